What follows belongs to an exercise in optimizing a design on an open flow for small area and a short achievable clock period; a production flow would make more cautious choices. At most, simulation tests tie the RTL to the original design; equivalence was not proved. Runs are listed by start time; runs that overlapped did not see each other's results, and the first one shown may already differ from the original design. Some runs may be left out. An edit can pass the tests and still lose a function that they never use. Function not checked in runs 2 to 4, 7 to 10, 19 to 21, 23, 26, 29 to 33, 35 to 38 and 42: the RTL went through the layout flow alone. Power is estimated from default activity; no workload was simulated.

==> design.v <==
module MULTI_32bit(clk, rst,A, B, F);
   input clk, rst;
   input [31:0]A;
   input [31:0]B;
   output [31:0]F;
   reg [31:0]F;
reg [62:0] P1;
reg [64:0] P2;
reg [31:0] P3;
wire [1:0]sign;
wire [49:0]mantissa;
assign sign = A[31]+B[31];
always @ ( posedge clk )
begin
	P1[0] <= (sign == 1'b1) ? 1'b1 : 1'b0;
	P1[31:1] <= A[30:0];
	P1[62:32] <= B[30:0];
	P2[0] <= P1[0];
	P2[48:1] <={1'b1, P1[23:1]} * {1'b1, P1[54:32]};
	P2[56:49] <= P1[31:24];
	P2[64:57] <= P1[62:55];
    P3[0] = P2[0];
    if(P2[48] == 1) begin
	   P3[23:1] = P2[47:25];
       P3[31:24] = P2[56:49] + P2[64:57] - 8'b01111111 + 8'h1;
	end
	else if(P2[47] == 1) begin
	   P3[23:1] = P2[46:24];
       P3[31:24] = P2[56:49] + P2[64:57] - 8'b01111111 ;
	end
	F[31] <= P3[0];
	F[30:0] <= P3[31:1];
end
endmodule
==> run.sh <==
#!/bin/bash
# synth_recipe.tcl (not shown) runs the flow's synth.tcl, then flattens the netlist and writes it again
# the make line also repeats each setting of config.mk as NAME=value (left out here)
make -C /OpenROAD-flow-scripts/flow DESIGN_CONFIG=/design/flow/config.mk WORK_HOME=/design/flow/orfs CLKGATE_MAP_FILE= SYNTH_SCRIPT=/design/flow/synth_recipe.tcl finish
==> config.mk <==
export PLATFORM = sky130hd
export DESIGN_NAME = MULTI_32bit
export DESIGN_NICKNAME = MULTI_32bit
export VERILOG_FILES = /design/flow/design.v
export SDC_FILE = /design/flow/constraint.sdc
export NUM_CORES = 4
export LEC_CHECK = 0
export ABC_CLOCK_PERIOD_IN_PS = 4500
export CAP_MARGIN = 20
export CORE_MARGIN = 2
export CORE_UTILIZATION = 40
export SETUP_SLACK_MARGIN = 2
export SLEW_MARGIN = 20
==> constraint.sdc <==
create_clock -name core_clock -period 7.0 [get_ports {clk}]
set_input_delay 1.4000 -clock core_clock [delete_from_list [all_inputs] [get_ports {clk}]]
set_output_delay 1.4000 -clock core_clock [all_outputs]
set_load 0.01 [all_outputs]
==> results_dict.tcl, run 1 <==
set metrics [dict create \
    status "no timing/DRC/antenna violations" \
    r2r-start "P1[14]" \
    rr_endpoint "P2[34]" \
    clk_path_buf_depth 2 \
    yosysTopAreaCellShare 0.438 \
    synth_cell_types 56 \
    fmax_mhz 152 \
    post-route-period-util 0.942 \
    grt_overflow 0 \
    die_w_um 239 \
    ys.warnings.count 1 \
    setup_tns_ps 0 \
    place_congestion 0.906 \
    multi_input_comb_area_sq_um 17300 \
    startpoint "P1[14]" \
    fin_skew_ps 29.0 \
    dieHeight_um 239 \
    cp-end-kind "flop" \
    rrSetupSlack_ps 410 \
    antenna_found_initial 0 \
    slew_violations 0 \
    clkTransAtPathRegs_ps 60 \
    rsz0062_at_grt "yes" \
    root_buffer "clkbuf_16" \
    layout-area-overhead-vs-synth_pct 25.2 \
    worstRegToRegCells 26 \
    dieArea_sq_um 57000 \
    worst_path_most_repeated_cell "fa_1" \
    n_fill_cell 4921 \
    tightest_slew_ps 1060 \
    mappedNetlistArea_sq_um 22000 \
    groute.usage.overall 0.233 \
    hold_viol 0 \
    routed_wl_mm 64.2 \
    port_buffers 96 \
    grt_pass1_wl_mm 99.7 \
    max_stage_delay_ps 530 \
    finalNetCount 3300 \
    crit_end "P2[34]" \
    yosysSeqAreaShare 0.139 \
    max_cap_violations 0 \
    synth-edff-count 31 \
    final_common_cell "inv_1" \
    numClockSinks 137 \
    relSlewSlack 0.290 \
    ant_nets 0 \
    start_util 0.402 \
    synth_ff_type "dfxtp_1" \
    cts-htree-levels 4 \
    drcViolationCount 0 \
    clk_latency_ps 490 \
    drt_iter0_markers 1074 \
    critPathKind "flop to flop" \
    synth.avg_cell_area_sq_um 9.55 \
    setup_violations 0 \
    avgViaCountPerCell 4.99 \
    cts_made_buffers 17 \
    layout_common_cells "inv_1 (553), fa_1 (464), nand2_1 (269)" \
    async_flop_share 0 \
    routedWlPerCell_um 19.5 \
    dp_hpwl_mm 48.9 \
    startpoint_type "flop" \
    cts_tree "yes" \
    min_path_type "flop to flop" \
    vias 16400 \
    ys_ff_latch 137 \
    grt_pass1_vias 18400 \
    crit_family "adder cells" \
    cp.depth 26 \
    worstPathArrival_ps 6950 \
    register_area_sq_um 3170 \
    crit_fanout 5 \
    cp_num_buf_inv 8 \
    num_rows 86 \
    core_sq_um 54800 \
    synthCells 2307 \
    grt_max_degree 34 \
    dr.pass1.iters 5 \
    worst_path_max_delay_cell "fa_2" \
    synth_area_leaders "fa_1 (44%), ha_1 (10%), inv_1 (9.9%), dfxtp_1 (9.6%), and2_1 (6.8%)" \
    required_ps 7360 \
    synth.largest_area_cell "fa_1" \
    io_pins 98 \
    cts_hold_buf 0 \
    drive_gt1_frac 0.183 \
    period_needed_ps 6590 \
]
[through the flow]
stage          setup WS [ps]  hold WS [ps]   util  area (sq um)  cells
2_1_floorplan            908           310      -         22600   2307
3_3_place_gp             104           310  0.456         25000   3150
3_5_place_dp            77.8           312  0.456         25000   3150
5_1_grt                  203           329  0.504         27600   3286
4_1_cts                  436           327  0.477         26100   3213
6_report                 408           326  0.504         27600   3288
[worst min path at each step]
stage	start	endpoint	slack, ps	depth (start not counted)
finish	P1[62]	P2[64]	330	0
global route	P1[55]	P2[57]	330	0
CTS	P1[30]	P2[55]	330	0
detailed placement	P1[55]	P2[57]	310	0
global placement	P1[0]	P2[0]	310	0
floorplan	P1[0]	P2[0]	310	0
[routing by layer]
metal / global-route usage / up-vias / wire [um]
met1: 0.295 / 8511 / 26700
met2: 0.397 / 489 / 31700
li1: - / 7309 / -
met3: 0.0411 / 105 / 3900
met5: 0 / - / 0
met4: 0.0917 / 0 / 1940
[kinds of logic (layout without fill, tap and decap cells)]
group,count (synthesis),count (layout),share of synthesized area
other,0,2,0
DFF,137,137,0.139
muxes,1,1,0.000454
xor gates and xnor gates,37,37,0.0147
buffers and inverters,679,954,0.116
adders and majority gates,665,665,0.542
AOI/OAI and AO/OA,151,151,0.0483
and+or+nand+nor,637,637,0.141
[state kept, by name (all words and copies together), names as in the netlist]
signal / count
P1: 63
P2: 42
P3: 31
F: 1
[layout make-up]
| type | instances | area share |
|---|---|---|
| timing repair buffer | 338 | 0.126 |
| inverter | 584 | 0.0810 |
| clock buffer | 21 | 0.0171 |
| antenna | 2 | 0.000181 |
| clock inverter | 11 | 0.00304 |
| sequential | 137 | 0.115 |
| multi-input combinational | 1491 | 0.626 |
| tap | 704 | 0.0319 |
[cell usage after synthesis, drive strengths merged (4+ instances only)]
| cell | number |
|---|---|
| nor3 | 8 |
| a22o | 26 |
| nand2b | 6 |
| a31oi | 5 |
| inv | 581 |
| dfxtp | 106 |
| a211oi | 7 |
| a21oi | 39 |
| o21ai | 30 |
| and3 | 4 |
| clkbuf | 94 |
| o21a | 4 |
| a21o | 16 |
| ha | 183 |
| and2 | 240 |
| xnor2 | 23 |
| nand3 | 13 |
| o211ai | 4 |
| xor2 | 14 |
| nor2 | 66 |
| nand2 | 282 |
| fa | 482 |
| edfxtp | 31 |
| nand4 | 8 |
[repair_timing]
item | CTS | global route
setup endpoints to repair | 25 | 25
pin swaps | 17 | 72
buffers inserted | 29 | 68
gates resized for setup | 75 | 184
gates cloned | 2 | 5
Power of run 1 is not shown: default switching activity piles up to over one toggle a cycle in this logic, so the estimate is an artifact.
## Run 2: large edit since run 1, in outline
design.v: 34 -> 2342 lines; modules unchanged: 0
  MULTI_32bit: edited, 34 -> 2342 lines, not shown
--- a/config.mk
+++ b/config.mk
@@ -5,9 +5,9 @@
 export SDC_FILE = /design/flow/constraint.sdc
 export NUM_CORES = 4
 export LEC_CHECK = 0
-export ABC_CLOCK_PERIOD_IN_PS = 4500
+export ABC_CLOCK_PERIOD_IN_PS = 2500
 export CAP_MARGIN = 20
 export CORE_MARGIN = 2
 export CORE_UTILIZATION = 40
-export SETUP_SLACK_MARGIN = 2
+export SETUP_SLACK_MARGIN = 4.5
 export SLEW_MARGIN = 20
==> results_dict.tcl, run 2 <==
set metrics [dict create \
    synthCells 2286 \
    min_path_type "flop to flop" \
    rr_endpoint "F[17]" \
    dieHeight_um 243 \
    synth_most_common_cell "inv_1" \
    root_buffer "clkbuf_16" \
    top_register "F" \
    clkTransAtPathRegs_ps 60 \
    grt_overflow 0 \
    core_sq_um 56300 \
    drcViolationCount 0 \
    rsz0062_at_grt "yes" \
    crit_fanout 5 \
    synth_common_cells "inv_1 (450), dfxtp_1 (348), xnor2_1 (270), fa_1 (258), a22oi_1 (242)" \
    yosysTopAreaCellShare 0.306 \
    synth.avg_cell_area_sq_um 9.95 \
    antenna_cells 0 \
    critPathKind "flop to flop" \
    ys_ff_latch 348 \
    async_flop_share 0 \
    layout_setup_ws_ps 2560 \
    grt_pass1_vias 17700 \
    relSlewSlack 0.475 \
    tightest_slew_ps 780 \
    register_area_sq_um 7010 \
    design_area_sq_um 28200 \
    layout-area-overhead-vs-synth_pct 24.1 \
    io_pins 98 \
    grt_max_degree 49 \
    final_common_cell "inv_1" \
    setup_tns_ps 0 \
    synth.largest_area_cell "dfxtp_1" \
    die_w_um 243 \
    clk_path_buf_depth 3 \
    fin_skew_ps 17.8 \
    synth_ff_type "dfxtp_1" \
    drive_gt1_frac 0.191 \
    cp-end-kind "flop" \
    r2r-start "r2_c15_2" \
    layout_common_cells "inv_1 (436), dfxtp_1 (330), xnor2_1 (253)" \
    yosysSeqAreaShare 0.306 \
    period_needed_ps 4440 \
    port_buffers 96 \
    grt_pass1_wl_mm 103 \
    post-route-period-util 0.634 \
    multi_input_comb_area_sq_um 14700 \
    slew_violations 0 \
    synth_cell_types 66 \
    worstPathArrival_ps 4900 \
    ant_nets 0 \
    min_from "r1_s" \
    numClockSinks 348 \
    start_util 0.404 \
    num_rows 87 \
    max_cap_violations 0 \
    cts_tree "yes" \
    whs_path_depth 0 \
    routedWlPerCell_um 21.5 \
    hold_viol 0 \
    dieArea_sq_um 58800 \
    startpoint_type "flop" \
    min_to "r2_s" \
    cts-htree-levels 2 \
    fmax_mhz 225 \
    dp_hpwl_mm 43.4 \
    worstRegToRegCells 15 \
    groute.usage.overall 0.229 \
    routed_wl_mm 69.0 \
    fin_util 0.502 \
    mappedNetlistArea_sq_um 22800 \
    finalNetCount 2856 \
    required_ps 7460 \
    dp_slack_ps 1870 \
    synth_area_leaders "dfxtp_1 (31%), fa_1 (23%), xnor2_1 (10%), a22oi_1 (8.0%), inv_1 (7.4%)" \
    synth-edff-count 0 \
    ys.warnings.count 1 \
    avgViaCountPerCell 5.26 \
    status "no timing/DRC/antenna violations" \
    rrSetupSlack_ps 2560 \
    vias 16900 \
    startpoint "r2_c15_2" \
    cts_made_buffers 41 \
    clk_latency_ps 580 \
    dr.pass1.iters 6 \
    antenna_found_initial 0 \
    n_fill_cell 5079 \
    largest_reg_flops 32 \
    cts_hold_buf 0 \
    drt_iter0_markers 1425 \
    setup_violations 0 \
    place_congestion 0.868 \
    place_area_sq_um 24700 \
]
-- run 2: changes by cell type after synthesis, sizes merged, moves of 198 or more --
| cell | change |
|---|---|
| and2 | -238 |
| fa | -224 |
| dfxtp | +242 |
| nand2 | -198 |
| xnor2 | +247 |
| a22oi | +242 |
-- run 2: per-stage QoR --
| stage | hold slack (ps) | cells |
|---|---|---|
| finish | 325 | 3213 |
| global route | 331 | 3213 |
| CTS | 329 | 3171 |
| detailed placement | 315 | 3049 |
| global placement | 311 | 3049 |
| floorplan | 310 | 2286 |
-- run 2: cell families (layout without fill, tap and decap cells) --
family	after synthesis	count (layout)	synth area share
simple gates	208	208	0.0458
compound gates	433	433	0.133
mux	20	20	0.00951
fa+ha+maj	363	363	0.285
flops	348	348	0.306
buf+inv	600	771	0.100
xor+xnor	314	314	0.121
-- run 2: how the worst max path moves through the flow --
stage	to	slack, ps	cells past startpoint
after CTS	F[17]	2630	15
final	F[17]	2560	15
after global placement	F[22]	1860	15
after detailed placement	F[22]	1870	15
after floorplan	F[16]	2960	15
after global routing	F[20]	2460	16
-- run 2: area by class of cell --
type / instances / share of cell area
flip-flops and latches: 348 / 0.248
repair buffers: 245 / 0.0873
multi-input cells: 1338 / 0.520
clock buffers: 59 / 0.0423
well taps: 756 / 0.0335
inverters: 453 / 0.0614
clock inverters: 14 / 0.00704
-- run 2: timing repair --
| action | in CTS | in global routing |
|---|---|---|
| cloned | 7 | 8 |
| resized for setup | 300 | 144 |
| buffers inserted | 42 | 34 |
| pin swaps | 30 | 49 |
| endpoints found under the setup margin | 211 | 50 |
-- run 2: worst max-delay path, stage by stage, from the launching register on --
cell and delay [ps]:
dfxtp_2 320, inv_2 40, fa_1 520, inv_1 50, fa_1 480, fa_1 550, ha_4 320, and3_4 210
nand3_4 70, or4b_4 530, nand4_4 180, a21oi_4 90, o31a_4 320, o31ai_4 240, xor2_2 130, mux2_2 270
-- run 2: layer usage --
metal	share of wire	track usage	vias up	routed length (um)
met1	0.41	0.291	8457	28200
met3	0.078	0.0425	173	5360
met4	0.040	0.0968	0	2770
met5	0	0	-	0
met2	0.47	0.382	723	32700
li1	-	-	7547	-
Power of run 2 is left out for the same reason.
==> run 3: too many edits to list; what changed since run 2 <==
design.v: 2342 -> 2271 lines; modules unchanged: 0
  MULTI_32bit: edited, 2342 -> 2271 lines, not shown
==> results_dict.tcl, run 3 <==
set metrics [dict create \
    relSlewSlack 0.559 \
    async_flop_share 0 \
    routed_wl_mm 72.9 \
    layoutNonFillerInstCount 3128 \
    finalNetCount 2846 \
    min_path_type "flop to flop" \
    clk_latency_ps 550 \
    setup_violations 0 \
    place_congestion 0.866 \
    drcViolationCount 0 \
    mappedNetlistArea_sq_um 21100 \
    startpoint "r2_c19_2" \
    synth_common_cells "inv_1 (384), xnor2_1 (283), dfxtp_1 (274), fa_1 (258), a22oi_1 (242)" \
    grt_pass1_vias 18200 \
    groute.usage.overall 0.267 \
    max_stage_delay_ps 580 \
    fmax_mhz 238 \
    clkTransAtPathRegs_ps 60 \
    ys.warnings.count 1 \
    avgViaCountPerCell 5.53 \
    dr.pass1.iters 5 \
    cts_made_buffers 35 \
    routedWlPerCell_um 23.3 \
    yosysTopAreaCellShare 0.260 \
    rsz0062_at_grt "yes" \
    r2r-start "r2_c19_2" \
    period_needed_ps 4200 \
    ys_ff_latch 274 \
    cts-htree-levels 2 \
    cp_num_buf_inv 4 \
    yosysSeqAreaShare 0.260 \
    post-route-period-util 0.599 \
    hold_viol 0 \
    layout_common_cells "inv_1 (322), xnor2_1 (249), dfxtp_1 (246)" \
    critPathKind "flop to flop" \
    grt_overflow 0 \
    cp-end-kind "flop" \
    min_from "r2_s" \
    crit_fanout 5 \
    worstPathArrival_ps 4630 \
    cts_tree "yes" \
    io_pins 98 \
    dieArea_sq_um 54600 \
    root_buffer "clkbuf_16" \
    dp_hpwl_mm 41.2 \
    drive_gt1_frac 0.356 \
    port_buffers 96 \
    n_fill_cell 4310 \
    fin_util 0.558 \
    num_rows 84 \
    cts_hold_buf 0 \
    die_w_um 234 \
    start_util 0.403 \
    synth_most_common_cell "inv_1" \
    largest_reg_flops 32 \
    fin_skew_ps 25.6 \
    synth.largest_area_cell "dfxtp_1" \
    max_cap_violations 0 \
    slew_violations 0 \
    top_register "F" \
    worst_path_max_delay_cell "fa_1" \
    setup_tns_ps 0 \
    vias 17300 \
    startpoint_type "flop" \
    tightest_slew_ps 659 \
    clk_path_buf_depth 3 \
    antenna_found_initial 0 \
    synthCells 2144 \
    crit_family "adder cells" \
    dieHeight_um 234 \
    layout-area-overhead-vs-synth_pct 38.3 \
    synth_cell_types 63 \
    final_common_cell "inv_1" \
    grt_pass1_wl_mm 109 \
    ant_nets 0 \
    status "no timing/DRC/antenna violations" \
    path_cells "inv_2 -> fa_1 -> fa_1 -> inv_2 -> ha_4 -> nand4_4 -> a2111oi_4 -> o21ai_4 -> a2111oi_4 -> buf_4 -> o41ai_4 -> a21oi_2 -> o31a_4 -> buf_12 -> xnor2_4 -> mux2_4" \
    synth-edff-count 0 \
    drt_iter0_markers 1479 \
    grt_max_degree 49 \
    synth_ff_type "dfxtp_1" \
    synth.avg_cell_area_sq_um 9.84 \
    required_ps 7430 \
    core_sq_um 52300 \
    numClockSinks 274 \
    synth_area_leaders "dfxtp_1 (26%), fa_1 (24%), xnor2_1 (12%), a22oi_1 (8.6%), inv_1 (6.8%)" \
    antenna_cells 0 \
    dp.cells 2816 \
]
-- run 3: cell types whose count changed after synthesis, sizes merged, moves of 9 or more --
cell,previous run,this run
nand2b,27,18
xnor2,270,284
nand3,17,7
mux2,13,3
o21ai,60,45
o211ai,19,5
inv,452,392
dfxtp,348,274
a21oi,61,84
nand2,84,72
-- run 3: logic make-up after synthesis --
kind of cell	count (synthesis)	share of synthesized area
adder cells (fa/ha/maj)	363	0.307
AO/OA/AOI/OAI	452	0.150
buffers and inverters	539	0.0973
multiplexers	13	0.00634
XOR/XNOR	336	0.140
flip-flops	274	0.260
AND/OR/NAND/NOR	167	0.0387
-- run 3: worst paths after layout --
path	to	slack, ps	cells after the start
setup / recovery	F[12]	2800	16
hold reg to reg	F[31]	320	0
setup reg to reg	F[12]	2800	16
hold / removal	F[31]	320	0
-- run 3: per-layer routing --
metal / wire length, um / vias up / share of wire / track usage
met2: 32700 / 1028 / 0.45 / 0.420
met5: 0 / - / 0 / 0
met1: 28200 / 8517 / 0.39 / 0.336
li1: - / 7484 / - / -
met3: 7420 / 265 / 0.10 / 0.0630
met4: 4560 / 0 / 0.063 / 0.152
-- run 3: repair_timing --
| action | in CTS | in global routing |
|---|---|---|
| setup endpoints to repair | 186 | 146 |
| pin swaps | 230 | 115 |
| gates resized for setup | 547 | 142 |
| gates cloned | 23 | 1 |
| setup buffers | 168 | 59 |
-- run 3: final cells by class --
type	instances	area, sq um	share of cell area
clock inverters	13	189	0.00647
repair buffers	366	3960	0.136
well taps	688	861	0.0295
inverters	393	1560	0.0535
multi-input cells	1346	16100	0.550
clock buffers	47	1000	0.0343
flip-flops and latches	274	5550	0.190
repair inverters	1	8.76	0.000300
-- run 3: per-stage QoR --
stage          cell area, sq um  hold WS [ps]  setup slack [ps]
2_1_floorplan             22300           310              3100
3_3_place_gp              23300           311              2050
3_5_place_dp              23300           313              2030
4_1_cts                   28100           327              2820
5_1_grt                   29200           333              2620
6_report                  29200           324              2800
Power of run 3 is not shown: the default activity estimate is doubtful for this run.
==> run 4: too many edits to list; what changed since run 3 <==
design.v: 2271 -> 2816 lines; modules unchanged: 0
  MULTI_32bit: edited, 2271 -> 2816 lines, not shown
==> results_dict.tcl, run 4 <==
set metrics [dict create \
    p_leak_nw 13.7 \
    hold_viol 0 \
    grt_pass1_vias 18200 \
    post-route-period-util 0.544 \
    worstPathArrival_ps 4300 \
    dp_hpwl_mm 45.9 \
    r2r-start "r2_c5_0" \
    dr.pass1.iters 5 \
    clk_path_buf_depth 3 \
    die_w_um 255 \
    grt_overflow 0 \
    grt_max_degree 45 \
    top_register "F" \
    cts-htree-levels 2 \
    fin_util 0.511 \
    fmax_mhz 263 \
    layoutNonFillerInstCount 3333 \
    clkTransAtPathRegs_ps 60 \
    finalNetCount 2870 \
    dieArea_sq_um 65100 \
    clk_latency_ps 640 \
    ant_nets 0 \
    routed_wl_mm 78.6 \
    dp_slack_ps 2670 \
    start_util 0.402 \
    tightest_slew_ps 951 \
    path_cells "inv_1 -> fa_1 -> inv_2 -> ha_4 -> nand4_1 -> a221oi_2 -> o211ai_1 -> a2111o_1 -> a31o_4 -> a22oi_4 -> o21ai_4 -> xnor2_4 -> buf_12 -> clkbuf_16 -> mux2_2" \
    avgViaCountPerCell 5.22 \
    startpoint "r2_c5_0" \
    holdWs_ps 324 \
    cp.depth 15 \
    required_ps 7490 \
    antenna_found_initial 0 \
    synth-edff-count 0 \
    dp.cells 3117 \
    ys.warnings.count 1 \
    ir_drop_mv 0.288 \
    place_area_sq_um 28100 \
    layout_common_cells "dfxtp_1 (496), inv_1 (305), fa_1 (227)" \
    largest_reg_flops 32 \
    layout_setup_ws_ps 3190 \
    final_common_cell "dfxtp_1" \
    max_cap_violations 0 \
    rsz0062_at_grt "yes" \
    root_buffer "clkbuf_16" \
    cp_num_buf_inv 4 \
    yosysSeqAreaShare 0.398 \
    critPathKind "flop to flop" \
    startpoint_type "flop" \
    core_sq_um 62700 \
    crit_fanout 11 \
    cp-end-kind "flop" \
    powerDensity_nw_per_um2 515 \
    setup_tns_ps 0 \
    synth.avg_cell_area_sq_um 11.0 \
    mappedNetlistArea_sq_um 25200 \
    ys_ff_latch 502 \
    status "no timing/DRC/antenna violations" \
    crit_family "compound AO/OA/AOI/OAI gates" \
    synth_ff_type "dfxtp_1" \
    crit_end "F[1]" \
    rrSetupSlack_ps 3190 \
    num_rows 92 \
    groute.usage.overall 0.235 \
    port_buffers 96 \
    synth_cell_types 53 \
    cts_made_buffers 54 \
    antenna_cells 0 \
    vias 17400 \
    async_flop_share 0 \
    slew_violations 0 \
    cts_tree "yes" \
    drt_iter0_markers 1454 \
    numClockSinks 502 \
    relSlewSlack 0.366 \
    synth_common_cells "dfxtp_1 (502), inv_1 (311), xnor2_1 (269), fa_1 (258), a22oi_1 (242)" \
    layout-area-overhead-vs-synth_pct 27.0 \
    worstRegToRegCells 15 \
    fin_skew_ps 36.5 \
    routedWlPerCell_um 23.6 \
    synth.largest_area_cell "dfxtp_1" \
    place_congestion 0.810 \
    design_area_sq_um 32000 \
    io_pins 98 \
    max_stage_delay_ps 550 \
    min_path_type "flop to flop" \
    dieHeight_um 255 \
    rr_endpoint "F[1]" \
    drive_gt1_frac 0.230 \
    yosysTopAreaCellShare 0.398 \
    worst_path_max_delay_cell "fa_1" \
    total_power_mw 16.5 \
    grt_pass1_wl_mm 112 \
    setup_violations 0 \
    drcViolationCount 0 \
    synthCells 2296 \
    period_needed_ps 3810 \
    synth_most_common_cell "dfxtp_1" \
    synth_area_leaders "dfxtp_1 (40%), fa_1 (20%), xnor2_1 (9.3%), a22oi_1 (7.2%), ha_1 (5.2%)" \
]
[run 4: cell types whose count changed in the layout (fill, tap and decap cells not counted), sizes merged, moves of 12 or more]
cell,change
dfxtp,+228
buf,-128
inv,-69
clkbuf,+40
clkdlybuf4s50,-40
xnor2,-16
clkinv,+12
xor2,+12
[run 4: cell families (layout without fill, tap and decap cells)]
kind of cell / after synthesis / count (layout) / share of synthesized area
flops: 502 / 502 / 0.398
fa+ha+maj: 363 / 363 / 0.257
mux: 15 / 15 / 0.00660
simple gates: 181 / 181 / 0.0343
compound gates: 427 / 430 / 0.116
buf+inv: 474 / 662 / 0.0712
xor+xnor: 334 / 334 / 0.117
[run 4: worst min path at each step]
stage / start / end / depth (start not counted)
final: r1_e[0] / r2_e[0] / 0
after global routing: r1_c1_0 / r2_c1_0 / 0
after CTS: r1_c4_2 / r2_c4_1 / 0
after detailed placement: r1_c46_2 / r2_c46_2 / 0
after global placement: r2_s / F[31] / 0
after floorplan: r2_s / F[31] / 0
[run 4: report_power, final]
part	internal (mW)	leakage [nW]	total (mW)	switching, mW
clock network	1.89	0.964	3.15	1.26
registers	3.83	4.23	4.25	0.419
logic	4.08	8.54	9.10	5.02
total	9.80	13.7	16.5	6.70
[run 4: metal layers]
metal | vias up | routed length [um] | track usage
li1 | 7711 | - | -
met1 | 8770 | 32600 | 0.304
met2 | 732 | 36700 | 0.383
met3 | 176 | 6010 | 0.0491
met4 | 0 | 3300 | 0.100
met5 | - | 0 | 0
[run 4: area by class of cell]
| cell class | instances | area [sq um] |
|---|---|---|
| Fill cell | 5462 | 30700 |
| Multi-Input combinational cell | 1323 | 14900 |
| Sequential cell | 502 | 10100 |
| Timing Repair Buffer | 236 | 2610 |
| Clock buffer | 66 | 1480 |
| Inverter | 321 | 1370 |
| Tap cell | 846 | 1060 |
| Clock inverter | 36 | 508 |
| Timing Repair inverter | 3 | 26.3 |
[run 4: worst reg2reg max path, cell delays in order, from the launching register on]
cell,delay (ps)
dfxtp_2,310
inv_1,50
fa_1,550
inv_2,50
ha_4,260
nand4_1,120
a221oi_2,270
o211ai_1,120
a2111o_1,500
a31o_4,310
a22oi_4,230
o21ai_4,100
xnor2_4,180
buf_12,150
clkbuf_16,170
mux2_2,340
[run 4: what timing repair did]
action | 4_1_cts | 5_1_grt
resized for setup | 351 | 78
setup buffers | 70 | 19
pin swaps | 44 | 28
hold endpoints to repair | 0 | 0
gates cloned | 13 | 12
setup endpoints to repair | 333 | 81
hold buffers | 0 | 0
## Run 5: large edit since run 4, in outline
design.v: 2816 -> 2728 lines; modules unchanged: 0
  MULTI_32bit: edited, 2816 -> 2728 lines, not shown
==> results_dict.tcl, run 5 <==
set metrics [dict create \
    status "no timing/DRC/antenna violations" \
    cp-end-kind "flop" \
    holdWs_ps 328 \
    clk_path_buf_depth 3 \
    die_w_um 252 \
    synth_cell_types 65 \
    period_needed_ps 2860 \
    critPathKind "flop to flop" \
    max_cap_violations 0 \
    synth_common_cells "dfxtp_1 (458), inv_1 (346), xnor2_1 (274), fa_1 (258), a22oi_1 (242)" \
    ir_drop_mv 0.239 \
    max_stage_delay_ps 480 \
    relSlewSlack 0.391 \
    setup_violations 0 \
    layout-area-overhead-vs-synth_pct 30.5 \
    num_rows 91 \
    synth.largest_area_cell "dfxtp_1" \
    startpoint_type "flop" \
    drive_gt1_frac 0.313 \
    numClockSinks 458 \
    met1_length_mm 33.3 \
    fin_skew_ps 16.5 \
    rsz0062_at_grt "yes" \
    slew_violations 0 \
    grt_pass1_vias 19000 \
    dieArea_sq_um 63700 \
    grt_overflow 0 \
    n_fill_cell 5225 \
    grt_pass1_wl_mm 118 \
    io_pins 98 \
    clkTransAtPathRegs_ps 60 \
    grt_max_degree 42 \
    drcViolationCount 0 \
    avgViaCountPerCell 5.34 \
    min_to "r2_e[4]" \
    port_buffers 96 \
    routedWlPerCell_um 24.2 \
    worst_path_max_delay_cell "a2111o_1" \
    post-route-period-util 0.408 \
    tightest_slew_ps 914 \
    place_congestion 0.844 \
    dr.pass1.iters 5 \
    top_register "F" \
    dp_hpwl_mm 46.6 \
    powerDensity_nw_per_um2 488 \
    start_util 0.402 \
    core_sq_um 61400 \
    vias 17600 \
    cp_num_buf_inv 2 \
    ant_nets 0 \
    synth_most_common_cell "dfxtp_1" \
    yosysTopAreaCellShare 0.372 \
    required_ps 7480 \
    whs_path_depth 0 \
    crit_family "compound AO/OA/AOI/OAI gates" \
    min_from "r1_e[4]" \
    ys.warnings.count 1 \
    cp.depth 12 \
    synth.avg_cell_area_sq_um 10.8 \
    cts-htree-levels 2 \
    layout_common_cells "dfxtp_1 (423), inv_1 (320), xnor2_1 (219)" \
    rr_endpoint "F[9]" \
    rrSetupSlack_ps 4140 \
    final_common_cell "dfxtp_1" \
    top_layer "met5" \
    path_cells "ha_4 -> nand4_1 -> a2111o_1 -> a211o_4 -> nand3_4 -> nor2b_4 -> nor3_4 -> buf_6 -> o211a_4 -> nor2_4 -> buf_12 -> mux2_4" \
    synth_area_leaders "dfxtp_1 (37%), fa_1 (21%), xnor2_1 (9.7%), a22oi_1 (7.4%), ha_1 (5.3%)" \
    setup_tns_ps 0 \
    largest_reg_flops 32 \
    synth_ff_type "dfxtp_1" \
    p_leak_nw 13.8 \
    synth-edff-count 0 \
    dieHeight_um 252 \
    worstRegToRegCells 12 \
    mappedNetlistArea_sq_um 24700 \
    fmax_mhz 350 \
    finalNetCount 2903 \
    wl_met2_mm 37.2 \
    worstPathArrival_ps 3340 \
    yosysSeqAreaShare 0.372 \
    cts_made_buffers 50 \
    startpoint "r2_c2_1" \
    async_flop_share 0 \
    total_power_mw 15.7 \
    routed_wl_mm 79.9 \
    dr_wl_met3_mm 6.04 \
    root_buffer "clkbuf_16" \
    clk_latency_ps 600 \
    drt_iter0_markers 1522 \
    r2r-start "r2_c2_1" \
    crit_fanout 7 \
    antenna_found_initial 5 \
    ys_ff_latch 458 \
    hold_viol 0 \
    cts_tree "yes" \
    min_path_type "flop to flop" \
    fin_util 0.525 \
    groute.usage.overall 0.249 \
    synthCells 2291 \
    antenna_cells 0 \
]
## run 5: cell count changes after synthesis, moves of 5 or more
| cell | change |
|---|---|
| a21o_1 | +7 |
| and3_1 | -6 |
| clkbuf_1 | -11 |
| dfxtp_1 | -44 |
| inv_1 | +35 |
| mux2_4 | +7 |
| nand2_1 | -11 |
| nor2_1 | -6 |
| nor3_1 | +8 |
| o21ai_0 | -8 |
| xnor2_1 | +5 |
## run 5: area by class of cell
| cell class | instances | area (sq um) | share of cell area |
|---|---|---|---|
| Inverter | 356 | 1470 | 0.0456 |
| Tap cell | 790 | 988 | 0.0307 |
| Clock buffer | 68 | 1470 | 0.0456 |
| Multi-Input combinational cell | 1340 | 15900 | 0.492 |
| Timing Repair inverter | 3 | 26.3 | 0.000816 |
| Timing Repair Buffer | 265 | 2960 | 0.0918 |
| Clock inverter | 24 | 238 | 0.00738 |
| Sequential cell | 458 | 9210 | 0.286 |
## run 5: metrics by stage
stage | cell area, sq um | setup slack (ps) | cells
finish | 32200 | 4140 | 3304
global route | 32200 | 4050 | 3304
CTS | 31600 | 4130 | 3279
detailed placement | 27700 | 2690 | 3064
global placement | 27700 | 2490 | 3062
floorplan | 26800 | 4140 | 2291
## run 5: routing by layer
metal | up-vias | track usage
li1 | 7821 | -
met4 | 4 | 0.0986
met2 | 717 | 0.406
met3 | 181 | 0.0458
met5 | - | 0
met1 | 8919 | 0.329
## run 5: cells by family after synthesis
| group | count (synthesis) | share of synthesized area |
|---|---|---|
| compound gates | 443 | 0.124 |
| simple gates | 174 | 0.0359 |
| mux | 20 | 0.0100 |
| fa+ha+maj | 363 | 0.263 |
| flops | 458 | 0.372 |
| xor+xnor | 336 | 0.119 |
| buf+inv | 497 | 0.0764 |
## run 5: worst max-delay path by stage
stage,endpoint,slack (ps)
2_1_floorplan,r1_c26_7,4140
3_3_place_gp,r1_c24_5,2490
3_5_place_dp,r1_c24_5,2690
4_1_cts,F[13],4130
5_1_grt,F[2],4050
6_report,F[9],4140
## run 5: worst register-to-register path, cell delays in order (launching register included)
cell and delay (ps):
dfxtp_2 330, ha_4 250, nand4_1 100, a2111o_1 480, a211o_4 390, nand3_4 110, nor2b_4 60, nor3_4 150
buf_6 150, o211a_4 220, nor2_4 70, buf_12 150, mux2_4 300
## run 5: power by group
| part | internal [mW] | leakage [nW] | switching, mW |
|---|---|---|---|
| Clock | 1.62 | 0.860 | 1.14 |
| Combinational | 4.12 | 9.06 | 4.93 |
| Sequential | 3.52 | 3.86 | 0.394 |
| Total | 9.26 | 13.8 | 6.46 |
## run 5: timing repair
item | CTS | global route
resized for setup | 497 | 122
hold buffers | 0 | 0
buffers inserted | 106 | 16
endpoints found under the setup margin | 357 | 105
pin swaps | 113 | 91
cloned | 17 | 9
==> run 6: changes to the inputs <==
==> flow/run.sh (new file) <==
#!/bin/bash
# The standard layout, but with port buffers of a plain buffer cell
# (buffer_ports otherwise picks a delay cell, clkdlybuf4s50_1).
set -euo pipefail
export BUFFER_PORTS_ARGS="-buffer_cell sky130_fd_sc_hd__buf_4"
bash standard.sh > make_finish.log 2>&1
==> standard.sh (new file) <==
#!/bin/bash
# synth_recipe.tcl (not shown) runs the flow's synth.tcl, then flattens the netlist and writes it again
# the make line also repeats each setting of config.mk as NAME=value (left out here)
make -C /OpenROAD-flow-scripts/flow DESIGN_CONFIG=/design/flow/config.mk WORK_HOME=/design/flow/orfs CLKGATE_MAP_FILE= SYNTH_SCRIPT=/design/flow/synth_recipe.tcl "${@:-finish}"
removed: run.sh
==> results_dict.tcl, run 6 <==
set metrics [dict create \
    synth_area_leaders "dfxtp_1 (37%), fa_1 (21%), xnor2_1 (9.7%), a22oi_1 (7.4%), ha_1 (5.3%)" \
    max_stage_delay_ps 380 \
    dr.pass1.iters 5 \
    clk_latency_ps 600 \
    yosysSeqAreaShare 0.372 \
    numClockSinks 458 \
    finalNetCount 2810 \
    register_area_sq_um 9220 \
    routedWlPerCell_um 23.3 \
    dieArea_sq_um 63700 \
    avgViaCountPerCell 5.34 \
    grt_overflow 0 \
    whs_path_depth 0 \
    antenna_found_initial 4 \
    min_from "r1_e[6]" \
    fmax_mhz 347 \
    async_flop_share 0 \
    io_pins 98 \
    dp.cells 3045 \
    layout_common_cells "dfxtp_1 (418), inv_1 (322), xnor2_1 (229)" \
    worstPathArrival_ps 3350 \
    synth_cell_types 65 \
    powerDensity_nw_per_um2 505 \
    n_fill_cell 5317 \
    die_w_um 252 \
    synth-edff-count 0 \
    synth_most_common_cell "dfxtp_1" \
    top_register "F" \
    drt_iter0_markers 1249 \
    core_sq_um 61400 \
    clk_path_buf_depth 3 \
    worstRegToRegCells 12 \
    cts_hold_buf 0 \
    crit_fanout 13 \
    synth_common_cells "dfxtp_1 (458), inv_1 (346), xnor2_1 (274), fa_1 (258), a22oi_1 (242)" \
    antenna_cells 0 \
    relSlewSlack 0.534 \
    synth.avg_cell_area_sq_um 10.8 \
    slew_violations 0 \
    min_to "r2_e[6]" \
    setup_tns_ps 0 \
    grt_max_degree 46 \
    hold_viol 0 \
    required_ps 7470 \
    multi_input_comb_area_sq_um 15700 \
    cts-htree-levels 2 \
    synth.largest_area_cell "dfxtp_1" \
    layout_setup_ws_ps 4120 \
    cts_tree "yes" \
    status "no timing/DRC/antenna violations" \
    dp_slack_ps 3220 \
    dieHeight_um 252 \
    final_common_cell "dfxtp_1" \
    rr_endpoint "F[3]" \
    setup_violations 0 \
    rsz0062_at_grt "yes" \
    grt_pass1_wl_mm 111 \
    rrSetupSlack_ps 4120 \
    max_cap_violations 0 \
    num_rows 91 \
    crit_family "simple AND/OR/NAND/NOR gates" \
    routed_wl_mm 74.7 \
    startpoint "r2_c14_1" \
    layout-area-overhead-vs-synth_pct 24.8 \
    ant_nets 0 \
    start_util 0.402 \
    place_congestion 0.814 \
    dp_hpwl_mm 45.5 \
    clkTransAtPathRegs_ps 60 \
    drive_gt1_frac 0.293 \
    worst_path_max_delay_cell "ha_1" \
    grt_pass1_vias 18200 \
    ir_drop_mv 0.264 \
    synthCells 2291 \
    post-route-period-util 0.411 \
    r2r-start "r2_c14_1" \
    cp-end-kind "flop" \
    tightest_slew_ps 699 \
    startpoint_type "flop" \
    layoutNonFillerInstCount 3209 \
    cp_num_buf_inv 2 \
    min_path_type "flop to flop" \
    mappedNetlistArea_sq_um 24700 \
    p_leak_nw 13.0 \
    root_buffer "clkbuf_16" \
    critPathKind "flop to flop" \
    period_needed_ps 2880 \
    ys_ff_latch 458 \
    groute.usage.overall 0.233 \
    largest_reg_flops 32 \
    port_buffers 96 \
    fin_skew_ps 17.1 \
    cts_made_buffers 50 \
    ys.warnings.count 1 \
    vias 17100 \
    synth_ff_type "dfxtp_1" \
    drcViolationCount 0 \
    path_cells "ha_1 -> and4_4 -> nand4_1 -> a211o_1 -> nand3_4 -> nor2b_4 -> nor3_4 -> buf_4 -> o211a_4 -> nor2_4 -> buf_12 -> mux2_4" \
    yosysTopAreaCellShare 0.372 \
]
## run 6: cell counts after synthesis
No cell type changed its count.
## run 6: what timing repair did
item	in CTS	in global routing
gates resized for setup	143	146
gates cloned	3	4
setup endpoints to repair	137	111
pin swaps	64	97
setup buffers	37	30
## run 6: worst max-delay path by stage
stage	end	slack, ps	depth (start not counted)
2_1_floorplan	r1_c26_7	4140	6
3_3_place_gp	r1_c19_2	3320	7
3_5_place_dp	r1_c19_2	3220	7
4_1_cts	F[26]	4120	12
5_1_grt	F[10]	4030	12
6_report	F[3]	4120	12
## run 6: final cells by class
class                      instances  share of cell area
clock inverter                    21              0.0103
multi-input combinational       1338               0.510
sequential                       458               0.299
tap                              790              0.0321
timing repair inverter             1            0.000284
inverter                         356              0.0473
timing repair buffer             176              0.0546
clock buffer                      69              0.0462
## run 6: power by group
group | internal, mW | total [mW] | switching, mW
clock | 1.71 | 2.81 | 1.09
combinational | 3.97 | 8.82 | 4.84
sequential | 3.52 | 3.91 | 0.387
total | 9.21 | 15.5 | 6.32
## run 6: cell families (layout without fill, tap and decap cells)
logic type,count (synthesis),after routing,synth area share
flip-flops,458,458,0.372
AO/OA/AOI/OAI,443,445,0.124
AND/OR/NAND/NOR,174,174,0.0359
buffers and inverters,497,623,0.0764
multiplexers,20,20,0.0100
adder cells (fa/ha/maj),363,363,0.263
XOR/XNOR,336,336,0.119
## run 6: per-stage QoR
| stage | util | cell area (sq um) | hold slack (ps) | power, mW |
|---|---|---|---|---|
| after floorplan | - | 26800 | 310 | 9.03 |
| after global placement | 0.445 | 27300 | 313 | 11.6 |
| after detailed placement | 0.445 | 27300 | 313 | 11.8 |
| after CTS | 0.488 | 30000 | 323 | 15.1 |
| after global routing | 0.502 | 30800 | 324 | 16.7 |
| final | 0.502 | 30800 | 322 | 15.5 |
## run 6: worst register-to-register path: cells and delay by family, from the launching register on
family / cells / cell delay, ps
buf+inv: 2 / 310
flops: 1 / 310
compound gates: 2 / 550
fa+ha+maj: 1 / 380
mux: 1 / 300
simple gates: 6 / 910
## run 6: per-layer routing
metal | global-route usage | wire, um
met1 | 0.309 | 32100
met2 | 0.388 | 35100
met3 | 0.0404 | 5240
met4 | 0.0691 | 2270
met5 | 0 | 0
==> run 7: too many edits to list; what changed since run 6 <==
design.v: 2728 -> 3816 lines; modules unchanged: 0
  MULTI_32bit: edited, 2728 -> 3816 lines, not shown
==> results_dict.tcl, run 7 <==
set metrics [dict create \
    cts_hold_buf 0 \
    fin_skew_ps 16.9 \
    die_w_um 253 \
    holdWs_ps 327 \
    critPathKind "flop to flop" \
    startpoint_type "flop" \
    synth.avg_cell_area_sq_um 10.5 \
    clkTransAtPathRegs_ps 60 \
    vias 17500 \
    drive_gt1_frac 0.342 \
    dieHeight_um 253 \
    synth-edff-count 0 \
    cts_tree "yes" \
    antenna_found_initial 0 \
    cp-end-kind "flop" \
    required_ps 7500 \
    synth_cell_types 63 \
    synth_area_leaders "dfxtp_1 (37%), fa_1 (21%), xnor2_1 (9.4%), a22oi_1 (7.3%), inv_1 (5.6%)" \
    dp_slack_ps 3370 \
    grt_max_degree 46 \
    worstRegToRegCells 7 \
    numClockSinks 456 \
    cts-htree-levels 2 \
    port_buffers 96 \
    synthCells 2361 \
    synth.largest_area_cell "dfxtp_1" \
    hold_viol 0 \
    top_register "F" \
    slew_violations 0 \
    post-route-period-util 0.396 \
    io_pins 98 \
    root_buffer "clkbuf_16" \
    drcViolationCount 0 \
    whs_path_depth 0 \
    dp_hpwl_mm 45.1 \
    layout-area-overhead-vs-synth_pct 26.0 \
    groute.usage.overall 0.230 \
    multi_input_comb_area_sq_um 15800 \
    final_common_cell "dfxtp_1" \
    largest_reg_flops 32 \
    relSlewSlack 0.363 \
    yosysSeqAreaShare 0.368 \
    num_rows 91 \
    cts_made_buffers 51 \
    grt_overflow 0 \
    yosysTopAreaCellShare 0.368 \
    dieArea_sq_um 64000 \
    dr.pass1.iters 5 \
    core_sq_um 61500 \
    fmax_mhz 361 \
    grt_pass1_wl_mm 110 \
    place_congestion 0.854 \
    routed_wl_mm 75.1 \
    clk_latency_ps 600 \
    synth_most_common_cell "dfxtp_1" \
    min_path_type "flop to flop" \
    ys.warnings.count 1 \
    status "no timing/DRC/antenna violations" \
    start_util 0.403 \
    tightest_slew_ps 955 \
    ant_nets 0 \
    crit_fanout 1 \
    mappedNetlistArea_sq_um 24800 \
    n_fill_cell 5366 \
    antenna_cells 0 \
    routedWlPerCell_um 22.8 \
    layout_common_cells "dfxtp_1 (371), inv_1 (284), xnor2_1 (220)" \
    ys_ff_latch 456 \
    synth_ff_type "dfxtp_1" \
    worstPathArrival_ps 3270 \
    max_cap_violations 0 \
    grt_pass1_vias 18200 \
    synth_common_cells "dfxtp_1 (456), inv_1 (373), xnor2_1 (267), fa_1 (257), a22oi_1 (242)" \
    setup_tns_ps 0 \
    drt_iter0_markers 1301 \
    rsz0062_at_grt "yes" \
    register_area_sq_um 9240 \
    avgViaCountPerCell 5.31 \
    clk_path_buf_depth 3 \
    fin_util 0.508 \
    setup_violations 0 \
    layout_setup_ws_ps 4230 \
    finalNetCount 2886 \
    async_flop_share 0 \
    period_needed_ps 2770 \
]
==> run 7: cell types whose count changed after synthesis, moves of 8 or more <==
cell,delta
xor2_1,-17
mux2i_1,+13
clkbuf_1,+9
a21o_1,-12
o21ai_0,+13
nand2_1,+16
nand2b_1,+8
inv_1,+27
nand3_1,+19
a21oi_1,-8
mux2_2,-10
==> run 7: per-stage QoR <==
step	instance area [sq um]	std cells
2_1_floorplan	26700	2361
3_3_place_gp	27400	3107
3_5_place_dp	27400	3107
4_1_cts	30100	3244
5_1_grt	31200	3287
6_report	31200	3287
==> run 7: path summary, 6_finish.rpt <==
kind,slack (ps),start,to
worst max-delay path,4230,r1_c14_5,r2_p15
worst min-delay path,330,r1_e[6],r2_e[6]
worst max register to register,4230,r1_c14_5,r2_p15
worst min register to register,330,r1_e[6],r2_e[6]
==> run 7: area by class of cell <==
| type | count | area share |
|---|---|---|
| timing repair buffer | 193 | 0.0625 |
| multi-input combinational | 1370 | 0.505 |
| sequential | 456 | 0.296 |
| clock inverter | 15 | 0.00657 |
| timing repair inverter | 2 | 0.000561 |
| inverter | 383 | 0.0498 |
| tap | 790 | 0.0316 |
| clock buffer | 78 | 0.0479 |
==> run 7: timing repair <==
action / in CTS / in global routing
gates resized for setup: 206 / 177
setup endpoints to repair: 181 / 120
buffers inserted: 38 / 35
pin swaps: 89 / 107
gates cloned: 6 / 8
==> run 7: kinds of logic after synthesis <==
group           count (synthesis)  share of synthesized area
buf+inv                       536                     0.0817
xor+xnor                      313                      0.111
simple gates                  234                     0.0465
mux                            17                    0.00707
compound gates                442                      0.124
fa+ha+maj                     363                      0.261
flops                         456                      0.368
==> run 7: routing by layer <==
| layer | up-vias | wire [um] | GRT usage | part of all wire |
|---|---|---|---|---|
| li1 | 7819 | - | - | - |
| met1 | 8801 | 31500 | 0.298 | 0.42 |
| met4 | 0 | 2320 | 0.0827 | 0.031 |
| met5 | - | 0 | 0 | 0 |
| met2 | 706 | 35400 | 0.375 | 0.47 |
| met3 | 140 | 5870 | 0.0515 | 0.078 |
==> run 7: worst max-delay path, stage by stage, from the launching register on <==
cell and delay [ps]:
dfxtp_2 320, fa_1 550, inv_2 40, fa_2 370, fa_2 480, fa_1 620
inv_2 70, ha_4 210
Power of run 7 is not shown: the default activity estimate is doubtful for this run.
--- run 8: outline of the changes from run 7 ---
design.v: 3816 -> 3814 lines; modules unchanged: 0
  MULTI_32bit: edited, 3816 -> 3814 lines, not shown
==> results_dict.tcl, run 8 <==
set metrics [dict create \
    status "no timing/DRC/antenna violations" \
    r2r-start "r1_c18_8" \
    synth.avg_cell_area_sq_um 10.9 \
    synth_cell_types 49 \
    routedWlPerCell_um 23.1 \
    fin_skew_ps 22.6 \
    hold_viol 0 \
    fin_util 0.515 \
    cts_tree "yes" \
    mappedNetlistArea_sq_um 25100 \
    required_ps 7470 \
    routed_wl_mm 76.4 \
    synth_ff_type "dfxtp_1" \
    layout-area-overhead-vs-synth_pct 27.0 \
    num_rows 91 \
    slew_violations 0 \
    rsz0062_at_grt "yes" \
    layout_common_cells "dfxtp_1 (416), inv_1 (268), xnor2_1 (224)" \
    setup_tns_ps 0 \
    ys.warnings.count 1 \
    vias 17100 \
    period_needed_ps 2940 \
    min_from "r1_s" \
    ys_ff_latch 480 \
    rrSetupSlack_ps 4060 \
    port_buffers 96 \
    cts_made_buffers 53 \
    min_to "r2_s" \
    startpoint_type "flop" \
    dr.pass1.iters 5 \
    top_register "F" \
    relSlewSlack 0.339 \
    max_cap_violations 0 \
    ant_nets 0 \
    drive_gt1_frac 0.348 \
    dieArea_sq_um 64800 \
    yosysSeqAreaShare 0.383 \
    grt_pass1_vias 18200 \
    die_w_um 254 \
    post-route-period-util 0.419 \
    cts-htree-levels 2 \
    yosysTopAreaCellShare 0.383 \
    groute.usage.overall 0.230 \
    fmax_mhz 341 \
    tightest_slew_ps 991 \
    grt_overflow 0 \
    synth_common_cells "dfxtp_1 (480), inv_1 (372), xnor2_1 (268), fa_1 (257), a22oi_1 (242)" \
    cp-end-kind "flop" \
    largest_reg_flops 32 \
    synth-edff-count 0 \
    crit_fanout 3 \
    clk_path_buf_depth 3 \
    drcViolationCount 0 \
    worstRegToRegCells 8 \
    worstPathArrival_ps 3400 \
    grt_pass1_wl_mm 110 \
    holdWs_ps 326 \
    core_sq_um 61800 \
    whs_path_depth 0 \
    clk_latency_ps 610 \
    avgViaCountPerCell 5.19 \
    io_pins 98 \
    synth_area_leaders "dfxtp_1 (38%), fa_1 (21%), xnor2_1 (9.4%), a22oi_1 (7.2%), inv_1 (5.6%)" \
    async_flop_share 0 \
    clkTransAtPathRegs_ps 60 \
    place_congestion 0.831 \
    finalNetCount 2856 \
    synth.largest_area_cell "dfxtp_1" \
    setup_violations 0 \
    synth_most_common_cell "dfxtp_1" \
    grt_max_degree 42 \
    start_util 0.406 \
    synthCells 2307 \
    cts_hold_buf 0 \
    antenna_found_initial 1 \
    critPathKind "flop to flop" \
    dp_hpwl_mm 44.9 \
    numClockSinks 480 \
    root_buffer "clkbuf_16" \
    final_common_cell "dfxtp_1" \
    drt_iter0_markers 1350 \
    dieHeight_um 254 \
    min_path_type "flop to flop" \
    rr_endpoint "r2_g20" \
]
## run 8: worst max-delay path, stage by stage, from the launching register on
cell and delay, ps:
dfxtp_2 320, fa_2 560, inv_2 40, fa_2 400, fa_2 460, fa_1 480, inv_1 140, ha_4 230
a21o_1 180
## run 8: timing repair
| action | CTS | global route |
|---|---|---|
| buffers inserted | 31 | 55 |
| gates cloned | 9 | 8 |
| setup endpoints to repair | 201 | 145 |
| endpoints found under the hold margin | 0 | 0 |
| gates resized for setup | 222 | 130 |
| pin swaps | 90 | 89 |
## run 8: worst max-delay path by stage
stage                          end  depth (start not counted)  slack, ps      from
after floorplan           r1_c25_7                          7       4110     B[21]
after global placement    r1_c19_2                          7       3250      B[1]
after detailed placement  r1_c19_2                          7       3240      B[1]
after CTS                   r2_g35                          8       4080  r1_c34_0
after global routing        r2_g30                          8       4020  r1_c29_6
final                       r2_g20                          8       4060  r1_c18_8
## run 8: logic make-up (layout without fill, tap and decap cells)
kind of cell | after synthesis | after routing | synth area share
and+or+nand+nor | 184 | 184 | 0.0378
buffers and inverters | 528 | 683 | 0.0799
other | 0 | 1 | 0
AOI/OAI and AO/OA | 402 | 403 | 0.116
DFF | 480 | 480 | 0.383
adders and majority gates | 363 | 363 | 0.258
xor gates and xnor gates | 318 | 319 | 0.112
muxes | 32 | 32 | 0.0138
## run 8: layout make-up
type | instances | area (sq um)
diodes | 1 | 2.50
clock buffers | 83 | 1630
clock inverters | 9 | 80.1
fillers | 5353 | 30000
inverters | 382 | 1550
multi-input cells | 1301 | 15700
flip-flops and latches | 480 | 9690
well taps | 837 | 1050
repair buffers | 206 | 2160
repair inverters | 3 | 26.3
## run 8: stage by stage
step	std cells	setup slack (ps)	instance area, sq um
after global placement	3105	3250	28000
after floorplan	2307	4110	27300
after global routing	3301	4020	31900
after detailed placement	3106	3240	28000
after CTS	3238	4080	30800
final	3302	4060	31900
## run 8: routing by layer
| metal | wire, um | GRT usage |
|---|---|---|
| met1 | 32600 | 0.302 |
| met2 | 36000 | 0.376 |
| met3 | 5630 | 0.0455 |
| met4 | 2160 | 0.0797 |
| met5 | 0 | 0.00451 |
Power of run 8 is not shown: the default activity estimate is doubtful for this run.
--- run 9: outline of the changes from run 8 ---
design.v: 3814 -> 3766 lines; modules unchanged: 0
  MULTI_32bit: edited, 3814 -> 3766 lines, not shown
--- a/config.mk
+++ b/config.mk
@@ -9,5 +9,5 @@
 export CAP_MARGIN = 20
 export CORE_MARGIN = 2
 export CORE_UTILIZATION = 40
-export SETUP_SLACK_MARGIN = 4.5
+export SETUP_SLACK_MARGIN = 4.8
 export SLEW_MARGIN = 20
==> results_dict.tcl, run 9 <==
set metrics [dict create \
    dp_slack_ps 3440 \
    slew_violations 0 \
    finalNetCount 3006 \
    dieHeight_um 254 \
    groute.usage.overall 0.261 \
    vias 18200 \
    synth.avg_cell_area_sq_um 10.5 \
    grt_pass1_wl_mm 123 \
    synth_area_leaders "dfxtp_1 (37%), fa_1 (21%), xnor2_1 (9.3%), a22oi_1 (7.3%), inv_1 (5.6%)" \
    max_cap_violations 0 \
    tightest_slew_ps 619 \
    final_common_cell "dfxtp_1" \
    critPathKind "flop to flop" \
    clk_latency_ps 600 \
    yosysSeqAreaShare 0.366 \
    synth_ff_type "dfxtp_1" \
    drcViolationCount 0 \
    grt_max_degree 43 \
    largest_reg_flops 32 \
    die_w_um 254 \
    register_area_sq_um 9310 \
    dp_hpwl_mm 46.0 \
    worstPathArrival_ps 3320 \
    dieArea_sq_um 64400 \
    path_cells "fa_2 -> inv_2 -> fa_2 -> fa_2 -> fa_1 -> inv_1 -> ha_2" \
    multi_input_comb_area_sq_um 17100 \
    grt_overflow 0 \
    n_fill_cell 5045 \
    drt_iter0_markers 1323 \
    total_power_mw 18.0 \
    post-route-period-util 0.404 \
    antenna_cells 0 \
    avgViaCountPerCell 5.26 \
    synthCells 2366 \
    top_register "F" \
    hold_viol 0 \
    ir_drop_mv 0.334 \
    layout-area-overhead-vs-synth_pct 39.5 \
    port_buffers 96 \
    clk_path_buf_depth 3 \
    crit_fanout 1 \
    layout_common_cells "dfxtp_1 (322), inv_1 (274), xnor2_1 (181)" \
    cts-htree-levels 2 \
    relSlewSlack 0.588 \
    routedWlPerCell_um 24.1 \
    place_congestion 0.812 \
    status "no timing/DRC/antenna violations" \
    grt_pass1_vias 19100 \
    ys_ff_latch 456 \
    antenna_found_initial 0 \
    num_rows 91 \
    fmax_mhz 354 \
    ys.warnings.count 1 \
    rsz0062_at_grt "yes" \
    worst_path_most_repeated_cell "fa_2" \
    start_util 0.404 \
    max_stage_delay_ps 590 \
    required_ps 7490 \
    layout_setup_ws_ps 4170 \
    cp-end-kind "flop" \
    powerDensity_nw_per_um2 519 \
    async_flop_share 0 \
    setup_violations 0 \
    cts_tree "yes" \
    p_leak_nw 14.4 \
    synth_common_cells "dfxtp_1 (456), inv_1 (375), xnor2_1 (264), fa_1 (257), a22oi_1 (243)" \
    yosysTopAreaCellShare 0.366 \
    fin_util 0.564 \
    period_needed_ps 2830 \
    core_sq_um 61700 \
    numClockSinks 456 \
    place_area_sq_um 28300 \
    worst_path_max_delay_cell "fa_2" \
    mappedNetlistArea_sq_um 24900 \
    dr.pass1.iters 5 \
    startpoint_type "flop" \
    design_area_sq_um 34800 \
    io_pins 98 \
    ant_nets 0 \
    routed_wl_mm 83.3 \
    synth_most_common_cell "dfxtp_1" \
    drive_gt1_frac 0.474 \
    rrSetupSlack_ps 4170 \
    clkTransAtPathRegs_ps 60 \
    root_buffer "clkbuf_16" \
    synth-edff-count 0 \
    fin_skew_ps 27.1 \
    min_path_type "flop to flop" \
    synth_cell_types 70 \
    synth.largest_area_cell "dfxtp_1" \
    cts_made_buffers 50 \
    setup_tns_ps 0 \
]
-- run 9: stage by stage --
step                instances  hold slack, ps
floorplan                2366             310
global placement         3158             311
detailed placement       3158             312
CTS                      3417             324
global route             3453             328
finish                   3453             322
-- run 9: worst paths after layout --
path            start  endpoint  cells after the start
min reg2reg   r1_e[4]   r2_e[4]                      0
max          r1_c16_2    r2_p17                      7
min           r1_e[4]   r2_e[4]                      0
max reg2reg  r1_c16_2    r2_p17                      7
-- run 9: report_power, final --
group	switching, mW	internal, mW	total [mW]
Clock	1.13	1.69	2.82
Sequential	0.570	3.61	4.18
Combinational	5.81	5.23	11.0
-- run 9: worst max-delay path: cells and delay by family, from the launching register on --
family / cells / cell delay, ps
buffers and inverters: 2 / 140
flip-flops: 1 / 330
adder cells (fa/ha/maj): 5 / 2250
-- run 9: area by class of cell --
type	instances	share of cell area
Clock buffer	66	0.0397
Clock inverter	25	0.0100
Inverter	385	0.0467
Multi-Input combinational cell	1371	0.490
Sequential cell	456	0.268
Tap cell	837	0.0301
Timing Repair Buffer	304	0.113
Timing Repair inverter	9	0.00241
-- run 9: what timing repair did --
item,in CTS,in global routing
resized for setup,452,213
setup endpoints to repair,259,217
setup buffers,135,36
hold buffers,0,0
pin swaps,244,193
cloned,33,0
-- run 9: cell families (layout without fill, tap and decap cells) --
logic type      after synthesis  after routing  synth area share
mux                          25             25            0.0107
xor+xnor                    313            313             0.111
compound gates              433            433             0.123
flops                       456            456             0.366
fa+ha+maj                   363            363             0.259
buf+inv                     539            789            0.0826
simple gates                237            237            0.0470
-- run 9: metal layers --
layer / track usage / vias up / part of all wire
met4: 0.0995 / 0 / 0.039
met3: 0.0506 / 192 / 0.076
met5: 0 / - / 0
met1: 0.336 / 9165 / 0.41
li1: - / 8080 / -
met2: 0.434 / 741 / 0.47
==> run 10: changes to the inputs <==
--- a/config.mk
+++ b/config.mk
@@ -9,5 +9,5 @@
 export CAP_MARGIN = 20
 export CORE_MARGIN = 2
 export CORE_UTILIZATION = 40
-export SETUP_SLACK_MARGIN = 4.8
+export SETUP_SLACK_MARGIN = 4.0
 export SLEW_MARGIN = 20
==> results_dict.tcl, run 10 <==
set metrics [dict create \
    largest_reg_flops 32 \
    drcViolationCount 0 \
    cts_tree "yes" \
    p_leak_nw 12.3 \
    grt_max_degree 46 \
    groute.usage.overall 0.215 \
    synth_cell_types 70 \
    relSlewSlack 0.372 \
    min_path_type "flop to flop" \
    worstRegToRegCells 7 \
    status "no timing/DRC/antenna violations" \
    place_congestion 0.849 \
    ir_drop_mv 0.268 \
    layout-area-overhead-vs-synth_pct 12.6 \
    dp_hpwl_mm 44.8 \
    min_from "r1_e[7]" \
    yosysSeqAreaShare 0.366 \
    synth_most_common_cell "dfxtp_1" \
    design_area_sq_um 28100 \
    place_area_sq_um 26300 \
    top_register "F" \
    startpoint_type "primary input" \
    worst_path_max_delay_cell "inv_2" \
    fin_skew_ps 30.3 \
    hold_viol 0 \
    cp-end-kind "flop" \
    max_cap_violations 0 \
    min_to "r2_e[7]" \
    start_util 0.404 \
    num_rows 91 \
    ys.warnings.count 1 \
    async_flop_share 0 \
    vias 16900 \
    drive_gt1_frac 0.106 \
    synth_ff_type "dfxtp_1" \
    cts-htree-levels 2 \
    rrSetupSlack_ps 4050 \
    grt_pass1_vias 17900 \
    final_common_cell "dfxtp_1" \
    setup_tns_ps 0 \
    ant_nets 0 \
    drt_iter0_markers 1269 \
    cts_made_buffers 49 \
    cts_setup_buffers 0 \
    numClockSinks 456 \
    total_power_mw 14.5 \
    die_w_um 254 \
    finalNetCount 2810 \
    synth_area_leaders "dfxtp_1 (37%), fa_1 (21%), xnor2_1 (9.3%), a22oi_1 (7.3%), inv_1 (5.6%)" \
    period_needed_ps 2980 \
    crit_family "buffers and inverters" \
    cp_num_buf_inv 2 \
    required_ps 7480 \
    synthCells 2366 \
    grt_pass1_wl_mm 105 \
    clkTransAtPathRegs_ps 60 \
    max_stage_delay_ps 730 \
    worstPathArrival_ps 3460 \
    post-route-period-util 0.426 \
    clk_latency_ps 610 \
    cts_hold_buf 0 \
    grt_overflow 0 \
    yosysTopAreaCellShare 0.366 \
    slew_violations 0 \
    dieHeight_um 254 \
    dieArea_sq_um 64400 \
    io_pins 98 \
    routedWlPerCell_um 21.0 \
    powerDensity_nw_per_um2 516 \
    tightest_slew_ps 942 \
    whs_path_depth 0 \
    path_cells "buf_4 -> ha_1 -> nand2b_1 -> inv_2 -> xnor2_1 -> fa_1" \
    holdWs_ps 316 \
    setup_violations 0 \
    avgViaCountPerCell 5.18 \
    r2r-start "r1_c21_6" \
    synth.largest_area_cell "dfxtp_1" \
    critPathKind "primary input to flop" \
    synth-edff-count 0 \
    rsz0062_at_grt "no" \
    fmax_mhz 335 \
    routed_wl_mm 68.4 \
    port_buffers 96 \
    layoutNonFillerInstCount 3259 \
    dr.pass1.iters 6 \
    synth_common_cells "dfxtp_1 (456), inv_1 (375), xnor2_1 (264), fa_1 (257), a22oi_1 (243)" \
    clk_path_buf_depth 3 \
    mappedNetlistArea_sq_um 24900 \
    rr_endpoint "r2_p22" \
    core_sq_um 61700 \
    crit_fanout 24 \
    layout_common_cells "dfxtp_1 (456), inv_1 (375), xnor2_1 (264)" \
    ys_ff_latch 456 \
    antenna_found_initial 1 \
    root_buffer "clkbuf_16" \
    synth.avg_cell_area_sq_um 10.5 \
    dp.cells 3167 \
]
## run 10: logic make-up after synthesis
| group | count (synthesis) | share of synthesized area |
|---|---|---|
| buffers and inverters | 539 | 0.0826 |
| flip-flops | 456 | 0.366 |
| AO/OA/AOI/OAI | 433 | 0.123 |
| adder cells (fa/ha/maj) | 363 | 0.259 |
| XOR/XNOR | 313 | 0.111 |
| AND/OR/NAND/NOR | 237 | 0.0470 |
| multiplexers | 25 | 0.0107 |
## run 10: worst max path at each step
stage | cells past startpoint | slack [ps] | endpoint | start
4_1_cts | 6 | 4020 | r1_c24_4 | B[1]
5_1_grt | 7 | 4000 | r2_p22 | r1_c21_6
3_3_place_gp | 6 | 3200 | r1_c18_1 | B[1]
6_report | 6 | 4020 | r1_c24_7 | B[19]
2_1_floorplan | 6 | 4010 | r1_c26_7 | B[19]
3_5_place_dp | 6 | 3130 | r1_c19_2 | B[1]
## run 10: worst register-to-register path: stages, from the launching register on
cell,delay (ps)
dfxtp_1,330
fa_1,480
fa_1,560
inv_1,60
fa_1,500
fa_1,570
inv_1,50
ha_1,270
## run 10: what timing repair did
item,4_1_cts,5_1_grt
pin swaps,0,6
setup endpoints to repair,44,37
gates resized for setup,8,15
## run 10: layout make-up
type / count / area (sq um)
fill: 5704 / 33600
clock buffer: 65 / 1390
multi-input combinational: 1371 / 13800
clock inverter: 26 / 350
inverter: 385 / 1470
antenna: 1 / 2.50
timing repair buffer: 118 / 893
tap: 837 / 1050
sequential: 456 / 9130
## run 10: report_power, final
part	switching (mW)	internal, mW
registers	0.515	3.54
logic	4.35	3.32
clock network	1.11	1.66
total	5.98	8.51
## run 10: per-layer routing
layer  up-vias  GRT usage  routed length, um
met1      8412      0.283              29300
met5         -          0                  0
li1       7649          -                  -
met4         0     0.0850               2510
met3       170     0.0310               4630
met2       641      0.358              31900
## run 10: stage by stage
| stage | worst slack, ps | utilization |
|---|---|---|
| detailed placement | 3130 | 0.426 |
| finish | 4020 | 0.455 |
| global route | 4000 | 0.455 |
| CTS | 4020 | 0.455 |
| floorplan | 4010 | - |
| global placement | 3200 | 0.426 |
--- run 11: outline of the changes from run 10 ---
design.v: 3766 -> 3482 lines; modules unchanged: 0
  MULTI_32bit: edited, 3766 -> 3470 lines, shown in part
  MULTI_32bit_fa: new, 6 lines
  MULTI_32bit_ha: new, 6 lines
==> module MULTI_32bit, changes in run 11, first 16 of 902 lines <==
@@ -2643,598 +2643,6 @@
   assign pp346 = (one320 | (two321 & A[22])) ^ neg322;
   assign pp347 = (two321) ^ neg322;
   assign nn348 = ~neg322;
-  assign s349 = neg235 ^ pp20;
-  assign c350 = neg235 & pp20;
-  assign s351 = pp21 ^ pp48;
-  assign c352 = pp21 & pp48;
-  assign s353 = neg264 ^ pp22 ^ pp49;
-  assign c354 = (neg264 & pp22) | (neg264 & pp49) | (pp22 & pp49);
-  assign s355 = pp76 ^ pp103;
-  assign c356 = pp76 & pp103;
-  assign s357 = pp23 ^ pp50 ^ pp77;
-  assign c358 = (pp23 & pp50) | (pp23 & pp77) | (pp50 & pp77);
-  assign s359 = pp104 ^ pp131;
-  assign c360 = pp104 & pp131;
==> module MULTI_32bit_fa as of run 11 <==
module MULTI_32bit_fa(a, b, c, s, co);
  input a, b, c;
  output s, co;
  assign s = a ^ b ^ c;
  assign co = (a & b) | (a & c) | (b & c);
endmodule
==> module MULTI_32bit_ha as of run 11 <==
module MULTI_32bit_ha(a, b, s, co);
  input a, b;
  output s, co;
  assign s = a ^ b;
  assign co = a & b;
endmodule
--- a/config.mk
+++ b/config.mk
@@ -9,5 +9,7 @@
 export CAP_MARGIN = 20
 export CORE_MARGIN = 2
 export CORE_UTILIZATION = 40
-export SETUP_SLACK_MARGIN = 4.0
+export SETUP_SLACK_MARGIN = 4.3
 export SLEW_MARGIN = 20
+export SYNTH_HIERARCHICAL = 1
+export SYNTH_MINIMUM_KEEP_SIZE = 0
==> results_dict.tcl, run 11 <==
set metrics [dict create \
    antenna_found_initial 1 \
    grt_max_degree 55 \
    clkTransAtPathRegs_ps 60 \
    worst_path_max_delay_cell "a211oi_4" \
    tightest_slew_ps 992 \
    synth.largest_area_cell "dfxtp_1" \
    routedWlPerCell_um 24.9 \
    worstPathArrival_ps 3270 \
    dp_slack_ps 3320 \
    worst_path_most_repeated_cell "a21oi_2" \
    crit_fanout 5 \
    startpoint_type "flop" \
    clk_latency_ps 610 \
    critPathKind "flop to flop" \
    avgViaCountPerCell 5.59 \
    dp_hpwl_mm 42.0 \
    ant_nets 0 \
    hold_viol 0 \
    synth_most_common_cell "dfxtp_1" \
    ys_ff_latch 456 \
    vias 15800 \
    grt_pass1_vias 16700 \
    powerDensity_nw_per_um2 526 \
    startpoint "r2_p8" \
    path_cells "nand4_1 -> a211oi_4 -> o311ai_2 -> a21oi_2 -> or3_4 -> a21oi_2 -> nor4_4 -> buf_4 -> buf_12 -> buf_16 -> mux2_1" \
    min_from "r1_e[0]" \
    yosysSeqAreaShare 0.390 \
    clock_power_share 0.189 \
    switching_share 0.383 \
    top_register "F" \
    core_sq_um 57800 \
    power_frac_comb 0.538 \
    die_w_um 246 \
    setup_violations 0 \
    yosysTopAreaCellShare 0.390 \
    async_flop_share 0 \
    synth.avg_cell_area_sq_um 12.0 \
    largest_reg_flops 32 \
    synth_area_leaders "dfxtp_1 (39%), fa_1 (23%), xnor2_1 (11%), a22oi_1 (7.8%), ha_1 (5.5%)" \
    drt_iter0_markers 1357 \
    holdWs_ps 325 \
    p_seq_frac 0.273 \
    synth_common_cells "dfxtp_1 (456), xnor2_1 (291), fa_1 (265), a22oi_1 (242), clkbuf_1 (111)" \
    rsz0062_at_grt "yes" \
    fmax_mhz 359 \
    p_leak_nw 10.9 \
    cp-end-kind "flop" \
    fin_skew_ps 22.1 \
    ir_drop_mv 0.295 \
    synthCells 1953 \
    ys.warnings.count 7 \
    drive_gt1_frac 0.230 \
    min_path_type "flop to flop" \
    slew_violations 0 \
    post-route-period-util 0.398 \
    status "no timing/DRC/antenna violations" \
    required_ps 7490 \
    dp.cells 2686 \
    io_pins 98 \
    fin_util 0.488 \
    period_needed_ps 2790 \
    dieHeight_um 246 \
    grt_pass1_wl_mm 105 \
    drcViolationCount 0 \
    synth_ff_type "dfxtp_1" \
    cts_hold_buf 0 \
    relSlewSlack 0.339 \
    finalNetCount 2451 \
    grt_overflow 0 \
    dieArea_sq_um 60400 \
    groute.usage.overall 0.234 \
    mappedNetlistArea_sq_um 23400 \
    cts-htree-levels 2 \
    port_buffers 96 \
    root_buffer "clkbuf_16" \
    max_stage_delay_ps 380 \
    cts_tree "yes" \
    max_cap_violations 0 \
    clk_path_buf_depth 3 \
    layout_setup_ws_ps 4210 \
    cts_made_buffers 51 \
    power_switching_mw 5.70 \
    synth_cell_types 62 \
    layout_common_cells "dfxtp_1 (444), xnor2_1 (273), a22oi_1 (206)" \
    antenna_cells 0 \
    routed_wl_mm 70.2 \
    setup_tns_ps 0 \
    numClockSinks 456 \
    start_util 0.405 \
    num_rows 88 \
    r2r-start "r2_p8" \
    place_congestion 0.812 \
    layout-area-overhead-vs-synth_pct 20.6 \
    synth-edff-count 0 \
    dr.pass1.iters 6 \
    n_fill_cell 5055 \
    layoutNonFillerInstCount 2822 \
    final_common_cell "dfxtp_1" \
    internal-power_mw 9.17 \
]
run 11: Yosys stat by module, one instance, submodules excluded:
module,area [sq um],copies in the design
MULTI_32bit,17700,1
MULTI_32bit_fa,20.0,264
MULTI_32bit_ha,12.5,32
run 11: stage by stage:
stage          power [mW]  cell area (sq um)
2_1_floorplan        8.53              24700
6_report             14.9              28200
5_1_grt              16.1              28200
3_3_place_gp         10.7              25300
3_5_place_dp         10.9              25300
4_1_cts              14.5              27700
run 11: area by class of cell:
class                   instances  area, sq um  area share
repair inverters                4         35.0     0.00124
inverters                      30          279     0.00988
repair buffers                131         1220      0.0433
multi-input cells            1343        14800       0.524
flip-flops and latches        456         9140       0.324
clock buffers                  70         1490      0.0527
well taps                     765          957      0.0339
clock inverters                23          298      0.0105
run 11: power groups by stage:
stage	registers (mW)	logic (mW)	clock network, mW
floorplan	3.98	4.55	0
global placement	4.07	6.66	0
detailed placement	4.09	6.82	0
CTS	4.05	7.58	2.85
global route	4.14	8.99	2.97
finish	4.05	8.00	2.81
run 11: logic make-up after synthesis:
group | Yosys count | synth area share
mux | 18 | 0.00861
flops | 456 | 0.390
fa+ha+maj | 368 | 0.282
simple gates | 214 | 0.0497
xor+xnor | 314 | 0.118
other cells | 1 | 0.000160
compound gates | 410 | 0.123
buf+inv | 172 | 0.0290
run 11: path summary, 6_finish.rpt:
path	end	slack, ps	cells past startpoint
setup / recovery	F[13]	4210	11
hold / removal	r2_e[0]	330	0
setup reg to reg	F[13]	4210	11
hold reg to reg	r2_e[0]	330	0
run 11: worst max-delay path: cells and delay by family (launching register included):
kind	cells	cell delay, ps
AOI/OAI and AO/OA	4	890
and+or+nand+nor	3	720
buffers and inverters	3	410
DFF	1	330
muxes	1	310
run 11: what timing repair did:
item | 4_1_cts | 5_1_grt
cloned | 16 | 3
pin swaps | 43 | 38
endpoints found under the setup margin | 119 | 77
resized for setup | 86 | 86
buffers inserted | 7 | 17
run 11: layer usage:
metal / global-route usage / share of wire / vias up
li1: - / - / 6835
met1: 0.306 / 0.41 / 7963
met2: 0.379 / 0.46 / 788
met3: 0.0452 / 0.082 / 186
met4: 0.0950 / 0.040 / 0
met5: 0 / 0 / -
==> run 12: changes to the inputs <==
--- a/config.mk
+++ b/config.mk
@@ -9,7 +9,7 @@
 export CAP_MARGIN = 20
 export CORE_MARGIN = 2
 export CORE_UTILIZATION = 40
-export SETUP_SLACK_MARGIN = 4.3
+export SETUP_SLACK_MARGIN = 4.5
 export SLEW_MARGIN = 20
 export SYNTH_HIERARCHICAL = 1
 export SYNTH_MINIMUM_KEEP_SIZE = 0
==> results_dict.tcl, run 12 <==
set metrics [dict create \
    drt_iter0_markers 1178 \
    cts_made_buffers 50 \
    layout-area-overhead-vs-synth_pct 25.3 \
    rsz0062_at_grt "yes" \
    layout_setup_ws_ps 4250 \
    setup_tns_ps 0 \
    yosysSeqAreaShare 0.390 \
    synth_cell_types 62 \
    n_fill_cell 4841 \
    hold_viol 0 \
    synth-edff-count 0 \
    finalNetCount 2478 \
    synth.avg_cell_area_sq_um 12.0 \
    required_ps 7480 \
    dp_slack_ps 3250 \
    relSlewSlack 0.437 \
    port_buffers 96 \
    grt_max_degree 55 \
    ant_nets 0 \
    grt_pass1_vias 16400 \
    dp_hpwl_mm 42.5 \
    yosysTopAreaCellShare 0.390 \
    p_leak_nw 11.0 \
    status "no timing/DRC/antenna violations" \
    clk_latency_ps 610 \
    avgViaCountPerCell 5.52 \
    core_sq_um 57800 \
    io_pins 98 \
    start_util 0.405 \
    final_common_cell "dfxtp_1" \
    async_flop_share 0 \
    drive_gt1_frac 0.329 \
    startpoint_type "flop" \
    cts-htree-levels 2 \
    powerDensity_nw_per_um2 529 \
    slew_violations 0 \
    drcViolationCount 0 \
    dr.pass1.iters 5 \
    clkTransAtPathRegs_ps 60 \
    synth_ff_type "dfxtp_1" \
    crit_fanout 1 \
    critPathKind "flop to flop" \
    multi_input_comb_area_sq_um 15400 \
    total_power_mw 15.5 \
    min_path_type "flop to flop" \
    synthCells 1953 \
    place_congestion 0.824 \
    synth_common_cells "dfxtp_1 (456), xnor2_1 (291), fa_1 (265), a22oi_1 (242), clkbuf_1 (111)" \
    register_area_sq_um 9200 \
    mappedNetlistArea_sq_um 23400 \
    synth_most_common_cell "dfxtp_1" \
    num_rows 88 \
    layout_common_cells "dfxtp_1 (403), xnor2_1 (257), a22oi_1 (176)" \
    dieHeight_um 246 \
    grt_overflow 0 \
    tightest_slew_ps 843 \
    worstPathArrival_ps 3240 \
    period_needed_ps 2750 \
    cts_hold_buf 0 \
    groute.usage.overall 0.230 \
    setup_violations 0 \
    post-route-period-util 0.393 \
    synth_area_leaders "dfxtp_1 (39%), fa_1 (23%), xnor2_1 (11%), a22oi_1 (7.8%), ha_1 (5.5%)" \
    die_w_um 246 \
    vias 15700 \
    routedWlPerCell_um 25.1 \
    fmax_mhz 363 \
    ys_ff_latch 456 \
    largest_reg_flops 32 \
    cts_tree "yes" \
    clk_path_buf_depth 3 \
    ys.warnings.count 7 \
    routed_wl_mm 71.6 \
    numClockSinks 456 \
    synth.largest_area_cell "dfxtp_1" \
    cp-end-kind "flop" \
    root_buffer "clkbuf_16" \
    antenna_found_initial 1 \
    antenna_cells 0 \
    grt_pass1_wl_mm 102 \
    ir_drop_mv 0.427 \
    dieArea_sq_um 60400 \
    fin_skew_ps 22.2 \
    top_register "F" \
    max_cap_violations 0 \
]
-- run 12: path summary, 6_finish.rpt --
kind	cells past startpoint	end	slack (ps)	startpoint
worst max-delay path	5	r2_h30	4250	r1_c29_2
worst min-delay path	0	r2_e[0]	320	r1_e[0]
worst max register to register	5	r2_h30	4250	r1_c29_2
worst min register to register	0	r2_e[0]	320	r1_e[0]
-- run 12: per-stage QoR --
step | std cells | hold slack, ps | util | instance area, sq um
global route | 2848 | 332 | 0.507 | 29300
floorplan | 1963 | 310 | - | 25300
detailed placement | 2692 | 312 | 0.446 | 25800
CTS | 2812 | 326 | 0.493 | 28500
finish | 2848 | 324 | 0.507 | 29300
global placement | 2692 | 310 | 0.446 | 25800
-- run 12: timing repair --
action | in CTS | in global routing
gates cloned | 13 | 12
resized for setup | 161 | 102
pin swaps | 58 | 59
setup endpoints to repair | 198 | 116
setup buffers | 16 | 24
-- run 12: final cells by class --
type,count,area share
Clock buffer,73,0.0508
Clock inverter,18,0.00930
Inverter,30,0.0102
Multi-Input combinational cell,1336,0.524
Sequential cell,456,0.314
Tap cell,765,0.0326
Timing Repair Buffer,161,0.0572
Timing Repair inverter,9,0.00269
-- run 12: layer usage --
layer,up-vias,share of wire,GRT usage,routed length (um)
li1,6878,-,-,-
met1,8013,0.42,0.303,29900
met2,679,0.46,0.375,33300
met3,158,0.077,0.0389,5490
met4,0,0.041,0.0943,2920
met5,-,0,0,0
-- run 12: power breakdown --
group	switching, mW	internal [mW]	total (mW)
Combinational	4.46	4.17	8.63
Clock	1.09	1.70	2.79
Sequential	0.537	3.56	4.10
-- run 12: per-module statistics from Yosys, one instance, submodules excluded --
module / copies in the design / area [sq um]
MULTI_32bit_fa: 264 / 20.0
MULTI_32bit: 1 / 17700
MULTI_32bit_ha: 32 / 12.5
-- run 12: critical path: stages (launching register included) --
cell	delay, ps
dfxtp_1	320
fa_1	440
fa_2	550
fa_1	440
fa_2	610
ha_2	280
-- run 12: logic make-up after synthesis --
family                   Yosys count  synth area share
buffers and inverters            172            0.0290
multiplexers                      18           0.00861
XOR/XNOR                         314             0.118
flip-flops                       456             0.390
adder cells (fa/ha/maj)          368             0.282
other                              1          0.000160
AND/OR/NAND/NOR                  214            0.0497
AO/OA/AOI/OAI                    410             0.123
--- run 13: outline of the changes from run 12 ---
design.v: 3482 -> 3366 lines; modules unchanged: 2
  MULTI_32bit: edited, 3470 -> 3354 lines, not shown
==> results_dict.tcl, run 13 <==
set metrics [dict create \
    grt_pass1_vias 17100 \
    ant_nets 0 \
    ys.warnings.count 7 \
    top_register "F" \
    drcViolationCount 0 \
    routedWlPerCell_um 27.1 \
    antenna_cells 0 \
    design_area_sq_um 30600 \
    synth-edff-count 0 \
    min_from "r1_e[1]" \
    met1_length_mm 31.1 \
    cts_tree "yes" \
    setup_violations 0 \
    worstRegToRegCells 5 \
    drt_iter0_markers 1304 \
    total_power_mw 15.4 \
    avgViaCountPerCell 5.67 \
    p_leak_nw 11.8 \
    io_pins 98 \
    crit_end "r2_h34" \
    hold_viol 0 \
    grt_max_degree 55 \
    startpoint "r1_c33_0" \
    dieHeight_um 239 \
    dp_hpwl_mm 42.8 \
    dr.pass1.iters 5 \
    layoutNonFillerInstCount 2864 \
    grt_overflow 0 \
    relSlewSlack 0.594 \
    synth_common_cells "dfxtp_1 (397), xnor2_1 (284), fa_1 (266), a22oi_1 (242), clkbuf_1 (110)" \
    rr_endpoint "r2_h34" \
    status "no timing/DRC/antenna violations" \
    groute.usage.overall 0.264 \
    synthCells 1899 \
    powerDensity_nw_per_um2 502 \
    synth_cell_types 60 \
    crit_fanout 1 \
    fin_skew_ps 28.2 \
    yosysSeqAreaShare 0.359 \
    required_ps 7480 \
    start_util 0.403 \
    dp.cells 2620 \
    period_needed_ps 2680 \
    synth_area_leaders "dfxtp_1 (36%), fa_1 (24%), xnor2_1 (11%), a22oi_1 (8.2%), ha_1 (5.7%)" \
    synth.avg_cell_area_sq_um 11.7 \
    synth_most_common_cell "dfxtp_1" \
    fin_util 0.556 \
    num_rows 86 \
    rsz0062_at_grt "yes" \
    r2r-start "r1_c33_0" \
    clk_latency_ps 600 \
    dr_wl_met3_mm 7.49 \
    dp_slack_ps 3160 \
    largest_reg_flops 32 \
    final_common_cell "dfxtp_1" \
    mappedNetlistArea_sq_um 22200 \
    die_w_um 239 \
    path_cells "fa_2 -> fa_2 -> fa_1 -> fa_2 -> ha_4" \
    worst_path_most_repeated_cell "fa_2" \
    yosysTopAreaCellShare 0.359 \
    top_layer "met4" \
    antenna_found_initial 2 \
    vias 16200 \
    core_sq_um 55000 \
    place_congestion 0.805 \
    worst_path_max_delay_cell "fa_2" \
    holdWs_ps 326 \
    layout_common_cells "dfxtp_1 (356), a22oi_2 (170), xnor2_1 (160)" \
    clk_path_buf_depth 3 \
    cts_made_buffers 45 \
    wl_met2_mm 35.7 \
    place_area_sq_um 25400 \
    fmax_mhz 373 \
    layout_setup_ws_ps 4320 \
    cp-end-kind "flop" \
    worstPathArrival_ps 3160 \
    dieArea_sq_um 57300 \
    rrSetupSlack_ps 4320 \
    clkTransAtPathRegs_ps 50 \
    port_buffers 96 \
    root_buffer "clkbuf_16" \
    max_stage_delay_ps 630 \
    async_flop_share 0 \
    cts-htree-levels 2 \
    numClockSinks 397 \
    max_cap_violations 0 \
    synth_ff_type "dfxtp_1" \
    setup_tns_ps 0 \
    post-route-period-util 0.383 \
    routed_wl_mm 77.7 \
    layout-area-overhead-vs-synth_pct 38.0 \
    slew_violations 0 \
    grt_pass1_wl_mm 109 \
    ys_ff_latch 397 \
    synth.largest_area_cell "dfxtp_1" \
    tightest_slew_ps 609 \
    ir_drop_mv 0.487 \
    finalNetCount 2515 \
    startpoint_type "flop" \
    critPathKind "flop to flop" \
    drive_gt1_frac 0.458 \
    min_path_type "flop to flop" \
]
[run 13: cell count changes in the layout (fill, tap and decap cells not counted), sizes merged, moves of 6 or more]
cell    delta
nor2      +12
clkbuf    -10
o21a       -7
nand2      +6
a21oi      +8
nor3       +7
bufinv     -6
xnor2      -7
buf       +94
dfxtp     -59
[run 13: worst min path at each step]
| stage | endpoint | cells past startpoint | slack [ps] |
|---|---|---|---|
| floorplan | F[31] | 0 | 310 |
| global placement | r2_e[3] | 0 | 310 |
| detailed placement | r2_e[1] | 0 | 310 |
| CTS | r2_e[1] | 0 | 330 |
| global route | r2_e[1] | 0 | 330 |
| finish | r2_e[1] | 0 | 330 |
[run 13: worst max-delay path, delay by kind of cell, from the launching register on]
kind,cells,cell delay [ps]
fa+ha+maj,5,2240
flops,1,320
[run 13: kinds of logic after synthesis]
group	Yosys count	synth area share
AOI/OAI and AO/OA	404	0.126
xor gates and xnor gates	311	0.123
adders and majority gates	367	0.297
buffers and inverters	173	0.0308
DFF	397	0.359
muxes	21	0.0104
other	1	0.000169
and+or+nand+nor	225	0.0533
[run 13: modules after synthesis, one instance, submodules excluded]
module / cell area [sq um] / copies in the design
MULTI_32bit_fa: 20.0 / 265
MULTI_32bit: 16500 / 1
MULTI_32bit_ha: 12.5 / 31
[run 13: repair_timing]
item	in CTS	in global routing
setup buffers	72	64
pin swaps	71	159
hold buffers	0	0
endpoints found under the setup margin	266	138
cloned	18	9
gates resized for setup	177	201
[run 13: cell type report]
| cell class | instances | area [sq um] |
|---|---|---|
| Clock inverter | 15 | 214 |
| Clock buffer | 66 | 1290 |
| Timing Repair inverter | 10 | 105 |
| Sequential cell | 397 | 8000 |
| Fill cell | 4425 | 24400 |
| Inverter | 32 | 275 |
| Timing Repair Buffer | 253 | 3080 |
| Tap cell | 748 | 936 |
| Multi-Input combinational cell | 1343 | 16700 |
[run 13: report_power, final]
group / internal, mW / total, mW / leakage (nW) / switching (mW)
Clock: 1.43 / 2.43 / 0.733 / 0.991
Sequential: 3.31 / 3.88 / 3.34 / 0.569
Combinational: 4.37 / 9.06 / 7.68 / 4.69
Total: 9.11 / 15.4 / 11.8 / 6.25
[run 13: metal layers]
metal / vias to the layer above / global-route usage
met2: 874 / 0.427
met4: 0 / 0.121
li1: 6911 / -
met5: - / 0
met1: 8251 / 0.329
met3: 199 / 0.0721
==> run 14: changes to the inputs <==
--- a/config.mk
+++ b/config.mk
@@ -9,6 +9,7 @@
 export CAP_MARGIN = 20
 export CORE_MARGIN = 2
 export CORE_UTILIZATION = 40
+export CTS_BUF_LIST = sky130_fd_sc_hd__clkbuf_8
 export SETUP_SLACK_MARGIN = 4.5
 export SLEW_MARGIN = 20
 export SYNTH_HIERARCHICAL = 1
==> results_dict.tcl, run 14 <==
set metrics [dict create \
    status "no timing/DRC/antenna violations" \
    period_needed_ps 2710 \
    drcViolationCount 0 \
    path_cells "fa_2 -> fa_1 -> fa_1 -> fa_2 -> ha_4" \
    worstPathArrival_ps 3240 \
    p_leak_nw 11.4 \
    dr.pass1.iters 5 \
    cts_made_buffers 70 \
    layout-area-overhead-vs-synth_pct 33.7 \
    crit_family "adder cells" \
    max_cap_violations 0 \
    ir_drop_mv 0.488 \
    routedWlPerCell_um 26.9 \
    final_common_cell "dfxtp_1" \
    fmax_mhz 369 \
    die_w_um 239 \
    routed_wl_mm 76.8 \
    core_sq_um 55000 \
    ys.warnings.count 7 \
    synthCells 1899 \
    ant_nets 0 \
    synth.avg_cell_area_sq_um 11.7 \
    hold_viol 0 \
    worstRegToRegCells 5 \
    avgViaCountPerCell 5.59 \
    cts_tree "yes" \
    synth_most_common_cell "dfxtp_1" \
    antenna_found_initial 0 \
    slew_violations 0 \
    grt_pass1_vias 17200 \
    port_buffers 96 \
    root_buffer "clkbuf_8" \
    grt_pass1_wl_mm 109 \
    vias 16000 \
    powerDensity_nw_per_um2 520 \
    synth_ff_type "dfxtp_1" \
    largest_reg_flops 32 \
    dp_slack_ps 3160 \
    synth_common_cells "dfxtp_1 (397), xnor2_1 (284), fa_1 (266), a22oi_1 (242), clkbuf_1 (110)" \
    numClockSinks 397 \
    yosysTopAreaCellShare 0.359 \
    critPathKind "flop to flop" \
    ys_ff_latch 397 \
    synth_cell_types 60 \
    io_pins 98 \
    num_rows 86 \
    async_flop_share 0 \
    setup_violations 0 \
    place_congestion 0.805 \
    clk_path_buf_depth 3 \
    synth.largest_area_cell "dfxtp_1" \
    total_power_mw 15.4 \
    required_ps 7530 \
    cts-htree-levels 3 \
    clk_latency_ps 650 \
    setup_tns_ps 0 \
    cp_num_buf_inv 0 \
    crit_fanout 1 \
    mappedNetlistArea_sq_um 22200 \
    dieArea_sq_um 57300 \
    min_path_type "flop to flop" \
    rr_endpoint "r2_h31" \
    r2r-start "r1_c30_0" \
    rrSetupSlack_ps 4290 \
    cp.depth 5 \
    rsz0062_at_grt "yes" \
    top_register "F" \
    startpoint "r1_c30_0" \
    yosysSeqAreaShare 0.359 \
    dieHeight_um 239 \
    finalNetCount 2488 \
    max_stage_delay_ps 670 \
    startpoint_type "flop" \
    layout_common_cells "dfxtp_1 (318), xnor2_1 (210), fa_2 (153)" \
    crit_end "r2_h31" \
    cts_hold_buf 0 \
    layout_setup_ws_ps 4290 \
    drt_iter0_markers 1408 \
    cp-end-kind "flop" \
    dp_hpwl_mm 42.8 \
    worst_path_max_delay_cell "fa_2" \
    relSlewSlack 0.587 \
    groute.usage.overall 0.263 \
    post-route-period-util 0.387 \
    synth-edff-count 0 \
    synth_area_leaders "dfxtp_1 (36%), fa_1 (24%), xnor2_1 (11%), a22oi_1 (8.2%), ha_1 (5.7%)" \
    grt_overflow 0 \
    tightest_slew_ps 619 \
    start_util 0.403 \
    grt_max_degree 55 \
    fin_skew_ps 28.8 \
    drive_gt1_frac 0.430 \
    clkTransAtPathRegs_ps 60 \
]
[run 14: cell types whose count changed in the layout (fill, tap and decap cells not counted), moves of 27 or more]
cell and delta:
buf_4 -60, buf_6 +28, dfxtp_1 -38, a22oi_1 +32, dfxtp_2 +33, xnor2_1 +50, inv_1 +27, clkbuf_8 +76
clkbuf_16 -47, xnor2_2 -50, a22oi_2 -32
[run 14: logic make-up after synthesis]
kind of cell    count (synthesis)  share of synthesized area
other cells                     1                   0.000169
fa+ha+maj                     367                      0.297
flops                         397                      0.359
simple gates                  225                     0.0533
buf+inv                       173                     0.0308
compound gates                404                      0.126
mux                            21                     0.0104
xor+xnor                      311                      0.123
[run 14: cell type report]
cell class	instances	area, sq um
Multi-Input combinational cell	1343	16200
Fill cell	4547	25300
Antenna cell	1	2.50
Inverter	32	280
Sequential cell	397	8060
Tap cell	748	936
Clock inverter	42	310
Timing Repair Buffer	201	2560
Timing Repair inverter	10	92.6
Clock buffer	85	1170
[run 14: where the power goes]
part | internal, mW | switching [mW]
registers | 3.34 | 0.584
clock network | 1.26 | 1.02
logic | 4.48 | 4.73
[run 14: worst min path at each step]
| stage | cells past startpoint | start | endpoint |
|---|---|---|---|
| after CTS | 0 | r1_e[1] | r2_e[1] |
| after global placement | 0 | r1_e[3] | r2_e[3] |
| after global routing | 0 | r1_e[1] | r2_e[1] |
| after floorplan | 0 | r2_s | F[31] |
| final | 0 | r1_e[1] | r2_e[1] |
| after detailed placement | 0 | r1_e[1] | r2_e[1] |
[run 14: routing by layer]
layer | part of all wire | wire length, um | global-route usage
met1 | 0.40 | 30500 | 0.324
met2 | 0.45 | 34900 | 0.417
met3 | 0.10 | 7700 | 0.0838
met4 | 0.049 | 3760 | 0.131
met5 | 0 | 0 | 0
[run 14: per-stage QoR]
step           instances  instance area, sq um  hold WS [ps]   util
6_report            2859                 29600           324  0.539
5_1_grt             2858                 29600           328  0.539
4_1_cts             2824                 28700           322  0.522
3_5_place_dp        2620                 25400           313  0.461
3_3_place_gp        2617                 25300           311  0.460
2_1_floorplan       1909                 25000           310      -
[run 14: what timing repair did]
item / CTS / global route
buffers inserted: 60 / 26
cloned: 17 / 8
gates resized for setup: 208 / 129
pin swaps: 64 / 76
endpoints found under the setup margin: 290 / 148
[run 14: per-module statistics from Yosys, one instance, submodules excluded]
module / cell area [sq um] / flops+latches / cells / copies in the design
MULTI_32bit: 16500 / 397 / 1603 / 1
MULTI_32bit_ha: 12.5 / 0 / 1 / 31
MULTI_32bit_fa: 20.0 / 0 / 1 / 265
==> run 15: changes to the inputs <==
--- a/config.mk
+++ b/config.mk
@@ -8,7 +8,7 @@
 export ABC_CLOCK_PERIOD_IN_PS = 2500
 export CAP_MARGIN = 20
 export CORE_MARGIN = 2
-export CORE_UTILIZATION = 40
+export CORE_UTILIZATION = 60
 export CTS_BUF_LIST = sky130_fd_sc_hd__clkbuf_8
 export SETUP_SLACK_MARGIN = 4.5
 export SLEW_MARGIN = 20
==> results_dict.tcl, run 15 <==
set metrics [dict create \
    synth_area_leaders "dfxtp_1 (36%), fa_1 (24%), xnor2_1 (11%), a22oi_1 (8.2%), ha_1 (5.7%)" \
    dr.pass1.iters 8 \
    rr_endpoint "r2_h31" \
    setup_violations 0 \
    layout-area-overhead-vs-synth_pct 31.6 \
    fin_util 0.799 \
    total_power_mw 15.3 \
    core_sq_um 36500 \
    cts_made_buffers 67 \
    worstPathArrival_ps 3310 \
    synth_most_common_cell "dfxtp_1" \
    dp_hpwl_mm 40.9 \
    startpoint "r1_c30_2" \
    ys.warnings.count 7 \
    slew_violations 0 \
    layout_common_cells "dfxtp_1 (353), xnor2_1 (199), fa_2 (157)" \
    numClockSinks 397 \
    ant_nets 0 \
    grt_overflow 0 \
    min_path_type "flop to flop" \
    dieArea_sq_um 38500 \
    cts_hold_buf 0 \
    p_seq_frac 0.254 \
    dr_wl_met3_mm 9.33 \
    fin_skew_ps 41.5 \
    ys_ff_latch 397 \
    top_layer "met4" \
    finalNetCount 2507 \
    synth_ff_type "dfxtp_1" \
    startpoint_type "flop" \
    io_pins 98 \
    min_from "r1_e[1]" \
    p_leak_nw 11.3 \
    synth.largest_area_cell "dfxtp_1" \
    groute.usage.overall 0.390 \
    grt_pass1_vias 17400 \
    rrSetupSlack_ps 4200 \
    layoutNonFillerInstCount 2588 \
    drive_gt1_frac 0.428 \
    largest_reg_flops 32 \
    yosys.area_share.simple 0.0533 \
    clk_path_buf_depth 3 \
    grt_pass1_wl_mm 108 \
    powerDensity_nw_per_um2 523 \
    top_register "F" \
    synthCells 1899 \
    routed_wl_mm 76.3 \
    critPathKind "flop to flop" \
    synth_mux_area_frac 0.0104 \
    avgViaCountPerCell 6.52 \
    final_common_cell "dfxtp_1" \
    clk_latency_ps 650 \
    grt_max_degree 55 \
    synth_top_family_by_area "adder cells" \
    met1_length_mm 28.4 \
    tightest_slew_ps 606 \
    relSlewSlack 0.596 \
    place_congestion 0.890 \
    yosysSeqAreaShare 0.359 \
    cts_tree "yes" \
    switching_share 0.414 \
    antenna_found_initial 1 \
    wl_met2_mm 34.2 \
    r2r-start "r1_c30_2" \
    port_buffers 96 \
    synth-edff-count 0 \
    fmax_mhz 358 \
    period_needed_ps 2800 \
    synth_adder_area_share 0.297 \
    drcViolationCount 0 \
    synth.avg_cell_area_sq_um 11.7 \
    setup_tns_ps 0 \
    clkTransAtPathRegs_ps 60 \
    vias 16900 \
    drt_iter0_markers 1594 \
    holdWs_ps 323 \
    synth_xor_area_frac 0.123 \
    post-route-period-util 0.399 \
    synth_common_cells "dfxtp_1 (397), xnor2_1 (284), fa_1 (266), a22oi_1 (242), clkbuf_1 (110)" \
    routedWlPerCell_um 29.5 \
    yosysTopAreaCellShare 0.359 \
    synth_cell_types 60 \
    worstRegToRegCells 5 \
    max_cap_violations 0 \
    power_frac_comb 0.606 \
    power_switching_mw 6.32 \
    cts-htree-levels 3 \
    cp-end-kind "flop" \
    crit_fanout 1 \
    required_ps 7510 \
    die_w_um 196 \
    mappedNetlistArea_sq_um 22200 \
    n_fill_cell 2138 \
    dp.cells 2338 \
    clock_power_share 0.140 \
    internal-power_mw 8.94 \
    status "no timing/DRC/antenna violations" \
    crit_end "r2_h31" \
    root_buffer "clkbuf_8" \
    ir_drop_mv 0.502 \
    antenna_cells 0 \
    synth_compound_area_frac 0.126 \
    rsz0062_at_grt "yes" \
    hold_viol 0 \
    async_flop_share 0 \
    dieHeight_um 196 \
    num_rows 70 \
    start_util 0.607 \
]
==> run 15: cell types whose count changed in the layout (fill, tap and decap cells not counted), sizes merged <==
cell	previous run	this run
clkinvlp	2	1
inv	70	63
clkbuf	93	94
clkinv	7	3
o21ai	57	58
diode	1	0
buf	193	214
bufinv	5	4
==> run 15: worst max-delay path, stage by stage, from the launching register on <==
cell and delay [ps]:
dfxtp_2 330, fa_2 400, fa_1 580, fa_1 480, fa_2 650, ha_4 220
==> run 15: final cells by class <==
type                    count  area [sq um]  share of cell area
inverters                  32           290             0.00995
flip-flops and latches    397          8010               0.275
clock inverters            29           184             0.00630
repair buffers            222          2520              0.0863
clock buffers              86          1180              0.0406
well taps                 468           586              0.0201
multi-input cells        1344         16300               0.559
repair inverters           10          97.6             0.00335
==> run 15: power groups by stage <==
| stage | Combinational (mW) | Clock (mW) | Sequential, mW |
|---|---|---|---|
| final | 9.24 | 2.14 | 3.87 |
| after global routing | 10.1 | 2.26 | 3.95 |
| after CTS | 8.20 | 2.15 | 3.82 |
| after detailed placement | 7.47 | 0 | 3.85 |
| after global placement | 7.18 | 0 | 3.83 |
| after floorplan | 4.76 | 0 | 3.73 |
==> run 15: per-module statistics from Yosys (local to each module, per instance) <==
module / copies in the design / cell area [sq um] / cells / flops+latches
MULTI_32bit_ha: 31 / 12.5 / 1 / 0
MULTI_32bit_fa: 265 / 20.0 / 1 / 0
MULTI_32bit: 1 / 16500 / 1603 / 397
==> run 15: what timing repair did <==
item,in CTS,in global routing
setup endpoints to repair,265,140
pin swaps,50,82
buffers inserted,81,30
cloned,15,9
gates resized for setup,147,148
==> run 15: per-stage QoR <==
| stage | cell area [sq um] | setup slack [ps] |
|---|---|---|
| after floorplan | 25000 | 4150 |
| after global placement | 24900 | 3130 |
| after detailed placement | 25000 | 3130 |
| after CTS | 28100 | 4330 |
| after global routing | 29200 | 4210 |
| final | 29200 | 4200 |
==> run 15: how the worst min path moves through the flow <==
stage | to | slack (ps) | depth (start not counted)
final | r2_e[1] | 320 | 0
after detailed placement | r2_e[7] | 310 | 0
after floorplan | F[31] | 310 | 0
after global placement | r2_e[2] | 310 | 0
after global routing | r2_p2 | 330 | 0
after CTS | r2_e[1] | 320 | 0
==> run 15: metal layers <==
layer | GRT usage | vias up
met5 | 0 | -
met4 | 0.213 | 0
met3 | 0.132 | 342
met2 | 0.597 | 1244
met1 | 0.489 | 8405
li1 | - | 6886
==> run 15: cells by family after synthesis <==
logic type | count (synthesis)
AO/OA/AOI/OAI | 404
flip-flops | 397
adder cells (fa/ha/maj) | 367
XOR/XNOR | 311
AND/OR/NAND/NOR | 225
buffers and inverters | 173
multiplexers | 21
other | 1
==> run 16: changes to the inputs <==
--- a/config.mk
+++ b/config.mk
@@ -8,9 +8,9 @@
 export ABC_CLOCK_PERIOD_IN_PS = 2500
 export CAP_MARGIN = 20
 export CORE_MARGIN = 2
-export CORE_UTILIZATION = 60
+export CORE_UTILIZATION = 40
 export CTS_BUF_LIST = sky130_fd_sc_hd__clkbuf_8
-export SETUP_SLACK_MARGIN = 4.5
+export SETUP_SLACK_MARGIN = 4.1
 export SLEW_MARGIN = 20
 export SYNTH_HIERARCHICAL = 1
 export SYNTH_MINIMUM_KEEP_SIZE = 0
==> results_dict.tcl, run 16 <==
set metrics [dict create \
    status "no timing/DRC/antenna violations" \
    powerDensity_nw_per_um2 505 \
    min_from "r1_s" \
    numClockSinks 397 \
    num_rows 86 \
    synth_common_cells "dfxtp_1 (397), xnor2_1 (284), fa_1 (266), a22oi_1 (242), clkbuf_1 (110)" \
    io_pins 98 \
    yosysTopAreaCellShare 0.359 \
    max_cap_violations 0 \
    place_congestion 0.857 \
    grt_pass1_wl_mm 98.7 \
    cts_tree "yes" \
    synth_most_common_cell "dfxtp_1" \
    whs_path_depth 0 \
    layoutNonFillerInstCount 2761 \
    hold_viol 0 \
    cts_made_buffers 69 \
    core_sq_um 55000 \
    multi_input_comb_area_sq_um 13800 \
    rr_endpoint "F[17]" \
    crit_fanout 24 \
    groute.usage.overall 0.232 \
    cp-end-kind "flop" \
    drt_iter0_markers 1450 \
    setup_violations 0 \
    port_buffers 96 \
    ys_ff_latch 397 \
    yosysSeqAreaShare 0.359 \
    grt_max_degree 55 \
    dieArea_sq_um 57300 \
    clk_path_buf_depth 3 \
    synth_area_leaders "dfxtp_1 (36%), fa_1 (24%), xnor2_1 (11%), a22oi_1 (8.2%), ha_1 (5.7%)" \
    register_area_sq_um 7950 \
    routedWlPerCell_um 24.5 \
    clkTransAtPathRegs_ps 60 \
    fin_skew_ps 25.9 \
    worstPathArrival_ps 3420 \
    final_common_cell "dfxtp_1" \
    fmax_mhz 344 \
    post-route-period-util 0.416 \
    dp_hpwl_mm 41.6 \
    critPathKind "primary input to flop" \
    ant_nets 0 \
    relSlewSlack 0.434 \
    root_buffer "clkbuf_8" \
    required_ps 7510 \
    largest_reg_flops 32 \
    async_flop_share 0 \
    p_leak_nw 9.86 \
    slew_violations 0 \
    rsz0062_at_grt "yes" \
    worstRegToRegCells 9 \
    routed_wl_mm 67.5 \
    synth_cell_types 60 \
    antenna_found_initial 1 \
    start_util 0.403 \
    synth_ff_type "dfxtp_1" \
    dieHeight_um 239 \
    drive_gt1_frac 0.149 \
    startpoint_type "primary input" \
    min_to "r2_s" \
    layout-area-overhead-vs-synth_pct 13.8 \
    synth-edff-count 0 \
    top_register "F" \
    finalNetCount 2396 \
    avgViaCountPerCell 5.55 \
    tightest_slew_ps 848 \
    min_path_type "flop to flop" \
    grt_pass1_vias 16400 \
    drcViolationCount 0 \
    period_needed_ps 2910 \
    vias 15300 \
    fin_util 0.459 \
    layout_common_cells "dfxtp_1 (394), xnor2_1 (284), fa_1 (265)" \
    synth.avg_cell_area_sq_um 11.7 \
    clk_latency_ps 650 \
    ir_drop_mv 0.265 \
    cts-htree-levels 3 \
    n_fill_cell 4997 \
    ys.warnings.count 7 \
    dp.cells 2625 \
    die_w_um 239 \
    synth.largest_area_cell "dfxtp_1" \
    synthCells 1899 \
    mappedNetlistArea_sq_um 22200 \
    setup_tns_ps 0 \
    rrSetupSlack_ps 4210 \
    r2r-start "r2_p5" \
    dr.pass1.iters 5 \
    grt_overflow 0 \
]
==> run 16: layout make-up <==
type	instances	share of cell area
inverters	32	0.00585
multi-input cells	1342	0.546
clock buffers	92	0.0502
clock inverters	28	0.00605
diodes	1	0.0000992
repair buffers	121	0.0394
flip-flops and latches	397	0.315
well taps	748	0.0371
==> run 16: cells by family after synthesis <==
kind of cell | Yosys count | synth area share
fa+ha+maj | 367 | 0.297
buf+inv | 173 | 0.0308
xor+xnor | 311 | 0.123
simple gates | 225 | 0.0533
flops | 397 | 0.359
compound gates | 404 | 0.126
other cells | 1 | 0.000169
mux | 21 | 0.0104
==> run 16: worst max path at each step <==
stage | from | end | cells after the start
floorplan | B[9] | r1_c29_5 | 7
global placement | B[1] | r1_c21_4 | 5
detailed placement | B[1] | r1_c11_2 | 5
CTS | B[6] | r1_c10_2 | 6
global route | B[5] | r1_c28_5 | 6
finish | B[13] | r1_c14_4 | 5
==> run 16: worst max-delay path: stages <==
cell and delay [ps]:
buf_4 130, ha_2 760, nand2_1 140, xor2_1 470, fa_1 510
==> run 16: per-stage QoR <==
stage                     setup WS [ps]  area (sq um)  total power [mW]  hold slack [ps]
final                              4090         25200              12.7              321
after global routing               4040         25200              14.0              331
after CTS                          4050         25000              12.8              325
after detailed placement           2920         23500              10.5              312
after global placement             2990         23500              10.3              310
after floorplan                    4100         22400              8.23              310
==> run 16: routing by layer <==
metal / track usage / part of all wire / routed length [um] / vias up
met5: 0 / 0 / 0 / -
met4: 0.107 / 0.039 / 2620 / 0
met3: 0.0501 / 0.087 / 5860 / 187
met2: 0.380 / 0.47 / 31700 / 766
met1: 0.293 / 0.41 / 27400 / 7734
li1: - / - / - / 6639
==> run 16: repair_timing <==
action / CTS / global route
pin swaps: 1 / 4
gates resized for setup: 27 / 9
setup buffers: 1 / 11
hold buffers: 0 / 0
setup endpoints to repair: 192 / 93
cloned: 0 / 3
==> run 16: power breakdown <==
part	leakage [nW]	switching [mW]	internal, mW
registers	3.34	0.541	3.29
logic	5.73	3.59	3.14
clock network	0.793	0.969	1.21
total	9.86	5.10	7.64
==> run 16: modules after synthesis (local to each module, per instance) <==
module          times used  flip-flops and latches  area [sq um]  cells inside
MULTI_32bit_fa         265                       0          20.0             1
MULTI_32bit              1                     397         16500          1603
MULTI_32bit_ha          31                       0          12.5             1
==> run 17: changes to the inputs <==
--- a/config.mk
+++ b/config.mk
@@ -10,7 +10,7 @@
 export CORE_MARGIN = 2
 export CORE_UTILIZATION = 40
 export CTS_BUF_LIST = sky130_fd_sc_hd__clkbuf_8
-export SETUP_SLACK_MARGIN = 4.1
+export SETUP_SLACK_MARGIN = 4.2
 export SLEW_MARGIN = 20
 export SYNTH_HIERARCHICAL = 1
 export SYNTH_MINIMUM_KEEP_SIZE = 0
==> results_dict.tcl, run 17 <==
set metrics [dict create \
    p_leak_nw 9.91 \
    worstRegToRegCells 5 \
    ys_ff_latch 397 \
    place_congestion 0.840 \
    port_buffers 96 \
    top_register "F" \
    crit_end "r1_c24_5" \
    status "no timing/DRC/antenna violations" \
    synth_area_leaders "dfxtp_1 (36%), fa_1 (24%), xnor2_1 (11%), a22oi_1 (8.2%), ha_1 (5.7%)" \
    hold_viol 0 \
    synth_ff_type "dfxtp_1" \
    layoutNonFillerInstCount 2762 \
    avgViaCountPerCell 5.57 \
    clk_latency_ps 660 \
    routed_wl_mm 66.8 \
    ys.warnings.count 7 \
    fmax_mhz 354 \
    path_cells "buf_4 -> nand3b_1 -> o21ai_4 -> buf_12 -> a22oi_1 -> xnor2_1 -> fa_1" \
    groute.usage.overall 0.238 \
    cts_hold_buf 0 \
    cp-end-kind "flop" \
    antenna_found_initial 1 \
    period_needed_ps 2820 \
    clk_path_buf_depth 3 \
    synth-edff-count 0 \
    dp_slack_ps 3310 \
    crit_fanout 12 \
    powerDensity_nw_per_um2 505 \
    setup_tns_ps 0 \
    synthCells 1899 \
    use_met1 0.309 \
    drcViolationCount 0 \
    vias 15400 \
    routedWlPerCell_um 24.2 \
    fin_util 0.464 \
    layout_setup_ws_ps 4180 \
    grt_overflow 0 \
    min_path_type "flop to flop" \
    rr_endpoint "r2_h25" \
    startpoint_type "primary input" \
    r2r-start "r1_c24_0" \
    critPathKind "primary input to flop" \
    drive_gt1_frac 0.160 \
    numClockSinks 397 \
    rsz0062_at_grt "no" \
    largest_reg_flops 32 \
    worstPathArrival_ps 3350 \
    yosysTopAreaCellShare 0.359 \
    grt_use_met3 0.0549 \
    yosysSeqAreaShare 0.359 \
    required_ps 7530 \
    top_usage_layer "met2" \
    dp.cells 2620 \
    max_stage_delay_ps 500 \
    die_w_um 239 \
    startpoint "B[5]" \
    synth_common_cells "dfxtp_1 (397), xnor2_1 (284), fa_1 (266), a22oi_1 (242), clkbuf_1 (110)" \
    grt_pass1_wl_mm 101 \
    synth.avg_cell_area_sq_um 11.7 \
    multi_input_comb_area_sq_um 14000 \
    layout-area-overhead-vs-synth_pct 15.2 \
    async_flop_share 0 \
    ant_nets 0 \
    dieArea_sq_um 57300 \
    synth.largest_area_cell "dfxtp_1" \
    dr.pass1.iters 5 \
    ir_drop_mv 0.243 \
    mappedNetlistArea_sq_um 22200 \
    core_sq_um 55000 \
    cts_made_buffers 70 \
    setup_violations 0 \
    dp_hpwl_mm 41.3 \
    synth_most_common_cell "dfxtp_1" \
    dieHeight_um 239 \
    tightest_slew_ps 902 \
    worst_path_max_delay_cell "fa_1" \
    drt_iter0_markers 1243 \
    cts_tree "yes" \
    cts-htree-levels 3 \
    start_util 0.403 \
    max_cap_violations 0 \
    post-route-period-util 0.403 \
    finalNetCount 2397 \
    register_area_sq_um 7950 \
    num_rows 86 \
    use_met2 0.375 \
    final_common_cell "dfxtp_1" \
    io_pins 98 \
    layout_common_cells "dfxtp_1 (395), xnor2_1 (284), fa_1 (265)" \
    fin_skew_ps 34.7 \
    relSlewSlack 0.398 \
    n_fill_cell 4980 \
    synth_cell_types 60 \
    grt_max_degree 55 \
    root_buffer "clkbuf_8" \
    grt_pass1_vias 16500 \
    clkTransAtPathRegs_ps 60 \
    rrSetupSlack_ps 4290 \
    slew_violations 0 \
]
## run 17: metrics by stage
stage | power (mW) | hold slack (ps) | area [sq um]
after floorplan | 8.26 | 310 | 22800
after global placement | 10.3 | 310 | 23600
after detailed placement | 10.5 | 312 | 23600
after CTS | 12.9 | 323 | 25400
after global routing | 14.1 | 327 | 25500
final | 12.9 | 322 | 25500
## run 17: modules after synthesis, one instance, submodules excluded
module	area (sq um)	flip-flops and latches	times used	cells
MULTI_32bit_ha	12.5	0	31	1
MULTI_32bit	16500	397	1	1603
MULTI_32bit_fa	20.0	0	265	1
## run 17: what timing repair did
action	in CTS	in global routing
hold endpoints to repair	0	0
setup endpoints to repair	107	79
resized for setup	16	23
pin swaps	3	4
gates cloned	3	0
setup buffers	11	6
## run 17: how the worst min path moves through the flow
stage,slack [ps],end,start,cells past startpoint
after CTS,320,r2_e[5],r1_e[5],0
final,320,r2_e[5],r1_e[5],0
after global routing,330,r2_e[4],r1_e[4],0
after global placement,310,r2_s,r1_s,0
after floorplan,310,F[31],r2_s,0
after detailed placement,310,r2_e[5],r1_e[5],0
## run 17: final cells by class
cell class | count | share of cell area
repair buffers | 121 | 0.0396
clock inverters | 32 | 0.0107
clock buffers | 89 | 0.0480
well taps | 748 | 0.0366
multi-input cells | 1342 | 0.548
flip-flops and latches | 397 | 0.311
diodes | 1 | 0.0000980
inverters | 32 | 0.00617
## run 17: cell families after synthesis
kind of cell / after synthesis / synth area share
other: 1 / 0.000169
buffers and inverters: 173 / 0.0308
and+or+nand+nor: 225 / 0.0533
DFF: 397 / 0.359
muxes: 21 / 0.0104
adders and majority gates: 367 / 0.297
xor gates and xnor gates: 311 / 0.123
AOI/OAI and AO/OA: 404 / 0.126
## run 17: worst max-delay path: cells and delay by family
kind                       cells  cell delay (ps)
adders and majority gates      1              500
buffers and inverters          2              380
AOI/OAI and AO/OA              2              280
xor gates and xnor gates       1              340
and+or+nand+nor                1              430
## run 17: power breakdown
group          total [mW]  internal (mW)  switching, mW
Sequential           3.82           3.29          0.533
Combinational        6.78           3.17           3.61
Clock                2.30           1.30           1.01
## run 17: layer usage
layer  up-vias  part of all wire
li1       6644                 -
met1      7743              0.41
met2       811              0.46
met3       175             0.089
met4         0             0.041
met5         -                 0
==> run 18: changes to the inputs <==
--- a/config.mk
+++ b/config.mk
@@ -10,7 +10,7 @@
 export CORE_MARGIN = 2
 export CORE_UTILIZATION = 40
 export CTS_BUF_LIST = sky130_fd_sc_hd__clkbuf_8
-export SETUP_SLACK_MARGIN = 4.2
+export SETUP_SLACK_MARGIN = 4.3
 export SLEW_MARGIN = 20
 export SYNTH_HIERARCHICAL = 1
 export SYNTH_MINIMUM_KEEP_SIZE = 0
==> results_dict.tcl, run 18 <==
set metrics [dict create \
    status "no timing/DRC/antenna violations" \
    min_to "F[31]" \
    num_rows 86 \
    ys_ff_latch 397 \
    period_needed_ps 2710 \
    dp.cells 2614 \
    clk_latency_ps 660 \
    cp-end-kind "flop" \
    fin_util 0.490 \
    io_pins 98 \
    post-route-period-util 0.387 \
    startpoint_type "primary input" \
    fmax_mhz 369 \
    min_path_type "flop to flop" \
    hold_viol 0 \
    layout_common_cells "dfxtp_1 (393), fa_1 (256), xnor2_1 (230)" \
    setup_violations 0 \
    cts-htree-levels 3 \
    synth_common_cells "dfxtp_1 (397), xnor2_1 (284), fa_1 (266), a22oi_1 (242), clkbuf_1 (110)" \
    drive_gt1_frac 0.258 \
    synth_cell_types 60 \
    max_stage_delay_ps 590 \
    avgViaCountPerCell 5.60 \
    path_cells "buf_4 -> ha_4 -> nand2_1 -> xor2_1 -> fa_1" \
    dieHeight_um 239 \
    dr.pass1.iters 5 \
    synth_ff_type "dfxtp_1" \
    routed_wl_mm 72.2 \
    max_cap_violations 0 \
    final_common_cell "dfxtp_1" \
    synthCells 1899 \
    powerDensity_nw_per_um2 488 \
    grt_max_degree 56 \
    synth_area_leaders "dfxtp_1 (36%), fa_1 (24%), xnor2_1 (11%), a22oi_1 (8.2%), ha_1 (5.7%)" \
    rrSetupSlack_ps 4300 \
    multi_input_comb_area_sq_um 15200 \
    top_register "F" \
    relSlewSlack 0.429 \
    grt_pass1_vias 17000 \
    min_from "r2_s" \
    total_power_mw 13.1 \
    ys.warnings.count 7 \
    mappedNetlistArea_sq_um 22200 \
    worstRegToRegCells 5 \
    dp_slack_ps 3280 \
    tightest_slew_ps 855 \
    n_fill_cell 4842 \
    worst_path_max_delay_cell "ha_4" \
    vias 15600 \
    layoutNonFillerInstCount 2785 \
    worstPathArrival_ps 3230 \
    whs_path_depth 0 \
    layout_setup_ws_ps 4290 \
    place_area_sq_um 24700 \
    cts_made_buffers 68 \
    cts_tree "yes" \
    yosysSeqAreaShare 0.359 \
    fin_skew_ps 37.3 \
    finalNetCount 2428 \
    core_sq_um 55000 \
    cts_hold_buf 0 \
    place_congestion 0.837 \
    crit_fanout 24 \
    start_util 0.403 \
    setup_tns_ps 0 \
    root_buffer "clkbuf_8" \
    drt_iter0_markers 1202 \
    critPathKind "primary input to flop" \
    die_w_um 239 \
    numClockSinks 397 \
    dieArea_sq_um 57300 \
    p_leak_nw 10.5 \
    antenna_found_initial 1 \
    ant_nets 0 \
    routedWlPerCell_um 25.9 \
    design_area_sq_um 26900 \
    grt_pass1_wl_mm 108 \
    dp_hpwl_mm 42.3 \
    largest_reg_flops 32 \
    clk_path_buf_depth 3 \
    register_area_sq_um 7950 \
    port_buffers 96 \
    synth-edff-count 0 \
    synth.avg_cell_area_sq_um 11.7 \
    groute.usage.overall 0.257 \
    grt_overflow 0 \
    clkTransAtPathRegs_ps 60 \
    yosysTopAreaCellShare 0.359 \
    rr_endpoint "r2_p22" \
    synth.largest_area_cell "dfxtp_1" \
    slew_violations 0 \
    r2r-start "r1_c20_0" \
    ir_drop_mv 0.317 \
    rsz0062_at_grt "no" \
    async_flop_share 0 \
    required_ps 7520 \
    drcViolationCount 0 \
    synth_most_common_cell "dfxtp_1" \
    layout-area-overhead-vs-synth_pct 21.5 \
    holdWs_ps 317 \
]
run 18: cell counts after synthesis:
Identical to the previous run, type by type.
run 18: worst max-delay path by stage:
stage,start,endpoint,cells past startpoint
2_1_floorplan,A[24],r1_e[7],9
3_3_place_gp,B[1],r1_c17_3,5
3_5_place_dp,B[5],r1_c14_3,6
4_1_cts,r2_p5,F[5],9
5_1_grt,B[20],r1_c40_3,6
6_report,B[13],r1_c14_4,5
run 18: power breakdown:
part | internal, mW | switching (mW)
sequential | 3.29 | 0.548
combinational | 3.40 | 3.86
clock | 1.07 | 0.960
total | 7.76 | 5.37
run 18: final cells by class:
type | count | share of cell area
diodes | 1 | 0.0000929
clock buffers | 80 | 0.0409
clock inverters | 31 | 0.00646
inverters | 32 | 0.00897
multi-input cells | 1348 | 0.563
flip-flops and latches | 397 | 0.295
well taps | 748 | 0.0348
repair buffers | 147 | 0.0507
repair inverters | 1 | 0.000325
run 18: cells by family after synthesis:
| family | after synthesis | synth area share |
|---|---|---|
| AOI/OAI and AO/OA | 404 | 0.126 |
| DFF | 397 | 0.359 |
| adders and majority gates | 367 | 0.297 |
| xor gates and xnor gates | 311 | 0.123 |
| and+or+nand+nor | 225 | 0.0533 |
| buffers and inverters | 173 | 0.0308 |
| muxes | 21 | 0.0104 |
| other | 1 | 0.000169 |
run 18: worst max-delay path, delay by kind of cell:
family	cells	cell delay (ps)
simple gates	1	120
fa+ha+maj	2	1090
xor+xnor	1	420
buf+inv	1	170
run 18: layer usage:
layer / global-route usage / vias to the layer above / part of all wire
li1: - / 6723 / -
met3: 0.0552 / 178 / 0.081
met5: 0 / - / 0
met2: 0.414 / 699 / 0.47
met1: 0.335 / 8002 / 0.42
met4: 0.111 / 0 / 0.036
run 18: timing repair:
item,in CTS,in global routing
pin swaps,11,10
resized for setup,29,31
buffers inserted,24,24
setup endpoints to repair,211,111
endpoints found under the hold margin,0,0
gates cloned,9,2
run 18: per-module statistics from Yosys (local to each module, per instance):
module          copies in the design  flops+latches
MULTI_32bit_fa                   265              0
MULTI_32bit                        1            397
MULTI_32bit_ha                    31              0
--- run 19: outline of the changes from run 18 ---
design.v: 3366 -> 4044 lines; modules unchanged: 2
  MULTI_32bit: edited, 3354 -> 4003 lines, not shown
  MULTI_32bit_enc: new, 7 lines
  MULTI_32bit_c42: new, 9 lines, not shown
  MULTI_32bit_c42n: new, 8 lines, not shown
  MULTI_32bit_pp: new, 5 lines
==> module MULTI_32bit_enc as of run 19 <==
module MULTI_32bit_enc(y2, y1, y0, one, two, neg);
  input y2, y1, y0;
  output one, two, neg;
  assign one = y1 ^ y0;
  assign two = (y2 & ~y1 & ~y0) | (~y2 & y1 & y0);
  assign neg = y2 & ~(y1 & y0);
endmodule
==> module MULTI_32bit_pp as of run 19 <==
module MULTI_32bit_pp(one, two, t0, t1, pp);
  input one, two, t0, t1;
  output pp;
  assign pp = (one & t0) | (two & t1);
endmodule
==> results_dict.tcl, run 19 <==
set metrics [dict create \
    status "no timing/DRC/antenna violations" \
    place_congestion 0.852 \
    period_needed_ps 2740 \
    fin_skew_ps 31.5 \
    clk_path_buf_depth 3 \
    ys_ff_latch 397 \
    ant_nets 0 \
    mappedNetlistArea_sq_um 22400 \
    holdWs_ps 325 \
    fmax_mhz 365 \
    yosysTopAreaCellShare 0.355 \
    start_util 0.405 \
    relSlewSlack 0.567 \
    synth_cell_types 60 \
    core_sq_um 55200 \
    antenna_cells 0 \
    cts-htree-levels 3 \
    design_area_sq_um 26300 \
    avgViaCountPerCell 5.52 \
    setup_tns_ps 0 \
    grt_pass1_vias 16300 \
    fin_util 0.476 \
    yosysSeqAreaShare 0.355 \
    clk_latency_ps 650 \
    synthCells 1863 \
    layout_common_cells "dfxtp_1 (388), a22o_1 (297), xor2_1 (269)" \
    cp-end-kind "flop" \
    register_area_sq_um 7960 \
    worstPathArrival_ps 3220 \
    routedWlPerCell_um 23.4 \
    multi_input_comb_area_sq_um 14400 \
    total_power_mw 12.0 \
    num_rows 86 \
    drive_gt1_frac 0.168 \
    grt_overflow 0 \
    root_buffer "clkbuf_8" \
    place_area_sq_um 24000 \
    powerDensity_nw_per_um2 458 \
    post-route-period-util 0.391 \
    routed_wl_mm 65.6 \
    n_fill_cell 4912 \
    dp.cells 2639 \
    clkTransAtPathRegs_ps 60 \
    tightest_slew_ps 648 \
    dp_hpwl_mm 45.6 \
    grt_max_degree 34 \
    layout_setup_ws_ps 4260 \
    synth.largest_area_cell "dfxtp_1" \
    largest_reg_flops 32 \
    layout-area-overhead-vs-synth_pct 17.4 \
    vias 15500 \
    synth-edff-count 0 \
    synth_most_common_cell "dfxtp_1" \
    p_leak_nw 11.5 \
    synth_ff_type "dfxtp_1" \
    antenna_found_initial 0 \
    dr.pass1.iters 5 \
    crit_fanout 32 \
    dp_slack_ps 3070 \
    dieArea_sq_um 57800 \
    grt_pass1_wl_mm 98.5 \
    setup_violations 0 \
    ys.warnings.count 7 \
    startpoint_type "primary input" \
    top_register "F" \
    rsz0062_at_grt "yes" \
    ir_drop_mv 0.220 \
    synth_area_leaders "dfxtp_1 (36%), fa_1 (23%), a22o_1 (12%), xor2_1 (11%), ha_1 (6.2%)" \
    slew_violations 0 \
    max_cap_violations 0 \
    die_w_um 240 \
    synth.avg_cell_area_sq_um 12.0 \
    critPathKind "primary input to flop" \
    async_flop_share 0 \
    layoutNonFillerInstCount 2805 \
    drcViolationCount 0 \
    cts_hold_buf 0 \
    cts_made_buffers 68 \
    port_buffers 96 \
    dieHeight_um 240 \
    synth_common_cells "dfxtp_1 (397), a22o_1 (297), xor2_1 (269), fa_1 (255), ha_1 (111)" \
    io_pins 98 \
    groute.usage.overall 0.229 \
    cts_tree "yes" \
    drt_iter0_markers 1224 \
    hold_viol 0 \
    min_path_type "flop to flop" \
    final_common_cell "dfxtp_1" \
    required_ps 7480 \
    numClockSinks 397 \
    finalNetCount 2439 \
]
-- run 19: path summary, 6_finish.rpt --
| check | slack, ps | end | from | cells after the start |
|---|---|---|---|---|
| setup / recovery | 4260 | r1_c25_3 | B[17] | 6 |
| hold / removal | 320 | r2_e[4] | r1_e[4] | 0 |
| setup reg to reg | 4270 | r2_p22 | r1_c21_0 | 5 |
| hold reg to reg | 320 | r2_e[4] | r1_e[4] | 0 |
-- run 19: routing by layer --
metal,up-vias,track usage,part of all wire
met3,158,0.0442,0.071
met1,7785,0.304,0.43
met5,-,0,0
met2,662,0.359,0.45
li1,6873,-,-
met4,0,0.113,0.044
-- run 19: cells by family after synthesis --
family                     Yosys count  synth area share
AOI/OAI and AO/OA                  452             0.160
DFF                                397             0.355
adders and majority gates          366             0.290
xor gates and xnor gates           293             0.115
and+or+nand+nor                    173            0.0400
buffers and inverters              162            0.0283
muxes                               20            0.0114
-- run 19: critical path, stage by stage --
cell and delay (ps):
buf_6 320, inv_1 150, nand3_1 310, o21ai_4 260
a22o_1 270, fa_1 500
-- run 19: layout make-up --
type / count / share of cell area
clock inverters: 35 / 0.0104
inverters: 93 / 0.0134
well taps: 748 / 0.0356
multi-input cells: 1319 / 0.549
flip-flops and latches: 397 / 0.303
clock buffers: 85 / 0.0446
repair buffers: 128 / 0.0441
-- run 19: report_power, final --
group	internal [mW]	total (mW)	switching, mW
registers	3.12	3.65	0.526
clock network	1.25	2.22	0.972
logic	2.86	6.15	3.30
total	7.23	12.0	4.80
-- run 19: modules after synthesis (local to each module, per instance) --
module / flops+latches / cells inside
MULTI_32bit_pp: 0 / 1
MULTI_32bit: 397 / 1281
MULTI_32bit_fa: 0 / 1
MULTI_32bit_ha: 0 / 1
-- run 19: timing repair --
| action | 4_1_cts | 5_1_grt |
|---|---|---|
| setup endpoints to repair | 161 | 157 |
| setup buffers | 16 | 15 |
| pin swaps | 16 | 17 |
| gates resized for setup | 38 | 42 |
| cloned | 13 | 2 |
## Run 20: large edit since run 19, in outline
design.v: 4044 -> 3406 lines; modules unchanged: 6
  MULTI_32bit: edited, 4003 -> 3365 lines, not shown
==> results_dict.tcl, run 20 <==
set metrics [dict create \
    synth.avg_cell_area_sq_um 11.6 \
    synth_xor_area_frac 0.126 \
    top_register "F" \
    status "no timing/DRC/antenna violations" \
    whs_path_depth 0 \
    yosysSeqAreaShare 0.357 \
    groute.usage.overall 0.251 \
    synth_top_family_by_area "adder cells" \
    drcViolationCount 0 \
    relSlewSlack 0.441 \
    crit_fanout 5 \
    vias 15700 \
    yosys.area_share.simple 0.0459 \
    dr_wl_met3_mm 5.96 \
    core_sq_um 55100 \
    synth_mux_area_frac 0.00979 \
    synth_adder_area_share 0.292 \
    grt_overflow 0 \
    critPathKind "flop to flop" \
    worstPathArrival_ps 3440 \
    met1_length_mm 29.4 \
    rrSetupSlack_ps 4090 \
    grt_max_degree 56 \
    fmax_mhz 344 \
    antenna_found_initial 3 \
    min_path_type "flop to flop" \
    drt_iter0_markers 1250 \
    layoutNonFillerInstCount 2821 \
    post-route-period-util 0.416 \
    hold_viol 0 \
    wl_met2_mm 33.3 \
    synth-edff-count 0 \
    max_cap_violations 0 \
    clkTransAtPathRegs_ps 60 \
    dieArea_sq_um 57500 \
    async_flop_share 0 \
    slew_violations 0 \
    top_layer "met4" \
    cts_tree "yes" \
    dp_hpwl_mm 43.1 \
    startpoint_type "flop" \
    ant_nets 0 \
    start_util 0.404 \
    finalNetCount 2450 \
    period_needed_ps 2910 \
    synthCells 1923 \
    cts-htree-levels 3 \
    io_pins 98 \
    place_congestion 0.806 \
    dieHeight_um 240 \
    synth_ff_type "dfxtp_1" \
    dp.cells 2637 \
    synth_area_leaders "dfxtp_1 (36%), fa_1 (23%), xnor2_1 (11%), a22oi_1 (8.2%), ha_1 (6.3%)" \
    p_leak_nw 10.5 \
    tightest_slew_ps 837 \
    mappedNetlistArea_sq_um 22200 \
    synth_compound_area_frac 0.135 \
    die_w_um 240 \
    root_buffer "clkbuf_8" \
    cp-end-kind "flop" \
    numClockSinks 397 \
    clk_path_buf_depth 3 \
    worstRegToRegCells 11 \
    synth_common_cells "dfxtp_1 (397), xnor2_1 (292), fa_1 (255), a22oi_1 (244), ha_1 (112)" \
    clk_latency_ps 670 \
    avgViaCountPerCell 5.56 \
    powerDensity_nw_per_um2 538 \
    synth_most_common_cell "dfxtp_1" \
    grt_pass1_wl_mm 106 \
    setup_tns_ps 0 \
    cts_made_buffers 70 \
    dr.pass1.iters 6 \
    routed_wl_mm 71.2 \
    routedWlPerCell_um 25.2 \
    synth_cell_types 61 \
    rsz0062_at_grt "yes" \
    port_buffers 96 \
    yosysTopAreaCellShare 0.357 \
    synth.largest_area_cell "dfxtp_1" \
    ir_drop_mv 0.298 \
    fin_skew_ps 43.9 \
    drive_gt1_frac 0.249 \
    grt_pass1_vias 16600 \
    largest_reg_flops 32 \
    layout_common_cells "dfxtp_1 (384), xnor2_1 (289), fa_1 (236)" \
    required_ps 7530 \
    cts_hold_buf 0 \
    layout-area-overhead-vs-synth_pct 21.8 \
    ys.warnings.count 7 \
    num_rows 86 \
    setup_violations 0 \
    final_common_cell "dfxtp_1" \
    ys_ff_latch 397 \
]
-- run 20: changes by cell type in the layout (fill, tap and decap cells not counted), moves of 38 or more --
cell	before	now
a22oi_2	0	106
xnor2_1	24	289
a22oi_1	2	138
xor2_1	269	25
a22o_1	297	0
inv_1	105	67
-- run 20: logic make-up after synthesis --
logic type / after synthesis
buffers and inverters: 196
muxes: 20
xor gates and xnor gates: 318
DFF: 397
adders and majority gates: 367
AOI/OAI and AO/OA: 427
and+or+nand+nor: 198
-- run 20: repair_timing --
item,in CTS,in global routing
buffers inserted,13,26
setup endpoints to repair,203,114
pin swaps,17,28
gates resized for setup,58,57
gates cloned,14,3
-- run 20: layout make-up --
| class | count | area [sq um] |
|---|---|---|
| sequential | 397 | 7970 |
| inverter | 65 | 274 |
| antenna | 2 | 5.00 |
| fill | 4934 | 28000 |
| clock buffer | 87 | 1200 |
| tap | 748 | 936 |
| timing repair buffer | 143 | 1430 |
| clock inverter | 39 | 357 |
| multi-input combinational | 1340 | 14900 |
-- run 20: worst paths after layout --
check | startpoint | endpoint
min reg2reg | r1_e[3] | r2_e[3]
min | r1_e[3] | r2_e[3]
max | r2_p8 | F[21]
max reg2reg | r2_p8 | F[21]
-- run 20: routing by layer --
| layer | GRT usage | vias to the layer above |
|---|---|---|
| li1 | - | 6821 |
| met5 | 0 | - |
| met3 | 0.0622 | 159 |
| met1 | 0.321 | 7981 |
| met2 | 0.405 | 720 |
| met4 | 0.108 | 0 |
-- run 20: stage by stage --
step                total power, mW  utilization  hold slack [ps]  worst slack, ps  instance area, sq um
CTS                            14.1        0.481              324             4150                 26500
finish                         14.6        0.492              323             4090                 27100
global route                   15.8        0.492              330             3950                 27100
floorplan                      8.38            -              310             4130                 23900
detailed placement             11.2        0.443              312             3190                 24400
global placement               11.1        0.443              313             3170                 24400
-- run 20: per-module statistics from Yosys, one instance, submodules excluded --
module          area [sq um]  cells inside  copies in the design
MULTI_32bit_fa          20.0             1                   254
MULTI_32bit            16800          1638                     1
MULTI_32bit_ha          12.5             1                    31
-- run 20: power breakdown --
| group | switching (mW) | internal (mW) | total (mW) |
|---|---|---|---|
| Clock | 1.03 | 1.36 | 2.39 |
| Sequential | 0.560 | 3.29 | 3.85 |
| Combinational | 4.41 | 3.93 | 8.34 |
| Total | 6.00 | 8.58 | 14.6 |
-- run 20: critical path: stages (launching register included) --
cell and delay [ps]:
dfxtp_4 370, a21oi_4 160, o22ai_2 90, o41ai_2 330, nand4b_1 310, a221oi_4 470, o311ai_4 180, xor2_4 190
buf_12 150, buf_6 110, buf_12 130, mux2_1 320
==> run 21: changes to the inputs <==
==> design.v: back to that of run 19 <==
--- a/config.mk
+++ b/config.mk
@@ -10,7 +10,8 @@
 export CORE_MARGIN = 2
 export CORE_UTILIZATION = 40
 export CTS_BUF_LIST = sky130_fd_sc_hd__clkbuf_8
-export SETUP_SLACK_MARGIN = 4.3
+export SETUP_SLACK_MARGIN = 4.5
 export SLEW_MARGIN = 20
 export SYNTH_HIERARCHICAL = 1
 export SYNTH_MINIMUM_KEEP_SIZE = 0
+export TNS_END_PERCENT = 10
==> results_dict.tcl, run 21 <==
set metrics [dict create \
    place_congestion 0.883 \
    vias 15600 \
    power_switching_mw 4.83 \
    clk_latency_ps 670 \
    startpoint_type "primary input" \
    ys_ff_latch 397 \
    drcViolationCount 0 \
    die_w_um 240 \
    p_leak_nw 11.6 \
    fin_skew_ps 40.7 \
    post-route-period-util 0.391 \
    num_rows 86 \
    required_ps 7500 \
    worstPathArrival_ps 3240 \
    port_buffers 96 \
    final_common_cell "dfxtp_1" \
    crit_fanout 33 \
    synth_cell_types 60 \
    critPathKind "primary input to flop" \
    grt_pass1_vias 16200 \
    grt_overflow 0 \
    powerDensity_nw_per_um2 458 \
    yosysSeqAreaShare 0.355 \
    r2r-start "r1_c19_2" \
    synth_xor_area_frac 0.115 \
    status "no timing/DRC/antenna violations" \
    grt_pass1_wl_mm 99.0 \
    ys.warnings.count 7 \
    mappedNetlistArea_sq_um 22400 \
    max_cap_violations 0 \
    dp_slack_ps 3320 \
    setup_tns_ps 0 \
    yosys.area_share.simple 0.0400 \
    startpoint "B[17]" \
    clkTransAtPathRegs_ps 60 \
    ant_nets 0 \
    setup_violations 0 \
    grt_max_degree 34 \
    synth_mux_area_frac 0.0114 \
    routed_wl_mm 66.2 \
    period_needed_ps 2740 \
    synth-edff-count 0 \
    synth_compound_area_frac 0.160 \
    async_flop_share 0 \
    clk_path_buf_depth 3 \
    cts_made_buffers 70 \
    relSlewSlack 0.581 \
    synth.largest_area_cell "dfxtp_1" \
    numClockSinks 397 \
    synth.avg_cell_area_sq_um 12.0 \
    dieArea_sq_um 57800 \
    slew_violations 0 \
    antenna_found_initial 1 \
    fin_util 0.482 \
    synth_most_common_cell "dfxtp_1" \
    rsz0062_at_grt "yes" \
    drt_iter0_markers 1561 \
    synth_area_leaders "dfxtp_1 (36%), fa_1 (23%), a22o_1 (12%), xor2_1 (11%), ha_1 (6.2%)" \
    routedWlPerCell_um 23.5 \
    cts_hold_buf 0 \
    cp-end-kind "flop" \
    p_seq_frac 0.302 \
    layout_setup_ws_ps 4260 \
    layout_common_cells "dfxtp_1 (373), a22o_1 (297), xor2_1 (269)" \
    synthCells 1863 \
    dp_hpwl_mm 45.6 \
    min_path_type "flop to flop" \
    synth_adder_area_share 0.290 \
    dr.pass1.iters 6 \
    yosysTopAreaCellShare 0.355 \
    avgViaCountPerCell 5.52 \
    tightest_slew_ps 628 \
    layout-area-overhead-vs-synth_pct 19.0 \
    root_buffer "clkbuf_8" \
    groute.usage.overall 0.231 \
    dieHeight_um 240 \
    power_frac_comb 0.508 \
    synth_common_cells "dfxtp_1 (397), a22o_1 (297), xor2_1 (269), fa_1 (255), ha_1 (111)" \
    switching_share 0.396 \
    min_from "r1_e[1]" \
    synth_top_family_by_area "adder cells" \
    hold_viol 0 \
    internal-power_mw 7.37 \
    finalNetCount 2448 \
    drive_gt1_frac 0.181 \
    start_util 0.405 \
    io_pins 98 \
    cts-htree-levels 3 \
    core_sq_um 55200 \
    largest_reg_flops 32 \
    clock_power_share 0.190 \
    cts_tree "yes" \
    synth_ff_type "dfxtp_1" \
    fmax_mhz 365 \
    top_register "F" \
    ir_drop_mv 0.197 \
]
==> run 21: changes by cell type after synthesis, moves of 16 or more <==
cell      delta
a21oi_1     -16
a22o_1     +297
a22oi_1    -242
clkbuf_1    -72
inv_1       +39
nand2_1     -35
nor2_1      +20
xnor2_1    -268
xor2_1     +244
==> run 21: final timing paths <==
kind,to,slack [ps],depth (start not counted)
worst max-delay path,r1_c27_7,4260,6
worst min-delay path,r2_e[1],310,0
worst max register to register,r2_p20,4310,5
worst min register to register,r2_e[1],310,0
==> run 21: power by group through the flow <==
stage	Sequential (mW)	Combinational, mW	Clock [mW]
2_1_floorplan	3.53	3.81	0
3_3_place_gp	3.68	5.63	0
3_5_place_dp	3.68	5.75	0
4_1_cts	3.65	6.09	2.37
5_1_grt	3.75	6.98	2.48
6_report	3.68	6.20	2.32
==> run 21: what timing repair did <==
item	4_1_cts	5_1_grt
resized for setup	98	60
endpoints found under the setup margin	298	271
pin swaps	24	19
buffers inserted	26	8
cloned	17	1
==> run 21: kinds of logic after synthesis <==
family                     after synthesis
muxes                                   20
DFF                                    397
AOI/OAI and AO/OA                      452
buffers and inverters                  162
adders and majority gates              366
xor gates and xnor gates               293
and+or+nand+nor                        173
==> run 21: per-layer routing <==
metal	share of wire	global-route usage
met3	0.075	0.0485
met1	0.43	0.306
met4	0.038	0.0949
met2	0.46	0.366
met5	0	0
==> run 21: final cells by class <==
type,instances,area (sq um)
clock buffer,83,1140
multi-input combinational,1319,14500
timing repair buffer,135,1270
sequential,397,7990
fill,4903,28600
inverter,93,349
clock inverter,44,374
tap,748,936
antenna,1,2.50
==> run 21: Yosys stat by module (local to each module, per instance) <==
module          cell area, sq um  cells
MULTI_32bit_fa              20.0      1
MULTI_32bit_ha              12.5      1
MULTI_32bit_pp              8.76      1
MULTI_32bit                14300   1281
==> run 21: stage by stage <==
step                      instances  hold slack [ps]  power, mW  cell area, sq um
after CTS                      2810              319       12.1             26300
after global routing           2820              322       13.2             26600
after global placement         2640              310       9.30             23900
after floorplan                1863              310       7.34             22900
after detailed placement       2640              312       9.44             23900
final                          2820              311       12.2             26600
==> run 21: critical path, cell delays in order <==
cell and delay, ps:
clkbuf_8 310, inv_1 150, nand3_1 280, o21ai_4 220, a22o_1 280, fa_1 540
--- run 22: outline of the changes from run 21 ---
design.v: 4044 -> 4068 lines; modules unchanged: 6
  MULTI_32bit: edited, 4003 -> 4027 lines, not shown
--- a/config.mk
+++ b/config.mk
@@ -10,8 +10,7 @@
 export CORE_MARGIN = 2
 export CORE_UTILIZATION = 40
 export CTS_BUF_LIST = sky130_fd_sc_hd__clkbuf_8
-export SETUP_SLACK_MARGIN = 4.5
+export SETUP_SLACK_MARGIN = 4.3
 export SLEW_MARGIN = 20
 export SYNTH_HIERARCHICAL = 1
 export SYNTH_MINIMUM_KEEP_SIZE = 0
-export TNS_END_PERCENT = 10
==> results_dict.tcl, run 22 <==
set metrics [dict create \
    cts_tree "yes" \
    ir_drop_mv 0.246 \
    rrSetupSlack_ps 4300 \
    required_ps 7490 \
    period_needed_ps 2700 \
    slew_violations 0 \
    n_fill_cell 5051 \
    r2r-start "r1_c26_6" \
    dr_wl_met3_mm 3.66 \
    ys.warnings.count 7 \
    vias 14700 \
    drcViolationCount 0 \
    final_common_cell "dfxtp_1" \
    ant_nets 0 \
    clk_latency_ps 620 \
    start_util 0.406 \
    worstPathArrival_ps 3190 \
    cts_made_buffers 69 \
    antenna_found_initial 0 \
    routed_wl_mm 59.1 \
    num_rows 86 \
    p_leak_nw 11.4 \
    setup_tns_ps 0 \
    dieHeight_um 241 \
    layout-area-overhead-vs-synth_pct 15.0 \
    dieArea_sq_um 58200 \
    relSlewSlack 0.513 \
    groute.usage.overall 0.208 \
    core_sq_um 55400 \
    rr_endpoint "r2_h27" \
    min_path_type "flop to flop" \
    crit_fanout 1 \
    startpoint_type "flop" \
    hold_viol 0 \
    grt_overflow 0 \
    synth.avg_cell_area_sq_um 12.1 \
    place_area_sq_um 24000 \
    grt_pass1_vias 15200 \
    root_buffer "clkbuf_8" \
    dp_hpwl_mm 45.0 \
    fin_util 0.467 \
    cp-end-kind "flop" \
    tightest_slew_ps 731 \
    multi_input_comb_area_sq_um 14300 \
    powerDensity_nw_per_um2 459 \
    top_layer "met4" \
    die_w_um 241 \
    rsz0062_at_grt "yes" \
    synthCells 1860 \
    startpoint "r1_c26_6" \
    numClockSinks 397 \
    port_buffers 96 \
    fmax_mhz 370 \
    io_pins 98 \
    drt_iter0_markers 1128 \
    met1_length_mm 28.2 \
    fin_skew_ps 37.0 \
    place_congestion 0.851 \
    setup_violations 0 \
    wl_met2_mm 26.0 \
    clkTransAtPathRegs_ps 60 \
    post-route-period-util 0.386 \
    layout_common_cells "dfxtp_1 (385), a22o_1 (297), xor2_1 (268)" \
    grt_max_degree 38 \
    avgViaCountPerCell 5.30 \
    register_area_sq_um 7970 \
    dr.pass1.iters 5 \
    status "no timing/DRC/antenna violations" \
    finalNetCount 2423 \
    grt_pass1_wl_mm 90.5 \
    routedWlPerCell_um 21.3 \
    crit_end "r2_h27" \
    clk_path_buf_depth 3 \
    cts-htree-levels 3 \
    design_area_sq_um 25900 \
    top_register "F" \
    max_cap_violations 0 \
    critPathKind "flop to flop" \
    mappedNetlistArea_sq_um 22500 \
    worstRegToRegCells 5 \
    largest_reg_flops 32 \
    drive_gt1_frac 0.153 \
]
## run 22: critical path, stage by stage (launching register included)
cell and delay [ps]:
dfxtp_1 330, fa_1 450, fa_2 560, fa_1 440
fa_1 490, ha_1 300
## run 22: per-layer routing
metal	vias up	global-route usage
met4	0	0.0666
met5	-	0.00168
met3	84	0.0356
met1	7399	0.299
met2	502	0.319
li1	6732	-
## run 22: timing repair
item,in CTS,in global routing
buffers inserted,4,2
hold buffers,0,0
endpoints found under the hold margin,0,0
resized for setup,42,53
setup endpoints to repair,65,125
cloned,2,0
pin swaps,17,15
## run 22: worst min-delay path by stage
| stage | start | to | slack, ps | cells after the start |
|---|---|---|---|---|
| 3_5_place_dp | r1_e[4] | r2_e[4] | 310 | 0 |
| 3_3_place_gp | r1_c2_0 | r2_p2 | 310 | 0 |
| 6_report | r1_e[4] | r2_e[4] | 330 | 0 |
| 4_1_cts | r1_e[4] | r2_e[4] | 330 | 0 |
| 2_1_floorplan | r2_s | F[31] | 310 | 0 |
| 5_1_grt | r1_e[3] | r2_e[3] | 330 | 0 |
## run 22: layout make-up
cell class | instances | area share
Antenna cell | 1 | 0.0000966
Clock buffer | 88 | 0.0468
Clock inverter | 33 | 0.00725
Inverter | 92 | 0.0133
Multi-Input combinational cell | 1314 | 0.554
Sequential cell | 397 | 0.308
Tap cell | 748 | 0.0361
Timing Repair Buffer | 105 | 0.0350
## run 22: metrics by stage
stage | hold WS, ps | worst slack [ps] | std cells | power, mW
after global routing | 332 | 4210 | 2777 | 12.9
final | 326 | 4300 | 2778 | 11.9
after detailed placement | 312 | 3530 | 2648 | 9.44
after floorplan | 310 | 4130 | 1869 | 7.22
after global placement | 312 | 3580 | 2648 | 9.27
after CTS | 329 | 4210 | 2775 | 11.9
## run 22: power breakdown
part	switching, mW	total [mW]	internal (mW)
sequential	0.488	3.62	3.13
combinational	3.25	6.15	2.90
clock	0.946	2.12	1.17
total	4.68	11.9	7.21
## Run 23: large edit since run 22, in outline
design.v: 4068 -> 4116 lines; modules unchanged: 6
  MULTI_32bit: edited, 4027 -> 4075 lines, not shown
==> results_dict.tcl, run 23 <==
set metrics [dict create \
    dp_hpwl_mm 45.8 \
    power_switching_mw 4.51 \
    synth.avg_cell_area_sq_um 12.0 \
    n_fill_cell 5126 \
    holdWs_ps 319 \
    hold_viol 0 \
    p_leak_nw 11.6 \
    finalNetCount 2485 \
    grt_max_degree 43 \
    max_cap_violations 0 \
    numClockSinks 397 \
    min_path_type "flop to flop" \
    ir_drop_mv 0.235 \
    clk_latency_ps 650 \
    routed_wl_mm 60.1 \
    total_power_mw 11.6 \
    vias 14900 \
    start_util 0.406 \
    mappedNetlistArea_sq_um 22900 \
    startpoint_type "flop" \
    p_seq_frac 0.313 \
    num_rows 87 \
    root_buffer "clkbuf_8" \
    layout-area-overhead-vs-synth_pct 14.0 \
    slew_violations 0 \
    cts_tree "yes" \
    internal-power_mw 7.12 \
    setup_tns_ps 0 \
    power_frac_comb 0.497 \
    worstPathArrival_ps 3220 \
    crit_fanout 1 \
    core_sq_um 56500 \
    groute.usage.overall 0.205 \
    dieArea_sq_um 59300 \
    io_pins 98 \
    top_register "F" \
    met1_length_mm 28.9 \
    place_congestion 0.879 \
    synthCells 1908 \
    ant_nets 0 \
    dr_wl_met3_mm 3.70 \
    cts_made_buffers 69 \
    rsz0062_at_grt "yes" \
    dp_slack_ps 3570 \
    wl_met2_mm 26.0 \
    switching_share 0.388 \
    fmax_mhz 370 \
    cts-htree-levels 3 \
    cts_hold_buf 0 \
    top_layer "met4" \
    avgViaCountPerCell 5.27 \
    clk_path_buf_depth 3 \
    die_w_um 243 \
    setup_violations 0 \
    port_buffers 96 \
    layout_setup_ws_ps 4300 \
    relSlewSlack 0.471 \
    largest_reg_flops 32 \
    ys.warnings.count 7 \
    clkTransAtPathRegs_ps 60 \
    drcViolationCount 0 \
    grt_overflow 0 \
    antenna_found_initial 2 \
    critPathKind "flop to flop" \
    drt_iter0_markers 991 \
    cp-end-kind "flop" \
    powerDensity_nw_per_um2 444 \
    dp.cells 2709 \
    fin_skew_ps 32.9 \
    dr.pass1.iters 5 \
    layout_common_cells "dfxtp_1 (386), a22o_1 (297), xor2_1 (268)" \
    dieHeight_um 243 \
    required_ps 7520 \
    final_common_cell "dfxtp_1" \
    post-route-period-util 0.386 \
    drive_gt1_frac 0.147 \
    routedWlPerCell_um 21.2 \
    grt_pass1_wl_mm 92.2 \
    clock_power_share 0.189 \
    layoutNonFillerInstCount 2837 \
    status "no timing/DRC/antenna violations" \
    period_needed_ps 2700 \
    tightest_slew_ps 792 \
    grt_pass1_vias 15600 \
]
==> run 23: cell count changes in the layout (fill, tap and decap cells not counted), moves of 12 or more <==
| cell | before | now |
|---|---|---|
| nand2b_1 | 26 | 38 |
| o22ai_4 | 18 | 0 |
| o22ai_2 | 6 | 36 |
| nand2_1 | 61 | 74 |
| ha_1 | 119 | 133 |
==> run 23: worst paths after layout <==
path | startpoint | endpoint | slack [ps] | cells past startpoint
worst min register to register | r1_e[7] | r2_e[7] | 320 | 0
worst min-delay path | r1_e[7] | r2_e[7] | 320 | 0
worst max-delay path | r1_c29_5 | r2_h30 | 4300 | 5
worst max register to register | r1_c29_5 | r2_h30 | 4300 | 5
==> run 23: layout make-up <==
cell class	count	area, sq um	area share
clock inverters	37	274	0.0105
clock buffers	85	1170	0.0447
flip-flops and latches	397	7960	0.304
repair buffers	102	870	0.0333
inverters	92	345	0.0132
multi-input cells	1367	14600	0.558
diodes	1	2.50	0.0000957
well taps	756	946	0.0362
==> run 23: power groups by stage <==
stage / Sequential [mW] / Combinational [mW] / Clock, mW
floorplan: 3.53 / 3.70 / 0
global placement: 3.67 / 5.39 / 0
detailed placement: 3.68 / 5.55 / 0
CTS: 3.63 / 5.76 / 2.27
global route: 3.72 / 6.63 / 2.37
finish: 3.64 / 5.78 / 2.20
==> run 23: stage by stage <==
step,utilization,instance area (sq um)
6_report,0.463,26200
5_1_grt,0.463,26200
4_1_cts,0.461,26000
3_5_place_dp,0.433,24400
3_3_place_gp,0.433,24400
2_1_floorplan,-,23300
==> run 23: critical path, stage by stage (launching register included) <==
cell	delay [ps]
dfxtp_1	410
fa_2	480
fa_1	430
fa_1	520
fa_2	450
ha_1	300
==> run 23: what timing repair did <==
action | in CTS | in global routing
setup buffers | 3 | 0
endpoints found under the setup margin | 32 | 70
pin swaps | 6 | 12
cloned | 2 | 0
gates resized for setup | 10 | 43
==> run 23: routing by layer <==
metal | GRT usage | vias up
li1 | - | 6895
met1 | 0.295 | 7472
met2 | 0.311 | 478
met3 | 0.0341 | 94
met4 | 0.0724 | 0
met5 | 0 | -
==> run 24: changes to the inputs <==
==> design.v: back to that of run 22 <==
--- a/config.mk
+++ b/config.mk
@@ -10,7 +10,7 @@
 export CORE_MARGIN = 2
 export CORE_UTILIZATION = 40
 export CTS_BUF_LIST = sky130_fd_sc_hd__clkbuf_8
-export SETUP_SLACK_MARGIN = 4.3
+export SETUP_SLACK_MARGIN = 4.2
 export SLEW_MARGIN = 20
 export SYNTH_HIERARCHICAL = 1
 export SYNTH_MINIMUM_KEEP_SIZE = 0
==> results_dict.tcl, run 24 <==
set metrics [dict create \
    drive_gt1_frac 0.139 \
    start_util 0.406 \
    slew_violations 0 \
    clkTransAtPathRegs_ps 60 \
    worstPathArrival_ps 3300 \
    largest_reg_flops 32 \
    setup_tns_ps 0 \
    required_ps 7490 \
    min_path_type "flop to flop" \
    rsz0062_at_grt "yes" \
    dieArea_sq_um 58200 \
    internal-power_mw 7.23 \
    io_pins 98 \
    finalNetCount 2427 \
    fin_skew_ps 30.9 \
    worstRegToRegCells 11 \
    max_cap_violations 0 \
    routedWlPerCell_um 21.6 \
    antenna_found_initial 1 \
    ir_drop_mv 0.242 \
    avgViaCountPerCell 5.33 \
    powerDensity_nw_per_um2 460 \
    groute.usage.overall 0.207 \
    p_leak_nw 11.4 \
    vias 14800 \
    status "no timing/DRC/antenna violations" \
    relSlewSlack 0.465 \
    grt_pass1_vias 15100 \
    final_common_cell "dfxtp_1" \
    routed_wl_mm 60.0 \
    tightest_slew_ps 803 \
    mappedNetlistArea_sq_um 22500 \
    grt_max_degree 38 \
    cts_made_buffers 70 \
    layout_setup_ws_ps 4190 \
    grt_pass1_wl_mm 90.2 \
    port_buffers 96 \
    place_congestion 0.857 \
    synth.avg_cell_area_sq_um 12.1 \
    min_to "r2_s" \
    whs_path_depth 0 \
    cp-end-kind "flop" \
    ant_nets 0 \
    power_switching_mw 4.67 \
    cts-htree-levels 3 \
    p_seq_frac 0.304 \
    dr.pass1.iters 5 \
    r2r-start "r2_p3" \
    layout-area-overhead-vs-synth_pct 14.9 \
    root_buffer "clkbuf_8" \
    drcViolationCount 0 \
    top_register "F" \
    clk_latency_ps 650 \
    min_from "r1_s" \
    period_needed_ps 2810 \
    synthCells 1860 \
    startpoint_type "primary input" \
    fmax_mhz 356 \
    core_sq_um 55400 \
    switching_share 0.393 \
    clock_power_share 0.190 \
    numClockSinks 397 \
    num_rows 86 \
    critPathKind "primary input to flop" \
    clk_path_buf_depth 3 \
    layout_common_cells "dfxtp_1 (397), a22o_1 (297), xor2_1 (268)" \
    drt_iter0_markers 1275 \
    power_frac_comb 0.506 \
    crit_fanout 37 \
    rr_endpoint "F[21]" \
    rrSetupSlack_ps 4220 \
    die_w_um 241 \
    dp_slack_ps 3420 \
    dieHeight_um 241 \
    cts_tree "yes" \
    setup_violations 0 \
    hold_viol 0 \
    post-route-period-util 0.402 \
    ys.warnings.count 7 \
    dp_hpwl_mm 44.8 \
    grt_overflow 0 \
]
[run 24: worst max-delay path, cell delays in order]
cell    delay (ps)
buf_4          490
ha_1           550
a22o_1         360
fa_1           490
[run 24: layout make-up]
class / count / area [sq um]
clock buffer: 91 / 1250
tap: 748 / 936
fill: 5121 / 29600
multi-input combinational: 1314 / 14200
inverter: 92 / 345
antenna: 1 / 2.50
sequential: 397 / 7950
timing repair buffer: 108 / 905
clock inverter: 32 / 234
[run 24: worst max path at each step]
stage	from	to	slack (ps)	cells after the start
floorplan	A[24]	r1_e[7]	4130	9
global placement	r2_p20	F[21]	3480	10
detailed placement	r2_p10	F[21]	3420	10
CTS	r2_p3	F[21]	4170	11
global route	r2_p3	F[21]	4150	11
finish	B[19]	r1_c31_5	4190	4
[run 24: what timing repair did]
action	4_1_cts	5_1_grt
gates resized for setup	12	27
pin swaps	10	3
setup endpoints to repair	31	60
buffers inserted	9	0
hold buffers	0	0
gates cloned	2	0
[run 24: per-stage QoR]
stage,hold WS [ps],power [mW],utilization,std cells,area (sq um)
CTS,328,12.0,0.464,2782,25700
global route,339,12.9,0.467,2783,25900
detailed placement,312,9.44,0.433,2648,24000
floorplan,310,7.20,-,1869,22700
global placement,312,9.25,0.433,2648,24000
finish,325,11.9,0.467,2783,25900
[run 24: layer usage]
metal,routed length (um),share of wire,track usage,vias to the layer above
li1,-,-,-,6734
met4,1210,0.020,0.0552,0
met5,0,0,0,-
met3,3820,0.064,0.0395,97
met2,27500,0.46,0.330,540
met1,27400,0.46,0.290,7459
[run 24: power by group through the flow]
| stage | logic (mW) | clock network [mW] | registers [mW] |
|---|---|---|---|
| floorplan | 3.68 | 0 | 3.53 |
| global placement | 5.60 | 0 | 3.65 |
| detailed placement | 5.77 | 0 | 3.67 |
| CTS | 6.03 | 2.33 | 3.62 |
| global route | 6.80 | 2.42 | 3.70 |
| finish | 6.02 | 2.26 | 3.62 |
==> run 25: changes to the inputs <==
--- a/config.mk
+++ b/config.mk
@@ -10,7 +10,7 @@
 export CORE_MARGIN = 2
 export CORE_UTILIZATION = 40
 export CTS_BUF_LIST = sky130_fd_sc_hd__clkbuf_8
-export SETUP_SLACK_MARGIN = 4.2
+export SETUP_SLACK_MARGIN = 4.4
 export SLEW_MARGIN = 20
 export SYNTH_HIERARCHICAL = 1
 export SYNTH_MINIMUM_KEEP_SIZE = 0
==> results_dict.tcl, run 25 <==
set metrics [dict create \
    status "no timing/DRC/antenna violations" \
    register_area_sq_um 7970 \
    max_stage_delay_ps 600 \
    max_cap_violations 0 \
    core_sq_um 55400 \
    setup_tns_ps 0 \
    slew_violations 0 \
    required_ps 7520 \
    p_seq_frac 0.291 \
    antenna_found_initial 4 \
    n_fill_cell 4926 \
    switching_share 0.389 \
    crit_fanout 1 \
    clk_path_buf_depth 3 \
    hold_viol 0 \
    ir_drop_mv 0.319 \
    rrSetupSlack_ps 4280 \
    tightest_slew_ps 681 \
    worst_path_max_delay_cell "fa_2" \
    cts_hold_buf 0 \
    top_register "F" \
    die_w_um 241 \
    r2r-start "r1_c26_2" \
    grt_pass1_wl_mm 90.9 \
    worstRegToRegCells 5 \
    dieArea_sq_um 58200 \
    fin_skew_ps 32.3 \
    routedWlPerCell_um 21.5 \
    total_power_mw 12.5 \
    cts-htree-levels 3 \
    grt_max_degree 38 \
    cp-end-kind "flop" \
    port_buffers 96 \
    drt_iter0_markers 1216 \
    dr.pass1.iters 5 \
    internal-power_mw 7.64 \
    layout_common_cells "dfxtp_1 (378), a22o_1 (297), xor2_1 (256)" \
    clock_power_share 0.180 \
    routed_wl_mm 60.1 \
    powerDensity_nw_per_um2 469 \
    synthCells 1860 \
    worstPathArrival_ps 3250 \
    io_pins 98 \
    dp_hpwl_mm 45.4 \
    startpoint_type "flop" \
    layout-area-overhead-vs-synth_pct 18.4 \
    drcViolationCount 0 \
    period_needed_ps 2720 \
    power_switching_mw 4.86 \
    critPathKind "flop to flop" \
    num_rows 86 \
    finalNetCount 2437 \
    p_leak_nw 11.4 \
    cts_made_buffers 69 \
    path_cells "fa_2 -> fa_2 -> fa_1 -> fa_1 -> ha_2" \
    grt_pass1_vias 15300 \
    final_common_cell "dfxtp_1" \
    post-route-period-util 0.389 \
    ys.warnings.count 7 \
    grt_overflow 0 \
    setup_violations 0 \
    cts_tree "yes" \
    dieHeight_um 241 \
    clkTransAtPathRegs_ps 60 \
    place_congestion 0.865 \
    groute.usage.overall 0.210 \
    vias 14800 \
    avgViaCountPerCell 5.32 \
    largest_reg_flops 32 \
    synth.avg_cell_area_sq_um 12.1 \
    startpoint "r1_c26_2" \
    start_util 0.406 \
    root_buffer "clkbuf_8" \
    fmax_mhz 367 \
    ant_nets 0 \
    mappedNetlistArea_sq_um 22500 \
    rsz0062_at_grt "yes" \
    whs_path_depth 0 \
    min_from "r1_e[6]" \
    relSlewSlack 0.545 \
    clk_latency_ps 640 \
    min_path_type "flop to flop" \
    power_frac_comb 0.529 \
    numClockSinks 397 \
    multi_input_comb_area_sq_um 14800 \
    drive_gt1_frac 0.206 \
]
-- run 25: path summary, 6_finish.rpt --
kind / end
min reg2reg: r2_e[6]
max: r2_h27
min: r2_e[6]
max reg2reg: r2_h27
-- run 25: per-stage QoR --
stage,worst slack (ps),area [sq um],utilization,std cells,hold WS (ps)
floorplan,4130,23500,-,1869,310
global placement,3530,24300,0.438,2648,310
detailed placement,3470,24300,0.438,2648,312
CTS,4200,26300,0.475,2782,322
global route,4160,26700,0.481,2790,332
finish,4280,26700,0.481,2790,320
-- run 25: worst max-delay path: cells and delay by family (launching register included) --
family | cells | cell delay, ps
adder cells (fa/ha/maj) | 5 | 2280
flip-flops | 1 | 330
-- run 25: cell type report --
cell class,instances,area share
diodes,2,0.000188
repair buffers,118,0.0420
flip-flops and latches,397,0.299
multi-input cells,1315,0.555
inverters,92,0.0130
clock buffers,90,0.0465
well taps,748,0.0351
clock inverters,28,0.00878
-- run 25: per-layer routing --
metal  wire length, um  part of all wire  track usage  vias to the layer above
met3              4150             0.069       0.0427                      137
met5                 0                 0            0                        -
met2             25800              0.43        0.315                      525
met1             27900              0.46        0.294                     7438
li1                  -                 -            -                     6742
met4              2260             0.038       0.0926                        0
-- run 25: power by group through the flow --
stage	logic [mW]	clock network (mW)	registers (mW)
3_3_place_gp	5.64	0	3.65
4_1_cts	6.34	2.31	3.63
2_1_floorplan	3.73	0	3.53
6_report	6.61	2.25	3.64
5_1_grt	7.48	2.41	3.71
3_5_place_dp	5.82	0	3.66
-- run 25: timing repair --
item,CTS,global route
resized for setup,102,60
cloned,5,1
buffers inserted,11,5
endpoints found under the setup margin,131,116
hold endpoints to repair,0,0
pin swaps,45,41
--- run 26: outline of the changes from run 25 ---
design.v: 4068 -> 4078 lines; modules unchanged: 6
  MULTI_32bit: edited, 4027 -> 4027 lines, not shown
  MULTI_32bit_xor: new, 5 lines
  MULTI_32bit_and: new, 5 lines
==> module MULTI_32bit_xor as of run 26 <==
module MULTI_32bit_xor(a, b, y);
  input a, b;
  output y;
  assign y = a ^ b;
endmodule
==> module MULTI_32bit_and as of run 26 <==
module MULTI_32bit_and(a, b, y);
  input a, b;
  output y;
  assign y = a & b;
endmodule
--- a/config.mk
+++ b/config.mk
@@ -10,7 +10,7 @@
 export CORE_MARGIN = 2
 export CORE_UTILIZATION = 40
 export CTS_BUF_LIST = sky130_fd_sc_hd__clkbuf_8
-export SETUP_SLACK_MARGIN = 4.4
+export SETUP_SLACK_MARGIN = 4.3
 export SLEW_MARGIN = 20
 export SYNTH_HIERARCHICAL = 1
 export SYNTH_MINIMUM_KEEP_SIZE = 0
==> results_dict.tcl, run 26 <==
set metrics [dict create \
    cts_made_buffers 71 \
    hold_viol 0 \
    num_rows 87 \
    startpoint_type "flop" \
    tightest_slew_ps 846 \
    grt_max_degree 38 \
    layout_common_cells "dfxtp_1 (391), xor2_1 (308), a22o_1 (297)" \
    groute.usage.overall 0.208 \
    dieArea_sq_um 59300 \
    dieHeight_um 243 \
    max_stage_delay_ps 530 \
    io_pins 98 \
    synth.avg_cell_area_sq_um 11.8 \
    status "no timing/DRC/antenna violations" \
    worst_path_most_repeated_cell "fa_1" \
    drt_iter0_markers 1178 \
    p_leak_nw 11.4 \
    startpoint "r1_c31_0" \
    rsz0062_at_grt "yes" \
    min_path_type "flop to flop" \
    worstPathArrival_ps 3160 \
    synthCells 1948 \
    min_from "r1_c2_0" \
    routedWlPerCell_um 21.4 \
    ys.warnings.count 7 \
    largest_reg_flops 32 \
    final_common_cell "dfxtp_1" \
    relSlewSlack 0.435 \
    ir_drop_mv 0.249 \
    cts_tree "yes" \
    start_util 0.406 \
    die_w_um 243 \
    clkTransAtPathRegs_ps 60 \
    setup_violations 0 \
    fin_skew_ps 31.2 \
    drcViolationCount 0 \
    critPathKind "flop to flop" \
    layout-area-overhead-vs-synth_pct 14.9 \
    setup_tns_ps 0 \
    drive_gt1_frac 0.140 \
    mappedNetlistArea_sq_um 22900 \
    powerDensity_nw_per_um2 485 \
    grt_pass1_vias 16000 \
    fmax_mhz 377 \
    top_register "F" \
    place_congestion 0.856 \
    routed_wl_mm 61.5 \
    period_needed_ps 2650 \
    core_sq_um 56500 \
    clk_path_buf_depth 3 \
    grt_overflow 0 \
    dr.pass1.iters 5 \
    max_cap_violations 0 \
    clk_latency_ps 640 \
    worst_path_max_delay_cell "fa_1" \
    path_cells "fa_1 -> fa_1 -> fa_1 -> fa_1 -> xor2_1" \
    ant_nets 0 \
    dp_hpwl_mm 46.9 \
    antenna_found_initial 1 \
    grt_pass1_wl_mm 93.8 \
    cts-htree-levels 3 \
    cp_num_buf_inv 0 \
    required_ps 7510 \
    root_buffer "clkbuf_8" \
    total_power_mw 12.8 \
    post-route-period-util 0.379 \
    numClockSinks 397 \
    slew_violations 0 \
    rrSetupSlack_ps 4350 \
    cts_hold_buf 0 \
    avgViaCountPerCell 5.35 \
    cp-end-kind "flop" \
    port_buffers 96 \
    crit_fanout 2 \
    finalNetCount 2470 \
    vias 15400 \
    crit_family "adder cells" \
    r2r-start "r1_c31_0" \
]
==> run 26: worst paths after layout <==
check,endpoint,cells past startpoint
hold / removal,r2_p2,0
setup / recovery,r2_h32,5
setup reg to reg,r2_h32,5
hold reg to reg,r2_p2,0
==> run 26: area by class of cell <==
type | count | area, sq um
fillers | 5164 | 30100
inverters | 97 | 364
well taps | 756 | 946
flip-flops and latches | 397 | 7960
repair buffers | 105 | 846
clock inverters | 32 | 285
diodes | 2 | 5.00
multi-input cells | 1398 | 14700
clock buffers | 92 | 1270
==> run 26: layer usage <==
metal  track usage  wire length (um)
met1         0.294             28700
met2         0.313             26600
met3        0.0366              4110
met4        0.0888              2130
met5             0                 0
==> run 26: metrics by stage <==
step                utilization  hold WS, ps  area [sq um]  worst slack (ps)  cells
finish                    0.466          325         26400              4350   2879
global route              0.466          329         26400              4220   2878
CTS                       0.462          325         26100              4240   2874
detailed placement        0.432          313         24400              3590   2743
global placement          0.432          311         24400              3610   2743
floorplan                     -          310         23200              4120   1957
==> run 26: worst reg2reg max path, stage by stage, from the launching register on <==
cell,delay (ps)
dfxtp_1,310
fa_1,500
fa_1,450
fa_1,530
fa_1,520
xor2_1,210
==> run 26: repair_timing <==
action | CTS | global route
buffers inserted | 6 | 3
gates cloned | 1 | 0
pin swaps | 6 | 7
gates resized for setup | 11 | 43
setup endpoints to repair | 33 | 110
==> run 26: power breakdown <==
| part | switching, mW | leakage [nW] | internal (mW) |
|---|---|---|---|
| Clock | 0.986 | 0.838 | 1.36 |
| Sequential | 0.544 | 3.33 | 3.14 |
| Combinational | 3.52 | 7.23 | 3.22 |
==> run 27: changes to the inputs <==
--- a/design.v
+++ b/design.v
@@ -619,101 +619,101 @@
   always @(posedge clk) begin
     r2_s <= r1_s;
     r2_e <= r1_e;
-    r2_h23 <= h1342;
-    r2_h24 <= h1344;
-    r2_h25 <= h1346;
-    r2_h26 <= h1348;
-    r2_h27 <= h1350;
-    r2_h28 <= h1352;
-    r2_h29 <= h1354;
-    r2_h30 <= h1356;
-    r2_h31 <= h1358;
-    r2_h32 <= h1360;
-    r2_h33 <= h1362;
-    r2_h34 <= h1364;
-    r2_h35 <= h1366;
-    r2_h36 <= h1368;
-    r2_h37 <= h1370;
-    r2_h38 <= h1372;
-    r2_h39 <= h1374;
-    r2_h40 <= h1376;
-    r2_h41 <= h1378;
-    r2_h42 <= h1380;
-    r2_h43 <= h1382;
-    r2_h44 <= h1384;
-    r2_h45 <= h1386;
-    r2_h46 <= h1388;
-    r2_h47 <= h1390;
-    r2_g0 <= g1297;
-    r2_g1 <= g1299;
-    r2_g2 <= g1301;
-    r2_g3 <= g1303;
-    r2_g4 <= g1305;
-    r2_g5 <= g1307;
-    r2_g6 <= g1309;
-    r2_g7 <= g1311;
-    r2_g8 <= g1313;
-    r2_g9 <= g1315;
-    r2_g10 <= g1317;
-    r2_g11 <= g1319;
-    r2_g12 <= g1321;
-    r2_g13 <= g1323;
-    r2_g14 <= g1325;
-    r2_g15 <= g1327;
-    r2_g16 <= g1329;
-    r2_g17 <= g1331;
-    r2_g18 <= g1333;
-    r2_g19 <= g1335;
-    r2_g20 <= g1337;
-    r2_g21 <= g1339;
-    r2_g22 <= g1341;
-    r2_g23 <= g1343;
-    r2_g24 <= g1345;
-    r2_g25 <= g1347;
-    r2_g26 <= g1349;
-    r2_g27 <= g1351;
-    r2_g28 <= g1353;
-    r2_g29 <= g1355;
-    r2_g30 <= g1357;
-    r2_g31 <= g1359;
-    r2_g32 <= g1361;
-    r2_g33 <= g1363;
-    r2_g34 <= g1365;
-    r2_g35 <= g1367;
-    r2_g36 <= g1369;
-    r2_g37 <= g1371;
-    r2_g38 <= g1373;
-    r2_g39 <= g1375;
-    r2_g40 <= g1377;
-    r2_g41 <= g1379;
-    r2_g42 <= g1381;
-    r2_g43 <= g1383;
-    r2_g44 <= g1385;
-    r2_g45 <= g1387;
-    r2_g46 <= g1389;
+    r2_h23 <= h1319;
+    r2_h24 <= h1320;
+    r2_h25 <= h1321;
+    r2_h26 <= h1322;
+    r2_h27 <= h1323;
+    r2_h28 <= h1324;
+    r2_h29 <= h1325;
+    r2_h30 <= h1326;
+    r2_h31 <= h1327;
+    r2_h32 <= h1328;
+    r2_h33 <= h1329;
+    r2_h34 <= h1330;
+    r2_h35 <= h1331;
+    r2_h36 <= h1332;
+    r2_h37 <= h1333;
+    r2_h38 <= h1334;
+    r2_h39 <= h1335;
+    r2_h40 <= h1336;
+    r2_h41 <= h1337;
+    r2_h42 <= h1338;
+    r2_h43 <= h1339;
+    r2_h44 <= h1340;
+    r2_h45 <= h1341;
+    r2_h46 <= h1342;
+    r2_h47 <= h1343;
+    r2_g0 <= g1344;
+    r2_g1 <= g1345;
+    r2_g2 <= g1346;
+    r2_g3 <= g1347;
+    r2_g4 <= g1348;
+    r2_g5 <= g1349;
+    r2_g6 <= g1350;
+    r2_g7 <= g1351;
+    r2_g8 <= g1352;
+    r2_g9 <= g1353;
+    r2_g10 <= g1354;
+    r2_g11 <= g1355;
+    r2_g12 <= g1356;
+    r2_g13 <= g1357;
+    r2_g14 <= g1358;
+    r2_g15 <= g1359;
+    r2_g16 <= g1360;
+    r2_g17 <= g1361;
+    r2_g18 <= g1362;
+    r2_g19 <= g1363;
+    r2_g20 <= g1364;
+    r2_g21 <= g1365;
+    r2_g22 <= g1366;
+    r2_g23 <= g1367;
+    r2_g24 <= g1368;
+    r2_g25 <= g1369;
+    r2_g26 <= g1370;
+    r2_g27 <= g1371;
+    r2_g28 <= g1372;
+    r2_g29 <= g1373;
+    r2_g30 <= g1374;
+    r2_g31 <= g1375;
+    r2_g32 <= g1376;
+    r2_g33 <= g1377;
+    r2_g34 <= g1378;
+    r2_g35 <= g1379;
+    r2_g36 <= g1380;
+    r2_g37 <= g1381;
+    r2_g38 <= g1382;
+    r2_g39 <= g1383;
+    r2_g40 <= g1384;
+    r2_g41 <= g1385;
+    r2_g42 <= g1386;
+    r2_g43 <= g1387;
+    r2_g44 <= g1388;
+    r2_g45 <= g1389;
+    r2_g46 <= g1390;
     r2_g47 <= g1391;
-    r2_p1 <= h1298;
-    r2_p2 <= h1300;
-    r2_p3 <= h1302;
-    r2_p4 <= h1304;
-    r2_p5 <= h1306;
-    r2_p6 <= h1308;
-    r2_p7 <= h1310;
-    r2_p8 <= h1312;
-    r2_p9 <= h1314;
-    r2_p10 <= h1316;
-    r2_p11 <= h1318;
-    r2_p12 <= h1320;
-    r2_p13 <= h1322;
-    r2_p14 <= h1324;
-    r2_p15 <= h1326;
-    r2_p16 <= h1328;
-    r2_p17 <= h1330;
-    r2_p18 <= h1332;
-    r2_p19 <= h1334;
-    r2_p20 <= h1336;
-    r2_p21 <= h1338;
-    r2_p22 <= h1340;
+    r2_p1 <= h1297;
+    r2_p2 <= h1298;
+    r2_p3 <= h1299;
+    r2_p4 <= h1300;
+    r2_p5 <= h1301;
+    r2_p6 <= h1302;
+    r2_p7 <= h1303;
+    r2_p8 <= h1304;
+    r2_p9 <= h1305;
+    r2_p10 <= h1306;
+    r2_p11 <= h1307;
+    r2_p12 <= h1308;
+    r2_p13 <= h1309;
+    r2_p14 <= h1310;
+    r2_p15 <= h1311;
+    r2_p16 <= h1312;
+    r2_p17 <= h1313;
+    r2_p18 <= h1314;
+    r2_p19 <= h1315;
+    r2_p20 <= h1316;
+    r2_p21 <= h1317;
+    r2_p22 <= h1318;
   end
   wire one1;
   wire two2;
@@ -2011,100 +2011,100 @@
   wire s1294;
   wire c1295;
   wire h1296;
-  wire g1297;
+  wire h1297;
   wire h1298;
-  wire g1299;
+  wire h1299;
   wire h1300;
-  wire g1301;
+  wire h1301;
   wire h1302;
-  wire g1303;
+  wire h1303;
   wire h1304;
-  wire g1305;
+  wire h1305;
   wire h1306;
-  wire g1307;
+  wire h1307;
   wire h1308;
-  wire g1309;
+  wire h1309;
   wire h1310;
-  wire g1311;
+  wire h1311;
   wire h1312;
-  wire g1313;
+  wire h1313;
   wire h1314;
-  wire g1315;
+  wire h1315;
   wire h1316;
-  wire g1317;
+  wire h1317;
   wire h1318;
-  wire g1319;
+  wire h1319;
   wire h1320;
-  wire g1321;
+  wire h1321;
   wire h1322;
-  wire g1323;
+  wire h1323;
   wire h1324;
-  wire g1325;
+  wire h1325;
   wire h1326;
-  wire g1327;
+  wire h1327;
   wire h1328;
-  wire g1329;
+  wire h1329;
   wire h1330;
-  wire g1331;
+  wire h1331;
   wire h1332;
-  wire g1333;
+  wire h1333;
   wire h1334;
-  wire g1335;
+  wire h1335;
   wire h1336;
-  wire g1337;
+  wire h1337;
   wire h1338;
-  wire g1339;
+  wire h1339;
   wire h1340;
-  wire g1341;
+  wire h1341;
   wire h1342;
-  wire g1343;
-  wire h1344;
+  wire h1343;
+  wire g1344;
   wire g1345;
-  wire h1346;
+  wire g1346;
   wire g1347;
-  wire h1348;
+  wire g1348;
   wire g1349;
-  wire h1350;
+  wire g1350;
   wire g1351;
-  wire h1352;
+  wire g1352;
   wire g1353;
-  wire h1354;
+  wire g1354;
   wire g1355;
-  wire h1356;
+  wire g1356;
   wire g1357;
-  wire h1358;
+  wire g1358;
   wire g1359;
-  wire h1360;
+  wire g1360;
   wire g1361;
-  wire h1362;
+  wire g1362;
   wire g1363;
-  wire h1364;
+  wire g1364;
   wire g1365;
-  wire h1366;
+  wire g1366;
   wire g1367;
-  wire h1368;
+  wire g1368;
   wire g1369;
-  wire h1370;
+  wire g1370;
   wire g1371;
-  wire h1372;
+  wire g1372;
   wire g1373;
-  wire h1374;
+  wire g1374;
   wire g1375;
-  wire h1376;
+  wire g1376;
   wire g1377;
-  wire h1378;
+  wire g1378;
   wire g1379;
-  wire h1380;
+  wire g1380;
   wire g1381;
-  wire h1382;
+  wire g1382;
   wire g1383;
-  wire h1384;
+  wire g1384;
   wire g1385;
-  wire h1386;
+  wire g1386;
   wire g1387;
-  wire h1388;
+  wire g1388;
   wire g1389;
-  wire h1390;
+  wire g1390;
   wire g1391;
   wire G1392;
   wire G1393;
@@ -2890,10 +2890,102 @@
   assign c911 = A[22] | pp702;
   assign s1294 = ~(r1_c47_0 ^ r1_c47_2);
   assign c1295 = r1_c47_0 | r1_c47_2;
-  assign h1298 = r1_c1_0 ^ 1'b0;
-  assign g1299 = r1_c1_0 & 1'b0;
-  assign h1300 = r1_c2_0 ^ 1'b0;
-  assign g1301 = r1_c2_0 & 1'b0;
+  assign h1296 = r1_c0_0 ^ r1_c0_1;
+  assign h1297 = r1_c1_0 ^ 1'b0;
+  assign h1298 = r1_c2_0 ^ 1'b0;
+  assign h1299 = s1206 ^ r1_c3_2;
+  assign h1300 = c1207 ^ s1208;
+  assign h1301 = c1209 ^ s1210;
+  assign h1302 = c1211 ^ s1212;
+  assign h1303 = c1213 ^ s1214;
+  assign h1304 = c1215 ^ s1216;
+  assign h1305 = c1217 ^ s1218;
+  assign h1306 = c1219 ^ s1220;
+  assign h1307 = c1221 ^ s1222;
+  assign h1308 = c1223 ^ s1224;
+  assign h1309 = c1225 ^ s1226;
+  assign h1310 = c1227 ^ s1228;
+  assign h1311 = c1229 ^ s1230;
+  assign h1312 = c1231 ^ s1232;
+  assign h1313 = c1233 ^ s1234;
+  assign h1314 = c1235 ^ s1236;
+  assign h1315 = c1237 ^ s1238;
+  assign h1316 = c1239 ^ s1240;
+  assign h1317 = c1241 ^ s1242;
+  assign h1318 = c1243 ^ s1244;
+  assign h1319 = c1245 ^ s1246;
+  assign h1320 = c1247 ^ s1248;
+  assign h1321 = c1249 ^ s1250;
+  assign h1322 = c1251 ^ s1252;
+  assign h1323 = c1253 ^ s1254;
+  assign h1324 = c1255 ^ s1256;
+  assign h1325 = c1257 ^ s1258;
+  assign h1326 = c1259 ^ s1260;
+  assign h1327 = c1261 ^ s1262;
+  assign h1328 = c1263 ^ s1264;
+  assign h1329 = c1265 ^ s1266;
+  assign h1330 = c1267 ^ s1268;
+  assign h1331 = c1269 ^ s1270;
+  assign h1332 = c1271 ^ s1272;
+  assign h1333 = c1273 ^ s1274;
+  assign h1334 = c1275 ^ s1276;
+  assign h1335 = c1277 ^ s1278;
+  assign h1336 = c1279 ^ s1280;
+  assign h1337 = c1281 ^ s1282;
+  assign h1338 = c1283 ^ s1284;
+  assign h1339 = c1285 ^ s1286;
+  assign h1340 = c1287 ^ s1288;
+  assign h1341 = c1289 ^ s1290;
+  assign h1342 = c1291 ^ s1292;
+  assign h1343 = c1293 ^ s1294;
+  assign g1344 = r1_c0_0 & r1_c0_1;
+  assign g1345 = r1_c1_0 & 1'b0;
+  assign g1346 = r1_c2_0 & 1'b0;
+  assign g1347 = s1206 & r1_c3_2;
+  assign g1348 = c1207 & s1208;
+  assign g1349 = c1209 & s1210;
+  assign g1350 = c1211 & s1212;
+  assign g1351 = c1213 & s1214;
+  assign g1352 = c1215 & s1216;
+  assign g1353 = c1217 & s1218;
+  assign g1354 = c1219 & s1220;
+  assign g1355 = c1221 & s1222;
+  assign g1356 = c1223 & s1224;
+  assign g1357 = c1225 & s1226;
+  assign g1358 = c1227 & s1228;
+  assign g1359 = c1229 & s1230;
+  assign g1360 = c1231 & s1232;
+  assign g1361 = c1233 & s1234;
+  assign g1362 = c1235 & s1236;
+  assign g1363 = c1237 & s1238;
+  assign g1364 = c1239 & s1240;
+  assign g1365 = c1241 & s1242;
+  assign g1366 = c1243 & s1244;
+  assign g1367 = c1245 & s1246;
+  assign g1368 = c1247 & s1248;
+  assign g1369 = c1249 & s1250;
+  assign g1370 = c1251 & s1252;
+  assign g1371 = c1253 & s1254;
+  assign g1372 = c1255 & s1256;
+  assign g1373 = c1257 & s1258;
+  assign g1374 = c1259 & s1260;
+  assign g1375 = c1261 & s1262;
+  assign g1376 = c1263 & s1264;
+  assign g1377 = c1265 & s1266;
+  assign g1378 = c1267 & s1268;
+  assign g1379 = c1269 & s1270;
+  assign g1380 = c1271 & s1272;
+  assign g1381 = c1273 & s1274;
+  assign g1382 = c1275 & s1276;
+  assign g1383 = c1277 & s1278;
+  assign g1384 = c1279 & s1280;
+  assign g1385 = c1281 & s1282;
+  assign g1386 = c1283 & s1284;
+  assign g1387 = c1285 & s1286;
+  assign g1388 = c1287 & s1288;
+  assign g1389 = c1289 & s1290;
+  assign g1390 = c1291 & s1292;
+  assign g1391 = c1293 & s1294;
   assign G1392 = r2_g1 | (r2_p1 & r2_g0);
   assign G1393 = r2_g2 | (r2_p2 & r2_g1);
   assign P1394 = r2_p2 & r2_p1;
@@ -3928,98 +4020,6 @@
   MULTI_32bit_fa u_s1288 (.a(r1_c44_2), .b(s1204), .c(c1203), .s(s1288), .co(c1289));
   MULTI_32bit_fa u_s1290 (.a(r1_c45_0), .b(r1_c45_1), .c(c1205), .s(s1290), .co(c1291));
   MULTI_32bit_ha u_s1292 (.a(r1_c46_0), .b(r1_c46_1), .s(s1292), .co(c1293));
-  MULTI_32bit_xor u_h1296 (.a(r1_c0_0), .b(r1_c0_1), .y(h1296));
-  MULTI_32bit_and u_g1297 (.a(r1_c0_0), .b(r1_c0_1), .y(g1297));
-  MULTI_32bit_xor u_h1302 (.a(s1206), .b(r1_c3_2), .y(h1302));
-  MULTI_32bit_and u_g1303 (.a(s1206), .b(r1_c3_2), .y(g1303));
-  MULTI_32bit_xor u_h1304 (.a(c1207), .b(s1208), .y(h1304));
-  MULTI_32bit_and u_g1305 (.a(c1207), .b(s1208), .y(g1305));
-  MULTI_32bit_xor u_h1306 (.a(c1209), .b(s1210), .y(h1306));
-  MULTI_32bit_and u_g1307 (.a(c1209), .b(s1210), .y(g1307));
-  MULTI_32bit_xor u_h1308 (.a(c1211), .b(s1212), .y(h1308));
-  MULTI_32bit_and u_g1309 (.a(c1211), .b(s1212), .y(g1309));
-  MULTI_32bit_xor u_h1310 (.a(c1213), .b(s1214), .y(h1310));
-  MULTI_32bit_and u_g1311 (.a(c1213), .b(s1214), .y(g1311));
-  MULTI_32bit_xor u_h1312 (.a(c1215), .b(s1216), .y(h1312));
-  MULTI_32bit_and u_g1313 (.a(c1215), .b(s1216), .y(g1313));
-  MULTI_32bit_xor u_h1314 (.a(c1217), .b(s1218), .y(h1314));
-  MULTI_32bit_and u_g1315 (.a(c1217), .b(s1218), .y(g1315));
-  MULTI_32bit_xor u_h1316 (.a(c1219), .b(s1220), .y(h1316));
-  MULTI_32bit_and u_g1317 (.a(c1219), .b(s1220), .y(g1317));
-  MULTI_32bit_xor u_h1318 (.a(c1221), .b(s1222), .y(h1318));
-  MULTI_32bit_and u_g1319 (.a(c1221), .b(s1222), .y(g1319));
-  MULTI_32bit_xor u_h1320 (.a(c1223), .b(s1224), .y(h1320));
-  MULTI_32bit_and u_g1321 (.a(c1223), .b(s1224), .y(g1321));
-  MULTI_32bit_xor u_h1322 (.a(c1225), .b(s1226), .y(h1322));
-  MULTI_32bit_and u_g1323 (.a(c1225), .b(s1226), .y(g1323));
-  MULTI_32bit_xor u_h1324 (.a(c1227), .b(s1228), .y(h1324));
-  MULTI_32bit_and u_g1325 (.a(c1227), .b(s1228), .y(g1325));
-  MULTI_32bit_xor u_h1326 (.a(c1229), .b(s1230), .y(h1326));
-  MULTI_32bit_and u_g1327 (.a(c1229), .b(s1230), .y(g1327));
-  MULTI_32bit_xor u_h1328 (.a(c1231), .b(s1232), .y(h1328));
-  MULTI_32bit_and u_g1329 (.a(c1231), .b(s1232), .y(g1329));
-  MULTI_32bit_xor u_h1330 (.a(c1233), .b(s1234), .y(h1330));
-  MULTI_32bit_and u_g1331 (.a(c1233), .b(s1234), .y(g1331));
-  MULTI_32bit_xor u_h1332 (.a(c1235), .b(s1236), .y(h1332));
-  MULTI_32bit_and u_g1333 (.a(c1235), .b(s1236), .y(g1333));
-  MULTI_32bit_xor u_h1334 (.a(c1237), .b(s1238), .y(h1334));
-  MULTI_32bit_and u_g1335 (.a(c1237), .b(s1238), .y(g1335));
-  MULTI_32bit_xor u_h1336 (.a(c1239), .b(s1240), .y(h1336));
-  MULTI_32bit_and u_g1337 (.a(c1239), .b(s1240), .y(g1337));
-  MULTI_32bit_xor u_h1338 (.a(c1241), .b(s1242), .y(h1338));
-  MULTI_32bit_and u_g1339 (.a(c1241), .b(s1242), .y(g1339));
-  MULTI_32bit_xor u_h1340 (.a(c1243), .b(s1244), .y(h1340));
-  MULTI_32bit_and u_g1341 (.a(c1243), .b(s1244), .y(g1341));
-  MULTI_32bit_xor u_h1342 (.a(c1245), .b(s1246), .y(h1342));
-  MULTI_32bit_and u_g1343 (.a(c1245), .b(s1246), .y(g1343));
-  MULTI_32bit_xor u_h1344 (.a(c1247), .b(s1248), .y(h1344));
-  MULTI_32bit_and u_g1345 (.a(c1247), .b(s1248), .y(g1345));
-  MULTI_32bit_xor u_h1346 (.a(c1249), .b(s1250), .y(h1346));
-  MULTI_32bit_and u_g1347 (.a(c1249), .b(s1250), .y(g1347));
-  MULTI_32bit_xor u_h1348 (.a(c1251), .b(s1252), .y(h1348));
-  MULTI_32bit_and u_g1349 (.a(c1251), .b(s1252), .y(g1349));
-  MULTI_32bit_xor u_h1350 (.a(c1253), .b(s1254), .y(h1350));
-  MULTI_32bit_and u_g1351 (.a(c1253), .b(s1254), .y(g1351));
-  MULTI_32bit_xor u_h1352 (.a(c1255), .b(s1256), .y(h1352));
-  MULTI_32bit_and u_g1353 (.a(c1255), .b(s1256), .y(g1353));
-  MULTI_32bit_xor u_h1354 (.a(c1257), .b(s1258), .y(h1354));
-  MULTI_32bit_and u_g1355 (.a(c1257), .b(s1258), .y(g1355));
-  MULTI_32bit_xor u_h1356 (.a(c1259), .b(s1260), .y(h1356));
-  MULTI_32bit_and u_g1357 (.a(c1259), .b(s1260), .y(g1357));
-  MULTI_32bit_xor u_h1358 (.a(c1261), .b(s1262), .y(h1358));
-  MULTI_32bit_and u_g1359 (.a(c1261), .b(s1262), .y(g1359));
-  MULTI_32bit_xor u_h1360 (.a(c1263), .b(s1264), .y(h1360));
-  MULTI_32bit_and u_g1361 (.a(c1263), .b(s1264), .y(g1361));
-  MULTI_32bit_xor u_h1362 (.a(c1265), .b(s1266), .y(h1362));
-  MULTI_32bit_and u_g1363 (.a(c1265), .b(s1266), .y(g1363));
-  MULTI_32bit_xor u_h1364 (.a(c1267), .b(s1268), .y(h1364));
-  MULTI_32bit_and u_g1365 (.a(c1267), .b(s1268), .y(g1365));
-  MULTI_32bit_xor u_h1366 (.a(c1269), .b(s1270), .y(h1366));
-  MULTI_32bit_and u_g1367 (.a(c1269), .b(s1270), .y(g1367));
-  MULTI_32bit_xor u_h1368 (.a(c1271), .b(s1272), .y(h1368));
-  MULTI_32bit_and u_g1369 (.a(c1271), .b(s1272), .y(g1369));
-  MULTI_32bit_xor u_h1370 (.a(c1273), .b(s1274), .y(h1370));
-  MULTI_32bit_and u_g1371 (.a(c1273), .b(s1274), .y(g1371));
-  MULTI_32bit_xor u_h1372 (.a(c1275), .b(s1276), .y(h1372));
-  MULTI_32bit_and u_g1373 (.a(c1275), .b(s1276), .y(g1373));
-  MULTI_32bit_xor u_h1374 (.a(c1277), .b(s1278), .y(h1374));
-  MULTI_32bit_and u_g1375 (.a(c1277), .b(s1278), .y(g1375));
-  MULTI_32bit_xor u_h1376 (.a(c1279), .b(s1280), .y(h1376));
-  MULTI_32bit_and u_g1377 (.a(c1279), .b(s1280), .y(g1377));
-  MULTI_32bit_xor u_h1378 (.a(c1281), .b(s1282), .y(h1378));
-  MULTI_32bit_and u_g1379 (.a(c1281), .b(s1282), .y(g1379));
-  MULTI_32bit_xor u_h1380 (.a(c1283), .b(s1284), .y(h1380));
-  MULTI_32bit_and u_g1381 (.a(c1283), .b(s1284), .y(g1381));
-  MULTI_32bit_xor u_h1382 (.a(c1285), .b(s1286), .y(h1382));
-  MULTI_32bit_and u_g1383 (.a(c1285), .b(s1286), .y(g1383));
-  MULTI_32bit_xor u_h1384 (.a(c1287), .b(s1288), .y(h1384));
-  MULTI_32bit_and u_g1385 (.a(c1287), .b(s1288), .y(g1385));
-  MULTI_32bit_xor u_h1386 (.a(c1289), .b(s1290), .y(h1386));
-  MULTI_32bit_and u_g1387 (.a(c1289), .b(s1290), .y(g1387));
-  MULTI_32bit_xor u_h1388 (.a(c1291), .b(s1292), .y(h1388));
-  MULTI_32bit_and u_g1389 (.a(c1291), .b(s1292), .y(g1389));
-  MULTI_32bit_xor u_h1390 (.a(c1293), .b(s1294), .y(h1390));
-  MULTI_32bit_and u_g1391 (.a(c1293), .b(s1294), .y(g1391));
   wire [47:0] p = {q1819, q1818, q1817, q1816, q1815, q1814, q1813, q1812, q1811, q1810, q1809, q1808, q1807, q1806, q1805, q1804, q1803, q1802, q1801, q1800, q1799, q1798, q1797, q1796, q1795, 1'b0, 1'b0, 1'b0, 1'b0, 1'b0, 1'b0, 1'b0, 1'b0, 1'b0, 1'b0, 1'b0, 1'b0, 1'b0, 1'b0, 1'b0, 1'b0, 1'b0, 1'b0, 1'b0, 1'b0, 1'b0, 1'b0, 1'b0};
   wire [7:0] e1 = r2_e + 8'd1;
   always @(posedge clk)
--- a/config.mk
+++ b/config.mk
@@ -10,6 +10,8 @@
 export CORE_MARGIN = 2
 export CORE_UTILIZATION = 40
 export CTS_BUF_LIST = sky130_fd_sc_hd__clkbuf_8
+export CTS_CLUSTER_DIAMETER = 60
+export CTS_CLUSTER_SIZE = 20
 export SETUP_SLACK_MARGIN = 4.3
 export SLEW_MARGIN = 20
 export SYNTH_HIERARCHICAL = 1
==> results_dict.tcl, run 27 <==
set metrics [dict create \
    status "no timing/DRC/antenna violations" \
    critPathKind "flop to flop" \
    required_ps 7590 \
    ys.warnings.count 7 \
    tightest_slew_ps 751 \
    fin_util 0.455 \
    routed_wl_mm 58.1 \
    start_util 0.406 \
    relSlewSlack 0.499 \
    max_stage_delay_ps 520 \
    cts_made_buffers 30 \
    rsz0062_at_grt "yes" \
    grt_overflow 0 \
    drcViolationCount 0 \
    clk_latency_ps 700 \
    worstRegToRegCells 5 \
    finalNetCount 2386 \
    drive_gt1_frac 0.135 \
    core_sq_um 55400 \
    crit_fanout 1 \
    period_needed_ps 2710 \
    grt_max_degree 38 \
    mappedNetlistArea_sq_um 22500 \
    place_congestion 0.851 \
    cts_hold_buf 0 \
    max_cap_violations 0 \
    setup_tns_ps 0 \
    ir_drop_mv 0.278 \
    port_buffers 96 \
    fmax_mhz 370 \
    num_rows 86 \
    dieHeight_um 241 \
    groute.usage.overall 0.203 \
    ant_nets 0 \
    grt_pass1_wl_mm 89.0 \
    slew_violations 0 \
    powerDensity_nw_per_um2 444 \
    routedWlPerCell_um 21.4 \
    root_buffer "clkbuf_8" \
    fin_skew_ps 77.1 \
    post-route-period-util 0.386 \
    clk_path_buf_depth 3 \
    final_common_cell "dfxtp_1" \
    largest_reg_flops 32 \
    startpoint_type "flop" \
    grt_pass1_vias 14700 \
    hold_viol 0 \
    top_register "F" \
    synthCells 1860 \
    layout_common_cells "dfxtp_1 (381), a22o_1 (297), xor2_1 (268)" \
    layout-area-overhead-vs-synth_pct 11.9 \
    cp-end-kind "flop" \
    worst_path_most_repeated_cell "fa_1" \
    clkTransAtPathRegs_ps 110 \
    numClockSinks 397 \
    setup_violations 0 \
    drt_iter0_markers 1148 \
    worst_path_max_delay_cell "fa_1" \
    avgViaCountPerCell 5.31 \
    cts_tree "yes" \
    whs_path_depth 0 \
    p_leak_nw 10.9 \
    dp_hpwl_mm 45.0 \
    dr.pass1.iters 5 \
    antenna_found_initial 2 \
    min_path_type "flop to flop" \
    worstPathArrival_ps 3290 \
    cts-htree-levels 1 \
    vias 14400 \
    synth.avg_cell_area_sq_um 12.1 \
    path_cells "fa_2 -> fa_1 -> fa_1 -> fa_1 -> ha_1" \
    io_pins 98 \
    die_w_um 241 \
    dieArea_sq_um 58200 \
]
==> run 27: cell count changes in the layout (fill, tap and decap cells not counted), moves of 9 or more <==
cell	change
xor2_1	-40
clkbuf_8	-60
ha_1	+44
fa_2	+26
fa_1	-26
and2_1	-48
clkinv_2	-9
inv_1	-16
dfxtp_2	+9
dfxtp_1	-10
==> run 27: per-layer routing <==
metal | wire length, um | up-vias | global-route usage | part of all wire
met5 | 0 | - | 0 | 0
met4 | 1140 | 0 | 0.0455 | 0.020
met3 | 3300 | 51 | 0.0248 | 0.057
met2 | 25500 | 447 | 0.316 | 0.44
met1 | 28200 | 7269 | 0.302 | 0.48
li1 | - | 6630 | - | -
==> run 27: where the power goes <==
group          total, mW  internal (mW)  switching, mW
Clock               1.45          0.614          0.838
Sequential          3.61           3.13          0.486
Combinational       6.12           2.88           3.24
==> run 27: what timing repair did <==
action / CTS / global route
pin swaps: 17 / 18
endpoints found under the setup margin: 42 / 103
hold endpoints to repair: 0 / 0
setup buffers: 7 / 1
cloned: 2 / 0
gates resized for setup: 41 / 45
==> run 27: path summary, 6_finish.rpt <==
check | startpoint | end | slack, ps
worst min register to register | r1_e[4] | r2_e[4] | 340
worst max-delay path | r1_c26_1 | r2_h27 | 4300
worst max register to register | r1_c26_1 | r2_h27 | 4300
worst min-delay path | r1_e[4] | r2_e[4] | 340
==> run 27: area by class of cell <==
class	instances	area, sq um
Fill cell	5103	30200
Sequential cell	397	7970
Inverter	92	345
Antenna cell	1	2.50
Multi-Input combinational cell	1314	14300
Clock inverter	22	298
Clock buffer	32	440
Timing Repair Buffer	107	907
Tap cell	748	936
==> run 27: through the flow <==
step | area, sq um | hold WS, ps | worst slack (ps) | cells | total power, mW
floorplan | 22900 | 310 | 4130 | 1869 | 7.22
global placement | 24000 | 312 | 3580 | 2648 | 9.27
detailed placement | 24000 | 312 | 3530 | 2648 | 9.44
CTS | 25000 | 338 | 4290 | 2711 | 11.2
global route | 25200 | 344 | 4250 | 2713 | 12.2
finish | 25200 | 337 | 4300 | 2713 | 11.2
==> run 27: worst max-delay path, delay by kind of cell (launching register included) <==
kind | cells | cell delay, ps
DFF | 1 | 410
adders and majority gates | 5 | 2200
==> run 28: changes to the inputs <==
==> flow/run.sh (replaced) <==
#!/bin/bash
# The standard layout, but with port buffers of a plain buffer cell
# (buffer_ports otherwise picks a delay cell, clkdlybuf4s50_1).
set -euo pipefail
export BUFFER_PORTS_ARGS="-buffer_cell sky130_fd_sc_hd__buf_2"
bash standard.sh > make_finish.log 2>&1
--- a/config.mk
+++ b/config.mk
@@ -10,8 +10,6 @@
 export CORE_MARGIN = 2
 export CORE_UTILIZATION = 40
 export CTS_BUF_LIST = sky130_fd_sc_hd__clkbuf_8
-export CTS_CLUSTER_DIAMETER = 60
-export CTS_CLUSTER_SIZE = 20
 export SETUP_SLACK_MARGIN = 4.3
 export SLEW_MARGIN = 20
 export SYNTH_HIERARCHICAL = 1
==> results_dict.tcl, run 28 <==
set metrics [dict create \
    dp.cells 2650 \
    grt_max_degree 38 \
    start_util 0.406 \
    ant_nets 0 \
    slew_violations 0 \
    register_area_sq_um 7960 \
    max_stage_delay_ps 310 \
    core_sq_um 55400 \
    crit_family "compound AO/OA/AOI/OAI gates" \
    clkTransAtPathRegs_ps 60 \
    startpoint "r2_p3" \
    setup_violations 0 \
    grt_overflow 0 \
    worst_path_max_delay_cell "o2111ai_4" \
    avgViaCountPerCell 5.25 \
    layoutNonFillerInstCount 2792 \
    p_leak_nw 11.5 \
    routedWlPerCell_um 21.5 \
    period_needed_ps 2770 \
    finalNetCount 2440 \
    io_pins 98 \
    root_buffer "clkbuf_8" \
    antenna_found_initial 2 \
    routed_wl_mm 59.9 \
    relSlewSlack 0.529 \
    holdWs_ps 325 \
    ir_drop_mv 0.258 \
    mappedNetlistArea_sq_um 22500 \
    critPathKind "flop to flop" \
    n_fill_cell 4969 \
    required_ps 7530 \
    setup_tns_ps 0 \
    grt_pass1_vias 15500 \
    cts_tree "yes" \
    numClockSinks 397 \
    largest_reg_flops 32 \
    synth.avg_cell_area_sq_um 12.1 \
    clk_path_buf_depth 3 \
    port_buffers 96 \
    dieHeight_um 241 \
    rr_endpoint "F[3]" \
    drt_iter0_markers 971 \
    dp_hpwl_mm 45.0 \
    cts_made_buffers 69 \
    layout_common_cells "dfxtp_1 (384), a22o_1 (297), xor2_1 (268)" \
    crit_end "F[3]" \
    synthCells 1860 \
    vias 14700 \
    grt_pass1_wl_mm 91.4 \
    clk_latency_ps 630 \
    post-route-period-util 0.396 \
    max_cap_violations 0 \
    status "no timing/DRC/antenna violations" \
    groute.usage.overall 0.210 \
    startpoint_type "flop" \
    tightest_slew_ps 705 \
    cts_hold_buf 0 \
    fin_skew_ps 35.0 \
    fmax_mhz 361 \
    cp_num_buf_inv 2 \
    ys.warnings.count 7 \
    drcViolationCount 0 \
    dr.pass1.iters 5 \
    powerDensity_nw_per_um2 476 \
    drive_gt1_frac 0.167 \
    path_cells "a41o_1 -> a31o_1 -> o2111ai_4 -> nand4_4 -> and3_4 -> a211oi_4 -> xnor2_4 -> buf_6 -> bufbuf_16 -> a21o_1 -> a221oi_2" \
    rrSetupSlack_ps 4230 \
    place_area_sq_um 23800 \
    cp.depth 11 \
    rsz0062_at_grt "yes" \
    design_area_sq_um 26200 \
    place_congestion 0.860 \
    top_register "F" \
    worstRegToRegCells 11 \
    multi_input_comb_area_sq_um 14400 \
    die_w_um 241 \
    hold_viol 0 \
    final_common_cell "dfxtp_1" \
    worstPathArrival_ps 3300 \
    layout-area-overhead-vs-synth_pct 16.2 \
    cts-htree-levels 3 \
    num_rows 86 \
    min_path_type "flop to flop" \
    r2r-start "r2_p3" \
    crit_fanout 4 \
    dieArea_sq_um 58200 \
    cp-end-kind "flop" \
]
-- run 28: cell types whose count changed in the layout (fill, tap and decap cells not counted), sizes merged --
cell,before,now
clkbuf,32,90
buf,105,119
inv,100,106
bufinv,4,7
bufbuf,2,1
clkinvlp,2,1
-- run 28: how the worst min path moves through the flow --
stage                     startpoint       to  slack [ps]  depth (start not counted)
after global placement       r1_e[1]  r2_e[1]         310                          0
final                        r1_c2_0    r2_p2         320                          0
after CTS                    r1_c2_0    r2_p2         330                          0
after floorplan                 r2_s    F[31]         310                          0
after global routing         r1_e[3]  r2_e[3]         330                          0
after detailed placement     r1_c2_0    r2_p2         310                          0
-- run 28: per-stage QoR --
stage	util	total power, mW	worst slack (ps)
finish	0.472	12.4	4230
global route	0.472	13.5	4120
CTS	0.466	12.2	4140
detailed placement	0.429	9.35	3240
global placement	0.429	9.20	3240
floorplan	-	7.22	4130
-- run 28: what timing repair did --
action / CTS / global route
gates resized for setup: 60 / 77
pin swaps: 19 / 34
buffers inserted: 13 / 3
setup endpoints to repair: 235 / 118
cloned: 6 / 1
-- run 28: cell type report --
cell class                 count  share of cell area
antenna                        1           0.0000957
clock buffer                  88              0.0463
clock inverter                30              0.0125
inverter                      92              0.0132
multi-input combinational   1314               0.552
sequential                   397               0.304
tap                          748              0.0358
timing repair buffer         122              0.0359
-- run 28: report_power, final --
part	switching, mW	leakage (nW)	internal (mW)	total (mW)
clock	0.961	0.837	1.39	2.35
sequential	0.493	3.33	3.14	3.63
combinational	3.35	7.32	3.11	6.47
total	4.81	11.5	7.64	12.4
-- run 28: per-layer routing --
layer  track usage  share of wire  up-vias
met3        0.0480          0.071      100
met4        0.0731          0.027        0
met5             0              0        -
li1              -              -     6758
met2         0.324           0.44      494
met1         0.291           0.46     7308
--- run 29: outline of the changes from run 28 ---
design.v: 4078 -> 4112 lines; modules unchanged: 8
  MULTI_32bit: edited, 4027 -> 4055 lines, not shown
  MULTI_32bit_enc2: new, 6 lines
==> module MULTI_32bit_enc2 as of run 29 <==
module MULTI_32bit_enc2(y2, y1, y0, two, neg);
  input y2, y1, y0;
  output two, neg;
  assign two = (y2 & ~y1 & ~y0) | (~y2 & y1 & y0);
  assign neg = y2 & ~(y1 & y0);
endmodule
==> flow/run.sh (replaced) <==
#!/bin/bash
# The standard layout, but with port buffers of a plain buffer cell
# (buffer_ports otherwise picks a delay cell, clkdlybuf4s50_1).
set -euo pipefail
export BUFFER_PORTS_ARGS="-buffer_cell sky130_fd_sc_hd__buf_4"
bash standard.sh > make_finish.log 2>&1
--- a/config.mk
+++ b/config.mk
@@ -9,7 +9,9 @@
 export CAP_MARGIN = 20
 export CORE_MARGIN = 2
 export CORE_UTILIZATION = 40
-export CTS_BUF_LIST = sky130_fd_sc_hd__clkbuf_8
+export CTS_BUF_LIST = sky130_fd_sc_hd__clkbuf_16
+export CTS_CLUSTER_DIAMETER = 80
+export CTS_CLUSTER_SIZE = 30
 export SETUP_SLACK_MARGIN = 4.3
 export SLEW_MARGIN = 20
 export SYNTH_HIERARCHICAL = 1
==> results_dict.tcl, run 29 <==
set metrics [dict create \
    dp.cells 2682 \
    num_rows 86 \
    core_sq_um 55400 \
    grt_overflow 0 \
    avgViaCountPerCell 5.34 \
    ir_drop_mv 0.282 \
    fin_skew_ps 30.6 \
    dieHeight_um 241 \
    synthCells 1904 \
    n_fill_cell 5050 \
    routedWlPerCell_um 21.3 \
    critPathKind "flop to flop" \
    numClockSinks 397 \
    cts_made_buffers 25 \
    ant_nets 0 \
    rsz0062_at_grt "yes" \
    fmax_mhz 372 \
    worst_path_most_repeated_cell "fa_1" \
    grt_pass1_wl_mm 89.1 \
    p_leak_nw 11.0 \
    setup_tns_ps 0 \
    hold_viol 0 \
    total_power_mw 12.0 \
    status "no timing/DRC/antenna violations" \
    worst_path_max_delay_cell "fa_1" \
    cp-end-kind "flop" \
    clkTransAtPathRegs_ps 100 \
    worstPathArrival_ps 3140 \
    setup_violations 0 \
    layout_common_cells "dfxtp_1 (391), xor2_1 (311), a22o_1 (297)" \
    io_pins 98 \
    mappedNetlistArea_sq_um 22500 \
    powerDensity_nw_per_um2 466 \
    clk_path_buf_depth 3 \
    tightest_slew_ps 715 \
    finalNetCount 2350 \
    grt_pass1_vias 15100 \
    relSlewSlack 0.523 \
    start_util 0.406 \
    antenna_found_initial 0 \
    min_path_type "flop to flop" \
    startpoint_type "flop" \
    slew_violations 0 \
    root_buffer "clkbuf_16" \
    largest_reg_flops 32 \
    grt_max_degree 38 \
    groute.usage.overall 0.202 \
    post-route-period-util 0.384 \
    port_buffers 96 \
    drive_gt1_frac 0.127 \
    ys.warnings.count 7 \
    max_stage_delay_ps 560 \
    period_needed_ps 2690 \
    crit_fanout 2 \
    clk_latency_ps 590 \
    layoutNonFillerInstCount 2739 \
    dr.pass1.iters 6 \
    vias 14600 \
    dp_slack_ps 3230 \
    place_congestion 0.862 \
    required_ps 7450 \
    layout-area-overhead-vs-synth_pct 14.5 \
    cts-htree-levels 1 \
    max_cap_violations 0 \
    path_cells "fa_1 -> fa_1 -> fa_1 -> fa_1 -> xor2_1" \
    cts_tree "yes" \
    die_w_um 241 \
    cts_hold_buf 0 \
    layout_setup_ws_ps 4310 \
    dp_hpwl_mm 44.7 \
    routed_wl_mm 58.2 \
    synth.avg_cell_area_sq_um 11.8 \
    cp_num_buf_inv 0 \
    final_common_cell "dfxtp_1" \
    drcViolationCount 0 \
    drt_iter0_markers 1138 \
    crit_family "adder cells" \
    dieArea_sq_um 58200 \
    top_register "F" \
]
## run 29: layer usage
layer  up-vias  track usage  part of all wire
met5         -            0                 0
met4         0       0.0481             0.021
met3        66       0.0398             0.065
met2       439        0.320              0.46
met1      7414        0.285              0.46
li1       6715            -                 -
## run 29: area by class of cell
type	instances	area, sq um	share of cell area
well taps	748	936	0.0363
multi-input cells	1347	14700	0.568
flip-flops and latches	397	7960	0.309
clock buffers	25	626	0.0243
clock inverters	20	308	0.0119
repair buffers	109	942	0.0366
inverters	92	355	0.0138
diodes	1	2.50	0.0000971
## run 29: worst paths after layout
check,from,end,slack [ps],cells after the start
worst max register to register,r1_c35_0,r2_h36,4310,5
worst max-delay path,r1_c35_0,r2_h36,4310,5
worst min register to register,r1_c2_0,r2_p2,340,0
worst min-delay path,r1_c2_0,r2_p2,340,0
## run 29: stage by stage
stage	hold slack, ps	cell area [sq um]	util
final	335	25800	0.465
after detailed placement	313	24100	0.435
after CTS	337	25400	0.459
after global routing	343	25800	0.465
after floorplan	310	23000	-
after global placement	310	24100	0.434
## run 29: what timing repair did
action | in CTS | in global routing
resized for setup | 66 | 42
pin swaps | 11 | 13
setup buffers | 2 | 8
cloned | 1 | 0
setup endpoints to repair | 151 | 83
## run 29: where the power goes
group | internal (mW) | switching [mW]
combinational | 3.22 | 3.45
sequential | 3.12 | 0.509
clock | 0.753 | 0.970
total | 7.09 | 4.93
==> run 30: changes to the inputs <==
--- a/config.mk
+++ b/config.mk
@@ -12,6 +12,7 @@
 export CTS_BUF_LIST = sky130_fd_sc_hd__clkbuf_16
 export CTS_CLUSTER_DIAMETER = 80
 export CTS_CLUSTER_SIZE = 30
+export PLACE_DENSITY = 0.65
 export SETUP_SLACK_MARGIN = 4.3
 export SLEW_MARGIN = 20
 export SYNTH_HIERARCHICAL = 1
==> results_dict.tcl, run 30 <==
set metrics [dict create \
    power_switching_mw 4.81 \
    internal-power_mw 6.99 \
    drt_iter0_markers 1305 \
    num_rows 86 \
    ys.warnings.count 7 \
    tightest_slew_ps 674 \
    drcViolationCount 0 \
    clk_path_buf_depth 3 \
    die_w_um 241 \
    path_cells "clkbuf_8 -> nand2_1 -> o22ai_4 -> a22o_1 -> fa_1" \
    min_path_type "flop to flop" \
    top_register "F" \
    grt_overflow 0 \
    slew_violations 0 \
    r2r-start "r2_g43" \
    hold_viol 0 \
    period_needed_ps 2700 \
    layout_common_cells "dfxtp_1 (394), xor2_1 (312), a22o_1 (297)" \
    switching_share 0.408 \
    largest_reg_flops 32 \
    powerDensity_nw_per_um2 460 \
    relSlewSlack 0.551 \
    holdWs_ps 333 \
    port_buffers 96 \
    finalNetCount 2347 \
    worstPathArrival_ps 3120 \
    core_sq_um 55400 \
    max_cap_violations 0 \
    setup_violations 0 \
    cp_num_buf_inv 1 \
    final_common_cell "dfxtp_1" \
    grt_max_degree 38 \
    synthCells 1904 \
    drive_gt1_frac 0.117 \
    io_pins 98 \
    groute.usage.overall 0.197 \
    routed_wl_mm 57.4 \
    post-route-period-util 0.386 \
    place_area_sq_um 24100 \
    layout-area-overhead-vs-synth_pct 13.9 \
    ir_drop_mv 0.295 \
    dp_hpwl_mm 43.5 \
    clk_latency_ps 560 \
    mappedNetlistArea_sq_um 22500 \
    ant_nets 0 \
    total_power_mw 11.8 \
    rsz0062_at_grt "yes" \
    avgViaCountPerCell 5.43 \
    crit_fanout 37 \
    clkTransAtPathRegs_ps 100 \
    dieArea_sq_um 58200 \
    p_seq_frac 0.307 \
    dieHeight_um 241 \
    startpoint_type "primary input" \
    routedWlPerCell_um 21.0 \
    p_leak_nw 10.9 \
    root_buffer "clkbuf_16" \
    fin_skew_ps 20.3 \
    numClockSinks 397 \
    worst_path_max_delay_cell "fa_1" \
    vias 14800 \
    startpoint "B[15]" \
    place_congestion 0.847 \
    critPathKind "primary input to flop" \
    grt_pass1_wl_mm 87.9 \
    synth.avg_cell_area_sq_um 11.8 \
    cts-htree-levels 1 \
    setup_tns_ps 0 \
    cts_hold_buf 0 \
    required_ps 7420 \
    grt_pass1_vias 15400 \
    crit_family "compound AO/OA/AOI/OAI gates" \
    antenna_found_initial 3 \
    cts_tree "yes" \
    cp-end-kind "flop" \
    clock_power_share 0.136 \
    power_frac_comb 0.558 \
    status "no timing/DRC/antenna violations" \
    design_area_sq_um 25600 \
    min_from "r1_e[1]" \
    max_stage_delay_ps 460 \
    start_util 0.406 \
    dr.pass1.iters 5 \
    cts_made_buffers 23 \
    fmax_mhz 371 \
]
-- run 30: worst paths after layout --
check                  end  slack [ps]  cells past startpoint
hold reg to reg    r2_e[1]         330                      0
hold / removal     r2_e[1]         330                      0
setup reg to reg     F[22]        4310                      9
setup / recovery  r1_c23_6        4300                      5
-- run 30: layout make-up --
cell class                      instances  area (sq um)
Clock buffer                           23           576
Sequential cell                       397          7950
Inverter                               92           355
Fill cell                            5048         29800
Antenna cell                            1          2.50
Clock inverter                         17           269
Multi-Input combinational cell       1348         14600
Tap cell                              748           936
Timing Repair Buffer                  107           937
-- run 30: power by group through the flow --
| stage | clock network (mW) | registers (mW) | logic, mW |
|---|---|---|---|
| 5_1_grt | 1.73 | 3.70 | 7.34 |
| 3_3_place_gp | 0 | 3.63 | 6.18 |
| 6_report | 1.60 | 3.62 | 6.58 |
| 3_5_place_dp | 0 | 3.65 | 6.36 |
| 2_1_floorplan | 0 | 3.52 | 4.55 |
| 4_1_cts | 1.65 | 3.61 | 6.54 |
-- run 30: per-stage QoR --
stage          std cells  worst slack, ps   util
6_report            2733             4300  0.463
5_1_grt             2733             4180  0.463
4_1_cts             2723             4300  0.458
3_5_place_dp        2681             3280  0.435
3_3_place_gp        2681             3210  0.434
2_1_floorplan       1904             4120      -
-- run 30: per-layer routing --
layer | share of wire | track usage | up-vias | routed length, um
li1 | - | - | 6704 | -
met1 | 0.45 | 0.275 | 7466 | 25900
met2 | 0.45 | 0.315 | 568 | 25800
met3 | 0.069 | 0.0332 | 96 | 3990
met4 | 0.030 | 0.0556 | 0 | 1730
met5 | 0 | 0 | - | 0
-- run 30: timing repair --
item	CTS	global route
endpoints found under the hold margin	0	0
resized for setup	69	20
endpoints found under the setup margin	163	60
pin swaps	7	10
cloned	1	1
setup buffers	1	8
==> run 31: changes to the inputs <==
--- a/config.mk
+++ b/config.mk
@@ -12,7 +12,7 @@
 export CTS_BUF_LIST = sky130_fd_sc_hd__clkbuf_16
 export CTS_CLUSTER_DIAMETER = 80
 export CTS_CLUSTER_SIZE = 30
-export PLACE_DENSITY = 0.65
+export GPL_ROUTABILITY_DRIVEN = 0
 export SETUP_SLACK_MARGIN = 4.3
 export SLEW_MARGIN = 20
 export SYNTH_HIERARCHICAL = 1
==> results_dict.tcl, run 31 <==
set metrics [dict create \
    drcViolationCount 0 \
    path_cells "fa_1 -> fa_1 -> fa_1 -> fa_1 -> xor2_1" \
    startpoint "r1_c35_0" \
    grt_pass1_vias 15100 \
    routed_wl_mm 58.2 \
    relSlewSlack 0.523 \
    status "no timing/DRC/antenna violations" \
    top_register "F" \
    design_area_sq_um 25800 \
    dieArea_sq_um 58200 \
    finalNetCount 2350 \
    clk_latency_ps 590 \
    grt_max_degree 38 \
    dp_slack_ps 3230 \
    place_area_sq_um 24100 \
    cts-htree-levels 1 \
    port_buffers 96 \
    dp.cells 2682 \
    worst_path_max_delay_cell "fa_1" \
    setup_violations 0 \
    final_common_cell "dfxtp_1" \
    required_ps 7450 \
    root_buffer "clkbuf_16" \
    period_needed_ps 2690 \
    ant_nets 0 \
    p_leak_nw 11.0 \
    post-route-period-util 0.384 \
    fmax_mhz 372 \
    max_cap_violations 0 \
    tightest_slew_ps 715 \
    core_sq_um 55400 \
    drt_iter0_markers 1138 \
    max_stage_delay_ps 560 \
    clk_path_buf_depth 3 \
    cts_hold_buf 0 \
    worst_path_most_repeated_cell "fa_1" \
    start_util 0.406 \
    whs_path_depth 0 \
    min_path_type "flop to flop" \
    avgViaCountPerCell 5.34 \
    layoutNonFillerInstCount 2739 \
    min_from "r1_c2_0" \
    vias 14600 \
    layout-area-overhead-vs-synth_pct 14.5 \
    cp.depth 5 \
    io_pins 98 \
    crit_family "adder cells" \
    layout_setup_ws_ps 4310 \
    setup_tns_ps 0 \
    fin_util 0.465 \
    cp-end-kind "flop" \
    drive_gt1_frac 0.127 \
    mappedNetlistArea_sq_um 22500 \
    numClockSinks 397 \
    fin_skew_ps 30.6 \
    slew_violations 0 \
    worstRegToRegCells 5 \
    cp_num_buf_inv 0 \
    critPathKind "flop to flop" \
    ir_drop_mv 0.282 \
    hold_viol 0 \
    layout_common_cells "dfxtp_1 (391), xor2_1 (311), a22o_1 (297)" \
    dp_hpwl_mm 44.7 \
    holdWs_ps 335 \
    powerDensity_nw_per_um2 466 \
    routedWlPerCell_um 21.3 \
    synth.avg_cell_area_sq_um 11.8 \
    clkTransAtPathRegs_ps 100 \
    groute.usage.overall 0.202 \
    rsz0062_at_grt "yes" \
    ys.warnings.count 7 \
    antenna_found_initial 0 \
    dieHeight_um 241 \
    cts_tree "yes" \
    worstPathArrival_ps 3140 \
    cts_made_buffers 25 \
    crit_fanout 2 \
    dr.pass1.iters 6 \
    startpoint_type "flop" \
    r2r-start "r1_c35_0" \
    grt_overflow 0 \
    synthCells 1904 \
    die_w_um 241 \
    num_rows 86 \
    grt_pass1_wl_mm 89.1 \
    largest_reg_flops 32 \
    total_power_mw 12.0 \
]
run 31: cell count changes in the layout (fill, tap and decap cells not counted), sizes merged:
cell | previous run | this run
buf | 104 | 105
bufinv | 1 | 0
clkbuf | 25 | 28
clkinv | 5 | 3
inv | 103 | 109
nor2 | 30 | 29
run 31: what timing repair did:
| item | 4_1_cts | 5_1_grt |
|---|---|---|
| pin swaps | 11 | 13 |
| gates cloned | 1 | 0 |
| setup endpoints to repair | 151 | 83 |
| resized for setup | 66 | 42 |
| endpoints found under the hold margin | 0 | 0 |
| setup buffers | 2 | 8 |
run 31: final timing paths:
path	end	slack, ps
worst min-delay path	r2_p2	340
worst max register to register	r2_h36	4310
worst max-delay path	r2_h36	4310
worst min register to register	r2_p2	340
run 31: power by group:
group          total [mW]  switching (mW)  internal (mW)
clock network        1.72           0.970          0.753
registers            3.62           0.509           3.12
logic                6.67            3.45           3.22
run 31: layout make-up:
cell class | instances | area, sq um
Fill cell | 5050 | 29600
Tap cell | 748 | 936
Clock inverter | 20 | 308
Antenna cell | 1 | 2.50
Sequential cell | 397 | 7960
Inverter | 92 | 355
Multi-Input combinational cell | 1347 | 14700
Timing Repair Buffer | 109 | 942
Clock buffer | 25 | 626
run 31: layer usage:
layer	global-route usage	wire length (um)	vias to the layer above
met5	0	0	-
met3	0.0398	3780	66
met1	0.285	26600	7414
met4	0.0481	1210	0
met2	0.320	26700	439
li1	-	-	6715
--- run 32: outline of the changes from run 31 ---
design.v: 4112 -> 4174 lines; modules unchanged: 9
  MULTI_32bit: edited, 4055 -> 4117 lines, not shown
--- a/config.mk
+++ b/config.mk
@@ -12,7 +12,6 @@
 export CTS_BUF_LIST = sky130_fd_sc_hd__clkbuf_16
 export CTS_CLUSTER_DIAMETER = 80
 export CTS_CLUSTER_SIZE = 30
-export GPL_ROUTABILITY_DRIVEN = 0
 export SETUP_SLACK_MARGIN = 4.3
 export SLEW_MARGIN = 20
 export SYNTH_HIERARCHICAL = 1
==> results_dict.tcl, run 32 <==
set metrics [dict create \
    layout-area-overhead-vs-synth_pct 13.3 \
    ant_nets 0 \
    place_congestion 0.864 \
    top_register "F" \
    period_needed_ps 2710 \
    dr.pass1.iters 5 \
    clk_latency_ps 580 \
    worstPathArrival_ps 3190 \
    tightest_slew_ps 628 \
    slew_violations 0 \
    num_rows 87 \
    antenna_found_initial 2 \
    whs_path_depth 0 \
    routedWlPerCell_um 21.3 \
    root_buffer "clkbuf_16" \
    r2r-start "r2_p10" \
    p_leak_nw 11.1 \
    cts_made_buffers 26 \
    io_pins 98 \
    min_path_type "flop to flop" \
    layoutNonFillerInstCount 2789 \
    grt_max_degree 43 \
    routed_wl_mm 59.4 \
    ir_drop_mv 0.349 \
    start_util 0.405 \
    setup_violations 0 \
    synthCells 1944 \
    met1_length_mm 28.0 \
    drt_iter0_markers 1082 \
    top_layer "met4" \
    power_frac_comb 0.560 \
    critPathKind "flop to flop" \
    groute.usage.overall 0.200 \
    clk_path_buf_depth 3 \
    max_cap_violations 0 \
    wl_met2_mm 27.6 \
    final_common_cell "dfxtp_1" \
    dp_hpwl_mm 45.0 \
    rsz0062_at_grt "yes" \
    dp.cells 2729 \
    relSlewSlack 0.580 \
    min_from "r2_s" \
    finalNetCount 2390 \
    startpoint_type "flop" \
    power_switching_mw 4.99 \
    grt_overflow 0 \
    ys.warnings.count 7 \
    largest_reg_flops 32 \
    clock_power_share 0.144 \
    hold_viol 0 \
    grt_pass1_wl_mm 91.2 \
    setup_tns_ps 0 \
    status "no timing/DRC/antenna violations" \
    p_seq_frac 0.297 \
    dieArea_sq_um 59000 \
    required_ps 7480 \
    powerDensity_nw_per_um2 470 \
    startpoint "r2_p10" \
    rrSetupSlack_ps 4290 \
    port_buffers 96 \
    layout_common_cells "dfxtp_1 (395), xor2_1 (318), a22o_1 (297)" \
    min_to "F[31]" \
    cts_tree "yes" \
    worstRegToRegCells 10 \
    synth.avg_cell_area_sq_um 11.7 \
    cts-htree-levels 1 \
    numClockSinks 397 \
    dr_wl_met3_mm 2.64 \
    avgViaCountPerCell 5.30 \
    vias 14800 \
    drcViolationCount 0 \
    mappedNetlistArea_sq_um 22800 \
    post-route-period-util 0.387 \
    fmax_mhz 369 \
    drive_gt1_frac 0.128 \
    cp-end-kind "flop" \
    switching_share 0.410 \
    die_w_um 243 \
    clkTransAtPathRegs_ps 100 \
    rr_endpoint "F[9]" \
    core_sq_um 56400 \
    fin_skew_ps 16.2 \
    crit_fanout 25 \
    internal-power_mw 7.17 \
    dieHeight_um 243 \
    grt_pass1_vias 15500 \
]
run 32: how the worst max path moves through the flow:
stage / to / slack, ps / cells after the start
5_1_grt: F[20] / 4160 / 9
3_3_place_gp: r1_c10_1 / 3470 / 4
2_1_floorplan: r1_e[7] / 4120 / 9
4_1_cts: F[24] / 4210 / 10
3_5_place_dp: r1_c10_1 / 3460 / 4
6_report: F[9] / 4290 / 10
run 32: cell type report:
cell class	count	area, sq um
flip-flops and latches	397	7950
diodes	1	2.50
fillers	5306	30500
clock inverters	21	290
well taps	756	946
inverters	92	355
multi-input cells	1388	14700
repair buffers	107	920
clock buffers	27	676
run 32: routing by layer:
| layer | global-route usage | up-vias |
|---|---|---|
| li1 | - | 6838 |
| met1 | 0.286 | 7535 |
| met2 | 0.324 | 350 |
| met3 | 0.0198 | 55 |
| met4 | 0.0514 | 0 |
| met5 | 0 | - |
run 32: timing repair:
action / in CTS / in global routing
setup buffers: 3 / 3
endpoints found under the setup margin: 108 / 98
pin swaps: 5 / 4
hold endpoints to repair: 0 / 0
hold buffers: 0 / 0
gates resized for setup: 49 / 32
cloned: 2 / 3
run 32: per-stage QoR:
| stage | worst slack [ps] | cell area [sq um] | power [mW] | hold WS (ps) | util |
|---|---|---|---|---|---|
| 6_report | 4290 | 25900 | 12.2 | 328 | 0.459 |
| 5_1_grt | 4160 | 25900 | 13.2 | 334 | 0.459 |
| 4_1_cts | 4210 | 25600 | 12.0 | 329 | 0.455 |
| 3_5_place_dp | 3460 | 24300 | 10.1 | 312 | 0.431 |
| 3_3_place_gp | 3470 | 24300 | 9.97 | 310 | 0.431 |
| 2_1_floorplan | 4120 | 23200 | 8.08 | 310 | - |
run 32: power groups by stage:
stage / Sequential (mW) / Clock [mW] / Combinational [mW]
global placement: 3.63 / 0 / 6.34
finish: 3.61 / 1.75 / 6.81
CTS: 3.60 / 1.79 / 6.65
global route: 3.69 / 1.88 / 7.59
detailed placement: 3.65 / 0 / 6.50
floorplan: 3.52 / 0 / 4.56
run 32: worst max-delay path, stage by stage, from the launching register on:
cell and delay, ps:
dfxtp_4 370, nand4_1 210, nor3_2 240, o31ai_4 90
buf_6 140, o211a_4 250, o211a_4 260, o21a_4 240
o211ai_4 220, buf_12 210, mux2_2 360
==> run 33: changes to the inputs <==
==> design.v: back to that of run 29 <==
--- a/config.mk
+++ b/config.mk
@@ -12,7 +12,7 @@
 export CTS_BUF_LIST = sky130_fd_sc_hd__clkbuf_16
 export CTS_CLUSTER_DIAMETER = 80
 export CTS_CLUSTER_SIZE = 30
-export SETUP_SLACK_MARGIN = 4.3
+export SETUP_SLACK_MARGIN = 4.5
 export SLEW_MARGIN = 20
 export SYNTH_HIERARCHICAL = 1
 export SYNTH_MINIMUM_KEEP_SIZE = 0
==> results_dict.tcl, run 33 <==
set metrics [dict create \
    synth.avg_cell_area_sq_um 11.8 \
    layout_setup_ws_ps 4220 \
    cts_tree "yes" \
    required_ps 7470 \
    rsz0062_at_grt "yes" \
    dieHeight_um 241 \
    dieArea_sq_um 58200 \
    drive_gt1_frac 0.246 \
    worst_path_most_repeated_cell "o211a_4" \
    numClockSinks 397 \
    grt_overflow 0 \
    largest_reg_flops 32 \
    root_buffer "clkbuf_16" \
    worstPathArrival_ps 3250 \
    startpoint_type "flop" \
    clk_path_buf_depth 3 \
    status "no timing/DRC/antenna violations" \
    routed_wl_mm 59.5 \
    place_congestion 0.848 \
    dp_slack_ps 3260 \
    layout-area-overhead-vs-synth_pct 20.0 \
    layout_common_cells "dfxtp_1 (345), xor2_1 (306), a22o_1 (297)" \
    grt_pass1_wl_mm 90.7 \
    critPathKind "flop to flop" \
    routedWlPerCell_um 21.5 \
    ir_drop_mv 0.275 \
    synthCells 1904 \
    fin_skew_ps 23.1 \
    worst_path_max_delay_cell "dfxtp_2" \
    cp-end-kind "flop" \
    min_path_type "flop to flop" \
    hold_viol 0 \
    finalNetCount 2379 \
    antenna_found_initial 0 \
    drcViolationCount 0 \
    cts-htree-levels 1 \
    drt_iter0_markers 1107 \
    ant_nets 0 \
    dp.cells 2681 \
    post-route-period-util 0.397 \
    final_common_cell "dfxtp_1" \
    top_register "F" \
    port_buffers 96 \
    crit_fanout 6 \
    tightest_slew_ps 574 \
    core_sq_um 55400 \
    fmax_mhz 360 \
    ys.warnings.count 7 \
    max_stage_delay_ps 370 \
    relSlewSlack 0.617 \
    slew_violations 0 \
    grt_max_degree 38 \
    vias 14800 \
    setup_violations 0 \
    setup_tns_ps 0 \
    dp_hpwl_mm 44.6 \
    p_leak_nw 11.1 \
    cts_made_buffers 26 \
    holdWs_ps 333 \
    num_rows 86 \
    powerDensity_nw_per_um2 471 \
    die_w_um 241 \
    avgViaCountPerCell 5.34 \
    clkTransAtPathRegs_ps 100 \
    io_pins 98 \
    start_util 0.406 \
    path_cells "nand4_1 -> nor3_2 -> o31ai_4 -> buf_6 -> o211a_4 -> o211a_4 -> o21a_4 -> o211ai_4 -> buf_12 -> buf_16 -> mux2_4" \
    dr.pass1.iters 5 \
    period_needed_ps 2780 \
    grt_pass1_vias 15400 \
    mappedNetlistArea_sq_um 22500 \
    groute.usage.overall 0.206 \
    total_power_mw 12.7 \
    max_cap_violations 0 \
    clk_latency_ps 600 \
    layoutNonFillerInstCount 2768 \
    antenna_cells 0 \
]
==> run 33: cell types whose count changed in the layout (fill, tap and decap cells not counted), sizes merged, moves of 2 or more <==
cell    previous run  this run
buf              105       135
nand2b            35        25
clkbuf            29        27
nand2             57        47
o22ai             30        20
clkinv             9         7
inv              103       106
xor2             342       332
==> run 33: power breakdown <==
part	switching, mW	internal (mW)
clock	0.968	0.776
sequential	0.514	3.13
combinational	3.68	3.65
total	5.16	7.56
==> run 33: path summary, 6_finish.rpt <==
check	startpoint	to	slack, ps	cells after the start
worst min register to register	r1_s	r2_s	330	0
worst max register to register	r2_p10	F[15]	4220	11
worst max-delay path	r2_p10	F[15]	4220	11
worst min-delay path	r1_s	r2_s	330	0
==> run 33: cell type report <==
type | count | area (sq um)
multi-input cells | 1348 | 15300
inverters | 92 | 358
well taps | 748 | 936
repair buffers | 136 | 1480
clock inverters | 21 | 323
flip-flops and latches | 397 | 8020
clock buffers | 26 | 651
fillers | 4887 | 28400
==> run 33: metrics by stage <==
stage,cell area (sq um),utilization
2_1_floorplan,23700,-
3_3_place_gp,24400,0.441
3_5_place_dp,24400,0.441
4_1_cts,26700,0.482
5_1_grt,27000,0.488
6_report,27000,0.488
==> run 33: timing repair <==
action                                  4_1_cts  5_1_grt
endpoints found under the setup margin      206      148
endpoints found under the hold margin         0        0
setup buffers                                21       12
pin swaps                                    85       52
hold buffers                                  0        0
gates cloned                                  7        0
resized for setup                           214       45
==> run 33: layer usage <==
layer | GRT usage | up-vias | routed length (um)
met4 | 0.0614 | 0 | 1870
met1 | 0.286 | 7427 | 27100
li1 | - | 6793 | -
met5 | 0 | - | 0
met2 | 0.334 | 472 | 27300
met3 | 0.0297 | 93 | 3290
==> run 33: worst max-delay path: cells and delay by family, from the launching register on <==
family / cells / cell delay [ps]
DFF: 1 / 370
muxes: 1 / 290
and+or+nand+nor: 2 / 440
AOI/OAI and AO/OA: 5 / 1050
buffers and inverters: 3 / 480
==> run 34: changes to the inputs <==
==> design.v: back to that of run 27 <==
--- a/config.mk
+++ b/config.mk
@@ -12,7 +12,7 @@
 export CTS_BUF_LIST = sky130_fd_sc_hd__clkbuf_16
 export CTS_CLUSTER_DIAMETER = 80
 export CTS_CLUSTER_SIZE = 30
-export SETUP_SLACK_MARGIN = 4.5
+export SETUP_SLACK_MARGIN = 4.3
 export SLEW_MARGIN = 20
 export SYNTH_HIERARCHICAL = 1
 export SYNTH_MINIMUM_KEEP_SIZE = 0
==> results_dict.tcl, run 34 <==
set metrics [dict create \
    status "no timing/DRC/antenna violations" \
    dr.pass1.iters 5 \
    crit_fanout 37 \
    max_cap_violations 0 \
    slew_violations 0 \
    setup_tns_ps 0 \
    rsz0062_at_grt "yes" \
    synth.avg_cell_area_sq_um 12.1 \
    grt_pass1_vias 14700 \
    vias 14300 \
    relSlewSlack 0.497 \
    die_w_um 241 \
    mappedNetlistArea_sq_um 22500 \
    max_stage_delay_ps 650 \
    cts-htree-levels 1 \
    largest_reg_flops 32 \
    setup_violations 0 \
    drt_iter0_markers 1039 \
    antenna_found_initial 0 \
    min_path_type "flop to flop" \
    num_rows 86 \
    drive_gt1_frac 0.137 \
    dp_hpwl_mm 45.0 \
    hold_viol 0 \
    dr_wl_met3_mm 3.26 \
    holdWs_ps 332 \
    grt_overflow 0 \
    place_congestion 0.851 \
    io_pins 98 \
    routed_wl_mm 58.3 \
    fmax_mhz 371 \
    dieHeight_um 241 \
    powerDensity_nw_per_um2 447 \
    clk_path_buf_depth 3 \
    drcViolationCount 0 \
    finalNetCount 2378 \
    required_ps 7460 \
    top_register "F" \
    critPathKind "primary input to flop" \
    cts_tree "yes" \
    cts_hold_buf 0 \
    grt_max_degree 38 \
    cts_made_buffers 22 \
    p_leak_nw 10.9 \
    n_fill_cell 5076 \
    ys.warnings.count 7 \
    numClockSinks 397 \
    antenna_cells 0 \
    dieArea_sq_um 58200 \
    tightest_slew_ps 754 \
    post-route-period-util 0.385 \
    core_sq_um 55400 \
    path_cells "buf_6 -> ha_2 -> a22o_1 -> fa_1" \
    fin_skew_ps 59.5 \
    synthCells 1860 \
    clk_latency_ps 590 \
    routedWlPerCell_um 21.6 \
    clkTransAtPathRegs_ps 90 \
    ant_nets 0 \
    top_layer "met4" \
    root_buffer "clkbuf_16" \
    final_common_cell "dfxtp_1" \
    avgViaCountPerCell 5.31 \
    groute.usage.overall 0.203 \
    grt_pass1_wl_mm 89.0 \
    wl_met2_mm 25.7 \
    ir_drop_mv 0.282 \
    cp-end-kind "flop" \
    start_util 0.406 \
    startpoint_type "primary input" \
    layout-area-overhead-vs-synth_pct 12.7 \
    worst_path_max_delay_cell "fa_1" \
    period_needed_ps 2700 \
    layout_common_cells "dfxtp_1 (376), a22o_1 (297), xor2_1 (268)" \
    met1_length_mm 28.3 \
    worstPathArrival_ps 3160 \
    port_buffers 96 \
]
## run 34: metrics by stage
step / power (mW) / cell area (sq um) / util / instances / setup slack (ps)
2_1_floorplan: 7.22 / 22900 / - / 1869 / 4130
3_3_place_gp: 9.27 / 24000 / 0.433 / 2648 / 3580
3_5_place_dp: 9.44 / 24000 / 0.433 / 2648 / 3530
4_1_cts: 11.3 / 25100 / 0.454 / 2694 / 4250
5_1_grt: 12.4 / 25400 / 0.458 / 2697 / 4220
6_report: 11.3 / 25400 / 0.458 / 2697 / 4300
## run 34: final timing paths
kind / to / slack [ps] / startpoint / cells after the start
worst max-delay path: r1_c18_4 / 4300 / B[3] / 4
worst min-delay path: r2_e[4] / 330 / r1_e[4] / 0
worst max register to register: r2_h32 / 4300 / r1_c31_3 / 5
worst min register to register: r2_e[4] / 330 / r1_e[4] / 0
## run 34: layout make-up
cell class	instances	area, sq um	share of cell area
inverters	92	345	0.0136
well taps	748	936	0.0369
multi-input cells	1314	14400	0.567
clock inverters	16	251	0.00991
flip-flops and latches	397	7980	0.314
repair buffers	107	915	0.0360
clock buffers	23	576	0.0227
## run 34: per-layer routing
metal,up-vias,track usage
met5,-,0
met1,7250,0.299
li1,6605,-
met2,420,0.318
met4,0,0.0443
met3,55,0.0293
## run 34: critical path, delay by kind of cell
kind | cells | cell delay, ps
AO/OA/AOI/OAI | 1 | 280
buffers and inverters | 1 | 350
adder cells (fa/ha/maj) | 2 | 1110
## run 34: what timing repair did
item / 4_1_cts / 5_1_grt
setup endpoints to repair: 111 / 70
setup buffers: 5 / 3
cloned: 2 / 0
pin swaps: 19 / 21
endpoints found under the hold margin: 0 / 0
resized for setup: 55 / 58
## run 34: power by group
part           switching (mW)  internal, mW  total (mW)
Combinational            3.24          2.87        6.11
Clock                   0.854         0.759        1.61
Sequential              0.488          3.13        3.62
==> run 35: too many edits to list; what changed since run 34 <==
design.v: 4078 -> 4070 lines; modules unchanged: 8
  MULTI_32bit: edited, 4027 -> 4013 lines, not shown
  MULTI_32bit_enc2: new, 6 lines
==> module MULTI_32bit_enc2 as of run 35 <==
module MULTI_32bit_enc2(y2, y1, y0, two, neg);
  input y2, y1, y0;
  output two, neg;
  assign two = (y2 & ~y1 & ~y0) | (~y2 & y1 & y0);
  assign neg = y2 & ~(y1 & y0);
endmodule
==> results_dict.tcl, run 35 <==
set metrics [dict create \
    final_common_cell "dfxtp_1" \
    p_seq_frac 0.284 \
    setup_violations 0 \
    r2r-start "r2_h32" \
    use_met1 0.288 \
    cts_hold_buf 0 \
    routedWlPerCell_um 22.1 \
    hold_viol 0 \
    mappedNetlistArea_sq_um 21900 \
    dp_slack_ps 3230 \
    slew_violations 0 \
    ir_drop_mv 0.269 \
    vias 14500 \
    grt_max_degree 38 \
    top_register "F" \
    grt_overflow 0 \
    power_frac_comb 0.571 \
    io_pins 98 \
    layout_setup_ws_ps 4210 \
    drt_iter0_markers 1214 \
    largest_reg_flops 32 \
    ys.warnings.count 7 \
    num_rows 85 \
    grt_pass1_vias 14900 \
    switching_share 0.411 \
    max_cap_violations 0 \
    crit_fanout 10 \
    core_sq_um 54000 \
    whs_path_depth 0 \
    rrSetupSlack_ps 4210 \
    drcViolationCount 0 \
    drive_gt1_frac 0.145 \
    relSlewSlack 0.361 \
    synth.avg_cell_area_sq_um 12.1 \
    grt_use_met3 0.0362 \
    post-route-period-util 0.398 \
    ant_nets 0 \
    fmax_mhz 359 \
    grt_pass1_wl_mm 88.4 \
    use_met2 0.321 \
    cts-htree-levels 1 \
    internal-power_mw 7.02 \
    setup_tns_ps 0 \
    synthCells 1816 \
    layout_common_cells "dfxtp_1 (368), xor2_1 (298), a22o_1 (297)" \
    dp_hpwl_mm 42.8 \
    dr.pass1.iters 5 \
    path_cells "a211oi_1 -> nor2_1 -> o31a_1 -> o31ai_4 -> a2111o_1 -> nand2_2 -> a211o_4 -> a21bo_1 -> a221oi_2" \
    power_switching_mw 4.89 \
    clkTransAtPathRegs_ps 90 \
    max_stage_delay_ps 450 \
    dieArea_sq_um 56700 \
    routed_wl_mm 58.0 \
    start_util 0.406 \
    min_path_type "flop to flop" \
    clock_power_share 0.146 \
    layout-area-overhead-vs-synth_pct 15.7 \
    groute.usage.overall 0.203 \
    dieHeight_um 238 \
    die_w_um 238 \
    finalNetCount 2295 \
    period_needed_ps 2790 \
    required_ps 7480 \
    port_buffers 96 \
    cp-end-kind "flop" \
    antenna_found_initial 1 \
    p_leak_nw 10.8 \
    tightest_slew_ps 959 \
    powerDensity_nw_per_um2 470 \
    worst_path_max_delay_cell "a211o_4" \
    avgViaCountPerCell 5.51 \
    cts_tree "yes" \
    clk_path_buf_depth 3 \
    rsz0062_at_grt "yes" \
    min_from "r1_e[7]" \
    clk_latency_ps 600 \
    fin_skew_ps 47.9 \
    root_buffer "clkbuf_16" \
    cts_made_buffers 26 \
    antenna_cells 0 \
    place_congestion 0.861 \
    status "no timing/DRC/antenna violations" \
    startpoint_type "flop" \
    critPathKind "flop to flop" \
    worstPathArrival_ps 3260 \
    rr_endpoint "F[4]" \
    min_to "r2_e[7]" \
    top_usage_layer "met2" \
    worstRegToRegCells 9 \
    numClockSinks 377 \
]
[run 35: cell count changes in the layout (fill, tap and decap cells not counted), sizes merged, moves of 6 or more]
cell,delta
and2,+46
dfxtp,-20
ha,-57
nor2b,-8
xor2,+50
nand4,-6
a21oi,-8
buf,+10
clkbuf,+9
conb,-11
nand2,-25
[run 35: power groups by stage]
stage               registers [mW]  logic (mW)  clock network (mW)
finish                        3.38        6.80                1.74
global route                  3.45        7.55                1.86
CTS                           3.38        6.60                1.79
detailed placement            3.44        6.41                   0
global placement              3.42        6.26                   0
floorplan                     3.34        4.55                   0
[run 35: cell type report]
type	count	area [sq um]
clock buffer	27	676
inverter	89	344
sequential	377	7580
fill	4878	28700
multi-input combinational	1293	14500
clock inverter	21	305
tap	696	871
timing repair buffer	121	1050
[run 35: metal layers]
| metal | wire, um | vias to the layer above |
|---|---|---|
| li1 | - | 6500 |
| met1 | 26200 | 7322 |
| met2 | 26200 | 552 |
| met3 | 4080 | 83 |
| met4 | 1590 | 0 |
| met5 | 0 | - |
[run 35: worst max path at each step]
stage / from / end / depth (start not counted)
2_1_floorplan: A[24] / r1_e[7] / 9
3_3_place_gp: B[13] / r1_c35_4 / 4
3_5_place_dp: B[13] / r1_c33_4 / 4
4_1_cts: r2_h23 / F[4] / 10
5_1_grt: r2_h32 / F[4] / 9
6_report: r2_h32 / F[4] / 9
[run 35: metrics by stage]
stage               area (sq um)  hold slack, ps   util  cells  total power, mW
floorplan                  22400             310      -   1816             7.89
global placement           23400             310  0.433   2544             9.68
detailed placement         23400             312  0.433   2544             9.85
CTS                        24900             334  0.460   2606             11.8
global route               25400             336  0.469   2624             12.9
finish                     25400             330  0.469   2624             11.9
[run 35: timing repair]
action | in CTS | in global routing
gates cloned | 3 | 4
setup endpoints to repair | 174 | 94
pin swaps | 7 | 18
gates resized for setup | 71 | 45
buffers inserted | 11 | 14
[run 35: critical path: cells and delay by family, from the launching register on]
family          cells  cell delay (ps)
simple gates        2              310
flops               1              380
compound gates      7             2000
## Run 36: large edit since run 35, in outline
design.v: 4070 -> 4064 lines; modules unchanged: 9
  MULTI_32bit: edited, 4013 -> 4007 lines, not shown
==> results_dict.tcl, run 36 <==
set metrics [dict create \
    ir_drop_mv 0.281 \
    use_met2 0.307 \
    drive_gt1_frac 0.173 \
    powerDensity_nw_per_um2 478 \
    num_rows 87 \
    layout_common_cells "dfxtp_1 (367), xor2_1 (320), a22o_1 (300)" \
    worst_path_max_delay_cell "or4_4" \
    path_cells "nand4_1 -> or4_4 -> or3b_4 -> and4b_4 -> nor2_8 -> o31ai_4 -> or2_4 -> mux2_4" \
    top_usage_layer "met2" \
    root_buffer "clkbuf_16" \
    cp_num_buf_inv 0 \
    worstPathArrival_ps 3140 \
    groute.usage.overall 0.195 \
    numClockSinks 381 \
    synthCells 1911 \
    n_fill_cell 5193 \
    dp.cells 2683 \
    max_stage_delay_ps 510 \
    finalNetCount 2362 \
    dieHeight_um 242 \
    startpoint_type "flop" \
    clkTransAtPathRegs_ps 110 \
    antenna_found_initial 0 \
    required_ps 7420 \
    async_flop_share 0 \
    internal-power_mw 7.22 \
    relSlewSlack 0.385 \
    dp_hpwl_mm 44.0 \
    power_switching_mw 5.09 \
    cts_tree "yes" \
    post-route-period-util 0.389 \
    grt_pass1_vias 15500 \
    synth-edff-count 0 \
    io_pins 98 \
    vias 14700 \
    power_frac_comb 0.588 \
    min_from "r1_s" \
    startpoint "r2_p22" \
    crit_fanout 6 \
    antenna_cells 0 \
    grt_pass1_wl_mm 89.2 \
    synth_most_common_cell "dfxtp_1" \
    mappedNetlistArea_sq_um 22600 \
    clk_latency_ps 580 \
    synth_common_cells "dfxtp_1 (381), xor2_1 (336), a22o_1 (300), fa_1 (255), inv_1 (75)" \
    rsz0062_at_grt "yes" \
    core_sq_um 56200 \
    grt_overflow 0 \
    routedWlPerCell_um 20.9 \
    register_area_sq_um 7650 \
    setup_violations 0 \
    place_congestion 0.841 \
    largest_reg_flops 32 \
    avgViaCountPerCell 5.36 \
    final_common_cell "dfxtp_1" \
    port_buffers 96 \
    grt_max_degree 36 \
    ys_ff_latch 381 \
    cts-htree-levels 1 \
    tightest_slew_ps 920 \
    period_needed_ps 2720 \
    total_power_mw 12.3 \
    drcViolationCount 0 \
    ys.warnings.count 7 \
    routed_wl_mm 57.5 \
    p_leak_nw 11.0 \
    ant_nets 0 \
    layout-area-overhead-vs-synth_pct 13.9 \
    start_util 0.403 \
    hold_viol 0 \
    synth.avg_cell_area_sq_um 11.8 \
    yosysSeqAreaShare 0.337 \
    clk_path_buf_depth 3 \
    clock_power_share 0.126 \
    p_seq_frac 0.286 \
    drt_iter0_markers 1169 \
    dieArea_sq_um 58500 \
    synth.largest_area_cell "dfxtp_1" \
    dr.pass1.iters 6 \
    slew_violations 0 \
    cts_hold_buf 0 \
    synth_cell_types 65 \
    status "no timing/DRC/antenna violations" \
    r2r-start "r2_p22" \
    cp-end-kind "flop" \
    grt_use_met3 0.0260 \
    synth_area_leaders "dfxtp_1 (34%), fa_1 (23%), xor2_1 (13%), a22o_1 (12%), ha_1 (3.5%)" \
    fin_skew_ps 56.0 \
    yosysTopAreaCellShare 0.337 \
    critPathKind "flop to flop" \
    top_register "F" \
    min_path_type "flop to flop" \
    synth_ff_type "dfxtp_1" \
    switching_share 0.414 \
    die_w_um 242 \
    cts_made_buffers 23 \
    setup_tns_ps 0 \
    use_met1 0.282 \
    max_cap_violations 0 \
    fmax_mhz 367 \
    crit_family "simple AND/OR/NAND/NOR gates" \
    layoutNonFillerInstCount 2747 \
    multi_input_comb_area_sq_um 15100 \
]
-- run 36: worst paths after layout --
kind,depth (start not counted),slack (ps),endpoint
worst min-delay path,0,320,r2_s
worst min register to register,0,320,r2_s
worst max-delay path,8,4280,F[1]
worst max register to register,8,4280,F[1]
-- run 36: metal layers --
metal / wire length [um] / vias to the layer above
met5: 0 / -
met3: 3130 / 95
met4: 1450 / 0
li1: - / 6754
met1: 27500 / 7389
met2: 25500 / 475
-- run 36: repair_timing --
action | CTS | global route
setup buffers | 15 | 6
pin swaps | 8 | 19
resized for setup | 36 | 45
setup endpoints to repair | 53 | 63
gates cloned | 4 | 0
hold endpoints to repair | 0 | 0
-- run 36: power by group through the flow --
stage | logic (mW) | registers (mW) | clock network (mW)
after detailed placement | 6.85 | 3.55 | 0
after global routing | 8.06 | 3.60 | 1.68
after CTS | 7.04 | 3.50 | 1.60
after global placement | 6.66 | 3.55 | 0
after floorplan | 4.97 | 3.42 | 0
final | 7.25 | 3.52 | 1.55
-- run 36: stage by stage --
step / utilization / setup WS [ps] / instance area [sq um] / hold slack (ps)
after floorplan: - / 4130 / 23500 / 310
after global placement: 0.434 / 3490 / 24400 / 315
after detailed placement: 0.434 / 3470 / 24400 / 313
after CTS: 0.454 / 4230 / 25500 / 320
after global routing: 0.459 / 4180 / 25800 / 324
final: 0.459 / 4280 / 25800 / 319
-- run 36: area by class of cell --
class,instances,share of cell area
Clock inverter,16,0.0101
Sequential cell,381,0.297
Multi-Input combinational cell,1377,0.588
Tap cell,756,0.0367
Timing Repair Buffer,119,0.0350
Clock buffer,23,0.0223
Inverter,75,0.0112
-- run 36: modules after synthesis, one instance, submodules excluded --
module / area [sq um] / copies in the design / flip-flops and latches
MULTI_32bit_fa: 20.0 / 254 / 0
MULTI_32bit_ha: 12.5 / 31 / 0
MULTI_32bit_xor: 8.76 / 58 / 0
MULTI_32bit_enc2: 28.8 / 20 / 0
MULTI_32bit: 13200 / 1 / 381
MULTI_32bit_and: 6.26 / 37 / 0
MULTI_32bit_pp: 8.76 / 300 / 0
-- run 36: cell families after synthesis --
group	count (synthesis)	synth area share
AOI/OAI and AO/OA	458	0.170
DFF	381	0.337
xor gates and xnor gates	378	0.146
adders and majority gates	319	0.261
and+or+nand+nor	201	0.0488
buffers and inverters	157	0.0273
muxes	17	0.00963
==> run 37: changes to the inputs <==
--- a/design.v
+++ b/design.v
@@ -3308,10 +3308,8 @@
   MULTI_32bit_pp u_pp53 (.one(one4), .two(two5), .t0(xt52), .t1(xt50), .pp(pp53));
   MULTI_32bit_pp u_pp55 (.one(one4), .two(two5), .t0(xi54), .t1(xt52), .pp(pp55));
   MULTI_32bit_pp u_pp57 (.one(one4), .two(two5), .t0(neg6), .t1(xi56), .pp(pp57));
-  MULTI_32bit_xor u_one1_0 (.a(B[2]), .b(B[1]), .y(one59));
-  MULTI_32bit_enc2 u_enc1_0 (.y2(B[3]), .y1(B[2]), .y0(B[1]), .two(two60), .neg(neg61));
-  MULTI_32bit_xor u_one1_1 (.a(B[2]), .b(B[1]), .y(one62));
-  MULTI_32bit_enc2 u_enc1_1 (.y2(B[3]), .y1(B[2]), .y0(B[1]), .two(two63), .neg(neg64));
+  MULTI_32bit_enc u_enc1_0 (.y2(B[3]), .y1(B[2]), .y0(B[1]), .one(one59), .two(two60), .neg(neg61));
+  MULTI_32bit_enc u_enc1_1 (.y2(B[3]), .y1(B[2]), .y0(B[1]), .one(one62), .two(two63), .neg(neg64));
   MULTI_32bit_pp u_pp66 (.one(one59), .two(two60), .t0(xt65), .t1(neg61), .pp(pp66));
   MULTI_32bit_pp u_pp68 (.one(one59), .two(two60), .t0(xt67), .t1(xt65), .pp(pp68));
   MULTI_32bit_pp u_pp70 (.one(one59), .two(two60), .t0(xt69), .t1(xt67), .pp(pp70));
@@ -3337,10 +3335,8 @@
   MULTI_32bit_pp u_pp111 (.one(one62), .two(two63), .t0(xt110), .t1(xt108), .pp(pp111));
   MULTI_32bit_pp u_pp113 (.one(one62), .two(two63), .t0(xi112), .t1(xt110), .pp(pp113));
   MULTI_32bit_pp u_pp115 (.one(one62), .two(two63), .t0(neg64), .t1(xi114), .pp(pp115));
-  MULTI_32bit_xor u_one2_0 (.a(B[4]), .b(B[3]), .y(one117));
-  MULTI_32bit_enc2 u_enc2_0 (.y2(B[5]), .y1(B[4]), .y0(B[3]), .two(two118), .neg(neg119));
-  MULTI_32bit_xor u_one2_1 (.a(B[4]), .b(B[3]), .y(one120));
-  MULTI_32bit_enc2 u_enc2_1 (.y2(B[5]), .y1(B[4]), .y0(B[3]), .two(two121), .neg(neg122));
+  MULTI_32bit_enc u_enc2_0 (.y2(B[5]), .y1(B[4]), .y0(B[3]), .one(one117), .two(two118), .neg(neg119));
+  MULTI_32bit_enc u_enc2_1 (.y2(B[5]), .y1(B[4]), .y0(B[3]), .one(one120), .two(two121), .neg(neg122));
   MULTI_32bit_pp u_pp124 (.one(one117), .two(two118), .t0(xt123), .t1(neg119), .pp(pp124));
   MULTI_32bit_pp u_pp126 (.one(one117), .two(two118), .t0(xt125), .t1(xt123), .pp(pp126));
   MULTI_32bit_pp u_pp128 (.one(one117), .two(two118), .t0(xt127), .t1(xt125), .pp(pp128));
@@ -3366,10 +3362,8 @@
   MULTI_32bit_pp u_pp169 (.one(one120), .two(two121), .t0(xt168), .t1(xt166), .pp(pp169));
   MULTI_32bit_pp u_pp171 (.one(one120), .two(two121), .t0(xi170), .t1(xt168), .pp(pp171));
   MULTI_32bit_pp u_pp173 (.one(one120), .two(two121), .t0(neg122), .t1(xi172), .pp(pp173));
-  MULTI_32bit_xor u_one3_0 (.a(B[6]), .b(B[5]), .y(one175));
-  MULTI_32bit_enc2 u_enc3_0 (.y2(B[7]), .y1(B[6]), .y0(B[5]), .two(two176), .neg(neg177));
-  MULTI_32bit_xor u_one3_1 (.a(B[6]), .b(B[5]), .y(one178));
-  MULTI_32bit_enc2 u_enc3_1 (.y2(B[7]), .y1(B[6]), .y0(B[5]), .two(two179), .neg(neg180));
+  MULTI_32bit_enc u_enc3_0 (.y2(B[7]), .y1(B[6]), .y0(B[5]), .one(one175), .two(two176), .neg(neg177));
+  MULTI_32bit_enc u_enc3_1 (.y2(B[7]), .y1(B[6]), .y0(B[5]), .one(one178), .two(two179), .neg(neg180));
   MULTI_32bit_pp u_pp182 (.one(one175), .two(two176), .t0(xt181), .t1(neg177), .pp(pp182));
   MULTI_32bit_pp u_pp184 (.one(one175), .two(two176), .t0(xt183), .t1(xt181), .pp(pp184));
   MULTI_32bit_pp u_pp186 (.one(one175), .two(two176), .t0(xt185), .t1(xt183), .pp(pp186));
@@ -3395,10 +3389,8 @@
   MULTI_32bit_pp u_pp227 (.one(one178), .two(two179), .t0(xt226), .t1(xt224), .pp(pp227));
   MULTI_32bit_pp u_pp229 (.one(one178), .two(two179), .t0(xi228), .t1(xt226), .pp(pp229));
   MULTI_32bit_pp u_pp231 (.one(one178), .two(two179), .t0(neg180), .t1(xi230), .pp(pp231));
-  MULTI_32bit_xor u_one4_0 (.a(B[8]), .b(B[7]), .y(one233));
-  MULTI_32bit_enc2 u_enc4_0 (.y2(B[9]), .y1(B[8]), .y0(B[7]), .two(two234), .neg(neg235));
-  MULTI_32bit_xor u_one4_1 (.a(B[8]), .b(B[7]), .y(one236));
-  MULTI_32bit_enc2 u_enc4_1 (.y2(B[9]), .y1(B[8]), .y0(B[7]), .two(two237), .neg(neg238));
+  MULTI_32bit_enc u_enc4_0 (.y2(B[9]), .y1(B[8]), .y0(B[7]), .one(one233), .two(two234), .neg(neg235));
+  MULTI_32bit_enc u_enc4_1 (.y2(B[9]), .y1(B[8]), .y0(B[7]), .one(one236), .two(two237), .neg(neg238));
   MULTI_32bit_pp u_pp240 (.one(one233), .two(two234), .t0(xt239), .t1(neg235), .pp(pp240));
   MULTI_32bit_pp u_pp242 (.one(one233), .two(two234), .t0(xt241), .t1(xt239), .pp(pp242));
   MULTI_32bit_pp u_pp244 (.one(one233), .two(two234), .t0(xt243), .t1(xt241), .pp(pp244));
@@ -3424,10 +3416,8 @@
   MULTI_32bit_pp u_pp285 (.one(one236), .two(two237), .t0(xt284), .t1(xt282), .pp(pp285));
   MULTI_32bit_pp u_pp287 (.one(one236), .two(two237), .t0(xi286), .t1(xt284), .pp(pp287));
   MULTI_32bit_pp u_pp289 (.one(one236), .two(two237), .t0(neg238), .t1(xi288), .pp(pp289));
-  MULTI_32bit_xor u_one5_0 (.a(B[10]), .b(B[9]), .y(one291));
-  MULTI_32bit_enc2 u_enc5_0 (.y2(B[11]), .y1(B[10]), .y0(B[9]), .two(two292), .neg(neg293));
-  MULTI_32bit_xor u_one5_1 (.a(B[10]), .b(B[9]), .y(one294));
-  MULTI_32bit_enc2 u_enc5_1 (.y2(B[11]), .y1(B[10]), .y0(B[9]), .two(two295), .neg(neg296));
+  MULTI_32bit_enc u_enc5_0 (.y2(B[11]), .y1(B[10]), .y0(B[9]), .one(one291), .two(two292), .neg(neg293));
+  MULTI_32bit_enc u_enc5_1 (.y2(B[11]), .y1(B[10]), .y0(B[9]), .one(one294), .two(two295), .neg(neg296));
   MULTI_32bit_pp u_pp298 (.one(one291), .two(two292), .t0(xt297), .t1(neg293), .pp(pp298));
   MULTI_32bit_pp u_pp300 (.one(one291), .two(two292), .t0(xt299), .t1(xt297), .pp(pp300));
   MULTI_32bit_pp u_pp302 (.one(one291), .two(two292), .t0(xt301), .t1(xt299), .pp(pp302));
@@ -3453,10 +3443,8 @@
   MULTI_32bit_pp u_pp343 (.one(one294), .two(two295), .t0(xt342), .t1(xt340), .pp(pp343));
   MULTI_32bit_pp u_pp345 (.one(one294), .two(two295), .t0(xi344), .t1(xt342), .pp(pp345));
   MULTI_32bit_pp u_pp347 (.one(one294), .two(two295), .t0(neg296), .t1(xi346), .pp(pp347));
-  MULTI_32bit_xor u_one6_0 (.a(B[12]), .b(B[11]), .y(one349));
-  MULTI_32bit_enc2 u_enc6_0 (.y2(B[13]), .y1(B[12]), .y0(B[11]), .two(two350), .neg(neg351));
-  MULTI_32bit_xor u_one6_1 (.a(B[12]), .b(B[11]), .y(one352));
-  MULTI_32bit_enc2 u_enc6_1 (.y2(B[13]), .y1(B[12]), .y0(B[11]), .two(two353), .neg(neg354));
+  MULTI_32bit_enc u_enc6_0 (.y2(B[13]), .y1(B[12]), .y0(B[11]), .one(one349), .two(two350), .neg(neg351));
+  MULTI_32bit_enc u_enc6_1 (.y2(B[13]), .y1(B[12]), .y0(B[11]), .one(one352), .two(two353), .neg(neg354));
   MULTI_32bit_pp u_pp356 (.one(one349), .two(two350), .t0(xt355), .t1(neg351), .pp(pp356));
   MULTI_32bit_pp u_pp358 (.one(one349), .two(two350), .t0(xt357), .t1(xt355), .pp(pp358));
   MULTI_32bit_pp u_pp360 (.one(one349), .two(two350), .t0(xt359), .t1(xt357), .pp(pp360));
@@ -3482,10 +3470,8 @@
   MULTI_32bit_pp u_pp401 (.one(one352), .two(two353), .t0(xt400), .t1(xt398), .pp(pp401));
   MULTI_32bit_pp u_pp403 (.one(one352), .two(two353), .t0(xi402), .t1(xt400), .pp(pp403));
   MULTI_32bit_pp u_pp405 (.one(one352), .two(two353), .t0(neg354), .t1(xi404), .pp(pp405));
-  MULTI_32bit_xor u_one7_0 (.a(B[14]), .b(B[13]), .y(one407));
-  MULTI_32bit_enc2 u_enc7_0 (.y2(B[15]), .y1(B[14]), .y0(B[13]), .two(two408), .neg(neg409));
-  MULTI_32bit_xor u_one7_1 (.a(B[14]), .b(B[13]), .y(one410));
-  MULTI_32bit_enc2 u_enc7_1 (.y2(B[15]), .y1(B[14]), .y0(B[13]), .two(two411), .neg(neg412));
+  MULTI_32bit_enc u_enc7_0 (.y2(B[15]), .y1(B[14]), .y0(B[13]), .one(one407), .two(two408), .neg(neg409));
+  MULTI_32bit_enc u_enc7_1 (.y2(B[15]), .y1(B[14]), .y0(B[13]), .one(one410), .two(two411), .neg(neg412));
   MULTI_32bit_pp u_pp414 (.one(one407), .two(two408), .t0(xt413), .t1(neg409), .pp(pp414));
   MULTI_32bit_pp u_pp416 (.one(one407), .two(two408), .t0(xt415), .t1(xt413), .pp(pp416));
   MULTI_32bit_pp u_pp418 (.one(one407), .two(two408), .t0(xt417), .t1(xt415), .pp(pp418));
@@ -3511,10 +3497,8 @@
   MULTI_32bit_pp u_pp459 (.one(one410), .two(two411), .t0(xt458), .t1(xt456), .pp(pp459));
   MULTI_32bit_pp u_pp461 (.one(one410), .two(two411), .t0(xi460), .t1(xt458), .pp(pp461));
   MULTI_32bit_pp u_pp463 (.one(one410), .two(two411), .t0(neg412), .t1(xi462), .pp(pp463));
-  MULTI_32bit_xor u_one8_0 (.a(B[16]), .b(B[15]), .y(one465));
-  MULTI_32bit_enc2 u_enc8_0 (.y2(B[17]), .y1(B[16]), .y0(B[15]), .two(two466), .neg(neg467));
-  MULTI_32bit_xor u_one8_1 (.a(B[16]), .b(B[15]), .y(one468));
-  MULTI_32bit_enc2 u_enc8_1 (.y2(B[17]), .y1(B[16]), .y0(B[15]), .two(two469), .neg(neg470));
+  MULTI_32bit_enc u_enc8_0 (.y2(B[17]), .y1(B[16]), .y0(B[15]), .one(one465), .two(two466), .neg(neg467));
+  MULTI_32bit_enc u_enc8_1 (.y2(B[17]), .y1(B[16]), .y0(B[15]), .one(one468), .two(two469), .neg(neg470));
   MULTI_32bit_pp u_pp472 (.one(one465), .two(two466), .t0(xt471), .t1(neg467), .pp(pp472));
   MULTI_32bit_pp u_pp474 (.one(one465), .two(two466), .t0(xt473), .t1(xt471), .pp(pp474));
   MULTI_32bit_pp u_pp476 (.one(one465), .two(two466), .t0(xt475), .t1(xt473), .pp(pp476));
@@ -3540,10 +3524,8 @@
   MULTI_32bit_pp u_pp517 (.one(one468), .two(two469), .t0(xt516), .t1(xt514), .pp(pp517));
   MULTI_32bit_pp u_pp519 (.one(one468), .two(two469), .t0(xi518), .t1(xt516), .pp(pp519));
   MULTI_32bit_pp u_pp521 (.one(one468), .two(two469), .t0(neg470), .t1(xi520), .pp(pp521));
-  MULTI_32bit_xor u_one9_0 (.a(B[18]), .b(B[17]), .y(one523));
-  MULTI_32bit_enc2 u_enc9_0 (.y2(B[19]), .y1(B[18]), .y0(B[17]), .two(two524), .neg(neg525));
-  MULTI_32bit_xor u_one9_1 (.a(B[18]), .b(B[17]), .y(one526));
-  MULTI_32bit_enc2 u_enc9_1 (.y2(B[19]), .y1(B[18]), .y0(B[17]), .two(two527), .neg(neg528));
+  MULTI_32bit_enc u_enc9_0 (.y2(B[19]), .y1(B[18]), .y0(B[17]), .one(one523), .two(two524), .neg(neg525));
+  MULTI_32bit_enc u_enc9_1 (.y2(B[19]), .y1(B[18]), .y0(B[17]), .one(one526), .two(two527), .neg(neg528));
   MULTI_32bit_pp u_pp530 (.one(one523), .two(two524), .t0(xt529), .t1(neg525), .pp(pp530));
   MULTI_32bit_pp u_pp532 (.one(one523), .two(two524), .t0(xt531), .t1(xt529), .pp(pp532));
   MULTI_32bit_pp u_pp534 (.one(one523), .two(two524), .t0(xt533), .t1(xt531), .pp(pp534));
@@ -3569,10 +3551,8 @@
   MULTI_32bit_pp u_pp575 (.one(one526), .two(two527), .t0(xt574), .t1(xt572), .pp(pp575));
   MULTI_32bit_pp u_pp577 (.one(one526), .two(two527), .t0(xi576), .t1(xt574), .pp(pp577));
   MULTI_32bit_pp u_pp579 (.one(one526), .two(two527), .t0(neg528), .t1(xi578), .pp(pp579));
-  MULTI_32bit_xor u_one10_0 (.a(B[20]), .b(B[19]), .y(one581));
-  MULTI_32bit_enc2 u_enc10_0 (.y2(B[21]), .y1(B[20]), .y0(B[19]), .two(two582), .neg(neg583));
-  MULTI_32bit_xor u_one10_1 (.a(B[20]), .b(B[19]), .y(one584));
-  MULTI_32bit_enc2 u_enc10_1 (.y2(B[21]), .y1(B[20]), .y0(B[19]), .two(two585), .neg(neg586));
+  MULTI_32bit_enc u_enc10_0 (.y2(B[21]), .y1(B[20]), .y0(B[19]), .one(one581), .two(two582), .neg(neg583));
+  MULTI_32bit_enc u_enc10_1 (.y2(B[21]), .y1(B[20]), .y0(B[19]), .one(one584), .two(two585), .neg(neg586));
   MULTI_32bit_pp u_pp588 (.one(one581), .two(two582), .t0(xt587), .t1(neg583), .pp(pp588));
   MULTI_32bit_pp u_pp590 (.one(one581), .two(two582), .t0(xt589), .t1(xt587), .pp(pp590));
   MULTI_32bit_pp u_pp592 (.one(one581), .two(two582), .t0(xt591), .t1(xt589), .pp(pp592));
==> results_dict.tcl, run 37 <==
set metrics [dict create \
    min_from "r1_e[4]" \
    fin_skew_ps 15.9 \
    hold_viol 0 \
    worstPathArrival_ps 3180 \
    clk_path_buf_depth 3 \
    synth-edff-count 0 \
    layout-area-overhead-vs-synth_pct 17.0 \
    synth_compound_area_frac 0.165 \
    worst_path_max_delay_cell "a211oi_4" \
    dp_slack_ps 3440 \
    synth.largest_area_cell "dfxtp_1" \
    p_leak_nw 11.3 \
    cts_hold_buf 0 \
    worst_path_most_repeated_cell "buf_12" \
    place_congestion 0.845 \
    min_path_type "flop to flop" \
    port_buffers 96 \
    die_w_um 241 \
    ir_drop_mv 0.339 \
    grt_pass1_vias 15400 \
    dp_hpwl_mm 44.1 \
    layout_setup_ws_ps 4270 \
    root_buffer "clkbuf_16" \
    antenna_cells 0 \
    post-route-period-util 0.390 \
    ant_nets 0 \
    rr_endpoint "F[22]" \
    synth.avg_cell_area_sq_um 11.9 \
    startpoint_type "flop" \
    clk_latency_ps 580 \
    crit_family "compound AO/OA/AOI/OAI gates" \
    drt_iter0_markers 1198 \
    cp_num_buf_inv 4 \
    vias 14600 \
    routed_wl_mm 57.8 \
    path_cells "a211oi_4 -> o21ai_2 -> a221oi_4 -> buf_6 -> o211ai_4 -> a31o_4 -> a41oi_4 -> buf_12 -> buf_12 -> xnor2_4 -> buf_12 -> a21o_1 -> o311a_1" \
    top_register "F" \
    dieArea_sq_um 58200 \
    whs_path_depth 0 \
    clkTransAtPathRegs_ps 100 \
    synth_adder_area_share 0.273 \
    dp.cells 2655 \
    synth_mux_area_frac 0.00934 \
    synth_cell_types 58 \
    synth_common_cells "dfxtp_1 (381), xor2_1 (315), a22o_1 (300), fa_1 (255), ha_1 (84)" \
    groute.usage.overall 0.200 \
    dieHeight_um 241 \
    io_pins 98 \
    finalNetCount 2394 \
    grt_overflow 0 \
    cp-end-kind "flop" \
    core_sq_um 55400 \
    yosys.area_share.simple 0.0443 \
    yosysSeqAreaShare 0.339 \
    min_to "r2_e[4]" \
    synth_area_leaders "dfxtp_1 (34%), fa_1 (23%), xor2_1 (12%), a22o_1 (12%), ha_1 (4.7%)" \
    synth_most_common_cell "dfxtp_1" \
    critPathKind "flop to flop" \
    drive_gt1_frac 0.190 \
    period_needed_ps 2730 \
    rrSetupSlack_ps 4270 \
    rsz0062_at_grt "yes" \
    num_rows 86 \
    relSlewSlack 0.417 \
    crit_fanout 4 \
    cts-htree-levels 1 \
    yosysTopAreaCellShare 0.339 \
    worstRegToRegCells 13 \
    layoutNonFillerInstCount 2755 \
    required_ps 7450 \
    r2r-start "r2_p10" \
    async_flop_share 0 \
    drcViolationCount 0 \
    start_util 0.406 \
    max_cap_violations 0 \
    synth_ff_type "dfxtp_1" \
    synthCells 1892 \
    cts_made_buffers 24 \
    avgViaCountPerCell 5.31 \
    status "no timing/DRC/antenna violations" \
    mappedNetlistArea_sq_um 22500 \
    fmax_mhz 366 \
    routedWlPerCell_um 21.0 \
    synth_xor_area_frac 0.142 \
    max_stage_delay_ps 370 \
    tightest_slew_ps 875 \
    synth_top_family_by_area "adder cells" \
    numClockSinks 381 \
    dr.pass1.iters 5 \
    powerDensity_nw_per_um2 469 \
    largest_reg_flops 32 \
    antenna_found_initial 0 \
    slew_violations 0 \
    final_common_cell "dfxtp_1" \
    ys_ff_latch 381 \
    grt_max_degree 36 \
    layout_common_cells "dfxtp_1 (374), xor2_1 (302), a22o_1 (300)" \
    cts_tree "yes" \
    grt_pass1_wl_mm 88.8 \
    ys.warnings.count 7 \
    setup_tns_ps 0 \
    setup_violations 0 \
]
run 37: changes by cell type in the layout (fill, tap and decap cells not counted), sizes merged, moves of 6 or more:
cell	before	now
buf	119	149
and2	63	41
ha	64	84
nor2b	1	21
xor2	336	316
xnor2	42	50
a21oi	29	35
run 37: report_power, final:
group | leakage (nW) | internal (mW) | switching (mW)
registers | 3.20 | 3.03 | 0.501
logic | 7.65 | 3.59 | 3.67
clock network | 0.407 | 0.695 | 0.877
total | 11.3 | 7.31 | 5.05
run 37: area by class of cell:
class,count,area [sq um]
Sequential cell,381,7640
Fill cell,4927,29100
Clock inverter,20,249
Tap cell,748,936
Clock buffer,24,601
Multi-Input combinational cell,1356,15200
Inverter,77,297
Timing Repair Buffer,149,1400
run 37: cells by family (layout without fill, tap and decap cells):
family,count (synthesis),count (layout)
adder cells (fa/ha/maj),339,339
flip-flops,381,381
AO/OA/AOI/OAI,443,443
AND/OR/NAND/NOR,189,189
buffers and inverters,158,270
XOR/XNOR,363,366
multiplexers,19,19
run 37: per-module statistics from Yosys, one instance, submodules excluded:
module / area [sq um] / times used / flip-flops and latches / cells inside
MULTI_32bit: 13000 / 1 / 381 / 1132
MULTI_32bit_and: 6.26 / 37 / 0 / 1
MULTI_32bit_enc: 41.3 / 20 / 0 / 5
MULTI_32bit_fa: 20.0 / 254 / 0 / 1
MULTI_32bit_ha: 12.5 / 31 / 0 / 1
MULTI_32bit_pp: 8.76 / 300 / 0 / 1
MULTI_32bit_xor: 8.76 / 38 / 0 / 1
run 37: metal layers:
layer	up-vias	routed length, um	global-route usage
met5	-	0	0
met4	0	1410	0.0511
met3	81	3450	0.0297
met2	433	25800	0.313
met1	7372	27100	0.290
li1	6737	-	-
run 37: worst max path at each step:
stage / slack, ps / cells past startpoint / endpoint / start
floorplan: 4080 / 7 / r1_c5_1 / B[4]
global placement: 3490 / 6 / r1_c24_6 / B[13]
detailed placement: 3440 / 6 / r1_c24_6 / B[13]
CTS: 4300 / 10 / F[2] / r2_g9
global route: 4200 / 11 / F[18] / r2_p22
finish: 4270 / 13 / F[22] / r2_p10
run 37: timing repair:
item | CTS | global route
gates cloned | 3 | 0
setup endpoints to repair | 110 | 55
hold endpoints to repair | 0 | 0
gates resized for setup | 24 | 31
buffers inserted | 44 | 9
pin swaps | 13 | 11
run 37: per-stage QoR:
stage	total power, mW	instance area [sq um]	util	hold WS [ps]
2_1_floorplan	8.32	23700	-	310
3_3_place_gp	10.2	24500	0.443	310
3_5_place_dp	10.3	24500	0.443	312
4_1_cts	12.3	26100	0.471	335
5_1_grt	13.4	26300	0.475	340
6_report	12.4	26300	0.475	332
--- run 38: outline of the changes from run 37 ---
design.v: 4044 -> 4120 lines; modules unchanged: 9
  MULTI_32bit: edited, 3987 -> 4063 lines, not shown
==> results_dict.tcl, run 38 <==
set metrics [dict create \
    status "no timing/DRC/antenna violations" \
    clk_path_buf_depth 3 \
    register_area_sq_um 7640 \
    avgViaCountPerCell 5.34 \
    cts_made_buffers 27 \
    synth_ff_type "dfxtp_1" \
    startpoint_type "flop" \
    holdWs_ps 321 \
    synth.avg_cell_area_sq_um 11.8 \
    n_fill_cell 5107 \
    tightest_slew_ps 582 \
    grt_max_degree 39 \
    die_w_um 244 \
    mappedNetlistArea_sq_um 23000 \
    cp-end-kind "flop" \
    layout-area-overhead-vs-synth_pct 16.5 \
    synth-edff-count 0 \
    synth_most_common_cell "dfxtp_1" \
    min_to "r2_e[7]" \
    design_area_sq_um 26800 \
    dieHeight_um 244 \
    core_sq_um 56600 \
    yosys.area_share.simple 0.0504 \
    dr.pass1.iters 5 \
    fin_skew_ps 23.7 \
    async_flop_share 0 \
    clk_latency_ps 600 \
    largest_reg_flops 32 \
    yosysSeqAreaShare 0.331 \
    port_buffers 96 \
    synth_cell_types 58 \
    cts_tree "yes" \
    critPathKind "flop to flop" \
    layoutNonFillerInstCount 2814 \
    vias 15000 \
    relSlewSlack 0.612 \
    r2r-start "r2_g9" \
    grt_pass1_vias 15500 \
    synth_top_family_by_area "adder cells" \
    layout_common_cells "dfxtp_1 (371), xor2_1 (324), a22o_1 (300)" \
    worstPathArrival_ps 3220 \
    start_util 0.407 \
    slew_violations 0 \
    synth_xor_area_frac 0.143 \
    finalNetCount 2451 \
    total_power_mw 12.7 \
    dieArea_sq_um 59500 \
    routedWlPerCell_um 21.1 \
    dp.cells 2723 \
    drcViolationCount 0 \
    fmax_mhz 365 \
    rr_endpoint "F[14]" \
    synthCells 1953 \
    synth_mux_area_frac 0.00913 \
    worstRegToRegCells 12 \
    place_area_sq_um 24900 \
    groute.usage.overall 0.199 \
    fin_util 0.474 \
    min_path_type "flop to flop" \
    dp_slack_ps 3200 \
    dp_hpwl_mm 44.9 \
    synth_adder_area_share 0.273 \
    synth_area_leaders "dfxtp_1 (33%), fa_1 (22%), xor2_1 (12%), a22o_1 (11%), ha_1 (5.1%)" \
    crit_fanout 4 \
    grt_pass1_wl_mm 90.8 \
    root_buffer "clkbuf_16" \
    ir_drop_mv 0.331 \
    rsz0062_at_grt "yes" \
    cts_hold_buf 0 \
    ys_ff_latch 381 \
    ys.warnings.count 7 \
    grt_overflow 0 \
    max_cap_violations 0 \
    powerDensity_nw_per_um2 472 \
    place_congestion 0.841 \
    synth_common_cells "dfxtp_1 (381), xor2_1 (325), a22o_1 (300), fa_1 (255), ha_1 (94)" \
    drive_gt1_frac 0.173 \
    cts-htree-levels 1 \
    hold_viol 0 \
    final_common_cell "dfxtp_1" \
    top_register "F" \
    layout_setup_ws_ps 4260 \
    clkTransAtPathRegs_ps 90 \
    drt_iter0_markers 1215 \
    yosysTopAreaCellShare 0.331 \
    synth.largest_area_cell "dfxtp_1" \
    required_ps 7480 \
    synth_compound_area_frac 0.166 \
    routed_wl_mm 59.3 \
    whs_path_depth 0 \
    post-route-period-util 0.392 \
    io_pins 98 \
    p_leak_nw 11.6 \
    setup_tns_ps 0 \
    num_rows 87 \
    period_needed_ps 2740 \
    setup_violations 0 \
    rrSetupSlack_ps 4260 \
    min_from "r1_e[7]" \
    multi_input_comb_area_sq_um 15800 \
    numClockSinks 381 \
    antenna_found_initial 1 \
    ant_nets 0 \
]
run 38: how the worst max path moves through the flow:
stage / start / to / slack, ps / depth (start not counted)
after global placement: B[1] / r1_c11_2 / 3240 / 6
after floorplan: A[24] / r1_e[7] / 4130 / 9
after global routing: r2_g9 / F[10] / 4150 / 13
final: r2_g9 / F[14] / 4260 / 12
after CTS: r2_g9 / F[12] / 4280 / 12
after detailed placement: B[1] / r1_c11_2 / 3200 / 6
run 38: repair_timing:
item                                    CTS  global route
setup buffers                            20            15
endpoints found under the setup margin  128           100
pin swaps                                14             9
gates resized for setup                  52            49
cloned                                    4             1
run 38: logic make-up after synthesis:
family / count (synthesis)
and+or+nand+nor: 219
xor gates and xnor gates: 373
adders and majority gates: 349
AOI/OAI and AO/OA: 453
buffers and inverters: 159
muxes: 19
DFF: 381
run 38: final cells by class:
type | count | share of cell area
multi-input combinational | 1416 | 0.588
sequential | 381 | 0.285
timing repair buffer | 133 | 0.0432
tap | 756 | 0.0353
clock buffer | 27 | 0.0252
clock inverter | 23 | 0.0124
inverter | 77 | 0.0111
antenna | 1 | 0.0000933
run 38: per-layer routing:
layer,track usage,vias up,wire length [um]
met4,0.0603,0,1760
met2,0.320,462,27400
li1,-,6926,-
met3,0.0326,99,3180
met1,0.274,7552,27000
met5,0,-,0
run 38: worst max-delay path, stage by stage, from the launching register on:
cell      delay, ps
dfxtp_2         340
a211oi_4        320
o21ai_2         110
a221oi_4        260
buf_12          160
o211ai_4        110
a31o_4          260
a41oi_4         240
buf_12          140
buf_12          110
xnor2_4         120
buf_6           150
mux2_4          290
run 38: per-module statistics from Yosys, one instance, submodules excluded:
module           cell area [sq um]  cells
MULTI_32bit_xor               8.76      1
MULTI_32bit_and               6.26      1
MULTI_32bit_ha                12.5      1
MULTI_32bit                  13100   1143
MULTI_32bit_enc               41.3      5
MULTI_32bit_pp                8.76      1
MULTI_32bit_fa                20.0      1
run 38: report_power, final:
part	total, mW	switching, mW	internal (mW)
logic	7.35	3.72	3.63
registers	3.53	0.497	3.03
clock network	1.78	0.878	0.907
total	12.7	5.09	7.57
==> run 39: too many edits to list; what changed since run 38 <==
design.v: 4120 -> 4078 lines; modules unchanged: 9
  MULTI_32bit: edited, 4063 -> 4021 lines, not shown
==> results_dict.tcl, run 39 <==
set metrics [dict create \
    status "no timing/DRC/antenna violations" \
    power_switching_mw 4.91 \
    p_seq_frac 0.290 \
    numClockSinks 381 \
    p_leak_nw 10.7 \
    internal-power_mw 7.01 \
    grt_max_degree 38 \
    tightest_slew_ps 673 \
    port_buffers 96 \
    place_area_sq_um 23500 \
    cts_made_buffers 23 \
    setup_violations 0 \
    period_needed_ps 2680 \
    required_ps 7430 \
    min_from "r1_e[3]" \
    whs_path_depth 0 \
    layout_common_cells "dfxtp_1 (374), xor2_1 (305), a22o_1 (297)" \
    rrSetupSlack_ps 4330 \
    cts_tree "yes" \
    drt_iter0_markers 1173 \
    grt_overflow 0 \
    grt_pass1_vias 15000 \
    die_w_um 238 \
    hold_viol 0 \
    power_frac_comb 0.580 \
    slew_violations 0 \
    routedWlPerCell_um 22.0 \
    switching_share 0.412 \
    ir_drop_mv 0.303 \
    clk_latency_ps 570 \
    drive_gt1_frac 0.135 \
    clock_power_share 0.130 \
    dr.pass1.iters 6 \
    path_cells "buf_6 -> nand2_1 -> o22ai_2 -> a22o_1 -> fa_1" \
    cts-htree-levels 1 \
    min_to "r2_e[3]" \
    worstRegToRegCells 11 \
    groute.usage.overall 0.205 \
    max_cap_violations 0 \
    core_sq_um 54100 \
    start_util 0.406 \
    total_power_mw 11.9 \
    antenna_found_initial 2 \
    avgViaCountPerCell 5.43 \
    io_pins 98 \
    fin_skew_ps 22.1 \
    dieArea_sq_um 56900 \
    rsz0062_at_grt "yes" \
    max_stage_delay_ps 460 \
    dp_hpwl_mm 43.7 \
    cp-end-kind "flop" \
    grt_pass1_wl_mm 88.7 \
    top_register "F" \
    ys.warnings.count 7 \
    setup_tns_ps 0 \
    synth.avg_cell_area_sq_um 11.9 \
    post-route-period-util 0.383 \
    num_rows 85 \
    place_congestion 0.853 \
    layout-area-overhead-vs-synth_pct 14.8 \
    critPathKind "primary input to flop" \
    largest_reg_flops 32 \
    holdWs_ps 323 \
    drcViolationCount 0 \
    clkTransAtPathRegs_ps 100 \
    crit_fanout 37 \
    startpoint_type "primary input" \
    powerDensity_nw_per_um2 472 \
    dieHeight_um 238 \
    design_area_sq_um 25200 \
    fmax_mhz 373 \
    relSlewSlack 0.551 \
    mappedNetlistArea_sq_um 22000 \
    vias 14300 \
    rr_endpoint "F[29]" \
    synthCells 1848 \
    worstPathArrival_ps 3110 \
    root_buffer "clkbuf_16" \
    finalNetCount 2314 \
    r2r-start "r2_g9" \
    min_path_type "flop to flop" \
    clk_path_buf_depth 3 \
    routed_wl_mm 58.0 \
    worst_path_max_delay_cell "fa_1" \
    final_common_cell "dfxtp_1" \
    ant_nets 0 \
    n_fill_cell 4884 \
]
[run 39: stage by stage]
step / setup slack (ps) / instances / utilization
2_1_floorplan: 4120 / 1848 / -
3_3_place_gp: 3180 / 2575 / 0.434
3_5_place_dp: 3210 / 2575 / 0.434
4_1_cts: 4220 / 2621 / 0.458
5_1_grt: 4210 / 2640 / 0.466
6_report: 4320 / 2641 / 0.466
[run 39: final cells by class]
type                    instances  area [sq um]  area share
inverters                      91           352      0.0139
diodes                          1          2.50   0.0000991
well taps                     696           871      0.0345
repair buffers                121          1120      0.0443
multi-input cells            1311         14500       0.572
flip-flops and latches        381          7640       0.302
clock inverters                17           243     0.00961
clock buffers                  23           576      0.0228
[run 39: repair_timing]
action	in CTS	in global routing
hold buffers	0	0
pin swaps	4	14
cloned	2	2
setup buffers	4	17
endpoints found under the setup margin	171	108
resized for setup	59	58
[run 39: worst max-delay path by stage]
stage / slack, ps / depth (start not counted) / end / start
floorplan: 4120 / 9 / r1_e[7] / A[24]
global placement: 3180 / 4 / r1_c33_4 / B[13]
detailed placement: 3210 / 4 / r1_c33_4 / B[15]
CTS: 4220 / 9 / F[15] / r2_g9
global route: 4210 / 10 / F[22] / r2_g11
finish: 4320 / 5 / r1_c23_4 / B[3]
[run 39: worst max-delay path: cells and delay by family]
kind | cells | cell delay, ps
compound gates | 2 | 740
simple gates | 1 | 120
fa+ha+maj | 1 | 460
buf+inv | 1 | 360
[run 39: layer usage]
| layer | vias to the layer above | global-route usage | wire length [um] |
|---|---|---|---|
| met5 | - | 0 | 0 |
| met4 | 0 | 0.0553 | 1730 |
| met3 | 86 | 0.0354 | 3820 |
| met2 | 518 | 0.318 | 25400 |
| met1 | 7196 | 0.295 | 27100 |
| li1 | 6528 | - | - |
[run 39: power by group through the flow]
stage | clock network, mW | registers, mW | logic [mW]
2_1_floorplan | 0 | 3.37 | 4.47
3_3_place_gp | 0 | 3.48 | 6.30
3_5_place_dp | 0 | 3.49 | 6.44
4_1_cts | 1.60 | 3.45 | 6.64
5_1_grt | 1.66 | 3.53 | 7.69
6_report | 1.55 | 3.46 | 6.91
==> run 40: changes to the inputs <==
--- a/config.mk
+++ b/config.mk
@@ -8,11 +8,11 @@
 export ABC_CLOCK_PERIOD_IN_PS = 2500
 export CAP_MARGIN = 20
 export CORE_MARGIN = 2
-export CORE_UTILIZATION = 40
+export CORE_UTILIZATION = 50
 export CTS_BUF_LIST = sky130_fd_sc_hd__clkbuf_16
 export CTS_CLUSTER_DIAMETER = 80
 export CTS_CLUSTER_SIZE = 30
-export SETUP_SLACK_MARGIN = 4.3
+export SETUP_SLACK_MARGIN = 4.35
 export SLEW_MARGIN = 20
 export SYNTH_HIERARCHICAL = 1
 export SYNTH_MINIMUM_KEEP_SIZE = 0
==> results_dict.tcl, run 40 <==
set metrics [dict create \
    status "no timing/DRC/antenna violations" \
    top_register "F" \
    dr_wl_met3_mm 3.98 \
    finalNetCount 2325 \
    routed_wl_mm 57.2 \
    clkTransAtPathRegs_ps 100 \
    final_common_cell "dfxtp_1" \
    synthCells 1848 \
    rsz0062_at_grt "yes" \
    place_congestion 0.855 \
    routedWlPerCell_um 22.5 \
    dp_hpwl_mm 43.1 \
    vias 14500 \
    clock_power_share 0.143 \
    dieArea_sq_um 45700 \
    met1_length_mm 26.2 \
    root_buffer "clkbuf_16" \
    io_pins 98 \
    layout_common_cells "dfxtp_1 (376), xor2_1 (298), a22o_1 (297)" \
    grt_pass1_wl_mm 86.7 \
    groute.usage.overall 0.255 \
    dp_slack_ps 3370 \
    tightest_slew_ps 623 \
    place_area_sq_um 23500 \
    wl_met2_mm 25.5 \
    grt_pass1_vias 14700 \
    worstPathArrival_ps 3200 \
    largest_reg_flops 32 \
    numClockSinks 381 \
    p_seq_frac 0.282 \
    slew_violations 0 \
    setup_tns_ps 0 \
    power_switching_mw 4.92 \
    ant_nets 0 \
    antenna_found_initial 1 \
    layout_setup_ws_ps 4280 \
    min_path_type "flop to flop" \
    powerDensity_nw_per_um2 476 \
    core_sq_um 43300 \
    start_util 0.508 \
    power_frac_comb 0.575 \
    drt_iter0_markers 965 \
    avgViaCountPerCell 5.68 \
    grt_overflow 0 \
    clk_latency_ps 590 \
    grt_max_degree 38 \
    crit_fanout 5 \
    design_area_sq_um 25600 \
    clk_path_buf_depth 3 \
    max_cap_violations 0 \
    setup_violations 0 \
    die_w_um 214 \
    total_power_mw 12.2 \
    switching_share 0.404 \
    top_layer "met4" \
    relSlewSlack 0.584 \
    dr.pass1.iters 7 \
    ir_drop_mv 0.361 \
    internal-power_mw 7.25 \
    critPathKind "flop to flop" \
    layout-area-overhead-vs-synth_pct 16.2 \
    startpoint_type "flop" \
    hold_viol 0 \
    synth.avg_cell_area_sq_um 11.9 \
    port_buffers 96 \
    dieHeight_um 214 \
    required_ps 7480 \
    fin_skew_ps 18.9 \
    fmax_mhz 367 \
    cts_hold_buf 0 \
    mappedNetlistArea_sq_um 22000 \
    period_needed_ps 2720 \
    post-route-period-util 0.389 \
    cts_made_buffers 27 \
    p_leak_nw 10.9 \
    ys.warnings.count 7 \
    drcViolationCount 0 \
    cts-htree-levels 1 \
    drive_gt1_frac 0.153 \
    cts_tree "yes" \
    cp-end-kind "flop" \
    num_rows 76 \
    antenna_cells 0 \
]
-- run 40: cell count changes in the layout (fill, tap and decap cells not counted), moves of 6 or more --
cell,delta
xor2_2,+6
mux2_4,+6
buf_6,-6
xor2_1,-7
fa_2,+14
mux2_2,-6
fa_1,-14
buf_8,+8
buf_12,+7
-- run 40: timing repair --
action	CTS	global route
gates resized for setup	60	71
buffers inserted	11	17
setup endpoints to repair	146	119
pin swaps	9	19
gates cloned	1	3
-- run 40: path summary, 6_finish.rpt --
| kind | from | endpoint | slack [ps] | cells after the start |
|---|---|---|---|---|
| max | r2_g9 | F[14] | 4280 | 11 |
| min | r1_s | r2_s | 330 | 0 |
| max reg2reg | r2_g9 | F[14] | 4280 | 11 |
| min reg2reg | r1_s | r2_s | 330 | 0 |
-- run 40: routing by layer --
| layer | GRT usage | vias up |
|---|---|---|
| li1 | - | 6554 |
| met1 | 0.370 | 7300 |
| met2 | 0.400 | 523 |
| met3 | 0.0384 | 79 |
| met4 | 0.0711 | 0 |
| met5 | 0 | - |
-- run 40: worst max-delay path: stages, from the launching register on --
cell and delay (ps):
dfxtp_2 350, a211oi_4 370, o21ai_4 120, a311oi_2 270, buf_4 190, a211oi_4 80, or2_4 270, a311oi_4 270
buf_4 170, buf_6 110, buf_16 120, mux2_4 290
-- run 40: stage by stage --
stage	util	hold slack, ps	std cells
4_1_cts	0.576	334	2525
3_5_place_dp	0.543	312	2464
3_3_place_gp	0.543	311	2464
5_1_grt	0.591	340	2545
2_1_floorplan	-	310	1848
6_report	0.591	333	2545
-- run 40: power by group through the flow --
stage	clock network, mW	logic (mW)	registers (mW)
after floorplan	0	4.49	3.37
after global placement	0	6.27	3.46
after detailed placement	0	6.40	3.48
after CTS	1.79	6.64	3.43
after global routing	1.85	7.75	3.51
final	1.74	7.00	3.43
-- run 40: layout make-up --
| cell class | count | area [sq um] |
|---|---|---|
| Tap cell | 585 | 732 |
| Fill cell | 3612 | 17700 |
| Clock buffer | 27 | 676 |
| Sequential cell | 381 | 7630 |
| Multi-Input combinational cell | 1311 | 14600 |
| Inverter | 91 | 354 |
| Clock inverter | 22 | 297 |
| Timing Repair Buffer | 128 | 1270 |
==> run 41: changes to the inputs <==
--- a/config.mk
+++ b/config.mk
@@ -12,7 +12,7 @@
 export CTS_BUF_LIST = sky130_fd_sc_hd__clkbuf_16
 export CTS_CLUSTER_DIAMETER = 80
 export CTS_CLUSTER_SIZE = 30
-export SETUP_SLACK_MARGIN = 4.35
+export SETUP_SLACK_MARGIN = 4.25
 export SLEW_MARGIN = 20
 export SYNTH_HIERARCHICAL = 1
 export SYNTH_MINIMUM_KEEP_SIZE = 0
==> results_dict.tcl, run 41 <==
set metrics [dict create \
    fmax_mhz 369 \
    grt_overflow 0 \
    r2r-start "r1_c33_0" \
    setup_tns_ps 0 \
    place_area_sq_um 23300 \
    largest_reg_flops 32 \
    clkTransAtPathRegs_ps 90 \
    antenna_cells 0 \
    numClockSinks 381 \
    max_cap_violations 0 \
    dp.cells 2467 \
    crit_fanout 37 \
    setup_violations 0 \
    grt_max_degree 38 \
    path_cells "buf_6 -> xor2_2 -> a22o_1 -> fa_1" \
    vias 14200 \
    grt_pass1_wl_mm 86.3 \
    startpoint_type "primary input" \
    layout-area-overhead-vs-synth_pct 13.4 \
    min_to "F[31]" \
    rsz0062_at_grt "yes" \
    clk_latency_ps 590 \
    critPathKind "primary input to flop" \
    die_w_um 214 \
    layout_common_cells "dfxtp_1 (368), xor2_1 (307), a22o_1 (297)" \
    worst_path_max_delay_cell "xor2_2" \
    p_leak_nw 10.7 \
    routedWlPerCell_um 22.3 \
    io_pins 98 \
    min_path_type "flop to flop" \
    ir_drop_mv 0.338 \
    post-route-period-util 0.387 \
    mappedNetlistArea_sq_um 22000 \
    worstPathArrival_ps 3160 \
    cts_made_buffers 25 \
    design_area_sq_um 24900 \
    ys.warnings.count 7 \
    drcViolationCount 0 \
    min_from "r2_s" \
    tightest_slew_ps 701 \
    drt_iter0_markers 1141 \
    num_rows 76 \
    core_sq_um 43300 \
    fin_skew_ps 19.2 \
    avgViaCountPerCell 5.62 \
    port_buffers 96 \
    synth.avg_cell_area_sq_um 11.9 \
    slew_violations 0 \
    clk_path_buf_depth 3 \
    dr.pass1.iters 5 \
    top_register "F" \
    finalNetCount 2309 \
    worstRegToRegCells 5 \
    place_congestion 0.857 \
    cp-end-kind "flop" \
    antenna_found_initial 0 \
    cts-htree-levels 1 \
    dieArea_sq_um 45700 \
    status "no timing/DRC/antenna violations" \
    drive_gt1_frac 0.135 \
    cts_tree "yes" \
    start_util 0.508 \
    powerDensity_nw_per_um2 479 \
    final_common_cell "dfxtp_1" \
    fin_util 0.576 \
    hold_viol 0 \
    period_needed_ps 2710 \
    ant_nets 0 \
    groute.usage.overall 0.254 \
    relSlewSlack 0.532 \
    root_buffer "clkbuf_16" \
    dieHeight_um 214 \
    whs_path_depth 0 \
    routed_wl_mm 56.3 \
    layoutNonFillerInstCount 2528 \
    dp_hpwl_mm 43.1 \
    required_ps 7450 \
    max_stage_delay_ps 610 \
    rr_endpoint "r2_h34" \
    rrSetupSlack_ps 4310 \
    cts_hold_buf 0 \
    startpoint "B[13]" \
    synthCells 1848 \
    grt_pass1_vias 14500 \
    n_fill_cell 3652 \
]
## run 41: changes by cell type in the layout (fill, tap and decap cells not counted), sizes merged
| cell | change |
|---|---|
| inv | -2 |
| bufinv | -1 |
| clkinv | +1 |
| buf | -10 |
| clkinvlp | +1 |
| nor2 | -1 |
| clkbuf | -5 |
## run 41: layout make-up
cell class | instances | area (sq um) | area share
Multi-Input combinational cell | 1310 | 14300 | 0.573
Tap cell | 585 | 732 | 0.0294
Sequential cell | 381 | 7640 | 0.307
Timing Repair Buffer | 115 | 976 | 0.0392
Clock inverter | 21 | 313 | 0.0126
Inverter | 91 | 352 | 0.0141
Clock buffer | 25 | 626 | 0.0251
## run 41: per-stage QoR
step	hold WS [ps]	power [mW]	worst slack, ps
final	332	11.9	4290
after global routing	337	12.9	4210
after CTS	333	11.9	4190
after detailed placement	312	9.93	3180
after global placement	310	9.77	3190
after floorplan	310	7.83	4120
## run 41: repair_timing
action | CTS | global route
pin swaps | 7 | 10
setup endpoints to repair | 157 | 80
gates resized for setup | 77 | 34
setup buffers | 9 | 5
gates cloned | 1 | 0
## run 41: how the worst max path moves through the flow
stage / to / slack (ps) / cells after the start
finish: r1_c18_5 / 4290 / 4
CTS: F[29] / 4190 / 11
global route: F[29] / 4210 / 11
detailed placement: r1_c28_6 / 3180 / 4
floorplan: r1_e[7] / 4120 / 9
global placement: r1_c28_6 / 3190 / 4
## run 41: critical path: cells and delay by family
kind / cells / cell delay (ps)
AO/OA/AOI/OAI: 1 / 270
XOR/XNOR: 1 / 610
adder cells (fa/ha/maj): 1 / 450
buffers and inverters: 1 / 390
## run 41: power by group
part | switching [mW] | leakage, nW | internal [mW]
Clock | 0.926 | 0.450 | 0.743
Combinational | 3.53 | 7.09 | 3.28
Sequential | 0.451 | 3.20 | 3.00
Total | 4.91 | 10.7 | 7.02
## run 41: routing by layer
| layer | track usage | up-vias | routed length (um) |
|---|---|---|---|
| met2 | 0.407 | 479 | 25700 |
| li1 | - | 6518 | - |
| met1 | 0.371 | 7149 | 26200 |
| met3 | 0.0357 | 52 | 3360 |
| met5 | 0 | - | 0 |
| met4 | 0.0460 | 0 | 995 |
==> run 42: too many edits to list; what changed since run 41 <==
design.v: 4078 -> 3420 lines; modules unchanged: 9
  MULTI_32bit: edited, 4021 -> 3363 lines, not shown
--- a/config.mk
+++ b/config.mk
@@ -12,7 +12,7 @@
 export CTS_BUF_LIST = sky130_fd_sc_hd__clkbuf_16
 export CTS_CLUSTER_DIAMETER = 80
 export CTS_CLUSTER_SIZE = 30
-export SETUP_SLACK_MARGIN = 4.25
+export SETUP_SLACK_MARGIN = 4.3
 export SLEW_MARGIN = 20
 export SYNTH_HIERARCHICAL = 1
 export SYNTH_MINIMUM_KEEP_SIZE = 0
==> results_dict.tcl, run 42 <==
set metrics [dict create \
    ir_drop_mv 0.411 \
    layoutNonFillerInstCount 2634 \
    synthCells 1967 \
    cp-end-kind "flop" \
    yosysSeqAreaShare 0.341 \
    status "no timing/DRC/antenna violations" \
    worst_path_max_delay_cell "a311o_2" \
    worst_path_most_repeated_cell "a311o_2" \
    start_util 0.506 \
    min_to "r2_e[7]" \
    antenna_cells 0 \
    avgViaCountPerCell 5.67 \
    core_sq_um 44200 \
    drt_iter0_markers 1137 \
    wl_met2_mm 27.6 \
    post-route-period-util 0.389 \
    fmax_mhz 367 \
    startpoint_type "flop" \
    place_congestion 0.828 \
    drive_gt1_frac 0.243 \
    async_flop_share 0 \
    clk_latency_ps 590 \
    mappedNetlistArea_sq_um 22400 \
    top_register "F" \
    die_w_um 215 \
    port_buffers 96 \
    worstPathArrival_ps 3200 \
    hold_viol 0 \
    root_buffer "clkbuf_16" \
    p_seq_frac 0.266 \
    path_cells "a211oi_4 -> o211ai_1 -> a311o_2 -> o21ai_4 -> a2111oi_4 -> a311o_2 -> buf_12 -> nor2b_1 -> o22ai_1 -> a21oi_1" \
    powerDensity_nw_per_um2 524 \
    cts_tree "yes" \
    clock_power_share 0.118 \
    setup_tns_ps 0 \
    relSlewSlack 0.503 \
    vias 14900 \
    dr.pass1.iters 5 \
    synth-edff-count 0 \
    synth_ff_type "dfxtp_1" \
    rsz0062_at_grt "yes" \
    drcViolationCount 0 \
    grt_pass1_vias 15400 \
    slew_violations 0 \
    ant_nets 0 \
    clk_path_buf_depth 3 \
    routedWlPerCell_um 23.0 \
    min_path_type "flop to flop" \
    power_frac_comb 0.616 \
    cts-htree-levels 1 \
    clkTransAtPathRegs_ps 100 \
    largest_reg_flops 32 \
    yosysTopAreaCellShare 0.341 \
    final_common_cell "dfxtp_1" \
    synth_common_cells "dfxtp_1 (381), xnor2_1 (295), fa_1 (255), a22oi_1 (241), clkbuf_1 (116)" \
    synth_cell_types 60 \
    finalNetCount 2430 \
    period_needed_ps 2720 \
    power_switching_mw 5.83 \
    grt_overflow 0 \
    dp.cells 2511 \
    dr_wl_met3_mm 3.77 \
    ys_ff_latch 381 \
    r2r-start "r2_p10" \
    synth_most_common_cell "dfxtp_1" \
    synth.avg_cell_area_sq_um 11.4 \
    routed_wl_mm 60.6 \
    dieArea_sq_um 46400 \
    top_layer "met4" \
    grt_pass1_wl_mm 93.1 \
    numClockSinks 381 \
    rr_endpoint "F[22]" \
    required_ps 7470 \
    ys.warnings.count 7 \
    cts_hold_buf 0 \
    min_from "r1_e[7]" \
    num_rows 77 \
    met1_length_mm 27.8 \
    max_cap_violations 0 \
    synth_area_leaders "dfxtp_1 (34%), fa_1 (23%), xnor2_1 (12%), a22oi_1 (8.1%), ha_1 (4.8%)" \
    multi_input_comb_area_sq_um 15400 \
    fin_skew_ps 24.8 \
    internal-power_mw 8.06 \
    layout-area-overhead-vs-synth_pct 18.6 \
    tightest_slew_ps 745 \
    io_pins 98 \
    max_stage_delay_ps 430 \
    groute.usage.overall 0.262 \
    register_area_sq_um 7640 \
    cts_made_buffers 24 \
    synth.largest_area_cell "dfxtp_1" \
    layout_common_cells "dfxtp_1 (367), xnor2_1 (289), fa_1 (242)" \
    crit_fanout 12 \
    critPathKind "flop to flop" \
    p_leak_nw 10.3 \
    whs_path_depth 0 \
    grt_max_degree 53 \
    n_fill_cell 3601 \
    rrSetupSlack_ps 4280 \
    switching_share 0.420 \
    worstRegToRegCells 10 \
    antenna_found_initial 2 \
    setup_violations 0 \
    dieHeight_um 215 \
    dp_hpwl_mm 43.0 \
]
[run 42: per-layer routing]
metal,global-route usage,vias to the layer above
met5,0,-
met4,0.0607,0
met3,0.0366,70
met2,0.418,473
met1,0.379,7629
li1,-,6775
[run 42: how the worst max path moves through the flow]
stage	start	to	slack [ps]	cells past startpoint
2_1_floorplan	A[24]	r1_e[7]	4130	9
3_3_place_gp	B[17]	r1_c29_6	3340	5
3_5_place_dp	B[1]	r1_c12_2	3370	5
4_1_cts	B[3]	r1_c16_3	4300	6
5_1_grt	r2_p10	F[22]	4210	10
6_report	r2_p10	F[22]	4280	10
[run 42: cells by family (layout without fill, tap and decap cells)]
logic type | Yosys count | after routing | share of synthesized area
buffers and inverters | 207 | 281 | 0.0360
multiplexers | 28 | 28 | 0.0158
XOR/XNOR | 351 | 351 | 0.137
flip-flops | 381 | 381 | 0.341
AND/OR/NAND/NOR | 244 | 244 | 0.0570
adder cells (fa/ha/maj) | 340 | 340 | 0.276
AO/OA/AOI/OAI | 416 | 417 | 0.137
[run 42: cell type report]
cell class	instances	share of cell area
timing repair buffer	176	0.0626
clock buffer	25	0.0236
clock inverter	19	0.00920
multi-input combinational	1380	0.580
tap	592	0.0279
sequential	381	0.288
inverter	61	0.00882
[run 42: stage by stage]
| step | util | total power, mW | area (sq um) | worst slack, ps | hold WS [ps] |
|---|---|---|---|---|---|
| finish | 0.600 | 13.9 | 26500 | 4280 | 335 |
| global route | 0.600 | 15.0 | 26500 | 4210 | 340 |
| CTS | 0.585 | 13.6 | 25800 | 4300 | 336 |
| detailed placement | 0.553 | 11.9 | 24500 | 3370 | 312 |
| global placement | 0.553 | 11.7 | 24500 | 3340 | 311 |
| floorplan | - | 9.45 | 24200 | 4130 | 310 |
[run 42: modules after synthesis (local to each module, per instance)]
| module | copies in the design | area (sq um) |
|---|---|---|
| MULTI_32bit | 1 | 15500 |
| MULTI_32bit_ha | 31 | 12.5 |
| MULTI_32bit_enc | 20 | 41.3 |
| MULTI_32bit_and | 37 | 6.26 |
| MULTI_32bit_xor | 38 | 8.76 |
| MULTI_32bit_fa | 254 | 20.0 |
[run 42: power by group through the flow]
stage | clock network (mW) | registers [mW] | logic, mW
after floorplan | 0 | 3.57 | 5.87
after global placement | 0 | 3.72 | 7.95
after detailed placement | 0 | 3.72 | 8.15
after CTS | 1.67 | 3.68 | 8.28
after global routing | 1.75 | 3.78 | 9.48
final | 1.63 | 3.70 | 8.57
[run 42: worst max-delay path: cells and delay by family (launching register included)]
kind            cells  cell delay, ps
compound gates      8            1970
flops               1             340
buf+inv             1             180
simple gates        1             130
[run 42: what timing repair did]
| item | CTS | global route |
|---|---|---|
| pin swaps | 13 | 26 |
| gates cloned | 1 | 0 |
| gates resized for setup | 29 | 42 |
| setup buffers | 35 | 43 |
| setup endpoints to repair | 131 | 93 |
==> run 43: changes to the inputs <==
==> design.v: back to that of run 39 <==
==> results_dict.tcl, run 43 <==
set metrics [dict create \
    relSlewSlack 0.559 \
    place_congestion 0.870 \
    cp_num_buf_inv 2 \
    grt_pass1_wl_mm 85.7 \
    setup_tns_ps 0 \
    synth.avg_cell_area_sq_um 11.9 \
    root_buffer "clkbuf_16" \
    use_met2 0.389 \
    grt_pass1_vias 14500 \
    worstRegToRegCells 12 \
    tightest_slew_ps 660 \
    cts_made_buffers 24 \
    rrSetupSlack_ps 4350 \
    fmax_mhz 374 \
    layoutNonFillerInstCount 2536 \
    dr.pass1.iters 7 \
    synthCells 1848 \
    num_rows 76 \
    fin_skew_ps 28.9 \
    final_common_cell "dfxtp_1" \
    layout_common_cells "dfxtp_1 (379), xor2_1 (305), a22o_1 (297)" \
    ys.warnings.count 7 \
    path_cells "buf_6 -> inv_8 -> nor2_4 -> a22o_1 -> fa_1" \
    startpoint_type "primary input" \
    powerDensity_nw_per_um2 467 \
    cts_tree "yes" \
    layout-area-overhead-vs-synth_pct 14.2 \
    period_needed_ps 2670 \
    post-route-period-util 0.382 \
    start_util 0.508 \
    vias 14300 \
    grt_use_met3 0.0350 \
    cts-htree-levels 1 \
    cp.depth 5 \
    r2r-start "r2_p10" \
    total_power_mw 11.7 \
    ir_drop_mv 0.297 \
    dieHeight_um 214 \
    required_ps 7440 \
    clk_latency_ps 590 \
    worst_path_max_delay_cell "nor2_4" \
    dp.cells 2464 \
    dp_hpwl_mm 42.8 \
    place_area_sq_um 23300 \
    die_w_um 214 \
    drive_gt1_frac 0.133 \
    port_buffers 96 \
    finalNetCount 2316 \
    drcViolationCount 0 \
    avgViaCountPerCell 5.62 \
    mappedNetlistArea_sq_um 22000 \
    core_sq_um 43300 \
    use_met1 0.368 \
    min_path_type "flop to flop" \
    slew_violations 0 \
    design_area_sq_um 25100 \
    rr_endpoint "F[29]" \
    critPathKind "primary input to flop" \
    crit_family "simple AND/OR/NAND/NOR gates" \
    ant_nets 0 \
    grt_max_degree 38 \
    largest_reg_flops 32 \
    dieArea_sq_um 45700 \
    top_usage_layer "met2" \
    p_leak_nw 10.7 \
    rsz0062_at_grt "yes" \
    antenna_found_initial 2 \
    cp-end-kind "flop" \
    clkTransAtPathRegs_ps 90 \
    routedWlPerCell_um 22.2 \
    numClockSinks 381 \
    max_stage_delay_ps 520 \
    worstPathArrival_ps 3110 \
    setup_violations 0 \
    clk_path_buf_depth 3 \
    io_pins 98 \
    hold_viol 0 \
    routed_wl_mm 56.2 \
    drt_iter0_markers 984 \
    crit_end "r1_c18_3" \
    grt_overflow 0 \
    status "no timing/DRC/antenna violations" \
    max_cap_violations 0 \
    groute.usage.overall 0.251 \
    crit_fanout 35 \
    top_register "F" \
    startpoint "B[1]" \
]
==> run 43: cell types whose count changed in the layout (fill, tap and decap cells not counted), sizes merged, moves of 8 or more <==
cell and change:
a21o -10, a22o +292, a22oi -240, buf -60, ha -21, inv +27
mux2i -8, nand2 -24, nand2b -10, nor2b -20, o21ai -11, xnor2 -270
xor2 +269
==> run 43: repair_timing <==
| action | 4_1_cts | 5_1_grt |
|---|---|---|
| resized for setup | 60 | 35 |
| gates cloned | 1 | 1 |
| endpoints found under the setup margin | 166 | 101 |
| buffers inserted | 4 | 20 |
| hold buffers | 0 | 0 |
| pin swaps | 8 | 18 |
| hold endpoints to repair | 0 | 0 |
==> run 43: where the power goes <==
group,switching (mW),internal [mW]
Combinational,3.46,3.23
Clock,0.891,0.699
Sequential,0.446,2.99
==> run 43: metrics by stage <==
| step | hold WS [ps] | setup slack (ps) | utilization |
|---|---|---|---|
| finish | 332 | 4330 | 0.580 |
| global route | 340 | 4280 | 0.580 |
| CTS | 328 | 4210 | 0.570 |
| global placement | 312 | 3260 | 0.539 |
| detailed placement | 314 | 3240 | 0.539 |
| floorplan | 310 | 4120 | - |
==> run 43: final cells by class <==
type	count	area (sq um)
multi-input cells	1310	14400
diodes	2	5.00
fillers	3666	18200
well taps	585	732
clock buffers	24	601
inverters	91	352
flip-flops and latches	381	7630
repair buffers	123	1150
clock inverters	20	268
==> run 43: worst min path at each step <==
stage,cells past startpoint,endpoint,startpoint
finish,0,r2_e[0],r1_e[0]
global route,0,r2_e[0],r1_e[0]
CTS,0,r2_e[4],r1_e[4]
detailed placement,0,r2_e[6],r1_e[6]
global placement,0,r2_e[1],r1_e[1]
floorplan,0,F[31],r2_s
==> run 43: layer usage <==
layer | vias up | share of wire
met5 | - | 0
met4 | 0 | 0.028
met3 | 75 | 0.063
met2 | 463 | 0.44
met1 | 7183 | 0.47
li1 | 6541 | -
==> run 43: worst register-to-register path: cells and delay by family, from the launching register on <==
kind | cells | cell delay, ps
AOI/OAI and AO/OA | 5 | 940
xor gates and xnor gates | 1 | 120
buffers and inverters | 3 | 510
DFF | 1 | 340
and+or+nand+nor | 3 | 670
--- run 44: outline of the changes from run 43 ---
design.v: 4078 -> 4026 lines; modules unchanged: 9
  MULTI_32bit: edited, 4021 -> 3969 lines, not shown
==> results_dict.tcl, run 44 <==
set metrics [dict create \
    antenna_cells 0 \
    routed_wl_mm 58.5 \
    synth.largest_area_cell "dfxtp_1" \
    routedWlPerCell_um 23.3 \
    place_congestion 0.846 \
    async_flop_share 0 \
    dieHeight_um 212 \
    top_register "F" \
    port_buffers 96 \
    cp-end-kind "flop" \
    worst_path_max_delay_cell "ha_2" \
    avgViaCountPerCell 5.68 \
    layout_setup_ws_ps 4300 \
    synth_compound_area_frac 0.155 \
    antenna_found_initial 0 \
    rsz0062_at_grt "yes" \
    worstPathArrival_ps 3130 \
    relSlewSlack 0.535 \
    mappedNetlistArea_sq_um 21700 \
    fmax_mhz 371 \
    ant_nets 0 \
    drive_gt1_frac 0.148 \
    p_leak_nw 10.7 \
    grt_pass1_vias 14700 \
    synth-edff-count 0 \
    drt_iter0_markers 1180 \
    drcViolationCount 0 \
    hold_viol 0 \
    crit_family "adder cells" \
    grt_max_degree 34 \
    startpoint "B[11]" \
    period_needed_ps 2700 \
    clkTransAtPathRegs_ps 80 \
    synth_area_leaders "dfxtp_1 (35%), fa_1 (24%), xor2_1 (12%), a22o_1 (12%), ha_1 (4.3%)" \
    cts_tree "yes" \
    required_ps 7440 \
    holdWs_ps 331 \
    ys_ff_latch 381 \
    io_pins 98 \
    synth_common_cells "dfxtp_1 (381), xor2_1 (303), a22o_1 (297), fa_1 (255), inv_1 (89)" \
    path_cells "buf_8 -> ha_2 -> a22o_1 -> fa_1" \
    largest_reg_flops 32 \
    dieArea_sq_um 45000 \
    synth.avg_cell_area_sq_um 12.0 \
    yosysTopAreaCellShare 0.352 \
    max_stage_delay_ps 790 \
    dp_slack_ps 3360 \
    cp_num_buf_inv 1 \
    synth_ff_type "dfxtp_1" \
    ys.warnings.count 7 \
    min_from "r1_e[2]" \
    clk_latency_ps 600 \
    powerDensity_nw_per_um2 485 \
    synthCells 1811 \
    start_util 0.505 \
    layoutNonFillerInstCount 2506 \
    r2r-start "r1_c32_0" \
    max_cap_violations 0 \
    root_buffer "clkbuf_16" \
    synth_xor_area_frac 0.133 \
    status "no timing/DRC/antenna violations" \
    synth_adder_area_share 0.278 \
    groute.usage.overall 0.265 \
    finalNetCount 2298 \
    grt_pass1_wl_mm 88.7 \
    layout-area-overhead-vs-synth_pct 14.2 \
    synth_top_family_by_area "adder cells" \
    synth_mux_area_frac 0.00901 \
    vias 14200 \
    setup_tns_ps 0 \
    post-route-period-util 0.385 \
    synth_cell_types 54 \
    critPathKind "primary input to flop" \
    cts-htree-levels 1 \
    core_sq_um 42900 \
    die_w_um 212 \
    yosysSeqAreaShare 0.352 \
    tightest_slew_ps 697 \
    slew_violations 0 \
    cts_hold_buf 0 \
    fin_skew_ps 35.9 \
    clk_path_buf_depth 3 \
    layout_common_cells "dfxtp_1 (367), xor2_1 (300), a22o_1 (297)" \
    cts_made_buffers 26 \
    design_area_sq_um 24800 \
    grt_overflow 0 \
    setup_violations 0 \
    num_rows 76 \
    crit_fanout 32 \
    synth_most_common_cell "dfxtp_1" \
    startpoint_type "primary input" \
    final_common_cell "dfxtp_1" \
    dp_hpwl_mm 41.1 \
    dr.pass1.iters 5 \
    place_area_sq_um 23100 \
    min_path_type "flop to flop" \
    dp.cells 2427 \
    ir_drop_mv 0.373 \
    numClockSinks 381 \
    yosys.area_share.simple 0.0437 \
]
run 44: logic make-up after synthesis:
logic type | after synthesis
adder cells (fa/ha/maj) | 329
XOR/XNOR | 330
AO/OA/AOI/OAI | 420
flip-flops | 381
multiplexers | 17
buffers and inverters | 156
AND/OR/NAND/NOR | 178
run 44: worst register-to-register path, cell delays in order (launching register included):
cell,delay [ps]
dfxtp_1,340
fa_1,500
fa_2,370
fa_1,480
fa_2,650
xor2_2,230
run 44: per-stage QoR:
step	utilization	power (mW)
6_report	0.577	12.0
5_1_grt	0.577	13.0
4_1_cts	0.571	11.8
3_5_place_dp	0.538	9.96
3_3_place_gp	0.538	9.84
2_1_floorplan	-	7.88
run 44: final timing paths:
kind	depth (start not counted)	end	slack [ps]
max	4	r1_c20_5	4300
min	0	r2_e[2]	330
max reg2reg	5	r2_h33	4300
min reg2reg	0	r2_e[2]	330
run 44: timing repair:
item / in CTS / in global routing
endpoints found under the setup margin: 199 / 106
buffers inserted: 18 / 4
resized for setup: 38 / 64
pin swaps: 16 / 22
gates cloned: 10 / 1
run 44: final cells by class:
class | instances | area (sq um)
fillers | 3645 | 18100
multi-input cells | 1285 | 14000
flip-flops and latches | 381 | 7640
repair buffers | 120 | 1070
well taps | 585 | 732
clock buffers | 26 | 651
inverters | 89 | 337
clock inverters | 20 | 278
run 44: Yosys stat by module, one instance, submodules excluded:
module | flops+latches | cell area (sq um) | cells | copies in the design
MULTI_32bit_fa | 0 | 20.0 | 1 | 254
MULTI_32bit_pp | 0 | 8.76 | 1 | 297
MULTI_32bit_xor | 0 | 8.76 | 1 | 38
MULTI_32bit_ha | 0 | 12.5 | 1 | 31
MULTI_32bit_and | 0 | 6.26 | 1 | 37
MULTI_32bit | 381 | 13000 | 1154 | 1
run 44: layer usage:
metal	global-route usage	wire, um	vias up
li1	-	-	6452
met1	0.367	25600	7099
met2	0.410	25700	570
met3	0.0581	4930	113
met4	0.0940	2210	0
met5	0	0	-
run 44: where the power goes:
group	total (mW)	switching [mW]	internal, mW
registers	3.43	0.433	3.00
logic	6.90	3.63	3.26
clock network	1.69	0.881	0.805
==> run 45: changes to the inputs <==
--- a/config.mk
+++ b/config.mk
@@ -12,7 +12,7 @@
 export CTS_BUF_LIST = sky130_fd_sc_hd__clkbuf_16
 export CTS_CLUSTER_DIAMETER = 80
 export CTS_CLUSTER_SIZE = 30
-export SETUP_SLACK_MARGIN = 4.3
+export SETUP_SLACK_MARGIN = 4.4
 export SLEW_MARGIN = 20
 export SYNTH_HIERARCHICAL = 1
 export SYNTH_MINIMUM_KEEP_SIZE = 0
==> results_dict.tcl, run 45 <==
set metrics [dict create \
    status "no timing/DRC/antenna violations" \
    n_fill_cell 3533 \
    rsz0062_at_grt "yes" \
    drive_gt1_frac 0.216 \
    finalNetCount 2312 \
    ys_ff_latch 381 \
    routed_wl_mm 59.5 \
    fmax_mhz 370 \
    p_leak_nw 10.7 \
    max_cap_violations 0 \
    dieHeight_um 212 \
    min_path_type "flop to flop" \
    holdWs_ps 336 \
    grt_pass1_vias 14800 \
    top_register "F" \
    io_pins 98 \
    routedWlPerCell_um 23.7 \
    numClockSinks 381 \
    vias 14400 \
    startpoint_type "flop" \
    synth_cell_types 54 \
    hold_viol 0 \
    synth_ff_type "dfxtp_1" \
    grt_overflow 0 \
    setup_violations 0 \
    tightest_slew_ps 540 \
    grt_pass1_wl_mm 90.2 \
    dieArea_sq_um 45000 \
    drcViolationCount 0 \
    synth_common_cells "dfxtp_1 (381), xor2_1 (303), a22o_1 (297), fa_1 (255), inv_1 (89)" \
    start_util 0.505 \
    synthCells 1811 \
    relSlewSlack 0.636 \
    ys.warnings.count 7 \
    synth_xor_area_frac 0.133 \
    cp-end-kind "flop" \
    dp_slack_ps 3350 \
    clkTransAtPathRegs_ps 110 \
    synth.largest_area_cell "dfxtp_1" \
    layout_common_cells "dfxtp_1 (346), xor2_1 (300), a22o_1 (297)" \
    largest_reg_flops 32 \
    synth_top_family_by_area "adder cells" \
    root_buffer "clkbuf_16" \
    crit_fanout 7 \
    post-route-period-util 0.387 \
    antenna_found_initial 1 \
    slew_violations 0 \
    fin_skew_ps 28.9 \
    mappedNetlistArea_sq_um 21700 \
    cts_made_buffers 21 \
    clk_path_buf_depth 3 \
    critPathKind "flop to flop" \
    synth_compound_area_frac 0.155 \
    yosysTopAreaCellShare 0.352 \
    dr.pass1.iters 5 \
    synth_adder_area_share 0.278 \
    final_common_cell "dfxtp_1" \
    worstPathArrival_ps 3160 \
    layout-area-overhead-vs-synth_pct 16.4 \
    yosysSeqAreaShare 0.352 \
    powerDensity_nw_per_um2 473 \
    avgViaCountPerCell 5.73 \
    synth-edff-count 0 \
    num_rows 76 \
    startpoint "r2_g11" \
    synth_area_leaders "dfxtp_1 (35%), fa_1 (24%), xor2_1 (12%), a22o_1 (12%), ha_1 (4.3%)" \
    die_w_um 212 \
    r2r-start "r2_g11" \
    async_flop_share 0 \
    period_needed_ps 2710 \
    cts-htree-levels 1 \
    clk_latency_ps 570 \
    groute.usage.overall 0.269 \
    rrSetupSlack_ps 4290 \
    min_from "r1_e[2]" \
    synth_mux_area_frac 0.00901 \
    dp_hpwl_mm 41.5 \
    drt_iter0_markers 1109 \
    setup_tns_ps 0 \
    synth_most_common_cell "dfxtp_1" \
    cts_tree "yes" \
    yosys.area_share.simple 0.0437 \
    place_congestion 0.857 \
    cts_hold_buf 0 \
    required_ps 7450 \
    ant_nets 0 \
    core_sq_um 42900 \
    layout_setup_ws_ps 4290 \
    ir_drop_mv 0.366 \
    port_buffers 96 \
    grt_max_degree 34 \
    synth.avg_cell_area_sq_um 12.0 \
]
run 45: cell count changes in the layout (fill, tap and decap cells not counted), moves of 5 or more:
| cell | delta |
|---|---|
| buf_4 | +13 |
| buf_12 | +9 |
| fa_1 | -88 |
| dfxtp_1 | -21 |
| dfxtp_2 | +18 |
| nand3_4 | +8 |
| nand3_1 | -5 |
| fa_2 | +88 |
run 45: per-layer routing:
layer  vias up  track usage  share of wire
met5         -            0              0
met4         0       0.0733          0.029
met3        85       0.0402          0.072
met2       522        0.422           0.45
met1      7342        0.391           0.45
li1       6465            -              -
run 45: worst paths after layout:
check	end	depth (start not counted)
hold / removal	r2_e[2]	0
hold reg to reg	r2_e[2]	0
setup reg to reg	F[11]	9
setup / recovery	F[11]	9
run 45: report_power, final:
part	internal [mW]	leakage, nW	switching [mW]
clock	0.595	0.338	0.819
sequential	3.01	3.20	0.444
combinational	3.40	7.13	3.66
run 45: final cells by class:
type | count | area, sq um | area share
Timing Repair Buffer | 139 | 1340 | 0.0530
Tap cell | 585 | 732 | 0.0290
Clock inverter | 15 | 176 | 0.00700
Multi-Input combinational cell | 1285 | 14400 | 0.572
Antenna cell | 2 | 5.00 | 0.000199
Sequential cell | 381 | 7680 | 0.305
Clock buffer | 21 | 526 | 0.0208
Inverter | 89 | 337 | 0.0133
run 45: cell families (layout without fill, tap and decap cells):
family | Yosys count | in the layout
AO/OA/AOI/OAI | 420 | 430
XOR/XNOR | 330 | 330
adder cells (fa/ha/maj) | 329 | 329
buffers and inverters | 156 | 264
flip-flops | 381 | 381
multiplexers | 17 | 17
other | 0 | 2
AND/OR/NAND/NOR | 178 | 179
run 45: what timing repair did:
item | CTS | global route
buffers inserted | 32 | 7
endpoints found under the setup margin | 238 | 111
pin swaps | 42 | 35
resized for setup | 99 | 63
gates cloned | 11 | 2
run 45: Yosys stat by module, one instance, submodules excluded:
module,times used,cells inside,cell area [sq um],flops+latches
MULTI_32bit_and,37,1,6.26,0
MULTI_32bit_xor,38,1,8.76,0
MULTI_32bit_ha,31,1,12.5,0
MULTI_32bit_fa,254,1,20.0,0
MULTI_32bit,1,1154,13000,381
MULTI_32bit_pp,297,1,8.76,0
run 45: per-stage QoR:
stage / area (sq um) / std cells / utilization / power (mW)
3_3_place_gp: 23400 / 2427 / 0.545 / 9.84
3_5_place_dp: 23400 / 2427 / 0.545 / 9.99
6_report: 25200 / 2517 / 0.588 / 11.9
5_1_grt: 25200 / 2516 / 0.588 / 12.8
2_1_floorplan: 22800 / 1811 / - / 7.91
4_1_cts: 24900 / 2506 / 0.581 / 11.7
run 45: worst max-delay path, cell delays in order (launching register included):
cell and delay [ps]:
dfxtp_4 380, o21ai_4 70, o21ai_2 180, o2111ai_4 180
and3_4 210, or4b_4 550, and3_4 170, a311o_2 390
clkbuf_16 190, mux2_2 260
==> run 46: changes to the inputs <==
--- a/config.mk
+++ b/config.mk
@@ -5,6 +5,7 @@
 export SDC_FILE = /design/flow/constraint.sdc
 export NUM_CORES = 4
 export LEC_CHECK = 0
+export ABC_AREA = 1
 export ABC_CLOCK_PERIOD_IN_PS = 2500
 export CAP_MARGIN = 20
 export CORE_MARGIN = 2
@@ -12,7 +13,7 @@
 export CTS_BUF_LIST = sky130_fd_sc_hd__clkbuf_16
 export CTS_CLUSTER_DIAMETER = 80
 export CTS_CLUSTER_SIZE = 30
-export SETUP_SLACK_MARGIN = 4.4
+export SETUP_SLACK_MARGIN = 4.3
 export SLEW_MARGIN = 20
 export SYNTH_HIERARCHICAL = 1
 export SYNTH_MINIMUM_KEEP_SIZE = 0
==> results_dict.tcl, run 46 <==
set metrics [dict create \
    status "no timing/DRC/antenna violations" \
    num_rows 80 \
    core_sq_um 47500 \
    max_cap_violations 0 \
    die_w_um 223 \
    dr.pass1.iters 5 \
    largest_reg_flops 32 \
    rrSetupSlack_ps 4320 \
    synth-edff-count 0 \
    synth_common_cells "nand2_1 (1410), dfxtp_1 (381), inv_1 (313), xor2_1 (271), fa_1 (255)" \
    hold_viol 0 \
    drt_iter0_markers 1428 \
    finalNetCount 3464 \
    ir_drop_mv 0.387 \
    startpoint_type "flop" \
    numClockSinks 381 \
    io_pins 98 \
    fmax_mhz 373 \
    worstRegToRegCells 7 \
    cts_setup_buffers 0 \
    period_needed_ps 2680 \
    worstPathArrival_ps 3170 \
    post-route-period-util 0.383 \
    synth_most_common_cell "nand2_1" \
    place_area_sq_um 25300 \
    fin_skew_ps 31.4 \
    powerDensity_nw_per_um2 476 \
    synth.largest_area_cell "dfxtp_1" \
    cp-end-kind "flop" \
    synth_ff_type "dfxtp_1" \
    port_buffers 96 \
    yosysTopAreaCellShare 0.319 \
    p_seq_frac 0.268 \
    ys_ff_latch 381 \
    cts_tree "yes" \
    power_frac_comb 0.590 \
    yosys.area_share.simple 0.254 \
    required_ps 7490 \
    whs_path_depth 0 \
    synth_mux_area_frac 0 \
    p_leak_nw 14.0 \
    relSlewSlack 0.549 \
    synth_top_family_by_area "simple AND/OR/NAND/NOR gates" \
    power_switching_mw 5.86 \
    clk_path_buf_depth 3 \
    synthCells 3006 \
    synth.avg_cell_area_sq_um 7.96 \
    drive_gt1_frac 0.0716 \
    setup_tns_ps 0 \
    fin_util 0.559 \
    start_util 0.504 \
    clock_power_share 0.142 \
    synth_adder_area_share 0.252 \
    ant_nets 0 \
    vias 18500 \
    design_area_sq_um 26600 \
    synth_compound_area_frac 0.0136 \
    total_power_mw 12.7 \
    tightest_slew_ps 674 \
    cts_hold_buf 0 \
    critPathKind "flop to flop" \
    final_common_cell "nand2_1" \
    holdWs_ps 337 \
    async_flop_share 0 \
    routedWlPerCell_um 17.6 \
    dieArea_sq_um 49600 \
    top_register "F" \
    min_from "r2_s" \
    setup_violations 0 \
    rr_endpoint "r2_h27" \
    cts_made_buffers 26 \
    mappedNetlistArea_sq_um 23900 \
    dp_hpwl_mm 49.2 \
    clkTransAtPathRegs_ps 110 \
    synth_xor_area_frac 0.101 \
    rsz0062_at_grt "yes" \
    switching_share 0.463 \
    avgViaCountPerCell 4.99 \
    internal-power_mw 6.80 \
    layout_common_cells "nand2_1 (1399), dfxtp_1 (376), inv_1 (303)" \
    cts-htree-levels 1 \
    synth_cell_types 30 \
    root_buffer "clkbuf_16" \
    layout-area-overhead-vs-synth_pct 11.0 \
    place_congestion 0.906 \
    ys.warnings.count 7 \
    r2r-start "r1_c26_6" \
    grt_overflow 0 \
    min_path_type "flop to flop" \
    yosysSeqAreaShare 0.319 \
    grt_pass1_vias 18400 \
    clk_latency_ps 590 \
    antenna_cells 0 \
    dieHeight_um 223 \
    routed_wl_mm 65.2 \
    crit_fanout 3 \
    min_to "F[31]" \
    synth_area_leaders "dfxtp_1 (32%), nand2_1 (22%), fa_1 (21%), xor2_1 (9.9%), inv_1 (4.9%)" \
    antenna_found_initial 0 \
    slew_violations 0 \
    grt_max_degree 32 \
    groute.usage.overall 0.267 \
    grt_pass1_wl_mm 102 \
    drcViolationCount 0 \
]
[run 46: what timing repair did]
item / in CTS / in global routing
resized for setup: 12 / 34
setup endpoints to repair: 43 / 82
cloned: 1 / 0
pin swaps: 1 / 10
[run 46: critical path: stages (launching register included)]
cell and delay (ps):
dfxtp_1 330, fa_1 450, fa_2 560, fa_1 420, fa_2 650, inv_1 60, nand2_1 60, nand2_1 50
[run 46: per-module statistics from Yosys, one instance, submodules excluded]
module | cells | copies in the design
MULTI_32bit_pp | 3 | 297
MULTI_32bit_xor | 5 | 38
MULTI_32bit_ha | 1 | 31
MULTI_32bit_fa | 1 | 254
MULTI_32bit | 1566 | 1
MULTI_32bit_and | 2 | 37
[run 46: layer usage]
metal	up-vias	wire length [um]	track usage
met5	-	0	0
met2	604	30000	0.445
met3	135	4250	0.0436
met4	0	2580	0.0922
met1	8703	28300	0.353
li1	9053	-	-
[run 46: cells by family after synthesis]
group / count (synthesis)
XOR/XNOR: 276
AO/OA/AOI/OAI: 59
AND/OR/NAND/NOR: 1586
flip-flops: 381
buffers and inverters: 375
adder cells (fa/ha/maj): 329
[run 46: per-stage QoR]
step | cells | setup slack (ps)
after floorplan | 3006 | 4090
after global placement | 3655 | 3570
after detailed placement | 3655 | 3550
after CTS | 3703 | 4300
after global routing | 3703 | 4280
final | 3703 | 4320
[run 46: worst max path at each step]
stage                     startpoint  endpoint  slack (ps)  cells past startpoint
after floorplan                A[24]   r1_e[7]        4090                      9
after global placement          B[1]  r1_c14_2        3570                      6
after detailed placement        B[1]  r1_c14_2        3550                      6
after CTS                       B[9]  r1_c29_5        4300                      8
after global routing        r1_c26_6    r2_h27        4280                      7
final                       r1_c26_6    r2_h27        4320                      7
[run 46: area by class of cell]
class	count	area, sq um
Fill cell	4398	21000
Multi-Input combinational cell	2251	15200
Sequential cell	381	7630
Inverter	313	1170
Tap cell	615	769
Timing Repair Buffer	96	766
Clock buffer	27	676
Clock inverter	20	357
[run 46: power groups by stage]
stage | clock network, mW | logic (mW) | registers [mW]
after floorplan | 0 | 5.18 | 3.33
after global placement | 0 | 7.14 | 3.43
final | 1.80 | 7.47 | 3.39
after global routing | 1.91 | 8.50 | 3.46
after CTS | 1.84 | 7.35 | 3.40
after detailed placement | 0 | 7.29 | 3.45
==> run 47: changes to the inputs <==
--- a/config.mk
+++ b/config.mk
@@ -5,7 +5,6 @@
 export SDC_FILE = /design/flow/constraint.sdc
 export NUM_CORES = 4
 export LEC_CHECK = 0
-export ABC_AREA = 1
 export ABC_CLOCK_PERIOD_IN_PS = 2500
 export CAP_MARGIN = 20
 export CORE_MARGIN = 2
@@ -13,6 +12,7 @@
 export CTS_BUF_LIST = sky130_fd_sc_hd__clkbuf_16
 export CTS_CLUSTER_DIAMETER = 80
 export CTS_CLUSTER_SIZE = 30
+export GPL_TIMING_DRIVEN = 0
 export SETUP_SLACK_MARGIN = 4.3
 export SLEW_MARGIN = 20
 export SYNTH_HIERARCHICAL = 1
==> results_dict.tcl, run 47 <==
set metrics [dict create \
    dieHeight_um 212 \
    cp-end-kind "flop" \
    grt_overflow 0 \
    max_stage_delay_ps 540 \
    ys_ff_latch 381 \
    async_flop_share 0 \
    path_cells "buf_4 -> clkbuf_16 -> nand2b_1 -> o21ai_2 -> a22o_1 -> fa_1" \
    r2r-start "r2_g9" \
    finalNetCount 2353 \
    yosysTopAreaCellShare 0.352 \
    grt_max_degree 31 \
    drt_iter0_markers 991 \
    core_sq_um 42900 \
    io_pins 98 \
    dieArea_sq_um 45000 \
    rrSetupSlack_ps 4290 \
    antenna_cells 0 \
    worstRegToRegCells 10 \
    final_common_cell "dfxtp_1" \
    grt_pass1_wl_mm 90.3 \
    ant_nets 0 \
    yosysSeqAreaShare 0.352 \
    routedWlPerCell_um 23.4 \
    worst_path_max_delay_cell "o21ai_2" \
    numClockSinks 381 \
    cts-htree-levels 1 \
    synth_cell_types 54 \
    n_fill_cell 3655 \
    critPathKind "primary input to flop" \
    dr.pass1.iters 5 \
    grt_pass1_vias 14900 \
    layout-area-overhead-vs-synth_pct 16.2 \
    power_switching_mw 4.97 \
    routed_wl_mm 59.9 \
    synth_area_leaders "dfxtp_1 (35%), fa_1 (24%), xor2_1 (12%), a22o_1 (12%), ha_1 (4.3%)" \
    p_leak_nw 11.0 \
    root_buffer "clkbuf_16" \
    setup_violations 0 \
    vias 14600 \
    worstPathArrival_ps 3210 \
    synth_most_common_cell "dfxtp_1" \
    drcViolationCount 0 \
    clkTransAtPathRegs_ps 100 \
    switching_share 0.414 \
    layout_setup_ws_ps 4260 \
    clk_latency_ps 590 \
    p_seq_frac 0.282 \
    synth.avg_cell_area_sq_um 12.0 \
    layout_common_cells "dfxtp_1 (360), xor2_1 (303), a22o_1 (295)" \
    rsz0062_at_grt "yes" \
    max_cap_violations 0 \
    place_congestion 0.907 \
    holdWs_ps 334 \
    cp_num_buf_inv 2 \
    setup_tns_ps 0 \
    hold_viol 0 \
    groute.usage.overall 0.270 \
    slew_violations 0 \
    num_rows 76 \
    powerDensity_nw_per_um2 477 \
    startpoint_type "primary input" \
    relSlewSlack 0.557 \
    start_util 0.505 \
    synth-edff-count 0 \
    tightest_slew_ps 665 \
    min_path_type "flop to flop" \
    total_power_mw 12.0 \
    synth.largest_area_cell "dfxtp_1" \
    clk_path_buf_depth 3 \
    cts_tree "yes" \
    synthCells 1811 \
    die_w_um 212 \
    top_register "F" \
    ir_drop_mv 0.332 \
    fin_skew_ps 17.8 \
    post-route-period-util 0.391 \
    fmax_mhz 365 \
    mappedNetlistArea_sq_um 21700 \
    whs_path_depth 0 \
    avgViaCountPerCell 5.69 \
    period_needed_ps 2740 \
    min_from "r1_e[0]" \
    min_to "r2_e[0]" \
    synth_ff_type "dfxtp_1" \
    required_ps 7470 \
    ys.warnings.count 7 \
    crit_fanout 10 \
    synth_common_cells "dfxtp_1 (381), xor2_1 (303), a22o_1 (297), fa_1 (255), inv_1 (89)" \
    internal-power_mw 7.04 \
    clock_power_share 0.129 \
    dp_slack_ps 3460 \
    status "no timing/DRC/antenna violations" \
    cts_made_buffers 23 \
    power_frac_comb 0.589 \
    antenna_found_initial 1 \
    largest_reg_flops 32 \
    rr_endpoint "F[12]" \
    port_buffers 96 \
    dp_hpwl_mm 45.0 \
    crit_family "compound AO/OA/AOI/OAI gates" \
    drive_gt1_frac 0.169 \
    cts_hold_buf 0 \
]
-- run 47: changes by cell type after synthesis, moves of 14 or more --
cell	before	now
a22o_1	0	297
and2_1	0	39
buf_2	16	2
clkbuf_1	11	31
inv_1	313	89
nand2_1	1410	45
nand2b_1	0	20
nand3_1	54	19
nor2_1	103	23
o21ai_0	14	30
xnor2_1	5	27
xor2_1	271	303
-- run 47: cells by family after synthesis --
group | after synthesis | share of synthesized area
AO/OA/AOI/OAI | 420 | 0.155
XOR/XNOR | 330 | 0.133
adder cells (fa/ha/maj) | 329 | 0.278
buffers and inverters | 156 | 0.0282
flip-flops | 381 | 0.352
multiplexers | 17 | 0.00901
AND/OR/NAND/NOR | 178 | 0.0437
-- run 47: Yosys stat by module, one instance, submodules excluded --
module,flops+latches,area (sq um)
MULTI_32bit_and,0,6.26
MULTI_32bit_fa,0,20.0
MULTI_32bit_xor,0,8.76
MULTI_32bit,381,13000
MULTI_32bit_pp,0,8.76
MULTI_32bit_ha,0,12.5
-- run 47: power groups by stage --
stage          combinational [mW]  sequential [mW]  clock, mW
3_5_place_dp                 6.70             3.42          0
5_1_grt                      7.84             3.47       1.66
3_3_place_gp                 6.59             3.41          0
6_report                     7.08             3.39       1.55
2_1_floorplan                4.51             3.37          0
4_1_cts                      6.86             3.38       1.59
-- run 47: how the worst max path moves through the flow --
stage	start	slack [ps]	to	cells past startpoint
after CTS	B[9]	4230	r1_c22_5	6
after global placement	A[3]	3480	r1_c20_6	5
after detailed placement	A[3]	3460	r1_c20_6	5
after floorplan	A[24]	4120	r1_e[7]	9
final	B[13]	4260	r1_c28_6	6
after global routing	r2_g9	4240	F[13]	10
-- run 47: repair_timing --
item / 4_1_cts / 5_1_grt
gates resized for setup: 35 / 63
setup endpoints to repair: 111 / 112
gates cloned: 10 / 4
pin swaps: 17 / 16
setup buffers: 7 / 5
-- run 47: metal layers --
layer  wire, um  share of wire  global-route usage
met4       1780          0.030              0.0733
met1      26800           0.45               0.381
met5          0              0                   0
met2      27000           0.45               0.434
met3       4330          0.072              0.0436
-- run 47: layout make-up --
class	instances	area, sq um	area share
clock buffers	23	576	0.0229
plain buffers	67	733	0.0291
multi-input cells	1288	14000	0.558
inverters	89	337	0.0134
clock inverters	18	250	0.00994
repair buffers	108	852	0.0339
flip-flops and latches	381	7660	0.304
well taps	585	732	0.0291
-- run 47: stage by stage --
stage               utilization  std cells  instance area, sq um
floorplan                     -       1811                 22300
global placement          0.554       2492                 23700
detailed placement        0.554       2492                 23700
CTS                       0.580       2550                 24900
global route              0.587       2559                 25200
finish                    0.587       2559                 25200

[port drivers added, routing unchanged]
The flow's constraints put no driver on any port. The routed layouts listed below were extracted and timed again, unchanged, in two steps.
Step 1, drivers: a clkbuf_16 drives clk and a buf_2 each remaining input, both assumed.
Step 2 times the ports against the registers' clock, not the clock port: input delays grow and output delays shrink by t, the midpoint of the rising clock arrivals with the driver on.
Slacks: ideal ports / drivers / drivers and shift; pairs: ideal ports / drivers.
| run | t (ns) | setup WS [ns] | worst data-port slew with drivers (ns) |
|---|---|---|---|
| run 1 | 0.533 | 0.408 / 0.408 / 0.408 | 0.05 |
| run 2 | 0.625 | 2.562 / 2.562 / 2.562 | 0.04 |
| run 3 | 0.595 | 2.805 / 2.805 / 2.805 | 0.05 |
| run 4 | 0.675 | 3.193 / 3.193 / 3.193 | 0.04 |
| run 5 | 0.654 | 4.141 / 4.141 / 3.888 | 0.05 |
| run 6 | 0.641 | 4.121 / 4.121 / 3.796 | 0.17 |
| run 7 | 0.659 | 4.229 / 4.229 / 3.848 | 0.08 |
| run 8 | 0.657 | 4.065 / 4.065 / 3.796 | 0.15 |
| run 9 | 0.651 | 4.172 / 4.172 / 3.855 | 0.18 |
| run 10 | 0.655 | 4.018 / 4.050 / 3.397 | 0.10 |
| run 11 | 0.657 | 4.213 / 4.213 / 3.691 | 0.06 |
| run 12 | 0.651 | 4.246 / 4.246 / 3.872 | 0.15 |
| run 13 | 0.639 | 4.322 / 4.322 / 3.776 | 0.17 |
| run 14 | 0.690 | 4.293 / 4.293 / 3.738 | 0.18 |
| run 15 | 0.684 | 4.204 / 4.204 / 3.789 | 0.17 |
| run 16 | 0.686 | 4.089 / 4.103 / 3.417 | 0.07 |
| run 17 | 0.700 | 4.178 / 4.202 / 3.502 | 0.05 |
| run 18 | 0.693 | 4.292 / 4.297 / 3.623 | 0.06 |
| run 19 | 0.686 | 4.263 / 4.270 / 3.588 | 0.11 |
| run 20 | 0.697 | 4.090 / 4.090 / 3.622 | 0.10 |
| run 21 | 0.703 | 4.260 / 4.274 / 3.571 | 0.09 |
| run 22 | 0.655 | 4.295 / 4.295 / 3.682 | 0.07 |
| run 23 | 0.678 | 4.296 / 4.296 / 3.654 | 0.08 |
| run 24 | 0.687 | 4.189 / 4.209 / 3.522 | 0.08 |
| run 25 | 0.669 | 4.278 / 4.278 / 3.742 | 0.09 |
| run 26 | 0.672 | 4.348 / 4.293 / 3.621 | 0.11 |
| run 27 | 0.713 | 4.295 / 4.295 / 3.636 | 0.07 |
| run 28 | 0.670 | 4.228 / 4.228 / 3.663 | 0.07 |
| run 29 | 0.633 | 4.310 / 4.310 / 3.708 | 0.08 |
| run 30 | 0.605 | 4.301 / 4.306 / 3.718 | 0.10 |
| run 31 | 0.633 | 4.310 / 4.310 / 3.708 | 0.08 |
| run 32 | 0.637 | 4.291 / 4.291 / 3.716 | 0.09 |
| run 33 | 0.643 | 4.224 / 4.224 / 3.839 | 0.08 |
| run 34 | 0.615 | 4.305 / 4.305 / 3.707 | 0.07 |
| run 35 | 0.633 | 4.214 / 4.214 / 3.628 | 0.06 |
| run 36 | 0.614 | 4.278 / 4.278 / 3.752 | 0.07 |
| run 37 | 0.626 | 4.271 / 4.271 / 3.718 | 0.08 |
| run 38 | 0.648 | 4.259 / 4.259 / 3.734 | 0.09 |
| run 39 | 0.621 | 4.321 / 4.327 / 3.720 | 0.07 |
| run 40 | 0.630 | 4.277 / 4.277 / 3.767 | 0.07 |
| run 41 | 0.645 | 4.289 / 4.313 / 3.669 | 0.07 |
| run 42 | 0.632 | 4.277 / 4.277 / 3.719 | 0.07 |
| run 43 | 0.633 | 4.326 / 4.349 / 3.717 | 0.09 |
| run 44 | 0.633 | 4.303 / 4.303 / 3.676 | 0.10 |
| run 45 | 0.613 | 4.294 / 4.294 / 3.759 | 0.11 |
| run 46 | 0.644 | 4.321 / 4.321 / 3.762 | 0.05 |
| run 47 | 0.635 | 4.264 / 4.293 / 3.663 | 0.04 |
After both steps every run listed still meets setup and hold. The setup slack of run 26, which loses most, moves by -0.055 ns with the drivers and by -0.727 ns with both steps.
